Source: an optimization exercise on an open RTL-to-GDS flow (aim: small area, a short achievable clock period and few clock cycles per item). Production flows keep margins and buffers that such runs may drop.
RTL that was checked went through simulation tests only; none was proved equivalent to the original.
Runs are listed by start time; runs that overlapped did not see each other's results, and the first one shown may already differ from the original design.
The series may have gaps, and a smaller design here may also do less where the tests do not look.
The RTL of runs 2 to 6, 9, 11, 12, 18, 20, 23, 25, 26, 29, 34 and 35 was laid out without a check of its function.
Power is estimated from default activity; no workload was simulated.

==> flow/design.v <==
module fpadder (output logic [31:0] sum, output logic ready,
		 input logic [31:0] a, input logic clock, nreset);
logic signA, signB;
logic [7:0] expA, expB;
logic [23:0] mantissaA, mantissaB;
logic [24:0] denormSum;
logic [4:0] normalizeCounter;
enum {reset, start, loada, loadb, checkSpecial, denormalize, adding, subtracting, normalizeAdd1, normalizeAdd2, normalizeSub1, normalizeSub2} state;
always_ff @(posedge clock, negedge nreset)
begin: SEQ
if (~nreset)
state <= reset;
else
begin  
case(state)
reset: begin
  signA <= '0;
  signB <= '0;
  mantissaA <= '0;
  mantissaB <= '0;
  expA <= '0;
  expB <= '0;
  sum <= '0;
  denormSum <= '0;
  normalizeCounter <= '0;
  state <= start;
end
start: begin
  normalizeCounter <= '0;
  state <= loada;
  end
  loada: begin
  sum <= 0;
  signA <= a[31];
  expA <= a[30:23];
  mantissaA[23:1] <= a[22:0];
  state <= loadb;
  end
  loadb: begin
  signB <= a[31];
  expB <= a[30:23];
  mantissaB[23:1] <= a[22:0];
  state <= checkSpecial;
end
checkSpecial : begin        
  if((expA == 8'b11111111) && (mantissaA[23:1] != 23'b00000000000000000000000))
  begin
  sum <= 32'b11111111111111111111111111111111;  
  state <= start;
  end
  else if((expB == 8'b11111111) && (mantissaB[23:1] != 23'b00000000000000000000000))
  begin
  sum <= 32'b11111111111111111111111111111111;  
  state <= start;
  end
  else if((expA == 8'b11111111) && (expB == 8'b11111111) && (signA != signB))
  begin
  sum <= 32'b11111111111111111111111111111111;  
  state <= start;
  end
  else if(expA == 8'b11111111)
  begin
  sum <= {signA, 31'b1111111100000000000000000000000};  
  state <= start;
  end
  else if(expB == 8'b11111111)
  begin
  sum <= {signB, 31'b1111111100000000000000000000000};  
  state <= start;
  end
  else if({expA, mantissaA[23:1]} == '0) 
  begin
  sum <= {signB, expB, mantissaB[23:1]};
  state <= start;
  end
  else if({expB, mantissaB[23:1]} == '0)
  begin
  sum <= {signA, expA, mantissaA[23:1]};
  state <= start;
  end
  else
  state <= denormalize;
end
denormalize : begin
  if (expA < expB)
  begin
  mantissaA[23:0] <= {1'b1, mantissaA[23:1]} >> (expB-expA);
  mantissaB[23:0] <= {1'b1, mantissaB[23:1]};
  sum[30:23] <= expB;
  end
  else
  begin
  mantissaB[23:0] <= {1'b1, mantissaB[23:1]} >> (expA-expB);
  mantissaA[23:0] <= {1'b1, mantissaA[23:1]};
  sum[30:23] <= expA;
  end
  if(signA == signB)
  begin
  state <= adding;
  end
  else
  begin
  state <= subtracting;
  end
end
adding: begin
  denormSum[24:0] <= mantissaA[23:0] + mantissaB[23:0];  
  sum[31] <= signA;
  state <= normalizeAdd1;
end
normalizeAdd1: begin
  if(denormSum[24])
  begin
  sum[30:23] <= sum[30:23] + 1'b1;
  sum[22:0] <= denormSum[23:1];
  end
  else
  sum[22:0] <= denormSum[22:0];
  state <= normalizeAdd2;
end
normalizeAdd2: begin
  if(sum[30:23] == 8'b11111111)
  sum[30:0] <= 31'b1111111100000000000000000000000;
  state <= start;
end
subtracting: begin
  if(mantissaA[23:0] == '0)
  begin
  sum <= {signB, expB, mantissaB[22:0]};
  state <= start;
  end
  else if(mantissaB[23:0] == '0)
  begin
  sum <= {signA, expA, mantissaA[22:0]};
  state <= start;
  end
  else if(signA)
  begin
  denormSum <= {signA, (~mantissaA[23:0] + 1'b1)} + {signB, mantissaB[23:0]};
  state <= normalizeSub1;
  end
  else
  begin
  denormSum <= {signA, mantissaA[23:0]} + {signB, (~mantissaB[23:0] + 1'b1)};
  state <= normalizeSub1;
end
end
normalizeSub1: begin
  if(denormSum[23:0] == '0)
  begin
  sum <= 0;
  state <= start;
  end
  else 
  begin
  if (denormSum[24])
  begin
  denormSum[23:0] <= ~denormSum[23:0] + 1'b1;
  sum[31] <= denormSum[24];
  end
  state <= normalizeSub2;
  end
end
normalizeSub2: begin
  if(~denormSum[23])
  begin
  denormSum[23:0] <= denormSum[23:0] << 1;
  sum[30:23] <= sum[30:23] - 1'b1;
  normalizeCounter <= normalizeCounter + 1'b1;
  state <= normalizeSub2;
  end
  else
  begin
  sum[22:0] <= denormSum[22:0];
  state <= start;
  end
end
endcase
end
end
always_comb
begin: COM
  ready = '0;
  case(state)
  reset : begin
  ready = '0;
  end
  start : begin
  ready = '1;
  end
  default : begin
  ready = '0;
  end
  endcase
  end
endmodule
==> flow/run.sh <==
#!/bin/bash
# synth_recipe.tcl (not shown) runs the flow's synth.tcl, then flattens the netlist and writes it again
# the make line also repeats each setting of config.mk as NAME=value (left out here)
make -C /OpenROAD-flow-scripts/flow DESIGN_CONFIG=/design/flow/config.mk WORK_HOME=/design/flow/orfs CLKGATE_MAP_FILE= SYNTH_SCRIPT=/design/flow/synth_recipe.tcl finish
==> flow/config.mk <==
export PLATFORM = sky130hd
export DESIGN_NAME = fpadder
export DESIGN_NICKNAME = fpadder
export VERILOG_FILES = /design/flow/design.v
export SDC_FILE = /design/flow/constraint.sdc
export NUM_CORES = 4
export LEC_CHECK = 0
export CAP_MARGIN = 20
export CORE_MARGIN = 2
export CORE_UTILIZATION = 40
export SLEW_MARGIN = 20
==> flow/constraint.sdc <==
create_clock -name core_clock -period 5.0 [get_ports {clock}]
set_input_delay 1.0000 -clock core_clock [delete_from_list [all_inputs] [get_ports {clock}]]
set_output_delay 1.0000 -clock core_clock [all_outputs]
set_load 0.01 [all_outputs]
==> results of run 1 <==
-- critical path, cell delays in order, from the launching register on --
cell	delay, ns
edfxtp_1	0.39
nor3_1	0.35
nand2b_1	0.18
nor4_2	0.28
nand2_1	0.19
nor3_1	0.21
xnor2_1	0.15
ha_1	0.30
a21o_1	0.21
a21o_1	0.17
a211oi_1	0.22
o31ai_1	0.19
a32oi_1	0.38
o31ai_1	0.17
a2111oi_0	0.52
mux2_2	0.40
nand3_1	0.07
-- flip-flops by register name, indices dropped and copies added, names as in the netlist --
signal,count
signB,1
expB,8
expA,8
signA,1
sum,32
denormSum,25
mantissaA,24
mantissaB,24
state,4
-- worst paths after layout --
path	end
max	denormSum[24]$_DFFE_PP_
min	denormSum[9]$_DFFE_PP_
max reg2reg	denormSum[24]$_DFFE_PP_
min reg2reg	denormSum[9]$_DFFE_PP_
max in group asynchronous	state[2]$_DFFE_PN0P_
min in group asynchronous	state[1]$_DFFE_PN0P_
-- cells by family after synthesis --
group	count (synthesis)	synth area share, %
fa+ha+maj	113	9.495
mux	60	4.764
simple gates	615	20.23
xor+xnor	122	6.990
compound gates	684	28.47
flops	127	24.82
buf+inv	207	5.230
-- per-layer routing --
layer | up-vias | share of wire (%)
met5 | - | 0
met4 | 0 | 2.8
met3 | 101 | 8.4
met2 | 743 | 45
met1 | 7363 | 44
li1 | 7246 | -
-- power by group through the flow --
stage                     Combinational [mW]  Sequential (mW)  Clock [mW]
after global routing                    8.25             2.34        1.24
after detailed placement                7.39             2.29           0
after global placement                  7.34             2.28           0
final                                   7.55             2.29        1.19
after floorplan                         5.35             2.03           0
after CTS                               7.43             2.27        1.20
-- synth_stat cells, types with 49 or more instances --
cell type and n:
a21oi_1 201, a22oi_1 70, clkbuf_1 121, edfxtp_1 123, ha_1 104, inv_1 57
nand2_1 159, nor2_1 159, nor3_1 56, o21ai_0 154, xnor2_1 73, xor2_1 49
-- cell type report --
| cell class | instances | area (sq um) |
|---|---|---|
| Timing Repair Buffer | 135 | 1191 |
| Fill cell | 3784 | 20550 |
| Clock inverter | 12 | 96.34 |
| Clock buffer | 20 | 436.7 |
| Inverter | 58 | 217.7 |
| Multi-Input combinational cell | 1594 | 10740 |
| Tap cell | 511 | 639.4 |
| Sequential cell | 127 | 3794 |
==> summary.md, run 1 <==
| Metric | Value |
|---|---|
| Outcome | complete, no violations |
| Clock network power share | 10.8% |
| Routing usage on met2 | 44.02% |
| FF+latch count, synth | 127 |
| Maximum buffer depth of the clock tree | 2 |
| DR iter-0 viols | 1567 |
| Clock sinks | 127 |
| Crit path from | mantissaB[4]$_DFFE_PP_ |
| Pwr Total | 11.03 mW |
| Initial antenna violation count | 0 |
| Slew headroom | 28.34% |
| Worst-Margin Slew | 1.067 ns |
| DP HPWL | 42140 um |
| Peak supply drop | 0.0003027 V |
| Critical path class | reg2reg |
| Post-Syn Instances | 1928 |
| CP Data Arrival Time | 4.84 ns |
| Yosys cell types | 85 |
| Postcts setup bufs | 0 |
| Synth-to-Final Area Change | 11.99% |
| 1st-pass router iterations | 5 |
| Min-Delay Path Class | reg2reg |
| Setup_tns | 0 ns |
| Most used routing layer | met2 |
| Vias in the first global route | 14480 |
| Total track usage | 27.64% |
| Synth area leaders | edfxtp_1, ha_1, a21oi_1, o21ai_0, xnor2_1 |
| Reg-to-Reg Start | mantissaB[4]$_DFFE_PP_ |
| WL final | 54660 um |
| Post-synth top area share | 24.16% |
| Synth area leader | edfxtp_1 |
| Fin util | 45.45% |
| Final WS setup | 0.4813 ns |
| Worst r2r path cells | 16 |
| Comb pwr share | 68.5% |
| M1 GR Usage | 38.28% |
| Finished Layout Cells | 2457 |
| Final period util | 90.37% |
| FMAX | 221.3 MHz |
| Placer Congestion | 0.9923 |
| Gates resized, CTS repair | 0 |
| Sw frac | 51.55% |
| Sequential share of power | 20.8% |
| Met3 usage | 4.017% |
| Global-route wire length before repair | 84230 um |
| Syn_nets | 2072 |
| Yosys warnings | 1 |
| Sw power | 5.687 mW |
| Post-Syn Area | 0.01529 sq mm |
| Die W | 199.5 um |
| IO Port Bufs | 66 |
| PwrDens | 644.4 mW/mm^2 |
| Wire per inst | 22.24 um |
| Fin Hold WS | 0.7254 ns |
| Hold path start | denormSum[8]$_DFFE_PP_ |
| Pre-CTS WS | 0.5413 ns |
| Int Power | 5.344 mW |
| Clk latency of the worst-skew pair | 0.46 ns |
| Die area | 0.03979 sq mm |
| Leakage | 6.421 nW |
| R2r setup slk | 0.48 ns |
| Cts hold-fix bufs | 0 |
| Final antenna-violating net count | 0 |
| Startpoint Class | register |
| Clk pin slew, worst setup/hold paths | 0.07 ns |
| CTS Root Buffer Type | clkbuf_16 |
| Asr flop ratio synth | 3.150% |
| Number of synthesized flops with an enable pin | 123 |
| Setup crit end kind | register |
| Initial Utilization | 40.58% |
| Antenna cells | 0 |
| Drt via density | 6.289 |
| RSZ-0062 raised after global routing | false |
| Leading register cell type out of synthesis | edfxtp_1 |
| Top-Level Pins | 67 |
| Final setup violation count | 0 |
| Max_cap viols | 0 |
| Core box area | 0.03767 sq mm |
| Worst endpoint required time | 5.32 ns |
| WHS Path Cells | 2 |
| CTS tree | yes |
| GR Overflow Total | 0 |
| Skew final | 0.01375 ns |
| Net count, final | 2077 |
| DRC viols | 0 |
| Commonest non-fill, non-tap cell in the layout | a21oi_1 |
| Crit path time final | 4.519 ns |
| Commonest non-fill, non-tap cells in the layout | a21oi_1, nand2_1, nor2_1 |
| Max FO, Critical Path | 5 |
| Mean Syn Cell Area | 7.928 sq um |
| Die Ht | 199.5 um |
| CTS buffer count | 17 |
| Final hold violation count | 0 |
| Largest net degree at the start of global routing | 60 |
| Fin. max-slew vios | 0 |
| Placed insts | 2425 |
| Share of layout cells above drive strength 1 | 7.760% |
| Final instance area | 0.01712 sq mm |
| Row count | 71 |
| Vias after detailed routing | 15450 |
| Register area share after synthesis | 24.82% |
| CTS H-tree depth | 4 |
| Placed Area | 0.01658 sq mm |
Testbench counts, summed over its fixed seeds: cycles 297,850, ops 32,000.
==> run 2, diff against run 1 <==
==> flow/design.v (replaced) <==
module fpadder (output logic [31:0] sum, output logic ready,
		 input logic [31:0] a, input logic clock, nreset);
logic rs, sa, sb;         
logic zr;                 
logic [31:0] r;           
logic dc, fs, fnan, finf;  
assign ready = ~rs & ~sa & ~sb;
always_ff @(posedge clock, negedge nreset)
  if (~nreset) begin
    rs <= 1'b1;
    sa <= 1'b0;
    sb <= 1'b0;
    zr <= 1'b1;
  end else begin
    rs <= 1'b0;
    sa <= ready;
    sb <= sa;
    if (sb) zr <= 1'b0;
  end
logic [7:0] eA, eB, eL, eS, d;
logic [22:0] fA, fB;
logic [23:0] mL, mS, mSal;
logic [24:0] D;
logic swp, zs, sub, aNaN, bNaN, nan, inf, sgn;
always_comb begin
  eA = r[30:23]; fA = r[22:0];
  eB = a[30:23]; fB = a[22:0];
  swp = (r[30:0] <= a[30:0]);
  zs  = (r[30:0] == '0) | (a[30:0] == '0);
  eL  = swp ? eB : eA;
  eS  = swp ? eA : eB;
  d   = swp ? (eB - eA) : (eA - eB);
  mL  = {1'b1, swp ? fB : fA};
  mS  = {1'b1, swp ? fA : fB};
  mSal = (zs || d >= 8'd24) ? 24'd0 : (mS >> d[4:0]);
  sub = r[31] ^ a[31];
  D   = sub ? ({1'b0, mL} - {1'b0, mSal}) : ({1'b0, mL} + {1'b0, mSal});
  aNaN = (eA == 8'hff) && (fA != '0);
  bNaN = (eB == 8'hff) && (fB != '0);
  nan = aNaN | bNaN | ((eA == 8'hff) && (eB == 8'hff) && sub);
  inf = (eA == 8'hff) | (eB == 8'hff);
  sgn = (eA == 8'hff) ? r[31] : (eB == 8'hff) ? a[31] : (swp ? a[31] : r[31]);
end
always_ff @(posedge clock) begin
  if (sb) begin
    r    <= {eL, D[23:0]};
    dc   <= D[24];
    fs   <= sgn;
    fnan <= nan;
    finf <= inf;
  end else
    r <= a;
end
logic [7:0] E;
logic [23:0] M, N;
logic [4:0] lz;
always_comb begin
  E = r[31:24];
  M = r[23:0];
  lz = 5'd0;
  for (int i = 0; i < 24; i++)
    if (M[i]) lz = 5'(23 - i);
  N = M << lz;
  if (zr)
    sum = 32'd0;
  else if (fnan)
    sum = 32'hffffffff;
  else if (finf || (dc && E == 8'hfe))
    sum = {fs, 8'hff, 23'd0};
  else if (dc)
    sum = {fs, E + 8'd1, M[23:1]};
  else if (M == '0)
    sum = 32'd0;
  else
    sum = {fs, E - {3'd0, lz}, N[22:0]};
end
endmodule
==> run 2 against run 1 <==
  * Highest routed layer unchanged
  * Worst hold slack lost 0.34 ns
  * Register-to-register slack lost 2.3 ns
  * Sequential share of layout area shrank 16 points
  * Clock skew grew 0.0021 ns
  * The layout now fails its checks (setup timing)
  * Setup slack lost 2.8 ns
  * Fmax shrank 38%
  * Synthesized cell count shrank 33%
  * Via count shrank 20%
  * Design area shrank 13%
  * Clock-buffer cell count shrank 14
==> summary.md, run 2 <==
| Metric | Value |
|---|---|
| Outcome | finished with violations (was complete, no violations) |
| Layout Check Fails | setup timing |
| Core box area | 0.02271 sq mm (was 0.03767 sq mm) |
| R2r setup slk | -1.78 ns (was 0.48 ns) |
| Syn_nets | 1398 (was 2072) |
| Yosys warnings | 1 (unchanged) |
| Mean Syn Cell Area | 7.212 sq um (was 7.928 sq um) |
| Clk pin slew, worst setup/hold paths | 0.07 ns (about the same) |
| CP Data Arrival Time | 7.46 ns (was 4.84 ns) |
| Skew final | 0.01584 ns (was 0.01375 ns) |
| WL final | 45690 um (was 54660 um) |
| Post-synth top area share | 9.841% (was 24.16%) |
| Vias after detailed routing | 12300 (was 15450) |
| Synth-to-Final Area Change | 60.53% (was 11.99%) |
| Top-count cell post-synth | nor2_1 (was a21oi_1) |
| Synth area leaders | ha_1, mux2i_1, dfxtp_1, o21ai_0, a21oi_1 (was edfxtp_1, ha_1, a21oi_1, o21ai_0, xnor2_1) |
| Antenna cells | 0 (unchanged) |
| Fin. max-slew vios | 0 (unchanged) |
| Slew headroom | 39.49% (was 28.34%) |
| RSZ-0062 raised after global routing | true (was false) |
| Leading register cell type out of synthesis | dfxtp_1 (was edfxtp_1) |
| Commonest non-fill, non-tap cell in the layout | buf_4 (was a21oi_1) |
| Biggest register | r (was sum) |
| Die area | 0.02444 sq mm (was 0.03979 sq mm) |
| Startpoint Class | input port (was register) |
| Crit path time final | 7.279 ns (was 4.519 ns) |
| Clk latency of the worst-skew pair | 0.31 ns (was 0.46 ns) |
| Yosys cell types | 99 (was 85) |
| Min-Delay Path Class | reg2reg (unchanged) |
| Pre-CTS WS | -3.118 ns (was 0.5413 ns) |
| Post-Syn Area | 0.009281 sq mm (was 0.01529 sq mm) |
| Final period util | 145.6% (was 90.37%) |
| Critical path class | in2reg (was reg2reg) |
| Maximum buffer depth of the clock tree | 2 (unchanged) |
| Setup crit end kind | register (unchanged) |
| Global-route wire length before repair | 68370 um (was 84230 um) |
| 1st-pass router iterations | 5 (unchanged) |
| Synth top cells by count | nor2_1, o21ai_0, nand2_1 (was a21oi_1, nand2_1, nor2_1) |
| IO Port Bufs | 66 (unchanged) |
| Clock sinks | 40 (was 127) |
| Register area share after synthesis | 9.302% (was 24.82%) |
| Die W | 156.3 um (was 199.5 um) |
| FF+latch count, synth | 40 (was 127) |
| Initial Utilization | 40.87% (was 40.58%) |
| Vias in the first global route | 11960 (was 14480) |
| GR Overflow Total | 0 (unchanged) |
| Net count, final | 1863 (was 2077) |
| Final hold violation count | 0 (unchanged) |
| Max FFs per register | 32 (unchanged) |
| DP HPWL | 34990 um (was 42140 um) |
| Synth area leader | ha_1 (was edfxtp_1) |
| Cts hold-fix bufs | 0 (unchanged) |
| CTS buffer count | 5 (was 17) |
| Top-Level Pins | 67 (unchanged) |
| Placer Congestion | 0.9721 (was 0.9923) |
| Row count | 55 (was 71) |
| Top cell by count, worst path | nand4_1 |
| CP max-delay cell | fa_2 (was a2111oi_0) |
| Share of layout cells above drive strength 1 | 43.30% (was 7.760%) |
| Die Ht | 156.3 um (was 199.5 um) |
| Max incr delay on CP | 0.40 ns (was 0.52 ns) |
| Drt via density | 6.035 (was 6.289) |
| Filler Cells Inserted | 1963 (was 3784) |
| Wire per inst | 22.42 um (was 22.24 um) |
| DR iter-0 viols | 916 (was 1567) |
| Initial antenna violation count | 1 (was 0) |
| Final WS setup | -2.279 ns (was 0.4813 ns) |
| CTS H-tree depth | 2 (was 4) |
| DRC viols | 0 (unchanged) |
| Max_cap viols | 0 (unchanged) |
| Max FO, Critical Path | 10 (was 5) |
| FMAX | 137.4 MHz (was 221.3 MHz) |
| Final antenna-violating net count | 0 (unchanged) |
| CTS tree | yes (unchanged) |
| Post-Syn Instances | 1287 (was 1928) |
| Worst-Margin Slew | 0.8982 ns (was 1.067 ns) |
| Number of synthesized flops with an enable pin | 4 (was 123) |
| Asr flop ratio synth | 10.00% (was 3.150%) |
| Worst endpoint required time | 5.18 ns (was 5.32 ns) |
| Largest net degree at the start of global routing | 70 (was 60) |
| Total track usage | 36.45% (was 27.64%) |
| Final setup violation count | 24 (was 0) |
| Commonest non-fill, non-tap cells in the layout | buf_4, nor2_1, nand2_1 (was a21oi_1, nand2_1, nor2_1) |
| CTS Root Buffer Type | clkbuf_16 (unchanged) |
-- run 2: kinds of logic (layout without fill, tap and decap cells) --
family                     count (synthesis)  in the layout  share of synthesized area (%)
AOI/OAI and AO/OA                        405            405                          28.15
xor gates and xnor gates                  59             59                          6.012
adders and majority gates                 77             77                          10.70
buffers and inverters                    167            633                          7.522
DFF                                       40             40                          9.302
muxes                                    128            128                          16.92
other                                      1              1                        0.04040
and+or+nand+nor                          410            410                          21.35
-- run 2: worst max-delay path: cells and delay by family --
family / cells / cell delay (ns)
simple gates: 7 / 1.13
compound gates: 14 / 2.54
buf+inv: 7 / 1.06
fa+ha+maj: 3 / 0.96
mux: 3 / 0.75
-- run 2: final timing paths --
path,startpoint,endpoint,cells after the start
min reg2reg,sa$_DFF_PN0_,sb$_DFF_PN0_,0
min,sa$_DFF_PN0_,sb$_DFF_PN0_,0
max reg2reg,r[21]$_DFF_P_,dc$_DFFE_PP_,32
max in group asynchronous,nreset,zr$_DFFE_PN1P_,1
min in group asynchronous,nreset,sa$_DFF_PN0_,1
max,a[7],dc$_DFFE_PP_,34
-- run 2: layout make-up --
cell class	instances	area, sq um	area share (%)
clock buffers	6	128.9	0.8650
clock inverters	2	12.51	0.08398
inverters	73	299.0	2.007
multi-input cells	1080	8801	59.07
flip-flops and latches	40	874.6	5.870
well taps	285	356.6	2.393
repair buffers	552	4427	29.71
-- run 2: stage by stage --
stage | setup TNS [ns] | cells | area, sq um | hold slack, ns | utilization (%)
after floorplan | -24.18 | 1287 | 9549 | 0.3548 | -
after global placement | -52.47 | 1950 | 13220 | 0.3753 | 58.20
after detailed placement | -55.19 | 1950 | 13220 | 0.3738 | 58.20
after CTS | -29.51 | 2012 | 14250 | 0.3882 | 62.73
after global routing | -37.91 | 2038 | 14900 | 0.4016 | 65.61
final | -33.72 | 2038 | 14900 | 0.3870 | 65.61
-- run 2: metal layers --
layer | GRT usage [%] | share of wire (%) | up-vias | routed length [um]
li1 | - | - | 5693 | -
met1 | 44.69 | 40 | 5800 | 18250
met2 | 62.72 | 47 | 634 | 21430
met3 | 4.071 | 7.2 | 173 | 3270
met4 | 19.27 | 6.0 | 0 | 2740
met5 | 0 | 0 | - | 0
-- run 2: what timing repair did --
action | in CTS | in global routing
pin swaps | 81 | 68
buffers inserted | 56 | 27
setup endpoints to repair | 42 | 50
resized for setup | 213 | 139
Power of run 2 is not shown: the default activity estimate is doubtful for this run.
==> run 3, diff against run 2 <==
==> flow/design.v (replaced) <==
module fpadder (output logic [31:0] sum, output logic ready,
		 input logic [31:0] a, input logic clock, nreset);
typedef enum logic [2:0] {S_RST, S_RDY, S_LA, S_LB, S_AL, S_AD, S_RV, S_NR} st_t;
st_t st;
logic [31:0] X;           
logic        hx;          
logic [22:0] Y;           
logic        hy;          
logic [4:0]  d;           
logic        kill;        
logic        sub;         
logic        zr, fnan, finf, isgn;
assign ready = (st == S_RDY);
logic [7:0] eA, eB, dAB, dBA, dd;
logic       azero, bzero, swp;
always_comb begin
  eA = X[30:23];
  eB = a[30:23];
  azero = (X[30:0] == '0);
  bzero = (a[30:0] == '0);
  swp = (eA < eB) | azero;
  dAB = eA - eB;
  dBA = eB - eA;
  dd  = swp ? dBA : dAB;
end
logic [4:0] dlow;         
logic [23:0] ysh;
always_comb begin
  dlow = d & (~d + 5'd1);
  ysh = {hy, Y};
  case (1'b1)
    dlow[0]: ysh = {1'd0, hy, Y[22:1]};
    dlow[1]: ysh = {2'd0, hy, Y[22:2]};
    dlow[2]: ysh = {4'd0, hy, Y[22:4]};
    dlow[3]: ysh = {8'd0, hy, Y[22:8]};
    dlow[4]: ysh = {16'd0, hy, Y[22:16]};
    default: ;
  endcase
end
logic [23:0] p, q;
logic [24:0] r;
always_comb begin
  p = {hx, X[22:0]} ^ {24{st == S_RV}};
  q = {hy, Y} ^ {24{sub & (st != S_RV)}};
  r = {1'b0, p} + {1'b0, q} + {24'd0, sub};
end
logic [23:0] m, msh;
logic [7:0]  ek;
always_comb begin
  m = {hx, X[22:0]};
  if (m[23:8] == '0)       begin msh = {m[7:0], 16'd0}; ek = 8'd16; end
  else if (m[23:16] == '0) begin msh = {m[15:0], 8'd0}; ek = 8'd8; end
  else if (m[23:20] == '0) begin msh = {m[19:0], 4'd0}; ek = 8'd4; end
  else if (m[23:22] == '0) begin msh = {m[21:0], 2'd0}; ek = 8'd2; end
  else                     begin msh = {m[22:0], 1'd0}; ek = 8'd1; end
end
always_ff @(posedge clock, negedge nreset)
  if (~nreset)
    st <= S_RST;
  else
    case (st)
      S_RST: st <= S_RDY;
      S_RDY: st <= S_LA;
      S_LA:  st <= S_LB;
      S_LB:  st <= (eA == 8'hff || eB == 8'hff) ? S_RDY :
                    (dd == 8'd0 || azero || bzero) ? S_AD : S_AL;
      S_AL:  st <= (kill || (d & ~dlow) == 5'd0) ? S_AD : S_AL;
      S_AD:  st <= (sub && !r[24]) ? S_RV : (sub && !r[23]) ? S_NR : S_RDY;
      S_RV:  st <= r[23] ? S_RDY : S_NR;
      S_NR:  st <= (m == '0 || msh[23]) ? S_RDY : S_NR;
      default: st <= S_RDY;
    endcase
always_ff @(posedge clock, negedge nreset)
  if (~nreset)
    zr <= 1'b1;
  else if (st == S_LB)
    zr <= 1'b0;
  else if (st == S_NR && m == '0)
    zr <= 1'b1;
always_ff @(posedge clock) begin
  case (st)
    S_LB: begin
      if (swp) X <= a;
      hx <= 1'b1;
      Y  <= swp ? X[22:0] : a[22:0];
      hy <= ~(azero | bzero);
      if (azero | bzero) Y <= '0;
      d  <= dd[4:0];
      kill <= (dd[7:5] != 3'd0);
      sub  <= X[31] ^ a[31];
      fnan <= ((eA == 8'hff) && (X[22:0] != '0)) || ((eB == 8'hff) && (a[22:0] != '0))
              || ((eA == 8'hff) && (eB == 8'hff) && (X[31] ^ a[31]));
      finf <= (eA == 8'hff) || (eB == 8'hff);
      isgn <= (eA == 8'hff) ? X[31] : a[31];
    end
    S_AL: begin
      if (kill) {hy, Y} <= '0;
      else {hy, Y} <= ysh;
      d <= d & ~dlow;
    end
    S_AD: begin
      if (!sub) begin
        if (r[24]) begin
          {hx, X[22:0]} <= r[24:1];
          X[30:23] <= X[30:23] + 8'd1;
          if (X[30:23] == 8'hfe) begin
            finf <= 1'b1;
            isgn <= X[31];
          end
        end else
          {hx, X[22:0]} <= r[23:0];
      end else if (r[24])
        {hx, X[22:0]} <= r[23:0];
    end
    S_RV: begin
      {hx, X[22:0]} <= r[23:0];
      X[31] <= ~X[31];
    end
    S_NR: begin
      {hx, X[22:0]} <= msh;
      X[30:23] <= X[30:23] - ek;
    end
    default: X <= a;
  endcase
end
always_comb begin
  if (zr)
    sum = 32'd0;
  else if (fnan)
    sum = 32'hffffffff;
  else if (finf)
    sum = {isgn, 8'hff, 23'd0};
  else
    sum = X;
end
endmodule
==> run 3 against run 2 <==
  * Now clean on timing, DRC and antenna
  * Die area shrank 10%
  * Clock-buffer cell count increased by 3
  * Non-clock buffer count decreased by 458
  * First-iteration DRC count fell by 2.6%
  * Critical path depth fell by 18
  * Sequential share of layout area increased by 16 points
  * Cell count fell by 34%
  * Synthesized cell count is 18% lower
  * Setup slack gained 2.7 ns
  * Sequential cell count is 31 higher
  * Wire length decreased by 36%
  * Largest cell class unchanged
  * Highest routed layer unchanged
==> summary.md, run 3 <==
| Metric | Value |
|---|---|
| Number of synthesized flops with an enable pin | 67 (was 4) |
| Commonest non-fill, non-tap cells in the layout | nor2_1, a21oi_1, nand2_1 (was buf_4, nor2_1, nand2_1) |
| Largest net degree at the start of global routing | 51 (was 70) |
| Share of layout cells above drive strength 1 | 6.075% (was 43.30%) |
| Worst-Margin Slew | 0.9668 ns (was 0.8982 ns) |
| Crit path time final | 4.612 ns (was 7.279 ns) |
| Core box area | 0.02030 sq mm (was 0.02271 sq mm) |
| RSZ-0062 raised after global routing | false (was true) |
| Clk latency of the worst-skew pair | 0.35 ns (was 0.31 ns) |
| Worst endpoint required time | 5.07 ns (was 5.18 ns) |
| Crit-path cells | clkinv_1, or3_1, nand2_1, buf_4, xnor2_1, inv_1, fa_1, nor2b_1, o2111ai_1, a211o_1, nand3_4, a31oi_4, o21ai_2, nand2_2, nor3_1, buf_4 |
| Asr flop ratio synth | 5.634% (was 10.00%) |
| Die area | 0.02195 sq mm (was 0.02444 sq mm) |
| Postcts setup bufs | 0 (was 56) |
| Skew final | 0.01026 ns (was 0.01584 ns) |
| Antenna cells | 0 (unchanged) |
| Slew headroom | 35.55% (was 39.49%) |
| Leading register cell type out of synthesis | edfxtp_1 (was dfxtp_1) |
| Outcome | complete, no violations (was finished with violations) |
| Syn_nets | 1138 (was 1398) |
| Wire per inst | 21.77 um (was 22.42 um) |
| Post-Syn Instances | 1054 (was 1287) |
| Post-Syn Area | 0.008314 sq mm (was 0.009281 sq mm) |
| Vias in the first global route | 7856 (was 11960) |
| Drt via density | 6.183 (was 6.035) |
| CTS tree | yes (unchanged) |
| Critical path class | reg2reg (was in2reg) |
| Biggest register | X (was r) |
| Final setup violation count | 0 (was 24) |
| WP buf/inv | 4 (was 7) |
| Placer Congestion | 0.9646 (was 0.9721) |
| CTS Root Buffer Type | clkbuf_16 (unchanged) |
| Top Registers | X: 32 flops, Y: 23 flops, d: 5 flops |
| Final hold violation count | 0 (unchanged) |
| Final antenna-violating net count | 0 (unchanged) |
| Gates resized, CTS repair | 0 (was 213) |
| Vias after detailed routing | 8285 (was 12300) |
| CTS H-tree depth | 3 (was 2) |
| Top cell by count, worst path | buf_4 (was nand4_1) |
| FMAX | 216.8 MHz (was 137.4 MHz) |
| Mean Syn Cell Area | 7.888 sq um (was 7.212 sq um) |
| Maximum buffer depth of the clock tree | 2 (unchanged) |
| 1st-pass router iterations | 5 (unchanged) |
| Die Ht | 148.2 um (was 156.3 um) |
| Post-synth top area share | 24.20% (was 9.841%) |
| Min-Delay Path Class | reg2reg (unchanged) |
| Max incr delay on CP | 0.46 ns (was 0.40 ns) |
| Global-route wire length before repair | 45060 um (was 68370 um) |
| Synth area leader | edfxtp_1 (was ha_1) |
| DR iter-0 viols | 892 (was 916) |
| Setup crit end kind | register (unchanged) |
| FF+latch count, synth | 71 (was 40) |
| Total track usage | 26.50% (was 36.45%) |
| CP top delay family | simple AND/OR/NAND/NOR gates (was compound AO/OA/AOI/OAI gates) |
| Die W | 148.2 um (was 156.3 um) |
| Clk pin slew, worst setup/hold paths | 0.06 ns (was 0.07 ns) |
| DRC viols | 0 (unchanged) |
| Max FO, Critical Path | 23 (was 10) |
| CP max-delay cell | or3_1 (was fa_2) |
| Synth top cells by count | a21oi_1, nor2_1, nand2_1 (was nor2_1, o21ai_0, nand2_1) |
| Register area share after synthesis | 25.42% (was 9.302%) |
| CP Data Arrival Time | 4.68 ns (was 7.46 ns) |
| Net count, final | 1149 (was 1863) |
| Setup_tns | 0 ns (was -33.72 ns) |
| Synth area leaders | edfxtp_1, xnor2_1, ha_1, a21oi_1, nor2_1 (was ha_1, mux2i_1, dfxtp_1, o21ai_0, a21oi_1) |
| DP HPWL | 21930 um (was 34990 um) |
| Initial antenna violation count | 0 (was 1) |
| Commonest non-fill, non-tap cell in the layout | nor2_1 (was buf_4) |
| Max_cap viols | 0 (unchanged) |
| Fin. max-slew vios | 0 (unchanged) |
| GR Overflow Total | 0 (unchanged) |
| Initial Utilization | 40.96% (was 40.87%) |
| WL final | 29170 um (was 45690 um) |
| Row count | 52 (was 55) |
| Startpoint Class | register (was input port) |
| Yosys warnings | 1 (unchanged) |
| Top-Level Pins | 67 (unchanged) |
| Max FFs per register | 32 (unchanged) |
| Final period util | 92.23% (was 145.6%) |
| Synth-to-Final Area Change | 14.10% (was 60.53%) |
| CTS buffer count | 9 (was 5) |
| Yosys cell types | 79 (was 99) |
| Cts hold-fix bufs | 0 (unchanged) |
| Clock sinks | 71 (was 40) |
| IO Port Bufs | 66 (unchanged) |
==> run 3: cell count changes after synthesis, sizes merged, moves of 22 or more <==
| cell | previous run | this run |
|---|---|---|
| mux2i | 87 | 35 |
| ha | 73 | 45 |
| dfxtp | 32 | 0 |
| edfxtp | 4 | 67 |
| xnor2 | 34 | 67 |
| nand2 | 113 | 88 |
| o21ai | 124 | 57 |
| inv | 72 | 44 |
| nor3 | 42 | 20 |
==> run 3: logic make-up (layout without fill, tap and decap cells) <==
family,count (synthesis),after routing,synth area share (%)
xor+xnor,78,78,8.217
mux,38,38,4.620
compound gates,339,339,27.51
fa+ha+maj,51,51,8.096
simple gates,337,337,19.46
buf+inv,140,156,6.682
flops,71,71,25.42
==> run 3: worst min-delay path, delay by kind of cell (launching register included) <==
kind / cells / cell delay (ns)
AOI/OAI and AO/OA: 3 / 0.21
and+or+nand+nor: 1 / 0.08
DFF: 1 / 0.33
==> run 3: cell type report <==
cell class | count | area (sq um)
clock inverter | 7 | 97.59
sequential | 71 | 2113
clock buffer | 9 | 225.2
multi-input combinational | 843 | 5657
inverter | 46 | 172.7
fill | 2024 | 10810
timing repair buffer | 94 | 883.3
tap | 270 | 337.8
==> run 3: final timing paths <==
| path | from | to | slack (ns) | cells after the start |
|---|---|---|---|---|
| max reg2reg | st[2]$_DFF_PN0_ | X[26]$_DFFE_PP_ | 0.39 | 16 |
| min reg2reg | kill$_DFFE_PP_ | st[0]$_DFF_PN0_ | 0.67 | 4 |
| min in group asynchronous | nreset | st[0]$_DFF_PN0_ | 0.88 | 1 |
| max in group asynchronous | nreset | zr$_DFFE_PN1P_ | 3.87 | 1 |
| max | st[2]$_DFF_PN0_ | X[26]$_DFFE_PP_ | 0.39 | 16 |
| min | kill$_DFFE_PP_ | st[0]$_DFF_PN0_ | 0.67 | 4 |
==> run 3: stage by stage <==
stage | instance area [sq um] | instances | utilization (%) | setup WS [ns] | hold WS [ns]
CTS | 9484 | 1340 | 46.72 | 0.2156 | 0.6715
global route | 9487 | 1340 | 46.73 | 0.03285 | 0.7373
global placement | 9161 | 1324 | 45.13 | 0.3910 | 0.6449
floorplan | 8318 | 1054 | - | 0.1303 | 0.5871
detailed placement | 9161 | 1324 | 45.13 | 0.2543 | 0.6549
finish | 9487 | 1340 | 46.73 | 0.3884 | 0.6657
==> run 3: layer usage <==
| layer | global-route usage (%) | vias to the layer above | wire, um |
|---|---|---|---|
| li1 | - | 3924 | - |
| met1 | 34.44 | 3922 | 12180 |
| met2 | 42.78 | 368 | 13600 |
| met3 | 5.307 | 71 | 2100 |
| met4 | 11.67 | 0 | 1294 |
| met5 | 0 | - | 0 |
Power of run 3 is not shown: the default activity estimate is doubtful for this run.
==> run 4, diff against run 3 <==
==> flow/design.v (replaced) <==
module fpadder (output logic [31:0] sum, output logic ready,
		 input logic [31:0] a, input logic clock, nreset);
logic s_rst, s_rdy, s_la, s_lb, s_al, s_ad, s_rv, s_nr;
logic [31:0] X;           
logic        hx;          
logic        cx;          
logic [23:0] Y;           
logic [4:0]  d;           
logic        kill;        
logic        sub;         
assign ready = s_rdy;
assign sum = X;
logic [7:0] eA, eB, dd;
logic       azero, bzero, swp, aspec, bspec, nan, sgnI;
always_comb begin
  eA = X[30:23];
  eB = a[30:23];
  azero = (X[30:0] == '0);
  bzero = (a[30:0] == '0);
  swp = (eA < eB) | azero;
  dd  = swp ? (eB - eA) : (eA - eB);
  aspec = (eA == 8'hff);
  bspec = (eB == 8'hff);
  nan = (aspec && (X[22:0] != '0)) || (bspec && (a[22:0] != '0))
        || (aspec && bspec && (X[31] ^ a[31]));
  sgnI = aspec ? X[31] : a[31];
end
logic [4:0] dlow;         
logic [23:0] ysh;
always_comb begin
  dlow = d & (~d + 5'd1);
  ysh = Y;
  case (1'b1)
    dlow[0]: ysh = {1'd0, Y[23:1]};
    dlow[1]: ysh = {2'd0, Y[23:2]};
    dlow[2]: ysh = {4'd0, Y[23:4]};
    dlow[3]: ysh = {8'd0, Y[23:8]};
    dlow[4]: ysh = {16'd0, Y[23:16]};
    default: ;
  endcase
  if (kill) ysh = '0;
end
logic [23:0] p, q;
logic [24:0] r;
always_comb begin
  p = {hx, X[22:0]} ^ {24{s_rv}};
  q = Y ^ {24{sub & ~s_rv}};
  r = {1'b0, p} + {1'b0, q} + {24'd0, sub | s_rv};
end
logic [23:0] m, msh;
logic [7:0]  en;
logic        mz;
always_comb begin
  m = {hx, X[22:0]};
  mz = (m == '0);
  if (cx)                  begin msh = {1'b1, m[23:1]};  en = X[30:23] + 8'd1; end
  else if (m[23:8] == '0)  begin msh = {m[7:0], 16'd0}; en = X[30:23] - 8'd16; end
  else if (m[23:16] == '0) begin msh = {m[15:0], 8'd0}; en = X[30:23] - 8'd8; end
  else if (m[23:20] == '0) begin msh = {m[19:0], 4'd0}; en = X[30:23] - 8'd4; end
  else if (m[23:22] == '0) begin msh = {m[21:0], 2'd0}; en = X[30:23] - 8'd2; end
  else                     begin msh = {m[22:0], 1'd0}; en = X[30:23] - 8'd1; end
end
always_ff @(posedge clock, negedge nreset)
  if (~nreset) begin
    s_rst <= 1'b1;
    {s_rdy, s_la, s_lb, s_al, s_ad, s_rv, s_nr} <= '0;
  end else begin
    s_rst <= 1'b0;
    s_rdy <= s_rst
           | (s_lb & (aspec | bspec))
           | (s_ad & (sub ? (r[24] & r[23]) : ~r[24]))
           | (s_rv & r[23])
           | (s_nr & (cx | mz | msh[23]));
    s_la  <= s_rdy;
    s_lb  <= s_la;
    s_al  <= (s_lb & ~(aspec | bspec) & ~(dd == 8'd0 || azero || bzero))
           | (s_al & ~(kill || (d & ~dlow) == 5'd0));
    s_ad  <= (s_lb & ~(aspec | bspec) & (dd == 8'd0 || azero || bzero))
           | (s_al & (kill || (d & ~dlow) == 5'd0));
    s_rv  <= s_ad & sub & ~r[24];
    s_nr  <= (s_ad & (sub ? (r[24] & ~r[23]) : r[24]))
           | (s_rv & ~r[23])
           | (s_nr & ~(cx | mz | msh[23]));
  end
always_ff @(posedge clock) begin
  if (s_lb)
    Y <= (azero | bzero) ? 24'd0 : {1'b1, swp ? X[22:0] : a[22:0]};
  else if (s_al)
    Y <= ysh;
  else
    Y <= '0;
  if (s_lb) begin
    d    <= dd[4:0];
    kill <= (dd[7:5] != 3'd0);
    sub  <= X[31] ^ a[31];
  end else if (s_al)
    d <= d & ~dlow;
  if (s_rst)
    X <= '0;
  else if (s_lb) begin
    hx <= 1'b1;
    cx <= 1'b0;
    if (nan)
      X <= 32'hffffffff;
    else if (aspec | bspec)
      X <= {sgnI, 8'hff, 23'd0};
    else if (swp)
      X <= a;
  end else if (s_ad | s_rv) begin
    {hx, X[22:0]} <= r[23:0];
    cx <= r[24] & ~sub;
    if (s_rv) X[31] <= ~X[31];
  end else if (s_nr) begin
    cx <= 1'b0;
    if (mz)
      X <= '0;
    else if (cx && X[30:23] == 8'hfe)
      X[30:0] <= {8'hff, 23'd0};
    else begin
      {hx, X[22:0]} <= msh;
      X[30:23] <= en;
    end
  end else if (s_la | s_rdy)
    X <= a;
end
endmodule
==> run 4 against run 3 <==
  * Still clean on timing, DRC and antenna
  * Clock skew up 0.0020 ns
  * Critical path depth decreased by 5
  * Wire length grew 17%
  * Worst hold slack worse by 0.23 ns
  * Area after synthesis up 3.4%
  * Largest cell class unchanged
==> summary.md, run 4 <==
| Metric | Value |
|---|---|
| Outcome | complete, no violations (unchanged) |
| Maximum buffer depth of the clock tree | 2 (unchanged) |
| Min-Delay Path Class | reg2reg (unchanged) |
| Die area | 0.02269 sq mm (was 0.02195 sq mm) |
| Total track usage | 30.31% (was 26.50%) |
| CP Data Arrival Time | 4.65 ns (was 4.68 ns) |
| Placer Congestion | 0.9820 (was 0.9646) |
| Synth-to-Final Area Change | 13.36% (was 14.10%) |
| Syn_nets | 1239 (was 1138) |
| Setup crit end kind | register (unchanged) |
| FMAX | 226.4 MHz (was 216.8 MHz) |
| Skew final | 0.01230 ns (was 0.01026 ns) |
| Final hold violation count | 0 (unchanged) |
| Slew headroom | 33.12% (was 35.55%) |
| Leading register cell type out of synthesis | edfxtp_1 (unchanged) |
| Yosys cell types | 79 (unchanged) |
| Cts hold-fix bufs | 0 (unchanged) |
| FF+latch count, synth | 73 (was 71) |
| CTS buffer count | 9 (unchanged) |
| Clk pin slew, worst setup/hold paths | 0.06 ns (about the same) |
| Net count, final | 1252 (was 1149) |
| GR Overflow Total | 0 (unchanged) |
| Fin util | 46.23% (was 46.73%) |
| Postcts setup bufs | 0 (unchanged) |
| Antenna cells | 0 (unchanged) |
| Initial Utilization | 40.78% (was 40.96%) |
| DP HPWL | 25570 um (was 21930 um) |
| Clock sinks | 73 (was 71) |
| CTS tree | yes (unchanged) |
| Critical path class | in2reg (was reg2reg) |
| RSZ-0062 raised after global routing | false (unchanged) |
| Gates resized, CTS repair | 0 (unchanged) |
| Hold path start | s_la$_DFF_PN0_ (was kill$_DFFE_PP_) |
| Top-Level Pins | 67 (unchanged) |
| Worst endpoint required time | 5.23 ns (was 5.07 ns) |
| Startpoint Class | input port (was register) |
| Vias in the first global route | 8657 (was 7856) |
| Wire per inst | 23.70 um (was 21.77 um) |
| Number of synthesized flops with an enable pin | 33 (was 67) |
| Commonest non-fill, non-tap cells in the layout | nor2_1, a21oi_1, nand2_1 (unchanged) |
| Die Ht | 150.6 um (was 148.2 um) |
| Multi-input logic area | 0.006191 sq mm (was 0.005657 sq mm) |
| Post-Syn Instances | 1151 (was 1054) |
| Max FO, Critical Path | 9 (was 23) |
| WHS Path Cells | 0 (was 4) |
| Clk latency of the worst-skew pair | 0.36 ns (was 0.35 ns) |
| Synth area leader | edfxtp_1 (unchanged) |
| Worst r2r path cells | 11 (was 16) |
| DR iter-0 viols | 969 (was 892) |
| Core box area | 0.02109 sq mm (was 0.02030 sq mm) |
| Post-synth top area share | 11.52% (was 24.20%) |
| Share of layout cells above drive strength 1 | 6.330% (was 6.075%) |
| Global-route wire length before repair | 52500 um (was 45060 um) |
| Reg area | 0.001833 sq mm (was 0.002113 sq mm) |
| Setup_tns | 0 ns (unchanged) |
| Mean Syn Cell Area | 7.471 sq um (was 7.888 sq um) |
| WL final | 34220 um (was 29170 um) |
| Final period util | 88.34% (was 92.23%) |
| Row count | 53 (was 52) |
| Largest net degree at the start of global routing | 42 (was 51) |
| Post-Syn Area | 0.008599 sq mm (was 0.008314 sq mm) |
| Vias after detailed routing | 9259 (was 8285) |
| Max FFs per register | 32 (unchanged) |
| IO Port Bufs | 66 (unchanged) |
| Asr flop ratio synth | 10.96% (was 5.634%) |
| Top-count cell post-synth | nor2_1 |
| Register area share after synthesis | 21.32% (was 25.42%) |
| Synth top cells by count | nor2_1, a21oi_1, nand2_1 (was a21oi_1, nor2_1, nand2_1) |
| DRC viols | 0 (unchanged) |
| Drt via density | 6.412 (was 6.183) |
| Commonest non-fill, non-tap cell in the layout | nor2_1 (unchanged) |
| Initial antenna violation count | 0 (unchanged) |
| Max_cap viols | 0 (unchanged) |
| Crit path time final | 4.417 ns (was 4.612 ns) |
| Top Registers | X: 32 flops, Y: 24 flops, d: 5 flops (was X: 32 flops, Y: 23 flops, d: 5 flops) |
| Final antenna-violating net count | 0 (unchanged) |
| Die W | 150.6 um (was 148.2 um) |
| R2r setup slk | 0.71 ns (was 0.39 ns) |
| CTS Root Buffer Type | clkbuf_16 (unchanged) |
| Hold Path End | s_lb$_DFF_PN0_ (was st[0]$_DFF_PN0_) |
| Synth area leaders | edfxtp_1, dfxtp_1, ha_1, a21oi_1, nor2_1 (was edfxtp_1, xnor2_1, ha_1, a21oi_1, nor2_1) |
| Filler Cells Inserted | 2202 (was 2024) |
| CTS H-tree depth | 3 (unchanged) |
| Biggest register | X (unchanged) |
| Fin. max-slew vios | 0 (unchanged) |
| Worst-Margin Slew | 0.9996 ns (was 0.9668 ns) |
| Reg-to-Reg Start | sub$_DFFE_PP_ (was st[2]$_DFF_PN0_) |
| 1st-pass router iterations | 5 (unchanged) |
| Yosys warnings | 1 (unchanged) |
| Final setup violation count | 0 (unchanged) |
| Reg-to-Reg End | cx$_SDFFCE_PP0P_ (was X[26]$_DFFE_PP_) |
[run 4: cell count changes in the layout (fill, tap and decap cells not counted), sizes merged, moves of 21 or more]
cell	previous run	this run
dfxtp	0	32
nand2	88	109
o22ai	9	33
edfxtp	67	33
xor2	11	33
xnor2	67	42
[run 4: worst max-delay path, cell delays in order]
cell	delay (ns)
clkdlybuf4s50_1	0.56
inv_1	0.07
ha_1	0.40
a21oi_1	0.28
a21oi_1	0.16
nor3_2	0.41
a2111oi_1	0.12
or4b_1	0.49
a311o_1	0.35
or4b_1	0.53
a32o_1	0.27
[run 4: layout make-up]
type,instances,area share [%]
clock buffer,10,2.349
clock inverter,6,0.9498
inverter,44,1.694
multi-input combinational,939,63.51
sequential,73,18.80
tap,275,3.530
timing repair buffer,97,9.164
[run 4: logic make-up after synthesis]
logic type      Yosys count  share of synthesized area [%]
buf+inv                 139                          6.722
fa+ha+maj                55                          8.235
other cells               1                        0.04361
flops                    73                          21.32
compound gates          404                          31.47
xor+xnor                 75                          7.639
simple gates            368                          20.35
mux                      36                          4.219
[run 4: metal layers]
layer | GRT usage (%) | vias to the layer above | wire, um
met5 | 0 | - | 0
li1 | - | 4346 | -
met1 | 41.42 | 4356 | 14800
met2 | 47.59 | 481 | 15230
met3 | 6.182 | 76 | 3079
met4 | 10.33 | 0 | 1113
[run 4: per-stage QoR]
step / setup slack (ns) / cell area [sq um] / hold slack [ns] / std cells
4_1_cts: 0.6120 / 9748 / 0.4386 / 1444
6_report: 0.5830 / 9748 / 0.4313 / 1444
3_3_place_gp: 0.3470 / 9427 / 0.4161 / 1428
2_1_floorplan: 1.097 / 8600 / 0.3671 / 1151
5_1_grt: 0.3652 / 9748 / 0.4459 / 1444
3_5_place_dp: 0.2684 / 9427 / 0.4046 / 1428
[run 4: worst max-delay path by stage]
stage	start	to	slack [ns]	cells past startpoint
6_report	a[26]	s_al$_DFF_PN0_	0.58	11
3_5_place_dp	a[26]	s_al$_DFF_PN0_	0.27	11
2_1_floorplan	a[26]	s_al$_DFF_PN0_	1.10	11
4_1_cts	a[26]	s_al$_DFF_PN0_	0.61	11
5_1_grt	sub$_DFFE_PP_	s_rdy$_DFF_PN0_	0.37	11
3_3_place_gp	a[28]	s_al$_DFF_PN0_	0.35	11
Power of run 4 is not shown: the default activity estimate is doubtful for this run.
==> run 5, diff against run 4 <==
--- a/flow/config.mk
+++ b/flow/config.mk
@@ -6,6 +6,8 @@
 export NUM_CORES = 4
 export LEC_CHECK = 0
+export ABC_CLOCK_PERIOD_IN_PS = 2800
 export CAP_MARGIN = 20
 export CORE_MARGIN = 2
 export CORE_UTILIZATION = 40
+export SETUP_SLACK_MARGIN = 2.2
 export SLEW_MARGIN = 20
==> run 5 against run 4 <==
  * Cell count rose by 8.2%
  * Sequential share of layout area fell by 4.2 points
  * Clock skew rose by 0.0051 ns
  * Non-clock buffer count rose by 116
  * Setup slack improved by 0.89 ns
  * Clock-buffer cell count did not move
  * Register-to-register slack improved by 0.80 ns
  * Worst hold slack improved by 0.0039 ns
  * Synthesized cell count did not move
  * First-iteration DRC count rose by 16%
  * Sequential cell count did not move
  * Area after synthesis did not move
  * Critical path type unchanged
  * Highest routed layer unchanged
==> summary.md, run 5 <==
| Metric | Value |
|---|---|
| WHS Path Cells | 0 (unchanged) |
| CTS Root Buffer Type | clkbuf_16 (unchanged) |
| Reg-to-Reg Start | X[23]$_SDFFE_PP0P_ (was sub$_DFFE_PP_) |
| CTS tree | yes (unchanged) |
| CTS H-tree depth | 3 (unchanged) |
| Yosys warnings | 1 (unchanged) |
| Worst r2r path cells | 13 (was 11) |
| Slew headroom | 23.29% (was 33.12%) |
| Global-route wire length before repair | 58180 um (was 52500 um) |
| Reg area | 0.001847 sq mm (was 0.001833 sq mm) |
| FMAX | 283.7 MHz (was 226.4 MHz) |
| Max FO, Critical Path | 5 (was 9) |
| Final setup violation count | 0 (unchanged) |
| RSZ-0062 raised after global routing | true (was false) |
| Outcome | complete, no violations (unchanged) |
| DR iter-0 viols | 1123 (was 969) |
| Placer Congestion | 0.9419 (was 0.9820) |
| Drt via density | 6.666 (was 6.412) |
| Die W | 150.6 um (unchanged) |
| Die area | 0.02269 sq mm (unchanged) |
| CTS buffer count | 9 (unchanged) |
| Fin Hold WS | 0.4352 ns (was 0.4313 ns) |
| Row count | 53 (unchanged) |
| Commonest non-fill, non-tap cells in the layout | nor2_1, buf_4, nand2_1 (was nor2_1, a21oi_1, nand2_1) |
| CP Data Arrival Time | 3.76 ns (was 4.65 ns) |
| DRC viols | 0 (unchanged) |
| Synth area leaders | edfxtp_1, dfxtp_1, ha_1, a21oi_1, nor2_1 (unchanged) |
| Final hold violation count | 0 (unchanged) |
| Die Ht | 150.6 um (unchanged) |
| Top Registers | X: 32 flops, Y: 24 flops, d: 5 flops (unchanged) |
| Wire per inst | 25.94 um (was 23.70 um) |
| Total track usage | 33.56% (was 30.31%) |
| IO Port Bufs | 66 (unchanged) |
| Final WS setup | 1.475 ns (was 0.5830 ns) |
| Final antenna-violating net count | 0 (unchanged) |
| R2r setup slk | 1.51 ns (was 0.71 ns) |
| Hold path start | s_la$_DFF_PN0_ (unchanged) |
| Leading register cell type out of synthesis | edfxtp_1 (unchanged) |
| Net count, final | 1371 (was 1252) |
| Register area share after synthesis | 21.32% (unchanged) |
| Final period util | 70.51% (was 88.34%) |
| Biggest register | X (unchanged) |
| Top-Level Pins | 67 (unchanged) |
| Syn_nets | 1239 (unchanged) |
| Pre-CTS WS | 0.4879 ns (was 0.2684 ns) |
| Hold Path End | s_lb$_DFF_PN0_ (unchanged) |
| Asr flop ratio synth | 10.96% (unchanged) |
| Vias after detailed routing | 10420 (was 9259) |
| Multi-input logic area | 0.007859 sq mm (was 0.006191 sq mm) |
| Reg-to-Reg End | s_al$_DFF_PN0_ (was cx$_SDFFCE_PP0P_) |
| Number of synthesized flops with an enable pin | 33 (unchanged) |
| Commonest non-fill, non-tap cell in the layout | nor2_1 (unchanged) |
| Setup crit end kind | register (unchanged) |
| Setup_tns | 0 ns (unchanged) |
| Vias in the first global route | 9653 (was 8657) |
| Post-Syn Instances | 1151 (unchanged) |
| Fin. max-slew vios | 0 (unchanged) |
| Antenna cells | 0 (unchanged) |
| Clk latency of the worst-skew pair | 0.36 ns (about the same) |
| Largest net degree at the start of global routing | 42 (unchanged) |
| Worst-Margin Slew | 1.151 ns (was 0.9996 ns) |
| Synth-to-Final Area Change | 47.34% (was 13.36%) |
| Crit path time final | 3.525 ns (was 4.417 ns) |
| Clk pin slew, worst setup/hold paths | 0.06 ns (about the same) |
| Fin util | 60.09% (was 46.23%) |
| Worst endpoint required time | 5.24 ns (was 5.23 ns) |
| Skew final | 0.01745 ns (was 0.01230 ns) |
| GR Overflow Total | 0 (unchanged) |
| 1st-pass router iterations | 6 (was 5) |
| Filler Cells Inserted | 1754 (was 2202) |
| DP HPWL | 25820 um (was 25570 um) |
| Critical path class | in2reg (unchanged) |
| Share of layout cells above drive strength 1 | 31.83% (was 6.330%) |
| Clock sinks | 73 (unchanged) |
| Max_cap viols | 0 (unchanged) |
| Top-count cell post-synth | nor2_1 (unchanged) |
| FF+latch count, synth | 73 (unchanged) |
| Startpoint Class | input port (unchanged) |
| Mean Syn Cell Area | 7.471 sq um (unchanged) |
| Initial Utilization | 40.78% (unchanged) |
| Maximum buffer depth of the clock tree | 2 (unchanged) |
| Synth top cells by count | nor2_1, a21oi_1, nand2_1 (unchanged) |
| Core box area | 0.02109 sq mm (unchanged) |
| Max FFs per register | 32 (unchanged) |
| Synth area leader | edfxtp_1 (unchanged) |
| Post-Syn Area | 0.008599 sq mm (unchanged) |
| WL final | 40540 um (was 34220 um) |
| Yosys cell types | 79 (unchanged) |
| Initial antenna violation count | 0 (unchanged) |
| Post-synth top area share | 11.52% (unchanged) |
| Min-Delay Path Class | reg2reg (unchanged) |
run 5: kinds of logic after synthesis:
group / after synthesis / synth area share (%)
buffers and inverters: 139 / 6.722
muxes: 36 / 4.219
and+or+nand+nor: 368 / 20.35
other: 1 / 0.04361
adders and majority gates: 55 / 8.235
DFF: 73 / 21.32
AOI/OAI and AO/OA: 404 / 31.47
xor gates and xnor gates: 75 / 7.639
run 5: layout make-up:
class                   instances  area share [%]
well taps                     275           2.716
repair buffers                213           16.69
clock inverters                 6          0.7307
clock buffers                  10           1.807
inverters                      44           1.461
flip-flops and latches         73           14.57
multi-input cells             942           62.02
run 5: critical path: stages:
cell      delay [ns]
buf_8           0.09
ha_4            0.13
inv_2           0.03
fa_2            0.36
nand3_4         0.09
a21oi_4         0.08
or3_4           0.43
a221oi_4        0.35
o31ai_1         0.11
a311o_1         0.35
or4b_4          0.50
a32o_1          0.24
run 5: worst max-delay path by stage:
stage | slack, ns | endpoint | cells past startpoint | start
finish | 1.47 | s_al$_DFF_PN0_ | 12 | a[23]
global route | 1.45 | s_al$_DFF_PN0_ | 12 | a[23]
CTS | 1.57 | s_al$_DFF_PN0_ | 12 | a[23]
detailed placement | 0.49 | s_al$_DFF_PN0_ | 11 | a[28]
global placement | 0.55 | s_al$_DFF_PN0_ | 11 | a[28]
floorplan | 1.33 | s_al$_DFF_PN0_ | 11 | a[28]
run 5: stage by stage:
stage / cells / instance area, sq um
detailed placement: 1425 / 9617
global placement: 1425 / 9617
CTS: 1514 / 11510
global route: 1563 / 12670
finish: 1563 / 12670
floorplan: 1151 / 8885
run 5: per-layer routing:
metal  GRT usage (%)  part of all wire (%)
met3           7.758                   9.6
met1           43.38                    39
met5               0                     0
met4           13.27                   4.7
met2           54.18                    46
run 5: repair_timing:
action | CTS | global route
hold buffers | 0 | 0
buffers inserted | 69 | 43
gates resized for setup | 235 | 135
endpoints found under the setup margin | 69 | 67
cloned | 4 | 6
pin swaps | 83 | 99
Power of run 5 is left out: the tool's default activity adds up to more than one toggle a clock period on the data nets, which glitch-free logic cannot reach.
==> run 6, diff against run 5 <==
==> flow/design.v (replaced) <==
module fpadder (output logic [31:0] sum, output logic ready,
		 input logic [31:0] a, input logic clock, nreset);
logic s_rst, s_z, s_a, s_b, s_c, s_v, s_n;
logic [31:0] R;           
logic [23:0] Q;           
logic        sub;         
logic        fnan, finf, isgn, flip;
logic [7:0]  eA, eB, dd;
logic        azero, bzero, swp, aspec, bspec;
logic [23:0] mS, mSal;
always_comb begin
  eA = R[30:23];
  eB = a[30:23];
  azero = (R[30:0] == '0);
  bzero = (a[30:0] == '0);
  swp = (eA < eB) | azero;
  dd  = swp ? (eB - eA) : (eA - eB);
  aspec = (eA == 8'hff);
  bspec = (eB == 8'hff);
  mS = {1'b1, swp ? R[22:0] : a[22:0]};
  mSal = (azero || bzero || dd >= 8'd24) ? 24'd0 : (mS >> dd[4:0]);
end
logic [23:0] p, q;
logic [24:0] D;
logic        sg;
always_comb begin
  p = {1'b1, R[22:0]} & {24{~s_v}};
  q = Q ^ {24{sub}};
  D = {1'b0, p} + {1'b0, q} + {24'd0, sub};
  sg = R[31] ^ s_v;
end
logic neg, far;
assign neg = sub & ~D[24] & s_c;
assign far = sub ? (D[24] | s_v) & D[23] : 1'b1;
logic [4:0]  lz;
logic [23:0] N;
always_comb begin
  lz = 5'd0;
  for (int i = 0; i < 24; i++)
    if (Q[i]) lz = 5'(23 - i);
  N = Q << lz;
end
assign ready = s_z | s_n | ((s_c | s_v) & ((finf | fnan) | (~neg & far)));
always_comb begin
  if (s_z)
    sum = 32'd0;
  else if (s_n)
    sum = (Q == '0) ? 32'd0 : {R[31] ^ flip, R[30:23] - {3'd0, lz}, N[22:0]};
  else if (fnan)
    sum = 32'hffffffff;
  else if (finf || (D[24] && !sub && R[30:23] == 8'hfe))
    sum = {finf ? isgn : R[31], 8'hff, 23'd0};
  else if (D[24] && !sub)
    sum = {R[31], R[30:23] + 8'd1, D[23:1]};
  else
    sum = {sg, R[30:23], D[22:0]};
end
always_ff @(posedge clock, negedge nreset)
  if (~nreset) begin
    s_rst <= 1'b1;
    {s_z, s_a, s_b, s_c, s_v, s_n} <= '0;
  end else begin
    s_rst <= 1'b0;
    s_z <= s_rst;
    s_a <= ready;
    s_b <= s_a;
    s_c <= s_b;
    s_v <= s_c & ~(finf | fnan) & neg;
    s_n <= (s_c | s_v) & ~(finf | fnan) & ~neg & ~far;
  end
always_ff @(posedge clock) begin
  if (s_b) begin
    if (swp) R <= a;
    Q    <= mSal;
    sub  <= R[31] ^ a[31];
    fnan <= (aspec && (R[22:0] != '0)) || (bspec && (a[22:0] != '0))
            || (aspec && bspec && (R[31] ^ a[31]));
    finf <= aspec | bspec;
    isgn <= aspec ? R[31] : a[31];
    flip <= 1'b0;
  end else if (s_c | s_v) begin
    Q <= D[23:0];
    if (s_v) flip <= 1'b1;
  end else if (s_a | s_z)
    R <= a;
end
endmodule
--- a/flow/config.mk
+++ b/flow/config.mk
@@ -6,8 +6,6 @@
 export NUM_CORES = 4
 export LEC_CHECK = 0
-export ABC_CLOCK_PERIOD_IN_PS = 2800
 export CAP_MARGIN = 20
 export CORE_MARGIN = 2
 export CORE_UTILIZATION = 40
-export SETUP_SLACK_MARGIN = 2.2
 export SLEW_MARGIN = 20
==> run 6 against run 5 <==
  * Non-clock buffer count down 6
  * Sequential share of layout area up 3.5 points
  * Via count down 15%
  * Highest routed layer unchanged
  * The layout now fails its checks (setup timing)
  * Die area up 0.74%
  * Register-to-register slack worse by 0.73 ns
==> summary.md, run 6 <==
| Metric | Value |
|---|---|
| Outcome | finished with violations (was complete, no violations) |
| Layout Check Fails | setup timing |
| Synth top cells by count | nand2_1, nor2_1, a21oi_1 (was nor2_1, a21oi_1, nand2_1) |
| Reg-to-Reg Start | R[23]$_DFFE_PP_ (was X[23]$_SDFFE_PP0P_) |
| Register area share after synthesis | 23.06% (was 21.32%) |
| Top Registers | R: 32 flops, Q: 24 flops (was X: 32 flops, Y: 24 flops, d: 5 flops) |
| Final period util | 100.9% (was 70.51%) |
| Max FO, Critical Path | 5 (unchanged) |
| Slew headroom | 33.97% (was 23.29%) |
| WL final | 31020 um (was 40540 um) |
| Placer Congestion | 0.9528 (was 0.9419) |
| Share of layout cells above drive strength 1 | 23.23% (was 31.83%) |
| Max FFs per register | 32 (unchanged) |
| CTS H-tree depth | 3 (unchanged) |
| R2r setup slk | 0.78 ns (was 1.51 ns) |
| Worst endpoint required time | 4.00 ns (was 5.24 ns) |
| Synth area leader | edfxtp_1 (unchanged) |
| Clock sinks | 68 (was 73) |
| Synth-to-Final Area Change | 27.44% (was 47.34%) |
| Hold path start | s_a$_DFF_PN0_ (was s_la$_DFF_PN0_) |
| Final hold violation count | 0 (unchanged) |
| Initial Utilization | 40.96% (was 40.78%) |
| Total track usage | 26.93% (was 33.56%) |
| Global-route wire length before repair | 46840 um (was 58180 um) |
| Critical path class | reg2out (was in2reg) |
| Die Ht | 151.2 um (was 150.6 um) |
| Initial antenna violation count | 0 (unchanged) |
| Synth area leaders | edfxtp_1, mux2i_1, ha_1, mux4_2, nand2_1 (was edfxtp_1, dfxtp_1, ha_1, a21oi_1, nor2_1) |
| Skew final | 0.008462 ns (was 0.01745 ns) |
| Max_cap viols | 0 (unchanged) |
| Final setup violation count | 2 (was 0) |
| Placed Area | 0.01033 sq mm (was 0.009617 sq mm) |
| Clk latency of the worst-skew pair | 0.35 ns (was 0.36 ns) |
| Setup crit end kind | primary output (was register) |
| Final antenna-violating net count | 0 (unchanged) |
| Worst r2r path cells | 14 (was 13) |
| Commonest non-fill, non-tap cell in the layout | buf_4 (was nor2_1) |
| 1st-pass router iterations | 5 (was 6) |
| Final instance area | 0.01104 sq mm (was 0.01267 sq mm) |
| Maximum buffer depth of the clock tree | 2 (unchanged) |
| Worst-Margin Slew | 0.9868 ns (was 1.151 ns) |
| Drt via density | 6.055 (was 6.666) |
| FMAX | 198.2 MHz (was 283.7 MHz) |
| Vias in the first global route | 8319 (was 9653) |
| Top-count cell post-synth | nand2_1 (was nor2_1) |
| Die W | 151.2 um (was 150.6 um) |
| GR Overflow Total | 0 (unchanged) |
| Syn_nets | 1111 (was 1239) |
| Die area | 0.02286 sq mm (was 0.02269 sq mm) |
| Reg-to-Reg End | Q[0]$_DFFE_PP_ (was s_al$_DFF_PN0_) |
| Post-synth top area share | 20.79% (was 11.52%) |
| Asr flop ratio synth | 10.29% (was 10.96%) |
| Antenna cells | 0 (unchanged) |
| Post-Syn Area | 0.008665 sq mm (was 0.008599 sq mm) |
| IO Port Bufs | 66 (unchanged) |
| CTS buffer count | 9 (unchanged) |
| Vias after detailed routing | 8858 (was 10420) |
| Biggest register | R (was X) |
| FF+latch count, synth | 68 (was 73) |
| CTS Root Buffer Type | clkbuf_16 (unchanged) |
| Leading register cell type out of synthesis | edfxtp_1 (unchanged) |
| Top-Level Pins | 67 (unchanged) |
| CTS tree | yes (unchanged) |
| RSZ-0062 raised after global routing | true (unchanged) |
| Yosys cell types | 83 (was 79) |
| Mean Syn Cell Area | 8.437 sq um (was 7.471 sq um) |
| Commonest non-fill, non-tap cells in the layout | buf_4, nand2_1, nor2_1 (was nor2_1, buf_4, nand2_1) |
| Final WS setup | -0.04427 ns (was 1.475 ns) |
| WHS Path Cells | 0 (unchanged) |
| Core box area | 0.02115 sq mm (was 0.02109 sq mm) |
| Number of synthesized flops with an enable pin | 60 (was 33) |
| CP Data Arrival Time | 4.04 ns (was 3.76 ns) |
| DRC viols | 0 (unchanged) |
| Largest net degree at the start of global routing | 31 (was 42) |
| Net count, final | 1267 (was 1371) |
| Wire per inst | 21.20 um (was 25.94 um) |
| Min-Delay Path Class | reg2reg (unchanged) |
| Row count | 53 (unchanged) |
| Clk pin slew, worst setup/hold paths | 0.05 ns (was 0.06 ns) |
| Post-Syn Instances | 1027 (was 1151) |
| DP HPWL | 24660 um (was 25820 um) |
| Yosys warnings | 1 (unchanged) |
| Startpoint Class | register (was input port) |
| DR iter-0 viols | 727 (was 1123) |
| Hold Path End | s_b$_DFF_PN0_ (was s_lb$_DFF_PN0_) |
| Fin. max-slew vios | 0 (unchanged) |
| Crit path time final | 5.044 ns (was 3.525 ns) |
==> run 6: cell count changes in the layout (fill, tap and decap cells not counted), moves of 19 or more <==
cell / previous run / this run
mux2i_1: 21 / 77
nor2b_1: 2 / 31
nor2_1: 111 / 83
edfxtp_1: 33 / 60
buf_4: 107 / 133
dfxtp_1: 24 / 1
mux4_2: 0 / 23
buf_6: 24 / 5
==> run 6: layer usage <==
metal  up-vias  routed length [um]  global-route usage (%)
met5         -                   0                       0
li1       4147                   -                       -
met2       363               14100                   43.03
met1      4276               13940                   38.00
met4         0                1095                   9.206
met3        72                1889                   2.801
==> run 6: kinds of logic (layout without fill, tap and decap cells) <==
kind of cell             after synthesis  after routing  share of synthesized area, %
AO/OA/AOI/OAI                        282            282                         22.14
XOR/XNOR                              60             60                         6.152
adder cells (fa/ha/maj)               50             50                         7.567
buffers and inverters                104            265                         4.924
flip-flops                            68             68                         23.06
multiplexers                         114            114                         16.72
other                                  1              1                       0.04328
AND/OR/NAND/NOR                      348            348                         19.39
==> run 6: through the flow <==
| stage | util (%) | worst slack, ns | hold WS (ns) | std cells | TNS [ns] |
|---|---|---|---|---|---|
| finish | 52.20 | -0.04427 | 0.3849 | 1463 | -0.05303 |
| floorplan | - | 0.006436 | 0.3546 | 1027 | 0 |
| global route | 52.20 | -0.1376 | 0.3947 | 1463 | -0.6756 |
| CTS | 50.90 | -0.1424 | 0.3888 | 1448 | -0.2663 |
| global placement | 48.86 | -0.1146 | 0.3590 | 1425 | -0.3181 |
| detailed placement | 48.86 | -0.1527 | 0.3722 | 1425 | -0.7090 |
==> run 6: area by class of cell <==
type	count	area (sq um)
well taps	275	344.1
multi-input cells	855	6509
clock buffers	9	225.2
inverters	42	157.7
fillers	1996	10110
clock inverters	7	115.1
repair buffers	207	1692
flip-flops and latches	68	1999
==> run 6: worst max-delay path by stage <==
stage	from	slack [ns]	end
2_1_floorplan	sub$_DFFE_PP_	0.006	sum[20]
3_3_place_gp	sub$_DFFE_PP_	-0.11	sum[20]
3_5_place_dp	sub$_DFFE_PP_	-0.15	sum[21]
4_1_cts	sub$_DFFE_PP_	-0.14	sum[10]
5_1_grt	sub$_DFFE_PP_	-0.14	sum[21]
6_report	sub$_DFFE_PP_	-0.04	sum[21]
==> run 6: worst max-delay path: stages, from the launching register on <==
cell and delay (ns):
edfxtp_1 0.47, buf_4 0.18, xor2_1 0.15, ha_1 0.29, nor2b_2 0.17, o31a_1 0.27, o41a_1 0.39, nor4_4 0.20
o31a_4 0.20, o22ai_4 0.09, a31o_4 0.27, a21o_4 0.22, or4_4 0.53, a21oi_2 0.13, buf_2 0.14
==> run 6: what timing repair did <==
item	CTS	global route
pin swaps	6	32
endpoints found under the setup margin	33	30
resized for setup	59	83
cloned	0	1
hold buffers	0	0
buffers inserted	7	14
Power of run 6 is left out for the same reason.
==> run 7, diff against run 6 <==
==> flow/design.v (replaced) <==
module fpadder (output logic [31:0] sum, output logic ready,
		 input logic [31:0] a, input logic clock, nreset);
logic s_a, s_b, s_c, s_v, s_n;
logic [31:0] R;           
logic [23:0] Q;           
logic        sub;         
logic        spec;        
logic        flip;        
logic [7:0]  eA, eB, dd;
logic        azero, bzero, swp, aspec, bspec, nan;
logic [23:0] mS, mSal;
always_comb begin
  eA = R[30:23];
  eB = a[30:23];
  azero = (R[30:0] == '0);
  bzero = (a[30:0] == '0);
  swp = (eA < eB) | azero;
  dd  = swp ? (eB - eA) : (eA - eB);
  aspec = (eA == 8'hff);
  bspec = (eB == 8'hff);
  nan = (aspec && (R[22:0] != '0)) || (bspec && (a[22:0] != '0))
        || (aspec && bspec && (R[31] ^ a[31]));
  mS = {1'b1, swp ? R[22:0] : a[22:0]};
  mSal = (azero || bzero || dd >= 8'd24) ? 24'd0 : (mS >> dd[4:0]);
end
logic [23:0] p, q;
logic [24:0] D;
logic        neg, far, cy, ovf;
always_comb begin
  p = {1'b1, R[22:0]} & {24{~s_v}};
  q = Q ^ {24{sub}};
  D = {1'b0, p} + {1'b0, q} + {24'd0, sub};
  neg = sub & ~D[24] & s_c;             
  far = sub ? (D[24] | s_v) & D[23] : 1'b1;
  cy  = ~sub & D[24];                   
  ovf = cy & (R[30:23] == 8'hfe);
end
logic [4:0]  lz;
logic [23:0] N;
always_comb begin
  lz = 5'd0;
  for (int i = 0; i < 24; i++)
    if (Q[i]) lz = 5'(23 - i);
  N = Q << lz;
end
assign ready = s_n | ((s_c | s_v) & ~spec & ~neg & far);
always_comb begin
  if (s_n)
    sum = {R[31] ^ flip, R[30:23] - {3'd0, lz}, N[22:0]};
  else if (cy)
    sum = {R[31], R[30:23] + 8'd1, D[23:1] & {23{~ovf}}};
  else
    sum = {R[31] ^ s_v, R[30:23], D[22:0]};
end
always_ff @(posedge clock, negedge nreset)
  if (~nreset) begin
    {s_a, s_b, s_c, s_v, s_n} <= '0;
  end else begin
    s_a <= ready;
    s_b <= s_a;
    s_c <= s_b;
    s_v <= s_c & ~spec & neg;
    s_n <= ((s_c | s_v) & (spec | (~neg & ~far))) | ~(s_a | s_b | s_c | s_v | s_n);
  end
always_ff @(posedge clock) begin
  flip <= 1'b0;
  if (~(s_a | s_b | s_c | s_v | s_n)) begin
    R <= '0;
    Q <= '0;
  end else if (s_b) begin
    if (aspec | bspec) begin
      R[31:23] <= {nan | (aspec ? R[31] : a[31]), 8'hff};
      Q <= {1'b1, {23{nan}}};
    end else begin
      if (swp) R <= a;
      Q <= mSal;
    end
    sub  <= R[31] ^ a[31];
    spec <= aspec | bspec;
  end else if ((s_c | s_v) & ~spec) begin
    Q <= D[23:0];
    flip <= s_v;
    if (s_c & sub & (D[23:0] == '0))
      R[31:23] <= '0;
  end else if (s_a | s_n)
    R <= a;
end
endmodule
==> run 7 against run 6 <==
  * Now clean on timing, DRC and antenna
  * Sequential cell count down 4
  * Clock skew up 0.0013 ns
  * Critical endpoint is now ready
  * Highest routed layer unchanged
  * Cell count up 4.1%
==> summary.md, run 7 <==
| Metric | Value |
|---|---|
| Outcome | complete, no violations (was finished with violations) |
| Yosys cell types | 82 (was 83) |
| DP HPWL | 26490 um (was 24660 um) |
| Synth area leaders | dfxtp_1, mux2i_1, ha_1, mux4_2, nand2_1 (was edfxtp_1, mux2i_1, ha_1, mux4_2, nand2_1) |
| Synth area leader | dfxtp_1 (was edfxtp_1) |
| Placed insts | 1499 (was 1425) |
| Filler Cells Inserted | 2104 (was 1996) |
| Reg-to-Reg Start | sub$_DFFE_PP_ (was R[23]$_DFFE_PP_) |
| CTS H-tree depth | 3 (unchanged) |
| Net count, final | 1326 (was 1267) |
| Crit-path cells | buf_12, xor2_1, ha_1, buf_4, buf_4, and3_2, nand3_1, a311oi_2, buf_4, o32ai_1, buf_4, xnor2_4, a21boi_1, o21ai_1, clkdlybuf4s50_1 (was buf_4, xor2_1, ha_1, nor2b_2, o31a_1, o41a_1, nor4_4, o31a_4, o22ai_4, a31o_4, a21o_4, or4_4, a21oi_2, buf_2) |
| Register area share after synthesis | 15.28% (was 23.06%) |
| Top-count cell post-synth | nand2_1 (unchanged) |
| Post-Syn Instances | 1159 (was 1027) |
| Synth-to-Final Area Change | 23.59% (was 27.44%) |
| Max_cap viols | 0 (unchanged) |
| Initial antenna violation count | 0 (unchanged) |
| Min-Delay Path Class | reg2reg (unchanged) |
| Share of layout cells above drive strength 1 | 16.67% (was 23.23%) |
| Final setup violation count | 0 (was 2) |
| Mux contribution to synthesized area | 14.59% (was 16.72%) |
| Reg area | 0.001329 sq mm (was 0.001999 sq mm) |
| Placer Congestion | 0.9500 (was 0.9528) |
| Cts hold-fix bufs | 0 (unchanged) |
| Die area | 0.02289 sq mm (was 0.02286 sq mm) |
| Fin util | 50.70% (was 52.20%) |
| DR iter-0 viols | 967 (was 727) |
| Final period util | 97.16% (was 100.9%) |
| CTS buffer count | 9 (unchanged) |
| Wire per inst | 22.21 um (was 21.20 um) |
| Worst path depth | 15 (was 14) |
| Clk latency of the worst-skew pair | 0.34 ns (was 0.35 ns) |
| Final hold violation count | 0 (unchanged) |
| Maximum buffer depth of the clock tree | 2 (unchanged) |
| GR Overflow Total | 0 (unchanged) |
| Drt via density | 6.408 (was 6.055) |
| CP top delay family | buffers and inverters (was compound AO/OA/AOI/OAI gates) |
| Slew headroom | 40.06% (was 33.97%) |
| Synth Area in XOR/XNOR | 5.840% (was 6.152%) |
| DRC viols | 0 (unchanged) |
| Worst r2r path cells | 14 (unchanged) |
| Biggest register | R (unchanged) |
| Top-Level Pins | 67 (unchanged) |
| Number of synthesized flops with an enable pin | 2 (was 60) |
| CP Data Arrival Time | 3.86 ns (was 4.04 ns) |
| Largest family of logic cells by synthesized area | compound AO/OA/AOI/OAI gates (unchanged) |
| Largest net degree at the start of global routing | 32 (was 31) |
| Skew final | 0.009795 ns (was 0.008462 ns) |
| Commonest non-fill, non-tap cell in the layout | nand2_1 (was buf_4) |
| Max incr delay on CP | 0.57 ns (was 0.53 ns) |
| Die Ht | 151.3 um (was 151.2 um) |
| Crit path time final | 4.858 ns (was 5.044 ns) |
| Vias in the first global route | 8955 (was 8319) |
| Clock sinks | 64 (was 68) |
| Post-Syn Area | 0.008677 sq mm (was 0.008665 sq mm) |
| Row count | 53 (unchanged) |
| Core box area | 0.02115 sq mm (unchanged) |
| Worst-Margin Slew | 0.8991 ns (was 0.9868 ns) |
| Finished Layout Cells | 1523 (was 1463) |
| Critical path class | reg2out (unchanged) |
| WL final | 33830 um (was 31020 um) |
| FMAX | 205.8 MHz (was 198.2 MHz) |
| Reg-to-Reg End | R[25]$_SDFFE_PP0P_ (was Q[0]$_DFFE_PP_) |
| Syn_nets | 1242 (was 1111) |
| Fin. max-slew vios | 0 (unchanged) |
| Final antenna-violating net count | 0 (unchanged) |
| Leading register cell type out of synthesis | dfxtp_1 (was edfxtp_1) |
| Synth top cells by count | nand2_1, a21oi_1, nor2_1 (was nand2_1, nor2_1, a21oi_1) |
| Max FFs per register | 32 (unchanged) |
| Initial Utilization | 41.02% (was 40.96%) |
| Fin Hold WS | 0.3767 ns (was 0.3849 ns) |
| Top cell by count, worst path | buf_4 |
| Crit path from | sub$_DFFE_PP_ (unchanged) |
| Multi-input logic area | 0.007084 sq mm (was 0.006509 sq mm) |
| Clk pin slew, worst setup/hold paths | 0.06 ns (was 0.05 ns) |
| Simple-Gate Fraction of Synth Area | 22.39% (was 19.39%) |
| Commonest non-fill, non-tap cells in the layout | nand2_1, a21oi_1, buf_4 (was buf_4, nand2_1, nor2_1) |
| Setup crit end kind | primary output (unchanged) |
| Setup crit end | ready (was sum[21]) |
| Die W | 151.3 um (was 151.2 um) |
| Startpoint Class | register (unchanged) |
| Synth Area in Compound Gates | 28.64% (was 22.14%) |
| WP buf/inv | 6 (was 2) |
| R2r setup slk | 0.56 ns (was 0.78 ns) |
| IO Port Bufs | 66 (unchanged) |
| Asr flop ratio synth | 7.813% (was 10.29%) |
| CP max-delay cell | clkdlybuf4s50_1 (was or4_4) |
| Adder-cell share of the synthesized area | 7.412% (was 7.567%) |
| Post-synth top area share | 13.15% (was 20.79%) |
| Mean Syn Cell Area | 7.487 sq um (was 8.437 sq um) |
| Max FO, Critical Path | 22 (was 5) |
| Vias after detailed routing | 9760 (was 8858) |
| Total track usage | 29.29% (was 26.93%) |
| Top Registers | R: 32 flops, Q: 24 flops (unchanged) |
| Yosys warnings | 1 (unchanged) |
| Antenna cells | 0 (unchanged) |
| CTS tree | yes (unchanged) |
| 1st-pass router iterations | 6 (was 5) |
| Worst endpoint required time | 4.00 ns (about the same) |
| FF+latch count, synth | 64 (was 68) |
| Global-route wire length before repair | 51960 um (was 46840 um) |
| CTS Root Buffer Type | clkbuf_16 (unchanged) |
## run 7: cell type report
| type | count | share of cell area (%) |
|---|---|---|
| Timing Repair Buffer | 154 | 13.44 |
| Sequential cell | 64 | 12.39 |
| Clock inverter | 5 | 0.9567 |
| Inverter | 45 | 1.587 |
| Clock buffer | 11 | 2.357 |
| Tap cell | 275 | 3.209 |
| Multi-Input combinational cell | 969 | 66.06 |
## run 7: timing repair
item / 4_1_cts / 5_1_grt
setup endpoints to repair: 20 / 32
pin swaps: 0 / 11
gates cloned: 0 / 1
buffers inserted: 0 / 7
resized for setup: 24 / 54
## run 7: worst min-delay path by stage
stage,start,endpoint,slack [ns],cells after the start
6_report,s_a$_DFF_PN0_,s_b$_DFF_PN0_,0.38,0
5_1_grt,s_a$_DFF_PN0_,s_b$_DFF_PN0_,0.39,0
4_1_cts,s_a$_DFF_PN0_,s_b$_DFF_PN0_,0.38,0
3_5_place_dp,s_a$_DFF_PN0_,s_b$_DFF_PN0_,0.37,0
3_3_place_gp,s_a$_DFF_PN0_,s_b$_DFF_PN0_,0.37,0
2_1_floorplan,s_b$_DFF_PN0_,s_c$_DFF_PN0_,0.35,0
## run 7: per-layer routing
layer	vias up	share of wire (%)	GRT usage, %
li1	4522	-	-
met2	471	45	45.38
met4	0	3.9	11.21
met1	4676	43	40.85
met3	91	7.8	4.578
met5	-	0	0
## run 7: cells by family (layout without fill, tap and decap cells)
kind of cell	after synthesis	in the layout
mux	95	95
simple gates	402	402
buf+inv	126	215
compound gates	366	366
fa+ha+maj	49	49
flops	64	64
xor+xnor	57	57
## run 7: metrics by stage
step                setup WS (ns)  instance area, sq um  setup TNS (ns)
floorplan                  0.1991                  8677               0
global placement          0.06502                 10040               0
detailed placement        0.05320                 10040               0
CTS                      0.002816                 10480               0
global route           -0.0004312                 10720      -0.0004312
finish                     0.1421                 10720               0
Testbench counts for the RTL of run 7, summed over its fixed seeds: cycles 106,173, ops 32,000.
Power of run 7 is left out for the same reason.
==> run 8, diff against run 7 <==
--- a/flow/config.mk
+++ b/flow/config.mk
@@ -6,6 +6,7 @@
 export NUM_CORES = 4
 export LEC_CHECK = 0
-export CAP_MARGIN = 20
+export CAP_MARGIN = 0
 export CORE_MARGIN = 2
-export CORE_UTILIZATION = 40
-export SLEW_MARGIN = 20
+export CORE_UTILIZATION = 60
+export CTS_BUF_LIST = sky130_fd_sc_hd__clkbuf_8
+export SLEW_MARGIN = 0
==> run 8 against run 7 <==
  * Now fails the layout checks on setup timing
  * Cell count down 6.9%
  * Sequential share of layout area rose by 0.38 points
  * Register-to-register slack worse by 0.15 ns
  * Fmax fell by 5.1%
==> summary.md, run 8 <==
| Metric | Value |
|---|---|
| Synth area leaders | dfxtp_1, mux2i_1, ha_1, mux4_2, nand2_1 (unchanged) |
| Skew final | 0.01596 ns (was 0.009795 ns) |
| Crit path time final | 5.118 ns (was 4.858 ns) |
| Reg area | 0.001330 sq mm (was 0.001329 sq mm) |
| Startpoint Class | register (unchanged) |
| Top Registers | R: 32 flops, Q: 24 flops (unchanged) |
| Critical path class | reg2out (unchanged) |
| Final setup violation count | 2 (was 0) |
| WL met2 | 14320 um (was 15270 um) |
| Number of synthesized flops with an enable pin | 2 (unchanged) |
| DRC viols | 0 (unchanged) |
| Largest net degree at the start of global routing | 30 (was 32) |
| RSZ-0062 raised after global routing | true |
| Multi-input logic area | 0.007153 sq mm (was 0.007084 sq mm) |
| DP HPWL | 24650 um (was 26490 um) |
| Post-synth top area share | 13.15% (unchanged) |
| Hold path start | s_a$_DFF_PN0_ (unchanged) |
| Final antenna-violating net count | 0 (unchanged) |
| Die area | 0.01544 sq mm (was 0.02289 sq mm) |
| Placer Congestion | 1.156 (was 0.9500) |
| Vias in the first global route | 9087 (was 8955) |
| Maximum buffer depth of the clock tree | 2 (unchanged) |
| CTS buffer count | 9 (unchanged) |
| Worst-Margin Slew | 0.8409 ns (was 0.8991 ns) |
| Crit path from | sub$_DFFE_PP_ (unchanged) |
| Final WS setup | -0.1185 ns (was 0.1421 ns) |
| Clk latency of the worst-skew pair | 0.37 ns (was 0.34 ns) |
| Core box area | 0.01399 sq mm (was 0.02115 sq mm) |
| Max FO, Critical Path | 23 (was 22) |
| Clock sinks | 64 (unchanged) |
| Initial Utilization | 62.03% (was 41.02%) |
| Setup crit end kind | primary output (unchanged) |
| Drt via density | 7.013 (was 6.408) |
| CP Data Arrival Time | 4.12 ns (was 3.86 ns) |
| Synth top cells by count | nand2_1, a21oi_1, nor2_1 (unchanged) |
| Synth area leader | dfxtp_1 (unchanged) |
| Hold Path End | s_b$_DFF_PN0_ (unchanged) |
| CTS Root Buffer Type | clkbuf_8 (was clkbuf_16) |
| Yosys cell types | 82 (unchanged) |
| Outcome | finished with violations (was complete, no violations) |
| Mean Syn Cell Area | 7.487 sq um (unchanged) |
| Initial antenna violation count | 0 (unchanged) |
| Global-route wire length before repair | 49780 um (was 51960 um) |
| Final hold violation count | 0 (unchanged) |
| Top-count cell post-synth | nand2_1 (unchanged) |
| Met3 Wirelength | 3690 um (was 2625 um) |
| WL final | 32200 um (was 33830 um) |
| Worst r2r path cells | 15 (was 14) |
| Top-Level Pins | 67 (unchanged) |
| Leading register cell type out of synthesis | dfxtp_1 (unchanged) |
| Row count | 43 (was 53) |
| Post-Syn Area | 0.008677 sq mm (unchanged) |
| Die Ht | 124.3 um (was 151.3 um) |
| Slew headroom | 43.54% (was 40.06%) |
| WHS Path Cells | 0 (unchanged) |
| Synth-to-Final Area Change | 20.01% (was 23.59%) |
| Asr flop ratio synth | 7.813% (unchanged) |
| Fin. max-slew vios | 0 (unchanged) |
| Max_cap viols | 0 (unchanged) |
| FMAX | 195.4 MHz (was 205.8 MHz) |
| Die W | 124.3 um (was 151.3 um) |
| Biggest register | R (unchanged) |
| Reg-to-Reg End | R[27]$_SDFFE_PP0P_ (was R[25]$_SDFFE_PP0P_) |
| Layout Check Fails | setup timing |
| CTS H-tree depth | 3 (unchanged) |
| Total track usage | 39.85% (was 29.29%) |
| Min-Delay Path Class | reg2reg (unchanged) |
| Vias after detailed routing | 9944 (was 9760) |
| IO Port Bufs | 66 (unchanged) |
| Reg-to-Reg Start | sub$_DFFE_PP_ (unchanged) |
| Syn_nets | 1242 (unchanged) |
| CTS tree | yes (unchanged) |
| GR Overflow Total | 0 (unchanged) |
| Clk pin slew, worst setup/hold paths | 0.08 ns (was 0.06 ns) |
| Post-Syn Instances | 1159 (unchanged) |
| 1st-pass router iterations | 8 (was 6) |
| Register area share after synthesis | 15.28% (unchanged) |
| DR iter-0 viols | 1284 (was 967) |
| Final period util | 102.4% (was 97.16%) |
| Placed insts | 1387 (was 1499) |
| Filler Cells Inserted | 1091 (was 2104) |
| Net count, final | 1316 (was 1326) |
| R2r setup slk | 0.41 ns (was 0.56 ns) |
| Share of layout cells above drive strength 1 | 17.53% (was 16.67%) |
| Worst endpoint required time | 4.00 ns (about the same) |
| FF+latch count, synth | 64 (unchanged) |
| Wire per inst | 22.71 um (was 22.21 um) |
| Max FFs per register | 32 (unchanged) |
| Yosys warnings | 1 (unchanged) |
| Finished Layout Cells | 1418 (was 1523) |
| Commonest non-fill, non-tap cell in the layout | nand2_1 (unchanged) |
| Commonest non-fill, non-tap cells in the layout | nand2_1, a21oi_1, nor2_1 (was nand2_1, a21oi_1, buf_4) |
| Fin util | 74.45% (was 50.70%) |
| Met1 wire length | 12670 um (was 14620 um) |
| Antenna cells | 0 (unchanged) |
| Max Used Layer | met4 (unchanged) |
## run 8: cell counts after synthesis
No cell type changed its count.
## run 8: worst max-delay path, cell delays in order (launching register included)
cell and delay (ns):
edfxtp_1 0.46, buf_6 0.19, xor2_1 0.16, ha_1 0.33, buf_4 0.18, o21a_1 0.18, a221o_1 0.37, nor3_2 0.17
o2bb2ai_2 0.16, o21ba_4 0.23, buf_4 0.13, buf_8 0.16, nor2b_1 0.22, a211oi_1 0.09, a31oi_1 0.15, clkdlybuf4s50_1 0.55
## run 8: what timing repair did
action,CTS,global route
endpoints found under the setup margin,31,31
buffers inserted,4,10
hold buffers,0,0
pin swaps,3,12
gates resized for setup,36,66
gates cloned,0,1
## run 8: cells by family (layout without fill, tap and decap cells)
family                     after synthesis  after routing  synth area share [%]
muxes                                   95             95                 14.59
DFF                                     64             64                 15.28
and+or+nand+nor                        402            402                 22.39
xor gates and xnor gates                57             57                 5.840
buffers and inverters                  126            205                 5.840
AOI/OAI and AO/OA                      366            366                 28.64
adders and majority gates               49             49                 7.412
## run 8: how the worst max path moves through the flow
stage | end | slack [ns] | depth (start not counted)
finish | sum[18] | -0.12 | 15
global route | sum[18] | -0.18 | 15
global placement | ready | -0.09 | 14
CTS | ready | -0.04 | 14
floorplan | sum[15] | 0.20 | 15
detailed placement | ready | -0.15 | 13
## run 8: stage by stage
stage	setup WS [ns]	hold WS [ns]	setup TNS, ns	cell area (sq um)
global placement	-0.09071	0.3742	-0.1072	9766
detailed placement	-0.1468	0.3689	-0.1632	9766
floorplan	0.1991	0.3519	0	8677
global route	-0.1763	0.4076	-0.4668	10410
finish	-0.1185	0.3948	-0.1999	10410
CTS	-0.03804	0.3913	-0.03804	10120
## run 8: layout make-up
| class | instances | share of cell area, % |
|---|---|---|
| clock buffers | 10 | 1.322 |
| repair buffers | 144 | 13.01 |
| clock inverters | 6 | 0.4205 |
| flip-flops and latches | 64 | 12.77 |
| multi-input cells | 969 | 68.69 |
| well taps | 180 | 2.163 |
| inverters | 45 | 1.622 |
## run 8: per-layer routing
layer  global-route usage (%)  vias to the layer above
met2                    62.10                      731
met3                    8.892                      127
li1                         -                     4477
met4                    17.05                        0
met5                        0                        -
met1                    53.19                     4609
Power of run 8 is left out for the same reason.
==> run 9, diff against run 8 <==
--- a/flow/design.v
+++ b/flow/design.v
@@ -29,5 +29,5 @@
 always_comb begin
   p = {1'b1, R[22:0]} & {24{~s_v}};
-  q = Q ^ {24{sub}};
+  q = Q;
   D = {1'b0, p} + {1'b0, q} + {24'd0, sub};
   neg = sub & ~D[24] & s_c;             
@@ -74,12 +74,12 @@
     end else begin
       if (swp) R <= a;
-      Q <= mSal;
+      Q <= mSal ^ {24{R[31] ^ a[31]}};
     end
     sub  <= R[31] ^ a[31];
     spec <= aspec | bspec;
   end else if ((s_c | s_v) & ~spec) begin
-    Q <= D[23:0];
+    Q <= D[23:0] ^ {24{neg}};          
     flip <= s_v;
-    if (s_c & sub & (D[23:0] == '0))
+    if (s_c & sub & (({1'b1, R[22:0]} ^ Q) == '1))
       R[31:23] <= '0;
   end else if (s_a | s_n)
==> flow/flow/run.sh (new file) <==
#!/bin/bash
# Standard layout (standard synthesis unchanged), except that the ports are
# buffered with plain buffers instead of the resizer's default pick (a delay
# cell).
set -euo pipefail
export BUFFER_PORTS_ARGS="-buffer_cell sky130_fd_sc_hd__buf_2"
bash standard.sh synth > synth.log 2>&1
bash standard.sh > layout.log 2>&1
==> flow/standard.sh (new file) <==
#!/bin/bash
# synth_recipe.tcl (not shown) runs the flow's synth.tcl, then flattens the netlist and writes it again
# the make line also repeats each setting of config.mk as NAME=value (left out here)
make -C /OpenROAD-flow-scripts/flow DESIGN_CONFIG=/design/flow/config.mk WORK_HOME=/design/flow/orfs CLKGATE_MAP_FILE= SYNTH_SCRIPT=/design/flow/synth_recipe.tcl "${@:-finish}"
==> flow/config.mk (replaced) <==
export PLATFORM = sky130hd
export DESIGN_NAME = fpadder
export DESIGN_NICKNAME = fpadder
export VERILOG_FILES = /design/flow/design.v
export SDC_FILE = /design/flow/constraint.sdc
export NUM_CORES = 4
export LEC_CHECK = 0
export CAP_MARGIN = 20
export CORE_MARGIN = 2
export CORE_UTILIZATION = 40
export SLEW_MARGIN = 20
removed: flow/run.sh
==> run 9 against run 8 <==
  * Clock skew fell by 0.0062 ns
  * Largest cell class unchanged
  * Now clean on timing, DRC and antenna
  * Critical path depth rose by 2
  * Worst hold slack improved by 0.055 ns
==> summary.md, run 9 <==
| Metric | Value |
|---|---|
| DP HPWL | 28140 um (was 24650 um) |
| Max_cap viols | 0 (unchanged) |
| IO Port Bufs | 66 (unchanged) |
| Final antenna-violating net count | 0 (unchanged) |
| CTS tree | yes (unchanged) |
| Met1 wire length | 15970 um (was 12670 um) |
| Yosys warnings | 1 (unchanged) |
| Max Used Layer | met4 (unchanged) |
| Synth area leaders | dfxtp_1, mux2i_1, a21oi_1, ha_1, nand2_1 (was dfxtp_1, mux2i_1, ha_1, mux4_2, nand2_1) |
| Clk latency of the worst-skew pair | 0.36 ns (was 0.37 ns) |
| Startpoint Class | register (unchanged) |
| Synth top cells by count | nand2_1, a21oi_1, mux2i_1 (was nand2_1, a21oi_1, nor2_1) |
| Row count | 55 (was 43) |
| Wire per inst | 22.78 um (was 22.71 um) |
| R2r setup slk | 0.56 ns (was 0.41 ns) |
| Skew final | 0.009727 ns (was 0.01596 ns) |
| Min-Delay Path Class | in2async (was reg2reg) |
| Critical path class | reg2out (unchanged) |
| Slew headroom | 38.93% (was 43.54%) |
| 1st-pass router iterations | 6 (was 8) |
| Commonest non-fill, non-tap cells in the layout | nand2_1, a21oi_1, mux2i_1 (was nand2_1, a21oi_1, nor2_1) |
| Clk pin slew, worst setup/hold paths | 0.06 ns (was 0.08 ns) |
| Placer Congestion | 0.9982 (was 1.156) |
| Total track usage | 29.63% (was 39.85%) |
| Top-count cell post-synth | nand2_1 (unchanged) |
| Worst-Margin Slew | 0.9161 ns (was 0.8409 ns) |
| Register area share after synthesis | 14.28% (was 15.28%) |
| Post-Syn Instances | 1242 (was 1159) |
| Largest net degree at the start of global routing | 42 (was 30) |
| Fin. max-slew vios | 0 (unchanged) |
| Syn_nets | 1326 (was 1242) |
| WL met2 | 16080 um (was 14320 um) |
| Post-synth top area share | 12.29% (was 13.15%) |
| Die W | 156.4 um (was 124.3 um) |
| Initial Utilization | 40.89% (was 62.03%) |
| Drt via density | 6.366 (was 7.013) |
| FMAX | 204.0 MHz (was 195.4 MHz) |
| DRC viols | 0 (unchanged) |
| Final setup violation count | 0 (was 2) |
| Antenna cells | 0 (unchanged) |
| Cts hold-fix bufs | 0 (unchanged) |
| CTS buffer count | 9 (unchanged) |
| Fin util | 46.55% (was 74.45%) |
| Crit path time final | 4.902 ns (was 5.118 ns) |
| Die area | 0.02445 sq mm (was 0.01544 sq mm) |
| Setup crit end kind | primary output (unchanged) |
| Number of synthesized flops with an enable pin | 2 (unchanged) |
| Worst r2r path cells | 15 (unchanged) |
| Met3 Wirelength | 3097 um (was 3690 um) |
| Max incr delay on CP | 0.49 ns (was 0.55 ns) |
| Biggest register | R (unchanged) |
| Clock sinks | 64 (unchanged) |
| FF+latch count, synth | 64 (unchanged) |
| Net count, final | 1389 (was 1316) |
| Asr flop ratio synth | 7.813% (unchanged) |
| CTS Root Buffer Type | clkbuf_16 (was clkbuf_8) |
| Top Registers | R: 32 flops, Q: 24 flops (unchanged) |
| Worst endpoint required time | 4.00 ns (about the same) |
| Vias in the first global route | 9692 (was 9087) |
| Synth-to-Final Area Change | 13.85% (was 20.01%) |
| GR Overflow Total | 0 (unchanged) |
| Max FFs per register | 32 (unchanged) |
| Crit-path cells | fa_2, inv_1, fa_1, nor2b_2, o31a_1, o31a_1, nor2_1, o21ai_0, buf_4, a21o_1, nand2_1, a21oi_1, buf_4, a22oi_1, nor2_1, a41o_1, buf_2 (was buf_6, xor2_1, ha_1, buf_4, o21a_1, a221o_1, nor3_2, o2bb2ai_2, o21ba_4, buf_4, buf_8, nor2b_1, a211oi_1, a31oi_1, clkdlybuf4s50_1) |
| Die Ht | 156.4 um (was 124.3 um) |
| Share of layout cells above drive strength 1 | 17.25% (was 17.53%) |
| Post-Syn Area | 0.009285 sq mm (was 0.008677 sq mm) |
| Maximum buffer depth of the clock tree | 2 (unchanged) |
| Initial antenna violation count | 2 (was 0) |
| Commonest non-fill, non-tap cell in the layout | nand2_1 (unchanged) |
| Final hold violation count | 0 (unchanged) |
| Global-route wire length before repair | 56330 um (was 49780 um) |
| CP max-delay cell | edfxtp_1 (was clkdlybuf4s50_1) |
| Synth area leader | dfxtp_1 (unchanged) |
| Setup_tns | 0 ns (was -0.1999 ns) |
| CP Data Arrival Time | 3.90 ns (was 4.12 ns) |
| DR iter-0 viols | 1017 (was 1284) |
| Top-Level Pins | 67 (unchanged) |
| Vias after detailed routing | 10150 (was 9944) |
| Core box area | 0.02271 sq mm (was 0.01399 sq mm) |
| CTS H-tree depth | 3 (unchanged) |
| Yosys cell types | 81 (was 82) |
| Leading register cell type out of synthesis | dfxtp_1 (unchanged) |
| Mean Syn Cell Area | 7.476 sq um (was 7.487 sq um) |
| Max FO, Critical Path | 17 (was 23) |
| Outcome | complete, no violations (was finished with violations) |
| WL final | 36340 um (was 32200 um) |
| Final period util | 98.03% (was 102.4%) |
## run 9: cell type report
class	count	area, sq um
sequential	64	1329
timing repair buffer	133	853.3
clock buffer	9	225.2
fill	2358	12140
multi-input combinational	1053	7523
tap	285	356.6
clock inverter	7	118.9
inverter	44	165.2
## run 9: logic make-up after synthesis
logic type / count (synthesis) / share of synthesized area [%]
compound gates: 392 / 27.27
simple gates: 396 / 20.59
flops: 64 / 14.28
xor+xnor: 79 / 7.452
fa+ha+maj: 50 / 7.142
mux: 136 / 17.53
buf+inv: 125 / 5.727
## run 9: per-layer routing
layer	vias up	track usage, %
li1	4746	-
met1	4820	40.30
met2	504	46.36
met3	84	5.899
met4	0	11.01
met5	-	0
## run 9: path summary, 6_finish.rpt
check,startpoint,to
min,nreset,s_a$_DFF_PN0_
min in group core_clock,s_a$_DFF_PN0_,s_b$_DFF_PN0_
max in group asynchronous,nreset,s_v$_DFF_PN0_
max,sub$_DFFE_PP_,sum[15]
min reg2reg,s_a$_DFF_PN0_,s_b$_DFF_PN0_
max reg2reg,R[23]$_SDFFE_PP0P_,Q[11]$_SDFFE_PP0N_
## run 9: worst max-delay path, delay by kind of cell (launching register included)
kind,cells,cell delay (ns)
AND/OR/NAND/NOR,4,0.41
adder cells (fa/ha/maj),2,0.67
buffers and inverters,4,0.62
AO/OA/AOI/OAI,7,1.33
flip-flops,1,0.49
## run 9: repair_timing
action                                 CTS  global route
pin swaps                                0             3
setup endpoints to repair                2            27
gates resized for setup                  1            21
endpoints found under the hold margin    0             0
setup buffers                            0             6
## run 9: stage by stage
step / instance area (sq um) / setup WS, ns / instances / hold slack, ns
final: 10570 / 0.09826 / 1595 / 0.4495
after global routing: 10570 / -0.04073 / 1595 / 0.4496
after CTS: 10450 / 0.008826 / 1589 / 0.4487
after detailed placement: 10100 / 0.07697 / 1573 / 0.4494
after global placement: 10100 / 0.1384 / 1573 / 0.4483
after floorplan: 9285 / 0.3849 / 1242 / 0.3842
Power of run 9 is left out for the same reason.
==> run 10, diff against run 9 <==
--- a/flow/design.v
+++ b/flow/design.v
@@ -29,5 +29,5 @@
 always_comb begin
   p = {1'b1, R[22:0]} & {24{~s_v}};
-  q = Q;
+  q = Q ^ {24{sub}};
   D = {1'b0, p} + {1'b0, q} + {24'd0, sub};
   neg = sub & ~D[24] & s_c;             
@@ -74,12 +74,12 @@
     end else begin
       if (swp) R <= a;
-      Q <= mSal ^ {24{R[31] ^ a[31]}};
+      Q <= mSal;
     end
     sub  <= R[31] ^ a[31];
     spec <= aspec | bspec;
   end else if ((s_c | s_v) & ~spec) begin
-    Q <= D[23:0] ^ {24{neg}};          
+    Q <= D[23:0];
     flip <= s_v;
-    if (s_c & sub & (({1'b1, R[22:0]} ^ Q) == '1))
+    if (s_c & sub & (D[23:0] == '0))
       R[31:23] <= '0;
   end else if (s_a | s_n)
==> run 10 against run 9 <==
  * Register-to-register slack worse by 0.07 ns
  * Setup slack better by 0.11 ns
  * Non-clock buffer count down 28
  * Core utilization down 0.46 points
  * Fmax up 2.2%
  * Global-route usage down 1.4 points
  * Clock skew down 0.0021 ns
  * Sequential share of layout area up 1.0 points
  * Worst hold slack worse by 0.068 ns
  * Area after synthesis down 6.5%
  * Clock-buffer cell count up 1
  * Still clean
==> summary.md, run 10 <==
| Metric | Value |
|---|---|
| Outcome | complete, no violations (unchanged) |
| Startpoint Class | register (unchanged) |
| Clock sinks | 64 (unchanged) |
| Share of layout cells above drive strength 1 | 17.43% (was 17.25%) |
| Asr flop ratio synth | 7.813% (unchanged) |
| Clk latency of the worst-skew pair | 0.34 ns (was 0.36 ns) |
| Skew final | 0.007661 ns (was 0.009727 ns) |
| Setup_tns | 0 ns (unchanged) |
| Vias in the first global route | 8716 (was 9692) |
| Final period util | 95.93% (was 98.03%) |
| Hold path start | s_a$_DFF_PN0_ |
| Finished Layout Cells | 1475 (was 1595) |
| Worst endpoint required time | 4.00 ns (about the same) |
| Row count | 53 (was 55) |
| Global-route wire length before repair | 49790 um (was 56330 um) |
| CP max-delay cell | dfrtp_2 (was edfxtp_1) |
| 1st-pass router iterations | 6 (unchanged) |
| Synth area leaders | dfxtp_1, mux2i_1, ha_1, mux4_2, nand2_1 (was dfxtp_1, mux2i_1, a21oi_1, ha_1, nand2_1) |
| GR Overflow Total | 0 (unchanged) |
| Commonest non-fill, non-tap cell in the layout | nand2_1 (unchanged) |
| Final hold violation count | 0 (unchanged) |
| WP buf/inv | 3 (was 4) |
| Crit-path cells | buf_12, nor2b_1, ha_1, nand2_1, o211ai_1, a221o_1, nor3_1, o2bb2ai_2, o21ba_2, a21oi_1, buf_4, a22oi_1, o22ai_1, buf_2 (was fa_2, inv_1, fa_1, nor2b_2, o31a_1, o31a_1, nor2_1, o21ai_0, buf_4, a21o_1, nand2_1, a21oi_1, buf_4, a22oi_1, nor2_1, a41o_1, buf_2) |
| Placer Congestion | 0.9744 (was 0.9982) |
| Final setup violation count | 0 (unchanged) |
| Vias after detailed routing | 9379 (was 10150) |
| Commonest non-fill, non-tap cells in the layout | nand2_1, a21oi_1, nor2_1 (was nand2_1, a21oi_1, mux2i_1) |
| Wire per inst | 21.86 um (was 22.78 um) |
| IO Port Bufs | 66 (unchanged) |
| Max_cap viols | 0 (unchanged) |
| Number of synthesized flops with an enable pin | 2 (unchanged) |
| Hold Path End | s_b$_DFF_PN0_ |
| Reg-to-Reg End | R[26]$_SDFFE_PP0P_ (was Q[11]$_SDFFE_PP0N_) |
| Post-synth top area share | 13.15% (was 12.29%) |
| Yosys warnings | 1 (unchanged) |
| FMAX | 208.5 MHz (was 204.0 MHz) |
| CTS H-tree depth | 3 (unchanged) |
| Register area share after synthesis | 15.28% (was 14.28%) |
| Leading register cell type out of synthesis | dfxtp_1 (unchanged) |
| Post-Syn Instances | 1159 (was 1242) |
| DP HPWL | 25300 um (was 28140 um) |
| Cts hold-fix bufs | 0 (unchanged) |
| Maximum buffer depth of the clock tree | 2 (unchanged) |
| Net count, final | 1277 (was 1389) |
| Post-Syn Area | 0.008677 sq mm (was 0.009285 sq mm) |
| Initial antenna violation count | 1 (was 2) |
| Syn_nets | 1242 (was 1326) |
| R2r setup slk | 0.49 ns (was 0.56 ns) |
| Placed insts | 1458 (was 1573) |
| Die area | 0.02289 sq mm (was 0.02445 sq mm) |
| Synth area leader | dfxtp_1 (unchanged) |
| Postcts setup bufs | 0 (unchanged) |
| CTS tree | yes (unchanged) |
| Reg-to-Reg Start | sub$_DFFE_PP_ (was R[23]$_SDFFE_PP0P_) |
| Die Ht | 151.3 um (was 156.4 um) |
| Filler Cells Inserted | 2143 (was 2358) |
| Max FO, Critical Path | 22 (was 17) |
| Pre-CTS WS | 0.2549 ns (was 0.07697 ns) |
| Synth-to-Final Area Change | 12.37% (was 13.85%) |
| Final antenna-violating net count | 0 (unchanged) |
| DR iter-0 viols | 995 (was 1017) |
| Core box area | 0.02115 sq mm (was 0.02271 sq mm) |
| WHS Path Cells | 0 |
| Max FFs per register | 32 (unchanged) |
| Critical path class | reg2out (unchanged) |
| WL final | 32240 um (was 36340 um) |
| FF+latch count, synth | 64 (unchanged) |
| Fin. max-slew vios | 0 (unchanged) |
| CTS buffer count | 9 (unchanged) |
| Yosys cell types | 82 (was 81) |
| Worst-Margin Slew | 0.9659 ns (was 0.9161 ns) |
| Biggest register | R (unchanged) |
| Drt via density | 6.359 (was 6.366) |
| Total track usage | 28.20% (was 29.63%) |
| Die W | 151.3 um (was 156.4 um) |
| Min-Delay Path Class | reg2reg (was in2async) |
| Setup crit end kind | primary output (unchanged) |
| Mean Syn Cell Area | 7.487 sq um (was 7.476 sq um) |
| Final WS setup | 0.2034 ns (was 0.09826 ns) |
| Fin Hold WS | 0.3818 ns (was 0.4495 ns) |
| Top-count cell post-synth | nand2_1 (unchanged) |
| Clk pin slew, worst setup/hold paths | 0.06 ns (about the same) |
| Initial Utilization | 41.02% (was 40.89%) |
| Worst r2r path cells | 13 (was 15) |
| Synth top cells by count | nand2_1, a21oi_1, nor2_1 (was nand2_1, a21oi_1, mux2i_1) |
| CP top delay family | compound AO/OA/AOI/OAI gates (unchanged) |
| CTS Root Buffer Type | clkbuf_16 (unchanged) |
| CP Data Arrival Time | 3.80 ns (was 3.90 ns) |
| DRC viols | 0 (unchanged) |
| Top Registers | R: 32 flops, Q: 24 flops (unchanged) |
| Top-Level Pins | 67 (unchanged) |
| Largest net degree at the start of global routing | 31 (was 42) |
| Slew headroom | 35.61% (was 38.93%) |
| Crit path time final | 4.797 ns (was 4.902 ns) |
| Max incr delay on CP | 0.48 ns (was 0.49 ns) |
==> run 10: cell types whose count changed after synthesis, sizes merged, moves of 12 or more <==
cell / delta
o211ai: -14
a21oi: -44
a211oi: +14
xor2: -12
mux2i: -40
nand2b: -12
==> run 10: timing repair <==
item,in CTS,in global routing
endpoints found under the setup margin,1,30
cloned,0,0
gates resized for setup,1,16
pin swaps,0,1
==> run 10: routing by layer <==
metal | up-vias | global-route usage (%) | part of all wire, %
met5 | - | 0 | 0
met4 | 0 | 11.45 | 3.8
met3 | 77 | 4.187 | 7.9
met2 | 443 | 43.03 | 45
met1 | 4451 | 39.74 | 44
li1 | 4408 | - | -
==> run 10: layout make-up <==
class | instances | area (sq um) | area share, %
diodes | 1 | 2.502 | 0.02566
clock inverters | 6 | 43.79 | 0.4491
well taps | 275 | 344.1 | 3.529
repair buffers | 105 | 664.4 | 6.814
multi-input cells | 969 | 6960 | 71.38
inverters | 45 | 168.9 | 1.732
flip-flops and latches | 64 | 1328 | 13.61
clock buffers | 10 | 239.0 | 2.451
==> run 10: worst max-delay path by stage <==
stage,startpoint,to,slack [ns],cells past startpoint
2_1_floorplan,sub$_DFFE_PP_,sum[15],0.20,15
3_3_place_gp,a[23],Q[10]$_SDFFE_PP0N_,0.29,15
3_5_place_dp,a[23],Q[10]$_SDFFE_PP0N_,0.25,15
4_1_cts,sub$_DFFE_PP_,sum[29],0.0005,14
5_1_grt,Q[0]$_SDFFE_PP0N_,sum[30],-0.01,18
6_report,s_v$_DFF_PN0_,sum[4],0.20,14
==> run 10: through the flow <==
step / instance area, sq um / util, %
final: 9751 / 46.09
after global routing: 9748 / 46.08
after CTS: 9671 / 45.71
after detailed placement: 9387 / 44.37
after global placement: 9387 / 44.37
after floorplan: 8677 / -
==> run 10: cell families after synthesis <==
logic type,after synthesis,synth area share (%)
simple gates,402,22.39
compound gates,366,28.64
buf+inv,126,5.840
mux,95,14.59
flops,64,15.28
xor+xnor,57,5.840
fa+ha+maj,49,7.412
==> run 10: worst register-to-register path: stages (launching register included) <==
cell	delay (ns)
edfxtp_1	0.41
buf_12	0.19
xor2_1	0.27
ha_2	0.38
a21o_1	0.20
a211oi_2	0.43
nor2b_1	0.23
a31o_2	0.20
a311oi_2	0.20
or3_1	0.41
or4_1	0.41
or4_4	0.54
a22oi_4	0.44
o21ai_2	0.08
Testbench counts for the RTL of run 10, summed over its fixed seeds: cycles 106,173, ops 32,000.
Power of run 10 is left out for the same reason.
==> run 11, diff against run 10 <==
--- a/flow/design.v
+++ b/flow/design.v
@@ -22,5 +22,4 @@
         || (aspec && bspec && (R[31] ^ a[31]));
   mS = {1'b1, swp ? R[22:0] : a[22:0]};
-  mSal = (azero || bzero || dd >= 8'd24) ? 24'd0 : (mS >> dd[4:0]);
 end
 logic [23:0] p, q;
@@ -29,5 +28,5 @@
 always_comb begin
   p = {1'b1, R[22:0]} & {24{~s_v}};
-  q = Q ^ {24{sub}};
+  q = Q;
   D = {1'b0, p} + {1'b0, q} + {24'd0, sub};
   neg = sub & ~D[24] & s_c;             
@@ -42,5 +41,14 @@
   for (int i = 0; i < 24; i++)
     if (Q[i]) lz = 5'(23 - i);
-  N = Q << lz;
+end
+logic [23:0] shin, shout, qrev;
+logic [4:0]  sha;
+always_comb begin
+  for (int i = 0; i < 24; i++) qrev[i] = Q[23 - i];
+  shin  = s_n ? qrev : mS;
+  sha   = s_n ? lz : dd[4:0];
+  shout = (~s_n & (azero || bzero || dd >= 8'd24)) ? 24'd0 : (shin >> sha);
+  for (int i = 0; i < 24; i++) N[i] = shout[23 - i];
+  mSal = shout;
 end
 assign ready = s_n | ((s_c | s_v) & ~spec & ~neg & far);
@@ -74,10 +82,10 @@
     end else begin
       if (swp) R <= a;
-      Q <= mSal;
+      Q <= mSal ^ {24{R[31] ^ a[31]}};
     end
     sub  <= R[31] ^ a[31];
     spec <= aspec | bspec;
   end else if ((s_c | s_v) & ~spec) begin
-    Q <= D[23:0];
+    Q <= D[23:0] ^ {24{neg}};          
     flip <= s_v;
     if (s_c & sub & (D[23:0] == '0))
==> run 11 against run 10 <==
  * The layout now fails its checks (setup timing)
  * Area after synthesis is 0.63% higher
  * Register-to-register slack worse by 0.13 ns
  * Largest cell class unchanged
  * Fmax is 11% lower
  * First-iteration DRC count is 16% higher
  * Sequential share of layout area is 2.3 points lower
  * Core utilization is 8.2 points higher
  * Clock-buffer cell count stayed put
  * Sequential cell count stayed put
  * Via count is 15% higher
  * Highest routed layer unchanged
  * Die area is 0.62% higher
  * Critical endpoint is now sum[15]
  * Global-route usage is 4.8 points higher
==> summary.md, run 11 <==
| Metric | Value |
|---|---|
| 1st-pass router iterations | 6 (unchanged) |
| Die W | 151.8 um (was 151.3 um) |
| Cts hold-fix bufs | 0 (unchanged) |
| Share of layout cells above drive strength 1 | 30.01% (was 17.43%) |
| Most used routing layer | met2 (unchanged) |
| Number of synthesized flops with an enable pin | 2 (unchanged) |
| Yosys warnings | 1 (unchanged) |
| Total track usage | 32.98% (was 28.20%) |
| Wire per inst | 21.63 um (was 21.86 um) |
| Final instance area | 0.01174 sq mm (was 0.009751 sq mm) |
| Setup crit end kind | primary output (unchanged) |
| Clock sinks | 64 (unchanged) |
| Synth top cells by count | nand2_1, a21oi_1, nor2_1 (unchanged) |
| Critical path class | in2out (was reg2out) |
| Final period util | 108.3% (was 95.93%) |
| Routing usage on met2 | 51.17% (was 43.03%) |
| Drt via density | 6.114 (was 6.359) |
| Vias after detailed routing | 10780 (was 9379) |
| Syn_nets | 1331 (was 1242) |
| Global-route wire length before repair | 57550 um (was 49790 um) |
| Row count | 54 (was 53) |
| Mean Syn Cell Area | 6.997 sq um (was 7.487 sq um) |
| Synth-to-Final Area Change | 34.42% (was 12.37%) |
| GR Overflow Total | 0 (unchanged) |
| Met3 usage | 5.269% (was 4.187%) |
| Die area | 0.02303 sq mm (was 0.02289 sq mm) |
| DP HPWL | 29960 um (was 25300 um) |
| Max_cap viols | 0 (unchanged) |
| Slew headroom | 37.03% (was 35.61%) |
| Synth area leaders | dfxtp_1, mux2i_1, nand2_1, ha_1, a21oi_1 (was dfxtp_1, mux2i_1, ha_1, mux4_2, nand2_1) |
| Final hold violation count | 0 (unchanged) |
| FMAX | 184.8 MHz (was 208.5 MHz) |
| Die Ht | 151.8 um (was 151.3 um) |
| CTS tree | yes (unchanged) |
| Initial antenna violation count | 0 (was 1) |
| WL final | 38130 um (was 32240 um) |
| Register area share after synthesis | 15.19% (was 15.28%) |
| Worst-Margin Slew | 0.9383 ns (was 0.9659 ns) |
| Commonest non-fill, non-tap cells in the layout | buf_4, nand2_1, nor2_1 (was nand2_1, a21oi_1, nor2_1) |
| Commonest non-fill, non-tap cell in the layout | buf_4 (was nand2_1) |
| Filler Cells Inserted | 2105 (was 2143) |
| Antenna cells | 0 (was 1) |
| Outcome | finished with violations (was complete, no violations) |
| Largest net degree at the start of global routing | 49 (was 31) |
| Max FO, Critical Path | 7 (was 22) |
| Leading register cell type out of synthesis | dfxtp_1 (unchanged) |
| Biggest register | R (unchanged) |
| Final WS setup | -0.4126 ns (was 0.2034 ns) |
| Yosys cell types | 83 (was 82) |
| CTS H-tree depth | 3 (unchanged) |
| FF+latch count, synth | 64 (unchanged) |
| Maximum buffer depth of the clock tree | 2 (unchanged) |
| Max FFs per register | 32 (unchanged) |
| Top-count cell post-synth | nand2_1 (unchanged) |
| Min-Delay Path Class | reg2reg (unchanged) |
| Post-synth top area share | 13.07% (was 13.15%) |
| Placed Area | 0.01070 sq mm (was 0.009387 sq mm) |
| DR iter-0 viols | 1157 (was 995) |
| Layout Check Fails | setup timing |
| Placer Congestion | 1.032 (was 0.9744) |
| Skew final | 0.008165 ns (was 0.007661 ns) |
| Final setup violation count | 23 (was 0) |
| Clk latency of the worst-skew pair | 0.36 ns (was 0.34 ns) |
| Initial Utilization | 40.39% (was 41.02%) |
| Post-Syn Area | 0.008732 sq mm (was 0.008677 sq mm) |
| CTS Root Buffer Type | clkbuf_16 (unchanged) |
| CTS buffer count | 9 (unchanged) |
| RSZ-0062 raised after global routing | true |
| M1 GR Usage | 42.89% (was 39.74%) |
| DRC viols | 0 (unchanged) |
| Asr flop ratio synth | 7.813% (unchanged) |
| Fin util | 54.29% (was 46.09%) |
| Final antenna-violating net count | 0 (unchanged) |
| Top Registers | R: 32 flops, Q: 24 flops (unchanged) |
| IO Port Bufs | 66 (unchanged) |
| Synth area leader | dfxtp_1 (unchanged) |
| Top-Level Pins | 67 (unchanged) |
| Post-Syn Instances | 1248 (was 1159) |
| Vias in the first global route | 10010 (was 8716) |
| Setup_tns | -7.312 ns (was 0 ns) |
| Fin Hold WS | 0.4153 ns (was 0.3818 ns) |
| Startpoint Class | input port (was register) |
| CP Data Arrival Time | 4.41 ns (was 3.80 ns) |
| Core box area | 0.02162 sq mm (was 0.02115 sq mm) |
| Fin. max-slew vios | 0 (unchanged) |
| Crit path time final | 5.413 ns (was 4.797 ns) |
| Worst endpoint required time | 4.00 ns (about the same) |
| Clk pin slew, worst setup/hold paths | 0.06 ns (about the same) |
| Net count, final | 1561 (was 1277) |
==> run 11: cell families after synthesis <==
logic type                 after synthesis  share of synthesized area, %
adders and majority gates               50                         7.480
and+or+nand+nor                        480                         26.19
buffers and inverters                  114                         5.445
AOI/OAI and AO/OA                      396                         29.78
DFF                                     64                         15.19
xor gates and xnor gates                66                         6.620
muxes                                   78                         9.299
==> run 11: final timing paths <==
check	start	to	slack, ns	depth (start not counted)
worst max-delay path	a[23]	sum[15]	-0.41	18
worst min-delay path	s_a$_DFF_PN0_	s_b$_DFF_PN0_	0.42	0
worst max register to register	R[1]$_SDFFE_PP0P_	R[28]$_SDFFE_PP0P_	0.36	17
worst min register to register	s_a$_DFF_PN0_	s_b$_DFF_PN0_	0.42	0
max in group asynchronous	nreset	s_v$_DFF_PN0_	4.39	1
min in group asynchronous	nreset	s_a$_DFF_PN0_	0.45	1
==> run 11: what timing repair did <==
action	CTS	global route
gates cloned	1	0
pin swaps	35	38
setup endpoints to repair	32	35
buffers inserted	32	10
gates resized for setup	72	50
==> run 11: area by class of cell <==
| class | count | area (sq um) | share of cell area, % |
|---|---|---|---|
| Timing Repair Buffer | 296 | 2212 | 18.85 |
| Inverter | 37 | 138.9 | 1.183 |
| Clock buffer | 10 | 239.0 | 2.036 |
| Sequential cell | 64 | 1333 | 11.35 |
| Multi-Input combinational cell | 1070 | 7422 | 63.23 |
| Clock inverter | 6 | 42.54 | 0.3624 |
| Tap cell | 280 | 350.3 | 2.985 |
==> run 11: per-layer routing <==
layer / up-vias / wire length (um)
li1: 5057 / -
met1: 5025 / 15780
met2: 559 / 16730
met3: 138 / 3121
met4: 0 / 2499
met5: - / 0
==> run 11: worst max-delay path, stage by stage <==
cell and delay [ns]:
buf_8 0.08, ha_4 0.13, inv_2 0.03, fa_2 0.33, a21o_1 0.19, a221o_1 0.37, a31oi_4 0.19, mux2_4 0.34
a211o_1 0.27, buf_12 0.15, buf_8 0.13, mux2i_2 0.14, mux2i_1 0.19, mux2_4 0.19, nor2_1 0.04, or3_4 0.38
a21oi_2 0.13, buf_2 0.14
==> run 11: stage by stage <==
step / instances / worst slack [ns]
final: 1763 / -0.4126
after global routing: 1763 / -0.5470
after CTS: 1758 / -0.4804
after detailed placement: 1710 / -0.5712
after global placement: 1710 / -0.5272
after floorplan: 1248 / -0.1102
Power of run 11 is left out for the same reason.
==> run 12, diff against run 11 <==
--- a/flow/design.v
+++ b/flow/design.v
@@ -89,5 +89,5 @@
     Q <= D[23:0] ^ {24{neg}};          
     flip <= s_v;
-    if (s_c & sub & (D[23:0] == '0))
+    if (s_c & sub & (({1'b1, R[22:0]} ^ Q) == '1))
       R[31:23] <= '0;
   end else if (s_a | s_n)
==> run 12 against run 11 <==
  * The layout still fails its checks (setup timing)
  * Largest cell class unchanged
  * Sequential share of layout area is 0.79 points lower
  * Setup slack better by 0.035 ns
  * Core utilization is 3.4 points higher
  * Worst hold slack worse by 0.028 ns
  * Global-route usage is 2.4 points higher
  * Sequential cell count stayed put
  * Via count is 6.8% higher
==> summary.md, run 12 <==
| Metric | Value |
|---|---|
| Reg-to-Reg End | Q[15]$_SDFFE_PP0N_ (was R[28]$_SDFFE_PP0P_) |
| Crit-path cells | buf_8, ha_4, inv_2, fa_2, a21o_1, a221oi_4, buf_6, o21ai_4, a221oi_2, o21ai_1, a2111oi_4, a31oi_4, buf_6, nor2_4, buf_6, o211ai_4, a21oi_2, buf_2 (was buf_8, ha_4, inv_2, fa_2, a21o_1, a221o_1, a31oi_4, mux2_4, a211o_1, buf_12, buf_8, mux2i_2, mux2i_1, mux2_4, nor2_1, or3_4, a21oi_2, buf_2) |
| Post-synth top area share | 12.75% (was 13.07%) |
| IO Port Bufs | 66 (unchanged) |
| Outcome | finished with violations (unchanged) |
| FMAX | 186.0 MHz (was 184.8 MHz) |
| Reg area | 0.001333 sq mm (unchanged) |
| Register area share after synthesis | 14.82% (was 15.19%) |
| GR Overflow Total | 0 (unchanged) |
| Largest net degree at the start of global routing | 63 (was 49) |
| Final period util | 107.6% (was 108.3%) |
| Antenna cells | 0 (unchanged) |
| Synth-to-Final Area Change | 41.00% (was 34.42%) |
| Final setup violation count | 24 (was 23) |
| Placer Congestion | 1.015 (was 1.032) |
| Asr flop ratio synth | 7.813% (unchanged) |
| CTS Root Buffer Type | clkbuf_16 (unchanged) |
| Die W | 153.6 um (was 151.8 um) |
| Final instance area | 0.01262 sq mm (was 0.01174 sq mm) |
| Setup_tns | -7.392 ns (was -7.312 ns) |
| Fin. max-slew vios | 0 (unchanged) |
| Number of synthesized flops with an enable pin | 2 (unchanged) |
| RSZ-0062 raised after global routing | true (unchanged) |
| Startpoint Class | input port (unchanged) |
| DR iter-0 viols | 1305 (was 1157) |
| FF+latch count, synth | 64 (unchanged) |
| Clk latency of the worst-skew pair | 0.35 ns (was 0.36 ns) |
| Maximum buffer depth of the clock tree | 2 (unchanged) |
| Hold path start | s_a$_DFF_PN0_ (unchanged) |
| Commonest non-fill, non-tap cell in the layout | buf_4 (unchanged) |
| DP HPWL | 32880 um (was 29960 um) |
| Drt via density | 6.344 (was 6.114) |
| Die Ht | 153.6 um (was 151.8 um) |
| Final WS setup | -0.3778 ns (was -0.4126 ns) |
| Commonest non-fill, non-tap cells in the layout | buf_4, nand2_1, nor2_1 (unchanged) |
| Final hold violation count | 0 (unchanged) |
| Finished Layout Cells | 1815 (was 1763) |
| Clk pin slew, worst setup/hold paths | 0.06 ns (about the same) |
| 1st-pass router iterations | 6 (unchanged) |
| Share of layout cells above drive strength 1 | 33.88% (was 30.01%) |
| Syn_nets | 1338 (was 1331) |
| Leading register cell type out of synthesis | dfxtp_1 (unchanged) |
| Top Registers | R: 32 flops, Q: 24 flops (unchanged) |
| Initial antenna violation count | 0 (unchanged) |
| Vias after detailed routing | 11510 (was 10780) |
| Total track usage | 35.39% (was 32.98%) |
| Post-Syn Instances | 1255 (was 1248) |
| Skew final | 0.009732 ns (was 0.008165 ns) |
| Crit path time final | 5.378 ns (was 5.413 ns) |
| Biggest register | R (unchanged) |
| Min-Delay Path Class | reg2reg (unchanged) |
| Row count | 54 (unchanged) |
| Yosys warnings | 1 (unchanged) |
| Placed Area | 0.01122 sq mm (was 0.01070 sq mm) |
| CP max-delay cell | a2111oi_4 (was or3_4) |
| Slew headroom | 33.75% (was 37.03%) |
| CTS buffer count | 9 (unchanged) |
| Multi-input logic area | 0.007826 sq mm (was 0.007422 sq mm) |
| Vias in the first global route | 11000 (was 10010) |
| Crit path from | a[23] (unchanged) |
| CP Data Arrival Time | 4.38 ns (was 4.41 ns) |
| Top-count cell post-synth | nand2_1 (unchanged) |
| Initial Utilization | 40.88% (was 40.39%) |
| Max_cap viols | 0 (unchanged) |
| Synth top cells by count | nand2_1, nor2_1, a21oi_1 (was nand2_1, a21oi_1, nor2_1) |
| Worst endpoint required time | 4.00 ns (about the same) |
| Critical path class | in2out (unchanged) |
| Placed insts | 1756 (was 1710) |
| Worst-Margin Slew | 0.9872 ns (was 0.9383 ns) |
| WHS Path Cells | 0 (unchanged) |
| Mean Syn Cell Area | 7.131 sq um (was 6.997 sq um) |
| Final antenna-violating net count | 0 (unchanged) |
| Core box area | 0.02189 sq mm (was 0.02162 sq mm) |
| Max FO, Critical Path | 7 (unchanged) |
| Top-Level Pins | 67 (unchanged) |
| Layout Check Fails | setup timing (unchanged) |
| Wire per inst | 23.70 um (was 21.63 um) |
| Die area | 0.02359 sq mm (was 0.02303 sq mm) |
| Setup crit end kind | primary output (unchanged) |
| Synth area leaders | dfxtp_1, ha_1, nand2_1, a21oi_1, xor2_1 (was dfxtp_1, mux2i_1, nand2_1, ha_1, a21oi_1) |
| Reg-to-Reg Start | R[1]$_SDFFE_PP0P_ (unchanged) |
| Global-route wire length before repair | 64870 um (was 57550 um) |
| Top cell by count, worst path | buf_6 |
| Hold Path End | s_b$_DFF_PN0_ (unchanged) |
| Post-Syn Area | 0.008950 sq mm (was 0.008732 sq mm) |
| DRC viols | 0 (unchanged) |
| CTS tree | yes (unchanged) |
| Max FFs per register | 32 (unchanged) |
| CTS H-tree depth | 3 (unchanged) |
| Yosys cell types | 84 (was 83) |
| WL final | 43020 um (was 38130 um) |
| Net count, final | 1613 (was 1561) |
| Synth area leader | dfxtp_1 (unchanged) |
| Max incr delay on CP | 0.42 ns (was 0.38 ns) |
| Clock sinks | 64 (unchanged) |
| Filler Cells Inserted | 2089 (was 2105) |
| R2r setup slk | 0.70 ns (was 0.36 ns) |
| Worst r2r path cells | 19 (was 17) |
-- run 12: per-layer routing --
layer  up-vias  global-route usage (%)  routed length (um)
met1      5429                   48.18               17440
met5         -                       0                   0
li1       5180                       -                   -
met3       170                   7.244                4948
met2       735                   53.82               18200
met4         0                   16.12                2424
-- run 12: layout make-up --
type                       instances  area share, %
timing repair buffer             351          20.82
tap                              280          2.776
sequential                        64          10.56
multi-input combinational       1060          62.02
inverter                          44          1.329
clock buffer                      13          1.983
clock inverter                     3         0.5156
-- run 12: per-stage QoR --
stage,utilization (%),hold slack [ns],setup WS (ns)
5_1_grt,57.65,0.3897,-0.5003
3_5_place_dp,51.24,0.3715,-0.6240
4_1_cts,55.88,0.3863,-0.3305
2_1_floorplan,-,0.3546,-0.1033
3_3_place_gp,51.24,0.3595,-0.5861
6_report,57.65,0.3869,-0.3778
-- run 12: worst max-delay path by stage --
stage and end:
3_5_place_dp sum[22], 6_report sum[8], 5_1_grt sum[4], 3_3_place_gp sum[22], 2_1_floorplan sum[19], 4_1_cts sum[4]
-- run 12: cell families (layout without fill, tap and decap cells) --
group	count (synthesis)	in the layout	synth area share [%]
buf+inv	132	411	5.928
mux	68	68	9.031
flops	64	64	14.82
compound gates	413	413	30.88
xor+xnor	90	90	8.807
fa+ha+maj	50	50	7.298
simple gates	438	439	23.24
-- run 12: worst max-delay path: cells and delay by family --
family                     cells  cell delay [ns]
buffers and inverters          6             0.77
adders and majority gates      2             0.45
AOI/OAI and AO/OA              9             1.99
and+or+nand+nor                1             0.15
-- run 12: repair_timing --
| action | in CTS | in global routing |
|---|---|---|
| resized for setup | 121 | 48 |
| setup buffers | 22 | 22 |
| hold endpoints to repair | 0 | 0 |
| cloned | 1 | 0 |
| pin swaps | 55 | 44 |
| endpoints found under the setup margin | 33 | 33 |
| hold buffers | 0 | 0 |
Power of run 12 is left out for the same reason.
==> run 13, diff against run 12 <==
--- a/flow/design.v
+++ b/flow/design.v
@@ -22,4 +22,5 @@
         || (aspec && bspec && (R[31] ^ a[31]));
   mS = {1'b1, swp ? R[22:0] : a[22:0]};
+  mSal = (azero || bzero || dd >= 8'd24) ? 24'd0 : (mS >> dd[4:0]);
 end
 logic [23:0] p, q;
@@ -28,5 +29,5 @@
 always_comb begin
   p = {1'b1, R[22:0]} & {24{~s_v}};
-  q = Q;
+  q = Q ^ {24{sub}};
   D = {1'b0, p} + {1'b0, q} + {24'd0, sub};
   neg = sub & ~D[24] & s_c;             
@@ -41,14 +42,5 @@
   for (int i = 0; i < 24; i++)
     if (Q[i]) lz = 5'(23 - i);
-end
-logic [23:0] shin, shout, qrev;
-logic [4:0]  sha;
-always_comb begin
-  for (int i = 0; i < 24; i++) qrev[i] = Q[23 - i];
-  shin  = s_n ? qrev : mS;
-  sha   = s_n ? lz : dd[4:0];
-  shout = (~s_n & (azero || bzero || dd >= 8'd24)) ? 24'd0 : (shin >> sha);
-  for (int i = 0; i < 24; i++) N[i] = shout[23 - i];
-  mSal = shout;
+  N = Q << lz;
 end
 assign ready = s_n | ((s_c | s_v) & ~spec & ~neg & far);
@@ -82,12 +74,12 @@
     end else begin
       if (swp) R <= a;
-      Q <= mSal ^ {24{R[31] ^ a[31]}};
+      Q <= mSal;
     end
     sub  <= R[31] ^ a[31];
     spec <= aspec | bspec;
   end else if ((s_c | s_v) & ~spec) begin
-    Q <= D[23:0] ^ {24{neg}};          
+    Q <= D[23:0];
     flip <= s_v;
-    if (s_c & sub & (({1'b1, R[22:0]} ^ Q) == '1))
+    if (s_c & sub & (D[23:0] == '0))
       R[31:23] <= '0;
   end else if (s_a | s_n)
--- a/flow/config.mk
+++ b/flow/config.mk
@@ -9,3 +9,5 @@
 export CORE_MARGIN = 2
 export CORE_UTILIZATION = 40
+export SETUP_SLACK_MARGIN = 1.0
 export SLEW_MARGIN = 20
+export TNS_END_PERCENT = 10
==> run 13 against run 12 <==
  * Now clean on timing, DRC and antenna
  * Core utilization down 8.8 points
  * Global-route usage fell by 6.3 points
  * Cell count is 18% lower
  * First-iteration DRC count down 36%
  * Critical path type is now reg2out
  * Critical endpoint is now sum[29]
  * Largest cell class unchanged
==> summary.md, run 13 <==
| Metric | Value |
|---|---|
| Outcome | complete, no violations (was finished with violations) |
| FMAX | 218.3 MHz (was 186.0 MHz) |
| CP max-delay cell | edfxtp_1 (was a2111oi_4) |
| Crit-path cells | buf_12, xor2_1, fa_2, a211oi_4, o21bai_1, nand3_1, a21bo_2, o2bb2ai_4, o21ba_4, buf_12, or2_2, nor2_4, a31oi_1, xnor2_1, buf_2 (was buf_8, ha_4, inv_2, fa_2, a21o_1, a221oi_4, buf_6, o21ai_4, a221oi_2, o21ai_1, a2111oi_4, a31oi_4, buf_6, nor2_4, buf_6, o211ai_4, a21oi_2, buf_2) |
| Crit path from | sub$_DFFE_PP_ (was a[23]) |
| Number of synthesized flops with an enable pin | 2 (unchanged) |
| Drt via density | 6.374 (was 6.344) |
| Core box area | 0.02115 sq mm (was 0.02189 sq mm) |
| Fin util | 48.85% (was 57.65%) |
| CP Data Arrival Time | 3.58 ns (was 4.38 ns) |
| Commonest non-fill, non-tap cell in the layout | nand2_1 (was buf_4) |
| Final period util | 91.62% (was 107.6%) |
| Fin Hold WS | 0.3846 ns (was 0.3869 ns) |
| Post-Syn Instances | 1159 (was 1255) |
| Synth area leaders | dfxtp_1, mux2i_1, ha_1, mux4_2, nand2_1 (was dfxtp_1, ha_1, nand2_1, a21oi_1, xor2_1) |
| IO Port Bufs | 66 (unchanged) |
| Yosys warnings | 1 (unchanged) |
| Largest net degree at the start of global routing | 29 (was 63) |
| Net count, final | 1299 (was 1613) |
| FF+latch count, synth | 64 (unchanged) |
| Final antenna-violating net count | 0 (unchanged) |
| Placed Area | 0.009525 sq mm (was 0.01122 sq mm) |
| Max_cap viols | 0 (unchanged) |
| Antenna cells | 0 (unchanged) |
| Register area share after synthesis | 15.28% (was 14.82%) |
| Die Ht | 151.3 um (was 153.6 um) |
| Initial antenna violation count | 0 (unchanged) |
| RSZ-0062 raised after global routing | true (unchanged) |
| Final instance area | 0.01033 sq mm (was 0.01262 sq mm) |
| Skew final | 0.01063 ns (was 0.009732 ns) |
| Post-synth top area share | 13.15% (was 12.75%) |
| Worst-Margin Slew | 0.9007 ns (was 0.9872 ns) |
| Initial Utilization | 41.02% (was 40.88%) |
| Synth area leader | dfxtp_1 (unchanged) |
| DP HPWL | 25610 um (was 32880 um) |
| Startpoint Class | register (was input port) |
| Commonest non-fill, non-tap cells in the layout | nand2_1, a21oi_1, nor2_1 (was buf_4, nand2_1, nor2_1) |
| Share of layout cells above drive strength 1 | 24.08% (was 33.88%) |
| Max incr delay on CP | 0.41 ns (was 0.42 ns) |
| Die W | 151.3 um (was 153.6 um) |
| Row count | 53 (was 54) |
| Top-Level Pins | 67 (unchanged) |
| Final setup violation count | 0 (was 24) |
| Max FFs per register | 32 (unchanged) |
| Vias in the first global route | 8915 (was 11000) |
| Slew headroom | 39.96% (was 33.75%) |
| Vias after detailed routing | 9536 (was 11510) |
| Max FO, Critical Path | 23 (was 7) |
| Yosys cell types | 82 (was 84) |
| CTS buffer count | 9 (unchanged) |
| Mean Syn Cell Area | 7.487 sq um (was 7.131 sq um) |
| Top-count cell post-synth | nand2_1 (unchanged) |
| Biggest register | R (unchanged) |
| CTS Root Buffer Type | clkbuf_16 (unchanged) |
| Crit path time final | 4.581 ns (was 5.378 ns) |
| Worst endpoint required time | 4.00 ns (about the same) |
| Die area | 0.02289 sq mm (was 0.02359 sq mm) |
| CTS H-tree depth | 3 (unchanged) |
| Asr flop ratio synth | 7.813% (unchanged) |
| Setup_tns | 0 ns (was -7.392 ns) |
| Clock sinks | 64 (unchanged) |
| Hold path start | s_a$_DFF_PN0_ (unchanged) |
| Synth top cells by count | nand2_1, a21oi_1, nor2_1 (was nand2_1, nor2_1, a21oi_1) |
| DRC viols | 0 (unchanged) |
| Fin. max-slew vios | 0 (unchanged) |
| Reg-to-Reg Start | sub$_DFFE_PP_ (was R[1]$_SDFFE_PP0P_) |
| Leading register cell type out of synthesis | dfxtp_1 (unchanged) |
| Post-Syn Area | 0.008677 sq mm (was 0.008950 sq mm) |
| Clk latency of the worst-skew pair | 0.35 ns (about the same) |
| Maximum buffer depth of the clock tree | 2 (unchanged) |
| WL final | 33320 um (was 43020 um) |
| Synth-to-Final Area Change | 19.09% (was 41.00%) |
| Wire per inst | 22.27 um (was 23.70 um) |
| Top Registers | R: 32 flops, Q: 24 flops (unchanged) |
| Placer Congestion | 0.9511 (was 1.015) |
| Top cell by count, worst path | buf_12 (was buf_6) |
| Setup crit end kind | primary output (unchanged) |
| Total track usage | 29.05% (was 35.39%) |
| Filler Cells Inserted | 2062 (was 2089) |
| Clk pin slew, worst setup/hold paths | 0.06 ns (about the same) |
| CTS tree | yes (unchanged) |
| GR Overflow Total | 0 (unchanged) |
| Critical path class | reg2out (was in2out) |
| Final hold violation count | 0 (unchanged) |
| Min-Delay Path Class | reg2reg (unchanged) |
| Global-route wire length before repair | 50800 um (was 64870 um) |
| DR iter-0 viols | 832 (was 1305) |
| Cts hold-fix bufs | 0 (unchanged) |
| Syn_nets | 1242 (was 1338) |
| 1st-pass router iterations | 6 (unchanged) |
## run 13: area by class of cell
type                       instances  area, sq um  share of cell area, %
clock inverter                     6        42.54                 0.4117
sequential                        64         1341                  12.98
inverter                          45        170.2                  1.647
tap                              275        344.1                  3.330
clock buffer                      10        229.0                  2.216
timing repair buffer             127        860.8                  8.330
multi-input combinational        969         7346                  71.09
## run 13: per-layer routing
layer | vias to the layer above | wire length, um | global-route usage [%]
met5 | - | 0 | 0
met1 | 4547 | 14260 | 40.22
met2 | 452 | 14890 | 44.66
met3 | 90 | 2590 | 4.006
met4 | 0 | 1581 | 13.36
li1 | 4447 | - | -
## run 13: kinds of logic (layout without fill, tap and decap cells)
logic type | Yosys count | after routing | synth area share (%)
xor+xnor | 57 | 57 | 5.840
simple gates | 402 | 402 | 22.39
flops | 64 | 64 | 15.28
compound gates | 366 | 366 | 28.64
fa+ha+maj | 49 | 49 | 7.412
mux | 95 | 95 | 14.59
buf+inv | 126 | 188 | 5.840
## run 13: final timing paths
kind	cells after the start	to	slack, ns
max	15	sum[29]	0.42
min	0	s_b$_DFF_PN0_	0.38
max reg2reg	13	R[29]$_SDFFE_PP0P_	0.62
min reg2reg	0	s_b$_DFF_PN0_	0.38
max in group asynchronous	1	s_c$_DFF_PN0_	4.37
min in group asynchronous	1	s_a$_DFF_PN0_	0.47
## run 13: through the flow
step	setup WS, ns	std cells
final	0.4188	1496
after global routing	0.2970	1496
after CTS	0.4225	1488
after detailed placement	0.2845	1461
after global placement	0.3573	1461
after floorplan	0.7831	1159
## run 13: what timing repair did
action | in CTS | in global routing
buffers inserted | 11 | 8
gates resized for setup | 39 | 47
endpoints found under the setup margin | 63 | 66
pin swaps | 15 | 20
## run 13: worst max-delay path, delay by kind of cell (launching register included)
| kind | cells | cell delay [ns] |
|---|---|---|
| AND/OR/NAND/NOR | 3 | 0.57 |
| buffers and inverters | 3 | 0.46 |
| adder cells (fa/ha/maj) | 1 | 0.32 |
| XOR/XNOR | 2 | 0.42 |
| flip-flops | 1 | 0.41 |
| AO/OA/AOI/OAI | 6 | 1.06 |
Testbench counts for the RTL of run 13, summed over its fixed seeds: cycles 106,173, ops 32,000.
Power of run 13 is left out for the same reason.
==> run 14, diff against run 13 <==
--- a/flow/config.mk
+++ b/flow/config.mk
@@ -9,5 +9,4 @@
 export CORE_MARGIN = 2
 export CORE_UTILIZATION = 40
-export SETUP_SLACK_MARGIN = 1.0
+export SETUP_SLACK_MARGIN = 0.5
 export SLEW_MARGIN = 20
-export TNS_END_PERCENT = 10
==> run 14 against run 13 <==
  * Still clean on timing, DRC and antenna
  * Synthesized cell count did not move
  * Design area rose by 5.7%
  * Clock-buffer cell count rose by 3
==> summary.md, run 14 <==
| Metric | Value |
|---|---|
| Outcome | complete, no violations (unchanged) |
| Clock sinks | 64 (unchanged) |
| FF+latch count, synth | 64 (unchanged) |
| Net count, final | 1336 (was 1299) |
| Post-synth top area share | 13.15% (unchanged) |
| Final hold violation count | 0 (unchanged) |
| CTS H-tree depth | 3 (unchanged) |
| Drt via density | 6.408 (was 6.374) |
| Register area share after synthesis | 15.28% (unchanged) |
| DRC viols | 0 (unchanged) |
| Yosys cell types | 82 (unchanged) |
| Row count | 53 (unchanged) |
| Wire per inst | 22.26 um (was 22.27 um) |
| Yosys warnings | 1 (unchanged) |
| Max FO, Critical Path | 15 (was 23) |
| Global-route wire length before repair | 51480 um (was 50800 um) |
| CTS tree | yes (unchanged) |
| Synth area leader | dfxtp_1 (unchanged) |
| FMAX | 218.5 MHz (was 218.3 MHz) |
| Final period util | 91.55% (was 91.62%) |
| Die Ht | 151.3 um (unchanged) |
| Setup crit end kind | primary output (unchanged) |
| Top Registers | R: 32 flops, Q: 24 flops (unchanged) |
| Clk latency of the worst-skew pair | 0.34 ns (was 0.35 ns) |
| Slew headroom | 40.62% (was 39.96%) |
| Syn_nets | 1242 (unchanged) |
| Startpoint Class | register (unchanged) |
| Skew final | 0.01013 ns (was 0.01063 ns) |
| CP Data Arrival Time | 3.58 ns (about the same) |
| Initial antenna violation count | 0 (unchanged) |
| Crit-path cells | buf_12, xor2_2, ha_1, nand2_2, o21ai_2, a221o_1, nor3_2, o2bb2ai_4, o21ba_4, a21oi_2, buf_6, a221o_1, and3_1, buf_2 (was buf_12, xor2_1, fa_2, a211oi_4, o21bai_1, nand3_1, a21bo_2, o2bb2ai_4, o21ba_4, buf_12, or2_2, nor2_4, a31oi_1, xnor2_1, buf_2) |
| RSZ-0062 raised after global routing | true (unchanged) |
| Max_cap viols | 0 (unchanged) |
| Synth top cells by count | nand2_1, a21oi_1, nor2_1 (unchanged) |
| Max incr delay on CP | 0.44 ns (was 0.41 ns) |
| Share of layout cells above drive strength 1 | 27.58% (was 24.08%) |
| CP max-delay cell | edfxtp_1 (unchanged) |
| CTS Root Buffer Type | clkbuf_16 (unchanged) |
| Die area | 0.02289 sq mm (unchanged) |
| Synth-to-Final Area Change | 25.85% (was 19.09%) |
| Clk pin slew, worst setup/hold paths | 0.06 ns (about the same) |
| Commonest non-fill, non-tap cells in the layout | nand2_1, buf_4, a21oi_1 (was nand2_1, a21oi_1, nor2_1) |
| Top cell by count, worst path | a221o_1 (was buf_12) |
| Initial Utilization | 41.02% (unchanged) |
| Final antenna-violating net count | 0 (unchanged) |
| Asr flop ratio synth | 7.813% (unchanged) |
| Min-Delay Path Class | reg2reg (unchanged) |
| Top-Level Pins | 67 (unchanged) |
| Synth area leaders | dfxtp_1, mux2i_1, ha_1, mux4_2, nand2_1 (unchanged) |
| Vias in the first global route | 8972 (was 8915) |
| Worst endpoint required time | 4.00 ns (about the same) |
| Fin Hold WS | 0.3756 ns (was 0.3846 ns) |
| GR Overflow Total | 0 (unchanged) |
| Top-count cell post-synth | nand2_1 (unchanged) |
| 1st-pass router iterations | 6 (unchanged) |
| Antenna cells | 0 (unchanged) |
| Die W | 151.3 um (unchanged) |
| CTS buffer count | 9 (unchanged) |
| Critical path class | reg2out (unchanged) |
| Worst-Margin Slew | 0.8907 ns (was 0.9007 ns) |
| Biggest register | R (unchanged) |
| IO Port Bufs | 66 (unchanged) |
| DR iter-0 viols | 1068 (was 832) |
| DP HPWL | 25550 um (was 25610 um) |
| Post-Syn Instances | 1159 (unchanged) |
| Crit path time final | 4.578 ns (was 4.581 ns) |
| Mean Syn Cell Area | 7.487 sq um (unchanged) |
| Commonest non-fill, non-tap cell in the layout | nand2_1 (unchanged) |
| Number of synthesized flops with an enable pin | 2 (unchanged) |
| Fin. max-slew vios | 0 (unchanged) |
| Leading register cell type out of synthesis | dfxtp_1 (unchanged) |
| Largest net degree at the start of global routing | 31 (was 29) |
| WL final | 34130 um (was 33320 um) |
| Total track usage | 29.12% (was 29.05%) |
| Cts hold-fix bufs | 0 (unchanged) |
| Setup_tns | 0 ns (unchanged) |
| Maximum buffer depth of the clock tree | 2 (unchanged) |
| Core box area | 0.02115 sq mm (unchanged) |
| Post-Syn Area | 0.008677 sq mm (unchanged) |
| Max FFs per register | 32 (unchanged) |
| Final setup violation count | 0 (unchanged) |
| Placer Congestion | 0.9703 (was 0.9511) |
| Vias after detailed routing | 9824 (was 9536) |
==> run 14: cell counts after synthesis <==
No cell type changed its count.
==> run 14: cell type report <==
type	count	area, sq um
Clock buffer	13	291.5
Clock inverter	3	68.82
Fill cell	2009	10230
Inverter	45	171.4
Multi-Input combinational cell	969	7500
Sequential cell	64	1343
Tap cell	275	344.1
Timing Repair Buffer	164	1202
==> run 14: cell families (layout without fill, tap and decap cells) <==
logic type | count (synthesis) | after routing | share of synthesized area (%)
compound gates | 366 | 366 | 28.64
flops | 64 | 64 | 15.28
simple gates | 402 | 402 | 22.39
fa+ha+maj | 49 | 49 | 7.412
xor+xnor | 57 | 57 | 5.840
buf+inv | 126 | 225 | 5.840
mux | 95 | 95 | 14.59
==> run 14: per-stage QoR <==
| stage | std cells | cell area, sq um | util, % | setup WS (ns) |
|---|---|---|---|---|
| after detailed placement | 1459 | 9383 | 44.35 | 0.1581 |
| after global routing | 1533 | 10920 | 51.62 | 0.2521 |
| after CTS | 1498 | 10300 | 48.70 | 0.4673 |
| after global placement | 1459 | 9383 | 44.35 | 0.2187 |
| after floorplan | 1159 | 8695 | - | 0.5892 |
| final | 1533 | 10920 | 51.62 | 0.4224 |
==> run 14: timing repair <==
action                                  CTS  global route
pin swaps                                31            40
resized for setup                        75            73
buffers inserted                         22            33
gates cloned                              1             2
endpoints found under the setup margin   34            41
==> run 14: metal layers <==
layer	track usage, %	part of all wire, %
met1	40.93	43
met2	44.84	46
met3	3.193	7.2
met4	12.99	4.2
met5	0	0
==> run 14: worst paths after layout <==
path	cells past startpoint	endpoint	slack [ns]	from
worst max-delay path	14	sum[16]	0.42	sub$_DFFE_PP_
worst max register to register	16	R[24]$_SDFFE_PP0P_	0.55	sub$_DFFE_PP_
max in group asynchronous	1	s_v$_DFF_PN0_	4.33	nreset
worst min-delay path	0	s_b$_DFF_PN0_	0.38	s_a$_DFF_PN0_
worst min register to register	0	s_b$_DFF_PN0_	0.38	s_a$_DFF_PN0_
min in group asynchronous	1	s_a$_DFF_PN0_	0.50	nreset
==> run 14: worst max-delay path, delay by kind of cell (launching register included) <==
| family | cells | cell delay [ns] |
|---|---|---|
| DFF | 1 | 0.44 |
| adders and majority gates | 1 | 0.37 |
| buffers and inverters | 3 | 0.49 |
| AOI/OAI and AO/OA | 6 | 1.24 |
| and+or+nand+nor | 3 | 0.52 |
| xor gates and xnor gates | 1 | 0.16 |
Power of run 14 is left out for the same reason.
==> run 15, diff against run 14 <==
--- a/flow/config.mk
+++ b/flow/config.mk
@@ -9,4 +9,4 @@
 export CORE_MARGIN = 2
 export CORE_UTILIZATION = 40
-export SETUP_SLACK_MARGIN = 0.5
+export CTS_BUF_LIST = sky130_fd_sc_hd__clkbuf_4 sky130_fd_sc_hd__clkbuf_8
 export SLEW_MARGIN = 20
==> run 15 against run 14 <==
  * Wire length fell by 5.5%
  * Worst hold slack improved by 0.019 ns
  * First-iteration DRC count fell by 8.5%
  * Sequential share of layout area rose by 1.4 points
  * Non-clock buffer count fell by 59
  * Clock-buffer cell count fell by 3
  * Setup slack got worse by 0.30 ns
  * Critical endpoint is now sum[17]
  * Die area did not move
  * Fmax fell by 6.1%
  * Critical path type unchanged
  * Cell count fell by 3.8%
==> summary.md, run 15 <==
| Metric | Value |
|---|---|
| Outcome | complete, no violations (unchanged) |
| Hold Path End | s_b$_DFF_PN0_ (unchanged) |
| Number of synthesized flops with an enable pin | 2 (unchanged) |
| Die W | 151.3 um (unchanged) |
| DR iter-0 viols | 977 (was 1068) |
| Synth area leaders | dfxtp_1, mux2i_1, ha_1, mux4_2, nand2_1 (unchanged) |
| Register area share after synthesis | 15.28% (unchanged) |
| IO Port Bufs | 66 (unchanged) |
| Startpoint Class | register (unchanged) |
| Fin util | 45.70% (was 51.62%) |
| Post-Syn Instances | 1159 (unchanged) |
| Net count, final | 1277 (was 1336) |
| Clk latency of the worst-skew pair | 0.38 ns (was 0.34 ns) |
| Post-Syn Area | 0.008677 sq mm (unchanged) |
| Slew headroom | 36.98% (was 40.62%) |
| Finished Layout Cells | 1474 (was 1533) |
| CTS H-tree depth | 3 (unchanged) |
| Synth-to-Final Area Change | 11.41% (was 25.85%) |
| Initial Utilization | 41.02% (unchanged) |
| WHS Path Cells | 0 (unchanged) |
| WL final | 32240 um (was 34130 um) |
| Max incr delay on CP | 0.48 ns (was 0.44 ns) |
| Commonest non-fill, non-tap cells in the layout | nand2_1, a21oi_1, nor2_1 (was nand2_1, buf_4, a21oi_1) |
| Postcts setup bufs | 0 (was 22) |
| Asr flop ratio synth | 7.813% (unchanged) |
| FF+latch count, synth | 64 (unchanged) |
| RSZ-0062 raised after global routing | true (unchanged) |
| Share of layout cells above drive strength 1 | 17.68% (was 27.58%) |
| Drt via density | 6.361 (was 6.408) |
| Die area | 0.02289 sq mm (unchanged) |
| Setup_tns | 0 ns (unchanged) |
| Clock sinks | 64 (unchanged) |
| DRC viols | 0 (unchanged) |
| Reg-to-Reg End | R[26]$_SDFFE_PP0P_ (was R[24]$_SDFFE_PP0P_) |
| Core box area | 0.02115 sq mm (unchanged) |
| Commonest non-fill, non-tap cell in the layout | nand2_1 (unchanged) |
| Critical path class | reg2out (unchanged) |
| CTS Root Buffer Type | clkbuf_8 (was clkbuf_16) |
| Placed insts | 1458 (was 1459) |
| Reg-to-Reg Start | sub$_DFFE_PP_ (unchanged) |
| Worst r2r path cells | 13 (was 16) |
| Hold path start | s_a$_DFF_PN0_ (unchanged) |
| Total track usage | 28.16% (was 29.12%) |
| CTS tree | yes (unchanged) |
| Top Registers | R: 32 flops, Q: 24 flops (unchanged) |
| Setup crit end kind | primary output (unchanged) |
| Crit path time final | 4.876 ns (was 4.578 ns) |
| Die Ht | 151.3 um (unchanged) |
| Row count | 53 (unchanged) |
| Maximum buffer depth of the clock tree | 2 (unchanged) |
| 1st-pass router iterations | 7 (was 6) |
| Biggest register | R (unchanged) |
| Largest net degree at the start of global routing | 31 (unchanged) |
| Antenna cells | 0 (unchanged) |
| Post-synth top area share | 13.15% (unchanged) |
| DP HPWL | 25300 um (was 25550 um) |
| Fin. max-slew vios | 0 (unchanged) |
| FMAX | 205.1 MHz (was 218.5 MHz) |
| CP Data Arrival Time | 3.88 ns (was 3.58 ns) |
| Worst-Margin Slew | 0.9453 ns (was 0.8907 ns) |
| Global-route wire length before repair | 49590 um (was 51480 um) |
| Syn_nets | 1242 (unchanged) |
| Max FFs per register | 32 (unchanged) |
| GR Overflow Total | 0 (unchanged) |
| Mean Syn Cell Area | 7.487 sq um (unchanged) |
| Placer Congestion | 0.9744 (was 0.9703) |
| Max_cap viols | 0 (unchanged) |
| Wire per inst | 21.87 um (was 22.26 um) |
| Final hold violation count | 0 (unchanged) |
| WP buf/inv | 2 (was 3) |
| Final period util | 97.53% (was 91.55%) |
| Max FO, Critical Path | 30 (was 15) |
| Synth top cells by count | nand2_1, a21oi_1, nor2_1 (unchanged) |
| Final setup violation count | 0 (unchanged) |
| Synth area leader | dfxtp_1 (unchanged) |
| R2r setup slk | 0.44 ns (was 0.55 ns) |
| Worst endpoint required time | 4.00 ns (about the same) |
| CTS buffer count | 9 (unchanged) |
| CP top delay family | compound AO/OA/AOI/OAI gates (unchanged) |
| Top cell by count, worst path | a211oi_1 (was a221o_1) |
| Initial antenna violation count | 0 (unchanged) |
| Vias in the first global route | 8727 (was 8972) |
| CP max-delay cell | fa_1 (was edfxtp_1) |
| Leading register cell type out of synthesis | dfxtp_1 (unchanged) |
| Yosys warnings | 1 (unchanged) |
| Skew final | 0.01205 ns (was 0.01013 ns) |
| Min-Delay Path Class | reg2reg (unchanged) |
| Top-Level Pins | 67 (unchanged) |
| Cts hold-fix bufs | 0 (unchanged) |
| Top-count cell post-synth | nand2_1 (unchanged) |
| Vias after detailed routing | 9376 (was 9824) |
| Final antenna-violating net count | 0 (unchanged) |
| Crit-path cells | buf_12, nand2b_1, nand2_1, fa_1, a211oi_1, o21ai_1, a31oi_2, nor2_1, nand4_1, o2111ai_1, a211oi_1, a211oi_1, nor3_1, buf_2 (was buf_12, xor2_2, ha_1, nand2_2, o21ai_2, a221o_1, nor3_2, o2bb2ai_4, o21ba_4, a21oi_2, buf_6, a221o_1, and3_1, buf_2) |
| Clk pin slew, worst setup/hold paths | 0.08 ns (was 0.06 ns) |
| Yosys cell types | 82 (unchanged) |
| Fin Hold WS | 0.3945 ns (was 0.3756 ns) |
[run 15: area by class of cell]
cell class | instances | area [sq um]
Multi-Input combinational cell | 969 | 6977
Timing Repair Buffer | 105 | 668.1
Fill cell | 2171 | 11490
Clock buffer | 10 | 137.6
Inverter | 45 | 168.9
Sequential cell | 64 | 1328
Tap cell | 275 | 344.1
Clock inverter | 6 | 43.79
[run 15: how the worst max path moves through the flow]
stage             startpoint                  to  slack (ns)  cells after the start
2_1_floorplan  sub$_DFFE_PP_             sum[15]        0.20                     15
3_3_place_gp           a[23]  Q[10]$_SDFFE_PP0N_        0.29                     15
4_1_cts        sub$_DFFE_PP_             sum[29]        0.01                     14
5_1_grt        sub$_DFFE_PP_             sum[29]       -0.07                     14
3_5_place_dp           a[23]  Q[10]$_SDFFE_PP0N_        0.25                     15
6_report       sub$_DFFE_PP_             sum[17]        0.12                     14
[run 15: metrics by stage]
step,setup WS [ns],cell area (sq um)
after CTS,0.01120,9574
after global routing,-0.07314,9667
after detailed placement,0.2549,9387
after global placement,0.2941,9387
after floorplan,0.1991,8677
final,0.1236,9667
[run 15: cells by family after synthesis]
kind of cell | Yosys count | share of synthesized area (%)
fa+ha+maj | 49 | 7.412
buf+inv | 126 | 5.840
flops | 64 | 15.28
mux | 95 | 14.59
xor+xnor | 57 | 5.840
compound gates | 366 | 28.64
simple gates | 402 | 22.39
[run 15: routing by layer]
metal	track usage, %	vias up	part of all wire (%)
li1	-	4408	-
met1	39.44	4450	44
met2	42.96	437	44
met3	4.699	81	8.0
met4	11.21	0	4.0
met5	0	-	0
[run 15: what timing repair did]
action	4_1_cts	5_1_grt
resized for setup	2	19
pin swaps	0	0
endpoints found under the setup margin	1	27
endpoints found under the hold margin	0	0
Power of run 15 is left out for the same reason.
==> run 16, diff against run 15 <==
--- a/flow/config.mk
+++ b/flow/config.mk
@@ -8,5 +8,4 @@
 export CAP_MARGIN = 20
 export CORE_MARGIN = 2
-export CORE_UTILIZATION = 40
-export CTS_BUF_LIST = sky130_fd_sc_hd__clkbuf_4 sky130_fd_sc_hd__clkbuf_8
+export CORE_UTILIZATION = 55
 export SLEW_MARGIN = 20
==> run 16 against run 15 <==
  * Global-route usage increased by 9.8 points
  * Setup slack improved by 0.023 ns
  * Register-to-register slack about the same
  * Still clean
  * Worst hold slack got worse by 0.023 ns
  * Clock skew decreased by 0.0016 ns
==> summary.md, run 16 <==
| Metric | Value |
|---|---|
| Outcome | complete, no violations (unchanged) |
| CP max-delay cell | a2bb2oi_1 (was fa_1) |
| Die area | 0.01680 sq mm (was 0.02289 sq mm) |
| Crit-path cells | buf_12, nand2b_1, nand2_1, fa_1, a211oi_2, o21ai_1, a31oi_2, buf_4, o21ai_0, a2bb2oi_1, a22oi_1, o221ai_1, buf_2 (was buf_12, nand2b_1, nand2_1, fa_1, a211oi_1, o21ai_1, a31oi_2, nor2_1, nand4_1, o2111ai_1, a211oi_1, a211oi_1, nor3_1, buf_2) |
| CTS buffer count | 9 (unchanged) |
| Skew final | 0.01045 ns (was 0.01205 ns) |
| Clk latency of the worst-skew pair | 0.35 ns (was 0.38 ns) |
| Final antenna-violating net count | 0 (unchanged) |
| Setup_tns | 0 ns (unchanged) |
| Met1 wire length | 13350 um (was 14070 um) |
| Total track usage | 37.92% (was 28.16%) |
| Post-Syn Area | 0.008677 sq mm (unchanged) |
| Max incr delay on CP | 0.59 ns (was 0.48 ns) |
| Synth area leader | dfxtp_1 (unchanged) |
| Drt via density | 6.761 (was 6.361) |
| Share of layout cells above drive strength 1 | 17.33% (was 17.68%) |
| WP buf/inv | 3 (was 2) |
| Top-count cell post-synth | nand2_1 (unchanged) |
| Register area share after synthesis | 15.28% (unchanged) |
| CTS Root Buffer Type | clkbuf_16 (was clkbuf_8) |
| Initial antenna violation count | 1 (was 0) |
| Commonest non-fill, non-tap cells in the layout | nand2_1, a21oi_1, nor2_1 (unchanged) |
| CTS H-tree depth | 3 (unchanged) |
| Die W | 129.6 um (was 151.3 um) |
| Synth area leaders | dfxtp_1, mux2i_1, ha_1, mux4_2, nand2_1 (unchanged) |
| CP Data Arrival Time | 3.85 ns (was 3.88 ns) |
| Final setup violation count | 0 (unchanged) |
| Final hold violation count | 0 (unchanged) |
| Clk pin slew, worst setup/hold paths | 0.05 ns (was 0.08 ns) |
| GR Overflow Total | 0 (unchanged) |
| WL met2 | 13860 um (was 14310 um) |
| Reg area | 0.001328 sq mm (unchanged) |
| Fin. max-slew vios | 0 (unchanged) |
| Clock sinks | 64 (unchanged) |
| DRC viols | 0 (unchanged) |
| Worst endpoint required time | 4.00 ns (about the same) |
| FF+latch count, synth | 64 (unchanged) |
| DP HPWL | 24330 um (was 25300 um) |
| Biggest register | R (unchanged) |
| Final period util | 97.07% (was 97.53%) |
| Critical path class | reg2out (unchanged) |
| Yosys cell types | 82 (unchanged) |
| Post-Syn Instances | 1159 (unchanged) |
| Top Registers | R: 32 flops, Q: 24 flops (unchanged) |
| Yosys warnings | 1 (unchanged) |
| Vias in the first global route | 8917 (was 8727) |
| CP top delay family | compound AO/OA/AOI/OAI gates (unchanged) |
| Placer Congestion | 1.062 (was 0.9744) |
| Post-synth top area share | 13.15% (unchanged) |
| Synth top cells by count | nand2_1, a21oi_1, nor2_1 (unchanged) |
| Met3 Wirelength | 2965 um (was 2577 um) |
| Synth-to-Final Area Change | 12.26% (was 11.41%) |
| Antenna cells | 0 (unchanged) |
| 1st-pass router iterations | 6 (was 7) |
| Min-Delay Path Class | reg2reg (unchanged) |
| Initial Utilization | 56.66% (was 41.02%) |
| Maximum buffer depth of the clock tree | 2 (unchanged) |
| Leading register cell type out of synthesis | dfxtp_1 (unchanged) |
| Max FO, Critical Path | 30 (unchanged) |
| Max_cap viols | 0 (unchanged) |
| Filler Cells Inserted | 1444 (was 2171) |
| Syn_nets | 1242 (unchanged) |
| RSZ-0062 raised after global routing | false (was true) |
| IO Port Bufs | 66 (unchanged) |
| Asr flop ratio synth | 7.813% (unchanged) |
| Mean Syn Cell Area | 7.487 sq um (unchanged) |
| Row count | 45 (was 53) |
| Crit path time final | 4.854 ns (was 4.876 ns) |
| Core box area | 0.01531 sq mm (was 0.02115 sq mm) |
| Setup crit end kind | primary output (unchanged) |
| DR iter-0 viols | 1545 (was 977) |
| Max FFs per register | 32 (unchanged) |
| FMAX | 206.0 MHz (was 205.1 MHz) |
| Die Ht | 129.6 um (was 151.3 um) |
| CTS tree | yes (unchanged) |
| Slew headroom | 40.60% (was 36.98%) |
| Worst-Margin Slew | 0.8846 ns (was 0.9453 ns) |
| Global-route wire length before repair | 49450 um (was 49590 um) |
| Max Used Layer | met4 (unchanged) |
| Number of synthesized flops with an enable pin | 2 (unchanged) |
| Largest net degree at the start of global routing | 32 (was 31) |
| Startpoint Class | register (unchanged) |
| Net count, final | 1278 (was 1277) |
| Vias after detailed routing | 9540 (was 9376) |
| WL final | 31530 um (was 32240 um) |
| Top-Level Pins | 67 (unchanged) |
| Multi-input logic area | 0.006974 sq mm (was 0.006977 sq mm) |
| Wire per inst | 22.35 um (was 21.87 um) |
| Commonest non-fill, non-tap cell in the layout | nand2_1 (unchanged) |
-- run 16: cell counts after synthesis --
No cell type changed its count.
-- run 16: final timing paths --
kind                          startpoint            endpoint  slack [ns]  cells past startpoint
setup / recovery           sub$_DFFE_PP_             sum[13]        0.15                     13
hold / removal             s_a$_DFF_PN0_       s_b$_DFF_PN0_        0.37                      0
setup reg to reg           sub$_DFFE_PP_  R[28]$_SDFFE_PP0P_        0.43                     15
hold reg to reg            s_a$_DFF_PN0_       s_b$_DFF_PN0_        0.37                      0
max in group asynchronous         nreset       s_n$_DFF_PN0_        4.37                      1
min in group asynchronous         nreset       s_c$_DFF_PN0_        0.48                      1
-- run 16: cell families after synthesis --
group           count (synthesis)  synth area share (%)
simple gates                  402                 22.39
compound gates                366                 28.64
buf+inv                       126                 5.840
mux                            95                 14.59
flops                          64                 15.28
xor+xnor                       57                 5.840
fa+ha+maj                      49                 7.412
-- run 16: per-layer routing --
metal  track usage [%]  vias to the layer above
met2             57.19                      510
met1             52.31                     4546
met5                 0                        -
li1                  -                     4411
met3             7.886                       73
met4             16.95                        0
-- run 16: cell type report --
cell class / instances / area share (%)
tap: 211 / 2.710
clock buffer: 13 / 3.006
multi-input combinational: 969 / 71.60
clock inverter: 3 / 0.2055
timing repair buffer: 106 / 7.116
sequential: 64 / 13.63
inverter: 45 / 1.734
-- run 16: what timing repair did --
action / 4_1_cts / 5_1_grt
hold buffers: 0 / 0
endpoints found under the setup margin: 4 / 28
buffers inserted: 0 / 0
gates resized for setup: 4 / 17
-- run 16: through the flow --
step / setup WS (ns) / instances / hold WS (ns) / area, sq um / util (%)
after global placement: 0.3309 / 1395 / 0.3658 / 9339 / 60.98
after global routing: 0.01176 / 1411 / 0.3896 / 9741 / 63.60
after detailed placement: 0.3185 / 1395 / 0.3696 / 9339 / 60.98
after floorplan: 0.1991 / 1159 / 0.3519 / 8677 / -
after CTS: 0.02056 / 1411 / 0.3728 / 9679 / 63.20
final: 0.1464 / 1411 / 0.3720 / 9741 / 63.60
Power of run 16 is left out for the same reason.
==> run 17, diff against run 16 <==
--- a/flow/design.v
+++ b/flow/design.v
@@ -5,5 +5,4 @@
 logic [23:0] Q;           
 logic        sub;         
-logic        spec;        
 logic        flip;        
 logic [7:0]  eA, eB, dd;
@@ -44,5 +43,5 @@
   N = Q << lz;
 end
-assign ready = s_n | ((s_c | s_v) & ~spec & ~neg & far);
+assign ready = s_n | ((s_c | s_v) & ~neg & far);
 always_comb begin
   if (s_n)
@@ -59,7 +58,8 @@
     s_a <= ready;
     s_b <= s_a;
-    s_c <= s_b;
-    s_v <= s_c & ~spec & neg;
-    s_n <= ((s_c | s_v) & (spec | (~neg & ~far))) | ~(s_a | s_b | s_c | s_v | s_n);
+    s_c <= s_b & ~(aspec | bspec);
+    s_v <= s_c & neg;
+    s_n <= (s_b & (aspec | bspec)) | ((s_c | s_v) & ~neg & ~far)
+         | ~(s_a | s_b | s_c | s_v | s_n);
   end
 always_ff @(posedge clock) begin
@@ -77,12 +77,12 @@
     end
     sub  <= R[31] ^ a[31];
-    spec <= aspec | bspec;
-  end else if ((s_c | s_v) & ~spec) begin
+  end else begin
     Q <= D[23:0];
     flip <= s_v;
     if (s_c & sub & (D[23:0] == '0))
       R[31:23] <= '0;
-  end else if (s_a | s_n)
-    R <= a;
+    if (s_a | s_n)
+      R <= a;
+  end
 end
 endmodule
--- a/flow/config.mk
+++ b/flow/config.mk
@@ -8,4 +8,4 @@
 export CAP_MARGIN = 20
 export CORE_MARGIN = 2
-export CORE_UTILIZATION = 55
+export CORE_UTILIZATION = 40
 export SLEW_MARGIN = 20
==> run 17 against run 16 <==
  * First-iteration DRC count fell by 52%
  * Synthesized cell count down 5.9%
  * Worst hold slack better by 0.033 ns
  * Fmax decreased by 0.88%
  * Via count decreased by 8.4%
  * Non-clock buffer count up 3
  * Register-to-register slack better by 0.29 ns
  * Wire length shrank 7.4%
  * Critical endpoint is now sum[19]
  * Largest cell class unchanged
==> summary.md, run 17 <==
| Metric | Value |
|---|---|
| Top Registers | R: 32 flops, Q: 24 flops (unchanged) |
| Min-Delay Path Class | reg2reg (unchanged) |
| DRC viols | 0 (unchanged) |
| Reg area | 0.001296 sq mm (was 0.001328 sq mm) |
| Fin. max-slew vios | 0 (unchanged) |
| Post-Syn Instances | 1091 (was 1159) |
| Post-Syn Area | 0.008250 sq mm (was 0.008677 sq mm) |
| Maximum buffer depth of the clock tree | 2 (unchanged) |
| CTS H-tree depth | 3 (unchanged) |
| Worst endpoint required time | 4.00 ns (about the same) |
| Setup_tns | 0 ns (unchanged) |
| Max FO, Critical Path | 15 (was 30) |
| Hold Path End | s_b$_DFF_PN0_ (unchanged) |
| Leading register cell type out of synthesis | dfxtp_1 (unchanged) |
| Worst r2r path cells | 14 (was 15) |
| Startpoint Class | register (unchanged) |
| Synth top cells by count | nand2_1, a21oi_1, mux2i_1 (was nand2_1, a21oi_1, nor2_1) |
| Total track usage | 26.09% (was 37.92%) |
| Synth Area in Compound Gates | 24.81% (was 28.64%) |
| Clk latency of the worst-skew pair | 0.34 ns (was 0.35 ns) |
| Filler Cells Inserted | 2070 (was 1444) |
| Worst-Margin Slew | 0.9487 ns (was 0.8846 ns) |
| Slew headroom | 36.52% (was 40.60%) |
| Drt via density | 6.142 (was 6.761) |
| Die W | 147.6 um (was 129.6 um) |
| Finished Layout Cells | 1422 (was 1411) |
| Number of synthesized flops with an enable pin | 1 (was 2) |
| Antenna cells | 0 (unchanged) |
| Clk pin slew, worst setup/hold paths | 0.06 ns (was 0.05 ns) |
| CTS buffer count | 9 (unchanged) |
| Hold path start | s_a$_DFF_PN0_ (unchanged) |
| Largest family of logic cells by synthesized area | compound AO/OA/AOI/OAI gates (unchanged) |
| Final hold violation count | 0 (unchanged) |
| Asr flop ratio synth | 7.937% (was 7.813%) |
| Adder-cell share of the synthesized area | 7.795% (was 7.412%) |
| FMAX | 204.2 MHz (was 206.0 MHz) |
| Vias in the first global route | 8193 (was 8917) |
| Yosys cell types | 78 (was 82) |
| Placed Area | 0.008971 sq mm (was 0.009339 sq mm) |
| Synth area leader | dfxtp_1 (unchanged) |
| Pre-CTS WS | 0.1881 ns (was 0.3185 ns) |
| DP HPWL | 23060 um (was 24330 um) |
| Simple-Gate Fraction of Synth Area | 22.69% (was 22.39%) |
| Largest net degree at the start of global routing | 31 (was 32) |
| Net count, final | 1230 (was 1278) |
| FF+latch count, synth | 63 (was 64) |
| Final period util | 97.93% (was 97.07%) |
| Top-Level Pins | 67 (unchanged) |
| R2r setup slk | 0.72 ns (was 0.43 ns) |
| Biggest register | R (unchanged) |
| Placed insts | 1397 (was 1395) |
| Setup crit end kind | primary output (unchanged) |
| Skew final | 0.01021 ns (was 0.01045 ns) |
| Wire per inst | 20.53 um (was 22.35 um) |
| Multi-input logic area | 0.006649 sq mm (was 0.006974 sq mm) |
| Final instance area | 0.009464 sq mm (was 0.009741 sq mm) |
| Register area share after synthesis | 15.71% (was 15.28%) |
| IO Port Bufs | 66 (unchanged) |
| Mux contribution to synthesized area | 17.39% (was 14.59%) |
| Final antenna-violating net count | 0 (unchanged) |
| Row count | 52 (was 45) |
| Reg-to-Reg Start | R[23]$_SDFFE_PP0P_ (was sub$_DFFE_PP_) |
| Syn_nets | 1174 (was 1242) |
| WL final | 29190 um (was 31530 um) |
| Final WS setup | 0.1035 ns (was 0.1464 ns) |
| Outcome | complete, no violations (unchanged) |
| Post-synth top area share | 13.83% (was 13.15%) |
| Vias after detailed routing | 8734 (was 9540) |
| GR Overflow Total | 0 (unchanged) |
| Initial antenna violation count | 0 (was 1) |
| Crit path time final | 4.896 ns (was 4.854 ns) |
| Synth-to-Final Area Change | 14.71% (was 12.26%) |
| Clock sinks | 63 (was 64) |
| DR iter-0 viols | 741 (was 1545) |
| Global-route wire length before repair | 45240 um (was 49450 um) |
| Synth Area in XOR/XNOR | 6.460% (was 5.840%) |
| Critical path class | reg2out (unchanged) |
| Initial Utilization | 40.77% (was 56.66%) |
| Share of layout cells above drive strength 1 | 16.15% (was 17.33%) |
| CP Data Arrival Time | 3.90 ns (was 3.85 ns) |
| Yosys warnings | 1 (unchanged) |
| Die area | 0.02179 sq mm (was 0.01680 sq mm) |
| Core box area | 0.02023 sq mm (was 0.01531 sq mm) |
| Cts hold-fix bufs | 0 (unchanged) |
| Max FFs per register | 32 (unchanged) |
| Reg-to-Reg End | Q[1]$_SDFF_PP0_ (was R[28]$_SDFFE_PP0P_) |
| Final setup violation count | 0 (unchanged) |
| Mean Syn Cell Area | 7.562 sq um (was 7.487 sq um) |
| CTS tree | yes (unchanged) |
| Synth area leaders | dfxtp_1, mux2i_1, ha_1, a21oi_1, mux4_2 (was dfxtp_1, mux2i_1, ha_1, mux4_2, nand2_1) |
| Max_cap viols | 0 (unchanged) |
| Placer Congestion | 0.9230 (was 1.062) |
| Commonest non-fill, non-tap cells in the layout | nand2_1, a21oi_1, mux2i_1 (was nand2_1, a21oi_1, nor2_1) |
| Commonest non-fill, non-tap cell in the layout | nand2_1 (unchanged) |
| Top-count cell post-synth | nand2_1 (unchanged) |
| Die Ht | 147.6 um (was 129.6 um) |
| WHS Path Cells | 0 (unchanged) |
| CTS Root Buffer Type | clkbuf_16 (unchanged) |
| 1st-pass router iterations | 5 (was 6) |
run 17: worst max-delay path, cell delays in order, from the launching register on:
cell and delay [ns]:
edfxtp_1 0.43, buf_12 0.19, xor2_1 0.20, fa_2 0.40
a21o_1 0.19, a221o_1 0.41, a41o_1 0.28, o21ba_2 0.23
or3_1 0.35, xor2_2 0.33, a22oi_1 0.15, a2bb2oi_1 0.24
buf_2 0.17
run 17: worst max-delay path by stage:
stage / startpoint / end
global route: sub$_DFFE_PP_ / sum[21]
CTS: sub$_DFFE_PP_ / sum[9]
floorplan: sub$_DFFE_PP_ / sum[21]
detailed placement: sub$_DFFE_PP_ / sum[1]
finish: sub$_DFFE_PP_ / sum[19]
global placement: sub$_DFFE_PP_ / sum[1]
run 17: cells by family after synthesis:
group	count (synthesis)
and+or+nand+nor	382
muxes	112
DFF	63
adders and majority gates	49
AOI/OAI and AO/OA	320
buffers and inverters	105
xor gates and xnor gates	60
run 17: stage by stage:
stage               utilization [%]  hold WS (ns)
detailed placement            44.34        0.3879
floorplan                         -        0.3671
global route                  46.77        0.4295
CTS                           46.00        0.4044
global placement              44.34        0.3792
finish                        46.77        0.4053
run 17: layout make-up:
type                       count  share of cell area (%)
timing repair buffer         109                   7.615
multi-input combinational    924                   70.25
clock inverter                 3                  0.4231
clock buffer                  13                   2.856
tap                          270                   3.570
inverter                      40                   1.586
sequential                    63                   13.70
run 17: metal layers:
layer / part of all wire (%) / wire length (um) / track usage, %
met1: 46 / 13430 / 37.28
met2: 45 / 13180 / 41.21
met3: 5.8 / 1697 / 2.840
met4: 3.0 / 880 / 8.462
met5: 0 / 0 / 0
run 17: timing repair:
action / 4_1_cts / 5_1_grt
gates cloned: 0 / 2
pin swaps: 0 / 4
resized for setup: 7 / 19
setup endpoints to repair: 21 / 30
buffers inserted: 0 / 7
Testbench counts for the RTL of run 17, summed over its fixed seeds: cycles 106,173, ops 32,000.
Power of run 17 is left out for the same reason.
==> run 18, diff against run 17 <==
--- a/flow/design.v
+++ b/flow/design.v
@@ -45,10 +45,11 @@
 assign ready = s_n | ((s_c | s_v) & ~neg & far);
 always_comb begin
+  sum[31] = R[31] ^ (s_n ? flip : s_v);
   if (s_n)
-    sum = {R[31] ^ flip, R[30:23] - {3'd0, lz}, N[22:0]};
+    sum[30:0] = {R[30:23] - {3'd0, lz}, N[22:0]};
   else if (cy)
-    sum = {R[31], R[30:23] + 8'd1, D[23:1] & {23{~ovf}}};
+    sum[30:0] = {R[30:23] + 8'd1, D[23:1] & {23{~ovf}}};
   else
-    sum = {R[31] ^ s_v, R[30:23], D[22:0]};
+    sum[30:0] = {R[30:23], D[22:0]};
 end
 always_ff @(posedge clock, negedge nreset)
==> run 18 against run 17 <==
  * Clock-buffer cell count shrank 2
  * Fmax shrank 0.60%
  * Sequential share of layout area shrank 1.6 points
  * First-iteration DRC count grew 89%
  * Wire length grew 25%
  * Non-clock buffer count grew 18
  * Register-to-register slack lost 0.21 ns
  * Core utilization grew 0.29 points
  * Design area grew 13%
==> summary.md, run 18 <==
| Metric | Value |
|---|---|
| Outcome | complete, no violations (unchanged) |
| Die area | 0.02465 sq mm (was 0.02179 sq mm) |
| Top Registers | R: 32 flops, Q: 24 flops (unchanged) |
| Final setup violation count | 0 (unchanged) |
| Final hold violation count | 0 (unchanged) |
| Placer Congestion | 1.038 (was 0.9230) |
| Worst-Margin Slew | 0.7838 ns (was 0.9487 ns) |
| Synth area leader | dfxtp_1 (unchanged) |
| Crit-path cells | clkbuf_16, xor2_1, ha_1, nand2_1, nor3_1, buf_4, o211ai_1, and3_1, nor3_2, a21oi_1, nor2_1, o32a_1, buf_2 (was buf_12, xor2_1, fa_2, a21o_1, a221o_1, a41o_1, o21ba_2, or3_1, xor2_2, a22oi_1, a2bb2oi_1, buf_2) |
| Synth-to-Final Area Change | 14.47% (was 14.71%) |
| WL final | 36520 um (was 29190 um) |
| Max incr delay on CP | 0.53 ns (was 0.43 ns) |
| Skew final | 0.009531 ns (was 0.01021 ns) |
| Critical path class | reg2out (unchanged) |
| DP HPWL | 28770 um (was 23060 um) |
| Synth top cells by count | nand2_1, a21oi_1, clkbuf_1 (was nand2_1, a21oi_1, mux2i_1) |
| Initial antenna violation count | 0 (unchanged) |
| Leading register cell type out of synthesis | dfxtp_1 (unchanged) |
| RSZ-0062 raised after global routing | true |
| Biggest register | R (unchanged) |
| Number of synthesized flops with an enable pin | 1 (unchanged) |
| CTS H-tree depth | 3 (unchanged) |
| Min-Delay Path Class | reg2reg (unchanged) |
| Wire per inst | 22.53 um (was 20.53 um) |
| Clk pin slew, worst setup/hold paths | 0.06 ns (about the same) |
| Final period util | 98.52% (was 97.93%) |
| Final WS setup | 0.07397 ns (was 0.1035 ns) |
| Pre-CTS WS | 0.2056 ns (was 0.1881 ns) |
| Clk latency of the worst-skew pair | 0.33 ns (was 0.34 ns) |
| Synth area leaders | dfxtp_1, a21oi_1, ha_1, mux2i_1, nand2_1 (was dfxtp_1, mux2i_1, ha_1, a21oi_1, mux4_2) |
| CP Data Arrival Time | 3.93 ns (was 3.90 ns) |
| Commonest non-fill, non-tap cell in the layout | nand2_1 (unchanged) |
| CTS Root Buffer Type | clkbuf_16 (unchanged) |
| Total track usage | 28.86% (was 26.09%) |
| Yosys warnings | 1 (unchanged) |
| Initial Utilization | 41.12% (was 40.77%) |
| DR iter-0 viols | 1400 (was 741) |
| Crit path time final | 4.926 ns (was 4.896 ns) |
| Fin. max-slew vios | 0 (unchanged) |
| Antenna cells | 0 (unchanged) |
| Top-Level Pins | 67 (unchanged) |
| FF+latch count, synth | 63 (unchanged) |
| Share of layout cells above drive strength 1 | 18.20% (was 16.15%) |
| Largest net degree at the start of global routing | 38 (was 31) |
| Max_cap viols | 0 (unchanged) |
| IO Port Bufs | 66 (unchanged) |
| Post-Syn Instances | 1254 (was 1091) |
| CTS buffer count | 9 (unchanged) |
| Max FO, Critical Path | 14 (was 15) |
| Worst endpoint required time | 4.00 ns (about the same) |
| Filler Cells Inserted | 2308 (was 2070) |
| Clock sinks | 63 (unchanged) |
| Core box area | 0.02278 sq mm (was 0.02023 sq mm) |
| Global-route wire length before repair | 55300 um (was 45240 um) |
| Die W | 157.0 um (was 147.6 um) |
| Row count | 55 (was 52) |
| Post-synth top area share | 12.18% (was 13.83%) |
| Final antenna-violating net count | 0 (unchanged) |
| Vias after detailed routing | 10650 (was 8734) |
| CTS tree | yes (unchanged) |
| Syn_nets | 1337 (was 1174) |
| Slew headroom | 47.75% (was 36.52%) |
| Setup crit end kind | primary output (unchanged) |
| Top-count cell post-synth | nand2_1 (unchanged) |
| Drt via density | 6.571 (was 6.142) |
| GR Overflow Total | 0 (unchanged) |
| CP max-delay cell | edfxtp_1 (unchanged) |
| Max FFs per register | 32 (unchanged) |
| 1st-pass router iterations | 6 (was 5) |
| Register area share after synthesis | 13.84% (was 15.71%) |
| Vias in the first global route | 9562 (was 8193) |
| DRC viols | 0 (unchanged) |
| Yosys cell types | 96 (was 78) |
| Asr flop ratio synth | 7.937% (unchanged) |
| Cts hold-fix bufs | 0 (unchanged) |
| Maximum buffer depth of the clock tree | 2 (unchanged) |
| Commonest non-fill, non-tap cells in the layout | nand2_1, a21oi_1, nor2_1 (was nand2_1, a21oi_1, mux2i_1) |
| Net count, final | 1386 (was 1230) |
| Die Ht | 157.0 um (was 147.6 um) |
| Post-Syn Area | 0.009365 sq mm (was 0.008250 sq mm) |
| Startpoint Class | register (unchanged) |
| Mean Syn Cell Area | 7.468 sq um (was 7.562 sq um) |
| FMAX | 203.0 MHz (was 204.2 MHz) |
-- run 18: cell count changes in the layout (fill, tap and decap cells not counted), moves of 12 or more --
cell,before,now
nor3_1,18,61
mux2i_1,79,53
buf_4,38,56
o31ai_1,5,19
a211oi_1,15,27
o21ai_0,60,48
-- run 18: path summary, 6_finish.rpt --
check	start	to	cells after the start	slack [ns]
worst max-delay path	sub$_DFFE_PP_	sum[20]	13	0.07
worst min-delay path	s_a$_DFF_PN0_	s_b$_DFF_PN0_	0	0.37
worst max register to register	R[23]$_SDFFE_PP0P_	Q[5]$_SDFF_PP0_	12	0.51
worst min register to register	s_a$_DFF_PN0_	s_b$_DFF_PN0_	0	0.37
max in group asynchronous	nreset	s_c$_DFF_PN0_	1	4.38
min in group asynchronous	nreset	s_v$_DFF_PN0_	1	0.48
-- run 18: through the flow --
| stage | hold WS (ns) | cell area, sq um | instances | TNS, ns | util [%] |
|---|---|---|---|---|---|
| global placement | 0.3482 | 10150 | 1598 | 0 | 44.55 |
| global route | 0.3974 | 10720 | 1621 | -0.07694 | 47.06 |
| floorplan | 0.3461 | 9365 | 1254 | 0 | - |
| CTS | 0.3691 | 10490 | 1614 | 0 | 46.04 |
| detailed placement | 0.3550 | 10150 | 1598 | 0 | 44.55 |
| finish | 0.3694 | 10720 | 1621 | 0 | 47.06 |
-- run 18: critical path: cells and delay by family (launching register included) --
family	cells	cell delay, ns
compound gates	3	0.57
xor+xnor	1	0.17
fa+ha+maj	1	0.39
buf+inv	3	0.63
flops	1	0.53
simple gates	5	1.29
-- run 18: cell families (layout without fill, tap and decap cells) --
kind of cell	Yosys count	after routing	synth area share (%)
buffers and inverters	133	187	5.838
AND/OR/NAND/NOR	463	463	25.06
flip-flops	63	63	13.84
adder cells (fa/ha/maj)	49	49	6.867
XOR/XNOR	45	45	4.208
AO/OA/AOI/OAI	413	413	30.78
multiplexers	88	88	13.40
-- run 18: layer usage --
metal	track usage (%)	share of wire (%)
met1	40.80	44
met2	44.32	43
met3	4.157	9.0
met4	11.13	4.3
met5	0	0
-- run 18: final cells by class --
type | count | area, sq um | area share, %
Sequential cell | 63 | 1296 | 12.09
Timing Repair Buffer | 127 | 865.8 | 8.077
Inverter | 44 | 165.2 | 1.541
Tap cell | 313 | 391.6 | 3.653
Clock buffer | 11 | 264.0 | 2.463
Clock inverter | 5 | 62.56 | 0.5836
Multi-Input combinational cell | 1058 | 7675 | 71.59
-- run 18: what timing repair did --
action,in CTS,in global routing
endpoints found under the setup margin,2,27
resized for setup,3,32
endpoints found under the hold margin,0,0
buffers inserted,0,4
gates cloned,0,3
pin swaps,0,14
Power of run 18 is left out for the same reason.
==> run 19, diff against run 18 <==
--- a/flow/design.v
+++ b/flow/design.v
@@ -45,11 +45,10 @@
 assign ready = s_n | ((s_c | s_v) & ~neg & far);
 always_comb begin
-  sum[31] = R[31] ^ (s_n ? flip : s_v);
   if (s_n)
-    sum[30:0] = {R[30:23] - {3'd0, lz}, N[22:0]};
+    sum = {R[31] ^ flip, R[30:23] - {3'd0, lz}, N[22:0]};
   else if (cy)
-    sum[30:0] = {R[30:23] + 8'd1, D[23:1] & {23{~ovf}}};
+    sum = {R[31], R[30:23] + 8'd1, D[23:1] & {23{~ovf}}};
   else
-    sum[30:0] = {R[30:23], D[22:0]};
+    sum = {R[31] ^ s_v, R[30:23], D[22:0]};
 end
 always_ff @(posedge clock, negedge nreset)
--- a/flow/config.mk
+++ b/flow/config.mk
@@ -6,4 +6,5 @@
 export NUM_CORES = 4
 export LEC_CHECK = 0
+export ABC_AREA = 1
 export CAP_MARGIN = 20
 export CORE_MARGIN = 2
==> run 19 against run 18 <==
  * Still clean
  * Design area is 13% lower
  * Fmax is 3.6% higher
  * First-iteration DRC count shrank 43%
  * Largest cell class unchanged
  * Highest routed layer unchanged
==> summary.md, run 19 <==
| Metric | Value |
|---|---|
| Outcome | complete, no violations (unchanged) |
| Die W | 148.8 um (was 157.0 um) |
| Placed Area | 0.008950 sq mm (was 0.01015 sq mm) |
| Clock sinks | 63 (unchanged) |
| Worst r2r path cells | 16 (was 12) |
| Global-route wire length before repair | 48560 um (was 55300 um) |
| Crit-path cells | buf_12, xor2_1, ha_1, nand2_1, nor4_2, nand3_1, nand3_1, inv_1, o21ai_1, buf_4, nand2_1, clkinvlp_4, nand2_4, buf_4, o22ai_1, nand2_1, nand3_1, buf_2 (was clkbuf_16, xor2_1, ha_1, nand2_1, nor3_1, buf_4, o211ai_1, and3_1, nor3_2, a21oi_1, nor2_1, o32a_1, buf_2) |
| Commonest non-fill, non-tap cell in the layout | nand2_1 (unchanged) |
| IO Port Bufs | 66 (unchanged) |
| Vias in the first global route | 9219 (was 9562) |
| Post-synth top area share | 17.54% (was 12.18%) |
| R2r setup slk | 0.93 ns (was 0.51 ns) |
| Fin. max-slew vios | 0 (unchanged) |
| Share of layout cells above drive strength 1 | 10.39% (was 18.20%) |
| Met1 wire length | 13690 um (was 15990 um) |
| Min-Delay Path Class | reg2reg (unchanged) |
| Final hold violation count | 0 (unchanged) |
| Reg-to-Reg End | Q[19]$_SDFF_PP0_ (was Q[5]$_SDFF_PP0_) |
| CTS H-tree depth | 3 (unchanged) |
| Synth area leader | nand2_1 (was dfxtp_1) |
| Final WS setup | 0.2433 ns (was 0.07397 ns) |
| Leading register cell type out of synthesis | dfxtp_1 (unchanged) |
| Reg-to-Reg Start | R[23]$_SDFFE_PP0P_ (unchanged) |
| Core box area | 0.02043 sq mm (was 0.02278 sq mm) |
| Initial antenna violation count | 0 (unchanged) |
| Yosys cell types | 58 (was 96) |
| FMAX | 210.2 MHz (was 203.0 MHz) |
| Final setup violation count | 0 (unchanged) |
| Number of synthesized flops with an enable pin | 1 (unchanged) |
| Final instance area | 0.009341 sq mm (was 0.01072 sq mm) |
| Row count | 52 (was 55) |
| Setup crit end kind | primary output (unchanged) |
| Critical path class | reg2out (unchanged) |
| Met3 Wirelength | 1919 um (was 3269 um) |
| Clk pin slew, worst setup/hold paths | 0.06 ns (about the same) |
| CTS tree | yes (unchanged) |
| DP HPWL | 24600 um (was 28770 um) |
| Final period util | 95.13% (was 98.52%) |
| Max incr delay on CP | 0.41 ns (was 0.53 ns) |
| CTS Root Buffer Type | clkbuf_16 (unchanged) |
| Top Registers | R: 32 flops, Q: 24 flops (unchanged) |
| FF+latch count, synth | 63 (unchanged) |
| Crit path time final | 4.757 ns (was 4.926 ns) |
| Synth-to-Final Area Change | 11.37% (was 14.47%) |
| Max Used Layer | met4 (unchanged) |
| WL met2 | 13970 um (was 15680 um) |
| Top-count cell post-synth | nand2_1 (unchanged) |
| Maximum buffer depth of the clock tree | 2 (unchanged) |
| Largest net degree at the start of global routing | 37 (was 38) |
| Worst-Margin Slew | 0.9436 ns (was 0.7838 ns) |
| Top-Level Pins | 67 (unchanged) |
| CP max-delay cell | edfxtp_1 (unchanged) |
| Startpoint Class | register (unchanged) |
| Final antenna-violating net count | 0 (unchanged) |
| Die Ht | 148.8 um (was 157.0 um) |
| Pre-CTS WS | 0.2049 ns (was 0.2056 ns) |
| Commonest non-fill, non-tap cells in the layout | nand2_1, inv_1, nand3_1 (was nand2_1, a21oi_1, nor2_1) |
| Fin util | 45.73% (was 47.06%) |
| Yosys warnings | 1 (unchanged) |
| Initial Utilization | 41.06% (was 41.12%) |
| Hold Path End | s_b$_DFF_PN0_ (unchanged) |
| Worst endpoint required time | 4.00 ns (about the same) |
| CTS buffer count | 9 (unchanged) |
| Net count, final | 1580 (was 1386) |
| Mean Syn Cell Area | 5.777 sq um (was 7.468 sq um) |
| Post-Syn Instances | 1452 (was 1254) |
| Vias after detailed routing | 9846 (was 10650) |
| Filler Cells Inserted | 2270 (was 2308) |
| Asr flop ratio synth | 7.937% (unchanged) |
| Synth area leaders | nand2_1, dfxtp_1, nand3_1, o21ai_0, inv_1 (was dfxtp_1, a21oi_1, ha_1, mux2i_1, nand2_1) |
| Cts hold-fix bufs | 0 (unchanged) |
| Synth top cells by count | nand2_1, inv_1, nand3_1, o21ai_0, a21oi_1 (was nand2_1, a21oi_1, clkbuf_1) |
| 1st-pass router iterations | 6 (unchanged) |
| WL final | 30700 um (was 36520 um) |
| Die area | 0.02214 sq mm (was 0.02465 sq mm) |
| Register area share after synthesis | 15.45% (was 13.84%) |
| DRC viols | 0 (unchanged) |
| CP Data Arrival Time | 3.76 ns (was 3.93 ns) |
| Total track usage | 27.88% (was 28.86%) |
| Slew headroom | 37.02% (was 47.75%) |
| Clk latency of the worst-skew pair | 0.34 ns (was 0.33 ns) |
| Setup_tns | 0 ns (unchanged) |
| Syn_nets | 1535 (was 1337) |
| Post-Syn Area | 0.008388 sq mm (was 0.009365 sq mm) |
| Wire per inst | 17.32 um (was 22.53 um) |
| GR Overflow Total | 0 (unchanged) |
| Placer Congestion | 0.9367 (was 1.038) |
| Max_cap viols | 0 (unchanged) |
| WHS Path Cells | 0 (unchanged) |
| DR iter-0 viols | 797 (was 1400) |
| Max FFs per register | 32 (unchanged) |
| Drt via density | 5.556 (was 6.571) |
| Max FO, Critical Path | 27 (was 14) |
| Biggest register | R (unchanged) |
| Antenna cells | 0 (unchanged) |
| Skew final | 0.01276 ns (was 0.009531 ns) |
| Hold path start | s_a$_DFF_PN0_ (unchanged) |
==> run 19: changes by cell type in the layout (fill, tap and decap cells not counted), moves of 49 or more <==
cell | before | now
nand3_1 | 37 | 155
nand2_1 | 126 | 392
mux2i_1 | 53 | 4
nor3_1 | 61 | 11
inv_1 | 41 | 157
o21ai_0 | 48 | 153
==> run 19: per-stage QoR <==
step | hold slack, ns | cells
5_1_grt | 0.3912 | 1772
2_1_floorplan | 0.3546 | 1452
6_report | 0.3686 | 1772
4_1_cts | 0.3708 | 1767
3_5_place_dp | 0.3639 | 1751
3_3_place_gp | 0.3588 | 1751
==> run 19: layout make-up <==
type	instances	area, sq um	area share, %
Clock buffer	13	260.3	2.786
Clock inverter	3	42.54	0.4554
Inverter	166	631.9	6.764
Multi-Input combinational cell	1155	6156	65.90
Sequential cell	63	1300	13.92
Tap cell	270	337.8	3.616
Timing Repair Buffer	102	613.1	6.563
==> run 19: repair_timing <==
item	CTS	global route
buffers inserted	0	5
endpoints found under the hold margin	0	0
endpoints found under the setup margin	6	27
resized for setup	1	13
pin swaps	0	2
==> run 19: logic make-up (layout without fill, tap and decap cells) <==
group | after synthesis | after routing | share of synthesized area (%)
AND/OR/NAND/NOR | 705 | 705 | 36.50
multiplexers | 4 | 4 | 0.4773
AO/OA/AOI/OAI | 345 | 345 | 22.57
XOR/XNOR | 52 | 52 | 5.653
flip-flops | 63 | 63 | 15.45
adder cells (fa/ha/maj) | 49 | 49 | 7.667
buffers and inverters | 234 | 284 | 11.68
==> run 19: routing by layer <==
metal  vias to the layer above  global-route usage (%)
met5                         -                       0
met4                         0                   11.57
met3                        67                   3.242
met2                       344                   45.69
met1                      4471                   37.31
li1                       4964                       -
==> run 19: worst max-delay path: cells and delay by family (launching register included) <==
kind | cells | cell delay, ns
and+or+nand+nor | 8 | 1.22
buffers and inverters | 6 | 0.89
DFF | 1 | 0.41
adders and majority gates | 1 | 0.38
AOI/OAI and AO/OA | 2 | 0.33
xor gates and xnor gates | 1 | 0.18
==> run 19: how the worst max path moves through the flow <==
stage          slack (ns)           from  cells after the start      end
2_1_floorplan        0.63  sub$_DFFE_PP_                     15  sum[29]
3_3_place_gp         0.24  s_v$_DFF_PN0_                     22  sum[17]
3_5_place_dp         0.20  s_v$_DFF_PN0_                     22  sum[17]
4_1_cts              0.04  s_v$_DFF_PN0_                     22  sum[17]
5_1_grt             -0.01  sub$_DFFE_PP_                     19  sum[13]
6_report             0.24  sub$_DFFE_PP_                     18  sum[13]
Testbench counts for the RTL of run 19, summed over its fixed seeds: cycles 106,173, ops 32,000.
Power of run 19 is left out for the same reason.
==> run 20, diff against run 19 <==
--- a/flow/design.v
+++ b/flow/design.v
@@ -31,5 +31,5 @@
   D = {1'b0, p} + {1'b0, q} + {24'd0, sub};
   neg = sub & ~D[24] & s_c;             
-  far = sub ? (D[24] | s_v) & D[23] : 1'b1;
+  far = sub ? (D[24] | s_v) & (D[23] | D[22]) : 1'b1;
   cy  = ~sub & D[24];                   
   ovf = cy & (R[30:23] == 8'hfe);
@@ -49,6 +49,8 @@
   else if (cy)
     sum = {R[31], R[30:23] + 8'd1, D[23:1] & {23{~ovf}}};
+  else if (D[23] | ~sub)
+    sum = {R[31] ^ s_v, R[30:23], D[22:0]};
   else
-    sum = {R[31] ^ s_v, R[30:23], D[22:0]};
+    sum = {R[31] ^ s_v, R[30:23] - 8'd1, D[21:0], 1'b0};
 end
 always_ff @(posedge clock, negedge nreset)
==> run 20 against run 19 <==
  * Sequential share of layout area fell by 0.68 points
  * Global-route usage rose by 0.39 points
  * Core utilization shrank 0.29 points
  * First-iteration DRC count is 23% higher
  * Register-to-register slack got worse by 0.03 ns
  * Critical path depth up 7
  * Largest cell class unchanged
==> summary.md, run 20 <==
| Metric | Value |
|---|---|
| Max FFs per register | 32 (unchanged) |
| Finished Layout Cells | 1844 (was 1772) |
| Fin Hold WS | 0.3871 ns (was 0.3686 ns) |
| GR Overflow Total | 0 (unchanged) |
| Vias in the first global route | 9517 (was 9219) |
| Pre-CTS WS | 0.07479 ns (was 0.2049 ns) |
| Final setup violation count | 0 (unchanged) |
| Die W | 151.7 um (was 148.8 um) |
| Syn_nets | 1596 (was 1535) |
| WL met2 | 14610 um (was 13970 um) |
| Fin. max-slew vios | 0 (unchanged) |
| Worst-Margin Slew | 0.9961 ns (was 0.9436 ns) |
| Post-Syn Instances | 1512 (was 1452) |
| Yosys warnings | 1 (unchanged) |
| Die area | 0.02302 sq mm (was 0.02214 sq mm) |
| Core box area | 0.02162 sq mm (was 0.02043 sq mm) |
| Clk pin slew, worst setup/hold paths | 0.05 ns (was 0.06 ns) |
| Mean Syn Cell Area | 5.774 sq um (was 5.777 sq um) |
| Synth area leaders | nand2_1, dfxtp_1, nand3_1, inv_1, ha_1 (was nand2_1, dfxtp_1, nand3_1, o21ai_0, inv_1) |
| Synth area leader | nand2_1 (unchanged) |
| Reg-to-Reg Start | R[23]$_SDFFE_PP0P_ (unchanged) |
| Critical path class | reg2out (unchanged) |
| FMAX | 205.8 MHz (was 210.2 MHz) |
| FF+latch count, synth | 63 (unchanged) |
| R2r setup slk | 0.90 ns (was 0.93 ns) |
| Top-Level Pins | 67 (unchanged) |
| Outcome | complete, no violations (unchanged) |
| Share of layout cells above drive strength 1 | 11.38% (was 10.39%) |
| Top-count cell post-synth | nand2_1 (unchanged) |
| Die Ht | 151.7 um (was 148.8 um) |
| Total track usage | 28.27% (was 27.88%) |
| Crit path time final | 4.860 ns (was 4.757 ns) |
| Top Registers | R: 32 flops, Q: 24 flops (unchanged) |
| Initial Utilization | 40.38% (was 41.06%) |
| Max FO, Critical Path | 26 (was 27) |
| Largest family of logic cells by synthesized area | simple AND/OR/NAND/NOR gates (unchanged) |
| DR iter-0 viols | 978 (was 797) |
| Largest net degree at the start of global routing | 46 (was 37) |
| Crit path from | sub$_DFFE_PP_ (unchanged) |
| Commonest non-fill, non-tap cells in the layout | nand2_1, nand3_1, inv_1 (was nand2_1, inv_1, nand3_1) |
| Final instance area | 0.009824 sq mm (was 0.009341 sq mm) |
| Mux contribution to synthesized area | 0.6880% (was 0.4773%) |
| CP Data Arrival Time | 3.86 ns (was 3.76 ns) |
| Synth top cells by count | nand2_1, nand3_1, inv_1 (was nand2_1, inv_1, nand3_1, o21ai_0, a21oi_1) |
| Yosys cell types | 56 (was 58) |
| Final WS setup | 0.1404 ns (was 0.2433 ns) |
| Placed insts | 1821 (was 1751) |
| Post-synth top area share | 15.44% (was 17.54%) |
| CTS H-tree depth | 3 (unchanged) |
| Reg-to-Reg End | Q[7]$_SDFF_PP0_ (was Q[19]$_SDFF_PP0_) |
| Slew headroom | 33.52% (was 37.02%) |
| Biggest register | R (unchanged) |
| Synth Area in Compound Gates | 21.79% (was 22.57%) |
| Row count | 54 (was 52) |
| Wire per inst | 17.84 um (was 17.32 um) |
| Commonest non-fill, non-tap cell in the layout | nand2_1 (unchanged) |
| Post-Syn Area | 0.008730 sq mm (was 0.008388 sq mm) |
| CTS buffer count | 9 (unchanged) |
| Cts hold-fix bufs | 0 (unchanged) |
| Drt via density | 5.678 (was 5.556) |
| CTS Root Buffer Type | clkbuf_16 (unchanged) |
| Maximum buffer depth of the clock tree | 2 (unchanged) |
| Max_cap viols | 0 (unchanged) |
| Net count, final | 1643 (was 1580) |
| CTS tree | yes (unchanged) |
| Global-route wire length before repair | 50420 um (was 48560 um) |
| Leading register cell type out of synthesis | dfxtp_1 (unchanged) |
| Met3 Wirelength | 2307 um (was 1919 um) |
| Worst r2r path cells | 17 (was 16) |
| Adder-cell share of the synthesized area | 7.510% (was 7.667%) |
| Synth Area in XOR/XNOR | 5.102% (was 5.653%) |
| Register area share after synthesis | 14.85% (was 15.45%) |
| Placer Congestion | 0.9775 (was 0.9367) |
| DRC viols | 0 (unchanged) |
| Skew final | 0.007001 ns (was 0.01276 ns) |
| Min-Delay Path Class | reg2reg (unchanged) |
| Max Used Layer | met4 (unchanged) |
| Clock sinks | 63 (unchanged) |
| Final hold violation count | 0 (unchanged) |
| Initial antenna violation count | 0 (unchanged) |
| 1st-pass router iterations | 7 (was 6) |
| Antenna cells | 0 (unchanged) |
| Setup crit end kind | primary output (unchanged) |
| WL final | 32890 um (was 30700 um) |
| Clk latency of the worst-skew pair | 0.34 ns (about the same) |
| Met1 wire length | 14330 um (was 13690 um) |
| Setup crit end | sum[16] (was sum[13]) |
| Number of synthesized flops with an enable pin | 1 (unchanged) |
| Placed Area | 0.009346 sq mm (was 0.008950 sq mm) |
| Worst endpoint required time | 4.00 ns (about the same) |
| Asr flop ratio synth | 7.937% (unchanged) |
| Final period util | 97.19% (was 95.13%) |
| Simple-Gate Fraction of Synth Area | 38.18% (was 36.50%) |
| Final antenna-violating net count | 0 (unchanged) |
| IO Port Bufs | 66 (unchanged) |
| DP HPWL | 26170 um (was 24600 um) |
| Synth-to-Final Area Change | 12.54% (was 11.37%) |
| Startpoint Class | register (unchanged) |
| Vias after detailed routing | 10470 (was 9846) |
[run 20: through the flow]
stage	util, %	setup TNS (ns)
floorplan	-	0
finish	45.44	0
CTS	44.80	0
global route	45.44	-0.1050
global placement	43.23	0
detailed placement	43.23	0
[run 20: area by class of cell]
type	count	area (sq um)
well taps	280	350.3
inverters	186	709.4
clock inverters	3	65.06
flip-flops and latches	63	1300
fillers	2349	11800
repair buffers	105	655.6
multi-input cells	1194	6474
clock buffers	13	270.3
[run 20: per-layer routing]
layer / track usage [%] / up-vias
li1: - / 5200
met1: 38.39 / 4723
met2: 44.19 / 466
met3: 3.084 / 81
met4: 14.63 / 0
met5: 0 / -
[run 20: cell families (layout without fill, tap and decap cells)]
group / count (synthesis) / in the layout
AO/OA/AOI/OAI: 337 / 337
AND/OR/NAND/NOR: 751 / 751
XOR/XNOR: 50 / 50
flip-flops: 63 / 63
buffers and inverters: 255 / 307
multiplexers: 6 / 6
adder cells (fa/ha/maj): 50 / 50
[run 20: worst min path at each step]
stage / slack, ns / depth (start not counted) / to / startpoint
after global routing: 0.39 / 0 / s_b$_DFF_PN0_ / s_a$_DFF_PN0_
after detailed placement: 0.38 / 0 / s_b$_DFF_PN0_ / s_a$_DFF_PN0_
after CTS: 0.39 / 0 / s_b$_DFF_PN0_ / s_a$_DFF_PN0_
after global placement: 0.36 / 0 / s_b$_DFF_PN0_ / s_a$_DFF_PN0_
final: 0.39 / 0 / s_b$_DFF_PN0_ / s_a$_DFF_PN0_
after floorplan: 0.35 / 0 / s_b$_DFF_PN0_ / s_a$_DFF_PN0_
[run 20: critical path, cell delays in order (launching register included)]
cell and delay [ns]:
edfxtp_1 0.41, buf_12 0.20, xor2_1 0.19, ha_1 0.35
buf_4 0.16, nand3_1 0.10, nand2_2 0.10, nand2_1 0.08
nand2_1 0.06, nand2_1 0.08, nand2_1 0.07, a21oi_2 0.18
o21ai_1 0.11, nand2_1 0.08, nand2_1 0.09, inv_1 0.07
o21ai_1 0.07, or2_2 0.30, nand2_2 0.12, inv_2 0.08
a21oi_1 0.13, o21ai_1 0.07, o21ai_0 0.11, nand2_1 0.10
nand2_1 0.09, buf_2 0.13
[run 20: repair_timing]
action,CTS,global route
gates resized for setup,2,24
buffers inserted,0,7
pin swaps,0,4
setup endpoints to repair,31,31
Power of run 20 is left out for the same reason.
==> run 21, diff against run 20 <==
--- a/flow/design.v
+++ b/flow/design.v
@@ -5,4 +5,5 @@
 logic [23:0] Q;           
 logic        sub;         
+logic        spec;        
 logic        flip;        
 logic [7:0]  eA, eB, dd;
@@ -31,5 +32,5 @@
   D = {1'b0, p} + {1'b0, q} + {24'd0, sub};
   neg = sub & ~D[24] & s_c;             
-  far = sub ? (D[24] | s_v) & (D[23] | D[22]) : 1'b1;
+  far = sub ? (D[24] | s_v) & D[23] : 1'b1;
   cy  = ~sub & D[24];                   
   ovf = cy & (R[30:23] == 8'hfe);
@@ -43,5 +44,5 @@
   N = Q << lz;
 end
-assign ready = s_n | ((s_c | s_v) & ~neg & far);
+assign ready = s_n | ((s_c | s_v) & ~spec & ~neg & far);
 always_comb begin
   if (s_n)
@@ -49,8 +50,6 @@
   else if (cy)
     sum = {R[31], R[30:23] + 8'd1, D[23:1] & {23{~ovf}}};
-  else if (D[23] | ~sub)
+  else
     sum = {R[31] ^ s_v, R[30:23], D[22:0]};
-  else
-    sum = {R[31] ^ s_v, R[30:23] - 8'd1, D[21:0], 1'b0};
 end
 always_ff @(posedge clock, negedge nreset)
@@ -60,8 +59,7 @@
     s_a <= ready;
     s_b <= s_a;
-    s_c <= s_b & ~(aspec | bspec);
-    s_v <= s_c & neg;
-    s_n <= (s_b & (aspec | bspec)) | ((s_c | s_v) & ~neg & ~far)
-         | ~(s_a | s_b | s_c | s_v | s_n);
+    s_c <= s_b;
+    s_v <= s_c & ~spec & neg;
+    s_n <= ((s_c | s_v) & (spec | (~neg & ~far))) | ~(s_a | s_b | s_c | s_v | s_n);
   end
 always_ff @(posedge clock) begin
@@ -79,12 +77,12 @@
     end
     sub  <= R[31] ^ a[31];
-  end else begin
+    spec <= aspec | bspec;
+  end else if ((s_c | s_v) & ~spec) begin
     Q <= D[23:0];
     flip <= s_v;
     if (s_c & sub & (D[23:0] == '0))
       R[31:23] <= '0;
-    if (s_a | s_n)
-      R <= a;
-  end
+  end else if (s_a | s_n)
+    R <= a;
 end
 endmodule
==> run 21 against run 20 <==
  * Cell count is 0.70% higher
  * Non-clock buffer count is 11 lower
  * Critical endpoint is now sum[17]
  * Sequential share of layout area is 0.37 points higher
  * Synthesized cell count is 2.5% higher
  * Critical path depth is 8 lower
  * Wire length is 6.1% higher
  * Area after synthesis is 1.2% higher
==> summary.md, run 21 <==
| Metric | Value |
|---|---|
| Outcome | complete, no violations (unchanged) |
| Max_cap viols | 0 (unchanged) |
| DRC viols | 0 (unchanged) |
| Asr flop ratio synth | 7.813% (was 7.937%) |
| Maximum buffer depth of the clock tree | 2 (unchanged) |
| Critical path class | reg2out (unchanged) |
| Biggest register | R (unchanged) |
| Crit path from | sub$_DFFE_PP_ (unchanged) |
| Crit path time final | 4.794 ns (was 4.860 ns) |
| Die W | 152.6 um (was 151.7 um) |
| Top Registers | R: 32 flops, Q: 24 flops (unchanged) |
| Max FO, Critical Path | 23 (was 26) |
| Row count | 54 (unchanged) |
| CTS Root Buffer Type | clkbuf_16 (unchanged) |
| Drt via density | 5.708 (was 5.678) |
| Top-Level Pins | 67 (unchanged) |
| Initial antenna violation count | 0 (unchanged) |
| CTS buffer count | 9 (unchanged) |
| Total track usage | 28.98% (was 28.27%) |
| Yosys warnings | 1 (unchanged) |
| CP max-delay cell | fa_1 (was edfxtp_1) |
| CP Data Arrival Time | 3.79 ns (was 3.86 ns) |
| CTS H-tree depth | 3 (unchanged) |
| Number of synthesized flops with an enable pin | 2 (was 1) |
| Crit-path cells | buf_6, inv_1, o21ai_2, fa_1, nand2_1, nor2_1, a211oi_2, o21ai_2, a21oi_1, o21ai_1, a21oi_1, xor2_2, nand2_1, o211ai_1, o21ai_0, nor2_1, buf_2 |
| Largest net degree at the start of global routing | 47 (was 46) |
| Final hold violation count | 0 (unchanged) |
| Max incr delay on CP | 0.44 ns (was 0.41 ns) |
| Min-Delay Path Class | reg2reg (unchanged) |
| Finished Layout Cells | 1857 (was 1844) |
| IO Port Bufs | 66 (unchanged) |
| GR Overflow Total | 0 (unchanged) |
| Synth area leader | nand2_1 (unchanged) |
| Final antenna-violating net count | 0 (unchanged) |
| Vias after detailed routing | 10600 (was 10470) |
| Share of layout cells above drive strength 1 | 9.892% (was 11.38%) |
| Skew final | 0.01517 ns (was 0.007001 ns) |
| Fin. max-slew vios | 0 (unchanged) |
| Register area share after synthesis | 15.02% (was 14.85%) |
| Global-route wire length before repair | 54140 um (was 50420 um) |
| Clk latency of the worst-skew pair | 0.35 ns (was 0.34 ns) |
| Antenna cells | 0 (unchanged) |
| Clk pin slew, worst setup/hold paths | 0.06 ns (was 0.05 ns) |
| Post-Syn Area | 0.008832 sq mm (was 0.008730 sq mm) |
| Syn_nets | 1633 (was 1596) |
| Startpoint Class | register (unchanged) |
| Final period util | 95.87% (was 97.19%) |
| Net count, final | 1655 (was 1643) |
| Fin Hold WS | 0.4206 ns (was 0.3871 ns) |
| Vias in the first global route | 9701 (was 9517) |
| Max FFs per register | 32 (unchanged) |
| Initial Utilization | 40.60% (was 40.38%) |
| Synth top cells by count | nand2_1, nand3_1, inv_1 (unchanged) |
| FMAX | 208.6 MHz (was 205.8 MHz) |
| Worst endpoint required time | 4.00 ns (about the same) |
| Wire per inst | 18.78 um (was 17.84 um) |
| Core box area | 0.02176 sq mm (was 0.02162 sq mm) |
| Yosys cell types | 53 (was 56) |
| Commonest non-fill, non-tap cells in the layout | nand2_1, nand3_1, inv_1 (unchanged) |
| DR iter-0 viols | 1069 (was 978) |
| CTS tree | yes (unchanged) |
| Placed insts | 1841 (was 1821) |
| WP buf/inv | 3 (was 5) |
| Post-Syn Instances | 1550 (was 1512) |
| 1st-pass router iterations | 5 (was 7) |
| Setup crit end kind | primary output (unchanged) |
| Reg-to-Reg Start | sub$_DFFE_PP_ (was R[23]$_SDFFE_PP0P_) |
| DP HPWL | 27420 um (was 26170 um) |
| Die Ht | 152.6 um (was 151.7 um) |
| Mean Syn Cell Area | 5.698 sq um (was 5.774 sq um) |
| Synth-to-Final Area Change | 10.43% (was 12.54%) |
| WL final | 34880 um (was 32890 um) |
| Hold path start | s_a$_DFF_PN0_ (unchanged) |
| Top-count cell post-synth | nand2_1 (unchanged) |
| Synth area leaders | nand2_1, dfxtp_1, nand3_1, inv_1, ha_1 (unchanged) |
| Placer Congestion | 1.005 (was 0.9775) |
| Leading register cell type out of synthesis | dfxtp_1 (unchanged) |
| FF+latch count, synth | 64 (was 63) |
| Clock sinks | 64 (was 63) |
| Slew headroom | 35.80% (was 33.52%) |
| CP top delay family | compound AO/OA/AOI/OAI gates (was simple AND/OR/NAND/NOR gates) |
| Final setup violation count | 0 (unchanged) |
| Commonest non-fill, non-tap cell in the layout | nand2_1 (unchanged) |
| Filler Cells Inserted | 2383 (was 2349) |
| Worst-Margin Slew | 0.9529 ns (was 0.9961 ns) |
| Die area | 0.02329 sq mm (was 0.02302 sq mm) |
| Post-synth top area share | 17.89% (was 15.44%) |
==> run 21: changes by cell type after synthesis, sizes merged, moves of 10 or more <==
cell	change
o21ai	-26
o22ai	+12
nand3	-27
clkbuf	+18
nand2	+60
inv	-18
or2	-10
==> run 21: metal layers <==
metal | up-vias | track usage (%) | wire [um]
li1 | 5259 | - | -
met1 | 4834 | 38.15 | 15140
met2 | 416 | 47.83 | 15930
met3 | 91 | 3.214 | 2174
met4 | 0 | 12.96 | 1643
met5 | - | 0 | 0
==> run 21: what timing repair did <==
action / in CTS / in global routing
setup endpoints to repair: 5 / 33
resized for setup: 2 / 21
buffers inserted: 0 / 0
gates cloned: 0 / 0
hold buffers: 0 / 0
pin swaps: 0 / 0
==> run 21: stage by stage <==
step                      area [sq um]  setup slack (ns)  utilization [%]  TNS [ns]
after detailed placement          9338            0.2579            42.92         0
final                             9753            0.2065            44.83         0
after global routing              9753          -0.06237            44.83   -0.1627
after CTS                         9672          0.006937            44.46         0
after global placement            9338            0.3255            42.92         0
after floorplan                   8832            0.7842                -         0
==> run 21: worst register-to-register path, cell delays in order (launching register included) <==
cell and delay (ns):
edfxtp_1 0.37, buf_6 0.20, inv_1 0.13, o21ai_2 0.09, fa_1 0.44, nand2_1 0.09
nor2_1 0.06, a211oi_2 0.28, o21ai_2 0.14, a21oi_1 0.23, xor2_1 0.72, nand4_1 0.16
nor3_1 0.44, nand3b_1 0.18, nand2_2 0.31, nand3_1 0.13, nand2_1 0.09, nor2_1 0.04
==> run 21: cell families (layout without fill, tap and decap cells) <==
| family | Yosys count | in the layout | synth area share (%) |
|---|---|---|---|
| AND/OR/NAND/NOR | 790 | 790 | 38.38 |
| AO/OA/AOI/OAI | 336 | 336 | 21.90 |
| buffers and inverters | 253 | 280 | 11.59 |
| flip-flops | 64 | 64 | 15.02 |
| XOR/XNOR | 58 | 58 | 5.837 |
| adder cells (fa/ha/maj) | 49 | 49 | 7.282 |
==> run 21: path summary, 6_finish.rpt <==
path                                      endpoint  slack, ns  depth (start not counted)
min in group asynchronous            s_c$_DFF_PN0_       0.48                          1
max in group asynchronous            s_b$_DFF_PN0_       4.33                          1
worst max register to register  R[24]$_SDFFE_PP0P_       0.79                         17
worst min register to register       s_b$_DFF_PN0_       0.42                          0
worst max-delay path                       sum[17]       0.21                         17
worst min-delay path                 s_b$_DFF_PN0_       0.42                          0
==> run 21: final cells by class <==
cell class | instances | area [sq um] | area share (%)
Timing Repair Buffer | 94 | 551.8 | 5.657
Clock inverter | 7 | 101.3 | 1.039
Multi-Input combinational cell | 1233 | 6558 | 67.24
Inverter | 170 | 640.6 | 6.568
Sequential cell | 64 | 1326 | 13.60
Tap cell | 280 | 350.3 | 3.592
Clock buffer | 9 | 225.2 | 2.309
Testbench counts for the RTL of run 21, summed over its fixed seeds: cycles 106,173, ops 32,000.
Power of run 21 is left out for the same reason.
==> run 22, diff against run 21 <==
--- a/flow/design.v
+++ b/flow/design.v
@@ -5,5 +5,4 @@
 logic [23:0] Q;           
 logic        sub;         
-logic        spec;        
 logic        flip;        
 logic [7:0]  eA, eB, dd;
@@ -44,5 +43,5 @@
   N = Q << lz;
 end
-assign ready = s_n | ((s_c | s_v) & ~spec & ~neg & far);
+assign ready = s_n | ((s_c | s_v) & ~neg & far);
 always_comb begin
   if (s_n)
@@ -59,7 +58,8 @@
     s_a <= ready;
     s_b <= s_a;
-    s_c <= s_b;
-    s_v <= s_c & ~spec & neg;
-    s_n <= ((s_c | s_v) & (spec | (~neg & ~far))) | ~(s_a | s_b | s_c | s_v | s_n);
+    s_c <= s_b & ~(aspec | bspec);
+    s_v <= s_c & neg;
+    s_n <= (s_b & (aspec | bspec)) | ((s_c | s_v) & ~neg & ~far)
+         | ~(s_a | s_b | s_c | s_v | s_n);
   end
 always_ff @(posedge clock) begin
@@ -77,12 +77,12 @@
     end
     sub  <= R[31] ^ a[31];
-    spec <= aspec | bspec;
-  end else if ((s_c | s_v) & ~spec) begin
+  end else begin
     Q <= D[23:0];
     flip <= s_v;
     if (s_c & sub & (D[23:0] == '0))
       R[31:23] <= '0;
-  end else if (s_a | s_n)
-    R <= a;
+    if (s_a | s_n)
+      R <= a;
+  end
 end
 endmodule
--- a/flow/config.mk
+++ b/flow/config.mk
@@ -10,3 +10,5 @@
 export CORE_MARGIN = 2
 export CORE_UTILIZATION = 40
+export CTS_CLUSTER_DIAMETER = 300
+export CTS_CLUSTER_SIZE = 60
 export SLEW_MARGIN = 20
==> run 22 against run 21 <==
  * Clock-buffer cell count rose by 4
  * Cell count fell by 4.6%
  * Core utilization rose by 0.90 points
  * Design area fell by 4.2%
  * Area after synthesis fell by 5.0%
  * Clock skew fell by 0.0024 ns
  * Wire length fell by 12%
  * Via count fell by 7.1%
  * Die area fell by 4.9%
  * Sequential cell count fell by 1
==> summary.md, run 22 <==
| Metric | Value |
|---|---|
| Max FFs per register | 32 (unchanged) |
| Die area | 0.02214 sq mm (was 0.02329 sq mm) |
| Synth Area in XOR/XNOR | 5.653% (was 5.837%) |
| Synth area leader | nand2_1 (unchanged) |
| Worst-Margin Slew | 0.9436 ns (was 0.9529 ns) |
| Number of synthesized flops with an enable pin | 1 (was 2) |
| Clk pin slew, worst setup/hold paths | 0.06 ns (about the same) |
| WHS Path Cells | 0 (unchanged) |
| Commonest non-fill, non-tap cells in the layout | nand2_1, inv_1, nand3_1 (was nand2_1, nand3_1, inv_1) |
| Yosys cell types | 58 (was 53) |
| Leading register cell type out of synthesis | dfxtp_1 (unchanged) |
| FF+latch count, synth | 63 (was 64) |
| Fin Hold WS | 0.3686 ns (was 0.4206 ns) |
| Max FO, Critical Path | 27 (was 23) |
| Placed Area | 0.008950 sq mm (was 0.009338 sq mm) |
| Worst r2r path cells | 16 (was 17) |
| CP Data Arrival Time | 3.76 ns (was 3.79 ns) |
| DP HPWL | 24600 um (was 27420 um) |
| Worst path depth | 18 (was 17) |
| Register area share after synthesis | 15.45% (was 15.02%) |
| Vias in the first global route | 9219 (was 9701) |
| Cts hold-fix bufs | 0 (unchanged) |
| Row count | 52 (was 54) |
| Global-route wire length before repair | 48560 um (was 54140 um) |
| Max incr delay on CP | 0.41 ns (was 0.44 ns) |
| Synth-to-Final Area Change | 11.37% (was 10.43%) |
| Post-synth top area share | 17.54% (was 17.89%) |
| Asr flop ratio synth | 7.937% (was 7.813%) |
| Share of layout cells above drive strength 1 | 10.39% (was 9.892%) |
| Slew headroom | 37.02% (was 35.80%) |
| Clk latency of the worst-skew pair | 0.34 ns (was 0.35 ns) |
| WL final | 30700 um (was 34880 um) |
| Crit-path cells | buf_12, xor2_1, ha_1, nand2_1, nor4_2, nand3_1, nand3_1, inv_1, o21ai_1, buf_4, nand2_1, clkinvlp_4, nand2_4, buf_4, o22ai_1, nand2_1, nand3_1, buf_2 (was buf_6, inv_1, o21ai_2, fa_1, nand2_1, nor2_1, a211oi_2, o21ai_2, a21oi_1, o21ai_1, a21oi_1, xor2_2, nand2_1, o211ai_1, o21ai_0, nor2_1, buf_2) |
| Antenna cells | 0 (unchanged) |
| Adder-cell share of the synthesized area | 7.667% (was 7.281%) |
| 1st-pass router iterations | 6 (was 5) |
| Final period util | 95.13% (was 95.87%) |
| Maximum buffer depth of the clock tree | 2 (unchanged) |
| Initial antenna violation count | 0 (unchanged) |
| Critical path class | reg2out (unchanged) |
| Worst endpoint required time | 4.00 ns (about the same) |
| Total track usage | 27.88% (was 28.98%) |
| Finished Layout Cells | 1772 (was 1857) |
| Placer Congestion | 0.9367 (was 1.005) |
| Biggest register | R (unchanged) |
| Mux contribution to synthesized area | 0.4773% (was 0%) |
| Clock sinks | 63 (was 64) |
| GR Overflow Total | 0 (unchanged) |
| CTS buffer count | 9 (unchanged) |
| Simple-Gate Fraction of Synth Area | 36.50% (was 38.38%) |
| Min-Delay Path Class | reg2reg (unchanged) |
| Commonest non-fill, non-tap cell in the layout | nand2_1 (unchanged) |
| Synth top cells by count | nand2_1, inv_1, nand3_1, o21ai_0, a21oi_1 (was nand2_1, nand3_1, inv_1) |
| Skew final | 0.01276 ns (was 0.01517 ns) |
| Drt via density | 5.556 (was 5.708) |
| Mean Syn Cell Area | 5.777 sq um (was 5.698 sq um) |
| Die W | 148.8 um (was 152.6 um) |
| Top-Level Pins | 67 (unchanged) |
| Yosys warnings | 1 (unchanged) |
| Post-Syn Area | 0.008388 sq mm (was 0.008832 sq mm) |
| Startpoint Class | register (unchanged) |
| CP max-delay cell | edfxtp_1 (was fa_1) |
| Setup crit end kind | primary output (unchanged) |
| CTS tree | yes (unchanged) |
| Max_cap viols | 0 (unchanged) |
| FMAX | 210.2 MHz (was 208.6 MHz) |
| Core box area | 0.02043 sq mm (was 0.02176 sq mm) |
| CP top delay family | simple AND/OR/NAND/NOR gates (was compound AO/OA/AOI/OAI gates) |
| Initial Utilization | 41.06% (was 40.60%) |
| Syn_nets | 1535 (was 1633) |
| Post-Syn Instances | 1452 (was 1550) |
| CTS H-tree depth | 3 (unchanged) |
| Outcome | complete, no violations (unchanged) |
| Net count, final | 1580 (was 1655) |
| Final setup violation count | 0 (unchanged) |
| Wire per inst | 17.32 um (was 18.78 um) |
| Largest net degree at the start of global routing | 37 (was 47) |
| Final instance area | 0.009341 sq mm (was 0.009753 sq mm) |
| Placed insts | 1751 (was 1841) |
| Synth Area in Compound Gates | 22.57% (was 21.90%) |
| Largest family of logic cells by synthesized area | simple AND/OR/NAND/NOR gates (unchanged) |
| WP buf/inv | 6 (was 3) |
| Die Ht | 148.8 um (was 152.6 um) |
| Vias after detailed routing | 9846 (was 10600) |
| Synth area leaders | nand2_1, dfxtp_1, nand3_1, o21ai_0, inv_1 (was nand2_1, dfxtp_1, nand3_1, inv_1, ha_1) |
| Top-count cell post-synth | nand2_1 (unchanged) |
| Crit path time final | 4.757 ns (was 4.794 ns) |
| Final hold violation count | 0 (unchanged) |
| DRC viols | 0 (unchanged) |
| DR iter-0 viols | 797 (was 1069) |
| CTS Root Buffer Type | clkbuf_16 (unchanged) |
| Final antenna-violating net count | 0 (unchanged) |
| IO Port Bufs | 66 (unchanged) |
| Fin. max-slew vios | 0 (unchanged) |
| Top Registers | R: 32 flops, Q: 24 flops (unchanged) |
-- run 22: per-layer routing --
layer	GRT usage (%)	part of all wire (%)	wire [um]	up-vias
li1	-	-	-	4964
met1	37.31	45	13690	4471
met2	45.69	46	13970	344
met3	3.242	6.3	1919	67
met4	11.57	3.6	1112	0
met5	0	0	0	-
-- run 22: final cells by class --
type,count,area (sq um)
clock inverters,3,42.54
clock buffers,13,260.3
fillers,2270,11090
repair buffers,102,613.1
inverters,166,631.9
well taps,270,337.8
flip-flops and latches,63,1300
multi-input cells,1155,6156
-- run 22: logic make-up (layout without fill, tap and decap cells) --
| group | Yosys count | count (layout) |
|---|---|---|
| xor+xnor | 52 | 52 |
| compound gates | 345 | 345 |
| flops | 63 | 63 |
| mux | 4 | 4 |
| fa+ha+maj | 49 | 49 |
| buf+inv | 234 | 284 |
| simple gates | 705 | 705 |
-- run 22: metrics by stage --
stage	setup slack (ns)	utilization [%]	setup TNS, ns
after floorplan	0.6323	-	0
after global placement	0.2380	43.81	0
after detailed placement	0.2049	43.81	0
after CTS	0.04014	45.30	0
after global routing	-0.01475	45.73	-0.03619
final	0.2433	45.73	0
-- run 22: path summary, 6_finish.rpt --
path | from | endpoint | slack, ns
worst min register to register | s_a$_DFF_PN0_ | s_b$_DFF_PN0_ | 0.37
worst max register to register | R[23]$_SDFFE_PP0P_ | Q[19]$_SDFF_PP0_ | 0.93
worst max-delay path | sub$_DFFE_PP_ | sum[13] | 0.24
min in group asynchronous | nreset | s_b$_DFF_PN0_ | 0.47
max in group asynchronous | nreset | s_v$_DFF_PN0_ | 4.37
worst min-delay path | s_a$_DFF_PN0_ | s_b$_DFF_PN0_ | 0.37
-- run 22: worst register-to-register path: cells and delay by family, from the launching register on --
kind            cells  cell delay [ns]
fa+ha+maj           2             0.71
flops               1             0.48
simple gates        3             0.59
mux                 1             0.33
buf+inv             2             0.49
compound gates      8             1.38
-- run 22: timing repair --
item,CTS,global route
resized for setup,1,13
setup endpoints to repair,6,27
pin swaps,0,2
buffers inserted,0,5
Testbench counts for the RTL of run 22, summed over its fixed seeds: cycles 106,173, ops 32,000.
Power of run 22 is left out for the same reason.
==> run 23, diff against run 22 <==
--- a/flow/design.v
+++ b/flow/design.v
@@ -23,4 +23,26 @@
   mSal = (azero || bzero || dd >= 8'd24) ? 24'd0 : (mS >> dd[4:0]);
 end
+function automatic logic [24:0] bk_add(input logic [23:0] x, y, input logic ci);
+  logic [24:0] g, p, gg, pp;
+  logic [23:0] h;
+  h = x ^ y;
+  g = {x & y, ci};
+  p = {h, 1'b0};
+  gg = g;
+  pp = p;
+  for (int l = 0; l < 5; l++)
+    for (int i = 0; i < 25; i++)
+      if ((i + 1) % (2 << l) == 0) begin
+        gg[i] = gg[i] | (pp[i] & gg[i - (1 << l)]);
+        pp[i] = pp[i] & pp[i - (1 << l)];
+      end
+  for (int l = 3; l >= 0; l--)
+    for (int i = 0; i < 25; i++)
+      if ((i + 1) % (2 << l) == (1 << l) && i >= (2 << l)) begin
+        gg[i] = gg[i] | (pp[i] & gg[i - (1 << l)]);
+        pp[i] = pp[i] & pp[i - (1 << l)];
+      end
+  bk_add = {gg[24], h ^ gg[23:0]};
+endfunction
 logic [23:0] p, q;
 logic [24:0] D;
@@ -29,5 +51,5 @@
   p = {1'b1, R[22:0]} & {24{~s_v}};
   q = Q ^ {24{sub}};
-  D = {1'b0, p} + {1'b0, q} + {24'd0, sub};
+  D = bk_add(p, q, sub);
   neg = sub & ~D[24] & s_c;             
   far = sub ? (D[24] | s_v) & D[23] : 1'b1;
--- a/flow/config.mk
+++ b/flow/config.mk
@@ -10,5 +10,3 @@
 export CORE_MARGIN = 2
 export CORE_UTILIZATION = 40
-export CTS_CLUSTER_DIAMETER = 300
-export CTS_CLUSTER_SIZE = 60
 export SLEW_MARGIN = 20
==> run 23 against run 22 <==
  * Now fails the layout checks on setup timing
  * Design area rose by 2.9%
  * Register-to-register slack lost 0.85 ns
  * Worst hold slack better by 0.0098 ns
  * Critical path depth is 14 higher
  * Clock-buffer cell count shrank 2
  * First-iteration DRC count rose by 6.3%
  * Die area down 0.36%
  * Critical path type unchanged
==> summary.md, run 23 <==
| Metric | Value |
|---|---|
| Placer Congestion | 0.9691 (was 0.9367) |
| Final hold violation count | 0 (unchanged) |
| CP Data Arrival Time | 4.53 ns (was 3.76 ns) |
| Vias in the first global route | 8896 (was 9219) |
| Syn_nets | 1494 (was 1535) |
| Leading register cell type out of synthesis | dfxtp_1 (unchanged) |
| Skew final | 0.01054 ns (was 0.01276 ns) |
| Critical path class | reg2out (unchanged) |
| CTS buffer count | 9 (unchanged) |
| Maximum buffer depth of the clock tree | 2 (unchanged) |
| Commonest non-fill, non-tap cells in the layout | nand2_1, nand3_1, inv_1 (was nand2_1, inv_1, nand3_1) |
| Antenna cells | 0 (unchanged) |
| Core box area | 0.02036 sq mm (was 0.02043 sq mm) |
| Vias after detailed routing | 9653 (was 9846) |
| Initial antenna violation count | 0 (unchanged) |
| Post-synth top area share | 18.10% (was 17.54%) |
| Top Registers | R: 32 flops, Q: 24 flops (unchanged) |
| Final antenna-violating net count | 0 (unchanged) |
| Total track usage | 27.09% (was 27.88%) |
| Clk pin slew, worst setup/hold paths | 0.06 ns (about the same) |
| Yosys warnings | 1 (unchanged) |
| Die W | 148.5 um (was 148.8 um) |
| Asr flop ratio synth | 7.937% (unchanged) |
| Final setup violation count | 33 (was 0) |
| Top-Level Pins | 67 (unchanged) |
| Share of layout cells above drive strength 1 | 15.29% (was 10.39%) |
| Outcome | finished with violations (was complete, no violations) |
| Mean Syn Cell Area | 5.965 sq um (was 5.777 sq um) |
| CP max-delay cell | edfxtp_1 (unchanged) |
| Clk latency of the worst-skew pair | 0.34 ns (about the same) |
| Global-route wire length before repair | 47580 um (was 48560 um) |
| Synth area leader | nand2_1 (unchanged) |
| GR Overflow Total | 0 (unchanged) |
| Clock sinks | 63 (unchanged) |
| Layout Check Fails | setup timing |
| Number of synthesized flops with an enable pin | 1 (unchanged) |
| Worst-Margin Slew | 0.9393 ns (was 0.9436 ns) |
| Startpoint Class | register (unchanged) |
| DP HPWL | 23930 um (was 24600 um) |
| DRC viols | 0 (unchanged) |
| Die Ht | 148.5 um (was 148.8 um) |
| CTS tree | yes (unchanged) |
| FMAX | 180.8 MHz (was 210.2 MHz) |
| Post-Syn Area | 0.008357 sq mm (was 0.008388 sq mm) |
| Max FFs per register | 32 (unchanged) |
| Largest net degree at the start of global routing | 47 (was 37) |
| Wire per inst | 17.19 um (was 17.32 um) |
| Biggest register | R (unchanged) |
| CTS H-tree depth | 3 (unchanged) |
| 1st-pass router iterations | 7 (was 6) |
| Row count | 52 (unchanged) |
| Worst endpoint required time | 4.00 ns (about the same) |
| FF+latch count, synth | 63 (unchanged) |
| Drt via density | 5.541 (was 5.556) |
| Post-Syn Instances | 1401 (was 1452) |
| Net count, final | 1560 (was 1580) |
| Synth-to-Final Area Change | 15.05% (was 11.37%) |
| Setup crit end kind | primary output (unchanged) |
| Max_cap viols | 0 (unchanged) |
| Min-Delay Path Class | reg2reg (unchanged) |
| Synth area leaders | nand2_1, dfxtp_1, nand3_1, ha_1, inv_1 (was nand2_1, dfxtp_1, nand3_1, o21ai_0, inv_1) |
| IO Port Bufs | 66 (unchanged) |
| RSZ-0062 raised after global routing | true |
| CTS Root Buffer Type | clkbuf_16 (unchanged) |
| Max FO, Critical Path | 5 (was 27) |
| Final period util | 110.6% (was 95.13%) |
| Yosys cell types | 55 (was 58) |
| Synth top cells by count | nand2_1, nand3_1, inv_1 (was nand2_1, inv_1, nand3_1, o21ai_0, a21oi_1) |
| Die area | 0.02206 sq mm (was 0.02214 sq mm) |
| Top cell by count, worst path | nand2_2 |
| Initial Utilization | 41.04% (was 41.06%) |
| R2r setup slk | 0.08 ns (was 0.93 ns) |
| Fin. max-slew vios | 0 (unchanged) |
| Commonest non-fill, non-tap cell in the layout | nand2_1 (unchanged) |
| Top-count cell post-synth | nand2_1 (unchanged) |
| Final WS setup | -0.5302 ns (was 0.2433 ns) |
| Register area share after synthesis | 15.51% (was 15.45%) |
| DR iter-0 viols | 847 (was 797) |
| Max incr delay on CP | 0.52 ns (was 0.41 ns) |
| Crit path time final | 5.530 ns (was 4.757 ns) |
| Slew headroom | 36.90% (was 37.02%) |
| Setup_tns | -12.82 ns (was 0 ns) |
| WL final | 29950 um (was 30700 um) |
## run 23: changes by cell type in the layout (fill, tap and decap cells not counted), sizes merged, moves of 5 or more
| cell | delta |
|---|---|
| nand2 | +21 |
| a21oi | -17 |
| o2111ai | +8 |
| o22ai | -16 |
| nand4 | -12 |
| fa | +11 |
| o21ai | -72 |
| buf | +22 |
| nor2 | -7 |
| o32ai | +5 |
| nor4 | +7 |
| nand3 | +57 |
| inv | -21 |
## run 23: final cells by class
type,instances,area [sq um]
multi-input combinational,1126,6326
timing repair inverter,1,7.507
inverter,142,545.5
clock buffer,11,242.7
sequential,63,1296
clock inverter,5,57.56
timing repair buffer,124,800.8
fill,2224,10750
tap,270,337.8
## run 23: routing by layer
layer	GRT usage (%)	part of all wire [%]
met1	37.50	46
met2	44.44	46
met3	2.945	5.2
met4	8.286	2.8
met5	0	0
## run 23: final timing paths
| check | start | end | cells after the start |
|---|---|---|---|
| hold reg to reg | s_a$_DFF_PN0_ | s_b$_DFF_PN0_ | 0 |
| setup / recovery | sub$_DFFE_PP_ | sum[10] | 32 |
| min in group asynchronous | nreset | s_a$_DFF_PN0_ | 1 |
| hold / removal | s_a$_DFF_PN0_ | s_b$_DFF_PN0_ | 0 |
| max in group asynchronous | nreset | s_c$_DFF_PN0_ | 1 |
| setup reg to reg | sub$_DFFE_PP_ | R[26]$_SDFFE_PP0P_ | 26 |
## run 23: critical path: cells and delay by family (launching register included)
kind,cells,cell delay (ns)
fa+ha+maj,2,0.46
xor+xnor,1,0.24
buf+inv,7,0.77
simple gates,16,1.37
flops,1,0.52
compound gates,6,0.86
## run 23: logic make-up after synthesis
group | synth area share (%)
buf+inv | 11.09
compound gates | 17.61
xor+xnor | 5.345
flops | 15.51
simple gates | 40.26
fa+ha+maj | 10.18
## run 23: stage by stage
stage          hold WS [ns]  std cells  setup slack, ns  utilization [%]  area, sq um
3_3_place_gp         0.3613       1714         -0.08850            44.41         9044
3_5_place_dp         0.3729       1714          -0.2660            44.41         9044
5_1_grt              0.3845       1742          -0.8275            47.21         9614
6_report             0.3784       1742          -0.5302            47.21         9614
2_1_floorplan        0.3546       1401          -0.1270                -         8429
4_1_cts              0.3811       1737          -0.4933            46.63         9497
## run 23: repair_timing
| action | CTS | global route |
|---|---|---|
| hold buffers | 0 | 0 |
| gates cloned | 1 | 0 |
| gates resized for setup | 27 | 23 |
| setup endpoints to repair | 33 | 42 |
| pin swaps | 21 | 27 |
| buffers inserted | 6 | 5 |
Power of run 23 is left out for the same reason.
==> run 24, diff against run 23 <==
--- a/flow/design.v
+++ b/flow/design.v
@@ -23,25 +23,17 @@
   mSal = (azero || bzero || dd >= 8'd24) ? 24'd0 : (mS >> dd[4:0]);
 end
-function automatic logic [24:0] bk_add(input logic [23:0] x, y, input logic ci);
-  logic [24:0] g, p, gg, pp;
+function automatic logic [24:0] sk_add(input logic [23:0] x, y, input logic ci);
+  logic [24:0] g, p;
   logic [23:0] h;
   h = x ^ y;
   g = {x & y, ci};
   p = {h, 1'b0};
-  gg = g;
-  pp = p;
   for (int l = 0; l < 5; l++)
     for (int i = 0; i < 25; i++)
-      if ((i + 1) % (2 << l) == 0) begin
-        gg[i] = gg[i] | (pp[i] & gg[i - (1 << l)]);
-        pp[i] = pp[i] & pp[i - (1 << l)];
+      if (((i >> l) & 1) == 1) begin
+        g[i] = g[i] | (p[i] & g[((i >> l) << l) - 1]);
+        p[i] = p[i] & p[((i >> l) << l) - 1];
       end
-  for (int l = 3; l >= 0; l--)
-    for (int i = 0; i < 25; i++)
-      if ((i + 1) % (2 << l) == (1 << l) && i >= (2 << l)) begin
-        gg[i] = gg[i] | (pp[i] & gg[i - (1 << l)]);
-        pp[i] = pp[i] & pp[i - (1 << l)];
-      end
-  bk_add = {gg[24], h ^ gg[23:0]};
+  sk_add = {g[24], h ^ g[23:0]};
 endfunction
 logic [23:0] p, q;
@@ -51,5 +43,5 @@
   p = {1'b1, R[22:0]} & {24{~s_v}};
   q = Q ^ {24{sub}};
-  D = bk_add(p, q, sub);
+  D = sk_add(p, q, sub);
   neg = sub & ~D[24] & s_c;             
   far = sub ? (D[24] | s_v) & D[23] : 1'b1;
==> run 24 against run 23 <==
  * The run now finishes clean
  * Critical path depth decreased by 9
  * Worst hold slack got worse by 0.0015 ns
  * Largest cell class unchanged
  * Wire length increased by 1.1%
  * Critical path type unchanged
  * Clock-buffer cell count increased by 1
  * Sequential share of layout area increased by 0.80 points
  * Synthesized cell count increased by 3.3%
==> summary.md, run 24 <==
| Metric | Value |
|---|---|
| Row count | 52 (unchanged) |
| Number of synthesized flops with an enable pin | 1 (unchanged) |
| Initial antenna violation count | 0 (unchanged) |
| Clk pin slew, worst setup/hold paths | 0.05 ns (was 0.06 ns) |
| Top cell by count, worst path | nand2_1 (was nand2_2) |
| Final antenna-violating net count | 0 (unchanged) |
| Finished Layout Cells | 1750 (was 1742) |
| Asr flop ratio synth | 7.937% (unchanged) |
| Critical path class | reg2out (unchanged) |
| Outcome | complete, no violations (was finished with violations) |
| DP HPWL | 24440 um (was 23930 um) |
| Total track usage | 27.47% (was 27.09%) |
| Post-Syn Instances | 1447 (was 1401) |
| Share of layout cells above drive strength 1 | 8.919% (was 15.29%) |
| Min-Delay Path Class | reg2reg (unchanged) |
| Drt via density | 5.623 (was 5.541) |
| Setup_tns | 0 ns (was -12.82 ns) |
| Mux contribution to synthesized area | 0.7278% (was 0%) |
| Leading register cell type out of synthesis | dfxtp_1 (unchanged) |
| 1st-pass router iterations | 6 (was 7) |
| Yosys warnings | 1 (unchanged) |
| Reg-to-Reg Start | R[24]$_SDFFE_PP0P_ (was sub$_DFFE_PP_) |
| Commonest non-fill, non-tap cell in the layout | nand2_1 (unchanged) |
| Hold path start | s_a$_DFF_PN0_ (unchanged) |
| Skew final | 0.005937 ns (was 0.01054 ns) |
| CTS H-tree depth | 3 (unchanged) |
| Max_cap viols | 0 (unchanged) |
| Max FO, Critical Path | 28 (was 5) |
| Worst r2r path cells | 16 (was 26) |
| Reg-to-Reg End | Q[11]$_SDFF_PP0_ (was R[26]$_SDFFE_PP0P_) |
| Synth Area in XOR/XNOR | 4.549% (was 5.345%) |
| DRC viols | 0 (unchanged) |
| Global-route wire length before repair | 47040 um (was 47580 um) |
| Maximum buffer depth of the clock tree | 2 (unchanged) |
| Synth area leader | nand2_1 (unchanged) |
| Placed insts | 1734 (was 1714) |
| Post-synth top area share | 17.97% (was 18.10%) |
| R2r setup slk | 0.69 ns (was 0.08 ns) |
| Vias in the first global route | 8784 (was 8896) |
| Final period util | 94.88% (was 110.6%) |
| Antenna cells | 0 (unchanged) |
| Max FFs per register | 32 (unchanged) |
| Syn_nets | 1533 (was 1494) |
| Fin Hold WS | 0.3769 ns (was 0.3784 ns) |
| Core box area | 0.02023 sq mm (was 0.02036 sq mm) |
| Simple-Gate Fraction of Synth Area | 38.10% (was 40.26%) |
| Startpoint Class | register (unchanged) |
| Net count, final | 1561 (was 1560) |
| Top Registers | R: 32 flops, Q: 24 flops (unchanged) |
| Commonest non-fill, non-tap cells in the layout | nand2_1, nand3_1, inv_1 (unchanged) |
| Crit path time final | 4.744 ns (was 5.530 ns) |
| Placer Congestion | 0.9909 (was 0.9691) |
| Final setup violation count | 0 (was 33) |
| Clk latency of the worst-skew pair | 0.34 ns (about the same) |
| Top-Level Pins | 67 (unchanged) |
| Post-Syn Area | 0.008252 sq mm (was 0.008357 sq mm) |
| Adder-cell share of the synthesized area | 8.522% (was 10.18%) |
| Top-count cell post-synth | nand2_1 (unchanged) |
| Fin. max-slew vios | 0 (unchanged) |
| Synth-to-Final Area Change | 10.22% (was 15.05%) |
| Cts hold-fix bufs | 0 (unchanged) |
| Synth top cells by count | nand2_1, nand3_1, inv_1 (unchanged) |
| CTS Root Buffer Type | clkbuf_16 (unchanged) |
| Initial Utilization | 40.78% (was 41.04%) |
| GR Overflow Total | 0 (unchanged) |
| Placed Area | 0.008793 sq mm (was 0.009044 sq mm) |
| Synth area leaders | nand2_1, dfxtp_1, nand3_1, o21ai_0, inv_1 (was nand2_1, dfxtp_1, nand3_1, ha_1, inv_1) |
| DR iter-0 viols | 854 (was 847) |
| Vias after detailed routing | 9840 (was 9653) |
| Worst-Margin Slew | 1.011 ns (was 0.9393 ns) |
| Register area share after synthesis | 15.71% (was 15.51%) |
| FF+latch count, synth | 63 (unchanged) |
| Die Ht | 147.6 um (was 148.5 um) |
| Die W | 147.6 um (was 148.5 um) |
| WHS Path Cells | 0 (unchanged) |
| Die area | 0.02179 sq mm (was 0.02206 sq mm) |
| Worst endpoint required time | 4.00 ns (about the same) |
| Synth Area in Compound Gates | 20.99% (was 17.61%) |
| Biggest register | R (unchanged) |
| Mean Syn Cell Area | 5.703 sq um (was 5.965 sq um) |
| CP top delay family | simple AND/OR/NAND/NOR gates (unchanged) |
| IO Port Bufs | 66 (unchanged) |
| Final hold violation count | 0 (unchanged) |
| Hold Path End | s_b$_DFF_PN0_ (unchanged) |
| Yosys cell types | 52 (was 55) |
| CTS buffer count | 9 (unchanged) |
| Largest net degree at the start of global routing | 47 (unchanged) |
| WL final | 30270 um (was 29950 um) |
| Setup crit end kind | primary output (unchanged) |
| Slew headroom | 32.11% (was 36.90%) |
| FMAX | 210.8 MHz (was 180.8 MHz) |
| Largest family of logic cells by synthesized area | simple AND/OR/NAND/NOR gates (unchanged) |
| Clock sinks | 63 (unchanged) |
| Max incr delay on CP | 0.45 ns (was 0.52 ns) |
| CP max-delay cell | edfxtp_1 (unchanged) |
| Final instance area | 0.009095 sq mm (was 0.009614 sq mm) |
| Wire per inst | 17.30 um (was 17.19 um) |
| CTS tree | yes (unchanged) |
| WP buf/inv | 4 (was 7) |
| CP Data Arrival Time | 3.74 ns (was 4.53 ns) |
| Crit-path cells | buf_6, xor2_1, ha_1, a21oi_1, nand2_1, nand3_1, nand2_1, nand2_1, nand2_1, a21o_2, nand2_1, nand2_4, nand3_2, nand2_1, nand2_1, nand2_1, nand2_2, inv_1, buf_12, nor3_1, a21oi_1, xnor2_1, buf_2 |
run 24: changes by cell type in the layout (fill, tap and decap cells not counted), moves of 11 or more:
cell / before / now
buf_4: 51 / 22
inv_1: 125 / 157
nand2_2: 20 / 3
nand3_1: 207 / 180
nor2_1: 68 / 90
o21ai_0: 71 / 154
o21ai_1: 39 / 28
xor2_1: 41 / 30
run 24: worst max path at each step:
stage	start	to	slack, ns	cells after the start
after floorplan	sub$_DFFE_PP_	sum[25]	0.66	21
after global placement	a[23]	Q[11]$_SDFF_PP0_	0.34	18
after detailed placement	a[23]	Q[11]$_SDFF_PP0_	0.34	18
after CTS	sub$_DFFE_PP_	sum[31]	0.20	23
after global routing	sub$_DFFE_PP_	sum[15]	-0.0008	18
final	sub$_DFFE_PP_	sum[31]	0.26	23
run 24: kinds of logic after synthesis:
logic type,count (synthesis)
fa+ha+maj,52
flops,63
mux,6
buf+inv,239
xor+xnor,42
simple gates,734
compound gates,311
run 24: cell type report:
cell class / instances / area (sq um)
Clock buffer: 12 / 236.5
Clock inverter: 4 / 22.52
Fill cell: 2267 / 11140
Inverter: 165 / 619.3
Multi-Input combinational cell: 1145 / 6042
Sequential cell: 63 / 1299
Tap cell: 270 / 337.8
Timing Repair Buffer: 91 / 538.0
run 24: routing by layer:
| layer | vias to the layer above | wire length [um] | global-route usage [%] |
|---|---|---|---|
| met2 | 383 | 13520 | 44.05 |
| met1 | 4512 | 13830 | 37.49 |
| li1 | 4888 | - | - |
| met4 | 0 | 1062 | 10.72 |
| met3 | 57 | 1857 | 3.673 |
| met5 | - | 0 | 0 |
run 24: per-stage QoR:
stage | utilization [%] | worst slack (ns)
after floorplan | - | 0.6565
after global placement | 43.46 | 0.3374
after detailed placement | 43.46 | 0.3442
after CTS | 44.74 | 0.2002
after global routing | 44.95 | -0.0007838
final | 44.95 | 0.2559
run 24: what timing repair did:
item / CTS / global route
setup endpoints to repair: 0 / 19
setup buffers: 0 / 0
gates resized for setup: 0 / 11
run 24: worst register-to-register path: stages, from the launching register on:
cell,delay [ns]
dfxtp_1,0.61
inv_1,0.28
fa_1,0.49
nor2_1,0.11
nor2_1,0.08
o21ai_2,0.18
a21oi_1,0.09
o21bai_1,0.12
nand2_1,0.29
inv_1,0.47
nand2_1,0.10
nand2_1,0.08
buf_4,0.19
clkinv_1,0.26
nor3_1,0.44
a21oi_1,0.19
o21ai_0,0.24
Testbench counts for the RTL of run 24, summed over its fixed seeds: cycles 106,173, ops 32,000.
Power of run 24 is left out for the same reason.
==> run 25, diff against run 24 <==
--- a/flow/design.v
+++ b/flow/design.v
@@ -59,10 +59,11 @@
 assign ready = s_n | ((s_c | s_v) & ~neg & far);
 always_comb begin
+  sum[31] = R[31] ^ (s_n ? flip : s_v);
   if (s_n)
-    sum = {R[31] ^ flip, R[30:23] - {3'd0, lz}, N[22:0]};
+    sum[30:0] = {R[30:23] - {3'd0, lz}, N[22:0]};
   else if (cy)
-    sum = {R[31], R[30:23] + 8'd1, D[23:1] & {23{~ovf}}};
+    sum[30:0] = {R[30:23] + 8'd1, D[23:1] & {23{~ovf}}};
   else
-    sum = {R[31] ^ s_v, R[30:23], D[22:0]};
+    sum[30:0] = {R[30:23], D[22:0]};
 end
 always_ff @(posedge clock, negedge nreset)
==> run 25 against run 24 <==
  * Sequential share of layout area decreased by 0.32 points
  * First-iteration DRC count up 0.23%
  * Worst hold slack improved by 0.034 ns
  * Still clean
  * Global-route usage up 0.44 points
  * Core utilization grew 0.89 points
  * Register-to-register slack better by 0.26 ns
  * Die area is 0.37% higher
  * Critical path depth is 3 lower
==> summary.md, run 25 <==
| Metric | Value |
|---|---|
| Max_cap viols | 0 (unchanged) |
| WL final | 30680 um (was 30270 um) |
| Top-Level Pins | 67 (unchanged) |
| Pre-CTS WS | 0.4540 ns (was 0.3442 ns) |
| Final setup violation count | 0 (unchanged) |
| FF+latch count, synth | 63 (unchanged) |
| Worst r2r path cells | 20 (was 16) |
| Cts hold-fix bufs | 0 (unchanged) |
| Mux contribution to synthesized area | 0.7704% (was 0.7278%) |
| Maximum buffer depth of the clock tree | 2 (unchanged) |
| Initial antenna violation count | 0 (unchanged) |
| Max FO, Critical Path | 27 (was 28) |
| CP Data Arrival Time | 3.77 ns (was 3.74 ns) |
| Number of synthesized flops with an enable pin | 1 (unchanged) |
| Routing usage on met2 | 46.77% (was 44.05%) |
| Skew final | 0.009698 ns (was 0.005937 ns) |
| Worst endpoint required time | 4.00 ns (about the same) |
| Share of layout cells above drive strength 1 | 10.04% (was 8.919%) |
| Antenna cells | 0 (unchanged) |
| Adder-cell share of the synthesized area | 8.489% (was 8.522%) |
| Vias in the first global route | 9004 (was 8784) |
| Vias after detailed routing | 9922 (was 9840) |
| Yosys cell types | 50 (was 52) |
| CTS H-tree depth | 3 (unchanged) |
| Clock sinks | 63 (unchanged) |
| GR Overflow Total | 0 (unchanged) |
| Clk latency of the worst-skew pair | 0.35 ns (was 0.34 ns) |
| CP top delay family | simple AND/OR/NAND/NOR gates (unchanged) |
| Max FFs per register | 32 (unchanged) |
| Synth top cells by count | nand2_1, inv_1, nand3_1 (was nand2_1, nand3_1, inv_1) |
| Drt via density | 5.593 (was 5.623) |
| FMAX | 209.8 MHz (was 210.8 MHz) |
| Hold path start | s_a$_DFF_PN0_ (unchanged) |
| 1st-pass router iterations | 7 (was 6) |
| Row count | 52 (unchanged) |
| R2r setup slk | 0.95 ns (was 0.69 ns) |
| Top cell by count, worst path | nand2_1 (unchanged) |
| Top-count cell post-synth | nand2_1 (unchanged) |
| Post-Syn Area | 0.008283 sq mm (was 0.008252 sq mm) |
| Commonest non-fill, non-tap cell in the layout | nand2_1 (unchanged) |
| DR iter-0 viols | 856 (was 854) |
| Worst-Margin Slew | 0.9554 ns (was 1.011 ns) |
| CTS Root Buffer Type | clkbuf_16 (unchanged) |
| Min-Delay Path Class | reg2reg (unchanged) |
| Placer Congestion | 0.9948 (was 0.9909) |
| Die W | 147.9 um (was 147.6 um) |
| Register area share after synthesis | 15.65% (was 15.71%) |
| IO Port Bufs | 66 (unchanged) |
| Met3 usage | 2.809% (was 3.673%) |
| Reg-to-Reg End | Q[20]$_SDFF_PP0_ (was Q[11]$_SDFF_PP0_) |
| Post-Syn Instances | 1461 (was 1447) |
| Syn_nets | 1547 (was 1533) |
| Crit path from | sub$_DFFE_PP_ (unchanged) |
| Die Ht | 147.9 um (was 147.6 um) |
| Slew headroom | 35.82% (was 32.11%) |
| Simple-Gate Fraction of Synth Area | 37.18% (was 38.10%) |
| Die area | 0.02187 sq mm (was 0.02179 sq mm) |
| Startpoint Class | register (unchanged) |
| DP HPWL | 24500 um (was 24440 um) |
| Synth Area in Compound Gates | 21.69% (was 20.99%) |
| Crit-path cells | buf_12, xor2_1, ha_1, a21oi_2, o21ai_1, inv_1, nor2_1, nor3_1, nand2_2, nand2_1, nand2_1, nand2_1, nand2_1, nand2_2, clkinvlp_4, buf_4, o22ai_1, nand2_1, o21ai_0, buf_2 (was buf_6, xor2_1, ha_1, a21oi_1, nand2_1, nand3_1, nand2_1, nand2_1, nand2_1, a21o_2, nand2_1, nand2_4, nand3_2, nand2_1, nand2_1, nand2_1, nand2_2, inv_1, buf_12, nor3_1, a21oi_1, xnor2_1, buf_2) |
| Asr flop ratio synth | 7.937% (unchanged) |
| Initial Utilization | 40.80% (was 40.78%) |
| Synth area leader | nand2_1 (unchanged) |
| Final antenna-violating net count | 0 (unchanged) |
| Yosys warnings | 1 (unchanged) |
| Synth area leaders | nand2_1, dfxtp_1, nand3_1, inv_1, o21ai_0 (was nand2_1, dfxtp_1, nand3_1, o21ai_0, inv_1) |
| Most used routing layer | met2 (unchanged) |
| Mean Syn Cell Area | 5.669 sq um (was 5.703 sq um) |
| Synth Area in XOR/XNOR | 4.637% (was 4.549%) |
| Synth-to-Final Area Change | 12.34% (was 10.22%) |
| M1 GR Usage | 38.13% (was 37.49%) |
| Global-route wire length before repair | 48710 um (was 47040 um) |
| WHS Path Cells | 0 (unchanged) |
| Commonest non-fill, non-tap cells in the layout | nand2_1, inv_1, nand3_1 (was nand2_1, nand3_1, inv_1) |
| Top Registers | R: 32 flops, Q: 24 flops (unchanged) |
| Crit path time final | 4.766 ns (was 4.744 ns) |
| Largest family of logic cells by synthesized area | simple AND/OR/NAND/NOR gates (unchanged) |
| Core box area | 0.02030 sq mm (was 0.02023 sq mm) |
| Largest net degree at the start of global routing | 47 (unchanged) |
| Clk pin slew, worst setup/hold paths | 0.06 ns (was 0.05 ns) |
| Leading register cell type out of synthesis | dfxtp_1 (unchanged) |
| Outcome | complete, no violations (unchanged) |
| Reg area | 0.001299 sq mm (unchanged) |
| Total track usage | 27.92% (was 27.47%) |
| Critical path class | reg2out (unchanged) |
| WP buf/inv | 5 (was 4) |
| CP max-delay cell | edfxtp_1 (unchanged) |
| Setup crit end kind | primary output (unchanged) |
| CTS tree | yes (unchanged) |
| Final hold violation count | 0 (unchanged) |
| Filler Cells Inserted | 2289 (was 2267) |
| Final period util | 95.31% (was 94.88%) |
| Multi-input logic area | 0.006087 sq mm (was 0.006042 sq mm) |
| Net count, final | 1585 (was 1561) |
| Max incr delay on CP | 0.41 ns (was 0.45 ns) |
| Reg-to-Reg Start | R[23]$_SDFFE_PP0P_ (was R[24]$_SDFFE_PP0P_) |
| Hold Path End | s_b$_DFF_PN0_ (unchanged) |
| Wire per inst | 17.30 um (about the same) |
| Fin. max-slew vios | 0 (unchanged) |
| Final WS setup | 0.2345 ns (was 0.2559 ns) |
| CTS buffer count | 9 (unchanged) |
| Biggest register | R (unchanged) |
| DRC viols | 0 (unchanged) |
| Post-synth top area share | 18.04% (was 17.97%) |
## run 25: logic make-up (layout without fill, tap and decap cells)
kind of cell	Yosys count	count (layout)
flip-flops	63	63
buffers and inverters	249	292
AND/OR/NAND/NOR	717	717
AO/OA/AOI/OAI	331	331
XOR/XNOR	43	43
adder cells (fa/ha/maj)	52	52
multiplexers	6	6
## run 25: worst max-delay path by stage
| stage | to | slack (ns) | cells after the start |
|---|---|---|---|
| floorplan | sum[4] | 0.69 | 22 |
| global placement | sum[7] | 0.51 | 19 |
| detailed placement | sum[7] | 0.45 | 19 |
| CTS | sum[7] | 0.07 | 19 |
| global route | sum[28] | -0.05 | 25 |
| finish | sum[21] | 0.23 | 20 |
## run 25: worst reg2reg max path: stages (launching register included)
cell      delay [ns]
dfxtp_1         0.46
inv_1           0.21
ha_1            0.30
fa_1            0.39
nor2_1          0.12
nor2_1          0.08
o21ai_2         0.14
a21oi_1         0.09
o21bai_2        0.13
nand2_2         0.18
inv_1           0.38
nand2_1         0.10
nand2_1         0.10
inv_1           0.14
nand2_1         0.12
nand4_2         0.16
nor2_4          0.25
nand2_2         0.18
o21ai_1         0.24
nand2_1         0.12
o21ai_1         0.11
## run 25: timing repair
| action | 4_1_cts | 5_1_grt |
|---|---|---|
| endpoints found under the setup margin | 0 | 31 |
| endpoints found under the hold margin | 0 | 0 |
| setup buffers | 0 | 3 |
| gates resized for setup | 0 | 17 |
## run 25: cell type report
cell class              instances  share of cell area, %
flip-flops and latches         63                  13.96
multi-input cells            1149                  65.42
inverters                     175                  7.100
clock buffers                  13                  2.918
repair inverters                1                0.08068
well taps                     270                  3.630
repair buffers                100                  6.468
clock inverters                 3                 0.4303
## run 25: metal layers
metal / share of wire, % / vias to the layer above
li1: - / 4947
met1: 44 / 4527
met2: 47 / 382
met3: 5.7 / 66
met4: 3.1 / 0
met5: 0 / -
## run 25: per-stage QoR
stage               TNS [ns]  hold WS [ns]  utilization (%)  std cells  cell area (sq um)
CTS                        0        0.4071            45.36       1770               9209
floorplan                  0        0.3546                -       1461               8283
global route        -0.06508        0.4182            45.84       1774               9305
detailed placement         0        0.3788            43.83       1754               8897
global placement           0        0.3836            43.83       1754               8897
finish                     0        0.4111            45.84       1774               9305
Power of run 25 is left out for the same reason.
==> run 26, diff against run 25 <==
==> flow/design.v (replaced) <==
module fpadder (output logic [31:0] sum, output logic ready,
		 input logic [31:0] a, input logic clock, nreset);
logic s_a, s_b, s_c, s_n;
logic [31:0] R;           
logic [23:0] Q;           
logic        sub;         
logic [7:0]  eA, eB, dd;
logic        azero, bzero, swp, swpe, aspec, bspec, nan;
logic [23:0] mS, mSal;
always_comb begin
  eA = R[30:23];
  eB = a[30:23];
  azero = (R[30:0] == '0);
  bzero = (a[30:0] == '0);
  swp  = (R[30:0] < a[30:0]) | azero;
  swpe = (eA < eB) | azero;
  dd   = swpe ? (eB - eA) : (eA - eB);
  aspec = (eA == 8'hff);
  bspec = (eB == 8'hff);
  nan = (aspec && (R[22:0] != '0)) || (bspec && (a[22:0] != '0))
        || (aspec && bspec && (R[31] ^ a[31]));
  mS = {1'b1, swp ? R[22:0] : a[22:0]};
  mSal = (azero || bzero || dd >= 8'd24) ? 24'd0 : (mS >> dd[4:0]);
end
function automatic logic [24:0] sk_add(input logic [23:0] x, y, input logic ci);
  logic [24:0] g, p;
  logic [23:0] h;
  h = x ^ y;
  g = {x & y, ci};
  p = {h, 1'b0};
  for (int l = 0; l < 5; l++)
    for (int i = 0; i < 25; i++)
      if (((i >> l) & 1) == 1) begin
        g[i] = g[i] | (p[i] & g[((i >> l) << l) - 1]);
        p[i] = p[i] & p[((i >> l) << l) - 1];
      end
  sk_add = {g[24], h ^ g[23:0]};
endfunction
logic [24:0] D;
logic        far, cy, ovf;
always_comb begin
  D = sk_add({1'b1, R[22:0]}, Q, sub);
  far = ~sub | D[23];                   
  cy  = ~sub & D[24];                   
  ovf = cy & (R[30:23] == 8'hfe);
end
logic [4:0]  lz;
logic [23:0] N;
always_comb begin
  lz = 5'd0;
  for (int i = 0; i < 24; i++)
    if (Q[i]) lz = 5'(23 - i);
  N = Q << lz;
end
assign ready = s_n | (s_c & far);
always_comb begin
  if (s_n)
    sum = {R[31], R[30:23] - {3'd0, lz}, N[22:0]};
  else if (cy)
    sum = {R[31], R[30:23] + 8'd1, D[23:1] & {23{~ovf}}};
  else
    sum = {R[31], R[30:23], D[22:0]};
end
always_ff @(posedge clock, negedge nreset)
  if (~nreset) begin
    {s_a, s_b, s_c, s_n} <= '0;
  end else begin
    s_a <= ready;
    s_b <= s_a;
    s_c <= s_b & ~(aspec | bspec);
    s_n <= (s_b & (aspec | bspec)) | (s_c & ~far) | ~(s_a | s_b | s_c | s_n);
  end
always_ff @(posedge clock) begin
  if (~(s_a | s_b | s_c | s_n)) begin
    R <= '0;
    Q <= '0;
  end else if (s_b) begin
    if (aspec | bspec) begin
      R[31:23] <= {nan | (aspec ? R[31] : a[31]), 8'hff};
      Q <= {1'b1, {23{nan}}};
    end else begin
      if (swp) R <= a;
      Q <= mSal ^ {24{R[31] ^ a[31]}};
    end
    sub  <= R[31] ^ a[31];
  end else begin
    Q <= D[23:0];
    if (s_c & sub & (D[23:0] == '0))
      R[31:23] <= '0;
    if (s_a | s_n)
      R <= a;
  end
end
endmodule
==> run 26 against run 25 <==
  * Via count rose by 8.2%
  * Critical path type unchanged
  * Wire length increased by 8.6%
  * Fmax is 0.68% lower
  * Critical endpoint is now sum[15]
  * Global-route usage up 0.36 points
==> summary.md, run 26 <==
| Metric | Value |
|---|---|
| Die W | 153.4 um (was 147.9 um) |
| Largest net degree at the start of global routing | 47 (unchanged) |
| Synth area leaders | nand3_1, nand2_1, dfxtp_1, ha_1, inv_1 (was nand2_1, dfxtp_1, nand3_1, inv_1, o21ai_0) |
| CP top delay family | compound AO/OA/AOI/OAI gates (was simple AND/OR/NAND/NOR gates) |
| Yosys cell types | 53 (was 50) |
| Worst-Margin Slew | 0.7510 ns (was 0.9554 ns) |
| GR Overflow Total | 0 (unchanged) |
| Final period util | 95.96% (was 95.31%) |
| Synth-to-Final Area Change | 10.90% (was 12.34%) |
| Commonest non-fill, non-tap cells in the layout | nand2_1, nand3_1, inv_1 (was nand2_1, inv_1, nand3_1) |
| Initial antenna violation count | 0 (unchanged) |
| Final hold violation count | 0 (unchanged) |
| Top Registers | R: 32 flops, Q: 24 flops (unchanged) |
| Asr flop ratio synth | 6.557% (was 7.937%) |
| Outcome | complete, no violations (unchanged) |
| Hold Path End | s_b$_DFF_PN0_ (unchanged) |
| Share of layout cells above drive strength 1 | 10.67% (was 10.04%) |
| Crit path time final | 4.798 ns (was 4.766 ns) |
| Post-Syn Area | 0.008932 sq mm (was 0.008283 sq mm) |
| Vias in the first global route | 9845 (was 9004) |
| Vias after detailed routing | 10740 (was 9922) |
| Worst r2r path cells | 25 (was 20) |
| WL met2 | 14490 um (was 14350 um) |
| Placer Congestion | 1.001 (was 0.9948) |
| WP buf/inv | 3 (was 5) |
| FF+latch count, synth | 61 (was 63) |
| CP max-delay cell | xnor2_1 (was edfxtp_1) |
| Final antenna-violating net count | 0 (unchanged) |
| Skew final | 0.009660 ns (was 0.009698 ns) |
| WHS Path Cells | 0 (unchanged) |
| IO Port Bufs | 66 (unchanged) |
| Hold path start | s_a$_DFF_PN0_ (unchanged) |
| Max Used Layer | met4 (unchanged) |
| DRC viols | 0 (unchanged) |
| Clk pin slew, worst setup/hold paths | 0.06 ns (about the same) |
| Reg-to-Reg Start | sub$_DFFE_PP_ (was R[23]$_SDFFE_PP0P_) |
| Fin. max-slew vios | 0 (unchanged) |
| Die Ht | 153.4 um (was 147.9 um) |
| Top-Level Pins | 67 (unchanged) |
| DR iter-0 viols | 882 (was 856) |
| CP Data Arrival Time | 3.80 ns (was 3.77 ns) |
| RSZ-0062 raised after global routing | false |
| Synth area leader | nand3_1 (was nand2_1) |
| Top-count cell post-synth | nand2_1 (unchanged) |
| Initial Utilization | 40.80% (about the same) |
| Crit-path cells | inv_1, fa_2, o21ai_2, nand3_1, nand2_1, nand2_1, nand2_1, nand2_1, nand2_2, a21boi_2, o21ai_4, buf_4, fa_1, xnor2_1, o22ai_1, nand2_1, o21ai_0, buf_2 (was buf_12, xor2_1, ha_1, a21oi_2, o21ai_1, inv_1, nor2_1, nor3_1, nand2_2, nand2_1, nand2_1, nand2_1, nand2_1, nand2_2, clkinvlp_4, buf_4, o22ai_1, nand2_1, o21ai_0, buf_2) |
| Die area | 0.02354 sq mm (was 0.02187 sq mm) |
| Setup crit end kind | primary output (unchanged) |
| Max FFs per register | 32 (unchanged) |
| Mean Syn Cell Area | 5.785 sq um (was 5.669 sq um) |
| Max incr delay on CP | 0.49 ns (was 0.41 ns) |
| Filler Cells Inserted | 2376 (was 2289) |
| Met1 wire length | 15100 um (was 13650 um) |
| Critical path class | reg2out (unchanged) |
| Clock sinks | 61 (was 63) |
| Wire per inst | 17.88 um (was 17.30 um) |
| Max_cap viols | 0 (unchanged) |
| CTS Root Buffer Type | clkbuf_16 (unchanged) |
| Min-Delay Path Class | reg2reg (unchanged) |
| Max FO, Critical Path | 4 (was 27) |
| Syn_nets | 1652 (was 1547) |
| Synth top cells by count | nand2_1, nand3_1, inv_1 (was nand2_1, inv_1, nand3_1) |
| CTS buffer count | 9 (unchanged) |
| Maximum buffer depth of the clock tree | 2 (unchanged) |
| Final setup violation count | 0 (unchanged) |
| FMAX | 208.4 MHz (was 209.8 MHz) |
| Setup_tns | 0 ns (unchanged) |
| Leading register cell type out of synthesis | dfxtp_1 (unchanged) |
| Biggest register | R (unchanged) |
| Clk latency of the worst-skew pair | 0.35 ns (about the same) |
| Worst endpoint required time | 4.00 ns (about the same) |
| Total track usage | 28.27% (was 27.92%) |
| DP HPWL | 27230 um (was 24500 um) |
| Post-synth top area share | 18.83% (was 18.04%) |
| Crit path from | sub$_DFFE_PP_ (unchanged) |
| Reg-to-Reg End | R[26]$_SDFFE_PP0P_ (was Q[20]$_SDFF_PP0_) |
| Register area share after synthesis | 14.01% (was 15.65%) |
| Drt via density | 5.759 (was 5.593) |
| R2r setup slk | 0.45 ns (was 0.95 ns) |
| Commonest non-fill, non-tap cell in the layout | nand2_1 (unchanged) |
| CTS H-tree depth | 3 (unchanged) |
| Core box area | 0.02189 sq mm (was 0.02030 sq mm) |
| Met3 Wirelength | 2235 um (was 1749 um) |
| Row count | 54 (was 52) |
| 1st-pass router iterations | 6 (was 7) |
| Number of synthesized flops with an enable pin | 1 (unchanged) |
| WL final | 33320 um (was 30680 um) |
| CTS tree | yes (unchanged) |
| Global-route wire length before repair | 53700 um (was 48710 um) |
| Startpoint Class | register (unchanged) |
| Net count, final | 1687 (was 1585) |
| Yosys warnings | 1 (unchanged) |
| Antenna cells | 0 (unchanged) |
| Slew headroom | 49.63% (was 35.82%) |
| Top cell by count, worst path | nand2_1 (unchanged) |
| Post-Syn Instances | 1544 (was 1461) |
run 26: cell count changes after synthesis, moves of 10 or more:
cell and delta:
nand3_1 +174, o21ai_1 -66, o21ai_0 -30, ha_1 +21, inv_1 -20, xor2_1 -16, nor2_1 -10
run 26: logic make-up after synthesis:
kind of cell	synth area share, %
AO/OA/AOI/OAI	15.80
XOR/XNOR	3.264
adder cells (fa/ha/maj)	11.04
buffers and inverters	10.53
flip-flops	14.01
AND/OR/NAND/NOR	45.36
run 26: how the worst max path moves through the flow:
stage,end,slack (ns),depth (start not counted)
global placement,sum[0],0.43,22
global route,R[29]$_SDFFE_PP0P_,0.02,25
detailed placement,sum[15],0.27,22
finish,sum[15],0.20,18
CTS,sum[8],0.02,21
floorplan,sum[28],0.99,21
run 26: metal layers:
metal,GRT usage (%),up-vias
li1,-,5321
met1,39.77,4918
met2,42.96,418
met3,3.771,78
met4,12.80,0
met5,0,-
run 26: what timing repair did:
item	4_1_cts	5_1_grt
hold buffers	0	0
setup buffers	0	2
setup endpoints to repair	10	35
pin swaps	0	1
gates resized for setup	1	12
run 26: stage by stage:
step	hold slack, ns	cells	worst slack, ns	util, %	instance area [sq um]
detailed placement	0.3667	1846	0.2707	43.50	9523
global route	0.3767	1864	0.02034	45.25	9906
CTS	0.3726	1862	0.01941	45.00	9851
global placement	0.3689	1846	0.4316	43.50	9523
finish	0.3718	1864	0.2020	45.25	9906
floorplan	0.3546	1544	0.9927	-	8932
run 26: layout make-up:
class | instances | area (sq um) | area share [%]
clock buffers | 10 | 239.0 | 2.413
clock inverters | 6 | 86.33 | 0.8715
inverters | 156 | 588.1 | 5.937
multi-input cells | 1248 | 6778 | 68.42
flip-flops and latches | 61 | 1252 | 12.64
well taps | 280 | 350.3 | 3.537
repair buffers | 103 | 611.8 | 6.177
run 26: worst register-to-register path, cell delays in order, from the launching register on:
cell and delay (ns):
edfxtp_1 0.42, inv_1 0.25, fa_2 0.30, o21ai_2 0.08
nand3_1 0.07, nand2_1 0.06, nand2_1 0.07, nand2_1 0.06
nand2_1 0.08, nand2_2 0.08, a21boi_2 0.27, o21ai_4 0.12
buf_4 0.16, fa_1 0.37, xnor2_1 0.49, nand3_1 0.13
nor3_1 0.20, nand4_1 0.11, nor3_1 0.26, nand3_1 0.11
nor2_1 0.11, nand3_1 0.10, nand2_2 0.27, nand3_1 0.13
nand2_1 0.09, nor2_1 0.04
Power of run 26 is left out for the same reason.
==> run 27, diff against run 26 <==
==> flow/design.v: back to that of run 24 <==
--- a/flow/config.mk
+++ b/flow/config.mk
@@ -6,5 +6,4 @@
 export NUM_CORES = 4
 export LEC_CHECK = 0
-export ABC_AREA = 1
 export CAP_MARGIN = 20
 export CORE_MARGIN = 2
==> run 27 against run 26 <==
  * Cell count down 21%
  * Fmax down 1.1%
  * First-iteration DRC count down 6.6%
  * Highest routed layer unchanged
==> summary.md, run 27 <==
| Metric | Value |
|---|---|
| Outcome | complete, no violations (unchanged) |
| Met3 Wirelength | 2097 um (was 2235 um) |
| Setup crit end kind | primary output (unchanged) |
| Largest net degree at the start of global routing | 37 (was 47) |
| Post-synth top area share | 12.93% (was 18.83%) |
| WL final | 32620 um (was 33320 um) |
| Multi-input logic area | 0.007091 sq mm (was 0.006778 sq mm) |
| CP Data Arrival Time | 3.85 ns (was 3.80 ns) |
| Initial antenna violation count | 0 (unchanged) |
| Number of synthesized flops with an enable pin | 1 (unchanged) |
| Net count, final | 1279 (was 1687) |
| Max FFs per register | 32 (unchanged) |
| WL met2 | 14810 um (was 14490 um) |
| Die W | 152.6 um (was 153.4 um) |
| Final instance area | 0.009986 sq mm (was 0.009906 sq mm) |
| Skew final | 0.006468 ns (was 0.009660 ns) |
| Row count | 54 (unchanged) |
| Asr flop ratio synth | 7.937% (was 6.557%) |
| Maximum buffer depth of the clock tree | 2 (unchanged) |
| Core box area | 0.02176 sq mm (was 0.02189 sq mm) |
| Reg area | 0.001297 sq mm (was 0.001252 sq mm) |
| Mean Syn Cell Area | 7.716 sq um (was 5.785 sq um) |
| Antenna cells | 0 (unchanged) |
| Vias after detailed routing | 9444 (was 10740) |
| Global-route wire length before repair | 50090 um (was 53700 um) |
| Biggest register | R (unchanged) |
| Max Used Layer | met4 (unchanged) |
| Critical path class | reg2out (unchanged) |
| 1st-pass router iterations | 5 (was 6) |
| GR Overflow Total | 0 (unchanged) |
| Top Registers | R: 32 flops, Q: 24 flops (unchanged) |
| Syn_nets | 1230 (was 1652) |
| CTS buffer count | 9 (unchanged) |
| Total track usage | 26.95% (was 28.27%) |
| Final period util | 97.06% (was 95.96%) |
| FF+latch count, synth | 63 (was 61) |
| Final setup violation count | 0 (unchanged) |
| Fin Hold WS | 0.3790 ns (was 0.3718 ns) |
| Drt via density | 6.390 (was 5.759) |
| Synth area leader | dfxtp_1 (was nand3_1) |
| Die area | 0.02327 sq mm (was 0.02354 sq mm) |
| DRC viols | 0 (unchanged) |
| Final antenna-violating net count | 0 (unchanged) |
| Pre-CTS WS | 0.09932 ns (was 0.2707 ns) |
| Top-count cell post-synth | nand2_1 (unchanged) |
| Yosys cell types | 87 (was 53) |
| Final WS setup | 0.1472 ns (was 0.2020 ns) |
| IO Port Bufs | 66 (unchanged) |
| Synth-to-Final Area Change | 13.13% (was 10.90%) |
| Vias in the first global route | 8678 (was 9845) |
| Commonest non-fill, non-tap cell in the layout | nand2_1 (unchanged) |
| Post-Syn Area | 0.008827 sq mm (was 0.008932 sq mm) |
| Worst-Margin Slew | 0.9790 ns (was 0.7510 ns) |
| Yosys warnings | 1 (unchanged) |
| Max FO, Critical Path | 15 (was 4) |
| Max_cap viols | 0 (unchanged) |
| Commonest non-fill, non-tap cells in the layout | nand2_1, a21oi_1, mux2i_1 (was nand2_1, nand3_1, inv_1) |
| Startpoint Class | register (unchanged) |
| Die Ht | 152.6 um (was 153.4 um) |
| Slew headroom | 34.73% (was 49.63%) |
| FMAX | 206.1 MHz (was 208.4 MHz) |
| Leading register cell type out of synthesis | dfxtp_1 (unchanged) |
| Fin util | 45.90% (was 45.25%) |
| Share of layout cells above drive strength 1 | 19.12% (was 10.67%) |
| Final hold violation count | 0 (unchanged) |
| Met1 wire length | 14600 um (was 15100 um) |
| Fin. max-slew vios | 0 (unchanged) |
| Clock sinks | 63 (was 61) |
| Clk latency of the worst-skew pair | 0.34 ns (was 0.35 ns) |
| Worst endpoint required time | 4.00 ns (about the same) |
| Clk pin slew, worst setup/hold paths | 0.06 ns (about the same) |
| DR iter-0 viols | 824 (was 882) |
| Top-Level Pins | 67 (unchanged) |
| Initial Utilization | 40.57% (was 40.80%) |
| Crit path time final | 4.853 ns (was 4.798 ns) |
| Register area share after synthesis | 14.68% (was 14.01%) |
| Placer Congestion | 0.9653 (was 1.001) |
| DP HPWL | 25740 um (was 27230 um) |
| Synth area leaders | dfxtp_1, mux4_2, mux2i_1, ha_1, nand2_1 (was nand3_1, nand2_1, dfxtp_1, ha_1, inv_1) |
| Min-Delay Path Class | reg2reg (unchanged) |
| Wire per inst | 22.07 um (was 17.88 um) |
| CTS Root Buffer Type | clkbuf_16 (unchanged) |
| Filler Cells Inserted | 2250 (was 2376) |
| Placed Area | 0.009587 sq mm (was 0.009523 sq mm) |
| Synth top cells by count | nand2_1, a21oi_1, mux2i_1 (was nand2_1, nand3_1, inv_1) |
| CTS tree | yes (unchanged) |
| CTS H-tree depth | 3 (unchanged) |
| Post-Syn Instances | 1144 (was 1544) |
run 27: final timing paths:
path,startpoint,depth (start not counted),end,slack [ns]
worst max-delay path,sub$_DFFE_PP_,14,sum[13],0.15
worst min-delay path,s_a$_DFF_PN0_,0,s_b$_DFF_PN0_,0.38
worst max register to register,sub$_DFFE_PP_,19,R[31]$_SDFFE_PP0P_,0.47
worst min register to register,s_a$_DFF_PN0_,0,s_b$_DFF_PN0_,0.38
max in group asynchronous,nreset,1,s_v$_DFF_PN0_,4.33
min in group asynchronous,nreset,1,s_n$_DFF_PN0_,0.49
run 27: repair_timing:
| action | CTS | global route |
|---|---|---|
| pin swaps | 0 | 9 |
| buffers inserted | 0 | 3 |
| gates cloned | 0 | 0 |
| gates resized for setup | 6 | 23 |
| setup endpoints to repair | 25 | 27 |
| hold buffers | 0 | 0 |
run 27: critical path: stages, from the launching register on:
cell      delay [ns]
edfxtp_1        0.41
buf_12          0.18
xor2_1          0.17
ha_1            0.34
o21ai_0         0.14
a211o_1         0.30
a21oi_2         0.23
o21ai_2         0.16
a211oi_2        0.35
o21a_2          0.30
nor2_2          0.08
buf_4           0.16
o31a_1          0.31
o221ai_1        0.21
buf_2           0.18
run 27: final cells by class:
class | count | area share, %
timing repair buffer | 121 | 7.693
multi-input combinational | 942 | 71.01
clock buffer | 12 | 2.468
sequential | 63 | 12.99
inverter | 56 | 2.105
clock inverter | 4 | 0.2255
tap | 280 | 3.508
run 27: per-stage QoR:
step	instances	setup TNS, ns
2_1_floorplan	1144	0
4_1_cts	1475	0
3_5_place_dp	1459	0
3_3_place_gp	1459	0
5_1_grt	1478	-0.001949
6_report	1478	0
run 27: logic make-up after synthesis:
kind of cell / after synthesis / synth area share [%]
flops: 63 / 14.68
fa+ha+maj: 52 / 7.966
mux: 105 / 16.40
compound gates: 351 / 27.71
simple gates: 377 / 21.09
buf+inv: 139 / 6.407
xor+xnor: 57 / 5.741
run 27: per-layer routing:
layer	up-vias	track usage (%)
li1	4429	-
met1	4521	37.92
met2	426	43.20
met3	68	2.759
met4	0	9.347
met5	-	0
Testbench counts for the RTL of run 27, summed over its fixed seeds: cycles 106,173, ops 32,000.
Power of run 27 is left out for the same reason.
==> run 28, diff against run 27 <==
--- a/flow/config.mk
+++ b/flow/config.mk
@@ -6,6 +6,7 @@
 export NUM_CORES = 4
 export LEC_CHECK = 0
+export ABC_AREA = 1
 export CAP_MARGIN = 20
 export CORE_MARGIN = 2
-export CORE_UTILIZATION = 40
+export CORE_UTILIZATION = 50
 export SLEW_MARGIN = 20
==> run 28 against run 27 <==
  * Non-clock buffer count shrank 24
  * Core utilization up 11 points
  * First-iteration DRC count shrank 7.4%
  * Cell count increased by 15%
  * Register-to-register slack better by 0.38 ns
  * Wire length is 9.5% lower
  * Critical path type unchanged
  * Highest routed layer unchanged
==> summary.md, run 28 <==
| Metric | Value |
|---|---|
| Outcome | complete, no violations (unchanged) |
| Final WS setup | 0.1941 ns (was 0.1472 ns) |
| Pre-CTS WS | 0.3430 ns (was 0.09932 ns) |
| Die W | 132.5 um (was 152.6 um) |
| Final antenna-violating net count | 0 (unchanged) |
| Crit path time final | 4.806 ns (was 4.853 ns) |
| Startpoint Class | register (unchanged) |
| Reg area | 0.001297 sq mm (unchanged) |
| Fin Hold WS | 0.3854 ns (was 0.3790 ns) |
| CTS buffer count | 9 (unchanged) |
| Register area share after synthesis | 15.71% (was 14.68%) |
| Finished Layout Cells | 1702 (was 1478) |
| Top-Level Pins | 67 (unchanged) |
| Skew final | 0.005497 ns (was 0.006468 ns) |
| CTS tree | yes (unchanged) |
| Max FFs per register | 32 (unchanged) |
| CTS H-tree depth | 3 (unchanged) |
| Biggest register | R (unchanged) |
| Multi-input logic area | 0.006048 sq mm (was 0.007091 sq mm) |
| Syn_nets | 1533 (was 1230) |
| Commonest non-fill, non-tap cell in the layout | nand2_1 (unchanged) |
| Clk latency of the worst-skew pair | 0.34 ns (about the same) |
| Critical path class | reg2out (unchanged) |
| 1st-pass router iterations | 6 (was 5) |
| Synth area leader | nand2_1 (was dfxtp_1) |
| Number of synthesized flops with an enable pin | 1 (unchanged) |
| Filler Cells Inserted | 1757 (was 2250) |
| Top-count cell post-synth | nand2_1 (unchanged) |
| Post-Syn Area | 0.008252 sq mm (was 0.008827 sq mm) |
| Total track usage | 33.01% (was 26.95%) |
| FMAX | 208.1 MHz (was 206.1 MHz) |
| Die area | 0.01755 sq mm (was 0.02327 sq mm) |
| DRC viols | 0 (unchanged) |
| Top Registers | R: 32 flops, Q: 24 flops (unchanged) |
| Synth top cells by count | nand2_1, nand3_1, inv_1 (was nand2_1, a21oi_1, mux2i_1) |
| Mean Syn Cell Area | 5.703 sq um (was 7.716 sq um) |
| GR Overflow Total | 0 (unchanged) |
| Maximum buffer depth of the clock tree | 2 (unchanged) |
| Fin. max-slew vios | 0 (unchanged) |
| Yosys cell types | 52 (was 87) |
| Synth-to-Final Area Change | 11.10% (was 13.13%) |
| CTS Root Buffer Type | clkbuf_16 (unchanged) |
| Net count, final | 1567 (was 1279) |
| Commonest non-fill, non-tap cells in the layout | nand2_1, nand3_1, inv_1 (was nand2_1, a21oi_1, mux2i_1) |
| Clock sinks | 63 (unchanged) |
| Setup crit end kind | primary output (unchanged) |
| Initial antenna violation count | 0 (unchanged) |
| Placer Congestion | 1.017 (was 0.9653) |
| Row count | 46 (was 54) |
| Final instance area | 0.009168 sq mm (was 0.009986 sq mm) |
| Wire per inst | 17.34 um (was 22.07 um) |
| Worst-Margin Slew | 0.8742 ns (was 0.9790 ns) |
| Drt via density | 5.807 (was 6.390) |
| WL final | 29510 um (was 32620 um) |
| Initial Utilization | 51.57% (was 40.57%) |
| Clk pin slew, worst setup/hold paths | 0.05 ns (was 0.06 ns) |
| Largest net degree at the start of global routing | 47 (was 37) |
| Share of layout cells above drive strength 1 | 9.354% (was 19.12%) |
| Core box area | 0.01600 sq mm (was 0.02176 sq mm) |
| Vias in the first global route | 8651 (was 8678) |
| Min-Delay Path Class | reg2reg (unchanged) |
| Post-synth top area share | 17.97% (was 12.93%) |
| CP Data Arrival Time | 3.81 ns (was 3.85 ns) |
| Final hold violation count | 0 (unchanged) |
| Final period util | 96.12% (was 97.06%) |
| RSZ-0062 raised after global routing | true |
| Max FO, Critical Path | 25 (was 15) |
| Synth area leaders | nand2_1, dfxtp_1, nand3_1, o21ai_0, inv_1 (was dfxtp_1, mux4_2, mux2i_1, ha_1, nand2_1) |
| Placed Area | 0.008761 sq mm (was 0.009587 sq mm) |
| Asr flop ratio synth | 7.937% (unchanged) |
| Yosys warnings | 1 (unchanged) |
| DP HPWL | 23940 um (was 25740 um) |
| Worst endpoint required time | 4.00 ns (about the same) |
| Vias after detailed routing | 9884 (was 9444) |
| Post-Syn Instances | 1447 (was 1144) |
| Antenna cells | 0 (unchanged) |
| Final setup violation count | 0 (unchanged) |
| IO Port Bufs | 66 (unchanged) |
| Placed insts | 1683 (was 1459) |
| Global-route wire length before repair | 46170 um (was 50090 um) |
| Die Ht | 132.5 um (was 152.6 um) |
| Leading register cell type out of synthesis | dfxtp_1 (unchanged) |
| Max_cap viols | 0 (unchanged) |
| FF+latch count, synth | 63 (unchanged) |
| Slew headroom | 41.66% (was 34.73%) |
| DR iter-0 viols | 763 (was 824) |
run 28: cell count changes in the layout (fill, tap and decap cells not counted), moves of 25 or more:
cell,delta
a211oi_1,-38
buf_4,-25
inv_1,+104
mux2i_1,-61
mux4_2,-30
nand2_1,+262
nand3_1,+150
nor2_1,+35
nor2b_1,-30
o21ai_0,+108
run 28: critical path, cell delays in order (launching register included):
cell	delay, ns
dfxtp_1	0.46
nor2_1	0.11
o311ai_0	0.39
nand3_1	0.12
nand3_1	0.10
nand3_1	0.16
nand3_1	0.11
nand2_1	0.06
nand2_1	0.06
nand2_1	0.05
nand3_1	0.06
nand3_1	0.12
buf_4	0.26
inv_1	0.16
buf_4	0.31
nand3_1	0.16
nand3_1	0.19
nand3_1	0.16
nand3b_1	0.17
nand2_1	0.06
nand2_1	0.08
buf_2	0.12
run 28: final cells by class:
class / count / share of cell area [%]
clock buffers: 14 / 3.112
multi-input cells: 1145 / 65.98
flip-flops and latches: 63 / 14.15
clock inverters: 2 / 0.6551
inverters: 165 / 6.756
well taps: 216 / 2.948
repair buffers: 97 / 6.401
run 28: cells by family after synthesis:
group                    share of synthesized area, %
AND/OR/NAND/NOR                                 38.10
adder cells (fa/ha/maj)                         8.522
XOR/XNOR                                        4.549
AO/OA/AOI/OAI                                   20.99
flip-flops                                      15.71
multiplexers                                   0.7279
buffers and inverters                           11.40
run 28: what timing repair did:
item	in CTS	in global routing
setup buffers	1	2
hold buffers	0	0
setup endpoints to repair	5	33
pin swaps	0	2
gates resized for setup	1	12
run 28: worst paths after layout:
check / from / end / slack (ns) / cells past startpoint
worst max register to register: R[23]$_SDFFE_PP0P_ / Q[4]$_SDFF_PP0_ / 0.85 / 19
max in group asynchronous: nreset / s_v$_DFF_PN0_ / 4.40 / 1
worst min register to register: s_a$_DFF_PN0_ / s_b$_DFF_PN0_ / 0.39 / 0
worst min-delay path: s_a$_DFF_PN0_ / s_b$_DFF_PN0_ / 0.39 / 0
min in group asynchronous: nreset / s_b$_DFF_PN0_ / 0.46 / 1
worst max-delay path: Q[0]$_SDFF_PP0_ / sum[18] / 0.19 / 21
run 28: metrics by stage:
stage                     utilization [%]   TNS, ns
after floorplan                         -         0
after global placement              54.75         0
after detailed placement            54.75         0
after CTS                           56.97         0
after global routing                57.30  -0.04424
final                               57.30         0
run 28: routing by layer:
metal,GRT usage (%),up-vias,wire [um]
li1,-,4904,-
met1,44.98,4514,13130
met2,52.76,394,13330
met3,3.602,72,1772
met4,14.58,0,1279
met5,0,-,0
Power of run 28 is left out for the same reason.
==> run 29, diff against run 28 <==
--- a/flow/design.v
+++ b/flow/design.v
@@ -21,5 +21,5 @@
         || (aspec && bspec && (R[31] ^ a[31]));
   mS = {1'b1, swp ? R[22:0] : a[22:0]};
-  mSal = (azero || bzero || dd >= 8'd24) ? 24'd0 : (mS >> dd[4:0]);
+  mSal = (azero || bzero || dd[7:5] != 3'd0) ? 24'd0 : (mS >> dd[4:0]);
 end
 function automatic logic [24:0] sk_add(input logic [23:0] x, y, input logic ci);
--- a/flow/config.mk
+++ b/flow/config.mk
@@ -9,4 +9,4 @@
 export CAP_MARGIN = 20
 export CORE_MARGIN = 2
-export CORE_UTILIZATION = 50
+export CORE_UTILIZATION = 40
 export SLEW_MARGIN = 20
==> run 29 against run 28 <==
  * Die area grew 27%
  * Design area grew 2.3%
  * Worst hold slack gained 0.0074 ns
  * Wire length grew 6.3%
  * Critical path type unchanged
  * First-iteration DRC count grew 27%
  * Critical path depth grew 3
  * Register-to-register slack lost 0.27 ns
  * Critical endpoint is now sum[28]
  * Via count grew 1.1%
  * Sequential cell count is the same
  * Core utilization shrank 12 points
  * Sequential share of layout area shrank 0.30 points
  * Area after synthesis grew 2.4%
==> summary.md, run 29 <==
| Metric | Value |
|---|---|
| DRC viols | 0 (unchanged) |
| CP max-delay cell | edfxtp_1 (was dfxtp_1) |
| Initial antenna violation count | 0 (unchanged) |
| Clock sinks | 63 (unchanged) |
| WL final | 31370 um (was 29510 um) |
| Final antenna-violating net count | 0 (unchanged) |
| Clk latency of the worst-skew pair | 0.34 ns (about the same) |
| Largest net degree at the start of global routing | 47 (unchanged) |
| Post-Syn Area | 0.008453 sq mm (was 0.008252 sq mm) |
| Synth area leaders | nand2_1, nand3_1, dfxtp_1, inv_1, ha_1 (was nand2_1, dfxtp_1, nand3_1, o21ai_0, inv_1) |
| Setup_tns | 0 ns (unchanged) |
| Share of layout cells above drive strength 1 | 10.51% (was 9.354%) |
| Biggest register | R (unchanged) |
| Final period util | 94.98% (was 96.12%) |
| GR Overflow Total | 0 (unchanged) |
| Filler Cells Inserted | 2299 (was 1757) |
| Reg-to-Reg Start | sub$_DFFE_PP_ (was R[23]$_SDFFE_PP0P_) |
| CTS Root Buffer Type | clkbuf_16 (unchanged) |
| Setup crit end kind | primary output (unchanged) |
| DR iter-0 viols | 967 (was 763) |
| Die Ht | 149.4 um (was 132.5 um) |
| Antenna cells | 0 (unchanged) |
| Drt via density | 5.619 (was 5.807) |
| CP top delay family | simple AND/OR/NAND/NOR gates (unchanged) |
| Crit path from | sub$_DFFE_PP_ (was Q[0]$_SDFF_PP0_) |
| Slew headroom | 39.11% (was 41.66%) |
| Final WS setup | 0.2512 ns (was 0.1941 ns) |
| Largest family of logic cells by synthesized area | simple AND/OR/NAND/NOR gates (unchanged) |
| Fin. max-slew vios | 0 (unchanged) |
| Synth top cells by count | nand2_1, nand3_1, inv_1 (unchanged) |
| Number of synthesized flops with an enable pin | 1 (unchanged) |
| Worst-Margin Slew | 0.9124 ns (was 0.8742 ns) |
| Wire per inst | 17.65 um (was 17.34 um) |
| CP Data Arrival Time | 3.75 ns (was 3.81 ns) |
| Core box area | 0.02089 sq mm (was 0.01600 sq mm) |
| Yosys cell types | 54 (was 52) |
| Clk pin slew, worst setup/hold paths | 0.06 ns (was 0.05 ns) |
| Register area share after synthesis | 15.33% (was 15.71%) |
| Commonest non-fill, non-tap cells in the layout | nand2_1, nand3_1, inv_1 (unchanged) |
| Pre-CTS WS | 0.3450 ns (was 0.3430 ns) |
| Max incr delay on CP | 0.42 ns (was 0.46 ns) |
| Total track usage | 27.83% (was 33.01%) |
| Synth area leader | nand2_1 (unchanged) |
| Final hold violation count | 0 (unchanged) |
| Adder-cell share of the synthesized area | 8.319% (was 8.522%) |
| CTS H-tree depth | 3 (unchanged) |
| Critical path class | reg2out (unchanged) |
| FMAX | 210.6 MHz (was 208.1 MHz) |
| Mux contribution to synthesized area | 0% (was 0.7278%) |
| Yosys warnings | 1 (unchanged) |
| WP buf/inv | 4 (unchanged) |
| Top-count cell post-synth | nand2_1 (unchanged) |
| Hold path start | s_a$_DFF_PN0_ (unchanged) |
| Crit path time final | 4.749 ns (was 4.806 ns) |
| Outcome | complete, no violations (unchanged) |
| Startpoint Class | register (unchanged) |
| Commonest non-fill, non-tap cell in the layout | nand2_1 (unchanged) |
| Min-Delay Path Class | reg2reg (unchanged) |
| Worst endpoint required time | 4.00 ns (about the same) |
| Fin util | 44.88% (was 57.30%) |
| Skew final | 0.007368 ns (was 0.005497 ns) |
| Die W | 149.4 um (was 132.5 um) |
| RSZ-0062 raised after global routing | false (was true) |
| Post-synth top area share | 17.05% (was 17.97%) |
| Leading register cell type out of synthesis | dfxtp_1 (unchanged) |
| Vias in the first global route | 9001 (was 8651) |
| Asr flop ratio synth | 7.937% (unchanged) |
| Max FO, Critical Path | 19 (was 25) |
| Die area | 0.02231 sq mm (was 0.01755 sq mm) |
| Syn_nets | 1554 (was 1533) |
| Vias after detailed routing | 9991 (was 9884) |
| Top-Level Pins | 67 (unchanged) |
| Top cell by count, worst path | nand2_1 (was nand3_1) |
| Crit-path cells | buf_12, xor2_1, ha_1, nand3_1, nand2_1, nand3_1, nand2_1, nand2_1, nand2_1, nand2_2, nand2_4, nand3_2, nand2_2, nand3_1, nand2_1, a21oi_2, nor2_4, buf_12, nand4_1, o21ai_2, inv_1, nor2_1, xor2_1, buf_2 (was nor2_1, o311ai_0, nand3_1, nand3_1, nand3_1, nand3_1, nand2_1, nand2_1, nand2_1, nand3_1, nand3_1, buf_4, inv_1, buf_4, nand3_1, nand3_1, nand3_1, nand3b_1, nand2_1, nand2_1, buf_2) |
| Top Registers | R: 32 flops, Q: 24 flops (unchanged) |
| 1st-pass router iterations | 9 (was 6) |
| CTS tree | yes (unchanged) |
| Placer Congestion | 0.9485 (was 1.017) |
| Global-route wire length before repair | 48650 um (was 46170 um) |
| CTS buffer count | 9 (unchanged) |
| Final setup violation count | 0 (unchanged) |
| Synth-to-Final Area Change | 10.91% (was 11.10%) |
| Max FFs per register | 32 (unchanged) |
| Row count | 53 (was 46) |
| Post-Syn Instances | 1468 (was 1447) |
| DP HPWL | 24740 um (was 23940 um) |
| Net count, final | 1584 (was 1567) |
| Synth Area in Compound Gates | 18.06% (was 20.99%) |
| Maximum buffer depth of the clock tree | 2 (unchanged) |
| Mean Syn Cell Area | 5.758 sq um (was 5.703 sq um) |
| Max_cap viols | 0 (unchanged) |
| Synth Area in XOR/XNOR | 5.077% (was 4.549%) |
| Simple-Gate Fraction of Synth Area | 41.39% (was 38.10%) |
| Initial Utilization | 40.47% (was 51.57%) |
| Cts hold-fix bufs | 0 (unchanged) |
| FF+latch count, synth | 63 (unchanged) |
| IO Port Bufs | 66 (unchanged) |
-- run 29: cell count changes after synthesis, sizes merged, moves of 8 or more --
cell	change
a21oi	+15
o22ai	+8
nand2	-10
nand3	+66
xor2	+8
o21ai	-49
-- run 29: kinds of logic (layout without fill, tap and decap cells) --
logic type,count (synthesis),after routing
flip-flops,63,63
AND/OR/NAND/NOR,789,789
buffers and inverters,244,279
AO/OA/AOI/OAI,271,271
adder cells (fa/ha/maj),52,52
XOR/XNOR,49,49
-- run 29: path summary, 6_finish.rpt --
| path | endpoint | slack (ns) | cells past startpoint |
|---|---|---|---|
| min | s_b$_DFF_PN0_ | 0.39 | 0 |
| min in group asynchronous | s_a$_DFF_PN0_ | 0.47 | 1 |
| max | sum[28] | 0.25 | 24 |
| max reg2reg | R[24]$_SDFFE_PP0P_ | 0.58 | 28 |
| min reg2reg | s_b$_DFF_PN0_ | 0.39 | 0 |
| max in group asynchronous | s_v$_DFF_PN0_ | 4.37 | 1 |
-- run 29: per-stage QoR --
step                      instances  hold WS [ns]  instance area, sq um
final                          1778        0.3928                  9375
after CTS                      1771        0.3952                  9230
after floorplan                1468        0.3546                  8453
after detailed placement       1755        0.3799                  8937
after global placement         1755        0.3654                  8937
after global routing           1778        0.4072                  9375
-- run 29: routing by layer --
metal | track usage [%] | up-vias | wire [um]
li1 | - | 4963 | -
met1 | 38.41 | 4551 | 14140
met2 | 44.33 | 413 | 14200
met3 | 3.394 | 64 | 1963
met4 | 10.43 | 0 | 1068
met5 | 0 | - | 0
-- run 29: timing repair --
action / in CTS / in global routing
endpoints found under the setup margin: 2 / 28
buffers inserted: 0 / 5
endpoints found under the hold margin: 0 / 0
pin swaps: 0 / 2
gates resized for setup: 1 / 12
cloned: 0 / 2
-- run 29: cell type report --
cell class / count / area, sq um / area share (%)
multi-input cells: 1161 / 6197 / 66.10
clock buffers: 12 / 246.5 / 2.629
repair buffers: 95 / 608.1 / 6.486
clock inverters: 4 / 45.04 / 0.4804
flip-flops and latches: 63 / 1299 / 13.85
inverters: 168 / 635.6 / 6.780
well taps: 275 / 344.1 / 3.670
-- run 29: worst reg2reg max path, delay by kind of cell (launching register included) --
kind            cells  cell delay, ns
compound gates      1            0.14
xor+xnor            2            0.33
fa+ha+maj           2            0.78
buf+inv             3            0.45
flops               1            0.42
simple gates       20            2.15
Power of run 29 is left out for the same reason.
==> run 30, diff against run 29 <==
--- a/flow/design.v
+++ b/flow/design.v
@@ -21,5 +21,5 @@
         || (aspec && bspec && (R[31] ^ a[31]));
   mS = {1'b1, swp ? R[22:0] : a[22:0]};
-  mSal = (azero || bzero || dd[7:5] != 3'd0) ? 24'd0 : (mS >> dd[4:0]);
+  mSal = (azero || bzero || dd >= 8'd24) ? 24'd0 : (mS >> dd[4:0]);
 end
 function automatic logic [24:0] sk_add(input logic [23:0] x, y, input logic ci);
--- a/flow/config.mk
+++ b/flow/config.mk
@@ -10,3 +10,4 @@
 export CORE_MARGIN = 2
 export CORE_UTILIZATION = 40
+export CTS_BUF_LIST = sky130_fd_sc_hd__clkbuf_8
 export SLEW_MARGIN = 20
==> run 30 against run 29 <==
  * Still clean
  * Register-to-register slack gained 0.12 ns
  * Worst hold slack worse by 0.011 ns
  * Cell count is 1.6% lower
  * Setup slack better by 0.011 ns
==> summary.md, run 30 <==
| Metric | Value |
|---|---|
| Maximum buffer depth of the clock tree | 2 (unchanged) |
| Register area share after synthesis | 15.71% (was 15.33%) |
| Yosys cell types | 52 (was 54) |
| Post-Syn Instances | 1447 (was 1468) |
| Critical path class | reg2out (unchanged) |
| Max incr delay on CP | 0.46 ns (was 0.42 ns) |
| 1st-pass router iterations | 7 (was 9) |
| Placer Congestion | 0.9909 (was 0.9485) |
| Share of layout cells above drive strength 1 | 9.054% (was 10.51%) |
| Initial antenna violation count | 0 (unchanged) |
| Die area | 0.02179 sq mm (was 0.02231 sq mm) |
| Post-synth top area share | 17.97% (was 17.05%) |
| DR iter-0 viols | 759 (was 967) |
| Placed Area | 0.008793 sq mm (was 0.008937 sq mm) |
| Syn_nets | 1533 (was 1554) |
| Max FO, Critical Path | 28 (was 19) |
| CTS buffer count | 9 (unchanged) |
| Synth top cells by count | nand2_1, nand3_1, inv_1 (unchanged) |
| CTS H-tree depth | 3 (unchanged) |
| FMAX | 211.1 MHz (was 210.6 MHz) |
| Vias in the first global route | 8779 (was 9001) |
| Synth-to-Final Area Change | 9.083% (was 10.91%) |
| Final antenna-violating net count | 0 (unchanged) |
| Crit path time final | 4.737 ns (was 4.749 ns) |
| Filler Cells Inserted | 2281 (was 2299) |
| Slew headroom | 32.51% (was 39.11%) |
| Asr flop ratio synth | 7.937% (unchanged) |
| Yosys warnings | 1 (unchanged) |
| IO Port Bufs | 66 (unchanged) |
| Hold Path End | s_b$_DFF_PN0_ (unchanged) |
| Core box area | 0.02023 sq mm (was 0.02089 sq mm) |
| Final instance area | 0.009001 sq mm (was 0.009375 sq mm) |
| CP max-delay cell | edfxtp_1 (unchanged) |
| Commonest non-fill, non-tap cell in the layout | nand2_1 (unchanged) |
| DP HPWL | 24440 um (was 24740 um) |
| Drt via density | 5.598 (was 5.619) |
| FF+latch count, synth | 63 (unchanged) |
| Leading register cell type out of synthesis | dfxtp_1 (unchanged) |
| CP Data Arrival Time | 3.74 ns (was 3.75 ns) |
| Biggest register | R (unchanged) |
| Setup crit end kind | primary output (unchanged) |
| Final period util | 94.75% (was 94.98%) |
| WL final | 30240 um (was 31370 um) |
| WHS Path Cells | 0 (unchanged) |
| Top-Level Pins | 67 (unchanged) |
| Multi-input logic area | 0.006050 sq mm (was 0.006197 sq mm) |
| Reg-to-Reg Start | R[24]$_SDFFE_PP0P_ (was sub$_DFFE_PP_) |
| Reg-to-Reg End | Q[11]$_SDFF_PP0_ (was R[24]$_SDFFE_PP0P_) |
| Skew final | 0.01076 ns (was 0.007368 ns) |
| Number of synthesized flops with an enable pin | 1 (unchanged) |
| Worst endpoint required time | 4.00 ns (about the same) |
| Clk pin slew, worst setup/hold paths | 0.07 ns (was 0.06 ns) |
| Clk latency of the worst-skew pair | 0.37 ns (was 0.34 ns) |
| Reg area | 0.001299 sq mm (unchanged) |
| Min-Delay Path Class | reg2reg (unchanged) |
| Outcome | complete, no violations (unchanged) |
| DRC viols | 0 (unchanged) |
| Worst-Margin Slew | 1.005 ns (was 0.9124 ns) |
| Wire per inst | 17.28 um (was 17.65 um) |
| Fin. max-slew vios | 0 (unchanged) |
| Vias after detailed routing | 9797 (was 9991) |
| Clock sinks | 63 (unchanged) |
| Initial Utilization | 40.78% (was 40.47%) |
| Largest net degree at the start of global routing | 47 (unchanged) |
| Hold path start | s_a$_DFF_PN0_ (unchanged) |
| Global-route wire length before repair | 47130 um (was 48650 um) |
| Die W | 147.6 um (was 149.4 um) |
| Row count | 52 (was 53) |
| Top Registers | R: 32 flops, Q: 24 flops (unchanged) |
| Top-count cell post-synth | nand2_1 (unchanged) |
| Crit-path cells | buf_6, xor2_1, ha_1, a21oi_1, nand2_1, nand3_1, nand2_1, nand2_1, nand2_1, a21o_2, nand2_1, nand2_4, nand3_2, nand2_1, nand2_1, nand2_1, nand2_2, inv_2, buf_12, nor3_1, a21oi_1, xnor2_1, buf_2 (was buf_12, xor2_1, ha_1, nand3_1, nand2_1, nand3_1, nand2_1, nand2_1, nand2_1, nand2_2, nand2_4, nand3_2, nand2_2, nand3_1, nand2_1, a21oi_2, nor2_4, buf_12, nand4_1, o21ai_2, inv_1, nor2_1, xor2_1, buf_2) |
| Antenna cells | 0 (unchanged) |
| Postcts setup bufs | 0 (unchanged) |
| Final hold violation count | 0 (unchanged) |
| Synth area leader | nand2_1 (unchanged) |
| Net count, final | 1561 (was 1584) |
| Worst r2r path cells | 16 (was 28) |
| Startpoint Class | register (unchanged) |
| R2r setup slk | 0.70 ns (was 0.58 ns) |
| Die Ht | 147.6 um (was 149.4 um) |
| Commonest non-fill, non-tap cells in the layout | nand2_1, nand3_1, inv_1 (unchanged) |
| CTS Root Buffer Type | clkbuf_8 (was clkbuf_16) |
| Post-Syn Area | 0.008252 sq mm (was 0.008453 sq mm) |
| Max_cap viols | 0 (unchanged) |
| Synth area leaders | nand2_1, dfxtp_1, nand3_1, o21ai_0, inv_1 (was nand2_1, nand3_1, dfxtp_1, inv_1, ha_1) |
| CTS tree | yes (unchanged) |
| Mean Syn Cell Area | 5.703 sq um (was 5.758 sq um) |
| Total track usage | 27.51% (was 27.83%) |
| GR Overflow Total | 0 (unchanged) |
| Max FFs per register | 32 (unchanged) |
| Top cell by count, worst path | nand2_1 (unchanged) |
| Final setup violation count | 0 (unchanged) |
run 30: routing by layer:
metal	share of wire (%)	vias to the layer above	GRT usage, %
met5	0	-	0
met4	3.6	0	10.67
met3	6.1	59	3.765
met2	44	383	44.05
met1	46	4462	37.56
li1	-	4893	-
run 30: logic make-up (layout without fill, tap and decap cells):
logic type               Yosys count  count (layout)  share of synthesized area (%)
adder cells (fa/ha/maj)           52              52                          8.522
AO/OA/AOI/OAI                    311             311                          20.99
multiplexers                       6               6                         0.7279
XOR/XNOR                          42              42                          4.549
buffers and inverters            239             272                          11.40
flip-flops                        63              63                          15.71
AND/OR/NAND/NOR                  734             734                          38.10
run 30: cell type report:
| cell class | count | area share [%] |
|---|---|---|
| Clock buffer | 9 | 1.376 |
| Multi-Input combinational cell | 1145 | 67.21 |
| Sequential cell | 63 | 14.43 |
| Clock inverter | 7 | 0.3753 |
| Timing Repair Buffer | 91 | 5.977 |
| Tap cell | 270 | 3.753 |
| Inverter | 165 | 6.881 |
run 30: worst max-delay path by stage:
stage / start / end / slack, ns / cells past startpoint
3_5_place_dp: a[23] / Q[11]$_SDFF_PP0_ / 0.34 / 18
6_report: sub$_DFFE_PP_ / sum[31] / 0.26 / 23
4_1_cts: sub$_DFFE_PP_ / sum[31] / 0.16 / 23
5_1_grt: sub$_DFFE_PP_ / sum[15] / -0.007 / 18
2_1_floorplan: sub$_DFFE_PP_ / sum[25] / 0.66 / 21
3_3_place_gp: a[23] / Q[11]$_SDFF_PP0_ / 0.34 / 18
run 30: what timing repair did:
action                                  in CTS  in global routing
resized for setup                            0                 13
endpoints found under the setup margin       0                 30
hold buffers                                 0                  0
run 30: metrics by stage:
step,std cells,utilization [%],setup TNS (ns),setup slack (ns),hold WS [ns]
after floorplan,1447,-,0,0.6565,0.3546
after global placement,1734,43.46,0,0.3374,0.3586
after detailed placement,1734,43.46,0,0.3442,0.3688
after CTS,1750,44.24,0,0.1609,0.3839
after global routing,1750,44.48,-0.006751,-0.006751,0.4061
final,1750,44.48,0,0.2626,0.3814
run 30: critical path: cells and delay by family (launching register included):
family / cells / cell delay, ns
xor gates and xnor gates: 2 / 0.39
and+or+nand+nor: 13 / 1.13
AOI/OAI and AO/OA: 3 / 0.48
DFF: 1 / 0.46
adders and majority gates: 1 / 0.34
buffers and inverters: 4 / 0.56
Testbench counts for the RTL of run 30, summed over its fixed seeds: cycles 106,173, ops 32,000.
Power of run 30 is left out for the same reason.
==> run 31, diff against run 30 <==
==> flow/flow/run.sh (replaced) <==
#!/bin/bash
# Standard layout (standard synthesis unchanged), except that the ports are
# buffered with small plain buffers instead of the resizer's default pick (a delay
# cell).
set -euo pipefail
export BUFFER_PORTS_ARGS="-buffer_cell sky130_fd_sc_hd__buf_1"
bash standard.sh synth > synth.log 2>&1
bash standard.sh > layout.log 2>&1
--- a/flow/config.mk
+++ b/flow/config.mk
@@ -10,4 +10,3 @@
 export CORE_MARGIN = 2
 export CORE_UTILIZATION = 40
-export CTS_BUF_LIST = sky130_fd_sc_hd__clkbuf_8
 export SLEW_MARGIN = 20
==> run 31 against run 30 <==
  * Core utilization is 0.14 points higher
  * Via count is 0.98% lower
  * Critical endpoint is now sum[3]
  * Worst hold slack worse by 0.0074 ns
  * Setup slack better by 0.022 ns
  * Still clean on timing, DRC and antenna
  * Global-route usage is 0.61 points lower
  * Register-to-register slack better by 0.08 ns
  * Die area stayed put
  * Critical path depth stayed put
==> summary.md, run 31 <==
| Metric | Value |
|---|---|
| Outcome | complete, no violations (unchanged) |
| Row count | 52 (unchanged) |
| CTS Root Buffer Type | clkbuf_16 (was clkbuf_8) |
| Initial Utilization | 40.78% (unchanged) |
| Max FFs per register | 32 (unchanged) |
| Syn_nets | 1533 (unchanged) |
| WL final | 29730 um (was 30240 um) |
| Initial antenna violation count | 0 (unchanged) |
| Synth area leaders | nand2_1, dfxtp_1, nand3_1, o21ai_0, inv_1 (unchanged) |
| Core box area | 0.02023 sq mm (unchanged) |
| Fin. max-slew vios | 0 (unchanged) |
| Setup_tns | 0 ns (unchanged) |
| Post-Syn Instances | 1447 (unchanged) |
| Clk latency of the worst-skew pair | 0.35 ns (was 0.37 ns) |
| Commonest non-fill, non-tap cells in the layout | nand2_1, nand3_1, inv_1 (unchanged) |
| DRC viols | 0 (unchanged) |
| Setup crit end kind | primary output (unchanged) |
| Die area | 0.02179 sq mm (unchanged) |
| Total track usage | 26.91% (was 27.51%) |
| Yosys cell types | 52 (unchanged) |
| FMAX | 212.1 MHz (was 211.1 MHz) |
| DR iter-0 viols | 702 (was 759) |
| Final setup violation count | 0 (unchanged) |
| IO Port Bufs | 66 (unchanged) |
| Clock sinks | 63 (unchanged) |
| CP max-delay cell | edfxtp_1 (unchanged) |
| Synth area leader | nand2_1 (unchanged) |
| GR Overflow Total | 0 (unchanged) |
| Final hold violation count | 0 (unchanged) |
| Post-Syn Area | 0.008252 sq mm (unchanged) |
| 1st-pass router iterations | 5 (was 7) |
| Synth-to-Final Area Change | 9.416% (was 9.083%) |
| Postcts setup bufs | 0 (unchanged) |
| Crit path from | sub$_DFFE_PP_ (unchanged) |
| FF+latch count, synth | 63 (unchanged) |
| Top Registers | R: 32 flops, Q: 24 flops (unchanged) |
| Die Ht | 147.6 um (unchanged) |
| Net count, final | 1560 (was 1561) |
| Wire per inst | 17.00 um (was 17.28 um) |
| CTS buffer count | 9 (unchanged) |
| Asr flop ratio synth | 7.937% (unchanged) |
| CP Data Arrival Time | 3.72 ns (was 3.74 ns) |
| Number of synthesized flops with an enable pin | 1 (unchanged) |
| Clk pin slew, worst setup/hold paths | 0.06 ns (was 0.07 ns) |
| Global-route wire length before repair | 46420 um (was 47130 um) |
| Max_cap viols | 0 (unchanged) |
| Top-Level Pins | 67 (unchanged) |
| Final antenna-violating net count | 0 (unchanged) |
| CTS tree | yes (unchanged) |
| Drt via density | 5.547 (was 5.598) |
| Slew headroom | 32.87% (was 32.51%) |
| Post-synth top area share | 17.97% (unchanged) |
| Max incr delay on CP | 0.44 ns (was 0.46 ns) |
| Commonest non-fill, non-tap cell in the layout | nand2_1 (unchanged) |
| Leading register cell type out of synthesis | dfxtp_1 (unchanged) |
| Die W | 147.6 um (unchanged) |
| Largest net degree at the start of global routing | 47 (unchanged) |
| Skew final | 0.007684 ns (was 0.01076 ns) |
| Max FO, Critical Path | 27 (was 28) |
| Crit path time final | 4.716 ns (was 4.737 ns) |
| Crit-path cells | buf_4, xor2_1, ha_1, a21oi_1, nand2_1, nand3_1, nand2_1, nand2_1, nand2_1, a21o_4, nand2_1, nand2_4, nand3_1, nand2_1, nand2_1, nand2_1, nand2_2, inv_2, buf_8, nand3_1, o21ai_0, a22o_1, buf_1 (was buf_6, xor2_1, ha_1, a21oi_1, nand2_1, nand3_1, nand2_1, nand2_1, nand2_1, a21o_2, nand2_1, nand2_4, nand3_2, nand2_1, nand2_1, nand2_1, nand2_2, inv_2, buf_12, nor3_1, a21oi_1, xnor2_1, buf_2) |
| RSZ-0062 raised after global routing | false |
| Top-count cell post-synth | nand2_1 (unchanged) |
| Antenna cells | 0 (unchanged) |
| DP HPWL | 23940 um (was 24440 um) |
| Gates resized, CTS repair | 0 (unchanged) |
| Register area share after synthesis | 15.71% (unchanged) |
| Critical path class | reg2out (unchanged) |
| Vias in the first global route | 8535 (was 8779) |
| Vias after detailed routing | 9701 (was 9797) |
| Final period util | 94.31% (was 94.75%) |
| Mean Syn Cell Area | 5.703 sq um (unchanged) |
| Maximum buffer depth of the clock tree | 2 (unchanged) |
| Worst-Margin Slew | 0.9992 ns (was 1.005 ns) |
| Reg-to-Reg Start | R[24]$_SDFFE_PP0P_ (unchanged) |
| Placer Congestion | 0.9896 (was 0.9909) |
| Share of layout cells above drive strength 1 | 4.462% (was 9.054%) |
| Top cell by count, worst path | nand2_1 (unchanged) |
| Synth top cells by count | nand2_1, nand3_1, inv_1 (unchanged) |
| Cts hold-fix bufs | 0 (unchanged) |
| Worst endpoint required time | 4.00 ns (about the same) |
| Startpoint Class | register (unchanged) |
| Biggest register | R (unchanged) |
| CTS H-tree depth | 3 (unchanged) |
| Hold path start | s_a$_DFF_PN0_ (unchanged) |
| Min-Delay Path Class | reg2reg (unchanged) |
| Yosys warnings | 1 (unchanged) |
## run 31: cell counts after synthesis
Identical to the previous run, type by type.
## run 31: cell type report
type / count / area (sq um)
Timing Repair Buffer: 90 / 461.7
Inverter: 165 / 619.3
Sequential cell: 63 / 1297
Multi-Input combinational cell: 1145 / 6043
Tap cell: 270 / 337.8
Clock inverter: 4 / 22.52
Fill cell: 2213 / 11210
Clock buffer: 12 / 246.5
## run 31: path summary, 6_finish.rpt
check / endpoint / slack (ns) / cells past startpoint
max: sum[3] / 0.28 / 23
max in group asynchronous: s_v$_DFF_PN0_ / 4.14 / 1
min reg2reg: s_b$_DFF_PN0_ / 0.37 / 0
min: s_b$_DFF_PN0_ / 0.37 / 0
max reg2reg: Q[11]$_SDFF_PP0_ / 0.78 / 16
min in group asynchronous: s_a$_DFF_PN0_ / 0.55 / 1
## run 31: critical path, delay by kind of cell, from the launching register on
kind	cells	cell delay, ns
adders and majority gates	1	0.34
and+or+nand+nor	13	1.09
DFF	1	0.44
xor gates and xnor gates	1	0.17
AOI/OAI and AO/OA	4	0.73
buffers and inverters	4	0.57
## run 31: kinds of logic after synthesis
family                   share of synthesized area (%)
AO/OA/AOI/OAI                                    20.99
flip-flops                                       15.71
XOR/XNOR                                         4.549
buffers and inverters                            11.40
multiplexers                                    0.7279
adder cells (fa/ha/maj)                          8.522
AND/OR/NAND/NOR                                  38.10
## run 31: stage by stage
stage               utilization (%)  hold slack (ns)  setup slack (ns)  area (sq um)  instances
global route                  44.62           0.3882          0.009646          9029       1749
detailed placement            43.07           0.3593            0.3901          8716       1733
CTS                           44.40           0.3714            0.1945          8985       1749
finish                        44.62           0.3740            0.2843          9029       1749
global placement              43.07           0.3581            0.4191          8716       1733
floorplan                         -           0.3546            0.6565          8252       1447
## run 31: per-layer routing
layer | global-route usage, % | vias up | share of wire (%)
li1 | - | 4898 | -
met1 | 37.50 | 4426 | 46
met2 | 42.91 | 329 | 45
met3 | 3.210 | 48 | 6.1
met4 | 9.567 | 0 | 2.9
met5 | 0 | - | 0
Power of run 31 is left out for the same reason.
==> run 32, diff against run 31 <==
--- a/flow/config.mk
+++ b/flow/config.mk
@@ -10,3 +10,4 @@
 export CORE_MARGIN = 2
 export CORE_UTILIZATION = 40
+export CTS_BUF_LIST = sky130_fd_sc_hd__clkbuf_4 sky130_fd_sc_hd__clkbuf_8
 export SLEW_MARGIN = 20
==> run 32 against run 31 <==
  * Critical path depth stayed put
  * Design area is 1.0% lower
  * Clock-buffer cell count stayed put
  * Via count hardly changed
  * Critical endpoint unchanged
  * Register-to-register slack worse by 0.07 ns
==> summary.md, run 32 <==
| Metric | Value |
|---|---|
| Vias after detailed routing | 9697 (was 9701) |
| Filler Cells Inserted | 2230 (was 2213) |
| Top cell by count, worst path | nand2_1 (unchanged) |
| Synth Area in Compound Gates | 20.99% (unchanged) |
| CP max-delay cell | edfxtp_1 (unchanged) |
| Post-synth top area share | 17.97% (unchanged) |
| Final hold violation count | 0 (unchanged) |
| Simple-Gate Fraction of Synth Area | 38.10% (unchanged) |
| Row count | 52 (unchanged) |
| Multi-input logic area | 0.006043 sq mm (unchanged) |
| Cts hold-fix bufs | 0 (unchanged) |
| Largest family of logic cells by synthesized area | simple AND/OR/NAND/NOR gates (unchanged) |
| Synth-to-Final Area Change | 8.279% (was 9.416%) |
| Top Registers | R: 32 flops, Q: 24 flops (unchanged) |
| Startpoint Class | register (unchanged) |
| FMAX | 210.8 MHz (was 212.1 MHz) |
| Die W | 147.6 um (unchanged) |
| 1st-pass router iterations | 5 (unchanged) |
| Finished Layout Cells | 1749 (unchanged) |
| Mean Syn Cell Area | 5.703 sq um (unchanged) |
| DR iter-0 viols | 697 (was 702) |
| Asr flop ratio synth | 7.937% (unchanged) |
| Reg area | 0.001296 sq mm (was 0.001297 sq mm) |
| Mux contribution to synthesized area | 0.7278% (unchanged) |
| Largest net degree at the start of global routing | 47 (unchanged) |
| Final antenna-violating net count | 0 (unchanged) |
| Placed insts | 1733 (unchanged) |
| Core box area | 0.02023 sq mm (unchanged) |
| Synth area leaders | nand2_1, dfxtp_1, nand3_1, o21ai_0, inv_1 (unchanged) |
| Fin. max-slew vios | 0 (unchanged) |
| Slew headroom | 32.03% (was 32.87%) |
| Synth Area in XOR/XNOR | 4.549% (unchanged) |
| Wire per inst | 16.97 um (was 17.00 um) |
| CP Data Arrival Time | 3.74 ns (was 3.72 ns) |
| Min-Delay Path Class | reg2reg (unchanged) |
| DP HPWL | 23940 um (unchanged) |
| Clk pin slew, worst setup/hold paths | 0.08 ns (was 0.06 ns) |
| Number of synthesized flops with an enable pin | 1 (unchanged) |
| Share of layout cells above drive strength 1 | 4.598% (was 4.462%) |
| Yosys warnings | 1 (unchanged) |
| Placer Congestion | 0.9896 (unchanged) |
| Register area share after synthesis | 15.71% (unchanged) |
| Initial antenna violation count | 0 (unchanged) |
| Die Ht | 147.6 um (unchanged) |
| Post-Syn Instances | 1447 (unchanged) |
| Total track usage | 26.87% (was 26.91%) |
| GR Overflow Total | 0 (unchanged) |
| Post-Syn Area | 0.008252 sq mm (unchanged) |
| Leading register cell type out of synthesis | dfxtp_1 (unchanged) |
| Max incr delay on CP | 0.45 ns (was 0.44 ns) |
| Syn_nets | 1533 (unchanged) |
| Critical path class | reg2out (unchanged) |
| Yosys cell types | 52 (unchanged) |
| CTS buffer count | 9 (unchanged) |
| Top-Level Pins | 67 (unchanged) |
| Antenna cells | 0 (unchanged) |
| DRC viols | 0 (unchanged) |
| Crit-path cells | buf_4, xor2_1, ha_1, a21oi_1, nand2_1, nand3_1, nand2_1, nand2_1, nand2_1, a21o_4, nand2_1, nand2_4, nand3_1, nand2_1, nand2_1, nand2_1, nand2_2, inv_2, buf_8, nand3_1, o21ai_0, a22o_1, buf_1 (unchanged) |
| Adder-cell share of the synthesized area | 8.522% (unchanged) |
| IO Port Bufs | 66 (unchanged) |
| Outcome | complete, no violations (unchanged) |
| Synth area leader | nand2_1 (unchanged) |
| Clk latency of the worst-skew pair | 0.37 ns (was 0.35 ns) |
| Die area | 0.02179 sq mm (unchanged) |
| CTS H-tree depth | 3 (unchanged) |
| Commonest non-fill, non-tap cells in the layout | nand2_1, nand3_1, inv_1 (unchanged) |
| Setup crit end kind | primary output (unchanged) |
| CTS tree | yes (unchanged) |
| Crit path time final | 4.743 ns (was 4.716 ns) |
| Max FFs per register | 32 (unchanged) |
| Final setup violation count | 0 (unchanged) |
| Worst-Margin Slew | 1.012 ns (was 0.9992 ns) |
| Final period util | 94.86% (was 94.31%) |
| Vias in the first global route | 8541 (was 8535) |
| CP top delay family | simple AND/OR/NAND/NOR gates (unchanged) |
| Max FO, Critical Path | 27 (unchanged) |
| WL final | 29690 um (was 29730 um) |
| FF+latch count, synth | 63 (unchanged) |
| Clock sinks | 63 (unchanged) |
| Drt via density | 5.544 (was 5.547) |
| Top-count cell post-synth | nand2_1 (unchanged) |
| WP buf/inv | 4 (unchanged) |
| Skew final | 0.01052 ns (was 0.007684 ns) |
| Maximum buffer depth of the clock tree | 2 (unchanged) |
| Max_cap viols | 0 (unchanged) |
| Net count, final | 1560 (unchanged) |
| Biggest register | R (unchanged) |
| CTS Root Buffer Type | clkbuf_8 (was clkbuf_16) |
| Fin Hold WS | 0.3784 ns (was 0.3740 ns) |
| Initial Utilization | 40.78% (unchanged) |
| Commonest non-fill, non-tap cell in the layout | nand2_1 (unchanged) |
| Global-route wire length before repair | 46410 um (was 46420 um) |
| Synth top cells by count | nand2_1, nand3_1, inv_1 (unchanged) |
| Worst endpoint required time | 4.00 ns (about the same) |
-- run 32: cell counts after synthesis --
Identical to the previous run, type by type.
-- run 32: cell type report --
type / instances / share of cell area, %
multi-input cells: 1145 / 67.64
flip-flops and latches: 63 / 14.51
inverters: 165 / 6.932
repair buffers: 90 / 5.181
well taps: 270 / 3.781
clock buffers: 12 / 1.708
clock inverters: 4 / 0.2521
-- run 32: worst paths after layout --
check / slack (ns) / cells past startpoint / from / to
min in group asynchronous: 0.53 / 1 / nreset / s_n$_DFF_PN0_
setup reg to reg: 0.71 / 16 / R[24]$_SDFFE_PP0P_ / Q[11]$_SDFF_PP0_
hold reg to reg: 0.38 / 0 / s_a$_DFF_PN0_ / s_b$_DFF_PN0_
max in group asynchronous: 4.17 / 1 / nreset / s_c$_DFF_PN0_
setup / recovery: 0.26 / 23 / sub$_DFFE_PP_ / sum[3]
hold / removal: 0.38 / 0 / s_a$_DFF_PN0_ / s_b$_DFF_PN0_
-- run 32: worst register-to-register path, stage by stage (launching register included) --
cell,delay [ns]
dfxtp_1,0.59
inv_1,0.27
fa_1,0.49
nor2_1,0.12
nor2_1,0.07
o21ai_2,0.17
a21oi_1,0.10
o21bai_1,0.13
nand2_1,0.27
inv_1,0.46
nand2_1,0.09
nand2_1,0.08
buf_4,0.18
clkinv_1,0.23
nor3_1,0.38
a21oi_1,0.18
o21ai_0,0.37
-- run 32: stage by stage --
step	utilization, %	setup TNS, ns	area, sq um	worst slack, ns
detailed placement	43.07	0	8716	0.3901
floorplan	-	0	8252	0.6565
finish	44.16	0	8935	0.2572
global placement	43.07	0	8716	0.4191
global route	44.16	-0.01961	8935	-0.01720
CTS	43.94	0	8891	0.1597
-- run 32: logic make-up (layout without fill, tap and decap cells) --
family,Yosys count,in the layout
flip-flops,63,63
AND/OR/NAND/NOR,734,734
adder cells (fa/ha/maj),52,52
XOR/XNOR,42,42
AO/OA/AOI/OAI,311,311
multiplexers,6,6
buffers and inverters,239,271
-- run 32: routing by layer --
layer  vias to the layer above  part of all wire, %  GRT usage, %
met5                         -                    0             0
met4                         0                  3.2         10.19
met3                        52                  5.4         2.870
met2                       310                   45         42.72
met1                      4439                   47         37.50
li1                       4896                    -             -
-- run 32: repair_timing --
action,in CTS,in global routing
setup buffers,0,0
setup endpoints to repair,0,28
resized for setup,0,13
Power of run 32 is left out for the same reason.
==> run 33, diff against run 32 <==
--- a/flow/config.mk
+++ b/flow/config.mk
@@ -10,4 +10,4 @@
 export CORE_MARGIN = 2
 export CORE_UTILIZATION = 40
-export CTS_BUF_LIST = sky130_fd_sc_hd__clkbuf_4 sky130_fd_sc_hd__clkbuf_8
+export CTS_BUF_LIST = sky130_fd_sc_hd__clkbuf_8
 export SLEW_MARGIN = 20
==> run 33 against run 32 <==
  * Synthesized cell count stayed put
  * Register-to-register slack hardly changed
  * Area after synthesis stayed put
  * Wire length is 0.25% lower
  * Critical endpoint unchanged
==> summary.md, run 33 <==
| Metric | Value |
|---|---|
| Vias after detailed routing | 9723 (was 9697) |
| Top-count cell post-synth | nand2_1 (unchanged) |
| Antenna cells | 0 (unchanged) |
| Cts hold-fix bufs | 0 (unchanged) |
| Commonest non-fill, non-tap cell in the layout | nand2_1 (unchanged) |
| Outcome | complete, no violations (unchanged) |
| Total track usage | 26.86% (was 26.87%) |
| CP Data Arrival Time | 3.73 ns (was 3.74 ns) |
| Clk pin slew, worst setup/hold paths | 0.08 ns (about the same) |
| Net count, final | 1560 (unchanged) |
| 1st-pass router iterations | 7 (was 5) |
| Commonest non-fill, non-tap cells in the layout | nand2_1, nand3_1, inv_1 (unchanged) |
| CP max-delay cell | edfxtp_1 (unchanged) |
| CTS Root Buffer Type | clkbuf_8 (unchanged) |
| Max_cap viols | 0 (unchanged) |
| Final hold violation count | 0 (unchanged) |
| Startpoint Class | register (unchanged) |
| Synth-to-Final Area Change | 8.249% (was 8.279%) |
| Row count | 52 (unchanged) |
| Initial Utilization | 40.78% (unchanged) |
| Largest net degree at the start of global routing | 47 (unchanged) |
| Leading register cell type out of synthesis | dfxtp_1 (unchanged) |
| Max incr delay on CP | 0.45 ns (about the same) |
| Top Registers | R: 32 flops, Q: 24 flops (unchanged) |
| Yosys warnings | 1 (unchanged) |
| Synth top cells by count | nand2_1, nand3_1, inv_1 (unchanged) |
| Critical path class | reg2out (unchanged) |
| CTS tree | yes (unchanged) |
| Syn_nets | 1533 (unchanged) |
| Top-Level Pins | 67 (unchanged) |
| Mean Syn Cell Area | 5.703 sq um (unchanged) |
| Wire per inst | 16.93 um (was 16.97 um) |
| Share of layout cells above drive strength 1 | 4.462% (was 4.598%) |
| Setup_tns | 0 ns (unchanged) |
| DP HPWL | 23940 um (unchanged) |
| Drt via density | 5.559 (was 5.544) |
| DR iter-0 viols | 636 (was 697) |
| Max FFs per register | 32 (unchanged) |
| Maximum buffer depth of the clock tree | 2 (unchanged) |
| WP buf/inv | 4 (unchanged) |
| Final antenna-violating net count | 0 (unchanged) |
| Post-Syn Area | 0.008252 sq mm (unchanged) |
| Min-Delay Path Class | reg2reg (unchanged) |
| IO Port Bufs | 66 (unchanged) |
| Final setup violation count | 0 (unchanged) |
| Skew final | 0.01041 ns (was 0.01052 ns) |
| DRC viols | 0 (unchanged) |
| Initial antenna violation count | 0 (unchanged) |
| Core box area | 0.02023 sq mm (unchanged) |
| Setup crit end kind | primary output (unchanged) |
| Post-synth top area share | 17.97% (unchanged) |
| Die W | 147.6 um (unchanged) |
| Biggest register | R (unchanged) |
| Asr flop ratio synth | 7.937% (unchanged) |
| Fin. max-slew vios | 0 (unchanged) |
| FMAX | 211.2 MHz (was 210.8 MHz) |
| Register area share after synthesis | 15.71% (unchanged) |
| Final period util | 94.68% (was 94.86%) |
| Clock sinks | 63 (unchanged) |
| CTS H-tree depth | 3 (unchanged) |
| Placer Congestion | 0.9896 (unchanged) |
| Post-Syn Instances | 1447 (unchanged) |
| Crit-path cells | buf_4, xor2_1, ha_1, a21oi_1, nand2_1, nand3_1, nand2_1, nand2_1, nand2_1, a21o_4, nand2_1, nand2_4, nand3_1, nand2_1, nand2_1, nand2_1, nand2_2, inv_2, buf_12, nand3_1, o21ai_0, a22o_1, buf_1 (was buf_4, xor2_1, ha_1, a21oi_1, nand2_1, nand3_1, nand2_1, nand2_1, nand2_1, a21o_4, nand2_1, nand2_4, nand3_1, nand2_1, nand2_1, nand2_1, nand2_2, inv_2, buf_8, nand3_1, o21ai_0, a22o_1, buf_1) |
| CTS buffer count | 9 (unchanged) |
| Max FO, Critical Path | 27 (unchanged) |
| Clk latency of the worst-skew pair | 0.37 ns (about the same) |
| WL final | 29610 um (was 29690 um) |
| Worst endpoint required time | 4.00 ns (about the same) |
| Final WS setup | 0.2662 ns (was 0.2572 ns) |
| Synth area leaders | nand2_1, dfxtp_1, nand3_1, o21ai_0, inv_1 (unchanged) |
| Filler Cells Inserted | 2229 (was 2230) |
| Yosys cell types | 52 (unchanged) |
| Vias in the first global route | 8541 (unchanged) |
| CP top delay family | simple AND/OR/NAND/NOR gates (unchanged) |
| Crit path time final | 4.734 ns (was 4.743 ns) |
| FF+latch count, synth | 63 (unchanged) |
| Die Ht | 147.6 um (unchanged) |
| Top cell by count, worst path | nand2_1 (unchanged) |
| Slew headroom | 34.31% (was 32.03%) |
| Worst-Margin Slew | 0.9779 ns (was 1.012 ns) |
| Global-route wire length before repair | 46400 um (was 46410 um) |
| Number of synthesized flops with an enable pin | 1 (unchanged) |
| Pre-CTS WS | 0.3901 ns (unchanged) |
| Synth area leader | nand2_1 (unchanged) |
| Die area | 0.02179 sq mm (unchanged) |
| GR Overflow Total | 0 (unchanged) |
## run 33: cell count changes in the layout (fill, tap and decap cells not counted), sizes merged
cell	before	now
clkbuf	14	12
inv	161	163
## run 33: repair_timing
| item | in CTS | in global routing |
|---|---|---|
| setup endpoints to repair | 0 | 28 |
| resized for setup | 0 | 14 |
| buffers inserted | 0 | 0 |
## run 33: final cells by class
class / instances / area, sq um / area share (%)
multi-input cells: 1145 / 6043 / 67.66
flip-flops and latches: 63 / 1296 / 14.51
inverters: 165 / 619.3 / 6.934
repair buffers: 90 / 467.9 / 5.239
well taps: 270 / 337.8 / 3.782
clock buffers: 10 / 137.6 / 1.541
clock inverters: 6 / 30.03 / 0.3362
## run 33: routing by layer
layer  GRT usage, %  up-vias  wire (um)
met2          42.72      336      13260
met1          37.49     4439      13690
met5              0        -          0
li1               -     4895          -
met4          10.19        0        931
met3          2.870       53       1726
## run 33: path summary, 6_finish.rpt
check / depth (start not counted) / start / to / slack (ns)
worst min register to register: 0 / s_a$_DFF_PN0_ / s_b$_DFF_PN0_ / 0.38
worst max-delay path: 23 / sub$_DFFE_PP_ / sum[3] / 0.27
worst max register to register: 16 / R[24]$_SDFFE_PP0P_ / Q[11]$_SDFF_PP0_ / 0.72
max in group asynchronous: 1 / nreset / s_v$_DFF_PN0_ / 4.17
min in group asynchronous: 1 / nreset / s_n$_DFF_PN0_ / 0.53
worst min-delay path: 0 / s_a$_DFF_PN0_ / s_b$_DFF_PN0_ / 0.38
## run 33: cells by family (layout without fill, tap and decap cells)
| group | count (synthesis) | after routing | share of synthesized area (%) |
|---|---|---|---|
| compound gates | 311 | 311 | 20.99 |
| flops | 63 | 63 | 15.71 |
| buf+inv | 239 | 271 | 11.40 |
| simple gates | 734 | 734 | 38.10 |
| mux | 6 | 6 | 0.7279 |
| xor+xnor | 42 | 42 | 4.549 |
| fa+ha+maj | 52 | 52 | 8.522 |
## run 33: stage by stage
step | cell area, sq um | std cells | utilization [%] | hold slack, ns
5_1_grt | 8932 | 1749 | 44.14 | 0.3935
2_1_floorplan | 8252 | 1447 | - | 0.3546
6_report | 8932 | 1749 | 44.14 | 0.3777
4_1_cts | 8884 | 1749 | 43.90 | 0.3751
3_3_place_gp | 8716 | 1733 | 43.07 | 0.3581
3_5_place_dp | 8716 | 1733 | 43.07 | 0.3593
## run 33: worst register-to-register path, delay by kind of cell, from the launching register on
kind	cells	cell delay (ns)
AOI/OAI and AO/OA	5	0.92
adders and majority gates	1	0.49
buffers and inverters	4	1.16
DFF	1	0.59
and+or+nand+nor	6	1.02
Power of run 33 is left out for the same reason.
==> run 34, diff against run 33 <==
--- a/flow/design.v
+++ b/flow/design.v
@@ -51,18 +51,33 @@
 logic [4:0]  lz;
 logic [23:0] N;
+logic [31:0] zt [0:5];
+logic [4:0]  ct [0:5][0:31];
 always_comb begin
-  lz = 5'd0;
-  for (int i = 0; i < 24; i++)
-    if (Q[i]) lz = 5'(23 - i);
+  for (int i = 0; i < 32; i++) begin
+    zt[0][i] = (i < 8) ? 1'b0 : ~Q[i - 8];
+    ct[0][i] = 5'd0;
+  end
+  for (int k = 1; k <= 5; k++)
+    for (int g = 0; g < 32; g++) begin
+      zt[k][g] = 1'b0;
+      ct[k][g] = 5'd0;
+      if (g < (32 >> k)) begin
+        zt[k][g] = zt[k-1][2*g+1] & zt[k-1][2*g];
+        ct[k][g] = zt[k-1][2*g+1] ? (ct[k-1][2*g] | 5'(1 << (k-1)))
+                                  : ct[k-1][2*g+1];
+      end
+    end
+  lz = ct[5][0];
   N = Q << lz;
 end
 assign ready = s_n | ((s_c | s_v) & ~neg & far);
 always_comb begin
+  sum[31] = R[31] ^ (s_n ? flip : s_v);
   if (s_n)
-    sum = {R[31] ^ flip, R[30:23] - {3'd0, lz}, N[22:0]};
+    sum[30:0] = {R[30:23] - {3'd0, lz}, N[22:0]};
   else if (cy)
-    sum = {R[31], R[30:23] + 8'd1, D[23:1] & {23{~ovf}}};
+    sum[30:0] = {R[30:23] + 8'd1, D[23:1] & {23{~ovf}}};
   else
-    sum = {R[31] ^ s_v, R[30:23], D[22:0]};
+    sum[30:0] = {R[30:23], D[22:0]};
 end
 always_ff @(posedge clock, negedge nreset)
@@ -80,5 +95,5 @@
   flip <= 1'b0;
   if (~(s_a | s_b | s_c | s_v | s_n)) begin
-    R <= '0;
+    R[31:23] <= {1'b0, 8'd24};
     Q <= '0;
   end else if (s_b) begin
@@ -95,5 +110,5 @@
     flip <= s_v;
     if (s_c & sub & (D[23:0] == '0))
-      R[31:23] <= '0;
+      R[31:23] <= {1'b0, 8'd24};         
     if (s_a | s_n)
       R <= a;
==> run 34 against run 33 <==
  * Worst hold slack improved by 0.024 ns
  * Via count rose by 3.7%
  * First-iteration DRC count rose by 50%
  * Non-clock buffer count did not move
  * Die area rose by 7.6%
  * Wire length rose by 4.4%
  * Design area rose by 6.0%
  * Clock-buffer cell count fell by 1
  * Synthesized cell count rose by 3.2%
  * Setup slack got worse by 0.014 ns
==> summary.md, run 34 <==
| Metric | Value |
|---|---|
| Syn_nets | 1579 (was 1533) |
| Share of layout cells above drive strength 1 | 6.793% (was 4.462%) |
| DRC viols | 0 (unchanged) |
| Synth area leader | nand2_1 (unchanged) |
| CTS tree | yes (unchanged) |
| Worst r2r path cells | 24 (was 16) |
| CTS buffer count | 9 (unchanged) |
| Core box area | 0.02182 sq mm (was 0.02023 sq mm) |
| Outcome | complete, no violations (unchanged) |
| Initial antenna violation count | 0 (unchanged) |
| Final setup violation count | 0 (unchanged) |
| Reg-to-Reg Start | sub$_DFFE_PP_ (was R[24]$_SDFFE_PP0P_) |
| Clock sinks | 63 (unchanged) |
| IO Port Bufs | 66 (unchanged) |
| FF+latch count, synth | 63 (unchanged) |
| Gates resized, CTS repair | 0 (unchanged) |
| Top-count cell post-synth | nand2_1 (unchanged) |
| Commonest non-fill, non-tap cell in the layout | nand2_1 (unchanged) |
| Die W | 153.2 um (was 147.6 um) |
| Max_cap viols | 0 (unchanged) |
| Yosys cell types | 58 (was 52) |
| Top Registers | R: 32 flops, Q: 24 flops (unchanged) |
| CTS H-tree depth | 3 (unchanged) |
| Cts hold-fix bufs | 0 (unchanged) |
| Critical path class | reg2out (unchanged) |
| Postcts setup bufs | 0 (unchanged) |
| Setup crit end kind | primary output (unchanged) |
| WL final | 30920 um (was 29610 um) |
| Mean Syn Cell Area | 5.960 sq um (was 5.703 sq um) |
| Top-Level Pins | 67 (unchanged) |
| CTS Root Buffer Type | clkbuf_8 (unchanged) |
| DR iter-0 viols | 952 (was 636) |
| Drt via density | 5.569 (was 5.559) |
| Global-route wire length before repair | 48610 um (was 46400 um) |
| WL met2 | 13930 um (was 13260 um) |
| WHS Path Cells | 0 (unchanged) |
| Clk latency of the worst-skew pair | 0.37 ns (about the same) |
| Maximum buffer depth of the clock tree | 2 (unchanged) |
| Post-Syn Instances | 1493 (was 1447) |
| Synth-to-Final Area Change | 6.370% (was 8.249%) |
| Placer Congestion | 0.9789 (was 0.9896) |
| CP Data Arrival Time | 3.75 ns (was 3.73 ns) |
| Skew final | 0.01352 ns (was 0.01041 ns) |
| Max Used Layer | met4 (unchanged) |
| Vias in the first global route | 9072 (was 8541) |
| R2r setup slk | 0.89 ns (was 0.72 ns) |
| Crit path time final | 4.748 ns (was 4.734 ns) |
| Hold Path End | s_b$_DFF_PN0_ (unchanged) |
| FMAX | 210.6 MHz (was 211.2 MHz) |
| Worst endpoint required time | 4.00 ns (about the same) |
| Max FFs per register | 32 (unchanged) |
| Setup_tns | 0 ns (unchanged) |
| 1st-pass router iterations | 6 (was 7) |
| Slew headroom | 34.39% (was 34.31%) |
| Largest net degree at the start of global routing | 41 (was 47) |
| Vias after detailed routing | 10090 (was 9723) |
| Startpoint Class | register (unchanged) |
| Die area | 0.02345 sq mm (was 0.02179 sq mm) |
| Min-Delay Path Class | reg2reg (unchanged) |
| Total track usage | 25.69% (was 26.86%) |
| Net count, final | 1612 (was 1560) |
| Final period util | 94.96% (was 94.68%) |
| Wire per inst | 17.07 um (was 16.93 um) |
| Register area share after synthesis | 17.15% (was 15.71%) |
| Met1 wire length | 14020 um (was 13690 um) |
| Worst-Margin Slew | 0.9831 ns (was 0.9779 ns) |
| Commonest non-fill, non-tap cells in the layout | nand2_1, nand3_1, inv_1 (unchanged) |
| Reg-to-Reg End | R[29]$_SDFFE_PP0P_ (was Q[11]$_SDFF_PP0_) |
| Die Ht | 153.2 um (was 147.6 um) |
| Antenna cells | 0 (unchanged) |
| GR Overflow Total | 0 (unchanged) |
| Synth area leaders | nand2_1, nand3_1, edfxtp_1, dfxtp_1, ha_1 (was nand2_1, dfxtp_1, nand3_1, o21ai_0, inv_1) |
| Clk pin slew, worst setup/hold paths | 0.08 ns (about the same) |
| Max FO, Critical Path | 12 (was 27) |
| Fin. max-slew vios | 0 (unchanged) |
| Biggest register | R (unchanged) |
| Final hold violation count | 0 (unchanged) |
| Number of synthesized flops with an enable pin | 24 (was 1) |
| DP HPWL | 25060 um (was 23940 um) |
| Filler Cells Inserted | 2444 (was 2229) |
| Post-synth top area share | 17.89% (was 17.97%) |
| Post-Syn Area | 0.008899 sq mm (was 0.008252 sq mm) |
| Asr flop ratio synth | 7.937% (unchanged) |
| Synth top cells by count | nand2_1, nand3_1, inv_1 (unchanged) |
| Met3 Wirelength | 1766 um (was 1726 um) |
| RSZ-0062 raised after global routing | false |
| Yosys warnings | 3 (was 1) |
| Initial Utilization | 40.78% (about the same) |
| Row count | 54 (was 52) |
| Final antenna-violating net count | 0 (unchanged) |
| Leading register cell type out of synthesis | dfxtp_1 (unchanged) |
| Hold path start | s_a$_DFF_PN0_ (unchanged) |
==> run 34: cell families after synthesis <==
family                   synth area share [%]
adder cells (fa/ha/maj)                 7.902
AND/OR/NAND/NOR                         45.08
flip-flops                              17.15
multiplexers                           0.1125
XOR/XNOR                                4.612
buffers and inverters                   10.83
AO/OA/AOI/OAI                           14.31
==> run 34: critical path: stages (launching register included) <==
cell and delay (ns):
dfxtp_1 0.37, nor2_2 0.15, nand3_2 0.12, nor2_2 0.14, nand2_2 0.14, inv_2 0.16, nand2_4 0.12, clkinv_2 0.20
o21ai_2 0.14, nand2_4 0.16, inv_2 0.06, ha_1 0.22, fa_1 0.45, inv_1 0.07, a21oi_1 0.06, o21ai_1 0.21
a21oi_1 0.12, nand3_1 0.09, nand2_1 0.06, xor2_1 0.13, buf_1 0.18
==> run 34: metal layers <==
metal,GRT usage (%),up-vias
met5,0,-
met4,10.45,0
met3,2.467,61
met2,40.80,329
met1,35.80,4641
li1,-,5055
==> run 34: area by class of cell <==
class | instances | area [sq um] | area share [%]
multi-input combinational | 1216 | 6430 | 67.93
clock inverter | 7 | 32.53 | 0.3437
clock buffer | 9 | 123.9 | 1.309
tap | 280 | 350.3 | 3.701
inverter | 146 | 560.5 | 5.922
timing repair buffer | 90 | 440.4 | 4.653
sequential | 63 | 1528 | 16.14
==> run 34: worst max-delay path by stage <==
stage | startpoint | endpoint | slack (ns) | cells past startpoint
final | Q[23]$_SDFF_PP0_ | sum[29] | 0.25 | 20
after global routing | s_v$_DFF_PN0_ | sum[7] | 0.02 | 15
after CTS | s_v$_DFF_PN0_ | sum[7] | 0.003 | 16
after detailed placement | s_v$_DFF_PN0_ | sum[7] | 0.46 | 16
after global placement | s_v$_DFF_PN0_ | sum[7] | 0.51 | 16
after floorplan | sub$_DFFE_PP_ | sum[3] | 0.85 | 17
==> run 34: through the flow <==
| step | hold WS, ns | utilization [%] | instance area, sq um | setup WS, ns | cells |
|---|---|---|---|---|---|
| after floorplan | 0.3546 | - | 8899 | 0.8451 | 1493 |
| after global placement | 0.3787 | 42.56 | 9288 | 0.5108 | 1793 |
| after detailed placement | 0.3780 | 42.56 | 9288 | 0.4555 | 1793 |
| after CTS | 0.4032 | 43.27 | 9444 | 0.002875 | 1809 |
| after global routing | 0.4272 | 43.37 | 9465 | 0.01649 | 1811 |
| final | 0.4020 | 43.37 | 9465 | 0.2518 | 1811 |
Power of run 34 is left out for the same reason.
==> run 35, diff against run 34 <==
--- a/flow/design.v
+++ b/flow/design.v
@@ -51,22 +51,8 @@
 logic [4:0]  lz;
 logic [23:0] N;
-logic [31:0] zt [0:5];
-logic [4:0]  ct [0:5][0:31];
 always_comb begin
-  for (int i = 0; i < 32; i++) begin
-    zt[0][i] = (i < 8) ? 1'b0 : ~Q[i - 8];
-    ct[0][i] = 5'd0;
-  end
-  for (int k = 1; k <= 5; k++)
-    for (int g = 0; g < 32; g++) begin
-      zt[k][g] = 1'b0;
-      ct[k][g] = 5'd0;
-      if (g < (32 >> k)) begin
-        zt[k][g] = zt[k-1][2*g+1] & zt[k-1][2*g];
-        ct[k][g] = zt[k-1][2*g+1] ? (ct[k-1][2*g] | 5'(1 << (k-1)))
-                                  : ct[k-1][2*g+1];
-      end
-    end
-  lz = ct[5][0];
+  lz = 5'd0;
+  for (int i = 0; i < 24; i++)
+    if (Q[i]) lz = 5'(23 - i);
   N = Q << lz;
 end
@@ -95,5 +81,5 @@
   flip <= 1'b0;
   if (~(s_a | s_b | s_c | s_v | s_n)) begin
-    R[31:23] <= {1'b0, 8'd24};
+    R <= '0;
     Q <= '0;
   end else if (s_b) begin
@@ -110,5 +96,5 @@
     flip <= s_v;
     if (s_c & sub & (D[23:0] == '0))
-      R[31:23] <= {1'b0, 8'd24};         
+      R[31:23] <= '0;
     if (s_a | s_n)
       R <= a;
==> run 35 against run 34 <==
  * Fmax increased by 0.20%
  * Sequential cell count unchanged
  * Worst hold slack improved by 0.0024 ns
  * Die area decreased by 6.7%
  * Wire length decreased by 2.1%
  * Core utilization increased by 1.7 points
  * Global-route usage increased by 1.7 points
  * Setup slack improved by 0.0094 ns
  * Synthesized cell count decreased by 2.1%
  * Non-clock buffer count increased by 10
  * Critical path type unchanged
==> summary.md, run 35 <==
| Metric | Value |
|---|---|
| Clk pin slew, worst setup/hold paths | 0.09 ns (was 0.08 ns) |
| Final period util | 94.78% (was 94.96%) |
| Final hold violation count | 0 (unchanged) |
| Reg-to-Reg Start | R[26]$_SDFFE_PP0P_ (was sub$_DFFE_PP_) |
| Max_cap viols | 0 (unchanged) |
| FF+latch count, synth | 63 (unchanged) |
| Post-Syn Area | 0.008283 sq mm (was 0.008899 sq mm) |
| GR Overflow Total | 0 (unchanged) |
| Yosys cell types | 50 (was 58) |
| Net count, final | 1584 (was 1612) |
| Synth area leader | nand2_1 (unchanged) |
| Skew final | 0.01501 ns (was 0.01352 ns) |
| Wire per inst | 17.08 um (was 17.07 um) |
| Max FFs per register | 32 (unchanged) |
| Hold path start | s_a$_DFF_PN0_ (unchanged) |
| Vias after detailed routing | 9824 (was 10090) |
| 1st-pass router iterations | 6 (unchanged) |
| DRC viols | 0 (unchanged) |
| Max FO, Critical Path | 15 (was 12) |
| Maximum buffer depth of the clock tree | 2 (unchanged) |
| Worst-Margin Slew | 0.8034 ns (was 0.9831 ns) |
| FMAX | 211.0 MHz (was 210.6 MHz) |
| Die W | 147.9 um (was 153.2 um) |
| DR iter-0 viols | 605 (was 952) |
| CP Data Arrival Time | 3.74 ns (was 3.75 ns) |
| Clock sinks | 63 (unchanged) |
| WL final | 30280 um (was 30920 um) |
| Placed insts | 1753 (was 1793) |
| Die Ht | 147.9 um (was 153.2 um) |
| Die area | 0.02187 sq mm (was 0.02345 sq mm) |
| Commonest non-fill, non-tap cell in the layout | nand2_1 (unchanged) |
| RSZ-0062 raised after global routing | true (was false) |
| Yosys warnings | 1 (was 3) |
| Largest net degree at the start of global routing | 47 (was 41) |
| Hold Path End | s_b$_DFF_PN0_ (unchanged) |
| Post-synth top area share | 18.04% (was 17.89%) |
| Final instance area | 0.009154 sq mm (was 0.009465 sq mm) |
| Fin Hold WS | 0.4044 ns (was 0.4020 ns) |
| Vias in the first global route | 9099 (was 9072) |
| Finished Layout Cells | 1773 (was 1811) |
| Final antenna-violating net count | 0 (unchanged) |
| Share of layout cells above drive strength 1 | 6.254% (was 6.793%) |
| Filler Cells Inserted | 2319 (was 2444) |
| Startpoint Class | register (unchanged) |
| Number of synthesized flops with an enable pin | 1 (was 24) |
| Min-Delay Path Class | reg2reg (unchanged) |
| Top Registers | R: 32 flops, Q: 24 flops (unchanged) |
| Clk latency of the worst-skew pair | 0.36 ns (was 0.37 ns) |
| Reg-to-Reg End | Q[8]$_SDFF_PP0_ (was R[29]$_SDFFE_PP0P_) |
| IO Port Bufs | 66 (unchanged) |
| Top-Level Pins | 67 (unchanged) |
| Initial Utilization | 40.80% (was 40.78%) |
| Reg area | 0.001300 sq mm (was 0.001528 sq mm) |
| Synth top cells by count | nand2_1, inv_1, nand3_1 (was nand2_1, nand3_1, inv_1) |
| Commonest non-fill, non-tap cells in the layout | nand2_1, inv_1, nand3_1 (was nand2_1, nand3_1, inv_1) |
| Leading register cell type out of synthesis | dfxtp_1 (unchanged) |
| DP HPWL | 24500 um (was 25060 um) |
| Drt via density | 5.541 (was 5.569) |
| Syn_nets | 1547 (was 1579) |
| CTS Root Buffer Type | clkbuf_8 (unchanged) |
| Setup_tns | 0 ns (unchanged) |
| Placed Area | 0.008795 sq mm (was 0.009288 sq mm) |
| Slew headroom | 46.03% (was 34.39%) |
| Fin. max-slew vios | 0 (unchanged) |
| CTS tree | yes (unchanged) |
| Initial antenna violation count | 0 (unchanged) |
| Mean Syn Cell Area | 5.669 sq um (was 5.960 sq um) |
| Biggest register | R (unchanged) |
| Asr flop ratio synth | 7.937% (unchanged) |
| Post-Syn Instances | 1461 (was 1493) |
| Critical path class | reg2out (unchanged) |
| Row count | 52 (was 54) |
| Crit path time final | 4.739 ns (was 4.748 ns) |
| Multi-input logic area | 0.006101 sq mm (was 0.006430 sq mm) |
| Register area share after synthesis | 15.65% (was 17.15%) |
| Placer Congestion | 1.015 (was 0.9789) |
| Outcome | complete, no violations (unchanged) |
| Worst r2r path cells | 20 (was 24) |
| CTS H-tree depth | 3 (unchanged) |
| WHS Path Cells | 0 (unchanged) |
| Final setup violation count | 0 (unchanged) |
| Total track usage | 27.40% (was 25.69%) |
| Setup crit end kind | primary output (unchanged) |
| CTS buffer count | 9 (unchanged) |
| Global-route wire length before repair | 48010 um (was 48610 um) |
| R2r setup slk | 0.80 ns (was 0.89 ns) |
| Antenna cells | 0 (unchanged) |
| Top-count cell post-synth | nand2_1 (unchanged) |
| Synth area leaders | nand2_1, dfxtp_1, nand3_1, inv_1, o21ai_0 (was nand2_1, nand3_1, edfxtp_1, dfxtp_1, ha_1) |
| Core box area | 0.02030 sq mm (was 0.02182 sq mm) |
| Worst endpoint required time | 4.00 ns (about the same) |
| Synth-to-Final Area Change | 10.51% (was 6.370%) |
run 35: changes by cell type in the layout (fill, tap and decap cells not counted), moves of 21 or more:
cell,delta
nand2_1,-28
dfxtp_1,+21
o21ai_0,+39
inv_1,+27
nand3_1,-118
edfxtp_1,-23
o21ai_1,+59
run 35: critical path, cell delays in order, from the launching register on:
cell and delay [ns]:
edfxtp_1 0.41, buf_8 0.19, buf_6 0.17, xnor2_1 0.29
inv_1 0.08, ha_1 0.20, a21oi_1 0.30, o21ai_1 0.23
a311oi_2 0.34, nand2_1 0.09, nand2_1 0.09, nand2_2 0.09
nand2_4 0.14, buf_6 0.19, nor2_1 0.07, inv_2 0.12
o22ai_1 0.08, nand2_1 0.07, o21ai_0 0.08, buf_2 0.15
run 35: how the worst max path moves through the flow:
stage          slack, ns           from  cells past startpoint  endpoint
2_1_floorplan       0.69  sub$_DFFE_PP_                     22    sum[4]
3_3_place_gp        0.47  sub$_DFFE_PP_                     21   sum[16]
3_5_place_dp        0.37  sub$_DFFE_PP_                     26   sum[21]
4_1_cts             0.05  sub$_DFFE_PP_                     26   sum[21]
5_1_grt            -0.08  sub$_DFFE_PP_                     25   sum[21]
6_report            0.26  sub$_DFFE_PP_                     19   sum[21]
run 35: logic make-up after synthesis:
kind of cell    Yosys count  synth area share, %
simple gates            717                37.18
compound gates          331                21.69
buf+inv                 249                11.59
flops                    63                15.65
fa+ha+maj                52                8.489
xor+xnor                 43                4.638
mux                       6               0.7704
run 35: cell type report:
type / instances / share of cell area, %
Clock buffer: 9 / 1.353
Tap cell: 270 / 3.691
Sequential cell: 63 / 14.20
Multi-Input combinational cell: 1149 / 66.65
Inverter: 175 / 7.244
Clock inverter: 7 / 0.7928
Timing Repair Buffer: 100 / 6.069
run 35: metal layers:
metal / global-route usage [%] / share of wire, %
met1: 36.06 / 44
met3: 3.333 / 6.4
met5: 0 / 0
met2: 45.84 / 46
met4: 10.67 / 4.0
run 35: what timing repair did:
item,4_1_cts,5_1_grt
pin swaps,1,3
setup endpoints to repair,6,32
setup buffers,1,2
resized for setup,2,33
hold buffers,0,0
hold endpoints to repair,0,0
cloned,0,1
run 35: per-stage QoR:
stage	worst slack (ns)	utilization [%]
6_report	0.2612	45.09
5_1_grt	-0.07699	45.09
4_1_cts	0.05096	44.34
3_5_place_dp	0.3718	43.32
3_3_place_gp	0.4661	43.32
2_1_floorplan	0.6940	-
Power of run 35 is left out for the same reason.

afterwards: timing with drivers on the ports:
Ports are ideal in the flow. The routed layouts listed here were re-timed in OpenROAD. Step 1 (the two cells are an assumption about what drives the block):
set clk [get_ports {clock}]
set_driving_cell -lib_cell sky130_fd_sc_hd__clkbuf_16 $clk
set_driving_cell -lib_cell sky130_fd_sc_hd__buf_2 [delete_from_list [all_inputs] $clk]
Step 2 also shifts input and output timing later by t, the mid clock arrival at the registers, as if the neighbouring blocks saw the same clock. Slacks: no drivers / after step 1 / after step 2; pairs: no drivers / after step 1.
| run | t (ns) | setup slack, ns | hold slack, ns |
|---|---|---|---|
| run 1 | 0.497 | 0.481 / 0.481 / 0.481 | 0.725 / 0.725 / 0.725 |
| run 2 | 0.344 | -2.279 / -2.262 / -2.606 | 0.387 / 0.387 / 0.387 |
| run 3 | 0.398 | 0.388 / 0.388 / 0.388 | 0.666 / 0.666 / 0.666 |
| run 4 | 0.394 | 0.583 / 0.601 / 0.207 | 0.431 / 0.431 / 0.431 |
| run 5 | 0.402 | 1.475 / 1.473 / 1.071 | 0.435 / 0.435 / 0.435 |
| run 6 | 0.383 | -0.044 / -0.085 / -0.029 | 0.385 / 0.385 / 0.385 |
| run 7 | 0.376 | 0.142 / 0.099 / -0.030 | 0.377 / 0.377 / 0.377 |
| run 8 | 0.393 | -0.118 / -0.153 / -0.099 | 0.395 / 0.395 / 0.395 |
| run 9 | 0.402 | 0.098 / 0.055 / -0.025 | 0.449 / 0.426 / 0.462 |
| run 10 | 0.383 | 0.203 / 0.155 / 0.147 | 0.382 / 0.382 / 0.382 |
| run 11 | 0.402 | -0.413 / -0.463 / -0.463 | 0.415 / 0.415 / 0.415 |
| run 12 | 0.394 | -0.378 / -0.431 / -0.431 | 0.387 / 0.387 / 0.387 |
| run 13 | 0.391 | 0.419 / 0.372 / 0.202 | 0.385 / 0.385 / 0.385 |
| run 14 | 0.374 | 0.422 / 0.380 / 0.327 | 0.376 / 0.376 / 0.376 |
| run 15 | 0.409 | 0.124 / 0.085 / 0.130 | 0.394 / 0.394 / 0.394 |
| run 16 | 0.385 | 0.146 / 0.101 / 0.199 | 0.372 / 0.372 / 0.372 |
| run 17 | 0.373 | 0.104 / 0.064 / 0.311 | 0.405 / 0.405 / 0.405 |
| run 18 | 0.370 | 0.074 / 0.032 / 0.158 | 0.369 / 0.369 / 0.369 |
| run 19 | 0.377 | 0.243 / 0.203 / 0.518 | 0.369 / 0.369 / 0.369 |
| run 20 | 0.379 | 0.140 / 0.096 / 0.475 | 0.387 / 0.387 / 0.387 |
| run 21 | 0.384 | 0.206 / 0.161 / 0.405 | 0.421 / 0.421 / 0.421 |
| run 22 | 0.377 | 0.243 / 0.203 / 0.518 | 0.369 / 0.369 / 0.369 |
| run 23 | 0.374 | -0.530 / -0.571 / -0.197 | 0.378 / 0.378 / 0.378 |
| run 24 | 0.385 | 0.256 / 0.209 / 0.278 | 0.377 / 0.377 / 0.377 |
| run 25 | 0.385 | 0.234 / 0.192 / 0.547 | 0.411 / 0.411 / 0.411 |
| run 26 | 0.384 | 0.202 / 0.160 / 0.446 | 0.372 / 0.372 / 0.372 |
| run 27 | 0.378 | 0.147 / 0.102 / 0.304 | 0.379 / 0.379 / 0.379 |
| run 28 | 0.386 | 0.194 / 0.148 / 0.473 | 0.385 / 0.385 / 0.385 |
| run 29 | 0.386 | 0.251 / 0.205 / 0.265 | 0.393 / 0.393 / 0.393 |
| run 30 | 0.403 | 0.263 / 0.226 / 0.301 | 0.381 / 0.381 / 0.381 |
| run 31 | 0.389 | 0.284 / 0.239 / 0.308 | 0.374 / 0.374 / 0.374 |
| run 32 | 0.406 | 0.257 / 0.217 / 0.255 | 0.378 / 0.378 / 0.378 |
| run 33 | 0.408 | 0.266 / 0.226 / 0.283 | 0.378 / 0.378 / 0.378 |
| run 34 | 0.400 | 0.252 / 0.213 / 0.613 | 0.402 / 0.402 / 0.402 |
| run 35 | 0.397 | 0.261 / 0.220 / 0.454 | 0.404 / 0.404 / 0.404 |
Met with ideal ports but missed after step 2: setup timing in run 7 and run 9. For run 5, which loses most, drivers alone change the setup slack by -0.002 ns; drivers and shift together by -0.404 ns.
